This is an optimization exercise on Yosys and OpenROAD, whose aim is small area, a short achievable clock period and few clock cycles, not a production implementation. Where RTL was checked, it was by simulation tests only, not by an equivalence proof against the original. The runs stand in the order in which they began. Some may have run side by side, so a run need not build on the results above it, and the first need not be the original design. Some runs may be left out. An edit can pass the tests and still lose a function that they never use. Function not checked in runs 4 to 7, 9, 13, 23, 24 and 27: the RTL went through the layout flow alone. Power and IR drop assume default switching activity.

==> flow/design.v <==
module ALU(a,b,cmd,res);
input [15:0] a,b;
input [2:0] cmd;
output [15:0] res;
assign res = (cmd==0) ? a+b : 
					(cmd==1) ? a-b : 
					(cmd==2) ? a&b : 
					(cmd==3) ? a|b : 
					(cmd==4) ? a^b : 
					(cmd==5) ? a << b : 
					(cmd==6) ? a >> b : 
					a >>> b;
endmodule
module MUX(sel,a,b,out);
parameter n=16;
input sel;
input [n-1:0] a,b;
output [n-1:0] out;
assign out = sel?b:a;
endmodule
module MUX2(sel,a,b,c,out);
parameter n=16;
input [1:0]sel;
input [n-1:0] a,b,c;
output [n-1:0] out;
assign out = sel==0?a:sel==1?b:c;
endmodule
module adder(a,b,result);
input[15:0] a,b;
output [15:0] result;
assign result = a+b;
endmodule
module sign_extend(in,out);
input [5:0] in;
output [15:0] out;
assign out= {{10{in[5]}},in};
endmodule
module controller(opcode,alu_com,w_en,pc_sel,reg1_data,reg2sel,alu_src,mem_write_en,mem_to_reg);
input [3:0] opcode;
input [15:0] reg1_data;
output reg w_en;
output pc_sel,reg2sel,alu_src,mem_write_en,mem_to_reg;
output reg [2:0] alu_com;
assign pc_sel= (opcode==4'b1100 &&reg1_data==0)?1:0;
assign reg2sel = (opcode==11)?1:0;
assign alu_src = (opcode>=9 && opcode <=11)?1:0;
assign mem_write_en = (opcode==11)?1:0;
assign mem_to_reg = (opcode==10)?0:1;
always@(opcode)begin
	case(opcode)
		1: alu_com=0;
		2: alu_com=1;
		3: alu_com=2;
		4: alu_com=3;
		5: alu_com=4;
		6: alu_com=5;
		7: alu_com=6;
		8: alu_com=7;
		9: alu_com=0;
		10: alu_com=0;
		11: alu_com=0;
		default: alu_com=0;
	endcase
	if(opcode>=1 && opcode <=10)
		w_en=1'b1;
	else
		w_en=1'b0;
end
endmodule
module hazard_detection(opcode,r1_decode,r2_decode,w_decode,w_exec,w_mem,w_wb,stall);
input [2:0] r1_decode,r2_decode,w_decode,w_exec,w_mem,w_wb;
input [3:0] opcode;
output stall;
assign stall = ( opcode >=1 && opcode <= 8)?
				(((r1_decode!=0) &&(r1_decode == w_exec || r1_decode==w_mem || r1_decode == w_wb))||
				((r2_decode!=0)&&( r2_decode == w_exec || r2_decode==w_mem || r2_decode == w_wb))?1:0):
				(( opcode== 9 || opcode==12|| opcode==10)?(((r1_decode!=0)&&(r1_decode == w_exec || r1_decode==w_mem || r1_decode == w_wb))?1:0):
				(( opcode == 11)?((((w_decode!=0)&&(w_decode == w_exec || w_decode==w_mem || w_decode == w_wb))||((r1_decode!=0)&&(r1_decode == w_exec || r1_decode==w_mem || r1_decode == w_wb)))?1:0):0));
endmodule
module forwardingUnit(forward_en,wb_mem,wb_wb,mem_reg,reg1,reg2,wb_reg,
									ex_opcode,mem_opcode,ALUsel1,ALUsel2,stall);
input forward_en,wb_mem,wb_wb;
input[2:0] mem_reg,wb_reg,reg1,reg2;
input [3:0] ex_opcode,mem_opcode;
output[1:0] ALUsel1,ALUsel2;
output stall;
assign ALUsel1 = (forward_en==0)?0: (((reg1!=0)&& (reg1==mem_reg))?1:(((reg1!=0)&&(reg1==wb_reg))?2:0))	;
assign ALUsel2 = (forward_en==0)?0: ( ((ex_opcode>=1 && ex_opcode<=8)||ex_opcode==11)?(((reg2!=0)&& (reg2==mem_reg&&wb_mem==1))?1:((reg2!=0)&&(reg2==wb_reg&&wb_wb==1))?2:0):0);
assign stall = (forward_en==0)?0: (((ex_opcode==10&&mem_opcode==11)||(mem_opcode==10)||(ex_opcode==10&&mem_opcode==10))&&(ALUsel1!=0||ALUsel2!=0))?1:0;	
endmodule
module pc(clk,rst,load,in,out);
input clk,rst,load;
input [15:0] in;
output [15:0]out;
reg [15:0] counter;
always@(posedge clk,posedge rst)begin
	if(rst)begin
		counter<=0;
	end
	else if(load) begin
		counter<=in;
	end
end
assign out = counter;
endmodule
module register(clk,rst,en,in,out);
parameter n=16;
input [n-1:0] in;
input clk,rst,en;
output reg [n-1:0] out;
always@(posedge clk,posedge rst) begin
	if(rst) out<=0;
	else if(en)
		out<=in;
end
endmodule
module fetch_id_reg(clk,rst,en,inst_out,inst_out_reg);
input [15:0] inst_out;
input clk,rst,en;
output reg [15:0] inst_out_reg;
always@(posedge clk,posedge rst)begin
 if(rst) inst_out_reg<=0;
 else if(en)
	inst_out_reg<=inst_out;
end
endmodule
module registerFile(clk,rst,rg_wrt_enable,rg_wrt_dest,rg_wrt_data,
		rg_rd_add1,rg_rd_data1,rg_rd_add2,rg_rd_data2,monitor_addr,monitor_data);
input clk,rst;
integer i;
input rg_wrt_enable;
input [2:0] rg_wrt_dest;
input [15:0] rg_wrt_data;
input [2:0] rg_rd_add1,monitor_addr;
output [15:0] rg_rd_data1;
input [2:0] rg_rd_add2;
output [15:0] rg_rd_data2,monitor_data;
reg [15:0] registers [7:0];
assign rg_rd_data1 = registers[rg_rd_add1];
assign rg_rd_data2 = registers[rg_rd_add2];
assign monitor_data = registers[monitor_addr];
always@(negedge clk)begin
	if(rst) begin
		registers [0] <= 0;
		registers [1] <= 0;
		registers [2] <= 0;
		registers [3] <= 0;
		registers [4] <= 0;
		registers [5] <= 0;
		registers [6] <= 0;
		registers [7] <= 0;
	end
	else if(rg_wrt_enable)begin
		registers[rg_wrt_dest] <= rg_wrt_data;
	end
	registers[0] <= 0;
end
endmodule
module mips16(clk,rst,imem_addr,imem_rdata,dmem_addr,dmem_wdata,dmem_we,dmem_rdata,dbg_raddr,dbg_rdata);
defparam id_ex.n=68;
defparam ex_mem.n=42;
defparam mem_wb.n=37;
input clk,rst;
output [15:0] imem_addr;
input [15:0] imem_rdata;
output [15:0] dmem_addr,dmem_wdata;
output dmem_we;
input [15:0] dmem_rdata;
input [2:0] dbg_raddr;
output [15:0] dbg_rdata;
wire pc_sel,reg2sel,alu_src,mem_write_en,mem_to_reg,enable2,enableBase;
wire [15:0] out_src1,out_src2,pc_out,pc_in,adder_out,sign_ex_out,branch_offset,monitor_regFile,aluIn2,mem_out,write_back_data;
wire [15:0] inst_out,inst_out_reg,rg_rd_data1,rg_rd_data2,alu_out,rg_wrt_data,branch_stall;
wire [2:0] alu_com,rg_wrt_dest,reg2src;
wire [67:0] id_ex_reg_out,id_ex_input,id_ex_next;
wire [41:0] ex_mem_reg_out,ex_mem_input;
wire [36:0] mem_wb_reg_out;
wire [1:0] ALUsel1,ALUsel2;
wire w_en,rg_wrt_enable,stall,reg_enable,memory_stall,forward_en,branch_hazard;
wire ready = 1'b0;
sign_extend ex(inst_out_reg[5:0],sign_ex_out);
adder add_offset(sign_ex_out,pc_out,branch_offset);
adder add1(16'd1,pc_out,adder_out);
MUX pc_mux(pc_sel,adder_out,branch_offset,pc_in);
pc p1(clk,rst,enableBase,pc_in,pc_out);
assign imem_addr = pc_out;
assign inst_out = imem_rdata;
assign branch_stall=inst_out& {16{~pc_sel}};
fetch_id_reg fe_id_reg(clk,rst,enableBase,branch_stall,inst_out_reg);
controller control(inst_out_reg[15:12],alu_com,w_en,pc_sel,rg_rd_data1,reg2sel,alu_src,mem_write_en,mem_to_reg);
hazard_detection hazard_detect(inst_out_reg[15:12],inst_out_reg[8:6],inst_out_reg[5:3],
								inst_out_reg[11:9],id_ex_reg_out[37:35],ex_mem_reg_out[2:0],mem_wb_reg_out[2:0],stall);
MUX #(3) reg2mux(reg2sel,inst_out_reg[5:3],inst_out_reg[11:9],reg2src);
registerFile regFile(clk,rst,rg_wrt_enable,rg_wrt_dest,rg_wrt_data,inst_out_reg[8:6],
				rg_rd_data1,reg2src,rg_rd_data2,dbg_raddr,monitor_regFile);
assign dbg_rdata = monitor_regFile;
assign id_ex_input = {inst_out_reg[15:12],inst_out_reg[8:6],reg2src,mem_to_reg,mem_write_en,alu_src,sign_ex_out,w_en,inst_out_reg[11:9],alu_com,rg_rd_data1,rg_rd_data2};
assign id_ex_next = memory_stall ? {id_ex_reg_out[67:32],out_src1,out_src2} : id_ex_input&{68{reg_enable}};
register id_ex(clk,rst,~ready,id_ex_next,id_ex_reg_out);
forwardingUnit fw(forward_en,ex_mem_reg_out[3],mem_wb_reg_out[3],ex_mem_reg_out[2:0]&{3{ex_mem_reg_out[3]}},id_ex_reg_out[63:61],id_ex_reg_out[60:58],mem_wb_reg_out[2:0]&{3{mem_wb_reg_out[3]}},
									id_ex_reg_out[67:64],ex_mem_reg_out[41:38],ALUsel1,ALUsel2,memory_stall);
MUX2 src2(ALUsel2,id_ex_reg_out[15:0],ex_mem_reg_out[19:4],write_back_data,out_src2);
MUX aluMux(id_ex_reg_out[55],out_src2,id_ex_reg_out[54:39],aluIn2);
MUX2 src1(ALUsel1,id_ex_reg_out[31:16],ex_mem_reg_out[19:4],write_back_data,out_src1);
ALU alu(out_src1,aluIn2,id_ex_reg_out[34:32],alu_out);
assign ex_mem_input = {id_ex_reg_out[67:64],id_ex_reg_out[57:56],out_src2,alu_out,id_ex_reg_out[38],id_ex_reg_out[37:35]};
register ex_mem(clk,rst,~ready,ex_mem_input&{42{~memory_stall}},ex_mem_reg_out);
assign dmem_addr = ex_mem_reg_out[19:4];
assign dmem_wdata = ex_mem_reg_out[35:20];
assign dmem_we = ex_mem_reg_out[36];
assign mem_out = dmem_rdata;
register mem_wb(clk,rst,1'b1,{ex_mem_reg_out[37],mem_out,ex_mem_reg_out[19:0]}&{37{~ready}},mem_wb_reg_out);
MUX wb_mux(mem_wb_reg_out[36],mem_wb_reg_out[35:20],mem_wb_reg_out[19:4],write_back_data);
assign rg_wrt_enable=mem_wb_reg_out[3];
assign rg_wrt_dest = mem_wb_reg_out[2:0];
assign rg_wrt_data = write_back_data;
assign forward_en = 1'b1;
assign branch_hazard = stall & (inst_out_reg[15:12]==4'd12);
assign reg_enable = ~branch_hazard;
assign enable2 = (forward_en==1&&memory_stall==1)?0:1;
assign enableBase = enable2 & reg_enable & ~ready;
endmodule
==> flow/run.sh <==
#!/bin/bash
# synth_recipe.tcl (not shown) runs the flow's synth.tcl, then flattens the netlist and writes it again
# the make line also repeats each setting of config.mk as NAME=value (left out here)
make -C /OpenROAD-flow-scripts/flow DESIGN_CONFIG=/design/flow/config.mk WORK_HOME=/design/flow/orfs CLKGATE_MAP_FILE= SYNTH_SCRIPT=/design/flow/synth_recipe.tcl finish
==> flow/config.mk <==
export PLATFORM = sky130hd
export DESIGN_NAME = mips16
export DESIGN_NICKNAME = mips16
export VERILOG_FILES = /design/flow/design.v
export SDC_FILE = /design/flow/constraint.sdc
export NUM_CORES = 4
export LEC_CHECK = 0
export CAP_MARGIN = 20
export CORE_MARGIN = 2
export CORE_UTILIZATION = 40
export SLEW_MARGIN = 20
==> flow/constraint.sdc <==
create_clock -name core_clock -period 11.0 [get_ports {clk}]
set_input_delay 2.2000 -clock core_clock [delete_from_list [all_inputs] [get_ports {clk}]]
set_output_delay 2.2000 -clock core_clock [all_outputs]
set_load 0.01 [all_outputs]
==> notes.md, run 1 <==
Critical path:
- The worst setup path is captured at a register.
- The logic depth of the worst setup path including buffers is 18.
- The kind of start point of the critical path is a register.
- The cell that appears most often on the critical path is o21ai_0.
- The critical register-to-register path startpoint is regFile.registers[3][11]$_SDFFCE_NN0P_.
- The endpoint identified for the worst register-to-register timing path is p1.counter[14]$_DFFE_PP0P_.
- Of all nets on the critical path, the largest fanout is 8.
- The signal arrival time at the worst endpoint is 11070 ps.
- The reg2reg setup slack is 380 ps.
- The critical path required time is 11440 ps.
- Among cell families on the critical path, the largest total delay comes from compound AO/OA/AOI/OAI gates.
- The critical path is of the reg2reg type.
- The start point of the critical path is regFile.registers[3][11]$_SDFFCE_NN0P_.
- The largest individual stage delay along the critical path comes from the cell and4_1.
- In this design, the stage delay of the slowest critical-path cell is 520 ps.
- Counting both buffers and inverters, the worst setup path holds a total of 0.
- The signal on the critical path passes through mux4_2, mux2i_1, nand4_1, nor4_1, and4_1, nand2_1, fa_1, nor2b_1, o21ai_0, a21boi_0, o21ai_0, a21boi_0, o21ai_0, a21o_1, a311oi_1, o21ai_0, nor3b_1, o31ai_1.
- In this run the worst setup path terminates at p1.counter[14]$_DFFE_PP0P_.
- Measured in cells, the most critical reg-to-reg path has a length of 18.

Synth:
- The number of different library cells used by synthesis comes to 94.
- The prevailing post-synth register cell is dfrtp_1.
- For this run, asynchronously set or reset flops after synthesis account for 56.9%.
- Ranked by total cell area, the synthesized netlist is headed by dfrtp_1 22%, edfxtp_1 17%, mux4_2 11%.
- The count of flip-flops with a built-in enable after synthesis is 112.
- The share of the yosys chip area belonging to registers is 40.3%.
- During synthesis, Yosys emitted a total of 7 warnings.
- The synthesized design contains 297 register bits.
- In the synthesized netlist, the number of instances is 1919.
- The mapped netlist covers 19600 um2.
- A synthesized cell averages 10.2 um2.
- The post-synthesis cell type with the largest combined area is dfrtp_1.
- The synthesized design devotes to its leading area cell type 21.6% of total area.

Power and ir drop:
- The worst-case vdd ir drop is 0.186 mV.
- The sum of internal, switching and leakage power is 0.00844 W.
- Summed over all cells, the static leakage comes to 9.69 nW.
- Power spread over the standard cell area amounts to 371 nW/um2.

STA:
- Setup repair after global routing left no endpoint under its margin.
- For the pin with the worst max-slew slack, the measured transition is 1180 ps.
- Adding up every negative setup slack in the final design gives 0 ps.
- Across the routed clock network, the largest skew measured is 79.6 ps.
- The final-report hold violation count is 0.
- The final count of pins violating max slew is 0.
- The number of setup violations in the final report is 0.
- The relative slew slack is 21.3%.

Global routing:
- The first global-routing pass estimated 98.1 mm of wire.
- The total global-route track usage is 25.5%.
- The largest net degree at the start of global routing is 141.
- After global routing the overflow that remains totals 0.
- The via count of the first global-routing pass was 16500.
- The initial antenna violation count is 1.

Detailed routing:
- Using the TritonRoute via totals, the vias-per-cell ratio works out to 6.04.
- The detailed router's first-iteration violation count is 1796.
- After detailed routing, the number of remaining DRC violations is 0.
- For this block, the routed nets add up to 64.5 mm of wire.
- The post-route antenna net violation count is 0.
- In the final routed layout, each cell accounts on average for 23.7 um.
- The routed layout has 16500 vias.
- The first detailed-routing pass took 5 iterations.

CTS:
- In this run the post-CTS setup repair buffer count came out at 0.
- The clock tree synthesis step divided the H-tree into 2 levels.
- No sink is reached through more buffers than the 3 on the longest clock path.
- The clock-pin slew on the worst setup and hold paths is 60 ps.
- The count of cells resized by post-cts repair is 0.
- Clock latency on the worst-skew pair, taken at its later pin, is 610 ps.
- For this design, the sink count on the clock tree is 297.
- The clock tree from TritonCTS is built.
- For this design, the CTS-stage hold fixing added 0 buffers.
- The number of buffers created by CTS is 37.
- Clock tree synthesis selected as its root buffer the cell clkbuf_16.

Layout:
- The share of the core filled with cells in the final layout is 46.7%.
- 0 antenna diodes ended up in the layout.
- After the last flow step, the layout net total stands at 2194.
- The register with the most flip-flops in the layout has 128 of them.
- The share of cells above drive strength 1 is 12.5%.
- In the final layout, the registers with the most flip-flops are regFile.registers (128), id_ex.out (58), ex_mem.out (42).
- The register with the most flip-flops in the final layout is regFile.registers.
- From synthesis to final layout, the design area changed by 15.9%.

Placement:
- The congestion estimate from routability-driven global placement came to 0.929.
- The quantity of I/O buffers inserted on ports is 101.
- Once detailed placement completed, the half-perimeter wirelength came to 43.9 mm.

Worst hold path:
- The path class of the tightest hold or removal check is reg2reg.
- The worst hold path begins at ex_mem.out[37]$_DFF_PP0_.

Die:
- 102 I/O pins were placed.
- The floorplan has 81 rows.
- The total core area is 48600 um2.
- From bottom edge to top edge, the die measures 225 um.
- The die outline width is 225 um.
- The initial core utilization is 40.3%.
- The die covers 50800 um2.

Run status:
- The run finished with no timing, DRC or antenna violations.

Flow run:
- The total of max-cap violations is 0.
## Yosys cell counts, drive strengths merged (9+ instances only)
library cell  instances
mux2                 26
nand2b               27
and2                 27
mux2i                94
dfrtp               169
a21o                 18
nand2               144
buf                  86
dfxtp                16
a31oi                24
o31ai                14
edfxtp              112
mux4                 96
a22oi                15
nor3                 35
ha                   77
inv                  81
clkbuf               83
xor2                 23
nand3                40
a221oi                9
a21oi                74
o21a                 19
or2                  10
nor2                210
nand4                19
o22ai                56
a211oi               12
o21ai               119
xnor2                39
o211ai               21
## routing by layer
layer | global-route usage [%] | routed length [um]
met5 | 0 | 13
met4 | 10.8 | 2510
met3 | 4.97 | 5680
met2 | 40.2 | 30000
met1 | 34.3 | 26200
## placed cells by master (no fill, tap or decap), types with 10 or more instances in the layout
cell type,Yosys,layout
o211ai_1,21,21
inv_1,77,206
buf_4,36,44
o22ai_1,53,53
xnor2_1,39,39
mux2i_1,94,89
a211oi_1,12,12
xor2_1,23,23
and2_1,26,26
a22oi_1,15,15
o21ai_1,11,10
clkbuf_16,0,38
mux4_2,96,96
mux2_2,23,23
nor2_1,209,209
ha_1,77,77
nand2b_1,27,27
a21o_1,18,18
clkdlybuf4s50_1,0,100
o31ai_1,13,12
nor3_1,35,35
o21ai_0,107,107
a21oi_1,73,73
nand4_1,19,19
dfxtp_1,16,16
nand3_1,40,40
conb_1,1,16
o21a_1,19,19
edfxtp_1,112,112
a31oi_1,24,24
dfrtp_1,169,168
nand2_1,142,142
## power breakdown
| part | switching [W] | internal (W) |
|---|---|---|
| Clock | 0.000616 | 0.000826 |
| Sequential | 0.000314 | 0.00147 |
| Combinational | 0.00324 | 0.00198 |
| Total | 0.00417 | 0.00427 |
## worst min path at each step
| stage | cells after the start | slack [ps] | to |
|---|---|---|---|
| after floorplan | 0 | 330 | mem_wb.out[36]$_DFF_PP0_ |
| after global placement | 0 | 340 | mem_wb.out[36]$_DFF_PP0_ |
| after detailed placement | 0 | 340 | mem_wb.out[36]$_DFF_PP0_ |
| after CTS | 0 | 350 | mem_wb.out[36]$_DFF_PP0_ |
| after global routing | 0 | 370 | mem_wb.out[36]$_DFF_PP0_ |
| final | 0 | 350 | mem_wb.out[36]$_DFF_PP0_ |
## layout make-up
cell class,count,area (um2)
multi-input combinational,1386,10700
clock inverter,147,709
sequential,297,7910
fill,4589,25900
clock buffer,46,1000
timing repair buffer,146,1360
tap,622,778
inverter,81,312
## cell families after synthesis
group / count (synthesis) / synth area share [%]
AND/OR/NAND/NOR: 554 / 12.9
AO/OA/AOI/OAI: 458 / 15.5
flip-flops: 297 / 40.3
buffers and inverters: 251 / 5.93
multiplexers: 216 / 17.4
adder cells (fa/ha/maj): 80 / 5.22
XOR/XNOR: 62 / 2.77
other: 1 / 0.0191
## metrics by stage
step | hold slack, ps | instance area (um2) | setup slack, ps | cells
after floorplan | 331 | 19700 | 424 | 1934
after global placement | 337 | 21000 | 639 | 2533
after CTS | 352 | 22700 | 445 | 2725
final | 355 | 22700 | 376 | 2725
after detailed placement | 340 | 21000 | 584 | 2533
after global routing | 365 | 22700 | 110 | 2725
Testbench counts, summed over its fixed seeds: cycles 38,078.
==> run 2, diff against run 1 <==
==> flow/design.v (replaced) <==
module mips16(clk,rst,imem_addr,imem_rdata,dmem_addr,dmem_wdata,dmem_we,dmem_rdata,dbg_raddr,dbg_rdata);
input clk,rst;
output [15:0] imem_addr;
input [15:0] imem_rdata;
output [15:0] dmem_addr,dmem_wdata;
output dmem_we;
input [15:0] dmem_rdata;
input [2:0] dbg_raddr;
output [15:0] dbg_rdata;
reg [15:0] ir;    
reg [15:0] npc;   
wire [3:0] op = ir[15:12];
wire [2:0] rd = ir[11:9];
wire [2:0] rs = ir[8:6];
wire [2:0] rt = ir[5:3];
wire [15:0] imm = {{10{ir[5]}},ir[5:0]};
reg [111:0] regs;
wire [127:0] rv = {regs,16'h0000};
wire is_st = (op == 4'd11);
wire [2:0] rb = is_st ? rd : rt;
wire [15:0] a = rv[rs*16 +: 16];
wire [15:0] b = rv[rb*16 +: 16];
assign dbg_rdata = rv[dbg_raddr*16 +: 16];
wire [15:0] addr = a + imm;
wire sub = (op == 4'd2);
wire [15:0] sum = a + (b ^ {16{sub}}) + {15'd0,sub};
wire left = (op == 4'd6);
wire [15:0] a_rev, sh_rev;
genvar g;
generate for (g = 0; g < 16; g = g + 1) begin : rev
  assign a_rev[g] = a[15-g];
  assign sh_rev[g] = sh[15-g];
end endgenerate
wire [15:0] sh_in = left ? a_rev : a;
wire [15:0] sh = (|b[15:4]) ? 16'h0000 : (sh_in >> b[3:0]);
wire [15:0] shres = left ? sh_rev : sh;
reg [15:0] res;
always @(*) begin
  case (op)
    4'd1, 4'd2: res = sum;
    4'd3: res = a & b;
    4'd4: res = a | b;
    4'd5: res = a ^ b;
    4'd6, 4'd7, 4'd8: res = shres;
    4'd9: res = addr;
    default: res = dmem_rdata;
  endcase
end
wire we = (op >= 4'd1) && (op <= 4'd10);
integer k;
always @(posedge clk) begin
  for (k = 1; k < 8; k = k + 1)
    if (rst || (we && rd == k))
      regs[(k-1)*16 +: 16] <= rst ? 16'h0000 : res;
end
assign dmem_addr = addr;
assign dmem_wdata = b;
assign dmem_we = is_st;
wire taken = (op == 4'd12) && (a == 16'h0000);
assign imem_addr = taken ? npc + imm : npc;
always @(posedge clk or posedge rst) begin
  if (rst) begin
    ir <= 16'h0000;
    npc <= 16'h0000;
  end else begin
    ir <= imem_rdata;
    npc <= imem_addr + 16'd1;
  end
end
endmodule
==> run 2 against run 1 <==
Synthesized cell count is 33% lower. Final cell count is 34% lower. Die area down 34%. Sequential cell count decreased by 153. Critical path depth decreased by 3. Final area is 35% lower. Sequential share of layout area decreased by 6.8 points. Sequential power is about 60% lower. Clock power shrank 58%. Worst hold slack gained 240 ps. Area after synthesis shrank 35%. Register-to-register slack improved by 3700 ps.
==> notes.md, run 2 <==
Detailed routing:
- The post-route antenna net violation count is 0 (unchanged).
- The via count was 11300 (was 16500).
- The detailed router's first-iteration violation count is 1251 (was 1796).
- The count of unresolved DRC violations after routing is 0 (unchanged).
- The via density per instance is 6.33 (was 6.04).
- The total detailed-routing wirelength was 44.6 mm (was 64.5 mm).
- The post-detailed-route wirelength per cell is 25.0 um (was 23.7 um).
- The number of iterations in the first detailed-routing pass came to 6 (was 5).

Global routing:
- The global route total overflow is 0 (unchanged).
- The largest net degree at the start of global routing came to 51 (was 141).
- The total global-route track usage was 26.5% (was 25.5%).
- The initial antenna violation count is 0 (was 1).
- The via count of the first global-routing pass came to 10700 (was 16500).
- The first-pass GRT wire length is 66.7 mm (was 98.1 mm).

Layout:
- The post-route standard cell area excluding fillers came to 14900 um2 (was 22700 um2).
- Leading registers by flop count: regs (112), ir (16), npc (16) (was regFile.registers (128), id_ex.out (58), ex_mem.out (42)).
- The count of nets after finishing is 1489 (was 2194).
- Most used cells in the layout excluding fill and tap cells: 112 x edfxtp_1, 107 x mux2i_1, 99 x clkdlybuf4s50_1, 88 x a21oi_1, 86 x nand2_1 (was 209 x nor2_1, 206 x inv_1, 168 x dfrtp_1, 142 x nand2_1, 112 x edfxtp_1).
- The share of cells above drive strength 1 is 13.2% (was 12.5%).
- The register ranked first by flip-flop count is regs (was regFile.registers).
- The number of flip-flops under the largest register name came to 112 (was 128).
- The most common cell after layout, fill and taps aside is edfxtp_1 (was nor2_1).
- The area overhead of the layout relative to synthesis is 16.4% (was 15.9%).

Placement:
- The pre-CTS worst setup slack is 4000 ps (was 584 ps).
- The cell area after placement is 14300 um2 (was 21000 um2).
- The quantity of I/O buffers inserted on ports is 101 (unchanged).
- The last weighted congestion value of the routability-driven placer was 0.916 (was 0.929).
- The detailed placement HPWL is 33.2 mm (was 43.9 mm).

Die:
- The area of the die is 33400 um2 (was 50800 um2).
- The number of placement rows is 65 (was 81).
- The die outline width is 183 um (was 225 um).
- The number of top-level pins is 102 (unchanged).
- The floorplan die height is 183 um (was 225 um).
- The total core area is 31600 um2 (was 48600 um2).
- The initial core utilization was 40.6% (was 40.3%).

CTS:
- The clock sink count is 144 (was 297).
- The clock-pin slew on the worst setup and hold paths came to 60 ps (about the same).
- The post-cts hold buffer count is 0 (unchanged).
- The buffer cell driving the clock tree root is clkbuf_16 (unchanged).
- The count of cells resized by post-cts repair came to 0 (unchanged).
- The clock latency on the worst-skew pair is 430 ps (was 610 ps).
- The number of buffers on the longest clock path is 2 (was 3).
- The clock tree from TritonCTS is built (unchanged).
- The number of buffers created by CTS was 17 (was 37).
- The count of buffers added by post-CTS timing repair for setup is 0 (unchanged).
- The number of H-tree levels is 4 (was 2).

Power and ir drop:
- The design internal power is 0.00142 W (was 0.00427 W).
- The sum of internal, switching and leakage power is 0.00227 W (was 0.00844 W).
- The leakage power is 6.01 nW (was 9.69 nW).
- The net switching power was 0.000851 W (was 0.00417 W).
- The combinational group share of total power is 42.0% (was 61.8%).
- The clock share of power is 26.5% (was 17.1%).
- The switching part of the total was 37.5% (was 49.4%).
- The power density normalized to cell area is 153 nW/um2 (was 371 nW/um2).
- The worst-case vdd ir drop is 0.0937 mV (was 0.186 mV).
- The part of the total power dissipated in sequential elements came to 31.5% (was 21.1%).

Flow run:
- The total of max-cap violations is 0 (unchanged).

Critical path:
- The library cell contributing the largest single delay on the critical path was mux4_2 (was and4_1).
- The largest stage delay on the critical path is 610 ps (was 520 ps).
- The critical path required time was 8800 ps (was 11440 ps).
- The kind of start point of the critical path is a register (unchanged).
- The maximum fanout encountered on the critical timing path is 50 (was 8).
- The signal arrival time at the worst endpoint is 5310 ps (was 11070 ps).
- The endpoint kind of the worst setup timing path was an output port (was register).
- The count of buffering cells on the critical path with inverters included is 4 (was 0).
- The class of the most critical setup path is reg2out (was reg2reg).
- The kind of cell with the highest combined delay on the critical path is buffers and inverters (was compound AO/OA/AOI/OAI gates).
- Ordered list of cells on the worst path: buf_4, mux4_2, mux2i_1, inv_1, ha_1, o21a_1, o21ai_0, inv_1, a41oi_1, a211o_1, o21ai_0, o21a_1, nor2_1, xnor2_1, clkdlybuf4s50_1 (was mux4_2, mux2i_1, nand4_1, nor4_1, and4_1, nand2_1, fa_1, nor2b_1, o21ai_0, a21boi_0, o21ai_0, a21boi_0, o21ai_0, a21o_1, a311oi_1, o21ai_0, nor3b_1, o31ai_1).

Synth:
- The share of the synthesized area in the top cell type is 26.3% (was 21.6%).
- The count of flip-flops with a built-in enable after synthesis is 112 (unchanged).
- The count of synthesis-stage warnings from yosys is 1 (was 7).
- The cell area after technology mapping is 12800 um2 (was 19600 um2).
- The number of storage elements in the synthesis netlist came to 144 (was 297).
- The number of distinct library cell variants in the gate-level netlist after synthesis is 84 (was 94).
- Most instantiated cells after synthesis: 112 x edfxtp_1, 108 x mux2i_1, 88 x a21oi_1 (was 209 x nor2_1, 169 x dfrtp_1, 142 x nand2_1).
- The share of the yosys chip area belonging to registers was 32.5% (was 40.3%).
- The number of instances in the synthesized netlist came to 1289 (was 1919).
- The prevailing post-synth register cell was edfxtp_1 (was dfrtp_1).
- Top cells by area in the synthesized netlist: edfxtp_1 26%, mux2i_1 8.4%, ha_1 7.8% (was dfrtp_1 22%, edfxtp_1 17%, mux4_2 11%).
- The share of async-settable or async-resettable flops after synthesis is 22.2% (was 56.9%).
- The most repeated cell in the gate-level netlist after synthesis is edfxtp_1 (was nor2_1).
- The mean instance size in the synthesized netlist is 9.93 um2 (was 10.2 um2).
- The post-synthesis cell type with the largest combined area is edfxtp_1 (was dfrtp_1).

STA:
- The transition time at the pin with the least slew margin is 1170 ps (was 1180 ps).
- The worst path uses 68.3% of the clock period.
- The final setup slack of the worst path is 3490 ps (was 376 ps).
- The clock skew is 11.3 ps (was 79.6 ps).
- The final-report hold violation count is 0 (unchanged).
- The post-route worst hold slack is 597 ps (was 355 ps).
- The relative slew slack is 21.5% (was 21.3%).
- The maximum achievable frequency is 0.133 GHz.
- The sum of negative setup slack is 0 ps (unchanged).
- Counting I/O delays and the setup requirement, the final critical path takes 7510 ps.
- The number of setup violations in the final report is 0 (unchanged).
- RSZ-0062 raised after global routing: no (unchanged).
- The final count of pins violating max slew is 0 (unchanged).

Worst hold path:
- The path class of the lowest-slack min-delay path is reg2reg (unchanged).

Run status:
- Result of the run: finished clean (unchanged).
==> run 2: cells by family (layout without fill, tap and decap cells) <==
| logic type | after synthesis | after routing | synth area share [%] |
|---|---|---|---|
| flip-flops | 144 | 144 | 32.5 |
| AND/OR/NAND/NOR | 325 | 325 | 13.1 |
| other | 0 | 2 | 0 |
| adder cells (fa/ha/maj) | 83 | 83 | 8.29 |
| XOR/XNOR | 64 | 64 | 4.38 |
| buffers and inverters | 141 | 234 | 4.97 |
| AO/OA/AOI/OAI | 346 | 346 | 18.5 |
| multiplexers | 186 | 186 | 18.2 |
==> run 2: final timing paths <==
kind | start | slack (ps) | end | depth (start not counted)
setup / recovery | ir[6]$_DFF_PP0_ | 3490 | dmem_addr[15] | 15
hold / removal | npc[15]$_DFF_PP0_ | 600 | npc[15]$_DFF_PP0_ | 2
setup reg to reg | ir[15]$_DFF_PP0_ | 4090 | regs[76]$_DFFE_PP_ | 19
hold reg to reg | npc[15]$_DFF_PP0_ | 600 | npc[15]$_DFF_PP0_ | 2
max in group asynchronous | rst | 7950 | ir[6]$_DFF_PP0_ | 3
min in group asynchronous | rst | 2500 | ir[6]$_DFF_PP0_ | 3
==> run 2: routing by layer <==
layer	up-vias	wire length (um)	part of all wire [%]	track usage, %
li1	5096	-	-	-
met1	5574	19500	44	37.1
met2	540	20100	45	41.7
met3	90	3620	8.1	4.21
met4	0	1330	3.0	9.41
met5	-	0	0	0
==> run 2: stage by stage <==
stage               cells  util, %
floorplan            1289        -
global placement     1751     45.2
detailed placement   1751     45.2
CTS                  1783     47.1
global route         1784     47.2
finish               1786     47.2
==> run 2: cell type report <==
class,count,area [um2]
fillers,2988,16700
multi-input cells,1004,8080
flip-flops and latches,144,4170
repair buffers,138,1290
well taps,402,503
clock buffers,19,433
inverters,64,244
clock inverters,13,175
diodes,2,5.00
==> run 2: worst register-to-register path, cell delays in order, from the launching register on <==
cell and delay (ps):
dfrtp_1 600, nand4b_4 260, inv_4 240, mux2_2 580, nand2_2 330, a2bb2oi_1 200
and2_1 160, buf_4 200, inv_1 480, xnor2_1 190, ha_1 390, a21oi_1 160
o21ai_0 150, a31oi_1 310, o21ai_0 200, o41ai_1 660, o21ai_0 230, a21oi_1 170
o21ai_0 130, a41oi_1 910
==> run 2: power by group through the flow <==
| stage | combinational [W] | clock, W | sequential, W |
|---|---|---|---|
| 3_5_place_dp | 0.000931 | 0 | 0.000725 |
| 3_3_place_gp | 0.000926 | 0 | 0.000724 |
| 4_1_cts | 0.000937 | 0.000612 | 0.000714 |
| 2_1_floorplan | 0.000618 | 0 | 0.000699 |
| 5_1_grt | 0.00102 | 0.000633 | 0.000722 |
| 6_report | 0.000954 | 0.000603 | 0.000716 |
Testbench counts for the RTL of run 2, summed over its fixed seeds: cycles 26,648.
==> run 3, diff against run 2 <==
--- a/flow/config.mk
+++ b/flow/config.mk
@@ -9,3 +9,4 @@
 export CORE_MARGIN = 2
 export CORE_UTILIZATION = 40
+export SETUP_SLACK_MARGIN = 5
 export SLEW_MARGIN = 20
==> run 3 against run 2 <==
Synthesized cell count unchanged. Routed wire length is 6.1% higher. Area after synthesis stayed put. Utilization rose by 3.2 points. Sequential share of layout area fell by 1.7 points. Via count rose by 4.3%. Clock skew is 1.4 ps higher. Total power increased by 3.9%. Final area increased by 6.7%. Sequential cell count did not move. Largest cell class unchanged.
==> notes.md, run 3 <==
CTS:
- The number of H-tree levels is 4 (unchanged).
- The clock latency on the worst-skew pair is 430 ps (about the same).
- The clock sink count is 144 (unchanged).
- The number of buffers on the longest clock path came to 2 (unchanged).
- The buffer cell driving the clock tree root was clkbuf_16 (unchanged).
- The number of buffers created by CTS was 17 (unchanged).
- The clock-pin slew on the worst setup and hold paths was 60 ps (about the same).
- The clock tree from TritonCTS is built (unchanged).

STA:
- The minimum clock period after layout is 6130 ps (was 7510 ps).
- The relative slew slack is 23.6% (was 21.5%).
- The transition time at the pin with the least slew margin came to 1140 ps (was 1170 ps).
- RSZ-0062 raised after global routing: yes (was no).
- The clock skew was 12.7 ps (was 11.3 ps).
- The maximum achievable frequency is 0.163 GHz (was 0.133 GHz).
- The share of the cycle needed by the critical path after routing came to 55.7% (was 68.3%).
- The number of setup violations in the final report is 0 (unchanged).
- The final-report hold violation count is 0 (unchanged).
- The final count of pins violating max slew came to 0 (unchanged).
- The sum of negative setup slack is 0 ps (unchanged).

Layout:
- The share of the core filled with cells in the final layout is 50.4% (was 47.2%).
- The area overhead of the layout relative to synthesis is 24.2% (was 16.4%).
- The number of flip-flops under the largest register name was 112 (unchanged).
- The register ranked first by flip-flop count is regs (unchanged).
- Leading registers by flop count: regs (112), ir (16), npc (16) (unchanged).
- Most used cells in the layout excluding fill and tap cells: 112 x edfxtp_1, 100 x mux2i_1, 86 x nand2_1, 84 x a21oi_1 (was 112 x edfxtp_1, 107 x mux2i_1, 99 x clkdlybuf4s50_1, 88 x a21oi_1, 86 x nand2_1).
- The share of cells above drive strength 1 was 22.1% (was 13.2%).
- The most common cell after layout, fill and taps aside is edfxtp_1 (unchanged).
- The count of nets after finishing came to 1543 (was 1489).
- The post-route standard cell area excluding fillers was 15900 um2 (was 14900 um2).

Placement:
- The quantity of I/O buffers inserted on ports came to 101 (unchanged).
- The cell area after placement came to 14300 um2 (unchanged).
- The detailed placement HPWL is 33.2 mm (unchanged).
- The last weighted congestion value of the routability-driven placer came to 0.916 (unchanged).

Detailed routing:
- The via count came to 11800 (was 11300).
- The count of unresolved DRC violations after routing is 0 (unchanged).
- The number of iterations in the first detailed-routing pass is 8 (was 6).
- The post-detailed-route wirelength per cell is 25.7 um (was 25.0 um).
- The met3 routed wirelength is 4.34 mm (was 3.62 mm).
- The detailed router's first-iteration violation count came to 1284 (was 1251).
- The post-route antenna net violation count is 0 (unchanged).
- The met1 wire length is 19.6 mm (was 19.5 mm).
- The uppermost signal routing layer after detailed routing is met4 (unchanged).
- The total detailed-routing wirelength is 47.4 mm (was 44.6 mm).
- The sum of met2 wire segment lengths after detailed routing is 21.6 mm (was 20.1 mm).
- The via density per instance is 6.41 (was 6.33).

Global routing:
- The initial antenna violation count came to 0 (unchanged).
- The first-pass GRT wire length was 69.3 mm (was 66.7 mm).
- The via count of the first global-routing pass is 11100 (was 10700).
- The total global-route track usage is 27.6% (was 26.5%).
- The global route total overflow is 0 (unchanged).
- The largest net degree at the start of global routing is 42 (was 51).

Synth:
- Most instantiated cells after synthesis: 112 x edfxtp_1, 108 x mux2i_1, 88 x a21oi_1 (unchanged).
- The count of synthesis-stage warnings from yosys is 1 (unchanged).
- The share of the yosys chip area belonging to registers is 32.5% (unchanged).
- The share of async-settable or async-resettable flops after synthesis came to 22.2% (unchanged).
- The cell area after technology mapping is 12800 um2 (unchanged).
- The count of flip-flops with a built-in enable after synthesis is 112 (unchanged).
- The number of instances in the synthesized netlist was 1289 (unchanged).
- The prevailing post-synth register cell was edfxtp_1 (unchanged).
- The share of the synthesized area in the top cell type is 26.3% (unchanged).
- The post-synthesis cell type with the largest combined area is edfxtp_1 (unchanged).
- The mean instance size in the synthesized netlist is 9.93 um2 (unchanged).
- The most repeated cell in the gate-level netlist after synthesis is edfxtp_1 (unchanged).
- Top cells by area in the synthesized netlist: edfxtp_1 26%, mux2i_1 8.4%, ha_1 7.8% (unchanged).
- The number of distinct library cell variants in the gate-level netlist after synthesis is 84 (unchanged).
- The number of storage elements in the synthesis netlist is 144 (unchanged).

Critical path:
- The maximum fanout encountered on the critical timing path is 6 (was 50).
- The largest stage delay on the critical path was 460 ps (was 610 ps).
- The endpoint kind of the worst setup timing path is an output port (unchanged).
- The reg-to-reg endpoint is regs[42]$_DFFE_PP_ (was regs[76]$_DFFE_PP_).
- The count of cells along the worst register-to-register path is 18 (was 19).
- The kind of start point of the critical path is a register (unchanged).
- The library cell contributing the largest single delay on the critical path is dfrtp_2 (was mux4_2).
- The class of the most critical setup path is reg2out (unchanged).
- Ordered list of cells on the worst path: bufbuf_16, mux2_2, o22ai_2, a21o_2, inv_1, ha_2, fa_2, a211oi_2, nor2_1, o211ai_1, a21oi_2, nor2_1, a211o_1, o21ai_1, xor2_1, buf_2 (was buf_4, mux4_2, mux2i_1, inv_1, ha_1, o21a_1, o21ai_0, inv_1, a41oi_1, a211o_1, o21ai_0, o21a_1, nor2_1, xnor2_1, clkdlybuf4s50_1).
- The critical path required time is 8800 ps (about the same).
- The critical register-to-register path startpoint is ir[14]$_DFF_PP0_ (was ir[15]$_DFF_PP0_).
- The most numerous cell type found on the critical path is nor2_1.
- The reg2reg setup slack is 5250 ps (was 4090 ps).
- The signal arrival time at the worst endpoint is 3930 ps (was 5310 ps).

Worst hold path:
- The number of cells on the worst hold path is 3 (was 2).
- The path class of the lowest-slack min-delay path is reg2reg (unchanged).
- The destination of the worst hold path is npc[0]$_DFF_PP0_ (was npc[15]$_DFF_PP0_).
- The startpoint of the tightest hold check path was npc[0]$_DFF_PP0_ (was npc[15]$_DFF_PP0_).

Power and ir drop:
- The worst-case vdd ir drop is 0.0937 mV (about the same).
- The leakage power was 6.51 nW (was 6.01 nW).
- The sum of internal, switching and leakage power is 0.00236 W (was 0.00227 W).
- The power density normalized to cell area came to 149 nW/um2 (was 153 nW/um2).

Flow run:
- The total of max-cap violations is 0 (unchanged).

Die:
- The number of placement rows is 65 (unchanged).
- The die outline width was 183 um (unchanged).
- The total core area is 31600 um2 (unchanged).
- The area of the die is 33400 um2 (unchanged).
- The floorplan die height is 183 um (unchanged).
- The initial core utilization was 40.6% (unchanged).
- The number of top-level pins was 102 (unchanged).

Run status:
- Result of the run: finished clean (unchanged).
## run 3: cell counts after synthesis
Identical to the previous run, type by type.
## run 3: how the worst max path moves through the flow
stage	start	endpoint	slack (ps)	depth (start not counted)
final	ir[6]$_DFF_PP0_	dmem_addr[14]	4870	16
after global routing	ir[6]$_DFF_PP0_	dmem_addr[14]	4730	16
after CTS	ir[6]$_DFF_PP0_	dmem_addr[15]	4830	18
after detailed placement	dbg_raddr[2]	dbg_rdata[14]	4000	7
after global placement	dbg_raddr[2]	dbg_rdata[0]	3990	7
after floorplan	dbg_raddr[0]	dbg_rdata[10]	5080	5
## run 3: kinds of logic after synthesis
group,share of synthesized area (%)
compound gates,18.5
xor+xnor,4.38
fa+ha+maj,8.29
buf+inv,4.97
flops,32.5
mux,18.2
simple gates,13.1
## run 3: power by group
group	leakage (nW)	total (W)	switching, W	internal (W)
sequential	1.55	0.000719	0.0000611	0.000658
combinational	4.67	0.00104	0.000595	0.000445
clock	0.290	0.000604	0.000241	0.000362
## run 3: through the flow
stage	worst slack, ps	hold slack, ps	cells
after floorplan	5080	612	1289
after global placement	3990	582	1751
after detailed placement	4000	590	1751
after CTS	4830	602	1820
after global routing	4730	655	1838
final	4870	623	1839
## run 3: critical path: cells and delay by family, from the launching register on
kind                       cells  cell delay, ps
xor gates and xnor gates       1             200
adders and majority gates      2             580
buffers and inverters          3             570
and+or+nand+nor                2             210
muxes                          1             350
DFF                            1             460
AOI/OAI and AO/OA              7            1130
## run 3: routing by layer
metal  up-vias  track usage, %
met5         -               0
met4         0            10.6
met3       116            5.20
met2       683            43.8
met1      5774            37.4
li1       5211               -
## run 3: final cells by class
class                   instances  area, um2
clock buffers                  19        433
repair buffers                191       1820
multi-input cells            1005       8530
inverters                      64        263
flip-flops and latches        144       4170
fillers                      2931      15700
well taps                     402        503
clock inverters                13        175
diodes                          1       2.50
## run 3: what timing repair did
action	in CTS	in global routing
endpoints found under the setup margin	76	93
gates cloned	5	1
setup buffers	32	16
resized for setup	120	71
pin swaps	16	21
hold buffers	0	0
==> run 4, diff against run 3 <==
==> flow/design.v (replaced) <==
module mips16(clk,rst,imem_addr,imem_rdata,dmem_addr,dmem_wdata,dmem_we,dmem_rdata,dbg_raddr,dbg_rdata);
input clk,rst;
output [15:0] imem_addr;
input [15:0] imem_rdata;
output [15:0] dmem_addr,dmem_wdata;
output dmem_we;
input [15:0] dmem_rdata;
input [2:0] dbg_raddr;
output [15:0] dbg_rdata;
wire [3:0] fop = imem_rdata[15:12];
wire [2:0] frd = imem_rdata[11:9];
wire [2:0] frs = imem_rdata[8:6];
wire [2:0] frt = imem_rdata[5:3];
wire f_st = (fop == 4'd11);
wire [2:0] frb = f_st ? frd : frt;
reg [111:0] regs;
wire [127:0] rv = {regs,16'h0000};
wire [15:0] ra = rv[frs*16 +: 16];
wire [15:0] rb = rv[frb*16 +: 16];
assign dbg_rdata = rv[dbg_raddr*16 +: 16];
reg e_we, e_st, e_bz;             
reg e_ld, e_addi, e_sum, e_sub, e_and, e_or, e_xor, e_sh, e_left;
reg [2:0] e_rd;
reg [5:0] e_imm;
reg [15:0] e_a, e_b;
reg [15:0] e_pc1;                 
wire [15:0] e_res;
wire fwd_a = e_we && (e_rd == frs);
wire fwd_b = e_we && (e_rd == frb);
always @(posedge clk) begin
  e_ld   <= (fop == 4'd10);
  e_addi <= (fop == 4'd9);
  e_sum  <= (fop == 4'd1) || (fop == 4'd2);
  e_sub  <= (fop == 4'd2);
  e_and  <= (fop == 4'd3);
  e_or   <= (fop == 4'd4);
  e_xor  <= (fop == 4'd5);
  e_sh   <= (fop == 4'd6) || (fop == 4'd7) || (fop == 4'd8);
  e_left <= (fop == 4'd6);
  e_rd   <= frd;
  e_imm  <= imem_rdata[5:0];
  e_a    <= fwd_a ? e_res : ra;
  e_b    <= fwd_b ? e_res : rb;
end
always @(posedge clk or posedge rst) begin
  if (rst) begin
    e_we <= 1'b0;
    e_st <= 1'b0;
    e_bz <= 1'b0;
    e_pc1 <= 16'h0000;
  end else begin
    e_we <= (fop >= 4'd1) && (fop <= 4'd10) && (frd != 3'd0);
    e_st <= f_st;
    e_bz <= (fop == 4'd12);
    e_pc1 <= imem_addr + 16'd1;
  end
end
wire [15:0] imm = {{10{e_imm[5]}},e_imm};
wire [15:0] addr = e_a + imm;
wire [15:0] sum = e_a + (e_b ^ {16{e_sub}}) + {15'd0,e_sub};
wire [15:0] a_rev, sh_rev, sh;
genvar g;
generate for (g = 0; g < 16; g = g + 1) begin : rev
  assign a_rev[g] = e_a[15-g];
  assign sh_rev[g] = sh[15-g];
end endgenerate
wire [15:0] sh_in = e_left ? a_rev : e_a;
assign sh = (|e_b[15:4]) ? 16'h0000 : (sh_in >> e_b[3:0]);
wire [15:0] shres = e_left ? sh_rev : sh;
assign e_res = ({16{e_sum}}  & sum)
             | ({16{e_and}}  & (e_a & e_b))
             | ({16{e_or}}   & (e_a | e_b))
             | ({16{e_xor}}  & (e_a ^ e_b))
             | ({16{e_sh}}   & shres)
             | ({16{e_addi}} & addr)
             | ({16{e_ld}}   & dmem_rdata);
integer k;
always @(posedge clk) begin
  for (k = 1; k < 8; k = k + 1)
    if (rst || (e_we && e_rd == k))
      regs[(k-1)*16 +: 16] <= rst ? 16'h0000 : e_res;
end
assign dmem_addr = addr;
assign dmem_wdata = e_b;
assign dmem_we = e_st;
wire taken = e_bz && (e_a == 16'h0000);
assign imem_addr = taken ? e_pc1 + imm : e_pc1;
endmodule
==> run 4 against run 3 <==
Still clean on timing, DRC and antenna. Clock power grew 1%. Utilization decreased by 3.2 points. Sequential power rose by about 30%. Critical path depth decreased by 9. Critical endpoint is now dbg_rdata[15].
==> notes.md, run 4 <==
Run status:
- Result of the run: finished clean (unchanged).

Synth:
- The share of async-settable or async-resettable flops after synthesis is 10.5% (was 22.2%).
- Top cells by area in the synthesized netlist: edfxtp_1 26%, dfxtp_1 7.6%, mux4_2 7.5% (was edfxtp_1 26%, mux2i_1 8.4%, ha_1 7.8%).
- The cell area after technology mapping is 13100 um2 (was 12800 um2).
- The post-synthesis cell type with the largest combined area is edfxtp_1 (unchanged).
- The mean instance size in the synthesized netlist is 10.1 um2 (was 9.93 um2).
- The share of the yosys chip area belonging to registers came to 36.8% (was 32.5%).
- The count of synthesis-stage warnings from yosys is 1 (unchanged).
- The number of distinct library cell variants in the gate-level netlist after synthesis is 75 (was 84).
- The count of flip-flops with a built-in enable after synthesis came to 112 (unchanged).
- The number of storage elements in the synthesis netlist came to 181 (was 144).
- The number of instances in the synthesized netlist is 1305 (was 1289).
- The prevailing post-synth register cell is edfxtp_1 (unchanged).
- The most repeated cell in the gate-level netlist after synthesis is nand2_1 (was edfxtp_1).
- Most instantiated cells after synthesis: 143 x nand2_1, 112 x edfxtp_1, 79 x ha_1 (was 112 x edfxtp_1, 108 x mux2i_1, 88 x a21oi_1).
- The share of the synthesized area in the top cell type is 25.6% (was 26.3%).

Layout:
- Most used cells in the layout excluding fill and tap cells: 143 x nand2_1, 112 x edfxtp_1, 83 x clkdlybuf4s50_1, 79 x ha_1, 75 x a21oi_1 (was 112 x edfxtp_1, 100 x mux2i_1, 86 x nand2_1, 84 x a21oi_1).
- The share of the core filled with cells in the final layout came to 47.2% (was 50.4%).
- The register ranked first by flip-flop count is regs (unchanged).
- The share of cells above drive strength 1 came to 13.0% (was 22.1%).
- The count of antenna diodes in the layout came to 0 (was 1).
- The count of nets after finishing is 1489 (was 1543).
- The most common cell after layout, fill and taps aside is nand2_1 (was edfxtp_1).
- The area overhead of the layout relative to synthesis is 16.6% (was 24.2%).
- The number of flip-flops under the largest register name is 112 (unchanged).

Die:
- The total core area came to 32500 um2 (was 31600 um2).
- The number of placement rows was 66 (was 65).
- The floorplan die height is 185 um (was 183 um).
- The initial core utilization is 40.5% (was 40.6%).
- The die outline width is 185 um (was 183 um).
- The number of top-level pins is 102 (unchanged).
- The area of the die is 34300 um2 (was 33400 um2).

STA:
- The transition time at the pin with the least slew margin is 1140 ps (about the same).
- The sum of negative setup slack is 0 ps (unchanged).
- RSZ-0062 raised after global routing: yes (unchanged).
- The final count of pins violating max slew came to 0 (unchanged).
- The clock skew is 17.9 ps (was 12.7 ps).
- The share of the cycle needed by the critical path after routing was 53.9% (was 55.7%).
- The maximum achievable frequency came to 0.169 GHz (was 0.163 GHz).
- The relative slew slack is 23.8% (was 23.6%).
- The final-report hold violation count came to 0 (unchanged).
- The number of setup violations in the final report is 0 (unchanged).
- The minimum clock period after layout is 5930 ps (was 6130 ps).

Power and ir drop:
- The design internal power was 0.00154 W (was 0.00146 W).
- The worst-case vdd ir drop came to 0.149 mV (was 0.0937 mV).
- The part of the total power dissipated in sequential elements is 37.6% (was 30.4%).
- The net switching power was 0.000941 W (was 0.000898 W).
- The sum of internal, switching and leakage power is 0.00248 W (was 0.00236 W).
- The clock share of power is 24.7% (was 25.5%).
- The combinational group share of total power is 37.7% (was 44.0%).
- The switching part of the total is 37.9% (was 38.0%).
- The power density normalized to cell area is 162 nW/um2 (was 149 nW/um2).
- The leakage power came to 5.95 nW (was 6.51 nW).

Detailed routing:
- The total detailed-routing wirelength is 41.8 mm (was 47.4 mm).
- The number of iterations in the first detailed-routing pass was 7 (was 8).
- The count of unresolved DRC violations after routing came to 0 (unchanged).
- The via count is 11200 (was 11800).
- The post-detailed-route wirelength per cell is 22.9 um (was 25.7 um).
- The post-route antenna net violation count is 0 (unchanged).
- The detailed router's first-iteration violation count is 992 (was 1284).
- The via density per instance came to 6.14 (was 6.41).

Placement:
- The last weighted congestion value of the routability-driven placer came to 0.910 (was 0.916).
- The quantity of I/O buffers inserted on ports was 101 (unchanged).
- The detailed placement HPWL is 28.0 mm (was 33.2 mm).

CTS:
- The buffer cell driving the clock tree root is clkbuf_16 (unchanged).
- The clock sink count came to 181 (was 144).
- The post-cts hold buffer count is 0 (unchanged).
- The clock-pin slew on the worst setup and hold paths is 70 ps (was 60 ps).
- The number of buffers on the longest clock path is 2 (unchanged).
- The clock latency on the worst-skew pair was 460 ps (was 430 ps).
- The clock tree from TritonCTS is built (unchanged).
- The number of buffers created by CTS is 17 (unchanged).
- The number of H-tree levels is 4 (unchanged).

Critical path:
- The signal arrival time at the worst endpoint is 3730 ps (was 3930 ps).
- The critical path required time is 8800 ps (about the same).
- The endpoint kind of the worst setup timing path is an output port (unchanged).
- The kind of start point of the critical path is a primary input (was register).
- The maximum fanout encountered on the critical timing path is 8 (was 6).
- The class of the most critical setup path is in2out (was reg2out).

Global routing:
- The total global-route track usage is 24.7% (was 27.6%).
- The largest net degree at the start of global routing is 51 (was 42).
- The first-pass GRT wire length was 63.5 mm (was 69.3 mm).
- The via count of the first global-routing pass is 10600 (was 11100).
- The initial antenna violation count came to 0 (unchanged).
- The global route total overflow came to 0 (unchanged).

Flow run:
- The total of max-cap violations came to 0 (unchanged).

Worst hold path:
- The path class of the lowest-slack min-delay path is reg2reg (unchanged).
==> run 4: cell count changes in the layout (fill, tap and decap cells not counted), sizes merged, moves of 15 or more <==
| cell | change |
|---|---|
| nand2 | +55 |
| o21ai | +34 |
| xor2 | +19 |
| a221o | +19 |
| and2 | +18 |
| nor2 | -24 |
| a22oi | +15 |
| dfxtp | +50 |
| nor3 | -22 |
| mux4 | +15 |
| mux2i | -79 |
| buf | -65 |
==> run 4: path summary, 6_finish.rpt <==
path,endpoint,slack (ps),start,cells after the start
max reg2reg,regs[93]$_DFFE_PP_,6600,e_sub$_DFF_P_,11
min in group asynchronous,e_bz$_DFF_PP0_,2850,rst,3
min,e_pc1[11]$_DFF_PP0_,630,e_pc1[11]$_DFF_PP0_,3
max,dbg_rdata[15],5070,dbg_raddr[0],7
min reg2reg,e_pc1[11]$_DFF_PP0_,630,e_pc1[11]$_DFF_PP0_,3
max in group asynchronous,e_pc1[11]$_DFF_PP0_,7880,rst,3
==> run 4: metal layers <==
metal | wire [um] | vias to the layer above | global-route usage (%) | part of all wire [%]
met5 | 0 | - | 0 | 0
met2 | 18900 | 512 | 39.0 | 45
li1 | - | 5103 | - | -
met1 | 18400 | 5519 | 34.3 | 44
met3 | 3180 | 71 | 3.95 | 7.6
met4 | 1240 | 0 | 8.44 | 3.0
==> run 4: cells by family after synthesis <==
kind of cell	share of synthesized area [%]
flip-flops	36.8
multiplexers	13.9
buffers and inverters	4.14
XOR/XNOR	4.67
adder cells (fa/ha/maj)	7.98
AND/OR/NAND/NOR	11.9
AO/OA/AOI/OAI	20.6
==> run 4: through the flow <==
| step | hold WS (ps) | cells | worst slack, ps | cell area (um2) |
|---|---|---|---|---|
| 3_3_place_gp | 606 | 1781 | 3910 | 14500 |
| 3_5_place_dp | 620 | 1781 | 3920 | 14500 |
| 5_1_grt | 680 | 1825 | 4910 | 15300 |
| 2_1_floorplan | 602 | 1305 | 5090 | 13100 |
| 6_report | 629 | 1825 | 5070 | 15300 |
| 4_1_cts | 632 | 1825 | 4930 | 15300 |
==> run 4: worst max-delay path, cell delays in order <==
cell	delay, ps
clkdlybuf4s15_2	260
buf_12	160
buf_4	150
mux4_2	500
nand2_1	70
o21ai_0	70
dlygate4sd2_1	310
==> run 4: cell type report <==
class | instances | area (um2)
clock buffers | 17 | 425
clock inverters | 15 | 155
fillers | 2964 | 17100
inverters | 52 | 195
multi-input cells | 987 | 7840
flip-flops and latches | 181 | 4840
well taps | 442 | 553
repair buffers | 131 | 1300
==> run 4: repair_timing <==
item	CTS	global route
gates resized for setup	31	12
cloned	2	0
buffers inserted	10	0
setup endpoints to repair	18	5
==> run 4: power groups by stage <==
| stage | Sequential [W] | Combinational [W] | Clock [W] |
|---|---|---|---|
| 2_1_floorplan | 0.000890 | 0.000628 | 0 |
| 3_3_place_gp | 0.000941 | 0.000899 | 0 |
| 3_5_place_dp | 0.000942 | 0.000912 | 0 |
| 4_1_cts | 0.000928 | 0.000921 | 0.000618 |
| 5_1_grt | 0.000942 | 0.00103 | 0.000645 |
| 6_report | 0.000933 | 0.000935 | 0.000612 |
==> run 5, diff against run 4 <==
--- a/flow/config.mk
+++ b/flow/config.mk
@@ -8,5 +8,6 @@
 export CAP_MARGIN = 20
 export CORE_MARGIN = 2
-export CORE_UTILIZATION = 40
+export CORE_UTILIZATION = 65
+export CTS_BUF_LIST = sky130_fd_sc_hd__clkbuf_4 sky130_fd_sc_hd__clkbuf_8
 export SETUP_SLACK_MARGIN = 5
 export SLEW_MARGIN = 20
==> run 5 against run 4 <==
Critical path type unchanged. Clock skew decreased by 2.1 ps. Non-clock buffer count is the same. Largest cell class unchanged. Still clean on timing, DRC and antenna. Via count grew 1.6%.
==> notes.md, run 5 <==
CTS:
- The clock tree from TritonCTS is built (unchanged).
- The post-cts hold buffer count is 0 (unchanged).
- The number of buffers created by CTS is 17 (unchanged).
- The number of buffers on the longest clock path came to 2 (unchanged).
- The number of H-tree levels is 4 (unchanged).
- The clock-pin slew on the worst setup and hold paths is 110 ps (was 70 ps).
- The buffer cell driving the clock tree root is clkbuf_8 (was clkbuf_16).
- The clock sink count is 181 (unchanged).
- The clock latency on the worst-skew pair is 480 ps (was 460 ps).

Synth:
- The cell area after technology mapping came to 13100 um2 (unchanged).
- The number of instances in the synthesized netlist is 1305 (unchanged).
- The number of distinct library cell variants in the gate-level netlist after synthesis came to 75 (unchanged).
- The share of the synthesized area in the top cell type was 25.6% (unchanged).
- Top cells by area in the synthesized netlist: edfxtp_1 26%, dfxtp_1 7.6%, mux4_2 7.5% (unchanged).
- The count of flip-flops with a built-in enable after synthesis came to 112 (unchanged).
- The mean instance size in the synthesized netlist was 10.1 um2 (unchanged).
- The share of async-settable or async-resettable flops after synthesis is 10.5% (unchanged).
- The post-synthesis cell type with the largest combined area is edfxtp_1 (unchanged).
- The prevailing post-synth register cell is edfxtp_1 (unchanged).
- The count of synthesis-stage warnings from yosys is 1 (unchanged).
- Most instantiated cells after synthesis: 143 x nand2_1, 112 x edfxtp_1, 79 x ha_1 (unchanged).
- The most repeated cell in the gate-level netlist after synthesis is nand2_1 (unchanged).
- The share of the yosys chip area belonging to registers is 36.8% (unchanged).
- The number of storage elements in the synthesis netlist is 181 (unchanged).

STA:
- RSZ-0062 raised after global routing: yes (unchanged).
- The transition time at the pin with the least slew margin is 1090 ps (was 1140 ps).
- The final-report hold violation count is 0 (unchanged).
- The number of setup violations in the final report is 0 (unchanged).
- The final count of pins violating max slew is 0 (unchanged).
- The share of the cycle needed by the critical path after routing came to 54.6% (was 53.9%).
- The sum of negative setup slack is 0 ps (unchanged).
- The minimum clock period after layout is 6010 ps (was 5930 ps).
- The maximum achievable frequency is 0.166 GHz (was 0.169 GHz).
- The relative slew slack is 26.9% (was 23.8%).
- The clock skew is 15.8 ps (was 17.9 ps).

Worst hold path:
- The number of cells on the worst hold path came to 3 (unchanged).
- The startpoint of the tightest hold check path is e_pc1[10]$_DFF_PP0_ (was e_pc1[11]$_DFF_PP0_).
- The path class of the lowest-slack min-delay path is reg2reg (unchanged).
- The destination of the worst hold path is e_pc1[10]$_DFF_PP0_ (was e_pc1[11]$_DFF_PP0_).

Detailed routing:
- The post-route antenna net violation count is 0 (unchanged).
- The number of iterations in the first detailed-routing pass is 6 (was 7).
- The post-detailed-route wirelength per cell is 23.6 um (was 22.9 um).
- The via count came to 11400 (was 11200).
- The count of unresolved DRC violations after routing is 0 (unchanged).
- The via density per instance is 6.89 (was 6.14).
- The total detailed-routing wirelength came to 38.9 mm (was 41.8 mm).
- The detailed router's first-iteration violation count is 1289 (was 992).

Critical path:
- The maximum fanout encountered on the critical timing path is 33 (was 8).
- The endpoint kind of the worst setup timing path is an output port (unchanged).
- The critical path required time is 8800 ps (about the same).
- The count of cells along the worst register-to-register path is 11 (unchanged).
- The reg-to-reg endpoint is regs[62]$_DFFE_PP_ (was regs[93]$_DFFE_PP_).
- The start point of the critical path is dbg_raddr[1] (was dbg_raddr[0]).
- The kind of start point of the critical path was a primary input (unchanged).
- The reg2reg setup slack was 6690 ps (was 6600 ps).
- The class of the most critical setup path was in2out (unchanged).
- The signal arrival time at the worst endpoint was 3810 ps (was 3730 ps).
- The critical register-to-register path startpoint is e_sub$_DFF_P_ (unchanged).

Layout:
- Most used cells in the layout excluding fill and tap cells: 143 x nand2_1, 112 x edfxtp_1, 83 x clkdlybuf4s50_1, 79 x ha_1, 74 x a21oi_1 (was 143 x nand2_1, 112 x edfxtp_1, 83 x clkdlybuf4s50_1, 79 x ha_1, 75 x a21oi_1).
- The area used by sequential logic in the layout was 4840 um2 (about the same).
- The share of cells above drive strength 1 is 12.9% (was 13.0%).
- The post-route standard cell area excluding fillers is 14900 um2 (was 15300 um2).
- The most common cell after layout, fill and taps aside is nand2_1 (unchanged).
- The combined area of the multi-input logic cells is 7830 um2 (was 7840 um2).
- The number of flip-flops under the largest register name is 112 (unchanged).
- The filler cell count came to 1488 (was 2964).
- The count of antenna diodes in the layout is 0 (unchanged).
- The count of nets after finishing is 1489 (unchanged).
- The register ranked first by flip-flop count was regs (unchanged).
- The area overhead of the layout relative to synthesis was 13.4% (was 16.6%).

Placement:
- The last weighted congestion value of the routability-driven placer is 0.996 (was 0.910).
- The detailed placement HPWL came to 26.1 mm (was 28.0 mm).
- The quantity of I/O buffers inserted on ports came to 101 (unchanged).
- The cell area after placement is 14300 um2 (was 14500 um2).

Die:
- The die outline width came to 146 um (was 185 um).
- The number of top-level pins was 102 (unchanged).
- The number of placement rows came to 52 (was 66).
- The initial core utilization came to 65.6% (was 40.5%).
- The area of the die was 21400 um2 (was 34300 um2).
- The floorplan die height is 146 um (was 185 um).
- The total core area came to 20000 um2 (was 32500 um2).

Power and ir drop:
- The power density normalized to cell area is 157 nW/um2 (was 162 nW/um2).
- The leakage power is 5.88 nW (was 5.95 nW).
- The worst-case vdd ir drop is 0.116 mV (was 0.149 mV).

Global routing:
- The initial antenna violation count is 0 (unchanged).
- The largest net degree at the start of global routing was 51 (unchanged).
- The first-pass GRT wire length came to 59.8 mm (was 63.5 mm).
- The total global-route track usage is 36.0% (was 24.7%).
- The via count of the first global-routing pass is 10600 (about the same).
- The global route total overflow is 0 (unchanged).

Flow run:
- The total of max-cap violations is 0 (unchanged).

Run status:
- Result of the run: finished clean (unchanged).
[run 5: logic make-up after synthesis]
group	synth area share, %
flops	36.8
buf+inv	4.14
fa+ha+maj	7.98
simple gates	11.9
compound gates	20.6
mux	13.9
xor+xnor	4.67
[run 5: timing repair]
item,in CTS,in global routing
buffers inserted,10,5
gates cloned,1,0
hold endpoints to repair,0,0
setup endpoints to repair,23,8
gates resized for setup,30,12
[run 5: critical path, cell delays in order]
cell and delay (ps):
buf_2 100, buf_12 240, nor2b_4 320, a22oi_1 140
o21ai_2 200, clkdlybuf4s50_1 580
[run 5: layer usage]
metal | track usage (%) | share of wire, % | vias to the layer above
met1 | 49.1 | 40 | 5438
li1 | - | - | 5128
met2 | 57.5 | 47 | 703
met3 | 7.53 | 9.5 | 115
met5 | 0 | 0 | -
met4 | 13.0 | 3.9 | 0
[run 5: how the worst max path moves through the flow]
stage                     to  cells past startpoint
6_report        dbg_rdata[4]                      6
5_1_grt         dbg_rdata[4]                      6
4_1_cts         dbg_rdata[7]                      6
3_5_place_dp    dbg_rdata[4]                      6
3_3_place_gp    dbg_rdata[4]                      6
2_1_floorplan  dbg_rdata[11]                      6
[run 5: cell type report]
class	count	area share, %
Inverter	52	1.31
Sequential cell	181	32.5
Multi-Input combinational cell	987	52.6
Clock buffer	17	1.57
Clock inverter	15	1.20
Timing Repair Buffer	131	8.54
Tap cell	270	2.27
[run 5: where the power goes]
part / leakage, nW / internal [W] / total (W) / switching [W]
combinational: 3.85 / 0.000421 / 0.000928 / 0.000507
sequential: 1.83 / 0.000813 / 0.000936 / 0.000123
clock: 0.207 / 0.000194 / 0.000469 / 0.000275
[run 5: per-stage QoR]
| stage | hold slack [ps] | utilization [%] | total power (W) | setup WS, ps | std cells |
|---|---|---|---|---|---|
| after floorplan | 602 | - | 0.00152 | 5090 | 1305 |
| after global placement | 611 | 71.3 | 0.00182 | 3970 | 1605 |
| after detailed placement | 625 | 71.3 | 0.00184 | 3900 | 1605 |
| after CTS | 640 | 74.0 | 0.00231 | 4860 | 1648 |
| after global routing | 669 | 74.3 | 0.00245 | 4980 | 1653 |
| final | 639 | 74.3 | 0.00233 | 4990 | 1653 |
==> run 6, diff against run 5 <==
==> flow/design.v (replaced) <==
module mips16(clk,rst,imem_addr,imem_rdata,dmem_addr,dmem_wdata,dmem_we,dmem_rdata,dbg_raddr,dbg_rdata);
input clk,rst;
output [15:0] imem_addr;
input [15:0] imem_rdata;
output [15:0] dmem_addr,dmem_wdata;
output dmem_we;
input [15:0] dmem_rdata;
input [2:0] dbg_raddr;
output [15:0] dbg_rdata;
reg [15:0] ir;    
reg [15:0] npc;   
wire [3:0] op = ir[15:12];
wire [2:0] rd = ir[11:9];
wire [2:0] rs = ir[8:6];
wire [2:0] rt = ir[5:3];
wire [15:0] imm = {{10{ir[5]}},ir[5:0]};
wire is_sub = (op == 4'd2);
wire is_bz  = (op == 4'd12);
wire is_st  = (op == 4'd11);
wire use_imm = is_bz || (op == 4'd9) || (op == 4'd10) || is_st;
reg [111:0] regs;
wire [127:0] rv = {regs,16'h0000};
wire [2:0] rb = is_st ? rd : rt;
wire [15:0] a = rv[rs*16 +: 16];
wire [15:0] b = rv[rb*16 +: 16];
assign dbg_rdata = rv[dbg_raddr*16 +: 16];
wire [15:0] x = is_bz ? npc : a;
wire [15:0] y = use_imm ? imm : (b ^ {16{is_sub}});
wire [15:0] sum = x + y + {15'd0,is_sub};
wire left = (op == 4'd6);
wire [3:0] s = b[3:0];
wire [3:0] r = left ? (4'd0 - s) : s;
wire [15:0] r1 = r[0] ? {a[0],a[15:1]} : a;
wire [15:0] r2 = r[1] ? {r1[1:0],r1[15:2]} : r1;
wire [15:0] r3 = r[2] ? {r2[3:0],r2[15:4]} : r2;
wire [15:0] r4 = r[3] ? {r3[7:0],r3[15:8]} : r3;
wire [15:0] mask;
genvar g;
generate for (g = 0; g < 16; g = g + 1) begin : m
  assign mask[g] = left ? (s <= g) : (s <= 15 - g);
end endgenerate
wire [15:0] shres = (|b[15:4]) ? 16'h0000 : (r4 & mask);
reg [15:0] res;
always @(*) begin
  case (op)
    4'd1, 4'd2, 4'd9: res = sum;
    4'd3: res = a & b;
    4'd4: res = a | b;
    4'd5: res = a ^ b;
    4'd6, 4'd7, 4'd8: res = shres;
    default: res = dmem_rdata;
  endcase
end
wire we = (op >= 4'd1) && (op <= 4'd10);
integer k;
always @(posedge clk) begin
  for (k = 1; k < 8; k = k + 1)
    if (rst || (we && rd == k))
      regs[(k-1)*16 +: 16] <= rst ? 16'h0000 : res;
end
assign dmem_addr = sum;
assign dmem_wdata = b;
assign dmem_we = is_st;
wire taken = is_bz && (a == 16'h0000);
assign imem_addr = taken ? sum : npc;
always @(posedge clk or posedge rst) begin
  if (rst) begin
    ir <= 16'h0000;
    npc <= 16'h0000;
  end else begin
    ir <= imem_rdata;
    npc <= imem_addr + 16'd1;
  end
end
endmodule
==> flow/flow/run.sh (new file) <==
#!/bin/bash
set -euo pipefail
export SETUP_SLACK_MARGIN=5.9
export BUFFER_PORTS_ARGS="-buffer_cell sky130_fd_sc_hd__buf_2"
bash standard.sh > standard.log 2>&1
==> flow/standard.sh (new file) <==
#!/bin/bash
# synth_recipe.tcl (not shown) runs the flow's synth.tcl, then flattens the netlist and writes it again
# the make line also repeats each setting of config.mk as NAME=value (left out here)
make -C /OpenROAD-flow-scripts/flow DESIGN_CONFIG=/design/flow/config.mk WORK_HOME=/design/flow/orfs CLKGATE_MAP_FILE= SYNTH_SCRIPT=/design/flow/synth_recipe.tcl "${@:-finish}"
--- a/flow/config.mk
+++ b/flow/config.mk
@@ -9,5 +9,3 @@
 export CORE_MARGIN = 2
 export CORE_UTILIZATION = 65
-export CTS_BUF_LIST = sky130_fd_sc_hd__clkbuf_4 sky130_fd_sc_hd__clkbuf_8
-export SETUP_SLACK_MARGIN = 5
 export SLEW_MARGIN = 20
removed: flow/run.sh
==> run 6 against run 5 <==
The flow now stops in global routing (5_1_grt). Area after synthesis shrank 12%. Synthesized cell count shrank 12%.
==> notes.md, run 6 <==
Run status:
- Result of the run: stopped before the end (was finished clean).
- The stage at which the run stopped is global routing (5_1_grt).
- The first error in the log reads "[ERROR GRT-0232] Routing congestion too high. Check the congestion heatmap in the GUI".

CTS:
- The number of buffers created by CTS is 17 (unchanged).
- The number of H-tree levels is 4 (unchanged).
- The number of buffers on the longest clock path is 2 (unchanged).
- The buffer cell driving the clock tree root is clkbuf_16 (was clkbuf_8).
- The clock sink count was 144 (was 181).

Synth:
- The prevailing post-synth register cell was edfxtp_1 (unchanged).
- The number of instances in the synthesized netlist is 1149 (was 1305).
- The post-synthesis cell type with the largest combined area is edfxtp_1 (unchanged).
- The cell area after technology mapping is 11600 um2 (was 13100 um2).
- The share of async-settable or async-resettable flops after synthesis came to 22.2% (was 10.5%).
- The mean instance size in the synthesized netlist is 10.1 um2 (about the same).
- The share of the synthesized area in the top cell type was 29.0% (was 25.6%).
- The count of flip-flops with a built-in enable after synthesis was 112 (unchanged).
- Top cells by area in the synthesized netlist: edfxtp_1 29%, mux2i_1 10%, dfrtp_1 6.9% (was edfxtp_1 26%, dfxtp_1 7.6%, mux4_2 7.5%).
- The share of the yosys chip area belonging to registers is 35.8% (was 36.8%).
- Most instantiated cells after synthesis: 117 x mux2i_1, 112 x edfxtp_1, 103 x a21oi_1 (was 143 x nand2_1, 112 x edfxtp_1, 79 x ha_1).
- The number of distinct library cell variants in the gate-level netlist after synthesis is 79 (was 75).
- The number of storage elements in the synthesis netlist came to 144 (was 181).
- The most repeated cell in the gate-level netlist after synthesis is mux2i_1 (was nand2_1).
- The count of synthesis-stage warnings from yosys is 1 (unchanged).

Placement:
- The quantity of I/O buffers inserted on ports is 101 (unchanged).
- The number of instances in the placed design came to 1428 (was 1605).
- The last weighted congestion value of the routability-driven placer came to 0.999 (was 0.996).
- The detailed placement HPWL came to 25.4 mm (was 26.1 mm).

Die:
- The die outline width is 138 um (was 146 um).
- The number of placement rows is 48 (was 52).
- The initial core utilization is 66.9% (was 65.6%).
- The floorplan die height is 138 um (was 146 um).
- The number of top-level pins is 102 (unchanged).

STA:
- The type of the worst endpoint after the last repair is a top-level output.
- After global-route timing repair, the worst endpoint was imem_addr[14].

Global routing:
- For this run the aggregate overflow at the end of global routing stands at 9.
- Entering global routing, the biggest net connects 42 pins.
- For this run, the total global-route usage over all layers was measured as 71.7%.
## run 6: worst max-delay path by stage
stage | from | to | slack, ps | cells after the start
after global placement | ir[14]$_DFF_PP0_ | imem_addr[14] | 3210 | 22
after CTS | ir[14]$_DFF_PP0_ | imem_addr[14] | 4020 | 21
after floorplan | ir[14]$_DFF_PP0_ | imem_addr[14] | 4340 | 19
after detailed placement | ir[14]$_DFF_PP0_ | imem_addr[14] | 3030 | 22
## run 6: power by group through the flow
stage | clock network [W] | registers [W] | logic (W)
CTS | 0.000615 | 0.000708 | 0.00113
detailed placement | 0 | 0.000718 | 0.000823
global placement | 0 | 0.000716 | 0.000810
floorplan | 0 | 0.000702 | 0.000597
## run 6: layer usage
layer / global-route usage, % / GRT overflow
met3: 58.1 / 0
met5: 31.1 / 0
met4: 62.8 / 5
met1: 75.1 / 0
met2: 86.5 / 4
## run 6: metrics by stage
stage	util (%)	setup slack [ps]	area, um2
after CTS	86.8	4020	15100
after detailed placement	72.8	3030	12600
after global placement	72.8	3210	12600
after floorplan	-	4340	12100
## run 6: what timing repair did
action                     4_1_cts
cloned                          11
setup endpoints to repair      189
pin swaps                       41
resized for setup              139
setup buffers                  119
hold buffers                     0
## run 6: cell families after synthesis
group / synth area share (%)
compound gates: 19.3
xor+xnor: 3.23
fa+ha+maj: 5.73
buf+inv: 5.39
flops: 35.8
mux: 20.3
simple gates: 10.3
==> run 7, diff against run 6 <==
==> flow/flow/run.sh (replaced) <==
#!/bin/bash
set -euo pipefail
export SETUP_SLACK_MARGIN=5.5
export BUFFER_PORTS_ARGS="-buffer_cell sky130_fd_sc_hd__buf_2"
bash standard.sh > standard.log 2>&1
--- a/flow/config.mk
+++ b/flow/config.mk
@@ -8,4 +8,4 @@
 export CAP_MARGIN = 20
 export CORE_MARGIN = 2
-export CORE_UTILIZATION = 65
+export CORE_UTILIZATION = 45
 export SLEW_MARGIN = 20
==> run 7 against run 6 <==
The run now finishes clean. Area after synthesis unchanged. Synthesized cell count is the same.
==> notes.md, run 7 <==
Run status:
- Result of the run: finished clean (was stopped before the end).

Die:
- The floorplan die height is 165 um (was 138 um).
- The die covers 27100 um2.
- The floorplan step defined a core boundary enclosing 25300 um2.
- The initial core utilization is 46.0% (was 66.9%).
- The die outline width is 165 um (was 138 um).
- The number of top-level pins is 102 (unchanged).
- The number of placement rows is 58 (was 48).

Synth:
- The count of synthesis-stage warnings from yosys is 1 (unchanged).
- The cell area after technology mapping is 11600 um2 (unchanged).
- The number of storage elements in the synthesis netlist came to 144 (unchanged).
- The post-synthesis cell type with the largest combined area is edfxtp_1 (unchanged).
- The share of the yosys chip area belonging to registers was 35.8% (unchanged).
- The prevailing post-synth register cell is edfxtp_1 (unchanged).
- The most repeated cell in the gate-level netlist after synthesis is mux2i_1 (unchanged).
- The count of flip-flops with a built-in enable after synthesis is 112 (unchanged).
- Most instantiated cells after synthesis: 117 x mux2i_1, 112 x edfxtp_1, 103 x a21oi_1 (unchanged).
- The number of instances in the synthesized netlist is 1149 (unchanged).
- Top cells by area in the synthesized netlist: edfxtp_1 29%, mux2i_1 10%, dfrtp_1 6.9% (unchanged).
- The number of distinct library cell variants in the gate-level netlist after synthesis is 79 (unchanged).
- The mean instance size in the synthesized netlist was 10.1 um2 (unchanged).
- The share of the synthesized area in the top cell type came to 29.0% (unchanged).
- The share of async-settable or async-resettable flops after synthesis came to 22.2% (unchanged).

Placement:
- The detailed placement HPWL is 28.3 mm (was 25.4 mm).
- The last weighted congestion value of the routability-driven placer is 0.963 (was 0.999).
- The pre-CTS worst setup slack is 2650 ps (was 3030 ps).
- The quantity of I/O buffers inserted on ports was 101 (unchanged).

STA:
- The number of setup violations in the final report is 0.
- The maximum achievable frequency is 0.142 GHz.
- The sum of negative setup slack is 0 ps.
- Setup repair after global routing could not meet its margin everywhere.
- The final critical path takes up 64.0% of the cycle.
- The final setup slack of the worst path is 3960 ps.
- The final count of pins violating max slew is 0.
- The minimum clock period after layout is 7040 ps.
- For the pin with the worst max-slew slack, the measured transition is 1060 ps.
- The final-report hold violation count is 0.
- In this run the tightest slew margin relative to its limit is 29.1%.
- On the final layout, the worst clock skew is 18.1 ps.

Global routing:
- The initial antenna violation count came to 0.
- For this run the aggregate overflow at the end of global routing stands at 0.
- The total global-route track usage is 32.3%.
- The largest net degree at the start of global routing is 43.
- The via count of the first global-routing pass is 10600.
- The first global-routing pass estimated 64.1 mm of wire.

CTS:
- The clock latency on the worst-skew pair is 440 ps.
- The clock sink count is 144 (unchanged).
- The number of buffers created by CTS was 17 (unchanged).
- Clock-pin slew was measured on the worst setup and hold paths at 70 ps.
- The buffer cell driving the clock tree root was clkbuf_16 (unchanged).
- The post-cts hold buffer count is 0 (unchanged).
- The number of H-tree levels is 4 (unchanged).
- The number of buffers on the longest clock path is 2 (unchanged).
- TritonCTS built the clock tree.

Critical path:
- The maximum fanout encountered on the critical timing path is 6.
- By startpoint and endpoint, the worst setup path is classified as reg2out.
- The critical path required time is 8800 ps.
- The signal arrival time at the worst endpoint is 4840 ps.
- The worst setup path is captured at an output port.
- The worst setup path is launched from a register.

Layout:
- In the final layout, the registers with the most flip-flops are regs (112), ir (16), npc (16).
- The count of nets after finishing is 1433.
- The register ranked first by flip-flop count is regs.
- After filler insertion, the fill cell instance count of the layout stands at 2061.
- Leaving out fill and tap cells, the most frequent cell in the layout is edfxtp_1.
- In the final layout, the share of cells above drive strength 1 is 37.7%.
- From synthesis to final layout, the design area changed by 31.3%.
- The count of antenna diodes in the layout is 0.
- The register with the most flip-flops in the layout has 112 of them.
- The library cells used most frequently in the layout, excluding fill and tap cells, are 112 x edfxtp_1, 108 x mux2i_1, 108 x buf_4, 82 x a21oi_1, 82 x buf_2.

Power and ir drop:
- The worst-case IR drop observed on VDD is 0.138 mV.
- For this design the ratio of total power to cell area is 162 nW/um2.
- The sum of internal, switching and leakage power is 0.00247 W.
- The leakage power is 6.47 nW.

Detailed routing:
- The number of iterations in the first detailed-routing pass is 6.
- The via density per instance is 6.46.
- The total detailed-routing wirelength is 44.1 mm.
- Once detail routing completed, the nets flagged for antenna violations numbered 0.
- The detailed router finished its first iteration with 1288 violations.
- Dividing the detail-routed wire length by the instance count gives 26.2 um.
- The via count is 10900.
- The count of unresolved DRC violations after routing is 0.

Worst hold path:
- The worst hold path belongs to the class reg2reg.

Flow run:
- The tool flagged a number of max-cap violations equal to 0.
## run 7: metrics by stage
step	hold WS, ps	utilization (%)	cells	area, um2
finish	632	60.4	1687	15300
floorplan	599	-	1149	11800
detailed placement	616	50.0	1533	12600
global route	658	60.4	1687	15300
CTS	635	58.0	1654	14600
global placement	615	49.9	1533	12600
## run 7: worst paths after layout
kind	start	endpoint	slack [ps]	cells past startpoint
max in group asynchronous	rst	ir[6]$_DFF_PP0_	8070	3
worst min-delay path	npc[1]$_DFF_PP0_	npc[1]$_DFF_PP0_	630	3
worst max register to register	ir[14]$_DFF_PP0_	regs[62]$_DFFE_PP_	5490	20
worst min register to register	npc[1]$_DFF_PP0_	npc[1]$_DFF_PP0_	630	3
worst max-delay path	ir[14]$_DFF_PP0_	imem_addr[14]	3960	19
min in group asynchronous	rst	npc[0]$_DFF_PP0_	2090	2
## run 7: area by class of cell
type | instances | area (um2) | share of cell area [%]
Multi-Input combinational cell | 863 | 7660 | 50.2
Sequential cell | 144 | 4180 | 27.4
Timing Repair Buffer | 249 | 2160 | 14.2
Clock buffer | 17 | 425 | 2.79
Tap cell | 330 | 413 | 2.71
Inverter | 69 | 285 | 1.87
Clock inverter | 15 | 135 | 0.886
## run 7: cells by family (layout without fill, tap and decap cells)
logic type                 count (synthesis)  after routing  synth area share (%)
adders and majority gates                 52             52                  5.73
AOI/OAI and AO/OA                        335            336                  19.3
xor gates and xnor gates                  42             42                  3.23
and+or+nand+nor                          240            240                  10.3
buffers and inverters                    144            350                  5.39
DFF                                      144            144                  35.8
muxes                                    192            193                  20.3
## run 7: worst max-delay path, stage by stage (launching register included)
cell      delay (ps)
dfrtp_2          420
nand4b_4         280
mux2_4           410
and2_4           210
a221oi_4         340
buf_12           190
nand2_4           50
nand3_2          100
o21ai_2           90
fa_2             370
fa_2             390
nor2b_4          120
o31a_1           190
o211ai_1         150
a32oi_2          280
a21o_1           160
a21oi_2           60
xnor2_2          150
mux2_4           290
buf_6            120
## run 7: metal layers
metal	GRT usage (%)	part of all wire, %
met3	6.30	8.5
met5	0	0
met4	14.4	4.7
met1	41.6	40
met2	52.8	47
## run 7: power by group
group          internal [W]  switching, W
combinational      0.000556      0.000634
sequential         0.000660     0.0000571
clock              0.000313      0.000248
total               0.00153      0.000939
## run 7: repair_timing
action / 4_1_cts / 5_1_grt
pin swaps: 40 / 38
gates cloned: 9 / 1
buffers inserted: 80 / 32
endpoints found under the hold margin: 0 / 0
gates resized for setup: 125 / 87
endpoints found under the setup margin: 185 / 140
==> run 8, diff against run 7 <==
==> flow/design.v (replaced) <==
module mips16(clk,rst,imem_addr,imem_rdata,dmem_addr,dmem_wdata,dmem_we,dmem_rdata,dbg_raddr,dbg_rdata);
input clk,rst;
output [15:0] imem_addr;
input [15:0] imem_rdata;
output [15:0] dmem_addr,dmem_wdata;
output dmem_we;
input [15:0] dmem_rdata;
input [2:0] dbg_raddr;
output [15:0] dbg_rdata;
wire [3:0] fop = imem_rdata[15:12];
wire [2:0] frd = imem_rdata[11:9];
wire [2:0] frs = imem_rdata[8:6];
wire [2:0] frt = imem_rdata[5:3];
wire f_st = (fop == 4'd11);
wire [2:0] frb = f_st ? frd : frt;
reg [111:0] regs;
wire [127:0] rv = {regs,16'h0000};
wire [15:0] ra = rv[frs*16 +: 16];
wire [15:0] rb = rv[frb*16 +: 16];
assign dbg_rdata = rv[dbg_raddr*16 +: 16];
reg e_we, e_st, e_bz;             
reg e_ld, e_useimm, e_sum, e_sub, e_and, e_or, e_xor, e_sh, e_left;
reg [2:0] e_rd;
reg [5:0] e_imm;
reg [15:0] e_a, e_b;
reg [15:0] e_pc1;                 
wire [15:0] e_res;
wire fwd_a = e_we && (e_rd == frs);
wire fwd_b = e_we && (e_rd == frb);
always @(posedge clk) begin
  e_ld    <= (fop == 4'd10);
  e_useimm <= (fop >= 4'd9) && (fop <= 4'd12);
  e_sum   <= (fop == 4'd1) || (fop == 4'd2) || (fop == 4'd9);
  e_sub   <= (fop == 4'd2);
  e_and   <= (fop == 4'd3);
  e_or    <= (fop == 4'd4);
  e_xor   <= (fop == 4'd5);
  e_sh    <= (fop == 4'd6) || (fop == 4'd7) || (fop == 4'd8);
  e_left  <= (fop == 4'd6);
  e_rd    <= frd;
  e_imm   <= imem_rdata[5:0];
  e_a     <= fwd_a ? e_res : ra;
  e_b     <= fwd_b ? e_res : rb;
end
always @(posedge clk or posedge rst) begin
  if (rst) begin
    e_we <= 1'b0;
    e_st <= 1'b0;
    e_bz <= 1'b0;
    e_pc1 <= 16'h0000;
  end else begin
    e_we <= (fop >= 4'd1) && (fop <= 4'd10) && (frd != 3'd0);
    e_st <= f_st;
    e_bz <= (fop == 4'd12);
    e_pc1 <= imem_addr + 16'd1;
  end
end
wire [15:0] imm = {{10{e_imm[5]}},e_imm};
wire [15:0] x = e_bz ? e_pc1 : e_a;
wire [15:0] y = e_useimm ? imm : (e_b ^ {16{e_sub}});
wire [15:0] sum = x + y + {15'd0,e_sub};
wire [3:0] s = e_b[3:0];
wire [3:0] r = e_left ? (4'd0 - s) : s;
wire [15:0] r1 = r[0] ? {e_a[0],e_a[15:1]} : e_a;
wire [15:0] r2 = r[1] ? {r1[1:0],r1[15:2]} : r1;
wire [15:0] r3 = r[2] ? {r2[3:0],r2[15:4]} : r2;
wire [15:0] r4 = r[3] ? {r3[7:0],r3[15:8]} : r3;
wire [15:0] mask;
genvar g;
generate for (g = 0; g < 16; g = g + 1) begin : m
  assign mask[g] = e_left ? (s <= g) : (s <= 15 - g);
end endgenerate
wire [15:0] shres = (|e_b[15:4]) ? 16'h0000 : (r4 & mask);
assign e_res = ({16{e_sum}} & sum)
             | ({16{e_and}} & (e_a & e_b))
             | ({16{e_or}}  & (e_a | e_b))
             | ({16{e_xor}} & (e_a ^ e_b))
             | ({16{e_sh}}  & shres)
             | ({16{e_ld}}  & dmem_rdata);
integer k;
always @(posedge clk) begin
  for (k = 1; k < 8; k = k + 1)
    if (rst || (e_we && e_rd == k))
      regs[(k-1)*16 +: 16] <= rst ? 16'h0000 : e_res;
end
assign dmem_addr = sum;
assign dmem_wdata = e_b;
assign dmem_we = e_st;
wire taken = e_bz && (e_a == 16'h0000);
assign imem_addr = taken ? sum : e_pc1;
endmodule
==> run 8 against run 7 <==
Still clean on timing, DRC and antenna. Final area shrank 2.8%. Sequential share of layout area up 5.4 points. Die area grew 5.9%. Critical path type unchanged. Critical endpoint unchanged. Highest routed layer unchanged.
==> notes.md, run 8 <==
Run status:
- Result of the run: finished clean (unchanged).

Detailed routing:
- The count of unresolved DRC violations after routing is 0 (unchanged).
- The post-detailed-route wirelength per cell is 24.9 um (was 26.2 um).
- The detailed router's first-iteration violation count came to 1034 (was 1288).
- The total detailed-routing wirelength is 42.1 mm (was 44.1 mm).
- The number of iterations in the first detailed-routing pass is 5 (was 6).
- The post-route antenna net violation count came to 0 (unchanged).
- The via count is 10800 (was 10900).
- The via density per instance is 6.39 (was 6.46).

Synth:
- The post-synthesis cell type with the largest combined area is edfxtp_1 (unchanged).
- The number of storage elements in the synthesis netlist is 181 (was 144).
- The mean instance size in the synthesized netlist is 9.98 um2 (was 10.1 um2).
- The share of the yosys chip area belonging to registers is 39.3% (was 35.8%).
- The number of instances in the synthesized netlist is 1235 (was 1149).
- The share of async-settable or async-resettable flops after synthesis was 10.5% (was 22.2%).
- The cell area after technology mapping is 12300 um2 (was 11600 um2).
- Most instantiated cells after synthesis: 152 x nand2_1, 112 x edfxtp_1, 104 x o21ai_0 (was 117 x mux2i_1, 112 x edfxtp_1, 103 x a21oi_1).
- The count of synthesis-stage warnings from yosys is 1 (unchanged).
- The share of the synthesized area in the top cell type came to 27.3% (was 29.0%).
- The count of flip-flops with a built-in enable after synthesis is 112 (unchanged).
- Top cells by area in the synthesized netlist: edfxtp_1 27%, dfxtp_1 8.1%, mux4_2 8.0% (was edfxtp_1 29%, mux2i_1 10%, dfrtp_1 6.9%).
- The most repeated cell in the gate-level netlist after synthesis is nand2_1 (was mux2i_1).
- The number of distinct library cell variants in the gate-level netlist after synthesis is 76 (was 79).
- The prevailing post-synth register cell is edfxtp_1 (unchanged).

Die:
- The total core area is 27000 um2 (was 25300 um2).
- The number of placement rows is 60 (was 58).
- The die outline width is 169 um (was 165 um).
- The initial core utilization is 45.7% (was 46.0%).
- The number of top-level pins was 102 (unchanged).
- The area of the die is 28700 um2 (was 27100 um2).
- The floorplan die height is 169 um (was 165 um).

Global routing:
- The total global-route track usage is 29.3% (was 32.3%).
- The global route total overflow was 0 (unchanged).
- The most utilized layer in the global route result is met2 (unchanged).
- The met2 track demand over resource is 48.9% (was 52.8%).
- The initial antenna violation count came to 0 (unchanged).
- The global-route met1 utilization was 38.3% (was 41.6%).
- The largest net degree at the start of global routing was 51 (was 43).
- The global routing met3 resource utilization is 4.85% (was 6.30%).
- The via count of the first global-routing pass is 10400 (was 10600).
- The first-pass GRT wire length came to 63.3 mm (was 64.1 mm).

CTS:
- The number of H-tree levels is 4 (unchanged).
- The clock-pin slew on the worst setup and hold paths is 70 ps (about the same).
- The clock sink count is 181 (was 144).
- The post-cts hold buffer count is 0 (unchanged).
- The clock tree from TritonCTS is built (unchanged).
- The buffer cell driving the clock tree root is clkbuf_16 (unchanged).
- The number of buffers created by CTS is 17 (unchanged).
- The clock latency on the worst-skew pair came to 440 ps (about the same).
- The number of buffers on the longest clock path is 2 (unchanged).

STA:
- The final setup slack of the worst path is 5370 ps (was 3960 ps).
- The maximum achievable frequency is 0.178 GHz (was 0.142 GHz).
- The number of setup violations in the final report was 0 (unchanged).
- The final count of pins violating max slew is 0 (unchanged).
- The minimum clock period after layout came to 5630 ps (was 7040 ps).
- The sum of negative setup slack is 0 ps (unchanged).
- The clock skew is 12.5 ps (was 18.1 ps).
- The post-route worst hold slack is 609 ps (was 632 ps).
- The share of the cycle needed by the critical path after routing is 51.2% (was 64.0%).
- The relative slew slack was 27.0% (was 29.1%).
- The transition time at the pin with the least slew margin came to 1100 ps (was 1060 ps).
- The final-report hold violation count is 0 (unchanged).
- RSZ-0062 raised after global routing: yes (unchanged).

Layout:
- The number of flip-flops under the largest register name is 112 (unchanged).
- The register ranked first by flip-flop count was regs (unchanged).
- Most used cells in the layout excluding fill and tap cells: 147 x nand2_1, 112 x edfxtp_1, 94 x buf_2, 81 x o21ai_0, 61 x nor2_1 (was 112 x edfxtp_1, 108 x mux2i_1, 108 x buf_4, 82 x a21oi_1, 82 x buf_2).
- The area overhead of the layout relative to synthesis was 20.4% (was 31.3%).
- The share of cells above drive strength 1 is 28.5% (was 37.7%).
- The count of nets after finishing is 1429 (was 1433).
- The count of antenna diodes in the layout is 0 (unchanged).
- The most common cell after layout, fill and taps aside is nand2_1 (was edfxtp_1).

Critical path:
- The library cell contributing the largest single delay on the critical path is fa_2 (was dfrtp_2).
- The class of the most critical setup path is reg2out (unchanged).
- Ordered list of cells on the worst path: buf_12, xnor2_1, nor2_1, a21oi_2, fa_2, fa_2, and2b_2, o2111ai_4, and3_4, o311ai_4, xor2_2, mux2i_2, inv_1, buf_2 (was nand4b_4, mux2_4, and2_4, a221oi_4, buf_12, nand2_4, nand3_2, o21ai_2, fa_2, fa_2, nor2b_4, o31a_1, o211ai_1, a32oi_2, a21o_1, a21oi_2, xnor2_2, mux2_4, buf_6).
- The maximum fanout encountered on the critical timing path came to 3 (was 6).
- The largest stage delay on the critical path was 400 ps (was 420 ps).
- The signal arrival time at the worst endpoint is 3430 ps (was 4840 ps).
- The critical path required time is 8800 ps (about the same).
- Counting stages on the worst path, the most repeated cell is fa_2.
- The endpoint kind of the worst setup timing path was an output port (unchanged).
- The kind of start point of the critical path is a register (unchanged).

Placement:
- The detailed placement HPWL is 27.5 mm (was 28.3 mm).
- The pre-CTS worst setup slack is 4340 ps (was 2650 ps).
- The quantity of I/O buffers inserted on ports is 101 (unchanged).
- The last weighted congestion value of the routability-driven placer came to 0.929 (was 0.963).

Worst hold path:
- The path class of the lowest-slack min-delay path is reg2reg (unchanged).

Power and ir drop:
- The leakage power is 6.02 nW (was 6.47 nW).
- The worst-case vdd ir drop was 0.105 mV (was 0.138 mV).
- The sum of internal, switching and leakage power is 0.00255 W (was 0.00247 W).
- The power density normalized to cell area came to 172 nW/um2 (was 162 nW/um2).

Flow run:
- The total of max-cap violations is 0 (unchanged).
-- run 8: layout make-up --
cell class / count / area [um2]
multi-input cells: 905 / 7370
inverters: 58 / 218
clock inverters: 12 / 129
flip-flops and latches: 181 / 4870
well taps: 341 / 427
fillers: 2346 / 12100
clock buffers: 20 / 437
repair buffers: 177 / 1390
-- run 8: per-stage QoR --
step | std cells | util (%) | instance area [um2]
after CTS | 1666 | 53.3 | 14400
after global routing | 1694 | 55.0 | 14800
final | 1694 | 55.0 | 14800
after floorplan | 1235 | - | 12400
after global placement | 1597 | 48.3 | 13000
after detailed placement | 1597 | 48.3 | 13000
-- run 8: final timing paths --
check	startpoint	to	slack (ps)	cells after the start
min in group asynchronous	rst	e_pc1[1]$_DFF_PP0_	2060	3
worst max-delay path	e_b[0]$_DFF_P_	imem_addr[14]	5370	14
worst min register to register	e_pc1[6]$_DFF_PP0_	e_pc1[6]$_DFF_PP0_	610	3
max in group asynchronous	rst	e_bz$_DFF_PP0_	8650	3
worst min-delay path	e_pc1[6]$_DFF_PP0_	e_pc1[6]$_DFF_PP0_	610	3
worst max register to register	e_b[0]$_DFF_P_	regs[22]$_DFFE_PP_	6380	11
-- run 8: power by group --
| group | switching (W) | total, W | leakage [nW] | internal [W] |
|---|---|---|---|---|
| Sequential | 0.000100 | 0.000914 | 1.83 | 0.000814 |
| Combinational | 0.000572 | 0.00102 | 3.92 | 0.000451 |
| Clock | 0.000278 | 0.000614 | 0.274 | 0.000336 |
-- run 8: kinds of logic (layout without fill, tap and decap cells) --
kind of cell,count (synthesis),count (layout),share of synthesized area [%]
buf+inv,149,267,4.80
fa+ha+maj,52,52,5.40
simple gates,334,334,12.5
flops,181,181,39.3
compound gates,328,328,18.0
xor+xnor,45,45,3.20
mux,146,146,16.8
-- run 8: layer usage --
metal  up-vias  share of wire (%)
li1       4836                  -
met1      5363                 41
met2       530                 48
met3        93                8.0
met4         0                3.5
met5         -                  0
-- run 8: worst max-delay path, delay by kind of cell, from the launching register on --
family	cells	cell delay (ps)
and+or+nand+nor	3	580
AOI/OAI and AO/OA	3	530
xor gates and xnor gates	2	380
adders and majority gates	2	760
buffers and inverters	3	310
DFF	1	330
muxes	1	120
-- run 8: repair_timing --
action / in CTS / in global routing
setup endpoints to repair: 42 / 33
gates resized for setup: 105 / 47
buffers inserted: 33 / 27
gates cloned: 4 / 0
pin swaps: 23 / 18
Testbench counts for the RTL of run 8, summed over its fixed seeds: cycles 26,648.
==> run 9, diff against run 8 <==
--- a/flow/design.v
+++ b/flow/design.v
@@ -20,5 +20,5 @@
 assign dbg_rdata = rv[dbg_raddr*16 +: 16];
 reg e_we, e_st, e_bz;             
-reg e_ld, e_useimm, e_sum, e_sub, e_and, e_or, e_xor, e_sh, e_left;
+reg e_ld, e_useimm, e_sum, e_sub, e_selg, e_selp, e_sh, e_left;
 reg [2:0] e_rd;
 reg [5:0] e_imm;
@@ -33,7 +33,6 @@
   e_sum   <= (fop == 4'd1) || (fop == 4'd2) || (fop == 4'd9);
   e_sub   <= (fop == 4'd2);
-  e_and   <= (fop == 4'd3);
-  e_or    <= (fop == 4'd4);
-  e_xor   <= (fop == 4'd5);
+  e_selg  <= (fop == 4'd3) || (fop == 4'd4);    
+  e_selp  <= (fop == 4'd4) || (fop == 4'd5);    
   e_sh    <= (fop == 4'd6) || (fop == 4'd7) || (fop == 4'd8);
   e_left  <= (fop == 4'd6);
@@ -59,21 +58,73 @@
 wire [15:0] x = e_bz ? e_pc1 : e_a;
 wire [15:0] y = e_useimm ? imm : (e_b ^ {16{e_sub}});
+wire [15:0] p = x ^ y;
+wire [15:0] gg = x & y;
+wire [15:0] g0 = {gg[15:1], gg[0] | (p[0] & e_sub)};
+wire [15:0] G1, P1, G2, P2, G3, P3, G4, P4;
+genvar g;
+generate for (g = 0; g < 16; g = g + 1) begin : pfx
+  if (g & 1) begin : l1
+    assign G1[g] = g0[g] | (p[g] & g0[g-1]);
+    assign P1[g] = p[g] & p[g-1];
+  end else begin : l1n
+    assign G1[g] = g0[g];
+    assign P1[g] = p[g];
+  end
+  if (g & 2) begin : l2
+    assign G2[g] = G1[g] | (P1[g] & G1[(g & ~3) + 1]);
+    assign P2[g] = P1[g] & P1[(g & ~3) + 1];
+  end else begin : l2n
+    assign G2[g] = G1[g];
+    assign P2[g] = P1[g];
+  end
+  if (g & 4) begin : l3
+    assign G3[g] = G2[g] | (P2[g] & G2[(g & ~7) + 3]);
+    assign P3[g] = P2[g] & P2[(g & ~7) + 3];
+  end else begin : l3n
+    assign G3[g] = G2[g];
+    assign P3[g] = P2[g];
+  end
+  if (g & 8) begin : l4
+    assign G4[g] = G3[g] | (P3[g] & G3[7]);
+  end else begin : l4n
+    assign G4[g] = G3[g];
+  end
+end endgenerate
+wire [15:0] carry = {G4[14:0], e_sub};
 wire [15:0] sum = x + y + {15'd0,e_sub};
 wire [3:0] s = e_b[3:0];
 wire [3:0] r = e_left ? (4'd0 - s) : s;
-wire [15:0] r1 = r[0] ? {e_a[0],e_a[15:1]} : e_a;
-wire [15:0] r2 = r[1] ? {r1[1:0],r1[15:2]} : r1;
-wire [15:0] r3 = r[2] ? {r2[3:0],r2[15:4]} : r2;
-wire [15:0] r4 = r[3] ? {r3[7:0],r3[15:8]} : r3;
+wire [31:0] a2 = {e_a, e_a};
+reg [15:0] q1, q2;
+integer i;
+always @(*) begin
+  for (i = 0; i < 16; i = i + 1) begin
+    case (r[1:0])
+      2'd0: q1[i] = a2[i];
+      2'd1: q1[i] = a2[i+1];
+      2'd2: q1[i] = a2[i+2];
+      default: q1[i] = a2[i+3];
+    endcase
+  end
+end
+wire [31:0] q1d = {q1, q1};
+always @(*) begin
+  for (i = 0; i < 16; i = i + 1) begin
+    case (r[3:2])
+      2'd0: q2[i] = q1d[i];
+      2'd1: q2[i] = q1d[i+4];
+      2'd2: q2[i] = q1d[i+8];
+      default: q2[i] = q1d[i+12];
+    endcase
+  end
+end
 wire [15:0] mask;
-genvar g;
 generate for (g = 0; g < 16; g = g + 1) begin : m
   assign mask[g] = e_left ? (s <= g) : (s <= 15 - g);
 end endgenerate
-wire [15:0] shres = (|e_b[15:4]) ? 16'h0000 : (r4 & mask);
+wire [15:0] shres = (|e_b[15:4]) ? 16'h0000 : (q2 & mask);
 assign e_res = ({16{e_sum}} & sum)
-             | ({16{e_and}} & (e_a & e_b))
-             | ({16{e_or}}  & (e_a | e_b))
-             | ({16{e_xor}} & (e_a ^ e_b))
+             | ({16{e_selg}} & gg)
+             | ({16{e_selp}} & p)
              | ({16{e_sh}}  & shres)
              | ({16{e_ld}}  & dmem_rdata);
==> run 9 against run 8 <==
Critical path depth is 2 lower. Final cell count down 6.3%. Final area shrank 5.6%. Via count down 5.4%. Worst setup slack improved by 32 ps. Maximum frequency up 0.57%. Sequential power increased by 1%. First-iteration DRC count grew 13%. Highest routed layer unchanged.
==> notes.md, run 9 <==
Run status:
- Result of the run: finished clean (unchanged).

CTS:
- The number of buffers created by CTS is 17 (unchanged).
- The number of buffers on the longest clock path is 2 (unchanged).
- The clock latency on the worst-skew pair was 450 ps (was 440 ps).
- The clock-pin slew on the worst setup and hold paths is 80 ps (was 70 ps).
- The buffer cell driving the clock tree root is clkbuf_16 (unchanged).
- The clock tree from TritonCTS was built (unchanged).
- The post-cts hold buffer count was 0 (unchanged).
- The clock sink count was 180 (was 181).
- The number of H-tree levels is 4 (unchanged).

Placement:
- The detailed placement HPWL was 25.3 mm (was 27.5 mm).
- The pre-CTS worst setup slack is 4460 ps (was 4340 ps).
- The last weighted congestion value of the routability-driven placer is 0.925 (was 0.929).
- The quantity of I/O buffers inserted on ports is 101 (unchanged).

Detailed routing:
- The sum of met2 wire segment lengths after detailed routing is 18.9 mm (was 20.2 mm).
- The met3 routed wirelength came to 3.14 mm (was 3.37 mm).
- The met1 wire length is 15.8 mm (was 17.1 mm).
- The via count is 10200 (was 10800).
- The post-detailed-route wirelength per cell came to 25.0 um (was 24.9 um).
- The via density per instance is 6.45 (was 6.39).
- The number of iterations in the first detailed-routing pass is 7 (was 5).
- The detailed router's first-iteration violation count is 1165 (was 1034).
- The count of unresolved DRC violations after routing is 0 (unchanged).
- The total detailed-routing wirelength is 39.6 mm (was 42.1 mm).
- The uppermost signal routing layer after detailed routing is met4 (unchanged).
- The post-route antenna net violation count was 0 (unchanged).

Layout:
- The share of cells above drive strength 1 was 29.8% (was 28.5%).
- The area overhead of the layout relative to synthesis is 20.3% (was 20.4%).
- The most common cell after layout, fill and taps aside is nand2_1 (unchanged).
- The count of nets after finishing came to 1304 (was 1429).
- The number of flip-flops under the largest register name is 112 (unchanged).
- Most used cells in the layout excluding fill and tap cells: 128 x nand2_1, 112 x edfxtp_1, 94 x buf_2, 75 x nor2_1, 73 x o21ai_0 (was 147 x nand2_1, 112 x edfxtp_1, 94 x buf_2, 81 x o21ai_0, 61 x nor2_1).
- The filler cell count came to 2197 (was 2346).
- The count of antenna diodes in the layout is 0 (unchanged).
- The register ranked first by flip-flop count is regs (unchanged).

Worst hold path:
- The destination of the worst hold path was e_pc1[6]$_DFF_PP0_ (unchanged).
- The startpoint of the tightest hold check path is e_pc1[6]$_DFF_PP0_ (unchanged).
- The path class of the lowest-slack min-delay path is reg2reg (unchanged).
- The number of cells on the worst hold path was 2 (was 3).

Synth:
- The mean instance size in the synthesized netlist was 10.1 um2 (was 9.98 um2).
- The largest family of logic cells by synthesized area is compound AO/OA/AOI/OAI gates (unchanged).
- The cell area after technology mapping is 11600 um2 (was 12300 um2).
- The number of storage elements in the synthesis netlist came to 180 (was 181).
- The area fraction in and, or, nand and nor cells after synthesis is 12.0% (was 12.5%).
- The mux share of post-synthesis cell area was 16.1% (was 16.8%).
- The number of instances in the synthesized netlist is 1152 (was 1235).
- The most repeated cell in the gate-level netlist after synthesis is nand2_1 (unchanged).
- The share of the synthesized area in the top cell type came to 28.9% (was 27.3%).
- The post-synthesis xor/xnor area fraction came to 3.45% (was 3.20%).
- The adder-cell area share of the yosys netlist is 2.60% (was 5.40%).
- The share of async-settable or async-resettable flops after synthesis came to 10.6% (was 10.5%).
- The share of the yosys chip area belonging to registers is 41.4% (was 39.3%).
- Most instantiated cells after synthesis: 136 x nand2_1, 112 x edfxtp_1, 92 x o21ai_0 (was 152 x nand2_1, 112 x edfxtp_1, 104 x o21ai_0).
- The count of flip-flops with a built-in enable after synthesis was 112 (unchanged).
- The count of synthesis-stage warnings from yosys is 1 (unchanged).
- The post-synthesis cell type with the largest combined area was edfxtp_1 (unchanged).
- The synthesized-area fraction occupied by ao, oa, aoi and oai cells was 20.1% (was 18.0%).
- The prevailing post-synth register cell is edfxtp_1 (unchanged).
- The number of distinct library cell variants in the gate-level netlist after synthesis is 69 (was 76).
- Top cells by area in the synthesized netlist: edfxtp_1 29%, dfxtp_1 8.4%, mux4_2 6.6% (was edfxtp_1 27%, dfxtp_1 8.1%, mux4_2 8.0%).

STA:
- The post-route worst hold slack is 649 ps (was 609 ps).
- The minimum clock period after layout was 5600 ps (was 5630 ps).
- The sum of negative setup slack is 0 ps (unchanged).
- The number of setup violations in the final report is 0 (unchanged).
- The final-report hold violation count is 0 (unchanged).
- The relative slew slack is 26.9% (was 27.0%).
- The share of the cycle needed by the critical path after routing came to 50.9% (was 51.2%).
- RSZ-0062 raised after global routing: yes (unchanged).
- The transition time at the pin with the least slew margin is 1100 ps (about the same).
- The maximum achievable frequency is 0.179 GHz (was 0.178 GHz).
- The final setup slack of the worst path is 5400 ps (was 5370 ps).
- The clock skew came to 17.8 ps (was 12.5 ps).
- The final count of pins violating max slew is 0 (unchanged).

Critical path:
- The kind of start point of the critical path is a register (unchanged).
- The critical register-to-register path startpoint was e_bz$_DFF_PP0_ (was e_b[0]$_DFF_P_).
- The most prevalent standard cell on the critical path was mux2_4 (was fa_2).
- Ordered list of cells on the worst path: buf_12, mux2_4, ha_4, o21a_1, o31a_1, o2111ai_4, a311o_1, a21oi_2, nor2_2, xnor2_2, mux2_4, buf_6 (was buf_12, xnor2_1, nor2_1, a21oi_2, fa_2, fa_2, and2b_2, o2111ai_4, and3_4, o311ai_4, xor2_2, mux2i_2, inv_1, buf_2).
- The signal arrival time at the worst endpoint is 3400 ps (was 3430 ps).
- The count of cells along the worst register-to-register path is 15 (was 11).
- The largest stage delay on the critical path is 520 ps (was 400 ps).
- The class of the most critical setup path is reg2out (unchanged).
- The reg-to-reg endpoint is regs[94]$_DFFE_PP_ (was regs[22]$_DFFE_PP_).
- The reg2reg setup slack is 7160 ps (was 6380 ps).
- The endpoint kind of the worst setup timing path is an output port (unchanged).
- The library cell contributing the largest single delay on the critical path is dfrtp_4 (was fa_2).
- The critical path required time is 8800 ps (about the same).
- The count of buffering cells on the critical path with inverters included came to 2 (was 3).
- The kind of cell with the highest combined delay on the critical path is compound AO/OA/AOI/OAI gates (was adder cells).
- The maximum fanout encountered on the critical timing path is 6 (was 3).

Die:
- The floorplan die height came to 165 um (was 169 um).
- The total core area is 25300 um2 (was 27000 um2).
- The number of top-level pins came to 102 (unchanged).
- The initial core utilization is 46.1% (was 45.7%).
- The die outline width is 165 um (was 169 um).
- The number of placement rows is 58 (was 60).
- The area of the die was 27200 um2 (was 28700 um2).

Flow run:
- The total of max-cap violations came to 0 (unchanged).

Global routing:
- The initial antenna violation count is 0 (unchanged).
- The global route total overflow is 0 (unchanged).
- The via count of the first global-routing pass is 9652 (was 10400).
- The largest net degree at the start of global routing is 51 (unchanged).
- The total global-route track usage was 29.0% (was 29.3%).
- The first-pass GRT wire length is 58.5 mm (was 63.3 mm).

Power and ir drop:
- The power density normalized to cell area is 182 nW/um2 (was 172 nW/um2).
- The leakage power is 5.52 nW (was 6.02 nW).
- The worst-case vdd ir drop was 0.106 mV (was 0.105 mV).
[run 9: timing repair]
| action | CTS | global route |
|---|---|---|
| gates resized for setup | 102 | 41 |
| pin swaps | 13 | 21 |
| gates cloned | 5 | 2 |
| endpoints found under the setup margin | 40 | 32 |
| setup buffers | 26 | 19 |
[run 9: power by group]
group,internal (W),switching (W)
Sequential,0.000820,0.000107
Clock,0.000328,0.000315
Combinational,0.000414,0.000558
Total,0.00156,0.000980
[run 9: worst max-delay path by stage]
stage | from | to | slack [ps] | cells after the start
2_1_floorplan | dbg_raddr[0] | dbg_rdata[13] | 5510 | 6
3_3_place_gp | dbg_raddr[1] | dbg_rdata[5] | 4500 | 6
3_5_place_dp | dbg_raddr[1] | dbg_rdata[5] | 4460 | 6
6_report | e_bz$_DFF_PP0_ | imem_addr[15] | 5400 | 12
5_1_grt | e_bz$_DFF_PP0_ | imem_addr[15] | 5290 | 12
4_1_cts | e_bz$_DFF_PP0_ | imem_addr[14] | 5360 | 12
[run 9: kinds of logic (layout without fill, tap and decap cells)]
family                     count (synthesis)  count (layout)
AOI/OAI and AO/OA                        333             333
xor gates and xnor gates                  45              45
adders and majority gates                 23              23
buffers and inverters                    126             230
DFF                                      180             180
muxes                                    138             138
and+or+nand+nor                          307             308
[run 9: area by class of cell]
type                    count  area, um2  share of cell area, %
multi-input cells         847       6750                   48.2
flip-flops and latches    180       4840                   34.6
repair buffers            167       1270                   9.09
clock buffers              17        425                   3.04
well taps                 330        413                   2.95
clock inverters            15        184                   1.31
inverters                  31        116                  0.831
[run 9: worst register-to-register path, cell delays in order, from the launching register on]
cell	delay, ps
dfrtp_4	520
mux2_4	230
inv_2	40
fa_2	360
fa_2	370
nand2b_4	170
a21oi_4	160
o21ai_2	90
a211oi_2	240
mux2i_1	210
nand3_1	120
buf_4	160
buf_6	110
buf_4	120
a21oi_1	430
nor2_1	240
[run 9: stage by stage]
stage	util [%]	area, um2	total power, W	cells
final	55.5	14000	0.00254	1587
after global routing	55.5	14000	0.00265	1587
after CTS	54.0	13600	0.00247	1566
after detailed placement	48.9	12300	0.00175	1503
after global placement	48.9	12300	0.00174	1503
after floorplan	-	11700	0.00146	1152
[run 9: layer usage]
metal / GRT usage, % / up-vias
li1: - / 4578
met1: 37.6 / 4991
met2: 48.1 / 561
met3: 4.57 / 113
met4: 13.1 / 0
met5: 0 / -
==> run 10, diff against run 9 <==
--- a/flow/design.v
+++ b/flow/design.v
@@ -92,5 +92,5 @@
 end endgenerate
 wire [15:0] carry = {G4[14:0], e_sub};
-wire [15:0] sum = x + y + {15'd0,e_sub};
+wire [15:0] sum = p ^ carry;
 wire [3:0] s = e_b[3:0];
 wire [3:0] r = e_left ? (4'd0 - s) : s;
--- a/flow/config.mk
+++ b/flow/config.mk
@@ -9,3 +9,5 @@
 export CORE_MARGIN = 2
 export CORE_UTILIZATION = 45
+export CTS_CLUSTER_DIAMETER = 100
+export CTS_CLUSTER_SIZE = 40
 export SLEW_MARGIN = 20
==> run 10 against run 9 <==
Still clean. Register-to-register slack worse by 720 ps. Worst setup slack worse by 55 ps. Clock-buffer cell count stayed put. Critical path depth is 1 higher. Clock skew up 1.7 ps. Critical path type unchanged. Largest cell class unchanged.
==> notes.md, run 10 <==
Layout:
- The register ranked first by flip-flop count was regs (unchanged).
- The most common cell after layout, fill and taps aside is nand2_1 (unchanged).
- The share of cells above drive strength 1 is 30.1% (was 29.8%).
- The area overhead of the layout relative to synthesis is 18.4% (was 20.3%).
- The count of antenna diodes in the layout was 0 (unchanged).
- The number of flip-flops under the largest register name was 112 (unchanged).
- Most used cells in the layout excluding fill and tap cells: 138 x nand2_1, 112 x edfxtp_1, 95 x buf_2, 77 x nor2_1, 65 x o21ai_0 (was 128 x nand2_1, 112 x edfxtp_1, 94 x buf_2, 75 x nor2_1, 73 x o21ai_0).
- The count of nets after finishing is 1306 (was 1304).

Synth:
- The count of synthesis-stage warnings from yosys is 1 (unchanged).
- The post-synthesis cell type with the largest combined area is edfxtp_1 (unchanged).
- The share of async-settable or async-resettable flops after synthesis is 10.6% (unchanged).
- The mean instance size in the synthesized netlist came to 10.2 um2 (was 10.1 um2).
- The prevailing post-synth register cell is edfxtp_1 (unchanged).
- The most repeated cell in the gate-level netlist after synthesis was nand2_1 (unchanged).
- The share of the yosys chip area belonging to registers is 40.7% (was 41.4%).
- The share of the synthesized area in the top cell type is 28.4% (was 28.9%).
- The number of instances in the synthesized netlist was 1156 (was 1152).
- Top cells by area in the synthesized netlist: edfxtp_1 28%, mux4_2 8.7%, dfxtp_1 8.3% (was edfxtp_1 29%, dfxtp_1 8.4%, mux4_2 6.6%).
- The cell area after technology mapping is 11800 um2 (was 11600 um2).
- The count of flip-flops with a built-in enable after synthesis is 112 (unchanged).
- The number of storage elements in the synthesis netlist is 180 (unchanged).
- The number of distinct library cell variants in the gate-level netlist after synthesis is 78 (was 69).
- Most instantiated cells after synthesis: 146 x nand2_1, 112 x edfxtp_1, 88 x o21ai_0 (was 136 x nand2_1, 112 x edfxtp_1, 92 x o21ai_0).

STA:
- The final count of pins violating max slew was 0 (unchanged).
- The minimum clock period after layout was 5650 ps (was 5600 ps).
- The number of setup violations in the final report was 0 (unchanged).
- The relative slew slack is 27.3% (was 26.9%).
- The final-report hold violation count is 0 (unchanged).
- The transition time at the pin with the least slew margin is 1090 ps (was 1100 ps).
- RSZ-0062 raised after global routing: yes (unchanged).
- The share of the cycle needed by the critical path after routing is 51.4% (was 50.9%).
- The sum of negative setup slack came to 0 ps (unchanged).
- The clock skew is 19.5 ps (was 17.8 ps).
- The post-route worst hold slack came to 660 ps (was 649 ps).
- The maximum achievable frequency came to 0.177 GHz (was 0.179 GHz).

Detailed routing:
- The via count is 10100 (was 10200).
- The post-route antenna net violation count is 0 (unchanged).
- The number of iterations in the first detailed-routing pass is 8 (was 7).
- The count of unresolved DRC violations after routing was 0 (unchanged).
- The via density per instance was 6.35 (was 6.45).
- The detailed router's first-iteration violation count came to 1134 (was 1165).
- The post-detailed-route wirelength per cell was 24.4 um (was 25.0 um).
- The total detailed-routing wirelength is 38.8 mm (was 39.6 mm).

Critical path:
- The class of the most critical setup path is reg2out (unchanged).
- The critical path required time is 8800 ps (about the same).
- The kind of start point of the critical path is a register (unchanged).
- The library cell contributing the largest single delay on the critical path is a2111oi_4 (was dfrtp_4).
- The maximum fanout encountered on the critical timing path came to 3 (was 6).
- The signal arrival time at the worst endpoint came to 3450 ps (was 3400 ps).
- The count of cells along the worst register-to-register path is 17 (was 15).
- The reg-to-reg endpoint is regs[89]$_DFFE_PP_ (was regs[94]$_DFFE_PP_).
- The critical register-to-register path startpoint was e_b[0]$_DFF_P_ (was e_bz$_DFF_PP0_).
- The endpoint kind of the worst setup timing path is an output port (unchanged).
- Ordered list of cells on the worst path: xnor2_2, o21ai_2, inv_1, fa_2, fa_2, nand2b_4, a21o_1, a2111oi_4, a211oi_2, a21oi_2, xor2_2, mux2_4, buf_6 (was buf_12, mux2_4, ha_4, o21a_1, o31a_1, o2111ai_4, a311o_1, a21oi_2, nor2_2, xnor2_2, mux2_4, buf_6).
- The largest stage delay on the critical path is 430 ps (was 520 ps).
- The reg2reg setup slack is 6440 ps (was 7160 ps).
- The start point of the critical path is e_b[0]$_DFF_P_ (was e_bz$_DFF_PP0_).
- The most prevalent standard cell on the critical path was fa_2 (was mux2_4).
- The end of the critical path is imem_addr[15] (unchanged).

Die:
- The initial core utilization is 45.7% (was 46.1%).
- The number of placement rows came to 59 (was 58).
- The die outline width is 166 um (was 165 um).
- The area of the die is 27600 um2 (was 27200 um2).
- The number of top-level pins was 102 (unchanged).
- The floorplan die height is 166 um (was 165 um).
- The total core area is 25900 um2 (was 25300 um2).

Global routing:
- The most utilized layer in the global route result was met2 (unchanged).
- The via count of the first global-routing pass is 9626 (was 9652).
- The initial antenna violation count was 0 (unchanged).
- The total global-route track usage is 27.7% (was 29.0%).
- The global routing met3 resource utilization is 5.70% (was 4.57%).
- The first-pass GRT wire length is 58.5 mm (about the same).
- The largest net degree at the start of global routing is 51 (unchanged).
- The met2 track demand over resource is 43.9% (was 48.1%).
- The global route total overflow is 0 (unchanged).
- The global-route met1 utilization is 36.8% (was 37.6%).

Placement:
- The quantity of I/O buffers inserted on ports came to 101 (unchanged).
- The last weighted congestion value of the routability-driven placer is 0.943 (was 0.925).
- The detailed placement HPWL is 25.1 mm (was 25.3 mm).

CTS:
- The clock sink count is 180 (unchanged).
- The number of buffers on the longest clock path came to 2 (unchanged).
- The number of buffers created by CTS was 17 (unchanged).
- The number of H-tree levels is 4 (unchanged).
- The post-cts hold buffer count was 0 (unchanged).
- The clock-pin slew on the worst setup and hold paths is 80 ps (about the same).
- The clock tree from TritonCTS was built (unchanged).
- The buffer cell driving the clock tree root is clkbuf_16 (unchanged).
- The clock latency on the worst-skew pair was 450 ps (about the same).

Power and ir drop:
- The worst-case vdd ir drop was 0.147 mV (was 0.106 mV).
- The leakage power is 5.49 nW (was 5.52 nW).
- The power density normalized to cell area is 179 nW/um2 (was 182 nW/um2).

Run status:
- Result of the run: finished clean (unchanged).

Worst hold path:
- The path class of the lowest-slack min-delay path is reg2reg (unchanged).

Flow run:
- The total of max-cap violations is 0 (unchanged).
## run 10: changes by cell type after synthesis, moves of 12 or more
cell / delta
a222oi_1: -13
mux2i_1: -17
clkbuf_1: -14
mux4_2: +12
a22oi_1: +15
and2_0: +13
## run 10: critical path: cells and delay by family, from the launching register on
kind | cells | cell delay, ps
xor+xnor | 2 | 230
buf+inv | 2 | 190
fa+ha+maj | 2 | 720
flops | 1 | 370
simple gates | 1 | 170
compound gates | 5 | 1050
mux | 1 | 280
## run 10: through the flow
stage                     worst slack [ps]  cell area [um2]  utilization, %  total power, W  cells
final                                 5350            14000            54.1         0.00251   1591
after global routing                  5210            14000            54.1         0.00261   1591
after CTS                             5270            13800            53.1         0.00244   1581
after detailed placement              4520            12500            48.1         0.00174   1514
after global placement                4590            12500            48.1         0.00173   1514
after floorplan                       5490            11900               -         0.00146   1156
## run 10: area by class of cell
cell class,instances,area (um2)
clock buffer,17,425
sequential,180,4840
tap,335,419
fill,2244,11900
inverter,38,143
multi-input combinational,848,6820
timing repair buffer,158,1180
clock inverter,15,188
## run 10: where the power goes
part / total (W) / switching [W] / internal [W] / leakage, nW
clock: 0.000642 / 0.000329 / 0.000313 / 0.295
combinational: 0.000931 / 0.000522 / 0.000409 / 3.38
sequential: 0.000934 / 0.000111 / 0.000823 / 1.82
## run 10: per-layer routing
metal / routed length, um / part of all wire [%]
met5: 0 / 0
met4: 1610 / 4.1
met3: 3220 / 8.3
met2: 17900 / 46
met1: 16100 / 41
## run 10: worst min-delay path by stage
stage	from	end	slack, ps	depth (start not counted)
6_report	e_pc1[0]$_DFF_PP0_	e_pc1[0]$_DFF_PP0_	660	2
5_1_grt	e_pc1[0]$_DFF_PP0_	e_pc1[0]$_DFF_PP0_	690	2
4_1_cts	e_pc1[12]$_DFF_PP0_	e_pc1[12]$_DFF_PP0_	650	3
3_5_place_dp	e_pc1[12]$_DFF_PP0_	e_pc1[12]$_DFF_PP0_	640	3
3_3_place_gp	e_pc1[12]$_DFF_PP0_	e_pc1[12]$_DFF_PP0_	620	3
2_1_floorplan	e_pc1[0]$_DFF_PP0_	e_pc1[0]$_DFF_PP0_	570	2
## run 10: repair_timing
| item | CTS | global route |
|---|---|---|
| pin swaps | 12 | 15 |
| buffers inserted | 30 | 10 |
| setup endpoints to repair | 44 | 33 |
| gates resized for setup | 86 | 38 |
| gates cloned | 5 | 0 |
## run 10: cell families (layout without fill, tap and decap cells)
logic type               after synthesis  in the layout  share of synthesized area (%)
AND/OR/NAND/NOR                      325            325                           12.8
AO/OA/AOI/OAI                        325            325                           18.8
flip-flops                           180            180                           40.7
adder cells (fa/ha/maj)               26             26                           3.06
buffers and inverters                128            228                           4.65
multiplexers                         129            129                           16.6
XOR/XNOR                              43             43                           3.34
Testbench counts for the RTL of run 10, summed over its fixed seeds: cycles 26,648.
==> run 11, diff against run 10 <==
==> flow/flow/run.sh (replaced) <==
#!/bin/bash
set -euo pipefail
export SETUP_SLACK_MARGIN=5.8
export BUFFER_PORTS_ARGS="-buffer_cell sky130_fd_sc_hd__buf_2"
bash standard.sh > standard.log 2>&1
--- a/flow/config.mk
+++ b/flow/config.mk
@@ -9,5 +9,3 @@
 export CORE_MARGIN = 2
 export CORE_UTILIZATION = 45
-export CTS_CLUSTER_DIAMETER = 100
-export CTS_CLUSTER_SIZE = 40
 export SLEW_MARGIN = 20
==> run 11 against run 10 <==
Still clean on timing, DRC and antenna. Non-clock buffer count rose by 11. Worst setup slack got worse by 69 ps. Worst hold slack got worse by 6.6 ps. Clock skew rose by 3.5 ps. Area after synthesis did not move. Synthesized cell count did not move. Sequential cell count did not move. Sequential share of layout area fell by 0.79 points. Critical path depth did not move. Sequential power barely moved. Largest power group is now combinational logic.
==> notes.md, run 11 <==
Synth:
- The count of synthesis-stage warnings from yosys is 1 (unchanged).
- The number of distinct library cell variants in the gate-level netlist after synthesis is 78 (unchanged).
- The cell area after technology mapping is 11800 um2 (unchanged).
- The share of async-settable or async-resettable flops after synthesis is 10.6% (unchanged).
- Most instantiated cells after synthesis: 146 x nand2_1, 112 x edfxtp_1, 88 x o21ai_0 (unchanged).
- The most repeated cell in the gate-level netlist after synthesis is nand2_1 (unchanged).
- The count of flip-flops with a built-in enable after synthesis was 112 (unchanged).
- The share of the yosys chip area belonging to registers came to 40.7% (unchanged).
- The share of the synthesized area in the top cell type is 28.4% (unchanged).
- The mean instance size in the synthesized netlist is 10.2 um2 (unchanged).
- Top cells by area in the synthesized netlist: edfxtp_1 28%, mux4_2 8.7%, dfxtp_1 8.3% (unchanged).
- The prevailing post-synth register cell is edfxtp_1 (unchanged).
- The post-synthesis cell type with the largest combined area is edfxtp_1 (unchanged).
- The number of instances in the synthesized netlist is 1156 (unchanged).
- The number of storage elements in the synthesis netlist is 180 (unchanged).

STA:
- The final count of pins violating max slew is 0 (unchanged).
- The maximum achievable frequency was 0.175 GHz (was 0.177 GHz).
- RSZ-0062 raised after global routing: yes (unchanged).
- The sum of negative setup slack was 0 ps (unchanged).
- The final-report hold violation count is 0 (unchanged).
- The number of setup violations in the final report is 0 (unchanged).
- The transition time at the pin with the least slew margin is 1080 ps (was 1090 ps).
- The share of the cycle needed by the critical path after routing is 52.0% (was 51.4%).
- The relative slew slack came to 27.8% (was 27.3%).
- The clock skew is 23.0 ps (was 19.5 ps).
- The final setup slack of the worst path came to 5280 ps (was 5350 ps).
- The post-route worst hold slack is 654 ps (was 660 ps).
- The minimum clock period after layout is 5720 ps (was 5650 ps).

Critical path:
- The endpoint kind of the worst setup timing path is an output port (unchanged).
- The maximum fanout encountered on the critical timing path came to 3 (unchanged).
- The reg2reg setup slack was 6800 ps (was 6440 ps).
- The kind of start point of the critical path is a register (unchanged).
- The signal arrival time at the worst endpoint is 3520 ps (was 3450 ps).
- The class of the most critical setup path was reg2out (unchanged).
- The count of cells along the worst register-to-register path is 14 (was 17).
- The critical register-to-register path startpoint is e_b[0]$_DFF_P_ (unchanged).
- The critical path required time is 8800 ps (about the same).
- The reg-to-reg endpoint was regs[35]$_DFFE_PP_ (was regs[89]$_DFFE_PP_).

Die:
- The die outline width is 166 um (unchanged).
- The number of placement rows came to 59 (unchanged).
- The total core area is 25900 um2 (unchanged).
- The number of top-level pins is 102 (unchanged).
- The initial core utilization is 45.7% (unchanged).
- The area of the die is 27600 um2 (unchanged).
- The floorplan die height is 166 um (unchanged).

CTS:
- The number of buffers created by CTS came to 17 (unchanged).
- The number of buffers on the longest clock path is 2 (unchanged).
- The number of H-tree levels came to 4 (unchanged).
- The clock latency on the worst-skew pair came to 450 ps (about the same).
- The post-cts hold buffer count is 0 (unchanged).
- The clock-pin slew on the worst setup and hold paths is 80 ps (about the same).
- The clock sink count is 180 (unchanged).
- The clock tree from TritonCTS is built (unchanged).
- The buffer cell driving the clock tree root was clkbuf_16 (unchanged).

Layout:
- The most common cell after layout, fill and taps aside was nand2_1 (unchanged).
- The number of flip-flops under the largest register name came to 112 (unchanged).
- The count of antenna diodes in the layout is 0 (unchanged).
- The count of nets after finishing came to 1317 (was 1306).
- The share of the core filled with cells in the final layout is 55.4% (was 54.1%).
- Most used cells in the layout excluding fill and tap cells: 143 x nand2_1, 112 x edfxtp_1, 88 x buf_2, 74 x nor2_1, 64 x o21ai_0 (was 138 x nand2_1, 112 x edfxtp_1, 95 x buf_2, 77 x nor2_1, 65 x o21ai_0).
- The register ranked first by flip-flop count is regs (unchanged).
- The non-filler instance count after layout is 1602 (was 1591).
- The area overhead of the layout relative to synthesis is 21.2% (was 18.4%).
- The share of cells above drive strength 1 came to 32.0% (was 30.1%).
- The filler cell count was 2206 (was 2244).

Placement:
- The detailed placement HPWL is 25.4 mm (was 25.1 mm).
- The pre-CTS worst setup slack came to 4660 ps (was 4520 ps).
- The last weighted congestion value of the routability-driven placer is 0.986 (was 0.943).
- The quantity of I/O buffers inserted on ports is 101 (unchanged).
- The number of instances in the placed design is 1515 (was 1514).

Worst hold path:
- The startpoint of the tightest hold check path is e_pc1[0]$_DFF_PP0_ (unchanged).
- The number of cells on the worst hold path is 2 (unchanged).
- The path class of the lowest-slack min-delay path was reg2reg (unchanged).
- The destination of the worst hold path is e_pc1[0]$_DFF_PP0_ (unchanged).

Global routing:
- The first-pass GRT wire length is 59.8 mm (was 58.5 mm).
- The largest net degree at the start of global routing was 51 (unchanged).
- The global route total overflow is 0 (unchanged).
- The initial antenna violation count is 0 (unchanged).
- The total global-route track usage is 28.3% (was 27.7%).
- The via count of the first global-routing pass is 9984 (was 9626).

Power and ir drop:
- The design internal power was 0.00161 W (was 0.00154 W).
- The clock share of power is 25.2% (was 25.6%).
- The net switching power was 0.00100 W (was 0.000962 W).
- The leakage power was 5.63 nW (was 5.49 nW).
- The part of the total power dissipated in sequential elements came to 35.9% (was 37.3%).
- The power density normalized to cell area is 182 nW/um2 (was 179 nW/um2).
- The switching part of the total came to 38.4% (about the same).
- The combinational group share of total power is 38.9% (was 37.1%).
- The worst-case vdd ir drop came to 0.112 mV (was 0.147 mV).

Detailed routing:
- The via density per instance is 6.33 (was 6.35).
- The detailed router's first-iteration violation count is 1088 (was 1134).
- The post-route antenna net violation count was 0 (unchanged).
- The total detailed-routing wirelength came to 39.5 mm (was 38.8 mm).
- The via count is 10100 (about the same).
- The number of iterations in the first detailed-routing pass was 9 (was 8).
- The count of unresolved DRC violations after routing is 0 (unchanged).
- The post-detailed-route wirelength per cell is 24.7 um (was 24.4 um).

Flow run:
- The total of max-cap violations is 0 (unchanged).

Run status:
- Result of the run: finished clean (unchanged).
-- run 11: cell types whose count changed in the layout (fill, tap and decap cells not counted), moves of 5 or more --
cell     change
buf_6        +8
buf_2        -7
mux2_2       -5
nand2_1      +5
mux2_4       +5
buf_4        +8
nand2_2      -5
-- run 11: logic make-up after synthesis --
family | after synthesis | share of synthesized area (%)
adders and majority gates | 26 | 3.06
buffers and inverters | 128 | 4.65
and+or+nand+nor | 325 | 12.8
AOI/OAI and AO/OA | 325 | 18.8
muxes | 129 | 16.6
DFF | 180 | 40.7
xor gates and xnor gates | 43 | 3.34
-- run 11: stage by stage --
| stage | instance area, um2 | power (W) |
|---|---|---|
| finish | 14300 | 0.00261 |
| global route | 14300 | 0.00272 |
| CTS | 14100 | 0.00253 |
| detailed placement | 12600 | 0.00176 |
| global placement | 12500 | 0.00174 |
| floorplan | 12000 | 0.00148 |
-- run 11: power groups by stage --
stage	combinational, W	sequential (W)	clock, W
after floorplan	0.000584	0.000895	0
after global placement	0.000796	0.000947	0
after detailed placement	0.000807	0.000949	0
after CTS	0.000937	0.000930	0.000661
after global routing	0.00109	0.000945	0.000686
final	0.00101	0.000935	0.000658
-- run 11: layer usage --
metal	vias to the layer above	part of all wire [%]	global-route usage (%)	routed length, um
met5	-	0	0	0
met4	0	4.0	12.4	1600
met3	94	8.2	4.03	3230
met2	553	47	46.3	18600
met1	4927	41	37.7	16100
li1	4569	-	-	-
-- run 11: cell type report --
type,instances,area [um2],share of cell area [%]
timing repair buffer,169,1340,9.31
sequential,180,4840,33.7
clock buffer,17,425,2.97
inverter,38,143,0.994
clock inverter,15,210,1.47
tap,335,419,2.92
multi-input combinational,848,6970,48.6
-- run 11: what timing repair did --
| item | 4_1_cts | 5_1_grt |
|---|---|---|
| setup buffers | 35 | 14 |
| pin swaps | 31 | 14 |
| resized for setup | 107 | 29 |
| endpoints found under the setup margin | 44 | 42 |
| cloned | 6 | 0 |
-- run 11: how the worst max path moves through the flow --
| stage | from | endpoint | slack [ps] | cells past startpoint |
|---|---|---|---|---|
| 6_report | e_b[0]$_DFF_P_ | imem_addr[15] | 5280 | 13 |
| 5_1_grt | e_b[0]$_DFF_P_ | imem_addr[15] | 5220 | 13 |
| 4_1_cts | e_b[0]$_DFF_P_ | imem_addr[15] | 5320 | 13 |
| 3_5_place_dp | dbg_raddr[1] | dbg_rdata[4] | 4660 | 6 |
| 3_3_place_gp | dbg_raddr[1] | dbg_rdata[4] | 4650 | 6 |
| 2_1_floorplan | dbg_raddr[1] | dbg_rdata[13] | 5700 | 5 |
-- run 11: critical path: stages, from the launching register on --
cell,delay (ps)
dfxtp_4,370
xnor2_2,140
o21ai_2,150
inv_1,70
fa_2,350
fa_2,350
nand2b_4,170
a21o_1,210
a2111oi_4,380
a211oi_2,90
a21oi_1,190
xor2_1,310
mux2_4,230
buf_6,90
==> run 12, diff against run 11 <==
==> flow/flow/run.sh (replaced) <==
#!/bin/bash
set -euo pipefail
export SETUP_SLACK_MARGIN=5.5
export BUFFER_PORTS_ARGS="-buffer_cell sky130_fd_sc_hd__buf_2"
export RECOVER_POWER=100
bash standard.sh > standard.log 2>&1
==> run 12 against run 11 <==
The layout now fails its checks (capacitance limit, slew limit). Worst setup slack worse by 1300 ps. Sequential power barely moved. Sequential cell count unchanged. Synthesized cell count unchanged. Area after synthesis unchanged. Global-route usage decreased by 0.64 points. Combinational power decreased by 13%. Sequential share of layout area up 1.6 points. Clock power fell by 2%. Final area down 4.6%. Via count shrank 0.51%. Largest power group is now sequential cells.
==> notes.md, run 12 <==
Synth:
- The post-synthesis cell type with the largest combined area is edfxtp_1 (unchanged).
- The cell area after technology mapping is 11800 um2 (unchanged).
- The most repeated cell in the gate-level netlist after synthesis is nand2_1 (unchanged).
- The prevailing post-synth register cell is edfxtp_1 (unchanged).
- The number of storage elements in the synthesis netlist came to 180 (unchanged).
- The count of flip-flops with a built-in enable after synthesis came to 112 (unchanged).
- Top cells by area in the synthesized netlist: edfxtp_1 28%, mux4_2 8.7%, dfxtp_1 8.3% (unchanged).
- The number of distinct library cell variants in the gate-level netlist after synthesis is 78 (unchanged).
- The share of the synthesized area in the top cell type is 28.4% (unchanged).
- Most instantiated cells after synthesis: 146 x nand2_1, 112 x edfxtp_1, 88 x o21ai_0 (unchanged).
- The mean instance size in the synthesized netlist was 10.2 um2 (unchanged).
- The count of synthesis-stage warnings from yosys is 1 (unchanged).
- The number of instances in the synthesized netlist was 1156 (unchanged).
- The share of async-settable or async-resettable flops after synthesis came to 10.6% (unchanged).
- The share of the yosys chip area belonging to registers is 40.7% (unchanged).

Layout:
- The share of cells above drive strength 1 is 23.2% (was 32.0%).
- Most used cells in the layout excluding fill and tap cells: 139 x nand2_1, 112 x edfxtp_1, 85 x o21ai_0, 78 x nor2_1, 63 x a21oi_1 (was 143 x nand2_1, 112 x edfxtp_1, 88 x buf_2, 74 x nor2_1, 64 x o21ai_0).
- The number of flip-flops under the largest register name is 112 (unchanged).
- The register ranked first by flip-flop count is regs (unchanged).
- The area overhead of the layout relative to synthesis is 15.6% (was 21.2%).
- The most common cell after layout, fill and taps aside is nand2_1 (unchanged).
- The count of nets after finishing was 1306 (was 1317).
- The filler cell count is 2308 (was 2206).
- The count of antenna diodes in the layout was 0 (unchanged).

Die:
- The area of the die came to 27600 um2 (unchanged).
- The initial core utilization is 45.7% (unchanged).
- The floorplan die height was 166 um (unchanged).
- The die outline width is 166 um (unchanged).
- The number of top-level pins came to 102 (unchanged).
- The number of placement rows came to 59 (unchanged).
- The total core area was 25900 um2 (unchanged).

Run status:
- Result of the run: failed layout checks (was finished clean).
- The layout checks failed on capacitance limit, slew limit.

Worst hold path:
- The number of cells on the worst hold path is 2 (unchanged).
- The destination of the worst hold path is e_pc1[0]$_DFF_PP0_ (unchanged).
- The startpoint of the tightest hold check path is e_pc1[0]$_DFF_PP0_ (unchanged).
- The path class of the lowest-slack min-delay path is reg2reg (unchanged).

Critical path:
- The class of the most critical setup path is in2reg (was reg2out).
- The count of cells along the worst register-to-register path is 16 (was 14).
- The kind of start point of the critical path is a primary input (was register).
- Ordered list of cells on the worst path: clkbuf_1, nand2b_1, or2_0, mux2i_4, clkbuf_1, and2_0, nand2_1, o21ai_0, a21oi_1, o21ai_0 (was xnor2_2, o21ai_2, inv_1, fa_2, fa_2, nand2b_4, a21o_1, a2111oi_4, a211oi_2, a21oi_1, xor2_1, mux2_4, buf_6).
- The endpoint kind of the worst setup timing path is a register (was output port).
- The largest stage delay on the critical path was 1800 ps (was 380 ps).
- The signal arrival time at the worst endpoint came to 7390 ps (was 3520 ps).
- The reg-to-reg endpoint is regs[89]$_DFFE_PP_ (was regs[35]$_DFFE_PP_).
- The maximum fanout encountered on the critical timing path is 50 (was 3).
- The library cell contributing the largest single delay on the critical path is clkbuf_1 (was a2111oi_4).
- The reg2reg setup slack is 5680 ps (was 6800 ps).
- The critical path required time was 11330 ps (was 8800 ps).
- The critical register-to-register path startpoint is e_b[2]$_DFF_P_ (was e_b[0]$_DFF_P_).

Global routing:
- The global route total overflow is 0 (unchanged).
- The total global-route track usage came to 27.7% (was 28.3%).
- The via count of the first global-routing pass is 9626 (was 9984).
- The first-pass GRT wire length is 58.5 mm (was 59.8 mm).
- The largest net degree at the start of global routing is 51 (unchanged).
- The initial antenna violation count is 0 (unchanged).

CTS:
- The clock latency on the worst-skew pair is 450 ps (about the same).
- The buffer cell driving the clock tree root is clkbuf_16 (unchanged).
- The post-cts hold buffer count came to 0 (unchanged).
- The number of H-tree levels is 4 (unchanged).
- The clock sink count is 180 (unchanged).
- The clock-pin slew on the worst setup and hold paths was 80 ps (about the same).
- The clock tree from TritonCTS is built (unchanged).
- The number of buffers created by CTS was 17 (unchanged).
- The number of buffers on the longest clock path is 2 (unchanged).

STA:
- The clock skew was 20.3 ps (was 23.0 ps).
- The share of the cycle needed by the critical path after routing came to 64.2% (was 52.0%).
- The number of setup violations in the final report is 0 (unchanged).
- The transition time at the pin with the least slew margin is 2530 ps (was 1080 ps).
- The sum of negative setup slack is 0 ps (unchanged).
- RSZ-0062 raised after global routing: yes (unchanged).
- The relative slew slack is -68.7% (was 27.8%).
- The final count of pins violating max slew was 96 (was 0).
- The maximum achievable frequency came to 0.142 GHz (was 0.175 GHz).
- The minimum clock period after layout is 7060 ps (was 5720 ps).
- The final-report hold violation count came to 0 (unchanged).
- The final setup slack of the worst path is 3940 ps (was 5280 ps).

Placement:
- The detailed placement HPWL was 25.1 mm (was 25.4 mm).
- The last weighted congestion value of the routability-driven placer is 0.943 (was 0.986).
- The quantity of I/O buffers inserted on ports came to 101 (unchanged).
- The pre-CTS worst setup slack came to 4520 ps (was 4660 ps).

Power and ir drop:
- The sum of internal, switching and leakage power came to 0.00245 W (was 0.00261 W).
- The worst-case vdd ir drop is 0.148 mV (was 0.112 mV).
- The power density normalized to cell area is 179 nW/um2 (was 182 nW/um2).
- The leakage power came to 5.23 nW (was 5.63 nW).

Flow run:
- The total of max-cap violations is 3 (was 0).

Detailed routing:
- The uppermost signal routing layer after detailed routing is met4 (unchanged).
- The met3 routed wirelength is 3.51 mm (was 3.23 mm).
- The via density per instance is 6.34 (was 6.33).
- The post-detailed-route wirelength per cell is 24.5 um (was 24.7 um).
- The post-route antenna net violation count came to 0 (unchanged).
- The total detailed-routing wirelength is 39.0 mm (was 39.5 mm).
- The sum of met2 wire segment lengths after detailed routing is 18.4 mm (was 18.6 mm).
- The met1 wire length is 15.7 mm (was 16.1 mm).
- The number of iterations in the first detailed-routing pass is 9 (unchanged).
- The via count is 10100 (about the same).
- The detailed router's first-iteration violation count is 1207 (was 1088).
- The count of unresolved DRC violations after routing is 0 (unchanged).
[run 12: metrics by stage]
step | hold slack (ps) | cells | util [%] | instance area (um2)
6_report | 662 | 1591 | 52.8 | 13700
3_5_place_dp | 637 | 1514 | 48.1 | 12500
4_1_cts | 648 | 1581 | 53.1 | 13800
5_1_grt | 688 | 1591 | 52.8 | 13700
2_1_floorplan | 574 | 1156 | - | 11900
3_3_place_gp | 623 | 1514 | 48.1 | 12500
[run 12: how the worst max path moves through the flow]
stage | startpoint | to | slack (ps) | cells past startpoint
6_report | imem_rdata[14] | e_b[5]$_DFF_P_ | 3940 | 10
5_1_grt | e_b[2]$_DFF_P_ | imem_addr[15] | 3640 | 12
4_1_cts | e_b[0]$_DFF_P_ | imem_addr[14] | 5270 | 12
3_5_place_dp | dbg_raddr[1] | dbg_rdata[11] | 4520 | 6
3_3_place_gp | dbg_raddr[1] | dbg_rdata[11] | 4590 | 6
2_1_floorplan | e_sub$_DFF_P_ | imem_addr[9] | 5490 | 13
[run 12: cells by family after synthesis]
| group | after synthesis | share of synthesized area [%] |
|---|---|---|
| compound gates | 325 | 18.8 |
| xor+xnor | 43 | 3.34 |
| simple gates | 325 | 12.8 |
| mux | 129 | 16.6 |
| buf+inv | 128 | 4.65 |
| flops | 180 | 40.7 |
| fa+ha+maj | 26 | 3.06 |
[run 12: per-layer routing]
layer | vias up | global-route usage [%]
li1 | 4530 | -
met1 | 4984 | 36.8
met2 | 508 | 43.9
met3 | 69 | 5.70
met4 | 0 | 12.2
met5 | - | 0
[run 12: report_power, final]
group | switching [W] | internal (W) | total (W)
logic | 0.000505 | 0.000369 | 0.000874
clock network | 0.000330 | 0.000313 | 0.000643
registers | 0.000111 | 0.000823 | 0.000933
total | 0.000945 | 0.00150 | 0.00245
[run 12: layout make-up]
| type | instances | area [um2] | area share (%) |
|---|---|---|---|
| multi-input cells | 848 | 6640 | 48.5 |
| flip-flops and latches | 180 | 4840 | 35.3 |
| repair buffers | 158 | 1040 | 7.62 |
| clock buffers | 17 | 425 | 3.11 |
| well taps | 335 | 419 | 3.06 |
| clock inverters | 15 | 188 | 1.37 |
| inverters | 38 | 143 | 1.04 |
[run 12: worst max-delay path, delay by kind of cell]
family	cells	cell delay, ps
buffers and inverters	2	2060
AO/OA/AOI/OAI	3	590
AND/OR/NAND/NOR	4	2160
multiplexers	1	320
[run 12: what timing repair did]
| item | in CTS | in global routing |
|---|---|---|
| gates resized for setup | 86 | 38 |
| gates cloned | 5 | 0 |
| pin swaps | 12 | 15 |
| setup buffers | 30 | 10 |
| setup endpoints to repair | 44 | 33 |
==> run 13, diff against run 12 <==
--- a/flow/design.v
+++ b/flow/design.v
@@ -20,4 +20,5 @@
 assign dbg_rdata = rv[dbg_raddr*16 +: 16];
 reg e_we, e_st, e_bz;             
+reg e_az;                         
 reg e_ld, e_useimm, e_sum, e_sub, e_selg, e_selp, e_sh, e_left;
 reg [2:0] e_rd;
@@ -28,4 +29,9 @@
 wire fwd_a = e_we && (e_rd == frs);
 wire fwd_b = e_we && (e_rd == frb);
+wire [15:0] fa = fwd_a ? e_res : ra;
+wire [15:0] fb = fwd_b ? e_res : rb;
+wire f_bz = (fop == 4'd12);
+wire f_sub = (fop == 4'd2);
+wire [15:0] pc1n = imem_addr + 16'd1;
 always @(posedge clk) begin
   e_ld    <= (fop == 4'd10);
@@ -39,6 +45,7 @@
   e_rd    <= frd;
   e_imm   <= imem_rdata[5:0];
-  e_a     <= fwd_a ? e_res : ra;
-  e_b     <= fwd_b ? e_res : rb;
+  e_a     <= f_bz ? pc1n : fa;
+  e_b     <= fb ^ {16{f_sub}};
+  e_az    <= (fa == 16'h0000);
 end
 always @(posedge clk or posedge rst) begin
@@ -51,11 +58,11 @@
     e_we <= (fop >= 4'd1) && (fop <= 4'd10) && (frd != 3'd0);
     e_st <= f_st;
-    e_bz <= (fop == 4'd12);
-    e_pc1 <= imem_addr + 16'd1;
+    e_bz <= f_bz;
+    e_pc1 <= pc1n;
   end
 end
 wire [15:0] imm = {{10{e_imm[5]}},e_imm};
-wire [15:0] x = e_bz ? e_pc1 : e_a;
-wire [15:0] y = e_useimm ? imm : (e_b ^ {16{e_sub}});
+wire [15:0] x = e_a;
+wire [15:0] y = e_useimm ? imm : e_b;
 wire [15:0] p = x ^ y;
 wire [15:0] gg = x & y;
@@ -138,5 +145,5 @@
 assign dmem_wdata = e_b;
 assign dmem_we = e_st;
-wire taken = e_bz && (e_a == 16'h0000);
+wire taken = e_bz && e_az;
 assign imem_addr = taken ? sum : e_pc1;
 endmodule
==> flow/flow/run.sh (replaced) <==
#!/bin/bash
set -euo pipefail
export SETUP_SLACK_MARGIN=5.5
export BUFFER_PORTS_ARGS="-buffer_cell sky130_fd_sc_hd__buf_2"
bash standard.sh > standard.log 2>&1
==> run 13 against run 12 <==
The run now finishes clean. Sequential share of layout area fell by 1.3 points. Sequential power about the same. Die area is 1.8% higher. Register-to-register slack better by 730 ps. Worst hold slack got worse by 190 ps. Maximum frequency grew 25%. Critical path type is now in2out. Largest power group is now combinational logic.
==> notes.md, run 13 <==
Run status:
- Result of the run: finished clean (was failed layout checks).

CTS:
- The buffer cell driving the clock tree root is clkbuf_16 (unchanged).
- The clock sink count is 181 (was 180).
- The clock latency on the worst-skew pair came to 450 ps (about the same).
- The number of buffers created by CTS is 17 (unchanged).
- The post-cts hold buffer count is 0 (unchanged).
- The number of buffers on the longest clock path is 2 (unchanged).
- The number of H-tree levels is 4 (unchanged).
- The clock tree from TritonCTS is built (unchanged).
- The clock-pin slew on the worst setup and hold paths is 70 ps (was 80 ps).

Layout:
- The count of antenna diodes in the layout is 0 (unchanged).
- The area overhead of the layout relative to synthesis was 18.5% (was 15.6%).
- The register ranked first by flip-flop count is regs (unchanged).
- The filler cell count was 2341 (was 2308).
- The number of flip-flops under the largest register name is 112 (unchanged).
- Most used cells in the layout excluding fill and tap cells: 125 x nand2_1, 112 x edfxtp_1, 98 x buf_2, 79 x o21ai_0, 68 x nor2_1 (was 139 x nand2_1, 112 x edfxtp_1, 85 x o21ai_0, 78 x nor2_1, 63 x a21oi_1).
- The non-filler instance count after layout is 1636 (was 1591).
- The most common cell after layout, fill and taps aside is nand2_1 (unchanged).
- The count of nets after finishing is 1351 (was 1306).
- The share of cells above drive strength 1 is 27.9% (was 23.2%).

Critical path:
- The signal arrival time at the worst endpoint was 3440 ps (was 7390 ps).
- The start point of the critical path is dbg_raddr[0] (was imem_rdata[14]).
- The reg-to-reg endpoint is e_a[15]$_DFF_P_ (was regs[89]$_DFFE_PP_).
- The critical register-to-register path startpoint is e_useimm$_DFF_P_ (was e_b[2]$_DFF_P_).
- The class of the most critical setup path is in2out (was in2reg).
- The critical path required time came to 8800 ps (was 11330 ps).
- The kind of cell with the highest combined delay on the critical path is buffers and inverters (was simple AND/OR/NAND/NOR gates).
- The end of the critical path was dbg_rdata[0] (was e_b[5]$_DFF_P_).
- The reg2reg setup slack came to 6410 ps (was 5680 ps).
- The endpoint kind of the worst setup timing path is an output port (was register).
- The library cell contributing the largest single delay on the critical path is buf_16 (was clkbuf_1).
- The count of buffering cells on the critical path with inverters included was 7 (was 2).
- The logic depth of the worst setup path including buffers was 10 (unchanged).
- Ordered list of cells on the worst path: buf_8, buf_12, buf_12, buf_6, nor2b_4, buf_6, buf_16, a22oi_2, o21ai_1, buf_2 (was clkbuf_1, nand2b_1, or2_0, mux2i_4, clkbuf_1, and2_0, nand2_1, o21ai_0, a21oi_1, o21ai_0).
- The largest stage delay on the critical path came to 150 ps (was 1800 ps).
- The kind of start point of the critical path is a primary input (unchanged).
- The maximum fanout encountered on the critical timing path came to 7 (was 50).
- The count of cells along the worst register-to-register path is 18 (was 16).

Synth:
- The share of async-settable or async-resettable flops after synthesis is 10.5% (was 10.6%).
- The share of the synthesized area in the top cell type is 27.9% (was 28.4%).
- The mean instance size in the synthesized netlist is 10.1 um2 (was 10.2 um2).
- The cell area after technology mapping is 12100 um2 (was 11800 um2).
- The number of instances in the synthesized netlist was 1195 (was 1156).
- The post-synthesis cell type with the largest combined area is edfxtp_1 (unchanged).
- The count of synthesis-stage warnings from yosys was 1 (unchanged).
- The most repeated cell in the gate-level netlist after synthesis is nand2_1 (unchanged).
- Most instantiated cells after synthesis: 128 x nand2_1, 112 x edfxtp_1, 96 x o21ai_0 (was 146 x nand2_1, 112 x edfxtp_1, 88 x o21ai_0).
- The count of flip-flops with a built-in enable after synthesis was 112 (unchanged).
- The share of the yosys chip area belonging to registers came to 40.1% (was 40.7%).
- Top cells by area in the synthesized netlist: edfxtp_1 28%, mux4_2 8.8%, dfxtp_1 8.3% (was edfxtp_1 28%, mux4_2 8.7%, dfxtp_1 8.3%).
- The number of storage elements in the synthesis netlist came to 181 (was 180).
- The number of distinct library cell variants in the gate-level netlist after synthesis is 75 (was 78).
- The prevailing post-synth register cell was edfxtp_1 (unchanged).

Die:
- The number of top-level pins is 102 (unchanged).
- The initial core utilization is 46.0% (was 45.7%).
- The number of placement rows is 59 (unchanged).
- The total core area is 26200 um2 (was 25900 um2).
- The area of the die was 28100 um2 (was 27600 um2).
- The floorplan die height is 168 um (was 166 um).
- The die outline width is 168 um (was 166 um).

Detailed routing:
- The count of unresolved DRC violations after routing is 0 (unchanged).
- The total detailed-routing wirelength is 41.1 mm (was 39.0 mm).
- The post-detailed-route wirelength per cell was 25.1 um (was 24.5 um).
- The via density per instance is 6.43 (was 6.34).
- The detailed router's first-iteration violation count is 1212 (was 1207).
- The post-route antenna net violation count is 0 (unchanged).
- The number of iterations in the first detailed-routing pass is 6 (was 9).
- The via count is 10500 (was 10100).

STA:
- The maximum achievable frequency is 0.177 GHz (was 0.142 GHz).
- The minimum clock period after layout is 5640 ps (was 7060 ps).
- The final count of pins violating max slew came to 0 (was 96).
- The relative slew slack is 18.7% (was -68.7%).
- The transition time at the pin with the least slew margin is 1200 ps (was 2530 ps).
- The final-report hold violation count is 0 (unchanged).
- RSZ-0062 raised after global routing: yes (unchanged).
- The post-route worst hold slack was 477 ps (was 662 ps).
- The sum of negative setup slack is 0 ps (unchanged).
- The share of the cycle needed by the critical path after routing is 51.3% (was 64.2%).
- The number of setup violations in the final report was 0 (unchanged).
- The clock skew is 15.2 ps (was 20.3 ps).
- The final setup slack of the worst path is 5360 ps (was 3940 ps).

Global routing:
- The most utilized layer in the global route result is met2 (unchanged).
- The global routing met3 resource utilization is 6.33% (was 5.70%).
- The via count of the first global-routing pass came to 9791 (was 9626).
- The global route total overflow was 0 (unchanged).
- The first-pass GRT wire length is 61.5 mm (was 58.5 mm).
- The global-route met1 utilization was 39.1% (was 36.8%).
- The met2 track demand over resource is 46.5% (was 43.9%).
- The total global-route track usage is 29.0% (was 27.7%).
- The initial antenna violation count came to 1 (was 0).
- The largest net degree at the start of global routing is 46 (was 51).

Placement:
- The detailed placement HPWL is 27.3 mm (was 25.1 mm).
- The last weighted congestion value of the routability-driven placer is 0.943 (about the same).
- The quantity of I/O buffers inserted on ports is 101 (unchanged).
- The pre-CTS worst setup slack was 4480 ps (was 4520 ps).
- The number of instances in the placed design is 1557 (was 1514).

Power and ir drop:
- The leakage power came to 5.76 nW (was 5.23 nW).
- The power density normalized to cell area is 182 nW/um2 (was 179 nW/um2).
- The worst-case vdd ir drop came to 0.112 mV (was 0.148 mV).

Flow run:
- The total of max-cap violations came to 0 (was 3).

Worst hold path:
- The path class of the lowest-slack min-delay path is reg2reg (unchanged).
- The number of cells on the worst hold path is 1 (was 2).
==> run 13: cell count changes after synthesis, sizes merged, moves of 12 or more <==
| cell | delta |
|---|---|
| clkbuf | +17 |
| buf | -13 |
| a211oi | +15 |
| nand2 | -20 |
| inv | +19 |
| a221oi | +12 |
==> run 13: layout make-up <==
cell class,instances,area [um2],area share (%)
flip-flops and latches,181,4860,34.0
well taps,335,419,2.94
clock inverters,15,200,1.40
multi-input cells,862,6930,48.5
clock buffers,17,425,2.98
repair buffers,168,1220,8.57
inverters,58,230,1.61
==> run 13: what timing repair did <==
action                                  in CTS  in global routing
setup buffers                               20                 24
endpoints found under the setup margin      40                 30
cloned                                       3                  0
pin swaps                                   13                 19
resized for setup                           73                 34
==> run 13: cells by family (layout without fill, tap and decap cells) <==
logic type | after synthesis | count (layout) | synth area share (%)
AO/OA/AOI/OAI | 349 | 349 | 19.6
buffers and inverters | 152 | 258 | 4.98
AND/OR/NAND/NOR | 304 | 304 | 11.7
adder cells (fa/ha/maj) | 26 | 26 | 3.01
flip-flops | 181 | 181 | 40.1
XOR/XNOR | 44 | 44 | 3.26
multiplexers | 139 | 139 | 17.3
==> run 13: how the worst min path moves through the flow <==
stage | start | end | slack [ps]
floorplan | e_pc1[0]$_DFF_PP0_ | e_pc1[0]$_DFF_PP0_ | 440
global placement | e_pc1[0]$_DFF_PP0_ | e_pc1[0]$_DFF_PP0_ | 470
detailed placement | e_pc1[0]$_DFF_PP0_ | e_pc1[0]$_DFF_PP0_ | 470
CTS | e_pc1[0]$_DFF_PP0_ | e_pc1[0]$_DFF_PP0_ | 480
global route | e_pc1[0]$_DFF_PP0_ | e_pc1[0]$_DFF_PP0_ | 520
finish | e_pc1[0]$_DFF_PP0_ | e_pc1[0]$_DFF_PP0_ | 480
==> run 13: per-layer routing <==
| metal | share of wire (%) | wire length (um) |
|---|---|---|
| met2 | 47 | 19200 |
| met5 | 0.032 | 13 |
| met3 | 9.0 | 3720 |
| met4 | 3.1 | 1280 |
| met1 | 41 | 16900 |
==> run 13: metrics by stage <==
| step | cell area, um2 | total power [W] | utilization, % |
|---|---|---|---|
| global placement | 12800 | 0.00179 | 48.8 |
| floorplan | 12100 | 0.00150 | - |
| detailed placement | 12800 | 0.00180 | 48.8 |
| finish | 14300 | 0.00259 | 54.5 |
| CTS | 13900 | 0.00252 | 53.2 |
| global route | 14300 | 0.00271 | 54.5 |
==> run 13: where the power goes <==
part	switching [W]	internal, W
logic	0.000560	0.000434
clock network	0.000314	0.000351
registers	0.000107	0.000826
total	0.000981	0.00161
==> run 14, diff against run 13 <==
--- a/flow/design.v
+++ b/flow/design.v
@@ -20,5 +20,4 @@
 assign dbg_rdata = rv[dbg_raddr*16 +: 16];
 reg e_we, e_st, e_bz;             
-reg e_az;                         
 reg e_ld, e_useimm, e_sum, e_sub, e_selg, e_selp, e_sh, e_left;
 reg [2:0] e_rd;
@@ -29,9 +28,4 @@
 wire fwd_a = e_we && (e_rd == frs);
 wire fwd_b = e_we && (e_rd == frb);
-wire [15:0] fa = fwd_a ? e_res : ra;
-wire [15:0] fb = fwd_b ? e_res : rb;
-wire f_bz = (fop == 4'd12);
-wire f_sub = (fop == 4'd2);
-wire [15:0] pc1n = imem_addr + 16'd1;
 always @(posedge clk) begin
   e_ld    <= (fop == 4'd10);
@@ -45,7 +39,6 @@
   e_rd    <= frd;
   e_imm   <= imem_rdata[5:0];
-  e_a     <= f_bz ? pc1n : fa;
-  e_b     <= fb ^ {16{f_sub}};
-  e_az    <= (fa == 16'h0000);
+  e_a     <= fwd_a ? e_res : ra;
+  e_b     <= fwd_b ? e_res : rb;
 end
 always @(posedge clk or posedge rst) begin
@@ -58,11 +51,11 @@
     e_we <= (fop >= 4'd1) && (fop <= 4'd10) && (frd != 3'd0);
     e_st <= f_st;
-    e_bz <= f_bz;
-    e_pc1 <= pc1n;
+    e_bz <= (fop == 4'd12);
+    e_pc1 <= imem_addr + 16'd1;
   end
 end
 wire [15:0] imm = {{10{e_imm[5]}},e_imm};
-wire [15:0] x = e_a;
-wire [15:0] y = e_useimm ? imm : e_b;
+wire [15:0] x = e_bz ? e_pc1 : e_a;
+wire [15:0] y = e_useimm ? imm : (e_b ^ {16{e_sub}});
 wire [15:0] p = x ^ y;
 wire [15:0] gg = x & y;
@@ -145,5 +138,5 @@
 assign dmem_wdata = e_b;
 assign dmem_we = e_st;
-wire taken = e_bz && e_az;
+wire taken = e_bz && (e_a == 16'h0000);
 assign imem_addr = taken ? sum : e_pc1;
 endmodule
==> flow/flow/run.sh (replaced) <==
#!/bin/bash
set -euo pipefail
export SETUP_SLACK_MARGIN=5.2
export BUFFER_PORTS_ARGS="-buffer_cell sky130_fd_sc_hd__buf_2"
bash standard.sh > standard.log 2>&1
==> run 14 against run 13 <==
Still clean. Die area down 1.7%. First-iteration DRC count up 6.2%. Final cell count down 3.8%. Routed wire length down 6.2%. Total power down 5.1%. Worst hold slack better by 190 ps. Combinational power down 12%. Synthesized cell count down 3.3%. Utilization down 2.1 points. Critical path type unchanged. Critical endpoint unchanged. Highest routed layer is now met4.
==> notes.md, run 14 <==
CTS:
- The clock tree from TritonCTS is built (unchanged).
- The buffer cell driving the clock tree root is clkbuf_16 (unchanged).
- The clock latency on the worst-skew pair is 450 ps (about the same).
- The number of H-tree levels is 4 (unchanged).
- The number of buffers created by CTS is 17 (unchanged).
- The number of buffers on the longest clock path was 2 (unchanged).
- The clock-pin slew on the worst setup and hold paths came to 80 ps (was 70 ps).
- The clock sink count is 180 (was 181).

Synth:
- The mean instance size in the synthesized netlist came to 10.2 um2 (was 10.1 um2).
- The share of the synthesized area in the top cell type is 28.4% (was 27.9%).
- The count of synthesis-stage warnings from yosys is 1 (unchanged).
- The count of flip-flops with a built-in enable after synthesis is 112 (unchanged).
- The number of distinct library cell variants in the gate-level netlist after synthesis is 78 (was 75).
- The prevailing post-synth register cell was edfxtp_1 (unchanged).
- The number of instances in the synthesized netlist came to 1156 (was 1195).
- Most instantiated cells after synthesis: 146 x nand2_1, 112 x edfxtp_1, 88 x o21ai_0 (was 128 x nand2_1, 112 x edfxtp_1, 96 x o21ai_0).
- The cell area after technology mapping is 11800 um2 (was 12100 um2).
- The number of storage elements in the synthesis netlist is 180 (was 181).
- The post-synthesis cell type with the largest combined area was edfxtp_1 (unchanged).
- The most repeated cell in the gate-level netlist after synthesis is nand2_1 (unchanged).
- Top cells by area in the synthesized netlist: edfxtp_1 28%, mux4_2 8.7%, dfxtp_1 8.3% (was edfxtp_1 28%, mux4_2 8.8%, dfxtp_1 8.3%).
- The share of the yosys chip area belonging to registers is 40.7% (was 40.1%).
- The share of async-settable or async-resettable flops after synthesis is 10.6% (was 10.5%).

STA:
- The final-report hold violation count is 0 (unchanged).
- The sum of negative setup slack is 0 ps (unchanged).
- The number of setup violations in the final report was 0 (unchanged).
- The clock skew is 18.1 ps (was 15.2 ps).
- The share of the cycle needed by the critical path after routing is 53.3% (was 51.3%).
- The transition time at the pin with the least slew margin is 1050 ps (was 1200 ps).
- The minimum clock period after layout is 5860 ps (was 5640 ps).
- The final count of pins violating max slew came to 0 (unchanged).
- RSZ-0062 raised after global routing: yes (unchanged).
- The relative slew slack is 29.5% (was 18.7%).
- The maximum achievable frequency is 0.171 GHz (was 0.177 GHz).

Placement:
- The quantity of I/O buffers inserted on ports is 101 (unchanged).
- The last weighted congestion value of the routability-driven placer is 0.978 (was 0.943).
- The detailed placement HPWL is 25.3 mm (was 27.3 mm).
- The cell area after placement is 12500 um2 (was 12800 um2).

Die:
- The area of the die is 27600 um2 (was 28100 um2).
- The number of placement rows is 59 (unchanged).
- The die outline width is 166 um (was 168 um).
- The number of top-level pins was 102 (unchanged).
- The total core area is 25900 um2 (was 26200 um2).
- The floorplan die height is 166 um (was 168 um).
- The initial core utilization is 45.7% (was 46.0%).

Detailed routing:
- The post-route antenna net violation count is 0 (unchanged).
- The count of unresolved DRC violations after routing came to 0 (unchanged).
- The total detailed-routing wirelength came to 38.6 mm (was 41.1 mm).
- The number of iterations in the first detailed-routing pass was 9 (was 6).
- The via density per instance was 6.32 (was 6.43).
- The post-detailed-route wirelength per cell is 24.5 um (was 25.1 um).
- The detailed router's first-iteration violation count is 1287 (was 1212).
- The via count is 9951 (was 10500).

Power and ir drop:
- The worst-case vdd ir drop was 0.111 mV (was 0.112 mV).
- The power density normalized to cell area is 181 nW/um2 (was 182 nW/um2).
- The leakage power is 5.34 nW (was 5.76 nW).

Global routing:
- The first-pass GRT wire length is 57.7 mm (was 61.5 mm).
- The initial antenna violation count is 0 (was 1).
- The total global-route track usage was 27.2% (was 29.0%).
- The global route total overflow is 0 (unchanged).
- The largest net degree at the start of global routing was 51 (was 46).
- The via count of the first global-routing pass is 9444 (was 9791).

Layout:
- The share of the core filled with cells in the final layout is 52.4% (was 54.5%).
- The count of antenna diodes in the layout is 0 (unchanged).
- Most used cells in the layout excluding fill and tap cells: 146 x nand2_1, 112 x edfxtp_1, 99 x buf_2, 80 x o21ai_0, 78 x nor2_1 (was 125 x nand2_1, 112 x edfxtp_1, 98 x buf_2, 79 x o21ai_0, 68 x nor2_1).
- The count of nets after finishing is 1289 (was 1351).
- The area overhead of the layout relative to synthesis came to 14.7% (was 18.5%).
- The share of cells above drive strength 1 is 26.6% (was 27.9%).
- The post-route standard cell area excluding fillers is 13600 um2 (was 14300 um2).
- The number of flip-flops under the largest register name is 112 (unchanged).
- The most common cell after layout, fill and taps aside is nand2_1 (unchanged).
- The register ranked first by flip-flop count is regs (unchanged).
- The filler cell count is 2289 (was 2341).

Critical path:
- The critical path required time was 8800 ps (about the same).
- The class of the most critical setup path is in2out (unchanged).
- The kind of start point of the critical path is a primary input (unchanged).
- The endpoint kind of the worst setup timing path is an output port (unchanged).
- The signal arrival time at the worst endpoint is 3660 ps (was 3440 ps).
- The maximum fanout encountered on the critical timing path is 17 (was 7).

Worst hold path:
- The path class of the lowest-slack min-delay path was reg2reg (unchanged).

Flow run:
- The total of max-cap violations is 0 (unchanged).

Run status:
- Result of the run: finished clean (unchanged).
[run 14: changes by cell type after synthesis, moves of 12 or more]
cell	previous run	this run
clkbuf_1	73	57
and2_0	1	17
a211oi_1	40	25
a221oi_1	15	3
inv_1	55	37
mux2i_1	45	31
nand2_1	128	146
[run 14: cell type report]
| type | instances | area (um2) | share of cell area (%) |
|---|---|---|---|
| multi-input combinational | 848 | 6650 | 48.9 |
| sequential | 180 | 4840 | 35.6 |
| timing repair buffer | 141 | 921 | 6.78 |
| clock buffer | 17 | 425 | 3.13 |
| tap | 335 | 419 | 3.09 |
| clock inverter | 15 | 194 | 1.43 |
| inverter | 38 | 143 | 1.05 |
[run 14: layer usage]
layer	part of all wire, %	GRT usage [%]	up-vias
met3	9.1	5.10	78
met1	41	37.0	4846
met2	46	42.6	534
met5	0	0	-
li1	-	-	4493
met4	3.6	12.1	0
[run 14: final timing paths]
| kind | end | slack (ps) | depth (start not counted) | from |
|---|---|---|---|---|
| min in group asynchronous | e_bz$_DFF_PP0_ | 2040 | 3 | rst |
| setup reg to reg | regs[57]$_DFFE_PP_ | 6430 | 18 | e_b[0]$_DFF_P_ |
| setup / recovery | dbg_rdata[0] | 5140 | 7 | dbg_raddr[1] |
| hold reg to reg | e_pc1[0]$_DFF_PP0_ | 670 | 2 | e_pc1[0]$_DFF_PP0_ |
| max in group asynchronous | e_bz$_DFF_PP0_ | 8640 | 3 | rst |
| hold / removal | e_pc1[0]$_DFF_PP0_ | 670 | 2 | e_pc1[0]$_DFF_PP0_ |
[run 14: kinds of logic after synthesis]
kind of cell             share of synthesized area (%)
AO/OA/AOI/OAI                                     18.8
AND/OR/NAND/NOR                                   12.8
flip-flops                                        40.7
multiplexers                                      16.6
buffers and inverters                             4.65
XOR/XNOR                                          3.34
adder cells (fa/ha/maj)                           3.06
[run 14: what timing repair did]
item / in CTS / in global routing
endpoints found under the setup margin: 40 / 19
buffers inserted: 11 / 12
cloned: 2 / 1
pin swaps: 7 / 17
hold buffers: 0 / 0
resized for setup: 35 / 28
hold endpoints to repair: 0 / 0
[run 14: critical path: stages]
cell and delay (ps):
buf_2 150, buf_12 210, nor2b_4 260, buf_2 310
a22oi_1 150, o21ai_2 200, buf_2 170
[run 14: metrics by stage]
| stage | setup WS, ps | hold slack, ps | instances | power, W |
|---|---|---|---|---|
| 2_1_floorplan | 5170 | 574 | 1156 | 0.00146 |
| 3_3_place_gp | 4780 | 632 | 1515 | 0.00173 |
| 3_5_place_dp | 4680 | 635 | 1515 | 0.00174 |
| 4_1_cts | 5140 | 668 | 1560 | 0.00242 |
| 5_1_grt | 5090 | 709 | 1574 | 0.00257 |
| 6_report | 5140 | 666 | 1574 | 0.00246 |
[run 14: report_power, final]
group / switching (W) / internal [W] / total, W
combinational: 0.000500 / 0.000375 / 0.000875
clock: 0.000331 / 0.000315 / 0.000646
sequential: 0.000115 / 0.000823 / 0.000938
total: 0.000947 / 0.00151 / 0.00246
Testbench counts for the RTL of run 14, summed over its fixed seeds: cycles 26,648.
==> run 15, diff against run 14 <==
==> flow/flow/run.sh (replaced) <==
#!/bin/bash
set -euo pipefail
export SETUP_SLACK_MARGIN=5.5
export BUFFER_PORTS_ARGS="-buffer_cell sky130_fd_sc_hd__buf_1"
bash standard.sh > standard.log 2>&1
--- a/flow/config.mk
+++ b/flow/config.mk
@@ -8,4 +8,5 @@
 export CAP_MARGIN = 20
 export CORE_MARGIN = 2
-export CORE_UTILIZATION = 45
+export CORE_UTILIZATION = 50
+export CTS_BUF_LIST = sky130_fd_sc_hd__clkbuf_8
 export SLEW_MARGIN = 20
==> run 15 against run 14 <==
First-iteration DRC count shrank 16%. Sequential share of layout area shrank 0.37 points. Critical path depth grew 6. Clock power shrank 25%. Sequential cell count is the same. Clock skew grew 6.0 ps. Area after synthesis is the same. Synthesized cell count is the same. Maximum frequency grew 0.48%. Routed wire length grew 1.8%. Non-clock buffer count grew 19. Register-to-register slack gained 100 ps. Critical path type is now reg2out.
==> notes.md, run 15 <==
Layout:
- The share of cells above drive strength 1 is 25.0% (was 26.6%).
- The number of flip-flops under the largest register name is 112 (unchanged).
- The most common cell after layout, fill and taps aside is nand2_1 (unchanged).
- Most used cells in the layout excluding fill and tap cells: 141 x nand2_1, 112 x edfxtp_1, 77 x nor2_1, 65 x buf_1, 64 x o21ai_0 (was 146 x nand2_1, 112 x edfxtp_1, 99 x buf_2, 80 x o21ai_0, 78 x nor2_1).
- The area overhead of the layout relative to synthesis is 16.1% (was 14.7%).
- The count of nets after finishing came to 1308 (was 1289).
- The register ranked first by flip-flop count is regs (unchanged).
- The count of antenna diodes in the layout is 0 (unchanged).
- The filler cell count is 2028 (was 2289).
- The combined area of the multi-input logic cells was 6820 um2 (was 6650 um2).
- The share of the core filled with cells in the final layout is 58.9% (was 52.4%).
- The area used by sequential logic in the layout is 4840 um2 (about the same).
- The non-filler instance count after layout is 1577 (was 1574).

STA:
- The transition time at the pin with the least slew margin was 1100 ps (was 1050 ps).
- The sum of negative setup slack came to 0 ps (unchanged).
- The final-report hold violation count is 0 (unchanged).
- The final count of pins violating max slew was 0 (unchanged).
- The relative slew slack was 26.5% (was 29.5%).
- The maximum achievable frequency is 0.171 GHz (about the same).
- The minimum clock period after layout is 5830 ps (was 5860 ps).
- The final setup slack of the worst path is 5170 ps (was 5140 ps).
- The share of the cycle needed by the critical path after routing was 53.0% (was 53.3%).
- The number of setup violations in the final report came to 0 (unchanged).
- RSZ-0062 raised after global routing: yes (unchanged).
- The post-route worst hold slack came to 668 ps (was 666 ps).
- The clock skew is 24.2 ps (was 18.1 ps).

CTS:
- The clock sink count was 180 (unchanged).
- The number of H-tree levels is 4 (unchanged).
- The number of buffers created by CTS is 17 (unchanged).
- The number of buffers on the longest clock path is 2 (unchanged).
- The clock-pin slew on the worst setup and hold paths is 100 ps (was 80 ps).
- The clock latency on the worst-skew pair is 490 ps (was 450 ps).
- The buffer cell driving the clock tree root is clkbuf_8 (was clkbuf_16).
- The post-cts hold buffer count is 0 (unchanged).
- The clock tree from TritonCTS is built (unchanged).

Worst hold path:
- The number of cells on the worst hold path came to 3 (was 2).
- The destination of the worst hold path is e_pc1[11]$_DFF_PP0_ (was e_pc1[0]$_DFF_PP0_).
- The startpoint of the tightest hold check path is e_pc1[11]$_DFF_PP0_ (was e_pc1[0]$_DFF_PP0_).
- The path class of the lowest-slack min-delay path is reg2reg (unchanged).

Die:
- The number of top-level pins is 102 (unchanged).
- The area of the die is 24900 um2 (was 27600 um2).
- The number of placement rows is 56 (was 59).
- The die outline width was 158 um (was 166 um).
- The floorplan die height was 158 um (was 166 um).
- The total core area was 23300 um2 (was 25900 um2).
- The initial core utilization was 50.7% (was 45.7%).

Power and ir drop:
- The power density normalized to cell area is 171 nW/um2 (was 181 nW/um2).
- The part of the total power dissipated in sequential elements was 40.1% (was 38.2%).
- The net switching power is 0.000931 W (was 0.000947 W).
- The leakage power is 5.22 nW (was 5.34 nW).
- The combinational group share of total power is 39.2% (was 35.6%).
- The design internal power was 0.00142 W (was 0.00151 W).
- The clock share of power was 20.7% (was 26.3%).
- The switching part of the total came to 39.7% (was 38.5%).
- The worst-case vdd ir drop was 0.0871 mV (was 0.111 mV).

Run status:
- Result of the run: finished clean (unchanged).

Synth:
- The count of synthesis-stage warnings from yosys was 1 (unchanged).
- The count of flip-flops with a built-in enable after synthesis is 112 (unchanged).
- The number of instances in the synthesized netlist is 1156 (unchanged).
- The post-synthesis cell type with the largest combined area is edfxtp_1 (unchanged).
- The number of storage elements in the synthesis netlist is 180 (unchanged).
- The share of the synthesized area in the top cell type is 28.4% (unchanged).
- The mean instance size in the synthesized netlist is 10.2 um2 (unchanged).
- The share of async-settable or async-resettable flops after synthesis is 10.6% (unchanged).
- The number of distinct library cell variants in the gate-level netlist after synthesis is 78 (unchanged).
- The most repeated cell in the gate-level netlist after synthesis was nand2_1 (unchanged).
- The cell area after technology mapping is 11800 um2 (unchanged).
- The share of the yosys chip area belonging to registers is 40.7% (unchanged).
- The prevailing post-synth register cell is edfxtp_1 (unchanged).
- Top cells by area in the synthesized netlist: edfxtp_1 28%, mux4_2 8.7%, dfxtp_1 8.3% (unchanged).
- Most instantiated cells after synthesis: 146 x nand2_1, 112 x edfxtp_1, 88 x o21ai_0 (unchanged).

Critical path:
- The signal arrival time at the worst endpoint came to 3630 ps (was 3660 ps).
- The critical register-to-register path startpoint is e_b[0]$_DFF_P_ (unchanged).
- The library cell contributing the largest single delay on the critical path is a2111oi_4 (was buf_2).
- The count of cells along the worst register-to-register path was 17 (was 18).
- The kind of start point of the critical path is a register (was primary input).
- The class of the most critical setup path is reg2out (was in2out).
- The largest stage delay on the critical path is 440 ps (was 310 ps).
- The most prevalent standard cell on the critical path is fa_2 (was buf_2).
- The reg2reg setup slack was 6530 ps (was 6430 ps).
- The reg-to-reg endpoint is regs[57]$_DFFE_PP_ (unchanged).
- Ordered list of cells on the worst path: xnor2_1, o21ai_1, inv_1, fa_2, fa_2, nand2b_4, a21o_1, a2111oi_4, buf_4, o21ai_4, nor3b_4, o31ai_2, buf_2 (was buf_2, buf_12, nor2b_4, buf_2, a22oi_1, o21ai_2, buf_2).
- The endpoint kind of the worst setup timing path is an output port (unchanged).
- The maximum fanout encountered on the critical timing path is 4 (was 17).
- The critical path required time came to 8800 ps (about the same).

Global routing:
- The first-pass GRT wire length is 58.3 mm (was 57.7 mm).
- The largest net degree at the start of global routing came to 51 (unchanged).
- The initial antenna violation count is 0 (unchanged).
- The total global-route track usage is 31.9% (was 27.2%).
- The via count of the first global-routing pass is 9436 (was 9444).
- The global route total overflow is 0 (unchanged).

Placement:
- The last weighted congestion value of the routability-driven placer is 0.961 (was 0.978).
- The pre-CTS worst setup slack is 4560 ps (was 4680 ps).
- The number of instances in the placed design was 1500 (was 1515).
- The quantity of I/O buffers inserted on ports was 101 (unchanged).
- The detailed placement HPWL is 25.7 mm (was 25.3 mm).

Detailed routing:
- The count of unresolved DRC violations after routing is 0 (unchanged).
- The via density per instance is 6.36 (was 6.32).
- The number of iterations in the first detailed-routing pass was 8 (was 9).
- The total detailed-routing wirelength was 39.3 mm (was 38.6 mm).
- The post-route antenna net violation count came to 0 (unchanged).
- The via count is 10000 (was 9951).
- The post-detailed-route wirelength per cell was 24.9 um (was 24.5 um).
- The detailed router's first-iteration violation count is 1080 (was 1287).

Flow run:
- The total of max-cap violations was 0 (unchanged).
run 15: worst max path at each step:
stage	from	end	slack, ps	depth (start not counted)
after CTS	e_b[0]$_DFF_P_	imem_addr[15]	5250	13
final	e_b[0]$_DFF_P_	imem_addr[14]	5170	13
after global placement	dbg_raddr[1]	dbg_rdata[11]	4670	6
after global routing	e_sub$_DFF_P_	imem_addr[14]	5000	13
after detailed placement	dbg_raddr[1]	dbg_rdata[11]	4560	6
after floorplan	e_sub$_DFF_P_	imem_addr[9]	5490	13
run 15: layout make-up:
| cell class | instances | share of cell area (%) |
|---|---|---|
| multi-input cells | 848 | 49.6 |
| flip-flops and latches | 180 | 35.2 |
| repair buffers | 160 | 8.25 |
| well taps | 319 | 2.90 |
| clock buffers | 17 | 1.70 |
| clock inverters | 15 | 1.28 |
| inverters | 38 | 1.04 |
run 15: through the flow:
step	power [W]	instance area, um2
floorplan	0.00146	11900
finish	0.00235	13700
global route	0.00246	13700
global placement	0.00171	12300
CTS	0.00227	13500
detailed placement	0.00172	12300
run 15: worst max-delay path, delay by kind of cell, from the launching register on:
| kind | cells | cell delay [ps] |
|---|---|---|
| flops | 1 | 380 |
| xor+xnor | 1 | 120 |
| compound gates | 5 | 1120 |
| simple gates | 2 | 340 |
| buf+inv | 3 | 460 |
| fa+ha+maj | 2 | 730 |
run 15: timing repair:
| action | 4_1_cts | 5_1_grt |
|---|---|---|
| endpoints found under the setup margin | 44 | 36 |
| setup buffers | 27 | 12 |
| pin swaps | 12 | 27 |
| gates resized for setup | 109 | 58 |
| gates cloned | 6 | 0 |
run 15: layer usage:
metal / track usage, % / wire (um) / up-vias
met5: 0 / 0 / -
met4: 13.0 / 1400 / 0
met3: 4.35 / 3210 / 69
met2: 52.7 / 19000 / 508
met1: 42.4 / 15700 / 4915
li1: - / - / 4538
run 15: power groups by stage:
stage | clock network, W | registers [W] | logic, W
after floorplan | 0 | 0.000895 | 0.000567
after global placement | 0 | 0.000952 | 0.000759
after detailed placement | 0 | 0.000955 | 0.000765
after CTS | 0.000489 | 0.000936 | 0.000847
after global routing | 0.000517 | 0.000951 | 0.000994
final | 0.000487 | 0.000941 | 0.000919
run 15: cell families (layout without fill, tap and decap cells):
kind of cell    count (synthesis)  count (layout)  synth area share [%]
compound gates                325             325                  18.8
simple gates                  325             325                  12.8
flops                         180             180                  40.7
mux                           129             129                  16.6
buf+inv                       128             230                  4.65
xor+xnor                       43              43                  3.34
fa+ha+maj                      26              26                  3.06
==> run 16, diff against run 15 <==
==> flow/flow/run.sh (replaced) <==
#!/bin/bash
set -euo pipefail
export SETUP_SLACK_MARGIN=5.5
export BUFFER_PORTS_ARGS="-buffer_cell sky130_fd_sc_hd__buf_2"
bash standard.sh > standard.log 2>&1
--- a/flow/config.mk
+++ b/flow/config.mk
@@ -8,5 +8,4 @@
 export CAP_MARGIN = 20
 export CORE_MARGIN = 2
-export CORE_UTILIZATION = 50
-export CTS_BUF_LIST = sky130_fd_sc_hd__clkbuf_8
+export CORE_UTILIZATION = 45
 export SLEW_MARGIN = 20
==> run 16 against run 15 <==
Still clean on timing, DRC and antenna. Clock skew fell by 4.7 ps. Clock-buffer cell count stayed put. Clock power rose by 32%. Combinational power grew 1%. Sequential power down 0.7%. Worst hold slack got worse by 7.5 ps. Area after synthesis did not move. Register-to-register slack worse by 90 ps. Worst setup slack better by 180 ps. Final cell count increased by 0.89%. Total power rose by 6.8%.
==> notes.md, run 16 <==
Die:
- The area of the die is 27600 um2 (was 24900 um2).
- The floorplan die height is 166 um (was 158 um).
- The die outline width is 166 um (was 158 um).
- The total core area is 25900 um2 (was 23300 um2).
- The initial core utilization is 45.7% (was 50.7%).
- The number of placement rows is 59 (was 56).
- The number of top-level pins is 102 (unchanged).

Placement:
- The detailed placement HPWL is 25.1 mm (was 25.7 mm).
- The last weighted congestion value of the routability-driven placer is 0.943 (was 0.961).
- The number of instances in the placed design came to 1514 (was 1500).
- The quantity of I/O buffers inserted on ports came to 101 (unchanged).

Synth:
- The post-synthesis xor/xnor area fraction came to 3.34% (unchanged).
- The area fraction in and, or, nand and nor cells after synthesis is 12.8% (unchanged).
- The prevailing post-synth register cell is edfxtp_1 (unchanged).
- The number of storage elements in the synthesis netlist is 180 (unchanged).
- The number of instances in the synthesized netlist came to 1156 (unchanged).
- The mux share of post-synthesis cell area was 16.6% (unchanged).
- Top cells by area in the synthesized netlist: edfxtp_1 28%, mux4_2 8.7%, dfxtp_1 8.3% (unchanged).
- The count of synthesis-stage warnings from yosys is 1 (unchanged).
- The share of the yosys chip area belonging to registers is 40.7% (unchanged).
- The synthesized-area fraction occupied by ao, oa, aoi and oai cells was 18.8% (unchanged).
- The adder-cell area share of the yosys netlist came to 3.06% (unchanged).
- The cell area after technology mapping was 11800 um2 (unchanged).
- The count of flip-flops with a built-in enable after synthesis is 112 (unchanged).
- The mean instance size in the synthesized netlist is 10.2 um2 (unchanged).
- The most repeated cell in the gate-level netlist after synthesis is nand2_1 (unchanged).
- The number of distinct library cell variants in the gate-level netlist after synthesis is 78 (unchanged).
- The largest family of logic cells by synthesized area was compound AO/OA/AOI/OAI gates (unchanged).
- The share of async-settable or async-resettable flops after synthesis is 10.6% (unchanged).
- The post-synthesis cell type with the largest combined area is edfxtp_1 (unchanged).
- Most instantiated cells after synthesis: 146 x nand2_1, 112 x edfxtp_1, 88 x o21ai_0 (unchanged).
- The share of the synthesized area in the top cell type is 28.4% (unchanged).

Power and ir drop:
- The worst-case vdd ir drop is 0.147 mV (was 0.0871 mV).
- The leakage power is 5.49 nW (was 5.22 nW).
- The power density normalized to cell area came to 179 nW/um2 (was 171 nW/um2).

CTS:
- The clock latency on the worst-skew pair was 450 ps (was 490 ps).
- The post-cts hold buffer count came to 0 (unchanged).
- The clock-pin slew on the worst setup and hold paths was 80 ps (was 100 ps).
- The number of H-tree levels is 4 (unchanged).
- The buffer cell driving the clock tree root is clkbuf_16 (was clkbuf_8).
- The clock sink count is 180 (unchanged).
- The clock tree from TritonCTS is built (unchanged).
- The number of buffers created by CTS was 17 (unchanged).
- The number of buffers on the longest clock path is 2 (unchanged).

Critical path:
- The critical path required time came to 8800 ps (about the same).
- The kind of start point of the critical path is a register (unchanged).
- The class of the most critical setup path is reg2out (unchanged).
- The maximum fanout encountered on the critical timing path is 3 (was 4).
- The signal arrival time at the worst endpoint is 3450 ps (was 3630 ps).
- The endpoint kind of the worst setup timing path is an output port (unchanged).

Layout:
- The area overhead of the layout relative to synthesis is 18.4% (was 16.1%).
- The number of flip-flops under the largest register name was 112 (unchanged).
- The most common cell after layout, fill and taps aside is nand2_1 (unchanged).
- The register ranked first by flip-flop count is regs (unchanged).
- The area used by sequential logic in the layout is 4840 um2 (about the same).
- The count of antenna diodes in the layout is 0 (unchanged).
- The combined area of the multi-input logic cells is 6820 um2 (about the same).
- The share of cells above drive strength 1 is 30.1% (was 25.0%).
- The filler cell count is 2244 (was 2028).
- The count of nets after finishing is 1306 (was 1308).
- Most used cells in the layout excluding fill and tap cells: 138 x nand2_1, 112 x edfxtp_1, 95 x buf_2, 77 x nor2_1, 65 x o21ai_0 (was 141 x nand2_1, 112 x edfxtp_1, 77 x nor2_1, 65 x buf_1, 64 x o21ai_0).
- The non-filler instance count after layout is 1591 (was 1577).

STA:
- The share of the cycle needed by the critical path after routing is 51.4% (was 53.0%).
- The final-report hold violation count is 0 (unchanged).
- The clock skew is 19.5 ps (was 24.2 ps).
- RSZ-0062 raised after global routing: yes (unchanged).
- The transition time at the pin with the least slew margin is 1090 ps (was 1100 ps).
- The relative slew slack is 27.3% (was 26.5%).
- The number of setup violations in the final report is 0 (unchanged).
- The minimum clock period after layout is 5650 ps (was 5830 ps).
- The maximum achievable frequency is 0.177 GHz (was 0.171 GHz).
- The final count of pins violating max slew came to 0 (unchanged).
- The sum of negative setup slack came to 0 ps (unchanged).

Detailed routing:
- The post-detailed-route wirelength per cell was 24.4 um (was 24.9 um).
- The via density per instance is 6.35 (was 6.36).
- The post-route antenna net violation count was 0 (unchanged).
- The via count was 10100 (was 10000).
- The detailed router's first-iteration violation count is 1134 (was 1080).
- The count of unresolved DRC violations after routing is 0 (unchanged).
- The total detailed-routing wirelength was 38.8 mm (was 39.3 mm).
- The number of iterations in the first detailed-routing pass came to 8 (unchanged).

Global routing:
- The via count of the first global-routing pass is 9626 (was 9436).
- The largest net degree at the start of global routing is 51 (unchanged).
- The global route total overflow is 0 (unchanged).
- The initial antenna violation count is 0 (unchanged).
- The first-pass GRT wire length came to 58.5 mm (was 58.3 mm).
- The total global-route track usage came to 27.7% (was 31.9%).

Run status:
- Result of the run: finished clean (unchanged).

Flow run:
- The total of max-cap violations is 0 (unchanged).

Worst hold path:
- The path class of the lowest-slack min-delay path is reg2reg (unchanged).
run 16: cell count changes in the layout (fill, tap and decap cells not counted), moves of 4 or more:
cell,delta
o21ai_1,-4
clkbuf_8,-17
buf_2,+74
clkbuf_2,-9
buf_12,+4
buf_1,-65
clkbuf_16,+15
run 16: logic make-up after synthesis:
logic type      count (synthesis)
mux                           129
compound gates                325
xor+xnor                       43
buf+inv                       128
flops                         180
fa+ha+maj                      26
simple gates                  325
run 16: timing repair:
action | 4_1_cts | 5_1_grt
gates cloned | 5 | 0
setup buffers | 30 | 10
pin swaps | 12 | 15
hold endpoints to repair | 0 | 0
endpoints found under the setup margin | 44 | 33
gates resized for setup | 86 | 38
run 16: layer usage:
metal	share of wire (%)	vias up	wire, um	global-route usage (%)
li1	-	4531	-	-
met1	41	4981	16100	36.8
met2	46	501	17900	43.9
met3	8.3	96	3220	5.70
met4	4.1	0	1610	12.2
met5	0	-	0	0
run 16: through the flow:
step           util [%]  hold slack, ps  setup WS [ps]  area [um2]  total power (W)
5_1_grt            54.1             688           5210       14000          0.00261
6_report           54.1             660           5350       14000          0.00251
3_5_place_dp       48.1             637           4520       12500          0.00174
3_3_place_gp       48.1             623           4590       12500          0.00173
2_1_floorplan         -             574           5490       11900          0.00146
4_1_cts            53.1             648           5270       13800          0.00244
run 16: final cells by class:
type                    instances  share of cell area, %
multi-input cells             848                   48.6
inverters                      38                   1.02
clock buffers                  17                   3.04
flip-flops and latches        180                   34.5
clock inverters                15                   1.34
well taps                     335                   2.99
repair buffers                158                   8.45
run 16: critical path: stages (launching register included):
cell	delay, ps
dfxtp_4	370
xnor2_2	130
o21ai_2	120
inv_1	70
fa_2	350
fa_2	370
nand2b_4	170
a21o_1	210
a2111oi_4	430
a211oi_2	110
a21oi_2	180
xor2_2	100
mux2_4	280
buf_6	120
run 16: final timing paths:
kind / to / from / slack (ps) / depth (start not counted)
max in group asynchronous: e_bz$_DFF_PP0_ / rst / 8640 / 3
min in group asynchronous: e_pc1[1]$_DFF_PP0_ / rst / 2020 / 3
hold reg to reg: e_pc1[0]$_DFF_PP0_ / e_pc1[0]$_DFF_PP0_ / 660 / 2
setup reg to reg: regs[89]$_DFFE_PP_ / e_b[0]$_DFF_P_ / 6440 / 17
hold / removal: e_pc1[0]$_DFF_PP0_ / e_pc1[0]$_DFF_PP0_ / 660 / 2
setup / recovery: imem_addr[15] / e_b[0]$_DFF_P_ / 5350 / 13
run 16: power by group:
part           switching [W]  total (W)  internal, W
clock               0.000329   0.000642     0.000313
combinational       0.000522   0.000931     0.000409
sequential          0.000111   0.000934     0.000823
total               0.000962    0.00251      0.00154
==> run 17, diff against run 16 <==
==> flow/flow/run.sh (replaced) <==
#!/bin/bash
set -euo pipefail
export SETUP_SLACK_MARGIN=5.5
export BUFFER_PORTS_ARGS="-buffer_cell sky130_fd_sc_hd__buf_1"
bash standard.sh > standard.log 2>&1
--- a/flow/config.mk
+++ b/flow/config.mk
@@ -8,4 +8,4 @@
 export CAP_MARGIN = 20
 export CORE_MARGIN = 2
-export CORE_UTILIZATION = 45
+export CORE_UTILIZATION = 55
 export SLEW_MARGIN = 20
==> run 17 against run 16 <==
Die area is 18% lower. Clock power is 4.2% higher. Sequential share of layout area is 0.25 points higher. Area after synthesis stayed put. Clock-buffer cell count stayed put. Largest power group unchanged. Critical path type unchanged. Critical path depth stayed put. Non-clock buffer count is 3 higher. Clock skew is 2.2 ps lower.
==> notes.md, run 17 <==
Run status:
- Result of the run: finished clean (unchanged).

Detailed routing:
- The total detailed-routing wirelength is 38.9 mm (was 38.8 mm).
- The post-route antenna net violation count is 0 (unchanged).
- The via count is 10200 (was 10100).
- The post-detailed-route wirelength per cell was 25.3 um (was 24.4 um).
- The detailed router's first-iteration violation count is 1174 (was 1134).
- The number of iterations in the first detailed-routing pass was 6 (was 8).
- The via density per instance is 6.65 (was 6.35).
- The count of unresolved DRC violations after routing is 0 (unchanged).

Layout:
- The register ranked first by flip-flop count is regs (unchanged).
- The filler cell count came to 1688 (was 2244).
- The area overhead of the layout relative to synthesis is 17.6% (was 18.4%).
- The combined area of the multi-input logic cells is 6780 um2 (was 6820 um2).
- The number of flip-flops under the largest register name is 112 (unchanged).
- The most common cell after layout, fill and taps aside is nand2_1 (unchanged).
- The share of the core filled with cells in the final layout was 66.0% (was 54.1%).
- The share of cells above drive strength 1 was 24.9% (was 30.1%).
- The count of nets after finishing is 1309 (was 1306).
- Most used cells in the layout excluding fill and tap cells: 140 x nand2_1, 112 x edfxtp_1, 77 x nor2_1, 69 x buf_1, 66 x o21ai_0 (was 138 x nand2_1, 112 x edfxtp_1, 95 x buf_2, 77 x nor2_1, 65 x o21ai_0).
- The count of antenna diodes in the layout came to 0 (unchanged).
- The area used by sequential logic in the layout is 4840 um2 (about the same).

Synth:
- The count of flip-flops with a built-in enable after synthesis is 112 (unchanged).
- The cell area after technology mapping was 11800 um2 (unchanged).
- The share of async-settable or async-resettable flops after synthesis came to 10.6% (unchanged).
- The most repeated cell in the gate-level netlist after synthesis was nand2_1 (unchanged).
- The share of the yosys chip area belonging to registers was 40.7% (unchanged).
- The number of instances in the synthesized netlist came to 1156 (unchanged).
- Most instantiated cells after synthesis: 146 x nand2_1, 112 x edfxtp_1, 88 x o21ai_0 (unchanged).
- The post-synthesis cell type with the largest combined area was edfxtp_1 (unchanged).
- The count of synthesis-stage warnings from yosys is 1 (unchanged).
- Top cells by area in the synthesized netlist: edfxtp_1 28%, mux4_2 8.7%, dfxtp_1 8.3% (unchanged).
- The number of distinct library cell variants in the gate-level netlist after synthesis is 78 (unchanged).
- The share of the synthesized area in the top cell type is 28.4% (unchanged).
- The prevailing post-synth register cell was edfxtp_1 (unchanged).
- The number of storage elements in the synthesis netlist is 180 (unchanged).
- The mean instance size in the synthesized netlist is 10.2 um2 (unchanged).

Power and ir drop:
- The leakage power is 5.32 nW (was 5.49 nW).
- The power density normalized to cell area is 181 nW/um2 (was 179 nW/um2).
- The switching part of the total is 37.5% (was 38.4%).
- The part of the total power dissipated in sequential elements was 37.4% (was 37.3%).
- The clock share of power was 26.6% (was 25.6%).
- The net switching power is 0.000945 W (was 0.000962 W).
- The combinational group share of total power came to 36.0% (was 37.1%).
- The worst-case vdd ir drop is 0.143 mV (was 0.147 mV).
- The design internal power is 0.00157 W (was 0.00154 W).

STA:
- The clock skew was 17.3 ps (was 19.5 ps).
- RSZ-0062 raised after global routing: yes (unchanged).
- The minimum clock period after layout is 5680 ps (was 5650 ps).
- The transition time at the pin with the least slew margin is 998 ps (was 1090 ps).
- The final count of pins violating max slew is 0 (unchanged).
- The sum of negative setup slack is 0 ps (unchanged).
- The relative slew slack is 33.5% (was 27.3%).
- The share of the cycle needed by the critical path after routing is 51.7% (was 51.4%).
- The final-report hold violation count was 0 (unchanged).
- The maximum achievable frequency is 0.176 GHz (was 0.177 GHz).
- The number of setup violations in the final report was 0 (unchanged).

Worst hold path:
- The path class of the lowest-slack min-delay path is reg2reg (unchanged).

CTS:
- The number of buffers created by CTS is 17 (unchanged).
- The buffer cell driving the clock tree root is clkbuf_16 (unchanged).
- The clock latency on the worst-skew pair was 440 ps (was 450 ps).
- The clock tree from TritonCTS is built (unchanged).
- The number of H-tree levels came to 4 (unchanged).
- The clock-pin slew on the worst setup and hold paths is 80 ps (about the same).
- The clock sink count is 180 (unchanged).
- The number of buffers on the longest clock path is 2 (unchanged).

Critical path:
- The class of the most critical setup path is reg2out (unchanged).
- The critical path required time is 8800 ps (about the same).
- The endpoint kind of the worst setup timing path is an output port (unchanged).
- The signal arrival time at the worst endpoint is 3480 ps (was 3450 ps).
- The kind of start point of the critical path was a register (unchanged).
- The reg2reg setup slack came to 6950 ps (was 6440 ps).
- The maximum fanout encountered on the critical timing path is 3 (unchanged).

Die:
- The number of placement rows is 53 (was 59).
- The initial core utilization is 56.1% (was 45.7%).
- The area of the die is 22700 um2 (was 27600 um2).
- The number of top-level pins is 102 (unchanged).
- The floorplan die height is 151 um (was 166 um).
- The total core area came to 21100 um2 (was 25900 um2).
- The die outline width is 151 um (was 166 um).

Flow run:
- The total of max-cap violations is 0 (unchanged).

Global routing:
- The global route total overflow is 0 (unchanged).
- The largest net degree at the start of global routing is 51 (unchanged).
- The first-pass GRT wire length is 57.8 mm (was 58.5 mm).
- The initial antenna violation count came to 0 (unchanged).
- The total global-route track usage is 34.5% (was 27.7%).
- The via count of the first global-routing pass is 9542 (was 9626).

Placement:
- The quantity of I/O buffers inserted on ports came to 101 (unchanged).
- The last weighted congestion value of the routability-driven placer is 0.958 (was 0.943).
- The detailed placement HPWL is 25.3 mm (was 25.1 mm).
==> run 17: area by class of cell <==
| type | count | area share (%) |
|---|---|---|
| clock buffer | 17 | 3.05 |
| tap | 275 | 2.47 |
| sequential | 180 | 34.8 |
| timing repair buffer | 161 | 8.36 |
| clock inverter | 15 | 1.61 |
| inverter | 38 | 1.02 |
| multi-input combinational | 848 | 48.7 |
==> run 17: path summary, 6_finish.rpt <==
| kind | cells after the start | from | endpoint |
|---|---|---|---|
| worst max-delay path | 13 | e_b[0]$_DFF_P_ | imem_addr[15] |
| worst min-delay path | 2 | e_pc1[0]$_DFF_PP0_ | e_pc1[0]$_DFF_PP0_ |
| worst max register to register | 16 | e_b[0]$_DFF_P_ | regs[9]$_DFFE_PP_ |
| worst min register to register | 2 | e_pc1[0]$_DFF_PP0_ | e_pc1[0]$_DFF_PP0_ |
| max in group asynchronous | 4 | rst | e_bz$_DFF_PP0_ |
| min in group asynchronous | 4 | rst | e_pc1[10]$_DFF_PP0_ |
==> run 17: cell families (layout without fill, tap and decap cells) <==
group	count (synthesis)	after routing	share of synthesized area (%)
flops	180	180	40.7
mux	129	129	16.6
buf+inv	128	231	4.65
simple gates	325	325	12.8
compound gates	325	325	18.8
fa+ha+maj	26	26	3.06
xor+xnor	43	43	3.34
==> run 17: power groups by stage <==
stage / registers [W] / clock network [W] / logic, W
2_1_floorplan: 0.000895 / 0 / 0.000567
3_3_place_gp: 0.000951 / 0 / 0.000758
3_5_place_dp: 0.000953 / 0 / 0.000763
4_1_cts: 0.000934 / 0.000675 / 0.000845
5_1_grt: 0.000950 / 0.000701 / 0.000977
6_report: 0.000942 / 0.000669 / 0.000907
==> run 17: worst max-delay path, cell delays in order (launching register included) <==
cell and delay (ps):
dfxtp_4 360, xnor2_2 130, o21ai_2 160, inv_2 60
fa_2 400, fa_2 370, nand2b_4 170, a21o_1 210
a2111oi_4 350, a211oi_2 90, a21oi_1 170, xor2_1 270
mux2_4 220, buf_6 90
==> run 17: what timing repair did <==
action,in CTS,in global routing
hold buffers,0,0
setup endpoints to repair,44,34
buffers inserted,31,8
pin swaps,22,31
gates resized for setup,108,54
gates cloned,6,0
==> run 17: per-layer routing <==
layer / vias up / global-route usage (%) / part of all wire (%)
li1: 4543 / - / -
met1: 4946 / 45.5 / 39
met2: 621 / 56.6 / 47
met3: 96 / 4.67 / 8.7
met4: 0 / 16.3 / 4.8
met5: - / 0 / 0
==> run 17: metrics by stage <==
step	std cells	hold WS (ps)	area, um2	total power [W]	setup slack [ps]
floorplan	1156	574	11900	0.00146	5490
global placement	1456	642	12300	0.00171	4730
detailed placement	1456	648	12300	0.00172	4680
CTS	1525	670	13700	0.00245	5270
global route	1534	712	13900	0.00263	5240
finish	1534	688	13900	0.00252	5320
==> run 18, diff against run 17 <==
==> flow/flow/run.sh (replaced) <==
#!/bin/bash
set -euo pipefail
export SETUP_SLACK_MARGIN=5.5
export BUFFER_PORTS_ARGS="-buffer_cell sky130_fd_sc_hd__buf_2"
export REMOVE_ABC_BUFFERS=1
bash standard.sh > standard.log 2>&1
--- a/flow/config.mk
+++ b/flow/config.mk
@@ -8,4 +8,4 @@
 export CAP_MARGIN = 20
 export CORE_MARGIN = 2
-export CORE_UTILIZATION = 55
+export CORE_UTILIZATION = 45
 export SLEW_MARGIN = 20
==> run 18 against run 17 <==
Critical path type unchanged. Final cell count is 4.2% higher. Largest power group is now combinational logic. Non-clock buffer count is 5 higher. Still clean. Combinational power increased by 5.1%.
==> notes.md, run 18 <==
STA:
- The relative slew slack came to 27.2% (was 33.5%).
- The clock skew is 24.2 ps (was 17.3 ps).
- The maximum achievable frequency is 0.173 GHz (was 0.176 GHz).
- The sum of negative setup slack is 0 ps (unchanged).
- The share of the cycle needed by the critical path after routing came to 52.4% (was 51.7%).
- The final count of pins violating max slew is 0 (unchanged).
- The final-report hold violation count came to 0 (unchanged).
- RSZ-0062 raised after global routing: yes (unchanged).
- The transition time at the pin with the least slew margin is 1090 ps (was 998 ps).
- The minimum clock period after layout came to 5770 ps (was 5680 ps).
- The number of setup violations in the final report is 0 (unchanged).

Global routing:
- The via count of the first global-routing pass is 9545 (was 9542).
- The initial antenna violation count came to 0 (unchanged).
- The global route total overflow is 0 (unchanged).
- The total global-route track usage came to 28.0% (was 34.5%).
- The largest net degree at the start of global routing is 51 (unchanged).
- The first-pass GRT wire length is 59.0 mm (was 57.8 mm).

Layout:
- The share of cells above drive strength 1 is 30.1% (was 24.9%).
- The register ranked first by flip-flop count was regs (unchanged).
- The number of flip-flops under the largest register name came to 112 (unchanged).
- The count of antenna diodes in the layout is 0 (unchanged).
- Most used cells in the layout excluding fill and tap cells: 140 x nand2_1, 112 x edfxtp_1, 94 x buf_2, 77 x nor2_1, 65 x o21ai_0 (was 140 x nand2_1, 112 x edfxtp_1, 77 x nor2_1, 69 x buf_1, 66 x o21ai_0).
- The count of nets after finishing is 1314 (was 1309).
- The most common cell after layout, fill and taps aside was nand2_1 (unchanged).
- The filler cell count is 2264 (was 1688).
- The area overhead of the layout relative to synthesis was 18.8% (was 17.6%).

Synth:
- The largest family of logic cells by synthesized area is compound AO/OA/AOI/OAI gates (unchanged).
- The number of instances in the synthesized netlist is 1156 (unchanged).
- Top cells by area in the synthesized netlist: edfxtp_1 28%, mux4_2 8.7%, dfxtp_1 8.3% (unchanged).
- The prevailing post-synth register cell is edfxtp_1 (unchanged).
- The share of async-settable or async-resettable flops after synthesis was 10.6% (unchanged).
- The most repeated cell in the gate-level netlist after synthesis is nand2_1 (unchanged).
- The count of synthesis-stage warnings from yosys is 1 (unchanged).
- The number of distinct library cell variants in the gate-level netlist after synthesis came to 78 (unchanged).
- The mean instance size in the synthesized netlist was 10.2 um2 (unchanged).
- The post-synthesis cell type with the largest combined area is edfxtp_1 (unchanged).
- The count of flip-flops with a built-in enable after synthesis came to 112 (unchanged).
- The mux share of post-synthesis cell area is 16.6% (unchanged).
- The share of the yosys chip area belonging to registers is 40.7% (unchanged).
- The cell area after technology mapping came to 11800 um2 (unchanged).
- The number of storage elements in the synthesis netlist is 180 (unchanged).
- The synthesized-area fraction occupied by ao, oa, aoi and oai cells was 18.8% (unchanged).
- The area fraction in and, or, nand and nor cells after synthesis came to 12.8% (unchanged).
- Most instantiated cells after synthesis: 146 x nand2_1, 112 x edfxtp_1, 88 x o21ai_0 (unchanged).
- The post-synthesis xor/xnor area fraction is 3.34% (unchanged).
- The adder-cell area share of the yosys netlist is 3.06% (unchanged).
- The share of the synthesized area in the top cell type is 28.4% (unchanged).

CTS:
- The number of H-tree levels came to 4 (unchanged).
- The clock-pin slew on the worst setup and hold paths is 80 ps (about the same).
- The buffer cell driving the clock tree root is clkbuf_16 (unchanged).
- The clock latency on the worst-skew pair is 450 ps (was 440 ps).
- The number of buffers created by CTS is 17 (unchanged).
- The number of buffers on the longest clock path was 2 (unchanged).
- The clock tree from TritonCTS is built (unchanged).
- The post-cts hold buffer count is 0 (unchanged).
- The clock sink count is 180 (unchanged).

Detailed routing:
- The count of unresolved DRC violations after routing came to 0 (unchanged).
- The number of iterations in the first detailed-routing pass was 8 (was 6).
- The post-detailed-route wirelength per cell was 24.7 um (was 25.3 um).
- The total detailed-routing wirelength is 39.5 mm (was 38.9 mm).
- The via count is 10100 (was 10200).
- The detailed router's first-iteration violation count is 1238 (was 1174).
- The post-route antenna net violation count was 0 (unchanged).
- The via density per instance is 6.34 (was 6.65).

Power and ir drop:
- The power density normalized to cell area is 179 nW/um2 (was 181 nW/um2).
- The combinational group share of total power is 37.8% (was 36.0%).
- The part of the total power dissipated in sequential elements is 36.8% (was 37.4%).
- The sum of internal, switching and leakage power came to 0.00252 W (about the same).
- The clock share of power is 25.5% (was 26.6%).
- The leakage power is 5.56 nW (was 5.32 nW).
- The design internal power came to 0.00158 W (was 0.00157 W).
- The net switching power is 0.000949 W (was 0.000945 W).
- The worst-case vdd ir drop was 0.107 mV (was 0.143 mV).
- The switching part of the total came to 37.6% (was 37.5%).

Worst hold path:
- The path class of the lowest-slack min-delay path is reg2reg (unchanged).

Critical path:
- The endpoint kind of the worst setup timing path is an output port (unchanged).
- The largest stage delay on the critical path is 430 ps (was 400 ps).
- Ordered list of cells on the worst path: buf_12, xnor2_4, o21ai_2, inv_2, fa_2, fa_2, nand2b_4, a21o_1, a2111oi_4, a211oi_2, a21oi_1, xor2_1, mux2_4, buf_6 (was xnor2_2, o21ai_2, inv_2, fa_2, fa_2, nand2b_4, a21o_1, a2111oi_4, a211oi_2, a21oi_1, xor2_1, mux2_4, buf_6).
- The kind of start point of the critical path is a register (unchanged).
- The class of the most critical setup path is reg2out (unchanged).
- The most prevalent standard cell on the critical path is fa_2 (unchanged).
- The signal arrival time at the worst endpoint was 3570 ps (was 3480 ps).
- The maximum fanout encountered on the critical timing path came to 3 (unchanged).
- The library cell contributing the largest single delay on the critical path is a2111oi_4 (was fa_2).
- The count of buffering cells on the critical path with inverters included came to 3 (was 2).
- The critical path required time is 8800 ps (about the same).
- The kind of cell with the highest combined delay on the critical path is compound AO/OA/AOI/OAI gates (unchanged).

Die:
- The total core area was 25900 um2 (was 21100 um2).
- The area of the die was 27600 um2 (was 22700 um2).
- The number of top-level pins was 102 (unchanged).
- The initial core utilization is 45.7% (was 56.1%).
- The floorplan die height is 166 um (was 151 um).
- The die outline width is 166 um (was 151 um).
- The number of placement rows is 59 (was 53).

Flow run:
- The total of max-cap violations is 0 (unchanged).

Placement:
- The quantity of I/O buffers inserted on ports is 101 (unchanged).
- The detailed placement HPWL was 25.5 mm (was 25.3 mm).
- The last weighted congestion value of the routability-driven placer is 0.939 (was 0.958).

Run status:
- Result of the run: finished clean (unchanged).
run 18: cell counts after synthesis:
No cell type changed its count.
run 18: cells by family after synthesis:
kind of cell / count (synthesis)
AO/OA/AOI/OAI: 325
buffers and inverters: 128
multiplexers: 129
flip-flops: 180
XOR/XNOR: 43
adder cells (fa/ha/maj): 26
AND/OR/NAND/NOR: 325
run 18: routing by layer:
metal	global-route usage (%)	routed length, um	up-vias
met3	4.22	3410	85
met2	46.2	18700	537
met5	0	0	-
met4	10.6	1500	0
li1	-	-	4542
met1	37.5	15900	4976
run 18: final timing paths:
kind,from,endpoint,slack (ps),cells past startpoint
worst min register to register,e_pc1[4]$_DFF_PP0_,e_pc1[4]$_DFF_PP0_,670,3
worst min-delay path,e_pc1[4]$_DFF_PP0_,e_pc1[4]$_DFF_PP0_,670,3
min in group asynchronous,rst,e_pc1[1]$_DFF_PP0_,2080,3
worst max-delay path,e_b[0]$_DFF_P_,imem_addr[15],5230,14
max in group asynchronous,rst,e_bz$_DFF_PP0_,8590,3
worst max register to register,e_b[0]$_DFF_P_,regs[31]$_DFFE_PP_,6880,16
run 18: through the flow:
step	instances	area, um2	hold slack [ps]	worst slack (ps)	utilization [%]
floorplan	1066	11400	574	4980	-
global placement	1516	12500	638	4520	48.1
detailed placement	1516	12500	653	4490	48.1
CTS	1582	13800	664	5100	53.3
global route	1599	14100	689	5070	54.3
finish	1599	14100	669	5230	54.3
run 18: tightest hold or removal path, cell delays in order (launching register included):
cell	delay [ps]
dfrtp_1	400
nand2_1	80
nand2_2	80
xnor2_1	70
run 18: layout make-up:
cell class | instances | area (um2) | area share (%)
Sequential cell | 180 | 4830 | 34.3
Clock buffer | 18 | 429 | 3.05
Timing Repair Buffer | 166 | 1300 | 9.21
Inverter | 38 | 143 | 1.01
Clock inverter | 14 | 173 | 1.23
Multi-Input combinational cell | 848 | 6780 | 48.2
Tap cell | 335 | 419 | 2.98
run 18: power groups by stage:
stage / Combinational (W) / Sequential, W / Clock, W
2_1_floorplan: 0.000529 / 0.000906 / 0
3_3_place_gp: 0.000795 / 0.000935 / 0
3_5_place_dp: 0.000801 / 0.000938 / 0
4_1_cts: 0.000901 / 0.000923 / 0.000645
5_1_grt: 0.00102 / 0.000936 / 0.000669
6_report: 0.000953 / 0.000929 / 0.000643
run 18: timing repair:
item | CTS | global route
endpoints found under the setup margin | 44 | 40
cloned | 5 | 0
buffers inserted | 29 | 16
gates resized for setup | 100 | 28
pin swaps | 25 | 19
==> run 19, diff against run 18 <==
==> flow/flow/run.sh (replaced) <==
#!/bin/bash
set -euo pipefail
export SETUP_SLACK_MARGIN=5.5
export BUFFER_PORTS_ARGS="-buffer_cell sky130_fd_sc_hd__buf_2"
bash standard.sh > standard.log 2>&1
--- a/flow/config.mk
+++ b/flow/config.mk
@@ -9,3 +9,4 @@
 export CORE_MARGIN = 2
 export CORE_UTILIZATION = 45
+export PLACE_DENSITY = 0.75
 export SLEW_MARGIN = 20
==> run 19 against run 18 <==
Clock skew shrank 2.1 ps. Final area grew 0.56%. Sequential cell count is the same. Worst setup slack gained 55 ps. Global-route usage shrank 0.54 points. Maximum frequency grew 0.97%. Final cell count is essentially flat. Utilization grew 0.30 points. Synthesized cell count is the same. Non-clock buffer count shrank 1. Worst hold slack lost 14 ps. Via count grew 3.8%. Largest power group unchanged.
==> notes.md, run 19 <==
Run status:
- Result of the run: finished clean (unchanged).

Global routing:
- The total global-route track usage is 27.5% (was 28.0%).
- The first-pass GRT wire length is 58.6 mm (was 59.0 mm).
- The via count of the first global-routing pass is 9847 (was 9545).
- The global route total overflow is 0 (unchanged).
- The largest net degree at the start of global routing came to 51 (unchanged).
- The initial antenna violation count is 1 (was 0).

Layout:
- The share of cells above drive strength 1 is 30.4% (was 30.1%).
- The register ranked first by flip-flop count is regs (unchanged).
- The count of nets after finishing is 1313 (was 1314).
- Most used cells in the layout excluding fill and tap cells: 143 x nand2_1, 112 x edfxtp_1, 95 x buf_2, 73 x nor2_1, 65 x o21ai_0 (was 140 x nand2_1, 112 x edfxtp_1, 94 x buf_2, 77 x nor2_1, 65 x o21ai_0).
- The count of antenna diodes in the layout is 0 (unchanged).
- The most common cell after layout, fill and taps aside is nand2_1 (unchanged).
- The area overhead of the layout relative to synthesis was 19.5% (was 18.8%).
- The number of flip-flops under the largest register name is 112 (unchanged).

Placement:
- The quantity of I/O buffers inserted on ports is 101 (unchanged).
- The last weighted congestion value of the routability-driven placer is 0.954 (was 0.939).
- The detailed placement HPWL is 24.5 mm (was 25.5 mm).

Detailed routing:
- The total detailed-routing wirelength is 39.2 mm (was 39.5 mm).
- The count of unresolved DRC violations after routing was 0 (unchanged).
- The detailed router's first-iteration violation count is 1553 (was 1238).
- The post-route antenna net violation count is 0 (unchanged).
- The via count is 10500 (was 10100).
- The number of iterations in the first detailed-routing pass was 9 (was 8).
- The via density per instance is 6.59 (was 6.34).
- The post-detailed-route wirelength per cell is 24.5 um (was 24.7 um).

Power and ir drop:
- The worst-case vdd ir drop is 0.109 mV (was 0.107 mV).
- The combinational group share of total power was 37.6% (was 37.8%).
- The design internal power is 0.00159 W (was 0.00158 W).
- The switching part of the total is 37.9% (was 37.6%).
- The part of the total power dissipated in sequential elements is 36.4% (was 36.8%).
- The power density normalized to cell area is 181 nW/um2 (was 179 nW/um2).
- The leakage power is 5.56 nW (about the same).
- The net switching power is 0.000972 W (was 0.000949 W).
- The clock share of power came to 25.9% (was 25.5%).

CTS:
- The clock sink count is 180 (unchanged).
- The number of H-tree levels is 4 (unchanged).
- The clock tree from TritonCTS was built (unchanged).
- The number of buffers on the longest clock path is 2 (unchanged).
- The clock latency on the worst-skew pair came to 450 ps (about the same).
- The number of buffers created by CTS is 17 (unchanged).
- The buffer cell driving the clock tree root is clkbuf_16 (unchanged).
- The clock-pin slew on the worst setup and hold paths is 80 ps (about the same).

Synth:
- The prevailing post-synth register cell was edfxtp_1 (unchanged).
- The cell area after technology mapping is 11800 um2 (unchanged).
- Most instantiated cells after synthesis: 146 x nand2_1, 112 x edfxtp_1, 88 x o21ai_0 (unchanged).
- Top cells by area in the synthesized netlist: edfxtp_1 28%, mux4_2 8.7%, dfxtp_1 8.3% (unchanged).
- The share of the yosys chip area belonging to registers is 40.7% (unchanged).
- The most repeated cell in the gate-level netlist after synthesis is nand2_1 (unchanged).
- The count of flip-flops with a built-in enable after synthesis was 112 (unchanged).
- The number of distinct library cell variants in the gate-level netlist after synthesis came to 78 (unchanged).
- The mean instance size in the synthesized netlist came to 10.2 um2 (unchanged).
- The number of storage elements in the synthesis netlist was 180 (unchanged).
- The share of async-settable or async-resettable flops after synthesis came to 10.6% (unchanged).
- The count of synthesis-stage warnings from yosys is 1 (unchanged).
- The share of the synthesized area in the top cell type is 28.4% (unchanged).
- The number of instances in the synthesized netlist is 1156 (unchanged).
- The post-synthesis cell type with the largest combined area is edfxtp_1 (unchanged).

Die:
- The die outline width is 166 um (unchanged).
- The number of placement rows is 59 (unchanged).
- The area of the die is 27600 um2 (unchanged).
- The total core area is 25900 um2 (unchanged).
- The number of top-level pins was 102 (unchanged).
- The floorplan die height is 166 um (unchanged).
- The initial core utilization was 45.7% (unchanged).

STA:
- The relative slew slack came to 28.9% (was 27.2%).
- The final count of pins violating max slew is 0 (unchanged).
- The minimum clock period after layout is 5710 ps (was 5770 ps).
- The number of setup violations in the final report is 0 (unchanged).
- The final-report hold violation count is 0 (unchanged).
- The transition time at the pin with the least slew margin came to 1060 ps (was 1090 ps).
- The post-route worst hold slack is 655 ps (was 669 ps).
- RSZ-0062 raised after global routing: yes (unchanged).
- The maximum achievable frequency is 0.175 GHz (was 0.173 GHz).
- The share of the cycle needed by the critical path after routing is 51.9% (was 52.4%).
- The sum of negative setup slack was 0 ps (unchanged).
- The clock skew is 22.1 ps (was 24.2 ps).

Critical path:
- The start point of the critical path is e_b[0]$_DFF_P_ (unchanged).
- The signal arrival time at the worst endpoint is 3510 ps (was 3570 ps).
- The maximum fanout encountered on the critical timing path is 3 (unchanged).
- The kind of start point of the critical path was a register (unchanged).
- The critical register-to-register path startpoint was e_b[0]$_DFF_P_ (unchanged).
- The class of the most critical setup path is reg2out (unchanged).
- The critical path required time is 8800 ps (about the same).
- The endpoint kind of the worst setup timing path is an output port (unchanged).

Worst hold path:
- The startpoint of the tightest hold check path is e_pc1[12]$_DFF_PP0_ (was e_pc1[4]$_DFF_PP0_).
- The path class of the lowest-slack min-delay path was reg2reg (unchanged).

Flow run:
- The total of max-cap violations came to 0 (unchanged).
run 19: worst paths after layout:
kind                                            end  slack, ps  cells past startpoint
worst max-delay path                   imem_addr[9]       5290                     14
worst min-delay path            e_pc1[12]$_DFF_PP0_        650                      3
worst max register to register   regs[73]$_DFFE_PP_       6720                     16
worst min register to register  e_pc1[12]$_DFF_PP0_        650                      3
max in group asynchronous            e_bz$_DFF_PP0_       8640                      3
min in group asynchronous            e_we$_DFF_PP0_       2040                      3
run 19: cell families after synthesis:
group	Yosys count	synth area share (%)
xor+xnor	43	3.34
fa+ha+maj	26	3.06
mux	129	16.6
buf+inv	128	4.65
compound gates	325	18.8
flops	180	40.7
simple gates	325	12.8
run 19: layout make-up:
type,count,area (um2)
clock buffers,17,425
clock inverters,15,206
fillers,2145,11800
inverters,38,143
multi-input cells,848,6840
flip-flops and latches,180,4840
well taps,335,419
repair buffers,165,1280
run 19: per-stage QoR:
| stage | util, % | instance area (um2) | setup slack [ps] | cells | total power [W] |
|---|---|---|---|---|---|
| final | 54.6 | 14100 | 5290 | 1598 | 0.00257 |
| after global routing | 54.6 | 14100 | 5180 | 1598 | 0.00267 |
| after CTS | 53.2 | 13800 | 5210 | 1585 | 0.00247 |
| after global placement | 48.2 | 12500 | 4620 | 1515 | 0.00171 |
| after detailed placement | 48.2 | 12500 | 4620 | 1515 | 0.00173 |
| after floorplan | - | 11900 | 5490 | 1156 | 0.00146 |
run 19: power by group through the flow:
stage / clock (W) / sequential [W] / combinational, W
CTS: 0.000665 / 0.000925 / 0.000880
floorplan: 0 / 0.000895 / 0.000567
global route: 0.000699 / 0.000940 / 0.00103
global placement: 0 / 0.000938 / 0.000774
finish: 0.000666 / 0.000935 / 0.000966
detailed placement: 0 / 0.000943 / 0.000788
run 19: timing repair:
action,4_1_cts,5_1_grt
pin swaps,15,18
setup endpoints to repair,44,36
cloned,6,1
gates resized for setup,78,54
buffers inserted,32,11
hold buffers,0,0
run 19: worst max-delay path: stages (launching register included):
cell,delay (ps)
dfxtp_4,370
xnor2_2,130
o21ai_2,160
inv_2,60
fa_2,340
fa_2,360
nand2b_4,180
a21oi_4,140
o21a_1,170
o21ai_2,80
nor2b_4,130
fa_2,420
xor2_4,180
o21ai_2,160
buf_2,160
run 19: layer usage:
layer,GRT usage [%],vias up,routed length (um)
met5,0,-,0
met4,12.6,0,1730
met3,7.58,124,4820
met2,42.8,797,18200
met1,35.8,5063,14400
li1,-,4545,-
==> run 20, diff against run 19 <==
==> flow/flow/run.sh (replaced) <==
#!/bin/bash
set -euo pipefail
export SETUP_SLACK_MARGIN=5.7
export BUFFER_PORTS_ARGS="-buffer_cell sky130_fd_sc_hd__buf_2"
bash standard.sh > standard.log 2>&1
--- a/flow/config.mk
+++ b/flow/config.mk
@@ -9,4 +9,4 @@
 export CORE_MARGIN = 2
 export CORE_UTILIZATION = 45
-export PLACE_DENSITY = 0.75
 export SLEW_MARGIN = 20
+export TNS_END_PERCENT = 10
==> run 20 against run 19 <==
Worst hold slack got worse by 15 ps. Clock-buffer cell count did not move. Non-clock buffer count fell by 21. Clock skew fell by 2.8 ps. Via count fell by 5.4%. Largest cell class unchanged. Area after synthesis did not move. Highest routed layer unchanged.
==> notes.md, run 20 <==
Global routing:
- The largest net degree at the start of global routing came to 51 (unchanged).
- The total global-route track usage came to 27.3% (was 27.5%).
- The first-pass GRT wire length was 58.2 mm (was 58.6 mm).
- The global route total overflow is 0 (unchanged).
- The via count of the first global-routing pass is 9495 (was 9847).
- The initial antenna violation count is 0 (was 1).

Power and ir drop:
- The design internal power is 0.00152 W (was 0.00159 W).
- The part of the total power dissipated in sequential elements came to 37.8% (was 36.4%).
- The worst-case vdd ir drop is 0.101 mV (was 0.109 mV).
- The leakage power is 5.32 nW (was 5.56 nW).
- The clock share of power is 25.8% (was 25.9%).
- The combinational group share of total power is 36.4% (was 37.6%).
- The net switching power is 0.000941 W (was 0.000972 W).
- The power density normalized to cell area is 181 nW/um2 (about the same).
- The switching part of the total is 38.2% (was 37.9%).

Critical path:
- The kind of start point of the critical path is a register (unchanged).
- The critical register-to-register path startpoint is e_bz$_DFF_PP0_ (was e_b[0]$_DFF_P_).
- The maximum fanout encountered on the critical timing path is 6 (was 3).
- The reg2reg setup slack was 6850 ps (was 6720 ps).
- The signal arrival time at the worst endpoint is 3530 ps (was 3510 ps).
- The class of the most critical setup path is reg2out (unchanged).
- The reg-to-reg endpoint is regs[25]$_DFFE_PP_ (was regs[73]$_DFFE_PP_).
- The endpoint kind of the worst setup timing path is an output port (unchanged).
- The count of cells along the worst register-to-register path is 15 (was 16).
- The critical path required time is 8800 ps (about the same).

Layout:
- The count of antenna diodes in the layout is 0 (unchanged).
- The area overhead of the layout relative to synthesis came to 14.8% (was 19.5%).
- The count of nets after finishing came to 1292 (was 1313).
- The share of the core filled with cells in the final layout is 52.5% (was 54.6%).
- Most used cells in the layout excluding fill and tap cells: 146 x nand2_1, 112 x edfxtp_1, 101 x buf_2, 76 x nor2_1, 71 x o21ai_0 (was 143 x nand2_1, 112 x edfxtp_1, 95 x buf_2, 73 x nor2_1, 65 x o21ai_0).
- The number of flip-flops under the largest register name came to 112 (unchanged).
- The share of cells above drive strength 1 is 26.8% (was 30.4%).
- The register ranked first by flip-flop count is regs (unchanged).
- The most common cell after layout, fill and taps aside was nand2_1 (unchanged).
- The non-filler instance count after layout was 1577 (was 1598).

Synth:
- The number of distinct library cell variants in the gate-level netlist after synthesis is 78 (unchanged).
- The count of synthesis-stage warnings from yosys is 1 (unchanged).
- The cell area after technology mapping is 11800 um2 (unchanged).
- The mean instance size in the synthesized netlist came to 10.2 um2 (unchanged).
- The most repeated cell in the gate-level netlist after synthesis is nand2_1 (unchanged).
- The post-synthesis cell type with the largest combined area was edfxtp_1 (unchanged).
- Most instantiated cells after synthesis: 146 x nand2_1, 112 x edfxtp_1, 88 x o21ai_0 (unchanged).
- The share of the yosys chip area belonging to registers came to 40.7% (unchanged).
- The share of the synthesized area in the top cell type is 28.4% (unchanged).
- The prevailing post-synth register cell is edfxtp_1 (unchanged).
- The number of storage elements in the synthesis netlist is 180 (unchanged).
- The share of async-settable or async-resettable flops after synthesis was 10.6% (unchanged).
- The count of flip-flops with a built-in enable after synthesis is 112 (unchanged).
- The number of instances in the synthesized netlist came to 1156 (unchanged).
- Top cells by area in the synthesized netlist: edfxtp_1 28%, mux4_2 8.7%, dfxtp_1 8.3% (unchanged).

Worst hold path:
- The destination of the worst hold path is e_pc1[15]$_DFF_PP0_ (was e_pc1[12]$_DFF_PP0_).
- The startpoint of the tightest hold check path is e_pc1[15]$_DFF_PP0_ (was e_pc1[12]$_DFF_PP0_).
- The path class of the lowest-slack min-delay path is reg2reg (unchanged).
- The number of cells on the worst hold path is 2 (was 3).

Detailed routing:
- The via density per instance is 6.32 (was 6.59).
- The detailed router's first-iteration violation count is 1088 (was 1553).
- The number of iterations in the first detailed-routing pass came to 7 (was 9).
- The uppermost signal routing layer after detailed routing is met4 (unchanged).
- The met1 wire length is 15.6 mm (was 14.4 mm).
- The sum of met2 wire segment lengths after detailed routing is 17.9 mm (was 18.2 mm).
- The post-route antenna net violation count is 0 (unchanged).
- The met3 routed wirelength is 3.09 mm (was 4.82 mm).
- The count of unresolved DRC violations after routing is 0 (unchanged).
- The post-detailed-route wirelength per cell came to 24.1 um (was 24.5 um).
- The total detailed-routing wirelength is 38.0 mm (was 39.2 mm).
- The via count came to 9959 (was 10500).

Placement:
- The detailed placement HPWL was 25.4 mm (was 24.5 mm).
- The number of instances in the placed design is 1514 (was 1515).
- The last weighted congestion value of the routability-driven placer is 0.953 (was 0.954).
- The quantity of I/O buffers inserted on ports is 101 (unchanged).

STA:
- The post-route worst hold slack is 640 ps (was 655 ps).
- The share of the cycle needed by the critical path after routing came to 52.1% (was 51.9%).
- RSZ-0062 raised after global routing: yes (unchanged).
- The number of setup violations in the final report is 0 (unchanged).
- The final count of pins violating max slew is 0 (unchanged).
- The final-report hold violation count is 0 (unchanged).
- The minimum clock period after layout is 5730 ps (was 5710 ps).
- The relative slew slack is 27.6% (was 28.9%).
- The clock skew is 19.3 ps (was 22.1 ps).
- The sum of negative setup slack is 0 ps (unchanged).
- The transition time at the pin with the least slew margin is 1080 ps (was 1060 ps).
- The maximum achievable frequency was 0.175 GHz (about the same).

CTS:
- The clock sink count is 180 (unchanged).
- The number of buffers created by CTS was 17 (unchanged).
- The clock latency on the worst-skew pair is 440 ps (was 450 ps).
- The buffer cell driving the clock tree root is clkbuf_16 (unchanged).
- The number of buffers on the longest clock path is 2 (unchanged).
- The number of H-tree levels is 4 (unchanged).
- The clock tree from TritonCTS is built (unchanged).
- The clock-pin slew on the worst setup and hold paths is 70 ps (was 80 ps).

Die:
- The number of placement rows is 59 (unchanged).
- The total core area is 25900 um2 (unchanged).
- The floorplan die height came to 166 um (unchanged).
- The number of top-level pins was 102 (unchanged).
- The initial core utilization came to 45.7% (unchanged).
- The area of the die is 27600 um2 (unchanged).
- The die outline width was 166 um (unchanged).

Run status:
- Result of the run: finished clean (unchanged).

Flow run:
- The total of max-cap violations is 0 (unchanged).
==> run 20: cell types whose count changed in the layout (fill, tap and decap cells not counted), sizes merged <==
cell | previous run | this run
buf | 162 | 144
bufinv | 2 | 0
clkbuf | 19 | 17
bufbuf | 1 | 0
clkinv | 6 | 7
inv | 44 | 45
==> run 20: cell families after synthesis <==
group | share of synthesized area [%]
AOI/OAI and AO/OA | 18.8
and+or+nand+nor | 12.8
DFF | 40.7
muxes | 16.6
buffers and inverters | 4.65
xor gates and xnor gates | 3.34
adders and majority gates | 3.06
==> run 20: worst max-delay path by stage <==
| stage | start | endpoint | slack (ps) |
|---|---|---|---|
| final | e_bz$_DFF_PP0_ | imem_addr[15] | 5270 |
| after floorplan | dbg_raddr[0] | dbg_rdata[12] | 5660 |
| after CTS | dbg_raddr[0] | dbg_rdata[12] | 5310 |
| after global placement | dbg_raddr[1] | dbg_rdata[4] | 4660 |
| after detailed placement | dbg_raddr[1] | dbg_rdata[4] | 4640 |
| after global routing | e_bz$_DFF_PP0_ | imem_addr[15] | 5200 |
==> run 20: power groups by stage <==
stage / Clock, W / Combinational (W) / Sequential, W
after CTS: 0.000642 / 0.000854 / 0.000926
after global placement: 0 / 0.000796 / 0.000943
after floorplan: 0 / 0.000574 / 0.000895
after detailed placement: 0 / 0.000800 / 0.000946
after global routing: 0.000670 / 0.000970 / 0.000940
final: 0.000635 / 0.000895 / 0.000932
==> run 20: metal layers <==
metal	vias to the layer above	GRT usage, %
li1	4503	-
met1	4875	37.0
met2	513	44.5
met3	68	4.39
met4	0	10.2
met5	-	0
==> run 20: final cells by class <==
class | count | area (um2)
Clock buffer | 17 | 425
Clock inverter | 15 | 188
Fill cell | 2353 | 12300
Inverter | 38 | 143
Multi-Input combinational cell | 848 | 6690
Sequential cell | 180 | 4840
Tap cell | 335 | 419
Timing Repair Buffer | 144 | 890
==> run 20: per-stage QoR <==
step / total power, W / setup slack [ps] / area (um2)
after floorplan: 0.00147 / 5660 / 12000
after CTS: 0.00242 / 5310 / 13500
after global placement: 0.00174 / 4660 / 12500
final: 0.00246 / 5270 / 13600
after detailed placement: 0.00175 / 4640 / 12500
after global routing: 0.00258 / 5200 / 13600
==> run 20: what timing repair did <==
item / 4_1_cts / 5_1_grt
pin swaps: 10 / 5
hold endpoints to repair: 0 / 0
resized for setup: 35 / 11
setup endpoints to repair: 44 / 39
hold buffers: 0 / 0
setup buffers: 22 / 9
==> run 20: worst max-delay path, stage by stage, from the launching register on <==
cell       delay, ps
dfrtp_4          500
buf_4            170
mux2_2           300
ha_4             330
o211ai_2         150
buf_4            160
a21o_1           200
a2111oi_4        410
a211oi_1         120
a21oi_1          170
xor2_1           250
mux2_4           200
buf_2            120
==> run 21, diff against run 20 <==
==> flow/flow/run.sh (replaced) <==
#!/bin/bash
set -euo pipefail
export SETUP_SLACK_MARGIN=5.5
export BUFFER_PORTS_ARGS="-buffer_cell sky130_fd_sc_hd__buf_2"
bash standard.sh > standard.log 2>&1
--- a/flow/config.mk
+++ b/flow/config.mk
@@ -10,3 +10,3 @@
 export CORE_UTILIZATION = 45
 export SLEW_MARGIN = 20
-export TNS_END_PERCENT = 10
+export TNS_END_PERCENT = 0
==> run 21 against run 20 <==
Sequential power is essentially flat. Total power shrank 1.6%. Clock-buffer cell count is the same. Worst hold slack gained 8.2 ps. Non-clock buffer count shrank 9. Register-to-register slack lost 400 ps. Die area is the same. Maximum frequency grew 0.14%. Critical path type unchanged.
==> notes.md, run 21 <==
Run status:
- Result of the run: finished clean (unchanged).

Detailed routing:
- The detailed router's first-iteration violation count is 1115 (was 1088).
- The post-route antenna net violation count is 0 (unchanged).
- The post-detailed-route wirelength per cell is 23.9 um (was 24.1 um).
- The via density per instance is 6.29 (was 6.32).
- The total detailed-routing wirelength is 37.4 mm (was 38.0 mm).
- The number of iterations in the first detailed-routing pass came to 8 (was 7).
- The via count was 9869 (was 9959).
- The count of unresolved DRC violations after routing was 0 (unchanged).

Global routing:
- The total global-route track usage is 26.9% (was 27.3%).
- The first-pass GRT wire length is 57.3 mm (was 58.2 mm).
- The via count of the first global-routing pass is 9441 (was 9495).
- The initial antenna violation count is 0 (unchanged).
- The global route total overflow is 0 (unchanged).
- The largest net degree at the start of global routing is 51 (unchanged).

Layout:
- Most used cells in the layout excluding fill and tap cells: 146 x nand2_1, 112 x edfxtp_1, 101 x buf_2, 84 x o21ai_0, 78 x nor2_1 (was 146 x nand2_1, 112 x edfxtp_1, 101 x buf_2, 76 x nor2_1, 71 x o21ai_0).
- The share of cells above drive strength 1 is 25.9% (was 26.8%).
- The count of antenna diodes in the layout is 0 (unchanged).
- The number of flip-flops under the largest register name is 112 (unchanged).
- The most common cell after layout, fill and taps aside is nand2_1 (unchanged).
- The register ranked first by flip-flop count was regs (unchanged).
- The count of nets after finishing was 1283 (was 1292).
- The area overhead of the layout relative to synthesis was 13.6% (was 14.8%).

Critical path:
- The endpoint kind of the worst setup timing path is an output port (unchanged).
- The signal arrival time at the worst endpoint is 3520 ps (was 3530 ps).
- The kind of start point of the critical path is a register (unchanged).
- The critical path required time is 8800 ps (about the same).
- The reg2reg setup slack is 6450 ps (was 6850 ps).
- The class of the most critical setup path is reg2out (unchanged).
- The reg-to-reg endpoint is regs[73]$_DFFE_PP_ (was regs[25]$_DFFE_PP_).
- The maximum fanout encountered on the critical timing path was 3 (was 6).
- The critical register-to-register path startpoint is e_b[0]$_DFF_P_ (was e_bz$_DFF_PP0_).
- The count of cells along the worst register-to-register path was 17 (was 15).

STA:
- The clock skew came to 19.1 ps (was 19.3 ps).
- The share of the cycle needed by the critical path after routing is 52.0% (was 52.1%).
- The relative slew slack was 28.1% (was 27.6%).
- The number of setup violations in the final report is 0 (unchanged).
- RSZ-0062 raised after global routing: yes (unchanged).
- The sum of negative setup slack is 0 ps (unchanged).
- The final count of pins violating max slew is 0 (unchanged).
- The maximum achievable frequency is 0.175 GHz (about the same).
- The final-report hold violation count is 0 (unchanged).
- The post-route worst hold slack came to 648 ps (was 640 ps).
- The transition time at the pin with the least slew margin is 1080 ps (about the same).
- The minimum clock period after layout is 5720 ps (was 5730 ps).

Worst hold path:
- The number of cells on the worst hold path came to 3 (was 2).
- The destination of the worst hold path is e_pc1[12]$_DFF_PP0_ (was e_pc1[15]$_DFF_PP0_).
- The path class of the lowest-slack min-delay path is reg2reg (unchanged).
- The startpoint of the tightest hold check path is e_pc1[12]$_DFF_PP0_ (was e_pc1[15]$_DFF_PP0_).

Synth:
- The number of storage elements in the synthesis netlist is 180 (unchanged).
- The mean instance size in the synthesized netlist came to 10.2 um2 (unchanged).
- The cell area after technology mapping is 11800 um2 (unchanged).
- The post-synthesis cell type with the largest combined area is edfxtp_1 (unchanged).
- Most instantiated cells after synthesis: 146 x nand2_1, 112 x edfxtp_1, 88 x o21ai_0 (unchanged).
- The share of the synthesized area in the top cell type is 28.4% (unchanged).
- The number of instances in the synthesized netlist is 1156 (unchanged).
- The number of distinct library cell variants in the gate-level netlist after synthesis is 78 (unchanged).
- Top cells by area in the synthesized netlist: edfxtp_1 28%, mux4_2 8.7%, dfxtp_1 8.3% (unchanged).
- The share of the yosys chip area belonging to registers is 40.7% (unchanged).
- The most repeated cell in the gate-level netlist after synthesis is nand2_1 (unchanged).
- The prevailing post-synth register cell is edfxtp_1 (unchanged).
- The share of async-settable or async-resettable flops after synthesis came to 10.6% (unchanged).
- The count of synthesis-stage warnings from yosys is 1 (unchanged).
- The count of flip-flops with a built-in enable after synthesis was 112 (unchanged).

Power and ir drop:
- The power density normalized to cell area was 180 nW/um2 (was 181 nW/um2).
- The worst-case vdd ir drop was 0.147 mV (was 0.101 mV).
- The leakage power came to 5.27 nW (was 5.32 nW).

Die:
- The area of the die is 27600 um2 (unchanged).
- The total core area came to 25900 um2 (unchanged).
- The die outline width was 166 um (unchanged).
- The floorplan die height is 166 um (unchanged).
- The initial core utilization is 45.7% (unchanged).
- The number of top-level pins is 102 (unchanged).
- The number of placement rows is 59 (unchanged).

CTS:
- The clock sink count is 180 (unchanged).
- The number of buffers on the longest clock path is 2 (unchanged).
- The number of buffers created by CTS was 17 (unchanged).
- The clock tree from TritonCTS is built (unchanged).
- The buffer cell driving the clock tree root was clkbuf_16 (unchanged).
- The clock-pin slew on the worst setup and hold paths is 80 ps (was 70 ps).
- The clock latency on the worst-skew pair is 450 ps (was 440 ps).
- The post-cts hold buffer count is 0 (unchanged).
- The number of H-tree levels is 4 (unchanged).

Flow run:
- The total of max-cap violations is 0 (unchanged).

Placement:
- The quantity of I/O buffers inserted on ports came to 101 (unchanged).
- The last weighted congestion value of the routability-driven placer is 0.943 (was 0.953).
- The detailed placement HPWL came to 25.1 mm (was 25.4 mm).
==> run 21: cell counts after synthesis <==
No cell type changed its count.
==> run 21: per-layer routing <==
metal	up-vias	part of all wire, %	track usage [%]
met5	-	0	0
met4	0	2.8	9.57
met3	65	8.3	4.96
met2	445	47	43.3
met1	4878	42	36.6
li1	4481	-	-
==> run 21: critical path, stage by stage, from the launching register on <==
cell and delay (ps):
dfxtp_4 370, xnor2_2 130, o21ai_2 140, inv_2 50, fa_2 390, fa_2 350, nand2b_4 170, a21oi_4 160
o21a_1 190, o21ai_2 90, nor2b_4 140, fa_2 370, xor2_2 180, o21ai_2 180, buf_2 160
==> run 21: kinds of logic (layout without fill, tap and decap cells) <==
kind of cell	count (synthesis)	after routing	synth area share, %
DFF	180	180	40.7
AOI/OAI and AO/OA	325	325	18.8
muxes	129	129	16.6
buffers and inverters	128	205	4.65
xor gates and xnor gates	43	43	3.34
and+or+nand+nor	325	325	12.8
adders and majority gates	26	26	3.06
==> run 21: repair_timing <==
action	4_1_cts	5_1_grt
setup buffers	17	4
pin swaps	9	11
setup endpoints to repair	44	36
cloned	1	0
resized for setup	32	8
==> run 21: area by class of cell <==
type                       instances  area (um2)
clock buffer                      17         425
clock inverter                    15         188
fill                            2308       12500
inverter                          38         143
multi-input combinational        848        6610
sequential                       180        4840
tap                              335         419
timing repair buffer             135         823
==> run 21: how the worst max path moves through the flow <==
stage,from,cells after the start,slack (ps),to
after global routing,e_bz$_DFF_PP0_,11,5130,imem_addr[8]
after floorplan,e_sub$_DFF_P_,13,5490,imem_addr[9]
after detailed placement,dbg_raddr[1],6,4520,dbg_rdata[11]
final,e_b[0]$_DFF_P_,14,5280,imem_addr[9]
after global placement,dbg_raddr[1],6,4590,dbg_rdata[11]
after CTS,e_b[0]$_DFF_P_,13,5270,imem_addr[15]
==> run 21: stage by stage <==
step | util, % | instances | cell area (um2) | worst slack [ps] | power [W]
after floorplan | - | 1156 | 11900 | 5490 | 0.00146
after global placement | 48.1 | 1514 | 12500 | 4590 | 0.00173
after detailed placement | 48.1 | 1514 | 12500 | 4520 | 0.00174
after CTS | 51.6 | 1564 | 13400 | 5270 | 0.00240
after global routing | 51.9 | 1568 | 13400 | 5130 | 0.00253
final | 51.9 | 1568 | 13400 | 5280 | 0.00242
==> run 21: where the power goes <==
part           internal, W  switching, W
clock network     0.000313      0.000325
registers         0.000823      0.000109
logic             0.000358      0.000495
==> run 22, diff against run 21 <==
--- a/flow/config.mk
+++ b/flow/config.mk
@@ -10,3 +10,3 @@
 export CORE_UTILIZATION = 45
 export SLEW_MARGIN = 20
-export TNS_END_PERCENT = 0
+export TNS_END_PERCENT = 10
==> run 22 against run 21 <==
Die area unchanged. Combinational power up 3.2%. Still clean on timing, DRC and antenna. Maximum frequency up 0.69%. Sequential power about the same. Total power up 1.2%. Clock skew up 4.4 ps. Final area up 0.87%. Clock power about the same. Non-clock buffer count up 5. Sequential cell count unchanged. Clock-buffer cell count unchanged.
==> notes.md, run 22 <==
Run status:
- Result of the run: finished clean (unchanged).

CTS:
- The number of H-tree levels is 4 (unchanged).
- The clock sink count is 180 (unchanged).
- The buffer cell driving the clock tree root is clkbuf_16 (unchanged).
- The post-cts hold buffer count is 0 (unchanged).
- The number of buffers on the longest clock path is 2 (unchanged).
- The clock tree from TritonCTS is built (unchanged).
- The clock latency on the worst-skew pair is 450 ps (about the same).
- The clock-pin slew on the worst setup and hold paths is 80 ps (about the same).
- The number of buffers created by CTS was 17 (unchanged).

Power and ir drop:
- The power density normalized to cell area is 181 nW/um2 (was 180 nW/um2).
- The design internal power is 0.00151 W (was 0.00149 W).
- The part of the total power dissipated in sequential elements is 38.1% (was 38.4%).
- The switching part of the total came to 38.4% (about the same).
- The clock share of power is 26.0% (was 26.3%).
- The worst-case vdd ir drop is 0.146 mV (was 0.147 mV).
- The leakage power came to 5.30 nW (was 5.27 nW).
- The net switching power is 0.000942 W (was 0.000930 W).
- The combinational group share of total power is 35.9% (was 35.2%).

Die:
- The total core area came to 25900 um2 (unchanged).
- The initial core utilization came to 45.7% (unchanged).
- The area of the die is 27600 um2 (unchanged).
- The floorplan die height came to 166 um (unchanged).
- The number of top-level pins is 102 (unchanged).
- The die outline width is 166 um (unchanged).
- The number of placement rows is 59 (unchanged).

STA:
- The final setup slack of the worst path is 5320 ps (was 5280 ps).
- RSZ-0062 raised after global routing: yes (unchanged).
- The clock skew is 23.5 ps (was 19.1 ps).
- The relative slew slack is 27.5% (was 28.1%).
- The final count of pins violating max slew is 0 (unchanged).
- The minimum clock period after layout was 5680 ps (was 5720 ps).
- The share of the cycle needed by the critical path after routing is 51.6% (was 52.0%).
- The final-report hold violation count is 0 (unchanged).
- The transition time at the pin with the least slew margin was 1090 ps (was 1080 ps).
- The sum of negative setup slack came to 0 ps (unchanged).
- The number of setup violations in the final report is 0 (unchanged).
- The maximum achievable frequency is 0.176 GHz (was 0.175 GHz).

Synth:
- The cell area after technology mapping came to 11800 um2 (unchanged).
- The share of the yosys chip area belonging to registers is 40.7% (unchanged).
- The most repeated cell in the gate-level netlist after synthesis was nand2_1 (unchanged).
- The number of distinct library cell variants in the gate-level netlist after synthesis is 78 (unchanged).
- The count of flip-flops with a built-in enable after synthesis is 112 (unchanged).
- Most instantiated cells after synthesis: 146 x nand2_1, 112 x edfxtp_1, 88 x o21ai_0 (unchanged).
- Top cells by area in the synthesized netlist: edfxtp_1 28%, mux4_2 8.7%, dfxtp_1 8.3% (unchanged).
- The count of synthesis-stage warnings from yosys is 1 (unchanged).
- The number of storage elements in the synthesis netlist is 180 (unchanged).
- The share of the synthesized area in the top cell type came to 28.4% (unchanged).
- The prevailing post-synth register cell is edfxtp_1 (unchanged).
- The number of instances in the synthesized netlist was 1156 (unchanged).
- The share of async-settable or async-resettable flops after synthesis is 10.6% (unchanged).
- The post-synthesis cell type with the largest combined area is edfxtp_1 (unchanged).
- The mean instance size in the synthesized netlist was 10.2 um2 (unchanged).

Critical path:
- The count of buffering cells on the critical path with inverters included is 3 (was 2).
- The most prevalent standard cell on the critical path is buf_2.
- The signal arrival time at the worst endpoint is 3480 ps (was 3520 ps).
- The class of the most critical setup path is in2out (was reg2out).
- The library cell contributing the largest single delay on the critical path is mux4_2 (was fa_2).
- The reg-to-reg endpoint is regs[89]$_DFFE_PP_ (was regs[73]$_DFFE_PP_).
- The kind of cell with the highest combined delay on the critical path is multiplexers (was adder cells).
- The critical register-to-register path startpoint is e_b[0]$_DFF_P_ (unchanged).
- The count of cells along the worst register-to-register path is 17 (unchanged).
- The critical path required time is 8800 ps (about the same).
- The endpoint kind of the worst setup timing path is an output port (unchanged).
- The reg2reg setup slack is 6560 ps (was 6450 ps).
- The largest stage delay on the critical path came to 560 ps (was 390 ps).
- The kind of start point of the critical path is a primary input (was register).
- Ordered list of cells on the worst path: buf_2, buf_12, mux4_2, nand2_1, o21ai_0, buf_2 (was xnor2_2, o21ai_2, inv_2, fa_2, fa_2, nand2b_4, a21oi_4, o21a_1, o21ai_2, nor2b_4, fa_2, xor2_2, o21ai_2, buf_2).
- The maximum fanout encountered on the critical timing path is 14 (was 3).

Detailed routing:
- The number of iterations in the first detailed-routing pass is 8 (unchanged).
- The count of unresolved DRC violations after routing is 0 (unchanged).
- The post-route antenna net violation count came to 0 (unchanged).
- The detailed router's first-iteration violation count is 1018 (was 1115).
- The post-detailed-route wirelength per cell is 24.0 um (was 23.9 um).
- The total detailed-routing wirelength is 37.8 mm (was 37.4 mm).
- The via count is 9936 (was 9869).
- The via density per instance is 6.32 (was 6.29).

Layout:
- The non-filler instance count after layout was 1573 (was 1568).
- The most common cell after layout, fill and taps aside is nand2_1 (unchanged).
- The share of cells above drive strength 1 came to 26.7% (was 25.9%).
- Most used cells in the layout excluding fill and tap cells: 145 x nand2_1, 112 x edfxtp_1, 99 x buf_2, 80 x o21ai_0, 77 x nor2_1 (was 146 x nand2_1, 112 x edfxtp_1, 101 x buf_2, 84 x o21ai_0, 78 x nor2_1).
- The number of flip-flops under the largest register name is 112 (unchanged).
- The count of nets after finishing is 1288 (was 1283).
- The register ranked first by flip-flop count is regs (unchanged).
- The count of antenna diodes in the layout was 0 (unchanged).
- The area overhead of the layout relative to synthesis is 14.6% (was 13.6%).

Placement:
- The detailed placement HPWL was 25.1 mm (unchanged).
- The last weighted congestion value of the routability-driven placer was 0.943 (unchanged).
- The number of instances in the placed design is 1514 (unchanged).
- The pre-CTS worst setup slack is 4520 ps (unchanged).
- The quantity of I/O buffers inserted on ports was 101 (unchanged).

Global routing:
- The total global-route track usage is 27.0% (was 26.9%).
- The largest net degree at the start of global routing is 51 (unchanged).
- The first-pass GRT wire length is 57.5 mm (was 57.3 mm).
- The via count of the first global-routing pass is 9486 (was 9441).
- The initial antenna violation count is 1 (was 0).
- The global route total overflow came to 0 (unchanged).

Worst hold path:
- The destination of the worst hold path was e_pc1[0]$_DFF_PP0_ (was e_pc1[12]$_DFF_PP0_).
- The number of cells on the worst hold path is 2 (was 3).
- The path class of the lowest-slack min-delay path is reg2reg (unchanged).
- The startpoint of the tightest hold check path is e_pc1[0]$_DFF_PP0_ (was e_pc1[12]$_DFF_PP0_).

Flow run:
- The total of max-cap violations is 0 (unchanged).
-- run 22: worst max-delay path by stage --
stage / cells past startpoint / from / end / slack, ps
3_5_place_dp: 6 / dbg_raddr[1] / dbg_rdata[11] / 4520
2_1_floorplan: 13 / e_sub$_DFF_P_ / imem_addr[9] / 5490
5_1_grt: 13 / e_b[0]$_DFF_P_ / imem_addr[15] / 5210
3_3_place_gp: 6 / dbg_raddr[1] / dbg_rdata[11] / 4590
4_1_cts: 12 / e_b[0]$_DFF_P_ / imem_addr[14] / 5270
6_report: 6 / dbg_raddr[0] / dbg_rdata[8] / 5320
-- run 22: tightest hold or removal path: cells and delay by family, from the launching register on --
kind	cells	cell delay, ps
compound gates	1	160
flops	1	400
simple gates	1	60
-- run 22: cell families (layout without fill, tap and decap cells) --
group	Yosys count	in the layout	synth area share (%)
AO/OA/AOI/OAI	325	325	18.8
AND/OR/NAND/NOR	325	325	12.8
flip-flops	180	180	40.7
multiplexers	129	129	16.6
buffers and inverters	128	210	4.65
XOR/XNOR	43	43	3.34
adder cells (fa/ha/maj)	26	26	3.06
-- run 22: cell type report --
type                       count  area (um2)
inverter                      38         143
tap                          335         419
clock buffer                  17         425
timing repair buffer         140         873
multi-input combinational    848        6680
fill                        2287       12300
clock inverter                15         188
sequential                   180        4840
-- run 22: what timing repair did --
action	CTS	global route
cloned	1	0
gates resized for setup	37	18
endpoints found under the setup margin	44	36
pin swaps	11	8
buffers inserted	22	4
-- run 22: power groups by stage --
stage               combinational [W]  clock [W]  sequential [W]
finish                       0.000881   0.000638        0.000933
global route                 0.000950   0.000669        0.000942
CTS                          0.000844   0.000644        0.000928
detailed placement           0.000790          0        0.000949
global placement             0.000784          0        0.000947
floorplan                    0.000567          0        0.000895
-- run 22: through the flow --
| step | area, um2 | util (%) | total power (W) | hold WS [ps] |
|---|---|---|---|---|
| final | 13600 | 52.3 | 0.00245 | 657 |
| after floorplan | 11900 | - | 0.00146 | 574 |
| after CTS | 13400 | 51.9 | 0.00242 | 648 |
| after global routing | 13600 | 52.3 | 0.00256 | 688 |
| after detailed placement | 12500 | 48.1 | 0.00174 | 637 |
| after global placement | 12500 | 48.1 | 0.00173 | 623 |
-- run 22: metal layers --
| metal | GRT usage, % | routed length, um | up-vias |
|---|---|---|---|
| li1 | - | - | 4484 |
| met1 | 36.6 | 15800 | 4927 |
| met2 | 43.4 | 17800 | 455 |
| met3 | 5.03 | 3040 | 68 |
| met4 | 9.98 | 1150 | 2 |
| met5 | 0 | 15 | - |
==> run 23, diff against run 22 <==
--- a/flow/design.v
+++ b/flow/design.v
@@ -20,4 +20,5 @@
 assign dbg_rdata = rv[dbg_raddr*16 +: 16];
 reg e_we, e_st, e_bz;             
+reg e_az;                         
 reg e_ld, e_useimm, e_sum, e_sub, e_selg, e_selp, e_sh, e_left;
 reg [2:0] e_rd;
@@ -28,4 +29,9 @@
 wire fwd_a = e_we && (e_rd == frs);
 wire fwd_b = e_we && (e_rd == frb);
+wire [15:0] fa = fwd_a ? e_res : ra;
+wire [15:0] fb = fwd_b ? e_res : rb;
+wire f_bz = (fop == 4'd12);
+wire f_sub = (fop == 4'd2);
+wire [15:0] pc1n = imem_addr + 16'd1;
 always @(posedge clk) begin
   e_ld    <= (fop == 4'd10);
@@ -39,6 +45,7 @@
   e_rd    <= frd;
   e_imm   <= imem_rdata[5:0];
-  e_a     <= fwd_a ? e_res : ra;
-  e_b     <= fwd_b ? e_res : rb;
+  e_a     <= f_bz ? pc1n : fa;
+  e_b     <= fb ^ {16{f_sub}};
+  e_az    <= (fa == 16'h0000);
 end
 always @(posedge clk or posedge rst) begin
@@ -51,11 +58,11 @@
     e_we <= (fop >= 4'd1) && (fop <= 4'd10) && (frd != 3'd0);
     e_st <= f_st;
-    e_bz <= (fop == 4'd12);
-    e_pc1 <= imem_addr + 16'd1;
+    e_bz <= f_bz;
+    e_pc1 <= pc1n;
   end
 end
 wire [15:0] imm = {{10{e_imm[5]}},e_imm};
-wire [15:0] x = e_bz ? e_pc1 : e_a;
-wire [15:0] y = e_useimm ? imm : (e_b ^ {16{e_sub}});
+wire [15:0] x = e_a;
+wire [15:0] y = e_useimm ? imm : e_b;
 wire [15:0] p = x ^ y;
 wire [15:0] gg = x & y;
@@ -138,5 +145,5 @@
 assign dmem_wdata = e_b;
 assign dmem_we = e_st;
-wire taken = e_bz && (e_a == 16'h0000);
+wire taken = e_bz && e_az;
 assign imem_addr = taken ? sum : e_pc1;
 endmodule
==> run 23 against run 22 <==
Routed wire length rose by 8.4%. Clock-buffer cell count unchanged. Clock power grew 0.9%. Global-route usage increased by 2.1 points. Sequential share of layout area shrank 1.1 points. First-iteration DRC count rose by 25%.
==> notes.md, run 23 <==
Synth:
- The share of async-settable or async-resettable flops after synthesis is 10.5% (was 10.6%).
- The cell area after technology mapping is 12100 um2 (was 11800 um2).
- The number of instances in the synthesized netlist is 1195 (was 1156).
- The share of the synthesized area in the top cell type is 27.9% (was 28.4%).
- The number of distinct library cell variants in the gate-level netlist after synthesis is 75 (was 78).
- The mean instance size in the synthesized netlist was 10.1 um2 (was 10.2 um2).
- The count of flip-flops with a built-in enable after synthesis is 112 (unchanged).
- The share of the yosys chip area belonging to registers came to 40.1% (was 40.7%).
- The number of storage elements in the synthesis netlist was 181 (was 180).
- The post-synthesis cell type with the largest combined area was edfxtp_1 (unchanged).
- Top cells by area in the synthesized netlist: edfxtp_1 28%, mux4_2 8.8%, dfxtp_1 8.3% (was edfxtp_1 28%, mux4_2 8.7%, dfxtp_1 8.3%).
- Most instantiated cells after synthesis: 128 x nand2_1, 112 x edfxtp_1, 96 x o21ai_0 (was 146 x nand2_1, 112 x edfxtp_1, 88 x o21ai_0).
- The prevailing post-synth register cell was edfxtp_1 (unchanged).
- The count of synthesis-stage warnings from yosys is 1 (unchanged).
- The most repeated cell in the gate-level netlist after synthesis is nand2_1 (unchanged).

Global routing:
- The initial antenna violation count was 0 (was 1).
- The global route total overflow is 0 (unchanged).
- The via count of the first global-routing pass was 9950 (was 9486).
- The first-pass GRT wire length is 61.9 mm (was 57.5 mm).
- The total global-route track usage was 29.1% (was 27.0%).
- The largest net degree at the start of global routing came to 46 (was 51).

Power and ir drop:
- The leakage power came to 5.68 nW (was 5.30 nW).
- The sum of internal, switching and leakage power is 0.00251 W (was 0.00245 W).
- The clock share of power is 25.6% (was 26.0%).
- The switching part of the total is 39.2% (was 38.4%).
- The net switching power is 0.000984 W (was 0.000942 W).
- The worst-case vdd ir drop was 0.107 mV (was 0.146 mV).
- The part of the total power dissipated in sequential elements was 36.8% (was 38.1%).
- The design internal power is 0.00153 W (was 0.00151 W).
- The power density normalized to cell area came to 179 nW/um2 (was 181 nW/um2).
- The combinational group share of total power is 37.5% (was 35.9%).

STA:
- The sum of negative setup slack was 0 ps (unchanged).
- The relative slew slack is 26.9% (was 27.5%).
- The number of setup violations in the final report is 0 (unchanged).
- The final count of pins violating max slew is 0 (unchanged).
- The final-report hold violation count is 0 (unchanged).
- The clock skew is 19.5 ps (was 23.5 ps).
- RSZ-0062 raised after global routing: yes (unchanged).
- The maximum achievable frequency is 0.179 GHz (was 0.176 GHz).
- The transition time at the pin with the least slew margin is 1090 ps (about the same).
- The share of the cycle needed by the critical path after routing is 50.9% (was 51.6%).
- The minimum clock period after layout is 5600 ps (was 5680 ps).

CTS:
- The number of buffers created by CTS came to 17 (unchanged).
- The clock tree from TritonCTS is built (unchanged).
- The clock sink count is 181 (was 180).
- The clock-pin slew on the worst setup and hold paths is 70 ps (was 80 ps).
- The number of H-tree levels was 4 (unchanged).
- The number of buffers on the longest clock path is 2 (unchanged).
- The clock latency on the worst-skew pair was 450 ps (about the same).
- The buffer cell driving the clock tree root is clkbuf_16 (unchanged).
- The post-cts hold buffer count came to 0 (unchanged).

Die:
- The die outline width is 168 um (was 166 um).
- The floorplan die height is 168 um (was 166 um).
- The area of the die was 28100 um2 (was 27600 um2).
- The number of placement rows is 59 (unchanged).
- The total core area is 26200 um2 (was 25900 um2).
- The initial core utilization was 46.0% (was 45.7%).
- The number of top-level pins is 102 (unchanged).

Detailed routing:
- The post-detailed-route wirelength per cell is 25.1 um (was 24.0 um).
- The via density per instance was 6.52 (was 6.32).
- The number of iterations in the first detailed-routing pass is 6 (was 8).
- The detailed router's first-iteration violation count is 1268 (was 1018).
- The via count came to 10600 (was 9936).
- The total detailed-routing wirelength came to 40.9 mm (was 37.8 mm).
- The post-route antenna net violation count was 0 (unchanged).
- The count of unresolved DRC violations after routing is 0 (unchanged).

Layout:
- The count of antenna diodes in the layout is 0 (unchanged).
- The most common cell after layout, fill and taps aside is nand2_1 (unchanged).
- The register ranked first by flip-flop count is regs (unchanged).
- The count of nets after finishing is 1344 (was 1288).
- Most used cells in the layout excluding fill and tap cells: 127 x nand2_1, 112 x edfxtp_1, 99 x buf_2, 85 x o21ai_0, 68 x nor2_1 (was 145 x nand2_1, 112 x edfxtp_1, 99 x buf_2, 80 x o21ai_0, 77 x nor2_1).
- The area overhead of the layout relative to synthesis came to 16.5% (was 14.6%).
- The number of flip-flops under the largest register name is 112 (unchanged).
- The share of cells above drive strength 1 is 25.3% (was 26.7%).

Placement:
- The last weighted congestion value of the routability-driven placer is 0.965 (was 0.943).
- The quantity of I/O buffers inserted on ports is 101 (unchanged).
- The detailed placement HPWL is 27.1 mm (was 25.1 mm).

Critical path:
- The count of cells along the worst register-to-register path is 33 (was 17).
- The kind of start point of the critical path is a primary input (unchanged).
- The endpoint kind of the worst setup timing path is an output port (unchanged).
- The class of the most critical setup path is in2out (unchanged).
- The signal arrival time at the worst endpoint is 3400 ps (was 3480 ps).
- The maximum fanout encountered on the critical timing path is 8 (was 14).
- The critical path required time is 8800 ps (about the same).

Worst hold path:
- The path class of the lowest-slack min-delay path was reg2reg (unchanged).
- The number of cells on the worst hold path is 1 (was 2).

Flow run:
- The total of max-cap violations is 0 (unchanged).

Run status:
- Result of the run: finished clean (unchanged).
## run 23: cell count changes after synthesis, sizes merged, moves of 8 or more
cell    before  now
a221oi       3   15
inv         37   56
nand2      148  128
buf         33   20
nor3         8   16
nor2        78   70
a211oi      25   40
clkbuf      57   74
mux2i       34   45
a221o       16    5
## run 23: logic make-up (layout without fill, tap and decap cells)
kind of cell / count (synthesis) / count (layout) / synth area share, %
compound gates: 349 / 349 / 19.6
xor+xnor: 44 / 44 / 3.26
fa+ha+maj: 26 / 26 / 3.01
buf+inv: 152 / 251 / 4.98
flops: 181 / 181 / 40.1
mux: 139 / 139 / 17.3
simple gates: 304 / 304 / 11.7
## run 23: repair_timing
item                                    in CTS  in global routing
buffers inserted                            35                  4
endpoints found under the setup margin      46                 33
endpoints found under the hold margin        0                  0
pin swaps                                    3                  7
cloned                                       3                  0
resized for setup                           48                 14
## run 23: path summary, 6_finish.rpt
check	from	endpoint	slack [ps]
worst max-delay path	dbg_raddr[0]	dbg_rdata[7]	5400
worst min-delay path	e_pc1[0]$_DFF_PP0_	e_pc1[0]$_DFF_PP0_	510
worst max register to register	e_useimm$_DFF_P_	e_a[15]$_DFF_P_	5590
worst min register to register	e_pc1[0]$_DFF_PP0_	e_pc1[0]$_DFF_PP0_	510
max in group asynchronous	rst	e_pc1[3]$_DFF_PP0_	8680
min in group asynchronous	rst	e_pc1[8]$_DFF_PP0_	2040
## run 23: area by class of cell
cell class / instances / area, um2
well taps: 335 / 419
fillers: 2325 / 12200
flip-flops and latches: 181 / 4850
repair buffers: 161 / 1120
clock buffers: 17 / 425
multi-input cells: 862 / 6810
inverters: 58 / 225
clock inverters: 15 / 184
## run 23: through the flow
stage	util, %	hold WS, ps	worst slack [ps]	instances	cell area, um2
finish	53.6	511	5400	1629	14000
CTS	53.2	510	5410	1625	13900
global route	53.6	536	5340	1629	14000
floorplan	-	439	5460	1195	12100
global placement	48.8	466	4600	1555	12800
detailed placement	48.8	500	4590	1555	12800
## run 23: power groups by stage
stage | Sequential [W] | Clock [W] | Combinational [W]
floorplan | 0.000893 | 0 | 0.000604
global placement | 0.000937 | 0 | 0.000850
detailed placement | 0.000939 | 0 | 0.000854
CTS | 0.000919 | 0.000648 | 0.000906
global route | 0.000933 | 0.000675 | 0.00101
finish | 0.000925 | 0.000644 | 0.000943
## run 23: layer usage
| metal | part of all wire, % | track usage, % |
|---|---|---|
| met5 | 0 | 0 |
| met3 | 8.9 | 3.85 |
| met4 | 3.4 | 11.0 |
| met2 | 47 | 46.8 |
| met1 | 41 | 40.3 |
## run 23: worst max-delay path: stages
cell,delay [ps]
buf_8,80
buf_12,130
buf_12,160
mux4_2,520
nand2_1,80
o21ai_1,70
buf_2,160
==> run 24, diff against run 23 <==
--- a/flow/design.v
+++ b/flow/design.v
@@ -20,5 +20,4 @@
 assign dbg_rdata = rv[dbg_raddr*16 +: 16];
 reg e_we, e_st, e_bz;             
-reg e_az;                         
 reg e_ld, e_useimm, e_sum, e_sub, e_selg, e_selp, e_sh, e_left;
 reg [2:0] e_rd;
@@ -29,9 +28,4 @@
 wire fwd_a = e_we && (e_rd == frs);
 wire fwd_b = e_we && (e_rd == frb);
-wire [15:0] fa = fwd_a ? e_res : ra;
-wire [15:0] fb = fwd_b ? e_res : rb;
-wire f_bz = (fop == 4'd12);
-wire f_sub = (fop == 4'd2);
-wire [15:0] pc1n = imem_addr + 16'd1;
 always @(posedge clk) begin
   e_ld    <= (fop == 4'd10);
@@ -45,7 +39,6 @@
   e_rd    <= frd;
   e_imm   <= imem_rdata[5:0];
-  e_a     <= f_bz ? pc1n : fa;
-  e_b     <= fb ^ {16{f_sub}};
-  e_az    <= (fa == 16'h0000);
+  e_a     <= fwd_a ? e_res : ra;
+  e_b     <= fwd_b ? e_res : rb;
 end
 always @(posedge clk or posedge rst) begin
@@ -58,11 +51,11 @@
     e_we <= (fop >= 4'd1) && (fop <= 4'd10) && (frd != 3'd0);
     e_st <= f_st;
-    e_bz <= f_bz;
-    e_pc1 <= pc1n;
+    e_bz <= (fop == 4'd12);
+    e_pc1 <= imem_addr + 16'd1;
   end
 end
 wire [15:0] imm = {{10{e_imm[5]}},e_imm};
-wire [15:0] x = e_a;
-wire [15:0] y = e_useimm ? imm : e_b;
+wire [15:0] x = e_bz ? e_pc1 : e_a;
+wire [15:0] y = e_useimm ? imm : (e_b ^ {16{e_sub}});
 wire [15:0] p = x ^ y;
 wire [15:0] gg = x & y;
@@ -99,5 +92,5 @@
 end endgenerate
 wire [15:0] carry = {G4[14:0], e_sub};
-wire [15:0] sum = p ^ carry;
+wire [15:0] sum = x + y + {15'd0,e_sub};
 wire [3:0] s = e_b[3:0];
 wire [3:0] r = e_left ? (4'd0 - s) : s;
@@ -145,5 +138,5 @@
 assign dmem_wdata = e_b;
 assign dmem_we = e_st;
-wire taken = e_bz && e_az;
+wire taken = e_bz && (e_a == 16'h0000);
 assign imem_addr = taken ? sum : e_pc1;
 endmodule
==> run 24 against run 23 <==
Still clean on timing, DRC and antenna. Total power is essentially flat. Clock skew shrank 2.2 ps. Critical path depth shrank 1. Largest power group is now sequential cells. Clock power grew 3.7%. Via count shrank 6.3%. First-iteration DRC count shrank 10%. Largest cell class unchanged.
==> notes.md, run 24 <==
Critical path:
- The kind of start point of the critical path is a primary input (unchanged).
- The critical register-to-register path startpoint is e_b[0]$_DFF_P_ (was e_useimm$_DFF_P_).
- The count of cells along the worst register-to-register path is 13 (was 33).
- The maximum fanout encountered on the critical timing path is 6 (was 8).
- The endpoint kind of the worst setup timing path is an output port (unchanged).
- The library cell contributing the largest single delay on the critical path is mux4_2 (unchanged).
- The signal arrival time at the worst endpoint is 3430 ps (was 3400 ps).
- The class of the most critical setup path is in2out (unchanged).
- Ordered list of cells on the worst path: buf_4, buf_12, mux4_2, nand2_1, o21ai_1, buf_2 (was buf_8, buf_12, buf_12, mux4_2, nand2_1, o21ai_1, buf_2).
- The reg-to-reg endpoint is regs[71]$_DFFE_PP_ (was e_a[15]$_DFF_P_).
- The critical path required time is 8800 ps (about the same).
- The largest stage delay on the critical path is 490 ps (was 520 ps).
- The reg2reg setup slack is 7140 ps (was 5590 ps).

Synth:
- The cell area after technology mapping is 11600 um2 (was 12100 um2).
- The number of distinct library cell variants in the gate-level netlist after synthesis is 69 (was 75).
- The prevailing post-synth register cell is edfxtp_1 (unchanged).
- The mean instance size in the synthesized netlist was 10.1 um2 (about the same).
- The share of the synthesized area in the top cell type is 28.9% (was 27.9%).
- The number of instances in the synthesized netlist is 1152 (was 1195).
- The post-synthesis cell type with the largest combined area was edfxtp_1 (unchanged).
- The count of flip-flops with a built-in enable after synthesis is 112 (unchanged).
- Top cells by area in the synthesized netlist: edfxtp_1 29%, dfxtp_1 8.4%, mux4_2 6.6% (was edfxtp_1 28%, mux4_2 8.8%, dfxtp_1 8.3%).
- The count of synthesis-stage warnings from yosys is 1 (unchanged).
- The share of the yosys chip area belonging to registers is 41.4% (was 40.1%).
- The most repeated cell in the gate-level netlist after synthesis is nand2_1 (unchanged).
- The number of storage elements in the synthesis netlist was 180 (was 181).
- Most instantiated cells after synthesis: 136 x nand2_1, 112 x edfxtp_1, 92 x o21ai_0 (was 128 x nand2_1, 112 x edfxtp_1, 96 x o21ai_0).
- The share of async-settable or async-resettable flops after synthesis is 10.6% (was 10.5%).

CTS:
- The clock-pin slew on the worst setup and hold paths is 80 ps (was 70 ps).
- The number of H-tree levels is 4 (unchanged).
- The number of buffers created by CTS is 17 (unchanged).
- The post-cts hold buffer count came to 0 (unchanged).
- The buffer cell driving the clock tree root is clkbuf_16 (unchanged).
- The clock tree from TritonCTS is built (unchanged).
- The number of buffers on the longest clock path is 2 (unchanged).
- The clock sink count is 180 (was 181).
- The clock latency on the worst-skew pair was 450 ps (about the same).

Detailed routing:
- The total detailed-routing wirelength is 38.6 mm (was 40.9 mm).
- The via count was 9962 (was 10600).
- The number of iterations in the first detailed-routing pass is 7 (was 6).
- The post-detailed-route wirelength per cell is 24.5 um (was 25.1 um).
- The detailed router's first-iteration violation count is 1137 (was 1268).
- The count of unresolved DRC violations after routing is 0 (unchanged).
- The via density per instance came to 6.31 (was 6.52).
- The post-route antenna net violation count is 0 (unchanged).

STA:
- The sum of negative setup slack came to 0 ps (unchanged).
- The minimum clock period after layout is 5630 ps (was 5600 ps).
- The transition time at the pin with the least slew margin is 1060 ps (was 1090 ps).
- The final-report hold violation count came to 0 (unchanged).
- RSZ-0062 raised after global routing: yes (unchanged).
- The relative slew slack is 29.6% (was 26.9%).
- The share of the cycle needed by the critical path after routing was 51.2% (was 50.9%).
- The clock skew is 17.3 ps (was 19.5 ps).
- The number of setup violations in the final report was 0 (unchanged).
- The maximum achievable frequency is 0.178 GHz (was 0.179 GHz).
- The final count of pins violating max slew is 0 (unchanged).

Die:
- The floorplan die height came to 165 um (was 168 um).
- The number of top-level pins is 102 (unchanged).
- The total core area is 25300 um2 (was 26200 um2).
- The number of placement rows is 58 (was 59).
- The area of the die came to 27200 um2 (was 28100 um2).
- The initial core utilization was 46.1% (was 46.0%).
- The die outline width is 165 um (was 168 um).

Global routing:
- The total global-route track usage is 28.7% (was 29.1%).
- The first-pass GRT wire length is 57.7 mm (was 61.9 mm).
- The via count of the first global-routing pass is 9330 (was 9950).
- The largest net degree at the start of global routing was 51 (was 46).
- The global route total overflow came to 0 (unchanged).
- The initial antenna violation count was 0 (unchanged).

Layout:
- The count of antenna diodes in the layout is 0 (unchanged).
- The most common cell after layout, fill and taps aside is nand2_1 (unchanged).
- The share of the core filled with cells in the final layout was 54.6% (was 53.6%).
- The number of flip-flops under the largest register name was 112 (unchanged).
- Most used cells in the layout excluding fill and tap cells: 136 x nand2_1, 112 x edfxtp_1, 98 x buf_2, 84 x o21ai_0, 76 x nor2_1 (was 127 x nand2_1, 112 x edfxtp_1, 99 x buf_2, 85 x o21ai_0, 68 x nor2_1).
- The share of cells above drive strength 1 is 27.3% (was 25.3%).
- The register ranked first by flip-flop count was regs (unchanged).
- The count of nets after finishing came to 1295 (was 1344).
- The area overhead of the layout relative to synthesis is 18.6% (was 16.5%).

Flow run:
- The total of max-cap violations was 0 (unchanged).

Worst hold path:
- The destination of the worst hold path is e_pc1[12]$_DFF_PP0_ (was e_pc1[0]$_DFF_PP0_).
- The startpoint of the tightest hold check path was e_pc1[12]$_DFF_PP0_ (was e_pc1[0]$_DFF_PP0_).
- The number of cells on the worst hold path was 3 (was 1).
- The path class of the lowest-slack min-delay path was reg2reg (unchanged).

Placement:
- The detailed placement HPWL is 24.8 mm (was 27.1 mm).
- The quantity of I/O buffers inserted on ports is 101 (unchanged).
- The last weighted congestion value of the routability-driven placer came to 0.911 (was 0.965).

Run status:
- Result of the run: finished clean (unchanged).

Power and ir drop:
- The power density normalized to cell area was 182 nW/um2 (was 179 nW/um2).
- The leakage power is 5.48 nW (was 5.68 nW).
- The worst-case vdd ir drop is 0.118 mV (was 0.107 mV).
## run 24: cell families after synthesis
kind of cell / Yosys count / synth area share (%)
muxes: 138 / 16.1
adders and majority gates: 23 / 2.60
AOI/OAI and AO/OA: 333 / 20.1
and+or+nand+nor: 307 / 12.0
DFF: 180 / 41.4
buffers and inverters: 126 / 4.32
xor gates and xnor gates: 45 / 3.45
## run 24: report_power, final
part	total (W)	switching (W)	internal, W
logic	0.000920	0.000533	0.000386
clock network	0.000668	0.000348	0.000320
registers	0.000922	0.000102	0.000820
## run 24: per-layer routing
metal	GRT usage, %	share of wire (%)
met2	47.1	47
met1	38.0	41
met5	0	0
met4	11.9	3.9
met3	4.42	7.9
## run 24: how the worst max path moves through the flow
stage	from	end	slack, ps	cells past startpoint
after global placement	dbg_raddr[1]	dbg_rdata[5]	4500	6
after floorplan	e_b[0]$_DFF_P_	imem_addr[14]	5470	12
after global routing	e_bz$_DFF_PP0_	imem_addr[10]	5310	10
final	dbg_raddr[0]	dbg_rdata[8]	5370	6
after detailed placement	dbg_raddr[1]	dbg_rdata[0]	4460	6
after CTS	e_b[0]$_DFF_P_	imem_addr[14]	5360	13
## run 24: repair_timing
action	4_1_cts	5_1_grt
setup buffers	28	9
resized for setup	72	19
pin swaps	13	14
setup endpoints to repair	40	34
cloned	5	0
## run 24: per-stage QoR
step | setup slack [ps] | hold WS, ps | instance area, um2 | power, W | std cells
floorplan | 5470 | 561 | 11700 | 0.00146 | 1152
global placement | 4500 | 615 | 12300 | 0.00174 | 1504
detailed placement | 4460 | 613 | 12300 | 0.00175 | 1504
CTS | 5360 | 632 | 13600 | 0.00247 | 1569
global route | 5310 | 650 | 13800 | 0.00262 | 1578
finish | 5370 | 633 | 13800 | 0.00251 | 1578
## run 24: critical path, delay by kind of cell
family                 cells  cell delay (ps)
buffers and inverters      3              500
muxes                      1              490
AOI/OAI and AO/OA          1              150
and+or+nand+nor            1               90
## run 24: cell type report
type,count,area [um2]
multi-input cells,846,6610
fillers,2210,11500
inverters,31,116
clock buffers,17,425
clock inverters,15,210
flip-flops and latches,180,4840
well taps,330,413
repair buffers,159,1180
==> run 25, diff against run 24 <==
--- a/flow/design.v
+++ b/flow/design.v
@@ -92,5 +92,5 @@
 end endgenerate
 wire [15:0] carry = {G4[14:0], e_sub};
-wire [15:0] sum = x + y + {15'd0,e_sub};
+wire [15:0] sum = p ^ carry;
 wire [3:0] s = e_b[3:0];
 wire [3:0] r = e_left ? (4'd0 - s) : s;
==> flow/flow/run.sh (replaced) <==
#!/bin/bash
set -euo pipefail
export SETUP_SLACK_MARGIN=5.5
export BUFFER_PORTS_ARGS="-buffer_cell sky130_fd_sc_hd__buf_2"
export SKIP_GATE_CLONING=1
export SKIP_LAST_GASP=1
bash standard.sh > standard.log 2>&1
==> run 25 against run 24 <==
Total power decreased by 2.5%. Sequential power rose by 1%. Global-route usage is 1.8 points lower. Worst hold slack improved by 26 ps. Still clean on timing, DRC and antenna. Clock-buffer cell count stayed put. Combinational power down 4.7%.
==> notes.md, run 25 <==
Global routing:
- The total global-route track usage is 26.9% (was 28.7%).
- The initial antenna violation count is 1 (was 0).
- The largest net degree at the start of global routing is 51 (unchanged).
- The global route total overflow is 0 (unchanged).
- The first-pass GRT wire length is 57.3 mm (was 57.7 mm).
- The via count of the first global-routing pass came to 9480 (was 9330).

Power and ir drop:
- The switching part of the total is 38.4% (was 39.2%).
- The power density normalized to cell area was 181 nW/um2 (was 182 nW/um2).
- The clock share of power was 26.0% (was 26.6%).
- The net switching power is 0.000940 W (was 0.000984 W).
- The part of the total power dissipated in sequential elements is 38.1% (was 36.7%).
- The worst-case vdd ir drop was 0.146 mV (was 0.118 mV).
- The combinational group share of total power is 35.8% (was 36.6%).
- The design internal power is 0.00151 W (was 0.00153 W).
- The leakage power is 5.28 nW (was 5.48 nW).

STA:
- The share of the cycle needed by the critical path after routing came to 52.1% (was 51.2%).
- RSZ-0062 raised after global routing: yes (unchanged).
- The transition time at the pin with the least slew margin is 1050 ps (was 1060 ps).
- The clock skew is 25.3 ps (was 17.3 ps).
- The relative slew slack is 29.7% (was 29.6%).
- The minimum clock period after layout is 5730 ps (was 5630 ps).
- The final-report hold violation count was 0 (unchanged).
- The number of setup violations in the final report is 0 (unchanged).
- The maximum achievable frequency is 0.175 GHz (was 0.178 GHz).
- The post-route worst hold slack is 659 ps (was 633 ps).
- The final count of pins violating max slew was 0 (unchanged).
- The sum of negative setup slack is 0 ps (unchanged).

Layout:
- The filler cell count is 2291 (was 2210).
- The number of flip-flops under the largest register name is 112 (unchanged).
- The most common cell after layout, fill and taps aside was nand2_1 (unchanged).
- The post-route standard cell area excluding fillers came to 13500 um2 (was 13800 um2).
- The register ranked first by flip-flop count is regs (unchanged).
- The non-filler instance count after layout came to 1571 (was 1578).
- The share of cells above drive strength 1 is 26.6% (was 27.3%).
- The count of antenna diodes in the layout came to 0 (unchanged).
- The area overhead of the layout relative to synthesis is 14.2% (was 18.6%).
- The count of nets after finishing is 1286 (was 1295).
- Most used cells in the layout excluding fill and tap cells: 145 x nand2_1, 112 x edfxtp_1, 99 x buf_2, 81 x o21ai_0, 77 x nor2_1 (was 136 x nand2_1, 112 x edfxtp_1, 98 x buf_2, 84 x o21ai_0, 76 x nor2_1).

Worst hold path:
- The path class of the lowest-slack min-delay path is reg2reg (unchanged).

Synth:
- The post-synthesis cell type with the largest combined area is edfxtp_1 (unchanged).
- The mean instance size in the synthesized netlist is 10.2 um2 (was 10.1 um2).
- Most instantiated cells after synthesis: 146 x nand2_1, 112 x edfxtp_1, 88 x o21ai_0 (was 136 x nand2_1, 112 x edfxtp_1, 92 x o21ai_0).
- The share of the yosys chip area belonging to registers was 40.7% (was 41.4%).
- The share of the synthesized area in the top cell type is 28.4% (was 28.9%).
- The count of synthesis-stage warnings from yosys came to 1 (unchanged).
- The count of flip-flops with a built-in enable after synthesis is 112 (unchanged).
- The most repeated cell in the gate-level netlist after synthesis is nand2_1 (unchanged).
- The number of storage elements in the synthesis netlist is 180 (unchanged).
- The share of async-settable or async-resettable flops after synthesis is 10.6% (unchanged).
- The number of instances in the synthesized netlist is 1156 (was 1152).
- The cell area after technology mapping is 11800 um2 (was 11600 um2).
- The prevailing post-synth register cell was edfxtp_1 (unchanged).
- Top cells by area in the synthesized netlist: edfxtp_1 28%, mux4_2 8.7%, dfxtp_1 8.3% (was edfxtp_1 29%, dfxtp_1 8.4%, mux4_2 6.6%).
- The number of distinct library cell variants in the gate-level netlist after synthesis is 78 (was 69).

Die:
- The die outline width was 166 um (was 165 um).
- The initial core utilization is 45.7% (was 46.1%).
- The floorplan die height was 166 um (was 165 um).
- The area of the die is 27600 um2 (was 27200 um2).
- The number of top-level pins is 102 (unchanged).
- The number of placement rows is 59 (was 58).
- The total core area is 25900 um2 (was 25300 um2).

Critical path:
- The class of the most critical setup path is in2out (unchanged).
- The kind of start point of the critical path is a primary input (unchanged).
- The critical path required time was 8800 ps (about the same).
- The endpoint kind of the worst setup timing path is an output port (unchanged).
- The signal arrival time at the worst endpoint is 3530 ps (was 3430 ps).
- The maximum fanout encountered on the critical timing path is 34 (was 6).

CTS:
- The clock-pin slew on the worst setup and hold paths is 80 ps (about the same).
- The clock latency on the worst-skew pair came to 450 ps (about the same).
- The buffer cell driving the clock tree root is clkbuf_16 (unchanged).
- The number of buffers created by CTS is 17 (unchanged).
- The number of H-tree levels is 4 (unchanged).
- The clock tree from TritonCTS is built (unchanged).
- The clock sink count is 180 (unchanged).
- The post-cts hold buffer count is 0 (unchanged).
- The number of buffers on the longest clock path is 2 (unchanged).

Placement:
- The number of instances in the placed design is 1514 (was 1504).
- The detailed placement HPWL was 25.1 mm (was 24.8 mm).
- The last weighted congestion value of the routability-driven placer is 0.943 (was 0.911).
- The quantity of I/O buffers inserted on ports came to 101 (unchanged).
- The cell area after placement is 12500 um2 (was 12300 um2).

Detailed routing:
- The number of iterations in the first detailed-routing pass came to 6 (was 7).
- The via count was 9918 (was 9962).
- The total detailed-routing wirelength was 37.6 mm (was 38.6 mm).
- The count of unresolved DRC violations after routing is 0 (unchanged).
- The via density per instance is 6.31 (about the same).
- The post-route antenna net violation count is 0 (unchanged).
- The post-detailed-route wirelength per cell is 23.9 um (was 24.5 um).
- The detailed router's first-iteration violation count is 1173 (was 1137).

Run status:
- Result of the run: finished clean (unchanged).

Flow run:
- The total of max-cap violations came to 0 (unchanged).
-- run 25: worst paths after layout --
path	start	to	slack [ps]	cells after the start
min in group asynchronous	rst	e_pc1[1]$_DFF_PP0_	2020	3
max in group asynchronous	rst	e_bz$_DFF_PP0_	8650	3
min reg2reg	e_pc1[0]$_DFF_PP0_	e_pc1[0]$_DFF_PP0_	660	2
max reg2reg	e_b[0]$_DFF_P_	regs[89]$_DFFE_PP_	6550	17
max	dbg_raddr[1]	dbg_rdata[12]	5270	6
min	e_pc1[0]$_DFF_PP0_	e_pc1[0]$_DFF_PP0_	660	2
-- run 25: stage by stage --
step	power [W]	setup WS (ps)	util, %
2_1_floorplan	0.00146	5490	-
3_3_place_gp	0.00173	4590	48.1
3_5_place_dp	0.00174	4520	48.1
4_1_cts	0.00241	5270	51.7
5_1_grt	0.00256	5200	52.2
6_report	0.00245	5270	52.2
-- run 25: routing by layer --
layer | vias up | track usage, % | routed length [um] | share of wire, %
met5 | - | 0 | 15 | 0.040
met4 | 2 | 10.8 | 1260 | 3.3
met3 | 76 | 4.74 | 3180 | 8.5
met2 | 509 | 43.0 | 17500 | 47
met1 | 4857 | 36.5 | 15600 | 42
li1 | 4474 | - | - | -
-- run 25: timing repair --
action,in CTS,in global routing
setup buffers,21,4
setup endpoints to repair,44,36
pin swaps,11,8
resized for setup,35,18
-- run 25: critical path, cell delays in order --
cell and delay [ps]:
buf_2 90, buf_8 300, mux2_2 380, a21oi_1 130, o21ai_0 180, buf_2 220
-- run 25: power by group through the flow --
stage / registers (W) / clock network, W / logic (W)
CTS: 0.000928 / 0.000644 / 0.000842
global placement: 0.000947 / 0 / 0.000784
finish: 0.000933 / 0.000638 / 0.000877
global route: 0.000942 / 0.000669 / 0.000947
floorplan: 0.000895 / 0 / 0.000567
detailed placement: 0.000949 / 0 / 0.000790
-- run 25: cell type report --
| class | instances | area [um2] | share of cell area [%] |
|---|---|---|---|
| Multi-Input combinational cell | 848 | 6680 | 49.4 |
| Sequential cell | 180 | 4840 | 35.8 |
| Timing Repair Buffer | 138 | 836 | 6.18 |
| Clock buffer | 17 | 425 | 3.15 |
| Tap cell | 335 | 419 | 3.10 |
| Clock inverter | 15 | 188 | 1.39 |
| Inverter | 38 | 143 | 1.05 |
-- run 25: kinds of logic (layout without fill, tap and decap cells) --
kind of cell,count (synthesis),in the layout,share of synthesized area (%)
xor+xnor,43,43,3.34
buf+inv,128,208,4.65
flops,180,180,40.7
fa+ha+maj,26,26,3.06
simple gates,325,325,12.8
compound gates,325,325,18.8
mux,129,129,16.6
Testbench counts for the RTL of run 25, summed over its fixed seeds: cycles 26,648.
==> run 26, diff against run 25 <==
==> flow/flow/run.sh (replaced) <==
#!/bin/bash
set -euo pipefail
export SETUP_SLACK_MARGIN=5.35
export BUFFER_PORTS_ARGS="-buffer_cell sky130_fd_sc_hd__buf_2"
bash standard.sh > standard.log 2>&1
--- a/flow/config.mk
+++ b/flow/config.mk
@@ -10,3 +10,3 @@
 export CORE_UTILIZATION = 45
 export SLEW_MARGIN = 20
-export TNS_END_PERCENT = 10
+export TNS_END_PERCENT = 5
==> run 26 against run 25 <==
Sequential power about the same. Via count decreased by 0.11%. Total power down 0.39%. Clock skew decreased by 5.7 ps. Worst setup slack got worse by 150 ps. Register-to-register slack worse by 40 ps. Clock power increased by 1%. Sequential share of layout area grew 0.17 points. Worst hold slack improved by 5.1 ps. Global-route usage up 0.23 points. Area after synthesis unchanged. Critical endpoint is now imem_addr[15].
==> notes.md, run 26 <==
CTS:
- The number of buffers on the longest clock path is 2 (unchanged).
- The number of buffers created by CTS is 17 (unchanged).
- The clock latency on the worst-skew pair is 450 ps (about the same).
- The buffer cell driving the clock tree root is clkbuf_16 (unchanged).
- The post-cts hold buffer count is 0 (unchanged).
- The clock tree from TritonCTS is built (unchanged).
- The number of H-tree levels is 4 (unchanged).
- The clock sink count is 180 (unchanged).
- The clock-pin slew on the worst setup and hold paths is 80 ps (about the same).

STA:
- The number of setup violations in the final report is 0 (unchanged).
- The minimum clock period after layout came to 5880 ps (was 5730 ps).
- The final count of pins violating max slew is 0 (unchanged).
- The clock skew is 19.6 ps (was 25.3 ps).
- The relative slew slack is 29.8% (was 29.7%).
- The share of the cycle needed by the critical path after routing is 53.4% (was 52.1%).
- The final-report hold violation count was 0 (unchanged).
- The maximum achievable frequency is 0.170 GHz (was 0.175 GHz).
- RSZ-0062 raised after global routing: yes (unchanged).
- The sum of negative setup slack is 0 ps (unchanged).
- The transition time at the pin with the least slew margin is 1050 ps (about the same).
- The final setup slack of the worst path is 5120 ps (was 5270 ps).

Die:
- The number of top-level pins is 102 (unchanged).
- The total core area is 25900 um2 (unchanged).
- The number of placement rows is 59 (unchanged).
- The initial core utilization is 45.7% (unchanged).
- The area of the die was 27600 um2 (unchanged).
- The floorplan die height came to 166 um (unchanged).
- The die outline width was 166 um (unchanged).

Layout:
- The count of nets after finishing came to 1282 (was 1286).
- The combined area of the multi-input logic cells is 6630 um2 (was 6680 um2).
- The area used by sequential logic in the layout is 4840 um2 (about the same).
- The share of the core filled with cells in the final layout is 51.9% (was 52.2%).
- Most used cells in the layout excluding fill and tap cells: 146 x nand2_1, 112 x edfxtp_1, 99 x buf_2, 84 x o21ai_0, 78 x nor2_1 (was 145 x nand2_1, 112 x edfxtp_1, 99 x buf_2, 81 x o21ai_0, 77 x nor2_1).
- The number of flip-flops under the largest register name was 112 (unchanged).
- The share of cells above drive strength 1 is 25.9% (was 26.6%).
- The register ranked first by flip-flop count is regs (unchanged).
- The count of antenna diodes in the layout is 0 (unchanged).
- The area overhead of the layout relative to synthesis came to 13.6% (was 14.2%).
- The filler cell count was 2298 (was 2291).
- The most common cell after layout, fill and taps aside is nand2_1 (unchanged).

Detailed routing:
- The via count came to 9907 (was 9918).
- The count of unresolved DRC violations after routing is 0 (unchanged).
- The post-route antenna net violation count is 0 (unchanged).
- The via density per instance is 6.32 (was 6.31).
- The detailed router's first-iteration violation count came to 1143 (was 1173).
- The number of iterations in the first detailed-routing pass is 8 (was 6).
- The post-detailed-route wirelength per cell is 24.2 um (was 23.9 um).
- The total detailed-routing wirelength is 37.9 mm (was 37.6 mm).

Placement:
- The last weighted congestion value of the routability-driven placer was 0.944 (was 0.943).
- The quantity of I/O buffers inserted on ports is 101 (unchanged).
- The pre-CTS worst setup slack came to 4670 ps (was 4520 ps).
- The detailed placement HPWL came to 25.1 mm (about the same).

Global routing:
- The global route total overflow is 0 (unchanged).
- The via count of the first global-routing pass came to 9612 (was 9480).
- The initial antenna violation count is 0 (was 1).
- The largest net degree at the start of global routing is 51 (unchanged).
- The first-pass GRT wire length is 57.6 mm (was 57.3 mm).
- The total global-route track usage was 27.1% (was 26.9%).

Flow run:
- The total of max-cap violations is 0 (unchanged).

Synth:
- The most repeated cell in the gate-level netlist after synthesis was nand2_1 (unchanged).
- The synthesized-area fraction occupied by ao, oa, aoi and oai cells came to 18.8% (unchanged).
- Most instantiated cells after synthesis: 146 x nand2_1, 112 x edfxtp_1, 88 x o21ai_0 (unchanged).
- The prevailing post-synth register cell is edfxtp_1 (unchanged).
- The post-synthesis xor/xnor area fraction is 3.34% (unchanged).
- The adder-cell area share of the yosys netlist is 3.06% (unchanged).
- The count of flip-flops with a built-in enable after synthesis was 112 (unchanged).
- The area fraction in and, or, nand and nor cells after synthesis is 12.8% (unchanged).
- The share of the yosys chip area belonging to registers is 40.7% (unchanged).
- The mean instance size in the synthesized netlist came to 10.2 um2 (unchanged).
- The share of async-settable or async-resettable flops after synthesis is 10.6% (unchanged).
- The share of the synthesized area in the top cell type came to 28.4% (unchanged).
- The number of storage elements in the synthesis netlist is 180 (unchanged).
- The number of instances in the synthesized netlist is 1156 (unchanged).
- The count of synthesis-stage warnings from yosys is 1 (unchanged).
- The mux share of post-synthesis cell area was 16.6% (unchanged).
- The cell area after technology mapping came to 11800 um2 (unchanged).
- The post-synthesis cell type with the largest combined area is edfxtp_1 (unchanged).
- The number of distinct library cell variants in the gate-level netlist after synthesis came to 78 (unchanged).
- Top cells by area in the synthesized netlist: edfxtp_1 28%, mux4_2 8.7%, dfxtp_1 8.3% (unchanged).
- The largest family of logic cells by synthesized area is compound AO/OA/AOI/OAI gates (unchanged).

Critical path:
- The maximum fanout encountered on the critical timing path is 3 (was 34).
- The count of cells along the worst register-to-register path is 17 (unchanged).
- The reg-to-reg endpoint is regs[105]$_DFFE_PP_ (was regs[89]$_DFFE_PP_).
- The critical path required time was 8800 ps (about the same).
- The signal arrival time at the worst endpoint is 3680 ps (was 3530 ps).
- The kind of start point of the critical path is a register (was primary input).
- The critical register-to-register path startpoint was e_b[0]$_DFF_P_ (unchanged).
- The endpoint kind of the worst setup timing path was an output port (unchanged).
- The class of the most critical setup path is reg2out (was in2out).
- The reg2reg setup slack came to 6510 ps (was 6550 ps).

Worst hold path:
- The number of cells on the worst hold path is 3 (was 2).
- The startpoint of the tightest hold check path is e_pc1[12]$_DFF_PP0_ (was e_pc1[0]$_DFF_PP0_).
- The path class of the lowest-slack min-delay path is reg2reg (unchanged).
- The destination of the worst hold path is e_pc1[12]$_DFF_PP0_ (was e_pc1[0]$_DFF_PP0_).

Power and ir drop:
- The power density normalized to cell area is 181 nW/um2 (about the same).
- The design internal power was 0.00150 W (was 0.00151 W).
- The worst-case vdd ir drop is 0.117 mV (was 0.146 mV).
- The combinational group share of total power is 35.2% (was 35.8%).
- The switching part of the total is 38.7% (was 38.4%).
- The part of the total power dissipated in sequential elements was 38.3% (was 38.1%).
- The clock share of power was 26.5% (was 26.0%).
- The leakage power is 5.26 nW (was 5.28 nW).
- The net switching power is 0.000943 W (was 0.000940 W).

Run status:
- Result of the run: finished clean (unchanged).
run 26: cells by family after synthesis:
logic type               after synthesis
XOR/XNOR                              43
AND/OR/NAND/NOR                      325
AO/OA/AOI/OAI                        325
multiplexers                         129
flip-flops                           180
buffers and inverters                128
adder cells (fa/ha/maj)               26
run 26: how the worst max path moves through the flow:
stage	slack, ps	endpoint	start	cells after the start
floorplan	5300	dbg_rdata[0]	dbg_raddr[1]	5
global placement	4790	imem_addr[9]	e_sub$_DFF_P_	14
detailed placement	4670	imem_addr[9]	e_sub$_DFF_P_	14
CTS	5140	imem_addr[14]	e_b[0]$_DFF_P_	13
global route	5040	imem_addr[15]	e_b[0]$_DFF_P_	14
finish	5120	imem_addr[15]	e_b[0]$_DFF_P_	14
run 26: per-stage QoR:
stage	power (W)	std cells	cell area (um2)	hold WS (ps)
2_1_floorplan	0.00146	1156	11900	574
3_5_place_dp	0.00174	1514	12500	647
6_report	0.00244	1567	13500	664
4_1_cts	0.00241	1560	13300	660
5_1_grt	0.00255	1567	13500	701
3_3_place_gp	0.00173	1514	12500	627
run 26: worst max-delay path, stage by stage, from the launching register on:
cell,delay (ps)
dfxtp_4,360
buf_12,130
xnor2_4,110
o21ai_2,150
inv_2,60
fa_2,390
fa_2,360
nand2b_4,170
a21o_1,240
a2111oi_4,450
a211oi_2,120
a21oi_2,190
xor2_2,100
mux2_4,270
buf_6,120
run 26: area by class of cell:
class | count | share of cell area, %
multi-input cells | 848 | 49.3
repair buffers | 134 | 6.04
well taps | 335 | 3.12
inverters | 38 | 1.06
flip-flops and latches | 180 | 36.0
clock buffers | 17 | 3.16
clock inverters | 15 | 1.41
run 26: per-layer routing:
layer | track usage (%) | vias up | share of wire (%)
met4 | 11.6 | 0 | 3.8
li1 | - | 4475 | -
met5 | 0 | - | 0
met2 | 43.2 | 509 | 47
met3 | 6.41 | 84 | 9.3
met1 | 35.7 | 4839 | 40
run 26: what timing repair did:
item | in CTS | in global routing
cloned | 1 | 0
setup endpoints to repair | 44 | 34
setup buffers | 13 | 7
gates resized for setup | 32 | 15
pin swaps | 12 | 12
run 26: power by group through the flow:
stage	Sequential, W	Combinational, W	Clock, W
3_5_place_dp	0.000943	0.000793	0
5_1_grt	0.000944	0.000929	0.000678
6_report	0.000934	0.000859	0.000645
3_3_place_gp	0.000942	0.000788	0
2_1_floorplan	0.000895	0.000565	0
4_1_cts	0.000929	0.000831	0.000652
==> run 27, diff against run 26 <==
--- a/flow/design.v
+++ b/flow/design.v
@@ -16,7 +16,17 @@
 reg [111:0] regs;
 wire [127:0] rv = {regs,16'h0000};
-wire [15:0] ra = rv[frs*16 +: 16];
-wire [15:0] rb = rv[frb*16 +: 16];
-assign dbg_rdata = rv[dbg_raddr*16 +: 16];
+function [15:0] rdport;
+  input [111:0] rg;
+  input [2:0] ad;
+  integer j;
+  begin
+    rdport = 16'h0000;
+    for (j = 1; j < 8; j = j + 1)
+      rdport = rdport | (rg[(j-1)*16 +: 16] & {16{ad == j}});
+  end
+endfunction
+wire [15:0] ra = rdport(regs, frs);
+wire [15:0] rb = rdport(regs, frb);
+assign dbg_rdata = rdport(regs, dbg_raddr);
 reg e_we, e_st, e_bz;             
 reg e_ld, e_useimm, e_sum, e_sub, e_selg, e_selp, e_sh, e_left;
==> flow/flow/run.sh (replaced) <==
#!/bin/bash
set -euo pipefail
export SETUP_SLACK_MARGIN=5.5
export BUFFER_PORTS_ARGS="-buffer_cell sky130_fd_sc_hd__buf_2"
bash standard.sh > standard.log 2>&1
--- a/flow/config.mk
+++ b/flow/config.mk
@@ -10,3 +10,3 @@
 export CORE_UTILIZATION = 45
 export SLEW_MARGIN = 20
-export TNS_END_PERCENT = 5
+export TNS_END_PERCENT = 10
==> run 27 against run 26 <==
Still clean on timing, DRC and antenna. Maximum frequency rose by 1.9%. Final cell count is 6.0% higher. Utilization up 1.4 points. Critical endpoint is now dbg_rdata[10].
==> notes.md, run 27 <==
Run status:
- Result of the run: finished clean (unchanged).

STA:
- The number of setup violations in the final report is 0 (unchanged).
- RSZ-0062 raised after global routing: yes (unchanged).
- The post-route worst hold slack is 613 ps (was 664 ps).
- The final count of pins violating max slew came to 0 (unchanged).
- The relative slew slack is 21.7% (was 29.8%).
- The final setup slack of the worst path is 5240 ps (was 5120 ps).
- The sum of negative setup slack was 0 ps (unchanged).
- The minimum clock period after layout was 5760 ps (was 5880 ps).
- The maximum achievable frequency is 0.173 GHz (was 0.170 GHz).
- The transition time at the pin with the least slew margin is 1170 ps (was 1050 ps).
- The final-report hold violation count is 0 (unchanged).
- The share of the cycle needed by the critical path after routing is 52.4% (was 53.4%).
- The clock skew is 18.5 ps (was 19.6 ps).

Die:
- The total core area was 26000 um2 (was 25900 um2).
- The number of placement rows is 59 (unchanged).
- The die outline width was 166 um (about the same).
- The initial core utilization is 45.6% (was 45.7%).
- The area of the die was 27600 um2 (about the same).
- The number of top-level pins is 102 (unchanged).
- The floorplan die height came to 166 um (about the same).

Global routing:
- The initial antenna violation count is 0 (unchanged).
- The most utilized layer in the global route result is met2 (unchanged).
- The global-route met1 utilization was 39.9% (was 35.7%).
- The global route total overflow is 0 (unchanged).
- The met2 track demand over resource is 46.9% (was 43.2%).
- The global routing met3 resource utilization was 4.58% (was 6.41%).
- The total global-route track usage is 29.2% (was 27.1%).
- The largest net degree at the start of global routing is 45 (was 51).
- The via count of the first global-routing pass is 10000 (was 9612).
- The first-pass GRT wire length was 62.1 mm (was 57.6 mm).

Placement:
- The detailed placement HPWL is 27.6 mm (was 25.1 mm).
- The last weighted congestion value of the routability-driven placer came to 0.969 (was 0.944).
- The cell area after placement is 12500 um2 (about the same).
- The pre-CTS worst setup slack is 4580 ps (was 4670 ps).
- The quantity of I/O buffers inserted on ports is 101 (unchanged).
- The number of instances in the placed design is 1584 (was 1514).

Worst hold path:
- The number of cells on the worst hold path was 2 (was 3).
- The destination of the worst hold path was e_b[12]$_DFF_P_ (was e_pc1[12]$_DFF_PP0_).
- The startpoint of the tightest hold check path was regs[12]$_DFFE_PP_ (was e_pc1[12]$_DFF_PP0_).
- The path class of the lowest-slack min-delay path is reg2reg (unchanged).

Detailed routing:
- The total detailed-routing wirelength is 40.9 mm (was 37.9 mm).
- The post-route antenna net violation count is 0 (unchanged).
- The number of iterations in the first detailed-routing pass is 8 (unchanged).
- The via count is 10700 (was 9907).
- The detailed router's first-iteration violation count is 1392 (was 1143).
- The via density per instance is 6.43 (was 6.32).
- The post-detailed-route wirelength per cell is 24.6 um (was 24.2 um).
- The count of unresolved DRC violations after routing was 0 (unchanged).

Critical path:
- The endpoint kind of the worst setup timing path is an output port (unchanged).
- Ordered list of cells on the worst path: buf_8, buf_12, buf_4, buf_4, buf_4, mux2i_1, o2bb2ai_1, a22oi_1, o21ai_0, buf_2 (was buf_12, xnor2_4, o21ai_2, inv_2, fa_2, fa_2, nand2b_4, a21o_1, a2111oi_4, a211oi_2, a21oi_2, xor2_2, mux2_4, buf_6).
- The reg-to-reg endpoint is regs[46]$_DFFE_PP_ (was regs[105]$_DFFE_PP_).
- The largest stage delay on the critical path is 190 ps (was 450 ps).
- The signal arrival time at the worst endpoint is 3560 ps (was 3680 ps).
- The reg2reg setup slack is 6860 ps (was 6510 ps).
- The class of the most critical setup path was in2out (was reg2out).
- The most prevalent standard cell on the critical path is buf_4 (was fa_2).
- The kind of cell with the highest combined delay on the critical path is buffers and inverters (was compound AO/OA/AOI/OAI gates).
- The maximum fanout encountered on the critical timing path came to 6 (was 3).
- The library cell contributing the largest single delay on the critical path is a22oi_1 (was a2111oi_4).
- The count of cells along the worst register-to-register path came to 14 (was 17).
- The critical path required time was 8800 ps (about the same).
- The kind of start point of the critical path is a primary input (was register).
- The count of buffering cells on the critical path with inverters included is 6 (was 3).
- The critical register-to-register path startpoint is e_sub$_DFF_P_ (was e_b[0]$_DFF_P_).

Synth:
- Top cells by area in the synthesized netlist: edfxtp_1 28%, dfxtp_1 8.3%, mux2i_1 5.2% (was edfxtp_1 28%, mux4_2 8.7%, dfxtp_1 8.3%).
- The count of synthesis-stage warnings from yosys is 1 (unchanged).
- Most instantiated cells after synthesis: 155 x nand2_1, 112 x edfxtp_1, 99 x nor2_1 (was 146 x nand2_1, 112 x edfxtp_1, 88 x o21ai_0).
- The prevailing post-synth register cell is edfxtp_1 (unchanged).
- The cell area after technology mapping came to 11800 um2 (about the same).
- The number of instances in the synthesized netlist came to 1226 (was 1156).
- The number of storage elements in the synthesis netlist is 180 (unchanged).
- The share of the yosys chip area belonging to registers was 40.7% (about the same).
- The share of the synthesized area in the top cell type was 28.4% (about the same).
- The share of async-settable or async-resettable flops after synthesis is 10.6% (unchanged).
- The count of flip-flops with a built-in enable after synthesis was 112 (unchanged).
- The most repeated cell in the gate-level netlist after synthesis is nand2_1 (unchanged).
- The post-synthesis cell type with the largest combined area is edfxtp_1 (unchanged).
- The mean instance size in the synthesized netlist is 9.66 um2 (was 10.2 um2).
- The number of distinct library cell variants in the gate-level netlist after synthesis was 76 (was 78).

CTS:
- The number of H-tree levels is 4 (unchanged).
- The clock latency on the worst-skew pair is 450 ps (about the same).
- The clock tree from TritonCTS is built (unchanged).
- The buffer cell driving the clock tree root is clkbuf_16 (unchanged).
- The post-cts hold buffer count is 0 (unchanged).
- The number of buffers on the longest clock path is 2 (unchanged).
- The clock sink count was 180 (unchanged).
- The number of buffers created by CTS is 17 (unchanged).
- The clock-pin slew on the worst setup and hold paths came to 80 ps (about the same).

Layout:
- The area overhead of the layout relative to synthesis was 16.9% (was 13.6%).
- The most common cell after layout, fill and taps aside is nand2_1 (unchanged).
- The non-filler instance count after layout is 1661 (was 1567).
- The count of nets after finishing is 1376 (was 1282).
- The number of flip-flops under the largest register name was 112 (unchanged).
- The count of antenna diodes in the layout was 0 (unchanged).
- The post-route standard cell area excluding fillers was 13900 um2 (was 13500 um2).
- The share of cells above drive strength 1 came to 23.1% (was 25.9%).
- The register ranked first by flip-flop count is regs (unchanged).
- The filler cell count is 2331 (was 2298).
- Most used cells in the layout excluding fill and tap cells: 154 x nand2_1, 112 x edfxtp_1, 99 x nor2_1, 96 x buf_2, 67 x o21ai_0 (was 146 x nand2_1, 112 x edfxtp_1, 99 x buf_2, 84 x o21ai_0, 78 x nor2_1).

Power and ir drop:
- The power density normalized to cell area is 182 nW/um2 (was 181 nW/um2).
- The worst-case vdd ir drop is 0.119 mV (was 0.117 mV).
- The leakage power is 5.75 nW (was 5.26 nW).

Flow run:
- The total of max-cap violations is 0 (unchanged).
## run 27: layout make-up
cell class / instances / area [um2] / share of cell area, %
repair buffers: 160 / 1110 / 8.02
multi-input cells: 906 / 6660 / 48.0
inverters: 48 / 180 / 1.30
clock inverters: 15 / 225 / 1.63
well taps: 335 / 419 / 3.03
flip-flops and latches: 180 / 4840 / 34.9
clock buffers: 17 / 425 / 3.07
## run 27: power by group
part,total (W),internal [W],switching [W]
clock,0.000674,0.000341,0.000334
sequential,0.000932,0.000825,0.000107
combinational,0.000922,0.000381,0.000540
total,0.00253,0.00155,0.000981
## run 27: timing repair
| action | CTS | global route |
|---|---|---|
| gates cloned | 2 | 0 |
| buffers inserted | 39 | 4 |
| endpoints found under the hold margin | 0 | 0 |
| pin swaps | 13 | 12 |
| setup endpoints to repair | 44 | 38 |
| gates resized for setup | 43 | 18 |
## run 27: kinds of logic (layout without fill, tap and decap cells)
kind of cell	Yosys count	count (layout)	synth area share (%)
simple gates	353	353	13.3
compound gates	350	350	20.6
flops	180	180	40.7
buf+inv	140	240	4.72
mux	128	128	13.7
xor+xnor	49	49	3.91
fa+ha+maj	26	26	3.06
## run 27: metal layers
metal  vias up  wire (um)
li1       4765          -
met1      5183      16600
met2       656      18900
met3        79       4060
met4         0       1400
met5         -          0
## run 27: worst min-delay path: cells and delay by family, from the launching register on
family	cells	cell delay (ps)
flops	1	380
compound gates	2	200
## run 27: worst max-delay path by stage
stage / from / end / slack (ps) / cells past startpoint
floorplan: dbg_raddr[2] / dbg_rdata[15] / 5450 / 5
global placement: dbg_raddr[1] / dbg_rdata[9] / 4620 / 7
detailed placement: dbg_raddr[1] / dbg_rdata[9] / 4580 / 7
CTS: e_bz$_DFF_PP0_ / imem_addr[9] / 5240 / 12
global route: e_sub$_DFF_P_ / imem_addr[15] / 5170 / 13
finish: dbg_raddr[1] / dbg_rdata[10] / 5240 / 10
## run 27: metrics by stage
stage                     util [%]  power, W
final                         53.3   0.00253
after CTS                     52.9   0.00249
after floorplan                  -   0.00148
after detailed placement      48.3   0.00177
after global routing          53.3   0.00264
after global placement        48.3   0.00176

[re-timing with driven ports]
The results above use ideal ports. As a check the final layouts listed here were re-extracted and re-timed, cells and wires unchanged.
Step 1 (the two cells are an assumption about what drives the block):
set clk [get_ports {clk}]
set_driving_cell -lib_cell sky130_fd_sc_hd__clkbuf_16 $clk
set_driving_cell -lib_cell sky130_fd_sc_hd__buf_2 [delete_from_list [all_inputs] $clk]
Step 2 also shifts input and output timing later by t, the mid clock arrival at the registers, as if the neighbouring blocks saw the same clock.
a / b / c = no drivers / after step 1 / after step 2; a / b = the first two.
run	t, ns	setup WS [ns]	worst slew at a driven data input, ns
run 2	0.478	3.488 / 3.435 / 3.914	0.05
run 3	0.475	4.870 / 4.818 / 5.046	0.05
run 4	0.501	5.068 / 5.044 / 5.044	0.05
run 5	0.514	4.989 / 4.967 / 4.967	0.05
run 7	0.482	3.960 / 3.909 / 4.391	0.14
run 8	0.484	5.369 / 5.316 / 5.355	0.16
run 9	0.488	5.401 / 5.349 / 5.386	0.06
run 10	0.490	5.346 / 5.297 / 5.367	0.06
run 11	0.487	5.277 / 5.226 / 5.379	0.06
run 12	0.490	3.937 / 3.964 / 3.474	0.06
run 13	0.495	5.357 / 5.313 / 5.313	0.06
run 14	0.492	5.140 / 5.120 / 5.120	0.04
run 15	0.520	5.168 / 5.122 / 5.379	0.06
run 16	0.490	5.346 / 5.297 / 5.367	0.06
run 17	0.484	5.315 / 5.265 / 5.391	0.05
run 18	0.487	5.234 / 5.181 / 5.342	0.14
run 19	0.493	5.289 / 5.239 / 5.393	0.07
run 20	0.483	5.272 / 5.223 / 5.282	0.04
run 21	0.491	5.280 / 5.230 / 5.291	0.04
run 22	0.488	5.320 / 5.299 / 5.300	0.04
run 23	0.494	5.398 / 5.349 / 5.349	0.05
run 24	0.490	5.370 / 5.320 / 5.320	0.06
run 25	0.488	5.273 / 5.248 / 5.248	0.04
run 26	0.494	5.124 / 5.074 / 5.133	0.03
run 27	0.486	5.235 / 5.192 / 5.192	0.06
The setup slack of run 12, which loses most, moves by +0.027 ns with the drivers and by -0.463 ns with both steps.
